This is an optimization exercise on Yosys and OpenROAD, whose aim is small area and a short achievable clock period, not a production implementation.
At most, simulation tests tie the RTL to the original design; equivalence was not proved.
Runs are listed by start time; runs that overlapped did not see each other's results, and the first one shown may already differ from the original design.
Some runs may be left out. An edit can pass the tests and still lose a function that they never use.
Only the layout flow was run in runs 2, 4, 13 to 15, 21, 22, 26, 27, 31, 33, 36, 41, 42, 45 and 51; the RTL was not checked for function there.

--- design/flow/config.mk ---
export PLATFORM = sky130hd
export DESIGN_NAME = fir
export DESIGN_NICKNAME = fir
export VERILOG_FILES = /design/flow/design.v
export SDC_FILE = /design/flow/constraint.sdc
export NUM_CORES = 4
export LEC_CHECK = 0
export CAP_MARGIN = 20
export CORE_MARGIN = 2
export CORE_UTILIZATION = 40
export SLEW_MARGIN = 20
--- design/flow/constraint.sdc ---
create_clock -name core_clock -period 30.0 [get_ports {clk}]
set_input_delay 6.0000 -clock core_clock [delete_from_list [all_inputs] [get_ports {clk}]]
set_output_delay 6.0000 -clock core_clock [all_outputs]
set_load 0.01 [all_outputs]
--- design/flow/design.v ---
module fixed(
input [15:0] data,
output [15:0] fixed
);
wire sign,expo_sign;
wire [3:0] expo_value;
wire [9:0] value;
reg [14:0] fixed_value,v_abs;
assign sign = data[15];
assign expo_sign = data[14];
assign expo_value =data[13:10];
assign value = data[9:0];
always @ (*) begin
  if(data==16'b0) fixed_value<=0;
  else begin
    if(expo_value==0) fixed_value<={4'b0001,value,1'b0};
    else if(expo_sign) 
            fixed_value<={1'b1,value}<<(expo_value-1);
        else 
            fixed_value<={1'b1,value}>>(expo_value-1);
end
end
always @(*)
begin
  if(sign)
  v_abs=(fixed_value^16'hFFFF)+1;
  else v_abs=fixed_value;
end
assign fixed={sign,v_abs};
endmodule
module fir (
input [15:0] signal,
input clk, 
output [15:0] out,
output [15:0] f1,
output [31:0] f2,f3,f4,
output [15:0] fo1
);
parameter signed[15:0] A0 = 16'b1_1111_11111110111; 
parameter signed[15:0] A1 = 16'b1_1111_11111110101; 
parameter signed[15:0] A2 = 16'b1_1111_11111110110; 
parameter signed[15:0] A3 = 16'b0_0000_00000010010;
parameter signed[15:0] A4 = 16'b0_0000_00001011010;
parameter signed[15:0] A5 = 16'b0_0000_00011001101;
parameter signed[15:0] A6 = 16'b0_0000_00101000111;
parameter signed[15:0] A7 = 16'b0_0000_00110010111;
parameter signed[15:0] A8 = 16'b0_0000_00110010111;
parameter signed[15:0] A9 = 16'b0_0000_00101000111;
parameter signed[15:0] A10 = 16'b0_0000_00011001101;
parameter signed[15:0] A11 = 16'b0_0000_00001011010;
parameter signed[15:0] A12 = 16'b0_0000_00000010010;
parameter signed[15:0] A13 = 16'b1_1111_11111110110;
parameter signed[15:0] A14 = 16'b1_1111_11111110101;
parameter signed[15:0] A15 = 16'b1_1111_11111110111;
wire [15:0] fix;
fixed f(.data(signal),.fixed(fix));
reg signed[15:0] d0,d1,d2,d3,d4,d5,d6,d7,d8,d9,d10,d11,d12,d13,d14,d15;
reg signed[31:0] p0,p1,p2,p3,p4,p5,p6,p7,p8,p9,p10,p11,p12,p13,p14,p15;
wire [15:0] o1,o2,o3,o4,o5,o6,o7;
always@(posedge clk)
begin
  d0<=fix;
  d1<=d0;
  d2<=d1;
  d3<=d2;
  d4<=d3;
  d5<=d4;
  d6<=d5;
  d7<=d6;
  d8<=d7;
  d9<=d8;
  d10<=d9;
  d11<=d10;
  d12<=d11;
  d13<=d12;
  d14<=d13;
  d15<=d14;
end
always@(negedge clk)
begin
  p0<=A0*d0;
  p1<=A1*d1;
  p2<=A2*d2;
  p3<=A3*d3;
  p4<=A4*d4;
  p5<=A5*d5;
  p6<=A6*d6;
  p7<=A7*d7;
  p8<=A8*d8;
  p9<=A9*d9;
  p10<=A10*d10;
  p11<=A11*d11;
  p12<=A12*d12;
  p13<=A13*d13;
  p14<=A14*d14;
  p15<=A15*d15;
end
assign o1=p0[26:11]+p1[26:11]+p2[26:11]; 
assign o2=p3[26:11]+p4[26:11]+p5[26:11];
assign o3=p6[26:11]+p7[26:11]+p8[26:11];
assign o4=p9[26:11]+p10[26:11]+p11[26:11];
assign o5=p12[26:11]+p13[26:11]+p14[26:11];
assign o6=o1+o2+o3;
assign o7=o4+o5+p15[26:11];
assign out=o6+o7;
assign f1=d0;
assign f2=p0;
assign f3=p1;
assign f4=p2;
assign fo1=o1;
endmodule
--- design/flow/run.sh ---
#!/bin/bash
# synth_recipe.tcl (not shown) runs the flow's synth.tcl, then flattens the netlist and writes it again
# the make line also repeats each setting of config.mk as NAME=value (left out here)
make -C /OpenROAD-flow-scripts/flow DESIGN_CONFIG=/design/flow/config.mk WORK_HOME=/design/flow/orfs CLKGATE_MAP_FILE= SYNTH_SCRIPT=/design/flow/synth_recipe.tcl finish
==> summary.txt, run 1 <==
Clocking
  – CTS root buffer: clkbuf_16
  – CTS tree: built
  – Postcts setup bufs: 0
  – CTS max path bufs: 3
  – CTS Hold Bufs: 0
  – Clock latency (worst-skew pair): 0.68 ns
  – Num Clock Sinks: 484
  – Clk slew on worst S/H paths: 0.06 ns
  – Total CTS buffers: 57
  – Htree depth: 2

Setup path
  – Critical Path Sink Type: output pin
  – Data arrival time of the critical path: 23.64 ns
  – CP Launch Type: register
  – WP data required: 24.00 ns
  – CP max stage cell: or4_1
  – Worst r2r path cells: 17
  – Worst-path fanout max: 9
  – Critical Path Start: p0[12]$_DFF_N_
  – Slack of the worst reg-to-reg path: 9.34 ns
  – Worst r2r src: d8[2]$_DFF_P_
  – R2R Path End: p8[25]$_DFF_N_
  – Worst path max stage delay: 0.56 ns
  – WP buf/inv: 3
  – Top cell by count, worst path: fa_1
  – CP Class: reg -> out
  – CP top delay family: adder cells

Synthesis
  – Synth area leader: ha_1
  – Ys async rst share: 0
  – Synthesized cell area: 48520 sq um
  – Sequential area share after synthesis: 0.1997
  – Largest cells by area after synthesis: ha_1 25%, fa_1 24%, dfxtp_1 20%
  – Post-synth EDFFs: 0
  – Main synth FF type: dfxtp_1
  – Warnings, synthesis: 2
  – Post-synth top area share: 0.2496
  – #FFs+latches synth: 484
  – Syn avg cell area: 9.977 sq um
  – Synthesized instance count: 4863
  – Synth unique cells: 80

GRT
  – Global Route Usage Sum: 0.1871
  – Largest net degree at the start of global routing: 33
  – Initial antenna violation count: 4
  – Grt ovf: 0
  – Number of global-route vias before repair: 33909
  – First-pass GRT wire length: 184100 um

Final layout
  – Net count, final: 6823
  – Share of cells above drive strength 1: 0.03319
  – Antenna diodes: 0
  – FF+latch area: 9689 sq um
  – Layout Area Growth over Synthesis: 12.82%
  – Multi-input gate area: 33890 sq um
  – Biggest regs: p0 (21), p1 (21), p2 (20)
  – Fillers: 11510
  – Commonest non-fill, non-tap cell in the layout: inv_1
  – Most frequent cells in the layout: 1459 x inv_1, 967 x ha_1, 584 x fa_1, 484 x dfxtp_1, 238 x xnor2_1

Min path
  – Hold/Removal Path Class: reg -> reg
  – Hold Path Stages: 0
  – Worst Hold End: d13[1]$_DFF_P_
  – Hold Path Origin: d12[1]$_DFF_P_

Die
  – Die Wd: 352.3 um
  – Starting Density: 0.4039
  – Die Area: 124100 sq um
  – Die H: 352.3 um
  – Rows: 127
  – I/O pin count: 161
  – Core Region: 120100 sq um

Place
  – Hpwl dp: 95500 um
  – GPL Wtd Cong: 0.8878
  – Port-buffer cells: 159

Timing
  – Max-slew violation count: 0
  – Worst-Margin Slew: 1.016 ns
  – Setup-failing EPs final: 0
  – Fin. Hold Viols: 0
  – Max transition margin: 0.3155
  – Clock skew: 0.05174 ns
  – Setup TNS: 0 ns

Drt
  – Vias: 32763
  – DRC: 0
  – Wire per inst: 16.29 um
  – DRT iter0 DRCs: 1408
  – DRT antenna net count: 0
  – Drt first pass iters: 5
  – Routed WL: 112600 um
  – Drt via density: 4.738

Flow run
  – Max cap viols: 0

Status
  – Outcome: complete, no violations
-- worst max path at each step --
stage / depth (start not counted) / slack, ns / end
2_1_floorplan: 29 / 1.92 / out[14]
3_3_place_gp: 31 / 0.59 / out[14]
3_5_place_dp: 31 / 0.55 / out[14]
4_1_cts: 32 / 0.001 / out[15]
5_1_grt: 29 / -0.01 / out[14]
6_report: 29 / 0.36 / out[14]
-- cells in the mapped netlist, types with 10 or more instances --
cell type / number
a211oi_1: 17
a21boi_0: 10
a21o_1: 50
a21oi_1: 135
a31oi_1: 29
and2_1: 29
and3_1: 14
buf_4: 39
clkbuf_1: 18
dfxtp_1: 484
fa_1: 584
ha_1: 968
inv_1: 1232
mux2_2: 25
mux2i_1: 18
nand2_1: 109
nand2b_1: 27
nand3_1: 59
nand4_1: 19
nor2_1: 192
nor2b_1: 29
nor3_1: 64
o2111ai_1: 10
o211ai_1: 16
o21a_1: 47
o21ai_0: 117
o21bai_1: 19
o31ai_1: 12
or3_1: 20
xnor2_1: 239
xor2_1: 79
-- timing repair --
| item | in CTS | in global routing |
|---|---|---|
| resized for setup | 4 | 18 |
| setup endpoints to repair | 3 | 5 |
| pin swaps | 1 | 5 |
| cloned | 0 | 0 |
-- cell type report --
type | count | share of cell area
multi-input cells | 3082 | 0.6191
flip-flops and latches | 484 | 0.1770
inverters | 1233 | 0.08455
well taps | 1612 | 0.03685
repair buffers | 168 | 0.03038
clock buffers | 66 | 0.02764
clock inverters | 270 | 0.02448
-- routing by layer --
metal	part of all wire	vias to the layer above	global-route usage
met5	0	-	0
met4	0.023	0	0.04214
met3	0.051	126	0.03120
met2	0.45	500	0.3056
met1	0.47	15832	0.2592
li1	-	16305	-
-- cells by family after synthesis --
kind of cell | share of synthesized area
AND/OR/NAND/NOR | 0.06120
adder cells (fa/ha/maj) | 0.4906
XOR/XNOR | 0.05808
other | 0.00007729
buffers and inverters | 0.1035
flip-flops | 0.1997
multiplexers | 0.01253
AO/OA/AOI/OAI | 0.07432
-- stage by stage --
step | setup WS (ns) | cell area, sq um | utilization | hold WS, ns | std cells
6_report | 0.3594 | 54740 | 0.4556 | 0.3640 | 6915
5_1_grt | -0.01366 | 54740 | 0.4556 | 0.3768 | 6915
4_1_cts | 0.001210 | 54660 | 0.4550 | 0.3732 | 6915
3_5_place_dp | 0.5494 | 51810 | 0.4313 | 0.3647 | 6580
3_3_place_gp | 0.5936 | 51810 | 0.4313 | 0.3648 | 6580
2_1_floorplan | 1.920 | 48520 | - | 0.3313 | 4863
-- worst register-to-register path, delay by kind of cell (launching register included) --
kind            cells  cell delay (ns)
compound gates      6             1.85
simple gates        2             0.46
xor+xnor            1             0.18
fa+ha+maj           6             2.45
flops               1             0.49
buf+inv             2             0.17
Power of run 1 is left out: the tool's default activity adds up to more than one toggle a clock period on the data nets, which glitch-free logic cannot reach.
==> run 2, diff against run 1 <==
==> design/flow/design.v (replaced) <==
module fixed(
input [15:0] data,
output [15:0] fixed
);
wire sign = data[15];
wire expo_sign = data[14];
wire [3:0] expo_value = data[13:10];
wire [9:0] value = data[9:0];
reg [14:0] fixed_value;
always @(*) begin
  if (data == 16'b0) fixed_value = 15'b0;
  else if (expo_value == 4'd0) fixed_value = {4'b0001, value, 1'b0};
  else if (expo_sign) fixed_value = {4'b0000, 1'b1, value} << (expo_value - 4'd1);
  else fixed_value = {4'b0000, 1'b1, value} >> (expo_value - 4'd1);
end
wire [14:0] mag = sign ? (~fixed_value + 15'd1) : fixed_value;
assign fixed = {sign, mag};
endmodule
module fir (
input [15:0] signal,
input clk,
output [15:0] out,
output [15:0] f1,
output [31:0] f2,f3,f4,
output [15:0] fo1
);
wire [15:0] fix;
fixed f(.data(signal),.fixed(fix));
reg signed [15:0] x;
always @(posedge clk) x <= fix;
wire signed [18:0] x19 = x;
wire signed [19:0] x20 = x;
wire signed [18:0] p5   = (x19 <<< 2) + x19;
wire signed [19:0] p9   = (x20 <<< 3) + x20;
wire signed [19:0] p11  = p9 + (x20 <<< 1);
wire signed [21:0] p45  = (p5 <<< 3) + p5;
wire signed [23:0] p205 = p45 + (p5 <<< 5);
wire signed [24:0] p407 = (p45 <<< 3) + p45 + (x20 <<< 1);
wire signed [24:0] p327 = p407 - (p5 <<< 4);
wire signed [19:0] n9   = -p9;
wire signed [19:0] n11  = -p11;
wire signed [18:0] n5   = -p5;
wire signed [8:0]  t9   = n9[19:11];      
wire signed [8:0]  t11  = n11[19:11];     
wire signed [8:0]  t10  = n5[18:10];      
wire signed [9:0]  t18  = p9[19:10];      
wire signed [11:0] t90  = p45[21:10];     
wire signed [12:0] t205 = p205[23:11];    
wire signed [13:0] t327 = p327[24:11];    
wire signed [13:0] t407 = p407[24:11];    
reg signed [8:0]  s15;
reg signed [9:0]  s14;
reg signed [9:0]  s13;
reg signed [10:0] s12;
reg signed [12:0] s11;
reg signed [13:0] s10;
reg signed [14:0] s9;
reg signed [15:0] s8, s7, s6, s5, s4, s3, s2, s1;
reg signed [9:0]  u;
reg signed [19:0] r3;
reg signed [19:0] d10, r4;
always @(posedge clk) begin
  s15 <= t9;
  s14 <= t11  + s15;
  s13 <= t10  + s14;
  s12 <= t18  + s13;
  s11 <= t90  + s12;
  s10 <= t205 + s11;
  s9  <= t327 + s10;
  s8  <= t407 + s9;
  s7  <= t407 + s8;
  s6  <= t327 + s7;
  s5  <= t205 + s6;
  s4  <= t90  + s5;
  s3  <= t18  + s4;
  s2  <= t10  + s3;
  s1  <= t11  + s2;
  u   <= t11 + $signed(d10[19:11]);
  r3  <= n11;
  d10 <= {n5, 1'b0};
  r4  <= d10;
end
wire signed [15:0] t0 = t9;
assign out = t0 + s1;
assign fo1 = t0 + u;
assign f1 = x;
assign f2 = {{12{n9[19]}}, n9};
assign f3 = {{12{r3[19]}}, r3};
assign f4 = {{12{r4[19]}}, r4};
endmodule
==> summary.txt, run 2 <==
Clocking
  – Clock latency (worst-skew pair): 0.56 ns
  – CTS root buffer: clkbuf_16
  – Num Clock Sinks: 293
  – Htree depth: 2
  – CTS tree: built
  – Postcts setup bufs: 0
  – Total CTS buffers: 34
  – CTS max path bufs: 3
  – CTS Hold Bufs: 0
  – Post-CTS resize count: 0
  – Clk slew on worst S/H paths: 0.06 ns

Final layout
  – Cell Count, Final, Fillers Out: 3355
  – Layout Area Growth over Synthesis: 14.86%
  – Most frequent cells in the layout: 336 x ha_1, 309 x xnor2_1, 293 x dfxtp_1, 235 x a21oi_1, 222 x inv_1
  – Largest Register: r3
  – Fin util: 0.4652
  – Fillers: 5269
  – Commonest non-fill, non-tap cell in the layout: ha_1
  – Net count, final: 2978
  – Share of cells above drive strength 1: 0.05063
  – Largest register FFs: 20
  – Biggest regs: r3 (20), r4 (19), d10 (18)
  – Antenna diodes: 0

Synthesis
  – Synth area leader: dfxtp_1
  – Post-synth top area share: 0.2629
  – Syn avg cell area: 9.092 sq um
  – Synthesized instance count: 2454
  – #FFs+latches synth: 293
  – Synthesized cell area: 22310 sq um
  – Post-synth EDFFs: 0
  – Main synth FF type: dfxtp_1
  – Commonest cells post-synth: 336 x ha_1, 311 x xnor2_1, 293 x dfxtp_1
  – Ys async rst share: 0
  – Synth unique cells: 85
  – Cell with the most instances after synthesis: ha_1
  – Sequential area share after synthesis: 0.2629
  – Warnings, synthesis: 2
  – Largest cells by area after synthesis: dfxtp_1 26%, ha_1 19%, xnor2_1 12%

Die
  – Core Region: 55090 sq um
  – I/O pin count: 161
  – Die Area: 57690 sq um
  – Starting Density: 0.4050
  – Die Wd: 240.2 um
  – Rows: 86
  – Die H: 240.2 um

GRT
  – First-pass GRT wire length: 87550 um
  – Initial antenna violation count: 1
  – Global Route Usage Sum: 0.1879
  – Largest net degree at the start of global routing: 33
  – Number of global-route vias before repair: 17470
  – Grt ovf: 0

Drt
  – Routed WL: 53280 um
  – DRT iter0 DRCs: 834
  – Drt via density: 5.084
  – DRC: 0
  – DRT antenna net count: 0
  – Vias: 17058
  – Wire per inst: 15.88 um
  – Drt first pass iters: 5

Setup path
  – WP data required: 24.00 ns
  – Worst-path fanout max: 14
  – CP Launch Type: register
  – CP Class: reg -> out
  – Worst path max stage delay: 0.58 ns
  – Data arrival time of the critical path: 7.40 ns
  – Top cell by count, worst path: a21oi_1
  – Critical Path Sink Type: output pin
  – CP max stage cell: xnor2_1

Timing
  – Fin. Hold Viols: 0
  – FMAX: 0.07462 GHz
  – Max transition margin: 0.3571
  – RSZ-0062 raised after global routing: false
  – Tcrit/Tclk final: 0.4467
  – Clock skew: 0.03044 ns
  – Setup-failing EPs final: 0
  – Setup TNS: 0 ns
  – Fin crit period: 13.40 ns
  – Worst-Margin Slew: 0.9643 ns
  – Max-slew violation count: 0

Flow run
  – Max cap viols: 0

Place
  – Hpwl dp: 42020 um
  – Placed cells: 3298
  – GPL Wtd Cong: 0.8669
  – Port-buffer cells: 159

Status
  – Outcome: complete, no violations

Min path
  – Hold/Removal Path Class: reg -> reg
run 2: worst max-delay path: cells and delay by family (launching register included):
family          cells  cell delay (ns)
compound gates     19             3.39
xor+xnor            3             0.99
fa+ha+maj           3             1.11
buf+inv             1             0.48
flops               1             0.50
simple gates        3             0.38
run 2: final cells by class:
type / instances / area, sq um / area share
Multi-Input combinational cell: 1849 / 15110 / 0.5897
Clock inverter: 14 / 201.4 / 0.007860
Timing Repair Buffer: 178 / 1734 / 0.06767
Sequential cell: 293 / 5866 / 0.2289
Inverter: 230 / 863.3 / 0.03369
Tap cell: 748 / 935.9 / 0.03652
Clock buffer: 43 / 915.9 / 0.03574
run 2: path summary, 6_finish.rpt:
kind,from,to,slack (ns),depth (start not counted)
setup / recovery,x[0]$_DFF_P_,out[15],16.60,29
hold / removal,d10[6]$_DFF_P_,r4[6]$_DFF_P_,0.33,0
setup reg to reg,x[0]$_DFF_P_,s6[15]$_DFF_P_,18.75,41
hold reg to reg,d10[6]$_DFF_P_,r4[6]$_DFF_P_,0.33,0
run 2: kinds of logic after synthesis:
logic type,synth area share
XOR/XNOR,0.1553
AND/OR/NAND/NOR,0.08641
buffers and inverters,0.06051
adder cells (fa/ha/maj),0.2345
other,0.0001681
AO/OA/AOI/OAI,0.1859
multiplexers,0.01436
flip-flops,0.2629
run 2: routing by layer:
metal  wire length [um]  vias to the layer above  GRT usage
met3               1895                       63    0.02411
met4                980                        0    0.04348
met1              24850                     7958     0.2442
met5                  0                        -          0
li1                   -                     8764          -
met2              25550                      273     0.3297
run 2: through the flow:
stage                     worst slack (ns)  hold slack, ns  instance area (sq um)
final                                16.60          0.3251                  25630
after global routing                 15.91          0.3327                  25630
after CTS                            16.55          0.3272                  25630
after detailed placement             17.16          0.3132                  24510
after global placement               17.28          0.3108                  24510
after floorplan                      17.94          0.3096                  22310
Power of run 2 is left out for the same reason.
==> run 3: too many edits to list; what changed since run 2 <==
design/flow/design.v: 90 -> 790 lines; modules unchanged: 0
  fixed: edited, 18 -> 16 lines, not shown
  fir: edited, 72 -> 204 lines, shown in part
  add_sk_16: new, 71 lines, not shown
  add_sk_20: new, 87 lines, not shown
  add_sk_19: new, 81 lines, not shown
  add_sk_22: new, 97 lines, not shown
  add_bk_24: new, 89 lines, not shown
  add_bk_25: new, 91 lines, not shown
  add_rip_10: new, 9 lines
  add_rip_11: new, 9 lines, not shown
  add_rip_13: new, 9 lines, not shown
  add_rip_14: new, 9 lines, not shown
  add_rip_15: new, 9 lines, not shown
  add_rip_16: new, 9 lines, not shown
==> module fir, changes in run 3, first 22 of 255 lines <==
@@ -8,64 +8,196 @@
 );
-wire [15:0] fix;
-fixed f(.data(signal),.fixed(fix));
+wire sign = signal[15];
+wire expo_sign = signal[14];
+wire [3:0] e = signal[13:10];
+wire [11:0] w = {1'b1, signal[9:0], 1'b0};
+wire [26:0] wl = {15'b0, w} << e;
+wire [11:0] wr = w >> e;
+wire left = expo_sign & (e != 4'd0);
+wire zero = (signal == 16'b0);
+wire [14:0] fv = zero ? 15'b0 : (left ? wl[16:2] : {3'b0, wr});
+wire fz = (fv == 15'b0);
+wire [15:0] mg = {sign & fz, fv};
+wire [19:0] sx = {20{~sign}};
+wire signed [15:0] xq_a = {1'b0, fv ^ {15{sign}}};
+wire signed [15:0] xq_b = 16'sd0;
+wire signed [15:0] xq;
+add_sk_16 i_xq (.a(xq_a), .b(xq_b), .ci(sign), .s(xq));
+wire signed [15:0] xin = {sign, xq[14:0]};
+wire signed [19:0] nc_x = {1'b0, mg, 3'b0} ^ sx;
==> module add_rip_10 as of run 3 <==
module add_rip_10(input [9:0] a, input [9:0] b, input ci, output [9:0] s);
wire [10:0] c;
assign c[0] = ci;
genvar i;
generate for (i = 0; i < 10; i = i + 1) begin : r
  assign s[i] = a[i] ^ b[i] ^ c[i];
  assign c[i+1] = (a[i] & b[i]) | (a[i] & c[i]) | (b[i] & c[i]);
end endgenerate
endmodule
==> summary.txt, run 3 <==
Status
  – Outcome: complete, no violations

Final layout
  – Fillers: 4803
  – Finished layout cell area: 24690 sq um
  – Most frequent cells in the layout: 335 x dfxtp_1, 326 x inv_1, 285 x fa_1, 190 x ha_1, 158 x clkdlybuf4s50_1
  – Antenna diodes: 0
  – Share of cells above drive strength 1: 0.04947
  – Largest Register: m45d
  – Commonest non-fill, non-tap cell in the layout: dfxtp_1
  – FF+latch area: 6706 sq um
  – Net count, final: 2547
  – Layout Area Growth over Synthesis: 15.69%
  – Largest register FFs: 21
  – Cell Count, Final, Fillers Out: 2770
  – Multi-input gate area: 12950 sq um
  – Biggest regs: m45d (21), m11d (20), n (20)

Drt
  – DRC: 0
  – DRT iter0 DRCs: 699
  – DRT antenna net count: 0
  – Routed WL: 49650 um
  – Drt first pass iters: 4
  – Wire per inst: 17.92 um
  – Drt via density: 4.883
  – Vias: 13526

Synthesis
  – Synth unique cells: 85
  – Synthesized instance count: 1914
  – Warnings, synthesis: 1
  – Commonest cells post-synth: 335 x dfxtp_1, 326 x inv_1, 285 x fa_1
  – Largest cells by area after synthesis: dfxtp_1 31%, fa_1 27%, ha_1 11%
  – Post-synth top area share: 0.3143
  – Synthesized cell area: 21340 sq um
  – Post-synth EDFFs: 0
  – Main synth FF type: dfxtp_1
  – Syn avg cell area: 11.15 sq um
  – Ys async rst share: 0
  – Sequential area share after synthesis: 0.3143
  – Synth area leader: dfxtp_1
  – #FFs+latches synth: 335
  – Cell with the most instances after synthesis: dfxtp_1

Place
  – Port-buffer cells: 159
  – Placed cells: 2703
  – Post-Place Worst Slack: 18.51 ns
  – GPL Wtd Cong: 0.8243
  – Hpwl dp: 39390 um
  – Area after DPL: 23400 sq um

Timing
  – RSZ-0062 raised after global routing: false
  – Setup TNS: 0 ns
  – FMAX: 0.09152 GHz
  – Worst-Margin Slew: 0.8859 ns
  – Max transition margin: 0.4094
  – Fin crit period: 10.93 ns
  – Worst setup margin: 19.07 ns
  – Tcrit/Tclk final: 0.3642
  – Setup-failing EPs final: 0
  – Max-slew violation count: 0
  – Fin. Hold Viols: 0
  – Clock skew: 0.03394 ns

GRT
  – Largest net degree at the start of global routing: 42
  – Grt ovf: 0
  – Number of global-route vias before repair: 14986
  – Initial antenna violation count: 0
  – First-pass GRT wire length: 81110 um
  – Global Route Usage Sum: 0.1852

Clocking
  – Clock latency (worst-skew pair): 0.56 ns
  – CTS Hold Bufs: 0
  – CTS tree: built
  – Post-CTS resize count: 0
  – CTS max path bufs: 3
  – Total CTS buffers: 38
  – Postcts setup bufs: 0
  – Num Clock Sinks: 335
  – Htree depth: 2
  – Clk slew on worst S/H paths: 0.06 ns
  – CTS root buffer: clkbuf_16

Setup path
  – WP data required: 30.45 ns
  – CP Launch Type: input port
  – Critical Path Sink Type: register
  – Worst-path fanout max: 35
  – CP Class: in -> reg
  – Data arrival time of the critical path: 11.38 ns

Flow run
  – Max cap viols: 0

Die
  – Die Area: 55210 sq um
  – I/O pin count: 161
  – Die Wd: 235.0 um
  – Starting Density: 0.4053
  – Die H: 235.0 um
  – Rows: 84
  – Core Region: 52660 sq um

Min path
  – Hold/Removal Path Class: reg -> reg
[run 3: final timing paths]
kind / start / to / slack, ns / cells after the start
hold / removal: nd[12]$_DFF_P_ / v15[1]$_DFF_P_ / 0.39 / 0
setup / recovery: signal[11] / n[17]$_DFF_P_ / 19.07 / 16
setup reg to reg: m11d[0]$_DFF_P_ / v6[15]$_DFF_P_ / 20.10 / 30
hold reg to reg: nd[12]$_DFF_P_ / v15[1]$_DFF_P_ / 0.39 / 0
[run 3: cell families (layout without fill, tap and decap cells)]
group                      Yosys count  after routing  share of synthesized area
and+or+nand+nor                    299            299                    0.07370
other                                1              1                  0.0001757
xor gates and xnor gates           132            132                    0.05418
muxes                               28             28                    0.02040
AOI/OAI and AO/OA                  250            250                    0.07980
buffers and inverters              394            562                    0.07869
adders and majority gates          475            475                     0.3788
DFF                                335            335                     0.3143
[run 3: critical path: stages]
cell and delay (ns):
clkdlybuf4s50_1 0.45, buf_4 0.35, clkinv_1 0.37, a21oi_1 0.55
a2bb2oi_1 0.22, o32ai_1 0.10, o21ai_0 0.58, ha_1 0.36
ha_1 0.36, nand2_1 0.09, or4b_2 0.67, and2_1 0.21
o21ai_0 0.31, a21oi_1 0.15, fa_1 0.45, xnor2_1 0.13
[run 3: routing by layer]
| metal | part of all wire | up-vias | GRT usage |
|---|---|---|---|
| li1 | - | 6453 | - |
| met1 | 0.46 | 6766 | 0.2515 |
| met2 | 0.48 | 231 | 0.3077 |
| met3 | 0.035 | 76 | 0.02373 |
| met4 | 0.027 | 0 | 0.05888 |
| met5 | 0 | - | 0 |
[run 3: cell type report]
type	count	share of cell area
Multi-Input combinational cell	1185	0.5247
Sequential cell	335	0.2717
Clock inverter	17	0.009021
Tap cell	688	0.03487
Timing Repair Buffer	167	0.06670
Inverter	328	0.04987
Clock buffer	50	0.04318
[run 3: through the flow]
| step | utilization | hold slack [ns] |
|---|---|---|
| after floorplan | - | 0.3513 |
| after global placement | 0.4444 | 0.4091 |
| after detailed placement | 0.4444 | 0.4108 |
| after CTS | 0.4688 | 0.3898 |
| after global routing | 0.4688 | 0.4035 |
| final | 0.4688 | 0.3886 |
Power of run 3 is left out for the same reason.
==> run 4: too many edits to list; what changed since run 3 <==
design/flow/design.v: 790 -> 1076 lines; modules unchanged: 7
  fir: edited, 204 -> 204 lines, not shown
  add_sk_24: new, 111 lines, not shown
  add_sk_25: new, 115 lines, not shown
  add_bk_10: new, 35 lines, not shown
  add_bk_11: new, 37 lines, not shown
  add_bk_13: new, 45 lines, not shown
  add_bk_14: new, 49 lines, not shown
  add_bk_15: new, 51 lines, not shown
  add_bk_16: new, 59 lines, not shown
  removed: add_bk_24, add_bk_25, add_rip_11, add_rip_13, add_rip_14, add_rip_15
==> summary.txt, run 4 <==
Synthesis
  – Ys async rst share: 0
  – Post-synth top area share: 0.2959
  – Synth unique cells: 80
  – Post-synth EDFFs: 0
  – #FFs+latches synth: 335
  – Main synth FF type: dfxtp_1
  – Sequential area share after synthesis: 0.2959
  – Synth area leader: dfxtp_1
  – Syn avg cell area: 10.68 sq um
  – Cell with the most instances after synthesis: dfxtp_1
  – Largest cells by area after synthesis: dfxtp_1 30%, fa_1 18%, ha_1 17%
  – Commonest cells post-synth: 335 x dfxtp_1, 316 x ha_1, 292 x inv_1
  – Warnings, synthesis: 1
  – Synthesized instance count: 2123
  – Synthesized cell area: 22660 sq um

Final layout
  – Most frequent cells in the layout: 335 x dfxtp_1, 316 x ha_1, 292 x inv_1, 202 x fa_1, 159 x clkdlybuf4s50_1
  – FF+latch area: 6706 sq um
  – Antenna diodes: 0
  – Largest Register: m45d
  – Commonest non-fill, non-tap cell in the layout: dfxtp_1
  – Net count, final: 2806
  – Biggest regs: m45d (21), m11d (20), n (20)
  – Largest register FFs: 21
  – Share of cells above drive strength 1: 0.04872
  – Layout Area Growth over Synthesis: 14.98%
  – Multi-input gate area: 14440 sq um
  – Fillers: 5250

Clocking
  – Clk slew on worst S/H paths: 0.06 ns
  – CTS root buffer: clkbuf_16
  – Clock latency (worst-skew pair): 0.56 ns
  – CTS max path bufs: 3
  – Postcts setup bufs: 0
  – CTS tree: built
  – CTS Hold Bufs: 0
  – Post-CTS resize count: 0
  – Total CTS buffers: 37
  – Htree depth: 2
  – Num Clock Sinks: 335

GRT
  – Largest net degree at the start of global routing: 39
  – Grt ovf: 0
  – Number of global-route vias before repair: 16229
  – Initial antenna violation count: 0
  – First-pass GRT wire length: 85380 um
  – Global Route Usage Sum: 0.1823

Timing
  – FMAX: 0.09030 GHz
  – Tcrit/Tclk final: 0.3691
  – Fin. Hold Viols: 0
  – Fin crit period: 11.07 ns
  – Setup-failing EPs final: 0
  – Worst-Margin Slew: 0.9716 ns
  – Max transition margin: 0.3501
  – Max-slew violation count: 0
  – Clock skew: 0.01796 ns
  – Setup TNS: 0 ns
  – RSZ-0062 raised after global routing: false

Drt
  – DRT antenna net count: 0
  – Vias: 14848
  – Drt first pass iters: 4
  – Routed WL: 51850 um
  – Drt via density: 4.860
  – DRC: 0
  – DRT iter0 DRCs: 606
  – Wire per inst: 16.97 um

Setup path
  – Slack of the worst reg-to-reg path: 20.47 ns
  – WP data required: 30.45 ns
  – Worst-path fanout max: 15
  – Data arrival time of the critical path: 11.52 ns
  – R2R Path End: s1[15]$_DFF_P_
  – Worst r2r path cells: 24
  – CP Class: in -> reg
  – CP Launch Type: input port
  – Critical Path Sink Type: register
  – Worst r2r src: n[2]$_DFF_P_

Place
  – Port-buffer cells: 159
  – GPL Wtd Cong: 0.8514
  – Hpwl dp: 41780 um

Min path
  – Hold Path Stages: 0
  – Hold Path Origin: nd[17]$_DFF_P_
  – Hold/Removal Path Class: reg -> reg
  – Worst Hold End: v15[6]$_DFF_P_

Die
  – Starting Density: 0.4035
  – Die H: 242.0 um
  – Rows: 87
  – Die Area: 58580 sq um
  – Die Wd: 242.0 um
  – Core Region: 56170 sq um
  – I/O pin count: 161

Status
  – Outcome: complete, no violations

Flow run
  – Max cap viols: 0
-- run 4: cell types whose count changed in the layout (fill, tap and decap cells not counted), moves of 13 or more --
cell / delta
o21a_1: +26
nand2_1: +13
xnor2_1: +15
a21o_1: +76
inv_1: -34
ha_1: +126
nor2_1: +16
xor2_1: +60
fa_1: -83
-- run 4: layer usage --
layer	vias up	wire length [um]	GRT usage
met5	-	0	0
met4	0	1361	0.05556
met3	84	1796	0.02769
li1	7392	-	-
met2	235	24190	0.3073
met1	7137	24500	0.2412
-- run 4: cell families (layout without fill, tap and decap cells) --
family	count (synthesis)	in the layout	synth area share
adders and majority gates	518	518	0.3529
AOI/OAI and AO/OA	358	358	0.1096
buffers and inverters	352	528	0.06707
DFF	335	335	0.2959
and+or+nand+nor	323	323	0.07199
xor gates and xnor gates	208	208	0.08071
muxes	28	28	0.02170
other	1	1	0.0001655
-- run 4: area by class of cell --
cell class,instances,area share
tap,756,0.03630
clock buffer,47,0.03932
multi-input combinational,1436,0.5540
clock inverter,20,0.006962
sequential,335,0.2574
inverter,292,0.04206
timing repair buffer,169,0.06396
-- run 4: worst max path at each step --
stage                    start       endpoint  depth (start not counted)
floorplan           signal[10]  n[17]$_DFF_P_                         21
global placement    signal[12]  n[16]$_DFF_P_                         21
detailed placement  signal[10]  n[17]$_DFF_P_                         21
CTS                 signal[12]  n[17]$_DFF_P_                         21
global route        signal[11]  n[17]$_DFF_P_                         21
finish              signal[14]  n[17]$_DFF_P_                         20
-- run 4: critical path, cell delays in order --
cell and delay (ns):
clkdlybuf4s50_1 0.72, nor4_1 0.53, a41oi_2 0.32, nand2_1 0.21, a211o_1 0.12, a21oi_1 0.06, a41oi_1 0.33, ha_1 0.33
inv_1 0.07, ha_1 0.22, ha_1 0.31, o21a_1 0.14, o21ai_0 0.15, a211oi_1 0.48, o2111ai_1 0.23, a21boi_0 0.49
o21a_1 0.19, nor2_1 0.06, fa_1 0.43, xnor2_1 0.13
-- run 4: per-stage QoR --
stage               setup WS [ns]  instance area [sq um]  hold slack, ns  instances  utilization
floorplan                   19.83                  22660          0.3308       2123            -
global placement            18.40                  24850          0.3374       2988       0.4425
detailed placement          18.39                  24850          0.3359       2988       0.4425
CTS                         18.98                  26060          0.3528       3055       0.4639
global route                18.43                  26060          0.3667       3055       0.4639
finish                      18.93                  26060          0.3499       3055       0.4639
Power of run 4 is left out for the same reason.
==> run 5, diff against run 4 <==
==> design/flow/design.v: back to that of run 3 <==
--- a/design/flow/config.mk
+++ b/design/flow/config.mk
@@ -7,5 +7,7 @@
 export LEC_CHECK = 0
+export ABC_AREA = 1
 export CAP_MARGIN = 20
 export CORE_MARGIN = 2
-export CORE_UTILIZATION = 40
+export CORE_UTILIZATION = 60
+export CTS_BUF_LIST = sky130_fd_sc_hd__clkbuf_4 sky130_fd_sc_hd__clkbuf_8
 export SLEW_MARGIN = 20
==> summary.txt, run 5 <==
Final layout
  – Layout Area Growth over Synthesis: 14.40%
  – Commonest non-fill, non-tap cell in the layout: inv_1
  – Share of cells above drive strength 1: 0.06952
  – Largest Register: m45d
  – Fillers: 2612
  – Most frequent cells in the layout: 385 x inv_1, 335 x dfxtp_1, 285 x fa_1, 233 x nand2_1, 190 x ha_1
  – Net count, final: 2692
  – Biggest regs: m45d (21), m11d (20), n (20)
  – Antenna diodes: 0
  – Largest register FFs: 21

Timing
  – Fin. Hold Viols: 0
  – FMAX: 0.09611 GHz
  – Tcrit/Tclk final: 0.3468
  – Fin crit period: 10.40 ns
  – RSZ-0062 raised after global routing: false
  – Worst-Margin Slew: 0.9096 ns
  – Setup-failing EPs final: 0
  – Clock skew: 0.02408 ns
  – Max-slew violation count: 0
  – Max transition margin: 0.3928
  – Setup TNS: 0 ns
  – Hold slack: 0.4108 ns

Setup path
  – CP Class: reg -> reg
  – CP Launch Type: register
  – Top cell by count, worst path: fa_1
  – Data arrival time of the critical path: 10.93 ns
  – Worst path max stage delay: 0.54 ns
  – Worst r2r src: m45d[1]$_DFF_P_
  – CP max stage cell: dfxtp_1
  – Worst-path fanout max: 8
  – WP data required: 30.52 ns
  – Critical Path Start: m45d[1]$_DFF_P_
  – Slack of the worst reg-to-reg path: 19.60 ns
  – Critical Path Sink Type: register

Die
  – Starting Density: 0.6094
  – Core Region: 34540 sq um
  – Die H: 191.3 um
  – I/O pin count: 161
  – Die Area: 36600 sq um
  – Rows: 68
  – Die Wd: 191.3 um

GRT
  – Largest net degree at the start of global routing: 31
  – Grt ovf: 0
  – First-pass GRT wire length: 78920 um
  – Number of global-route vias before repair: 14907
  – Global Route Usage Sum: 0.2843
  – Initial antenna violation count: 0

Clocking
  – CTS Hold Bufs: 0
  – CTS root buffer: clkbuf_8
  – CTS max path bufs: 3
  – Postcts setup bufs: 0
  – Clock latency (worst-skew pair): 0.65 ns
  – Htree depth: 2
  – Num Clock Sinks: 335
  – Total CTS buffers: 55
  – Clk slew on worst S/H paths: 0.06 ns
  – Post-CTS resize count: 0
  – CTS tree: built

Synthesis
  – Cell with the most instances after synthesis: inv_1
  – Warnings, synthesis: 1
  – Largest cells by area after synthesis: dfxtp_1 32%, fa_1 27%, ha_1 11%
  – Syn avg cell area: 10.35 sq um
  – Synth area leader: dfxtp_1
  – Mux contribution to synthesized area: 0.001070
  – Main synth FF type: dfxtp_1
  – Largest family of logic cells by synthesized area: adder cells
  – Post-synth EDFFs: 0
  – Synthesized cell area: 21050 sq um
  – Simple-Gate Fraction of Synth Area: 0.1077
  – Post-Synth XOR/XNOR Area: 0.05106
  – Post-synth top area share: 0.3186
  – #FFs+latches synth: 335
  – Sequential area share after synthesis: 0.3186
  – Synth Area in Compound Gates: 0.04773
  – Synthesized instance count: 2033
  – Synth unique cells: 54
  – Synth Area in Adders: 0.3840
  – Ys async rst share: 0
  – Commonest cells post-synth: 385 x inv_1, 335 x dfxtp_1, 285 x fa_1

Drt
  – Routed WL: 48700 um
  – DRT antenna net count: 0
  – Met1 WL: 21880 um
  – Top sig layer: met4
  – DR WL met3: 2496 um
  – DRT iter0 DRCs: 722
  – Drt first pass iters: 5
  – Vias: 13739
  – Met2 Routed Length: 23010 um
  – DRC: 0
  – Drt via density: 5.090
  – Wire per inst: 18.04 um

Flow run
  – Max cap viols: 0

Place
  – Hpwl dp: 39360 um
  – Port-buffer cells: 159
  – GPL Wtd Cong: 0.8597

Status
  – Outcome: complete, no violations

Min path
  – Hold Path Origin: nd[12]$_DFF_P_
  – Hold/Removal Path Class: reg -> reg
run 5: cell count changes in the layout (fill, tap and decap cells not counted), sizes merged, moves of 83 or more:
cell / delta
nand3: +100
inv: +97
nand2: +184
a21o: -96
fa: +83
ha: -126
run 5: worst max-delay path, delay by kind of cell (launching register included):
| family | cells | cell delay [ns] |
|---|---|---|
| AOI/OAI and AO/OA | 5 | 1.09 |
| adders and majority gates | 18 | 7.57 |
| and+or+nand+nor | 4 | 0.41 |
| buffers and inverters | 4 | 0.48 |
| xor gates and xnor gates | 1 | 0.19 |
| DFF | 1 | 0.54 |
run 5: cell families (layout without fill, tap and decap cells):
| logic type | Yosys count | count (layout) |
|---|---|---|
| AOI/OAI and AO/OA | 168 | 168 |
| xor gates and xnor gates | 121 | 121 |
| adders and majority gates | 475 | 475 |
| buffers and inverters | 443 | 654 |
| DFF | 335 | 335 |
| muxes | 2 | 2 |
| other | 1 | 1 |
| and+or+nand+nor | 488 | 488 |
run 5: through the flow:
step	utilization	area [sq um]	worst slack [ns]	cells
final	0.6971	24080	19.60	2699
after CTS	0.6971	24080	19.55	2699
after detailed placement	0.6607	22820	19.27	2598
after global routing	0.6971	24080	19.09	2699
after floorplan	-	21050	20.71	2033
after global placement	0.6607	22820	19.32	2598
run 5: worst paths after layout:
| path | to | cells past startpoint |
|---|---|---|
| hold reg to reg | v15[1]$_DFF_P_ | 0 |
| hold / removal | v15[1]$_DFF_P_ | 0 |
| setup / recovery | v6[15]$_DFF_P_ | 32 |
| setup reg to reg | v6[15]$_DFF_P_ | 32 |
run 5: area by class of cell:
cell class / count / area, sq um / area share
clock buffers: 83 / 1049 / 0.04354
clock inverters: 18 / 210.2 / 0.008729
inverters: 389 / 1463 / 0.06074
multi-input cells: 1255 / 12450 / 0.5172
flip-flops and latches: 335 / 6706 / 0.2785
well taps: 455 / 569.3 / 0.02364
repair buffers: 164 / 1629 / 0.06765
run 5: routing by layer:
| metal | vias up | GRT usage |
|---|---|---|
| met2 | 350 | 0.4670 |
| li1 | 6631 | - |
| met4 | 0 | 0.08521 |
| met5 | - | 0 |
| met3 | 80 | 0.05563 |
| met1 | 6678 | 0.3831 |
Power of run 5 is left out for the same reason.
==> run 6, diff against run 5 <==
==> design/flow/flow/run.sh (new file) <==
#!/bin/bash
# The standard layout, with the ports buffered by sky130_fd_sc_hd__buf_1 cells.
bash standard.sh BUFFER_PORTS_ARGS="-buffer_cell sky130_fd_sc_hd__buf_1" finish > standard.log 2>&1
==> design/flow/standard.sh (new file) <==
#!/bin/bash
# synth_recipe.tcl (not shown) runs the flow's synth.tcl, then flattens the netlist and writes it again
# the make line also repeats each setting of config.mk as NAME=value (left out here)
make -C /OpenROAD-flow-scripts/flow DESIGN_CONFIG=/design/flow/config.mk WORK_HOME=/design/flow/orfs CLKGATE_MAP_FILE= SYNTH_SCRIPT=/design/flow/synth_recipe.tcl "${@:-finish}"
--- a/design/flow/config.mk
+++ b/design/flow/config.mk
@@ -10,4 +10,3 @@
 export CORE_MARGIN = 2
-export CORE_UTILIZATION = 60
-export CTS_BUF_LIST = sky130_fd_sc_hd__clkbuf_4 sky130_fd_sc_hd__clkbuf_8
+export CORE_UTILIZATION = 40
 export SLEW_MARGIN = 20
removed: design/flow/run.sh
==> summary.txt, run 6 <==
Clocking
  – Clk slew on worst S/H paths: 0.06 ns
  – CTS max path bufs: 3
  – CTS tree: built
  – Postcts setup bufs: 0
  – Clock latency (worst-skew pair): 0.58 ns
  – Total CTS buffers: 38
  – Post-CTS resize count: 0
  – Num Clock Sinks: 335
  – CTS root buffer: clkbuf_16
  – CTS Hold Bufs: 0
  – Htree depth: 2

Drt
  – DRT antenna net count: 0
  – Drt via density: 4.661
  – Routed WL: 48650 um
  – DR WL met3: 1928 um
  – Vias: 13509
  – Met1 WL: 22530 um
  – Wire per inst: 16.79 um
  – DRT iter0 DRCs: 662
  – Drt first pass iters: 4
  – Met2 Routed Length: 23030 um
  – DRC: 0
  – Top sig layer: met4

Final layout
  – Biggest regs: m45d (21), m11d (20), n (20)
  – Net count, final: 2679
  – Layout Area Growth over Synthesis: 11.16%
  – Commonest non-fill, non-tap cell in the layout: inv_1
  – Antenna diodes: 0
  – Share of cells above drive strength 1: 0.05249
  – Largest Register: m45d
  – Largest register FFs: 21
  – Most frequent cells in the layout: 385 x inv_1, 335 x dfxtp_1, 285 x fa_1, 233 x nand2_1, 190 x ha_1

Timing
  – Max transition margin: 0.3121
  – RSZ-0062 raised after global routing: false
  – Tcrit/Tclk final: 0.3357
  – Worst-Margin Slew: 1.021 ns
  – Fin crit period: 10.07 ns
  – Setup-failing EPs final: 0
  – Setup TNS: 0 ns
  – FMAX: 0.09930 GHz
  – Max-slew violation count: 0
  – Fin. Hold Viols: 0
  – Clock skew: 0.03409 ns
  – Worst setup margin: 19.93 ns

Synthesis
  – Main synth FF type: dfxtp_1
  – Largest cells by area after synthesis: dfxtp_1 32%, fa_1 27%, ha_1 11%
  – Syn avg cell area: 10.35 sq um
  – Post-synth EDFFs: 0
  – Cell with the most instances after synthesis: inv_1
  – Synth area leader: dfxtp_1
  – Warnings, synthesis: 1
  – Ys async rst share: 0
  – #FFs+latches synth: 335
  – Commonest cells post-synth: 385 x inv_1, 335 x dfxtp_1, 285 x fa_1
  – Synth unique cells: 54
  – Post-synth top area share: 0.3186
  – Sequential area share after synthesis: 0.3186
  – Synthesized instance count: 2033
  – Synthesized cell area: 21050 sq um

Die
  – Die H: 233.4 um
  – I/O pin count: 161
  – Core Region: 52340 sq um
  – Die Wd: 233.4 um
  – Die Area: 54470 sq um
  – Rows: 84
  – Starting Density: 0.4022

GRT
  – Global Route Usage Sum: 0.1906
  – Largest net degree at the start of global routing: 31
  – Number of global-route vias before repair: 14667
  – Initial antenna violation count: 0
  – Grt ovf: 0
  – First-pass GRT wire length: 79230 um

Setup path
  – Critical Path Sink Type: register
  – CP max stage cell: dfxtp_1
  – Worst path max stage delay: 0.49 ns
  – Data arrival time of the critical path: 10.55 ns
  – Critical Path Start: m45d[1]$_DFF_P_
  – Top cell by count, worst path: fa_1
  – WP data required: 30.48 ns
  – CP Launch Type: register
  – CP Class: reg -> reg
  – Worst-path fanout max: 8
  – Worst r2r src: m45d[1]$_DFF_P_

Min path
  – Hold/Removal Path Class: reg -> reg
  – Hold Path Origin: nd[13]$_DFF_P_

Place
  – Hpwl dp: 40040 um
  – Post-Place Worst Slack: 19.75 ns
  – GPL Wtd Cong: 0.8856
  – Port-buffer cells: 159

Flow run
  – Max cap viols: 0

Status
  – Outcome: complete, no violations
[run 6: cell counts after synthesis]
No cell type changed its count.
[run 6: layout make-up]
class	instances	area, sq um
flip-flops and latches	335	6706
well taps	688	860.8
inverters	389	1463
clock buffers	47	1015
repair buffers	168	664.4
clock inverters	16	234.0
fillers	5013	28940
multi-input cells	1255	12450
[run 6: worst max-delay path: cells and delay by family (launching register included)]
| family | cells | cell delay (ns) |
|---|---|---|
| AO/OA/AOI/OAI | 5 | 1.13 |
| XOR/XNOR | 1 | 0.23 |
| adder cells (fa/ha/maj) | 18 | 7.39 |
| buffers and inverters | 4 | 0.39 |
| flip-flops | 1 | 0.49 |
| AND/OR/NAND/NOR | 4 | 0.34 |
[run 6: per-stage QoR]
step,area (sq um),util,hold slack (ns),instances
2_1_floorplan,21050,-,0.3513,2033
3_3_place_gp,22150,0.4232,0.4074,2835
3_5_place_dp,22150,0.4232,0.4088,2835
4_1_cts,23400,0.4470,0.4169,2898
5_1_grt,23400,0.4470,0.4277,2898
6_report,23400,0.4470,0.4137,2898
[run 6: cell families (layout without fill, tap and decap cells)]
group           Yosys count  after routing  share of synthesized area
compound gates          168            168                    0.04773
fa+ha+maj               475            475                     0.3840
other cells               1              1                  0.0001782
flops                   335            335                     0.3186
simple gates            488            488                     0.1077
buf+inv                 443            620                    0.08970
mux                       2              2                   0.001070
xor+xnor                121            121                    0.05106
[run 6: final timing paths]
check / endpoint / slack, ns / cells after the start
min reg2reg: v15[2]$_DFF_P_ / 0.41 / 0
min: v15[2]$_DFF_P_ / 0.41 / 0
max reg2reg: v6[15]$_DFF_P_ / 19.93 / 32
max: v6[15]$_DFF_P_ / 19.93 / 32
[run 6: per-layer routing]
| metal | vias up | track usage |
|---|---|---|
| met5 | - | 0 |
| met4 | 0 | 0.05202 |
| met3 | 72 | 0.03162 |
| met2 | 242 | 0.3176 |
| met1 | 6610 | 0.2568 |
| li1 | 6585 | - |
Power of run 6 is left out for the same reason.
==> run 7, diff against run 6 <==
==> design/flow/flow/run.sh (replaced) <==
#!/bin/bash
# The standard layout, with the ports buffered by sky130_fd_sc_hd__buf_2 cells.
bash standard.sh BUFFER_PORTS_ARGS="-buffer_cell sky130_fd_sc_hd__buf_2" finish > standard.log 2>&1
==> summary.txt, run 7 <==
Status
  – Outcome: complete, no violations

Synthesis
  – Cell with the most instances after synthesis: inv_1
  – Synthesized cell area: 21050 sq um
  – Post-synth EDFFs: 0
  – Largest family of logic cells by synthesized area: adder cells
  – Mux contribution to synthesized area: 0.001070
  – Warnings, synthesis: 1
  – Post-synth top area share: 0.3186
  – Post-Synth XOR/XNOR Area: 0.05106
  – Synth area leader: dfxtp_1
  – Commonest cells post-synth: 385 x inv_1, 335 x dfxtp_1, 285 x fa_1
  – Main synth FF type: dfxtp_1
  – Synth unique cells: 54
  – Syn avg cell area: 10.35 sq um
  – Sequential area share after synthesis: 0.3186
  – Ys async rst share: 0
  – Largest cells by area after synthesis: dfxtp_1 32%, fa_1 27%, ha_1 11%
  – Synth Area in Compound Gates: 0.04773
  – Synthesized instance count: 2033
  – #FFs+latches synth: 335
  – Simple-Gate Fraction of Synth Area: 0.1077
  – Synth Area in Adders: 0.3840

Die
  – Core Region: 52340 sq um
  – Rows: 84
  – Die Wd: 233.4 um
  – I/O pin count: 161
  – Die H: 233.4 um
  – Starting Density: 0.4022
  – Die Area: 54470 sq um

Timing
  – Max-slew violation count: 0
  – Tcrit/Tclk final: 0.3325
  – Fin crit period: 9.976 ns
  – FMAX: 0.1002 GHz
  – RSZ-0062 raised after global routing: false
  – Max transition margin: 0.3513
  – Fin. Hold Viols: 0
  – Setup-failing EPs final: 0
  – Worst setup margin: 20.02 ns
  – Worst-Margin Slew: 0.9628 ns
  – Clock skew: 0.02587 ns
  – Setup TNS: 0 ns

Clocking
  – Htree depth: 2
  – CTS tree: built
  – Post-CTS resize count: 0
  – CTS Hold Bufs: 0
  – Total CTS buffers: 39
  – Clock latency (worst-skew pair): 0.58 ns
  – CTS max path bufs: 3
  – Clk slew on worst S/H paths: 0.06 ns
  – Postcts setup bufs: 0
  – CTS root buffer: clkbuf_16
  – Num Clock Sinks: 335

Final layout
  – Largest register FFs: 21
  – Most frequent cells in the layout: 385 x inv_1, 335 x dfxtp_1, 285 x fa_1, 233 x nand2_1, 190 x ha_1
  – Antenna diodes: 0
  – Finished layout cell area: 23650 sq um
  – Commonest non-fill, non-tap cell in the layout: inv_1
  – Biggest regs: m45d (21), m11d (20), n (20)
  – Net count, final: 2675
  – Largest Register: m45d
  – Layout Area Growth over Synthesis: 12.37%
  – Share of cells above drive strength 1: 0.1248

GRT
  – Largest net degree at the start of global routing: 31
  – Initial antenna violation count: 0
  – Grt ovf: 0
  – Global Route Usage Sum: 0.1890
  – Number of global-route vias before repair: 14517
  – First-pass GRT wire length: 78860 um

Place
  – Post-Place Worst Slack: 19.99 ns
  – Port-buffer cells: 159
  – GPL Wtd Cong: 0.8856
  – Area after DPL: 22310 sq um
  – Hpwl dp: 39710 um

Flow run
  – Max cap viols: 0

Setup path
  – CP Launch Type: register
  – WP data required: 30.43 ns
  – Worst-path fanout max: 8
  – Top cell by count, worst path: fa_1
  – Data arrival time of the critical path: 10.41 ns
  – Critical Path Sink Type: register
  – CP max stage cell: fa_1
  – CP Class: reg -> reg
  – Worst path max stage delay: 0.51 ns

Drt
  – Drt via density: 4.627
  – Wire per inst: 16.79 um
  – DRC: 0
  – Routed WL: 48690 um
  – DRT antenna net count: 0
  – Vias: 13413
  – Drt first pass iters: 5
  – DRT iter0 DRCs: 524

Min path
  – Hold/Removal Path Class: reg -> reg
[run 7: per-layer routing]
metal  vias up  track usage  wire (um)
li1       6570            -          -
met1      6551       0.2547      22770
met2       226       0.3182      23220
met3        66      0.02881       1714
met4         0      0.04826        987
met5         -            0          0
[run 7: logic make-up after synthesis]
logic type                 after synthesis
AOI/OAI and AO/OA                      168
other                                    1
and+or+nand+nor                        488
buffers and inverters                  443
muxes                                    2
DFF                                    335
adders and majority gates              475
xor gates and xnor gates               121
[run 7: worst paths after layout]
check / start / endpoint / slack (ns) / cells after the start
setup / recovery: m45d[1]$_DFF_P_ / v7[15]$_DFF_P_ / 20.02 / 31
hold / removal: nd[12]$_DFF_P_ / v15[1]$_DFF_P_ / 0.41 / 0
setup reg to reg: m45d[1]$_DFF_P_ / v7[15]$_DFF_P_ / 20.02 / 31
hold reg to reg: nd[12]$_DFF_P_ / v15[1]$_DFF_P_ / 0.41 / 0
[run 7: final cells by class]
cell class | instances | area (sq um)
fill | 4914 | 28690
multi-input combinational | 1255 | 12450
sequential | 335 | 6706
inverter | 389 | 1463
clock buffer | 53 | 1109
tap | 688 | 860.8
timing repair buffer | 163 | 825.8
clock inverter | 16 | 234.0
[run 7: per-stage QoR]
| stage | util | hold WS (ns) | instances |
|---|---|---|---|
| 2_1_floorplan | - | 0.3513 | 2033 |
| 3_3_place_gp | 0.4263 | 0.4040 | 2830 |
| 3_5_place_dp | 0.4263 | 0.4099 | 2830 |
| 4_1_cts | 0.4519 | 0.4173 | 2899 |
| 5_1_grt | 0.4519 | 0.4230 | 2899 |
| 6_report | 0.4519 | 0.4123 | 2899 |
[run 7: worst max-delay path, delay by kind of cell, from the launching register on]
family | cells | cell delay [ns]
AOI/OAI and AO/OA | 3 | 0.66
xor gates and xnor gates | 2 | 0.34
adders and majority gates | 19 | 7.68
buffers and inverters | 1 | 0.06
DFF | 1 | 0.50
and+or+nand+nor | 6 | 0.59
Power of run 7 is left out for the same reason.
==> run 8, diff against run 7 <==
==> design/flow/run.sh (new file) <==
#!/bin/bash
# synth_recipe.tcl (not shown) runs the flow's synth.tcl, then flattens the netlist and writes it again
# the make line also repeats each setting of config.mk as NAME=value (left out here)
make -C /OpenROAD-flow-scripts/flow DESIGN_CONFIG=/design/flow/config.mk WORK_HOME=/design/flow/orfs CLKGATE_MAP_FILE= SYNTH_SCRIPT=/design/flow/synth_recipe.tcl finish
removed: design/flow/flow/run.sh
removed: design/flow/standard.sh
==> summary.txt, run 8 <==
Timing
  – Setup TNS: 0 ns
  – Clock skew: 0.03103 ns
  – Fin crit period: 10.32 ns
  – Tcrit/Tclk final: 0.3439
  – Worst-Margin Slew: 1.021 ns
  – Setup-failing EPs final: 0
  – Fin. Hold Viols: 0
  – Max-slew violation count: 0
  – Worst setup margin: 19.68 ns
  – RSZ-0062 raised after global routing: false
  – Max transition margin: 0.3121
  – FMAX: 0.09692 GHz

Flow run
  – Max cap viols: 0

Final layout
  – Net count, final: 2675
  – Most frequent cells in the layout: 385 x inv_1, 335 x dfxtp_1, 285 x fa_1, 233 x nand2_1, 190 x ha_1
  – Largest register FFs: 21
  – Antenna diodes: 0
  – Fin util: 0.4668
  – Commonest non-fill, non-tap cell in the layout: inv_1
  – Share of cells above drive strength 1: 0.05246
  – Largest Register: m45d
  – Layout Area Growth over Synthesis: 16.07%
  – Biggest regs: m45d (21), m11d (20), n (20)

Synthesis
  – Synth area leader: dfxtp_1
  – Sequential area share after synthesis: 0.3186
  – Cell with the most instances after synthesis: inv_1
  – Syn avg cell area: 10.35 sq um
  – Post-synth top area share: 0.3186
  – #FFs+latches synth: 335
  – Main synth FF type: dfxtp_1
  – Ys async rst share: 0
  – Commonest cells post-synth: 385 x inv_1, 335 x dfxtp_1, 285 x fa_1
  – Synthesized cell area: 21050 sq um
  – Synth unique cells: 54
  – Synthesized instance count: 2033
  – Warnings, synthesis: 1
  – Largest cells by area after synthesis: dfxtp_1 32%, fa_1 27%, ha_1 11%
  – Post-synth EDFFs: 0

GRT
  – Largest net degree at the start of global routing: 31
  – Grt ovf: 0
  – Number of global-route vias before repair: 15043
  – Initial antenna violation count: 0
  – Global Route Usage Sum: 0.1935
  – First-pass GRT wire length: 81060 um

Clocking
  – Num Clock Sinks: 335
  – CTS root buffer: clkbuf_16
  – CTS tree: built
  – Htree depth: 2
  – Clock latency (worst-skew pair): 0.58 ns
  – CTS Hold Bufs: 0
  – Post-CTS resize count: 0
  – Postcts setup bufs: 0
  – Total CTS buffers: 38
  – CTS max path bufs: 3
  – Clk slew on worst S/H paths: 0.06 ns

Setup path
  – WP data required: 30.45 ns
  – CP Launch Type: input port
  – Data arrival time of the critical path: 10.77 ns
  – Critical Path Sink Type: register
  – Worst-path fanout max: 17
  – CP Class: in -> reg

Die
  – Die Wd: 233.4 um
  – I/O pin count: 161
  – Core Region: 52340 sq um
  – Die Area: 54470 sq um
  – Rows: 84
  – Die H: 233.4 um
  – Starting Density: 0.4022

Place
  – Hpwl dp: 39920 um
  – GPL Wtd Cong: 0.8930
  – Port-buffer cells: 159
  – Post-Place Worst Slack: 19.13 ns

Drt
  – Routed WL: 49540 um
  – Wire per inst: 17.09 um
  – Drt first pass iters: 5
  – Drt via density: 4.648
  – DRT antenna net count: 0
  – DRC: 0
  – Vias: 13475
  – DRT iter0 DRCs: 627

Min path
  – Hold/Removal Path Class: reg -> reg

Status
  – Outcome: complete, no violations
[run 8: cell counts after synthesis]
Identical to the previous run, type by type.
[run 8: cells by family (layout without fill, tap and decap cells)]
| group | count (synthesis) | after routing | share of synthesized area |
|---|---|---|---|
| compound gates | 168 | 168 | 0.04773 |
| xor+xnor | 121 | 121 | 0.05106 |
| flops | 335 | 335 | 0.3186 |
| mux | 2 | 2 | 0.001070 |
| buf+inv | 443 | 621 | 0.08970 |
| simple gates | 488 | 488 | 0.1077 |
| fa+ha+maj | 475 | 475 | 0.3840 |
| other cells | 1 | 1 | 0.0001782 |
[run 8: critical path, stage by stage]
cell and delay (ns):
clkdlybuf4s50_1 1.08, inv_1 0.48, nor2_2 0.36, inv_1 0.10
nor2_1 0.10, o21ai_0 0.14, ha_1 0.35, inv_1 0.09
ha_1 0.28, ha_1 0.35, inv_1 0.08, o21bai_1 0.19
inv_1 0.08, o21a_1 0.18, o21ai_0 0.10, a21o_1 0.17
inv_1 0.08, fa_1 0.43, xnor2_1 0.13
[run 8: final timing paths]
kind,from,to,slack [ns],depth (start not counted)
worst max register to register,m45d[1]$_DFF_P_,v6[15]$_DFF_P_,19.84,32
worst min-delay path,nd[15]$_DFF_P_,v15[4]$_DFF_P_,0.40,0
worst max-delay path,signal[12],n[17]$_DFF_P_,19.68,19
worst min register to register,nd[15]$_DFF_P_,v15[4]$_DFF_P_,0.40,0
[run 8: final cells by class]
| class | count | area (sq um) |
|---|---|---|
| fillers | 4867 | 27910 |
| multi-input cells | 1255 | 12450 |
| flip-flops and latches | 335 | 6706 |
| repair buffers | 164 | 1629 |
| inverters | 389 | 1463 |
| clock buffers | 52 | 1074 |
| well taps | 688 | 860.8 |
| clock inverters | 16 | 245.2 |
[run 8: layer usage]
metal,vias to the layer above,part of all wire,global-route usage
li1,6575,-,-
met1,6574,0.45,0.2570
met2,250,0.48,0.3245
met3,76,0.041,0.03247
met4,0,0.027,0.05696
met5,-,0,0
[run 8: per-stage QoR]
step | instances | hold WS, ns | area [sq um]
finish | 2899 | 0.3974 | 24430
global route | 2899 | 0.4185 | 24430
CTS | 2899 | 0.4041 | 24430
detailed placement | 2831 | 0.4116 | 23110
global placement | 2831 | 0.4046 | 23110
floorplan | 2033 | 0.3513 | 21050
Power of run 8 is left out for the same reason.
==> run 9, diff against run 8 <==
--- a/design/flow/design.v
+++ b/design/flow/design.v
@@ -68,3 +68,4 @@
 add_sk_22 i_m45 (.a(m45_a), .b(m45_b), .ci(1'b0), .s(m45));
-reg signed [19:0] nd;          
+reg signed [9:0] ndh;          
+reg nz;                        
 reg signed [18:0] m5d;         
@@ -74,3 +75,4 @@
 always @(posedge clk) begin
-  nd <= n;
+  ndh <= n[19:10];
+  nz <= ~|n[9:0];
   m5d <= m5;
@@ -102,6 +104,6 @@
 add_bk_25 i_p327 (.a(p327_a), .b(p327_b), .ci(1'b1), .s(p327));
-wire signed [8:0]  t9   = nd[19:11];
+wire signed [8:0]  t9   = ndh[9:1];
 wire signed [8:0]  t11  = m11d[19:11];
 wire signed [8:0]  t10  = m5d[18:10];
-wire signed [9:0]  c18  = ~nd[19:10];     wire z18  = ~|nd[9:0];
+wire signed [9:0]  c18  = ~ndh;           wire z18  = nz;
 wire signed [11:0] c90  = ~m45d[21:10];   wire z90  = ~|m45d[9:0];
==> design/flow/flow/run.sh (new file) <==
#!/bin/bash
# The standard layout (standard.sh), with the ports buffered by buf_1 cells.
bash standard.sh BUFFER_PORTS_ARGS="-buffer_cell sky130_fd_sc_hd__buf_1" finish > standard.log 2>&1
==> design/flow/standard.sh (new file) <==
#!/bin/bash
# synth_recipe.tcl (not shown) runs the flow's synth.tcl, then flattens the netlist and writes it again
# the make line also repeats each setting of config.mk as NAME=value (left out here)
make -C /OpenROAD-flow-scripts/flow DESIGN_CONFIG=/design/flow/config.mk WORK_HOME=/design/flow/orfs CLKGATE_MAP_FILE= SYNTH_SCRIPT=/design/flow/synth_recipe.tcl "${@:-finish}"
removed: design/flow/run.sh
==> summary.txt, run 9 <==
Status
  – Outcome: complete, no violations

Drt
  – Wire per inst: 16.70 um
  – DRT antenna net count: 0
  – Drt via density: 4.678
  – DRT iter0 DRCs: 642
  – Vias: 13636
  – Drt first pass iters: 6
  – DRC: 0
  – Routed WL: 48690 um

Timing
  – FMAX: 0.09939 GHz
  – RSZ-0062 raised after global routing: false
  – Fin. Hold Viols: 0
  – Max transition margin: 0.3259
  – Setup-failing EPs final: 0
  – Clock skew: 0.02724 ns
  – Worst setup margin: 19.94 ns
  – Fin crit period: 10.06 ns
  – Tcrit/Tclk final: 0.3354
  – Max-slew violation count: 0
  – Worst-Margin Slew: 1.011 ns
  – Setup TNS: 0 ns

Clocking
  – Num Clock Sinks: 328
  – Postcts setup bufs: 0
  – CTS max path bufs: 3
  – Total CTS buffers: 37
  – Htree depth: 2
  – CTS root buffer: clkbuf_16
  – Clock latency (worst-skew pair): 0.58 ns
  – CTS tree: built
  – Clk slew on worst S/H paths: 0.05 ns
  – Post-CTS resize count: 0
  – CTS Hold Bufs: 0

Final layout
  – Most frequent cells in the layout: 394 x inv_1, 328 x dfxtp_1, 285 x fa_1, 253 x nand2_1, 190 x ha_1
  – Net count, final: 2701
  – Finished layout cell area: 23170 sq um
  – Largest Register: m45d
  – Fillers: 4950
  – Layout Area Growth over Synthesis: 10.97%
  – Commonest non-fill, non-tap cell in the layout: inv_1
  – Largest register FFs: 21
  – Biggest regs: m45d (21), m11d (20), n (20)
  – Antenna diodes: 0
  – Share of cells above drive strength 1: 0.04474
  – Fin util: 0.4498

Min path
  – Hold Path Origin: ndh[4]$_DFF_P_
  – Worst Hold End: v15[3]$_DFF_P_
  – Hold Path Stages: 0
  – Hold/Removal Path Class: reg -> reg

GRT
  – Initial antenna violation count: 1
  – First-pass GRT wire length: 79210 um
  – Grt ovf: 0
  – Global Route Usage Sum: 0.1906
  – Largest net degree at the start of global routing: 31
  – Number of global-route vias before repair: 14675

Synthesis
  – Largest cells by area after synthesis: dfxtp_1 31%, fa_1 27%, ha_1 11%
  – Synthesized instance count: 2057
  – Synthesized cell area: 20880 sq um
  – Warnings, synthesis: 1
  – Synth unique cells: 49
  – Ys async rst share: 0
  – Commonest cells post-synth: 394 x inv_1, 328 x dfxtp_1, 285 x fa_1
  – Post-synth EDFFs: 0
  – Post-synth top area share: 0.3145
  – Synth area leader: dfxtp_1
  – Main synth FF type: dfxtp_1
  – Cell with the most instances after synthesis: inv_1
  – #FFs+latches synth: 328
  – Sequential area share after synthesis: 0.3145
  – Syn avg cell area: 10.15 sq um

Die
  – Die Area: 54040 sq um
  – Core Region: 51510 sq um
  – Die Wd: 232.5 um
  – I/O pin count: 161
  – Die H: 232.5 um
  – Starting Density: 0.4053
  – Rows: 83

Place
  – Post-Place Worst Slack: 19.42 ns
  – GPL Wtd Cong: 0.8902
  – Port-buffer cells: 159
  – Area after DPL: 21970 sq um
  – Hpwl dp: 39520 um

Setup path
  – Worst-path fanout max: 17
  – CP Launch Type: input port
  – Worst r2r path cells: 32
  – WP data required: 30.46 ns
  – Data arrival time of the critical path: 10.52 ns
  – Worst r2r src: m45d[1]$_DFF_P_
  – CP Class: in -> reg
  – Critical Path Sink Type: register
  – R2R Path End: v6[15]$_DFF_P_
  – Slack of the worst reg-to-reg path: 19.95 ns

Flow run
  – Max cap viols: 0
[run 9: final cells by class]
class / count / area [sq um] / area share
clock buffers: 55 / 1064 / 0.04590
clock inverters: 10 / 135.1 / 0.005832
inverters: 400 / 1506 / 0.06502
multi-input cells: 1275 / 12390 / 0.5348
flip-flops and latches: 328 / 6566 / 0.2834
well taps: 680 / 850.8 / 0.03672
repair buffers: 167 / 656.9 / 0.02835
[run 9: worst max-delay path by stage]
stage	from	to	slack, ns
2_1_floorplan	m11d[0]$_DFF_P_	v6[15]$_DFF_P_	20.66
4_1_cts	m45d[1]$_DFF_P_	v6[15]$_DFF_P_	19.83
6_report	signal[10]	n[16]$_DFF_P_	19.94
3_3_place_gp	signal[10]	n[16]$_DFF_P_	19.47
3_5_place_dp	signal[10]	n[17]$_DFF_P_	19.42
5_1_grt	m45d[1]$_DFF_P_	v6[15]$_DFF_P_	19.25
[run 9: through the flow]
step                instances  hold WS [ns]
finish                   2915        0.4161
global route             2915        0.4330
CTS                      2915        0.4193
detailed placement       2850        0.4106
global placement         2850        0.4034
floorplan                2057        0.3546
[run 9: cells by family after synthesis]
logic type,Yosys count,share of synthesized area
AND/OR/NAND/NOR,515,0.1102
adder cells (fa/ha/maj),475,0.3871
buffers and inverters,454,0.09211
flip-flops,328,0.3145
AO/OA/AOI/OAI,168,0.04722
XOR/XNOR,116,0.04866
other,1,0.0001796
[run 9: metal layers]
layer / track usage / vias up / part of all wire
met5: 0 / - / 0.00027
met4: 0.06190 / 2 / 0.030
met3: 0.03824 / 78 / 0.044
met2: 0.3137 / 252 / 0.48
met1: 0.2517 / 6640 / 0.45
li1: - / 6664 / -
[run 9: critical path, stage by stage]
cell      delay [ns]
buf_1           0.73
nand2_1         0.20
and2_1          0.24
o21ai_0         0.20
nand2_1         0.08
o211ai_1        0.08
nand2_1         0.08
o21ai_0         0.18
inv_1           0.16
ha_1            0.31
inv_1           0.04
ha_1            0.30
ha_1            0.35
nand2_1         0.07
inv_1           0.05
nand2_1         0.07
a21oi_1         0.14
nor2_1          0.12
o21ai_0         0.42
inv_1           0.13
fa_1            0.55
inv_1           0.03
Power of run 9 is left out for the same reason.
==> run 10, diff against run 9 <==
--- a/design/flow/config.mk
+++ b/design/flow/config.mk
@@ -11,2 +11,4 @@
 export CORE_UTILIZATION = 40
+export CTS_CLUSTER_DIAMETER = 60
+export CTS_CLUSTER_SIZE = 40
 export SLEW_MARGIN = 20
==> summary.txt, run 10 <==
Status
  – Outcome: complete, no violations

Die
  – I/O pin count: 161
  – Core Region: 51510 sq um
  – Die Wd: 232.5 um
  – Die Area: 54040 sq um
  – Rows: 83
  – Starting Density: 0.4053
  – Die H: 232.5 um

Drt
  – DRT antenna net count: 0
  – Drt via density: 4.653
  – Drt first pass iters: 7
  – Vias: 13483
  – DRC: 0
  – DRT iter0 DRCs: 720
  – Routed WL: 47930 um
  – Wire per inst: 16.54 um

Timing
  – Fin. Hold Viols: 0
  – FMAX: 0.09908 GHz
  – Worst-Margin Slew: 1.027 ns
  – Fin crit period: 10.09 ns
  – Max-slew violation count: 0
  – Clock skew: 0.01711 ns
  – Setup-failing EPs final: 0
  – RSZ-0062 raised after global routing: false
  – Max transition margin: 0.3151
  – Setup TNS: 0 ns
  – Tcrit/Tclk final: 0.3364

Synthesis
  – Warnings, synthesis: 1
  – #FFs+latches synth: 328
  – Synth area leader: dfxtp_1
  – Post-synth top area share: 0.3145
  – Synth unique cells: 49
  – Largest cells by area after synthesis: dfxtp_1 31%, fa_1 27%, ha_1 11%
  – Synthesized instance count: 2057
  – Synthesized cell area: 20880 sq um
  – Main synth FF type: dfxtp_1
  – Ys async rst share: 0
  – Post-synth EDFFs: 0
  – Sequential area share after synthesis: 0.3145
  – Cell with the most instances after synthesis: inv_1
  – Syn avg cell area: 10.15 sq um
  – Commonest cells post-synth: 394 x inv_1, 328 x dfxtp_1, 285 x fa_1

GRT
  – Met2 GRT Util: 0.3093
  – First-pass GRT wire length: 78100 um
  – Number of global-route vias before repair: 14511
  – Largest net degree at the start of global routing: 31
  – GRT met3 Usage: 0.02892
  – Initial antenna violation count: 0
  – Met1 GRT Util: 0.2511
  – Global Route Usage Sum: 0.1862
  – GRT busiest layer: met2
  – Grt ovf: 0

Clocking
  – Clock latency (worst-skew pair): 0.57 ns
  – CTS root buffer: clkbuf_16
  – Total CTS buffers: 26
  – Num Clock Sinks: 328
  – Postcts setup bufs: 0
  – Htree depth: 1
  – CTS tree: built
  – CTS max path bufs: 3
  – Clk slew on worst S/H paths: 0.08 ns
  – Post-CTS resize count: 0
  – CTS Hold Bufs: 0

Setup path
  – Worst r2r src: m45d[1]$_DFF_P_
  – CP Class: in -> reg
  – Data arrival time of the critical path: 10.55 ns
  – R2R Path End: v6[15]$_DFF_P_
  – Top cell by count, worst path: nand2_1
  – CP top delay family: adder cells
  – Slack of the worst reg-to-reg path: 19.94 ns
  – Worst path cell trace: buf_1 -> nand2_1 -> and2_1 -> o21ai_0 -> nand2_1 -> o211ai_1 -> nand2_1 -> o21ai_0 -> inv_1 -> ha_1 -> inv_1 -> ha_1 -> ha_1 -> nand2_1 -> inv_1 -> nand2_1 -> a21oi_1 -> nor2_1 -> o21ai_0 -> inv_1 -> fa_1 -> xnor2_1
  – CP Launch Type: input port
  – Worst r2r path cells: 32
  – CP max stage cell: buf_1
  – Critical Path Sink Type: register
  – WP data required: 30.46 ns
  – Worst path max stage delay: 0.74 ns
  – Worst-path fanout max: 17
  – WP buf/inv: 5

Final layout
  – Commonest non-fill, non-tap cell in the layout: inv_1
  – Layout Area Growth over Synthesis: 9.474%
  – Net count, final: 2690
  – Fillers: 4956
  – Antenna diodes: 0
  – Share of cells above drive strength 1: 0.04238
  – Largest Register: m45d
  – Largest register FFs: 21
  – Most frequent cells in the layout: 394 x inv_1, 328 x dfxtp_1, 285 x fa_1, 253 x nand2_1, 190 x ha_1
  – Biggest regs: m45d (21), m11d (20), n (20)

Place
  – Port-buffer cells: 159
  – GPL Wtd Cong: 0.8902
  – Hpwl dp: 39520 um

Flow run
  – Max cap viols: 0

Min path
  – Hold Path Origin: ndh[4]$_DFF_P_
  – Hold/Removal Path Class: reg -> reg
  – Hold Path Stages: 0
  – Worst Hold End: v15[3]$_DFF_P_
run 10: changes by cell type in the layout (fill, tap and decap cells not counted), sizes merged:
cell,delta
bufinv,-1
clkbuf,-28
clkinv,+5
clkinvlp,-1
inv,+8
run 10: cell type report:
cell class | instances | area [sq um] | area share
Multi-Input combinational cell | 1275 | 12390 | 0.5420
Sequential cell | 328 | 6566 | 0.2873
Inverter | 400 | 1506 | 0.06591
Tap cell | 680 | 850.8 | 0.03722
Clock buffer | 27 | 664.4 | 0.02907
Timing Repair Buffer | 167 | 656.9 | 0.02874
Clock inverter | 21 | 222.7 | 0.009744
run 10: per-layer routing:
| metal | wire length, um | share of wire | vias up |
|---|---|---|---|
| met5 | 0 | 0 | - |
| met4 | 1383 | 0.029 | 0 |
| met3 | 1857 | 0.039 | 74 |
| met2 | 22710 | 0.47 | 222 |
| met1 | 21980 | 0.46 | 6539 |
| li1 | - | - | 6648 |
run 10: metrics by stage:
stage / util / hold slack, ns / instances / cell area (sq um) / setup WS, ns
floorplan: - / 0.3546 / 2057 / 20880 / 20.66
global placement: 0.4265 / 0.4034 / 2850 / 21970 / 19.47
detailed placement: 0.4265 / 0.4106 / 2850 / 21970 / 19.42
CTS: 0.4437 / 0.4254 / 2898 / 22860 / 19.81
global route: 0.4437 / 0.4389 / 2898 / 22860 / 19.23
finish: 0.4437 / 0.4200 / 2898 / 22860 / 19.91
run 10: logic make-up (layout without fill, tap and decap cells):
logic type	after synthesis	in the layout	share of synthesized area
compound gates	168	168	0.04722
xor+xnor	116	116	0.04866
fa+ha+maj	475	475	0.3871
buf+inv	454	615	0.09211
flops	328	328	0.3145
other cells	1	1	0.0001796
simple gates	515	515	0.1102
run 10: worst max-delay path by stage:
stage / slack, ns / cells past startpoint / start / endpoint
6_report: 19.91 / 22 / signal[10] / n[17]$_DFF_P_
5_1_grt: 19.23 / 32 / m45d[1]$_DFF_P_ / v6[15]$_DFF_P_
4_1_cts: 19.81 / 32 / m45d[1]$_DFF_P_ / v6[15]$_DFF_P_
3_5_place_dp: 19.42 / 22 / signal[10] / n[17]$_DFF_P_
3_3_place_gp: 19.47 / 22 / signal[10] / n[16]$_DFF_P_
2_1_floorplan: 20.66 / 32 / m11d[0]$_DFF_P_ / v6[15]$_DFF_P_
Power of run 10 is left out for the same reason.
==> run 11, diff against run 10 <==
--- a/design/flow/config.mk
+++ b/design/flow/config.mk
@@ -10,5 +10,6 @@
 export CORE_MARGIN = 2
-export CORE_UTILIZATION = 40
+export CORE_UTILIZATION = 55
 export CTS_CLUSTER_DIAMETER = 60
 export CTS_CLUSTER_SIZE = 40
+export PLACE_DENSITY = 0.7
 export SLEW_MARGIN = 20
==> summary.txt, run 11 <==
Status
  – Outcome: complete, no violations

Timing
  – Clock skew: 0.02818 ns
  – Fin crit period: 10.40 ns
  – Max transition margin: 0.2876
  – Setup TNS: 0 ns
  – Fin. Hold Viols: 0
  – RSZ-0062 raised after global routing: false
  – Setup-failing EPs final: 0
  – FMAX: 0.09615 GHz
  – Tcrit/Tclk final: 0.3467
  – Worst-Margin Slew: 1.069 ns
  – Max-slew violation count: 0

GRT
  – First-pass GRT wire length: 76610 um
  – Met1 GRT Util: 0.3409
  – Global Route Usage Sum: 0.2519
  – Met2 GRT Util: 0.4153
  – Grt ovf: 0
  – GRT met3 Usage: 0.03967
  – Number of global-route vias before repair: 14484
  – GRT busiest layer: met2
  – Largest net degree at the start of global routing: 31
  – Initial antenna violation count: 0

Synthesis
  – Commonest cells post-synth: 394 x inv_1, 328 x dfxtp_1, 285 x fa_1
  – #FFs+latches synth: 328
  – Sequential area share after synthesis: 0.3145
  – Post-synth top area share: 0.3145
  – Synthesized instance count: 2057
  – Syn avg cell area: 10.15 sq um
  – Cell with the most instances after synthesis: inv_1
  – Synth unique cells: 49
  – Warnings, synthesis: 1
  – Largest cells by area after synthesis: dfxtp_1 31%, fa_1 27%, ha_1 11%
  – Ys async rst share: 0
  – Synthesized cell area: 20880 sq um
  – Main synth FF type: dfxtp_1
  – Synth area leader: dfxtp_1
  – Post-synth EDFFs: 0

Setup path
  – CP Class: in -> reg
  – CP Launch Type: input port
  – Slack of the worst reg-to-reg path: 19.80 ns
  – WP buf/inv: 6
  – Worst path max stage delay: 0.77 ns
  – CP max stage cell: buf_1
  – R2R Path End: v6[15]$_DFF_P_
  – WP data required: 30.47 ns
  – Worst r2r path cells: 32
  – Crit path depth: 23
  – Worst-path fanout max: 21
  – CP top delay family: buffers and inverters
  – Top cell by count, worst path: nand2_1
  – Worst r2r src: m11d[0]$_DFF_P_
  – Critical Path Sink Type: register
  – Data arrival time of the critical path: 10.87 ns
  – Worst path cell trace: buf_1 -> inv_2 -> nor2_1 -> nand2_1 -> o21ai_0 -> nand2_1 -> o211ai_1 -> nand2_1 -> o21ai_0 -> inv_1 -> ha_1 -> inv_1 -> ha_1 -> ha_1 -> nand2_1 -> inv_1 -> nand2_1 -> a21oi_1 -> nor2_1 -> o21ai_0 -> inv_1 -> fa_1 -> xnor2_1

Die
  – Die H: 198.8 um
  – Starting Density: 0.5569
  – Core Region: 37490 sq um
  – Die Wd: 198.8 um
  – Rows: 71
  – I/O pin count: 161
  – Die Area: 39540 sq um

Min path
  – Hold Path Origin: ndh[6]$_DFF_P_
  – Hold Path Stages: 0
  – Hold/Removal Path Class: reg -> reg
  – Worst Hold End: v15[5]$_DFF_P_

Clocking
  – CTS tree: built
  – CTS max path bufs: 3
  – CTS root buffer: clkbuf_16
  – Post-CTS resize count: 0
  – Clk slew on worst S/H paths: 0.09 ns
  – Total CTS buffers: 27
  – Htree depth: 1
  – Postcts setup bufs: 0
  – Clock latency (worst-skew pair): 0.59 ns
  – Num Clock Sinks: 328
  – CTS Hold Bufs: 0

Drt
  – Routed WL: 46340 um
  – Drt via density: 5.019
  – DRT iter0 DRCs: 593
  – Drt first pass iters: 6
  – DRT antenna net count: 0
  – DRC: 0
  – Vias: 13702
  – Wire per inst: 16.98 um

Final layout
  – Largest Register: m45d
  – Fin util: 0.6079
  – Biggest regs: m45d (21), m11d (20), n (20)
  – Layout Area Growth over Synthesis: 9.145%
  – Most frequent cells in the layout: 394 x inv_1, 328 x dfxtp_1, 285 x fa_1, 253 x nand2_1, 190 x ha_1
  – Antenna diodes: 0
  – Cell Count, Final, Fillers Out: 2730
  – Largest register FFs: 21
  – Net count, final: 2690
  – Share of cells above drive strength 1: 0.04281
  – Commonest non-fill, non-tap cell in the layout: inv_1

Place
  – GPL Wtd Cong: 0.9038
  – Port-buffer cells: 159
  – Hpwl dp: 37660 um
  – Placed cells: 2680

Flow run
  – Max cap viols: 0
run 11: kinds of logic (layout without fill, tap and decap cells):
| logic type | count (synthesis) | count (layout) | synth area share |
|---|---|---|---|
| and+or+nand+nor | 515 | 515 | 0.1102 |
| AOI/OAI and AO/OA | 168 | 168 | 0.04722 |
| DFF | 328 | 328 | 0.3145 |
| buffers and inverters | 454 | 616 | 0.09211 |
| adders and majority gates | 475 | 475 | 0.3871 |
| xor gates and xnor gates | 116 | 116 | 0.04866 |
| other | 1 | 1 | 0.0001796 |
run 11: worst max-delay path by stage:
stage | from | slack [ns] | to
5_1_grt | signal[11] | 19.05 | n[17]$_DFF_P_
2_1_floorplan | m11d[0]$_DFF_P_ | 20.66 | v6[15]$_DFF_P_
3_3_place_gp | signal[11] | 19.07 | n[16]$_DFF_P_
3_5_place_dp | signal[11] | 19.03 | n[17]$_DFF_P_
4_1_cts | signal[11] | 19.61 | n[17]$_DFF_P_
6_report | signal[11] | 19.60 | n[17]$_DFF_P_
run 11: through the flow:
| stage | hold WS, ns | instance area (sq um) | setup slack (ns) |
|---|---|---|---|
| after floorplan | 0.3546 | 20880 | 20.66 |
| after global placement | 0.4111 | 21750 | 19.07 |
| after detailed placement | 0.4154 | 21750 | 19.03 |
| after CTS | 0.4234 | 22790 | 19.61 |
| after global routing | 0.4371 | 22790 | 19.05 |
| final | 0.4146 | 22790 | 19.60 |
run 11: cell type report:
| class | count | area, sq um |
|---|---|---|
| clock buffers | 29 | 703.2 |
| clock inverters | 21 | 334.1 |
| fillers | 3149 | 14700 |
| inverters | 400 | 1506 |
| multi-input cells | 1275 | 12390 |
| flip-flops and latches | 328 | 6566 |
| well taps | 511 | 639.4 |
| repair buffers | 166 | 649.4 |
run 11: routing by layer:
metal	wire length, um	vias up
met5	0	-
met1	20530	6667
met2	21940	314
met3	2436	81
li1	-	6640
met4	1445	0
Power of run 11 is left out for the same reason.
==> run 12, diff against run 11 <==
--- a/design/flow/config.mk
+++ b/design/flow/config.mk
@@ -10,6 +10,6 @@
 export CORE_MARGIN = 2
-export CORE_UTILIZATION = 55
+export CORE_UTILIZATION = 40
+export CTS_BUF_LIST = sky130_fd_sc_hd__clkbuf_8
 export CTS_CLUSTER_DIAMETER = 60
 export CTS_CLUSTER_SIZE = 40
-export PLACE_DENSITY = 0.7
 export SLEW_MARGIN = 20
==> summary.txt, run 12 <==
Timing
  – Tcrit/Tclk final: 0.3357
  – RSZ-0062 raised after global routing: false
  – Clock skew: 0.02943 ns
  – Setup-failing EPs final: 0
  – FMAX: 0.09929 GHz
  – Max transition margin: 0.3316
  – Fin. Hold Viols: 0
  – Max-slew violation count: 0
  – Fin crit period: 10.07 ns
  – Worst-Margin Slew: 1.003 ns
  – Setup TNS: 0 ns
  – Worst setup margin: 19.93 ns

Synthesis
  – Ys async rst share: 0
  – Main synth FF type: dfxtp_1
  – Sequential area share after synthesis: 0.3145
  – Largest family of logic cells by synthesized area: adder cells
  – Synthesized instance count: 2057
  – Post-Synth XOR/XNOR Area: 0.04866
  – Synth Area in Compound Gates: 0.04722
  – Synthesized cell area: 20880 sq um
  – Largest cells by area after synthesis: dfxtp_1 31%, fa_1 27%, ha_1 11%
  – Synth Area in Adders: 0.3871
  – Cell with the most instances after synthesis: inv_1
  – Simple-Gate Fraction of Synth Area: 0.1102
  – Synth area leader: dfxtp_1
  – Post-synth top area share: 0.3145
  – Syn avg cell area: 10.15 sq um
  – Commonest cells post-synth: 394 x inv_1, 328 x dfxtp_1, 285 x fa_1
  – Synth unique cells: 49
  – Mux contribution to synthesized area: 0
  – Warnings, synthesis: 1
  – #FFs+latches synth: 328
  – Post-synth EDFFs: 0

Final layout
  – Biggest regs: m45d (21), m11d (20), n (20)
  – Largest register FFs: 21
  – Layout Area Growth over Synthesis: 8.036%
  – Most frequent cells in the layout: 394 x inv_1, 328 x dfxtp_1, 285 x fa_1, 253 x nand2_1, 190 x ha_1
  – Net count, final: 2690
  – Commonest non-fill, non-tap cell in the layout: inv_1
  – Antenna diodes: 0
  – Largest Register: m45d
  – Share of cells above drive strength 1: 0.04238
  – Fillers: 5007

Drt
  – Drt via density: 4.639
  – DRT iter0 DRCs: 725
  – DRT antenna net count: 0
  – Drt first pass iters: 5
  – Wire per inst: 16.48 um
  – Vias: 13445
  – DRC: 0
  – Routed WL: 47770 um

Setup path
  – CP Class: reg -> reg
  – Critical Path Sink Type: register
  – Data arrival time of the critical path: 10.59 ns
  – WP buf/inv: 4
  – CP Launch Type: register
  – Worst r2r path cells: 32
  – Worst-path fanout max: 8
  – Crit path depth: 32
  – CP top delay family: adder cells
  – CP max stage cell: dfxtp_1
  – Top cell by count, worst path: fa_1
  – WP data required: 30.52 ns
  – Worst path max stage delay: 0.55 ns

Clocking
  – CTS max path bufs: 3
  – CTS Hold Bufs: 0
  – Num Clock Sinks: 328
  – Clk slew on worst S/H paths: 0.12 ns
  – Htree depth: 1
  – CTS root buffer: clkbuf_8
  – Post-CTS resize count: 0
  – Postcts setup bufs: 0
  – CTS tree: built
  – Total CTS buffers: 26
  – Clock latency (worst-skew pair): 0.63 ns

Die
  – Rows: 83
  – Starting Density: 0.4053
  – Die H: 232.5 um
  – Die Wd: 232.5 um
  – Die Area: 54040 sq um
  – Core Region: 51510 sq um
  – I/O pin count: 161

Place
  – GPL Wtd Cong: 0.8902
  – Port-buffer cells: 159
  – Post-Place Worst Slack: 19.42 ns
  – Hpwl dp: 39520 um

Min path
  – Hold/Removal Path Class: reg -> reg
  – Hold Path Stages: 0

Flow run
  – Max cap viols: 0

GRT
  – Number of global-route vias before repair: 14495
  – Global Route Usage Sum: 0.1862
  – Initial antenna violation count: 0
  – First-pass GRT wire length: 78130 um
  – Grt ovf: 0
  – Largest net degree at the start of global routing: 31

Status
  – Outcome: complete, no violations
-- run 12: cell counts after synthesis --
No cell type changed its count.
-- run 12: cell type report --
| type | count | area, sq um | area share |
|---|---|---|---|
| Multi-Input combinational cell | 1275 | 12390 | 0.5493 |
| Sequential cell | 328 | 6566 | 0.2911 |
| Inverter | 400 | 1506 | 0.06678 |
| Tap cell | 680 | 850.8 | 0.03772 |
| Timing Repair Buffer | 167 | 656.9 | 0.02912 |
| Clock buffer | 27 | 371.6 | 0.01647 |
| Clock inverter | 21 | 215.2 | 0.009541 |
-- run 12: final timing paths --
check                       start             end  slack, ns
setup / recovery  m45d[1]$_DFF_P_  v6[15]$_DFF_P_      19.93
hold / removal     ndh[4]$_DFF_P_  v15[3]$_DFF_P_       0.42
setup reg to reg  m45d[1]$_DFF_P_  v6[15]$_DFF_P_      19.93
hold reg to reg    ndh[4]$_DFF_P_  v15[3]$_DFF_P_       0.42
-- run 12: logic make-up (layout without fill, tap and decap cells) --
family          Yosys count  count (layout)
compound gates          168             168
xor+xnor                116             116
fa+ha+maj               475             475
buf+inv                 454             615
flops                   328             328
other cells               1               1
simple gates            515             515
-- run 12: worst register-to-register path: cells and delay by family, from the launching register on --
kind                     cells  cell delay, ns
AO/OA/AOI/OAI                5            1.12
XOR/XNOR                     1            0.19
adder cells (fa/ha/maj)     18            7.31
buffers and inverters        4            0.42
flip-flops                   1            0.55
AND/OR/NAND/NOR              4            0.35
-- run 12: through the flow --
stage               hold slack [ns]  cells  area (sq um)  utilization
CTS                          0.4304   2898         22560       0.4379
floorplan                    0.3546   2057         20880            -
global route                 0.4432   2898         22560       0.4379
global placement             0.4034   2850         21970       0.4265
detailed placement           0.4106   2850         21970       0.4265
finish                       0.4234   2898         22560       0.4379
-- run 12: per-layer routing --
| metal | GRT usage | vias to the layer above | wire, um |
|---|---|---|---|
| met4 | 0.05036 | 0 | 1224 |
| met2 | 0.3094 | 226 | 22700 |
| met3 | 0.03002 | 61 | 1950 |
| li1 | - | 6641 | - |
| met5 | 0 | - | 0 |
| met1 | 0.2519 | 6517 | 21890 |
Power of run 12 is left out for the same reason.
## Run 13: large edit since run 12, in outline
design/flow/design.v: 792 -> 746 lines; modules unchanged: 11
  fir: edited, 206 -> 281 lines, shown in part
  add_bk_16: new, 59 lines, not shown
  removed: add_bk_24, add_bk_25
==> module fir, changes in run 13, first 32 of 122 lines <==
@@ -66,6 +66,31 @@
 end
-wire signed [23:0] p205_a = m45d;
-wire signed [23:0] p205_b = m5d <<< 5;
-wire signed [23:0] p205;
-add_bk_24 i_p205 (.a(p205_a), .b(p205_b), .ci(1'b0), .s(p205));
+wire [23:0] p205_a = m45d;
+wire [23:0] p205_b = m5d <<< 5;
+wire p205_ci = 1'b0;
+wire [10:0] p205_g = p205_a[10:0] & p205_b[10:0];
+wire [10:0] p205_p = p205_a[10:0] | p205_b[10:0];
+wire [11:0] p205_c;
+wire p205_G1 = p205_g[0] | (p205_p[0] & p205_ci);
+wire p205_G2 = p205_g[2] | (p205_p[2] & p205_g[1]);
+wire p205_P2 = p205_p[2] & p205_p[1];
+wire p205_G3 = p205_g[4] | (p205_p[4] & p205_g[3]);
+wire p205_P3 = p205_p[4] & p205_p[3];
+wire p205_G4 = p205_g[6] | (p205_p[6] & p205_g[5]);
+wire p205_P4 = p205_p[6] & p205_p[5];
+wire p205_G5 = p205_g[8] | (p205_p[8] & p205_g[7]);
+wire p205_P5 = p205_p[8] & p205_p[7];
+wire p205_G6 = p205_g[10] | (p205_p[10] & p205_g[9]);
+wire p205_P6 = p205_p[10] & p205_p[9];
+wire p205_G7 = p205_G2 | (p205_P2 & p205_G1);
+wire p205_G8 = p205_G4 | (p205_P4 & p205_G3);
+wire p205_P8 = p205_P4 & p205_P3;
+wire p205_G9 = p205_G6 | (p205_P6 & p205_G5);
+wire p205_P9 = p205_P6 & p205_P5;
+wire p205_G10 = p205_G8 | (p205_P8 & p205_G7);
+wire p205_G11 = p205_G9 | (p205_P9 & p205_G10);
+assign p205_c[11] = p205_G11;
+wire [10:0] p205_k = {p205_p[9:0], p205_ci};
--- a/design/flow/config.mk
+++ b/design/flow/config.mk
@@ -11,3 +11,2 @@
 export CORE_UTILIZATION = 40
-export CTS_BUF_LIST = sky130_fd_sc_hd__clkbuf_8
 export CTS_CLUSTER_DIAMETER = 60
==> summary.txt, run 13 <==
Status
  – Outcome: complete, no violations

Setup path
  – CP max stage cell: buf_1
  – CP Launch Type: input port
  – Worst path max stage delay: 0.56 ns
  – WP data required: 30.53 ns
  – Data arrival time of the critical path: 11.21 ns
  – Critical Path Sink Type: register
  – Worst path cell trace: buf_1 -> inv_2 -> a21boi_0 -> nor3_1 -> o21ai_0 -> o221ai_1 -> a22oi_1 -> ha_1 -> inv_1 -> ha_1 -> ha_1 -> a21oi_1 -> o21ai_0 -> a21oi_1 -> inv_1 -> a21oi_1 -> o21bai_1 -> a21boi_0 -> o21bai_1 -> nand2_1 -> nand2_1 -> inv_1 -> fa_1 -> inv_1
  – Top cell by count, worst path: inv_1
  – Worst-path fanout max: 16
  – CP Class: in -> reg

Synthesis
  – Post-synth top area share: 0.3140
  – #FFs+latches synth: 328
  – Cell with the most instances after synthesis: inv_1
  – Synthesized cell area: 20910 sq um
  – Warnings, synthesis: 1
  – Commonest cells post-synth: 498 x inv_1, 328 x dfxtp_1, 314 x nand2_1
  – Ys async rst share: 0
  – Main synth FF type: dfxtp_1
  – Synth area leader: dfxtp_1
  – Synthesized instance count: 2223
  – Post-synth EDFFs: 0
  – Sequential area share after synthesis: 0.3140
  – Synth unique cells: 51
  – Syn avg cell area: 9.408 sq um
  – Largest cells by area after synthesis: dfxtp_1 31%, fa_1 22%, ha_1 12%

Timing
  – Max transition margin: 0.3506
  – Setup TNS: 0 ns
  – Worst-Margin Slew: 0.9619 ns
  – Fin crit period: 10.68 ns
  – Setup-failing EPs final: 0
  – Clock skew: 0.01756 ns
  – Tcrit/Tclk final: 0.3561
  – RSZ-0062 raised after global routing: false
  – Fin. Hold Viols: 0
  – FMAX: 0.09361 GHz
  – Max-slew violation count: 0

Drt
  – Vias: 13746
  – Routed WL: 45550 um
  – DRT antenna net count: 0
  – Drt via density: 4.482
  – DRC: 0
  – Wire per inst: 14.85 um
  – DRT iter0 DRCs: 513
  – Drt first pass iters: 5

Die
  – I/O pin count: 161
  – Starting Density: 0.4060
  – Core Region: 51510 sq um
  – Die Area: 54130 sq um
  – Rows: 83
  – Die Wd: 232.7 um
  – Die H: 232.7 um

Place
  – Port-buffer cells: 159
  – Hpwl dp: 37590 um
  – GPL Wtd Cong: 0.8553
  – Area after DPL: 22020 sq um

Clocking
  – Clk slew on worst S/H paths: 0.10 ns
  – CTS max path bufs: 3
  – Htree depth: 1
  – CTS root buffer: clkbuf_16
  – Num Clock Sinks: 328
  – CTS Hold Bufs: 0
  – CTS tree: built
  – Total CTS buffers: 28
  – Post-CTS resize count: 0
  – Postcts setup bufs: 0
  – Clock latency (worst-skew pair): 0.58 ns

Final layout
  – FF+latch area: 6566 sq um
  – Commonest non-fill, non-tap cell in the layout: inv_1
  – Fillers: 5011
  – Largest Register: m45d
  – Layout Area Growth over Synthesis: 10.21%
  – Largest register FFs: 21
  – Share of cells above drive strength 1: 0.04315
  – Biggest regs: m45d (21), m11d (20), n (20)
  – Multi-input gate area: 12060 sq um
  – Most frequent cells in the layout: 498 x inv_1, 328 x dfxtp_1, 314 x nand2_1, 226 x fa_1, 201 x ha_1
  – Fin util: 0.4475
  – Antenna diodes: 0
  – Finished layout cell area: 23050 sq um
  – Net count, final: 2809

GRT
  – Largest net degree at the start of global routing: 31
  – Global Route Usage Sum: 0.1756
  – Initial antenna violation count: 0
  – Number of global-route vias before repair: 14354
  – Grt ovf: 0
  – First-pass GRT wire length: 74840 um

Flow run
  – Max cap viols: 0

Min path
  – Hold/Removal Path Class: reg -> reg
-- run 13: cell count changes after synthesis, sizes merged, moves of 34 or more --
| cell | previous run | this run |
|---|---|---|
| o21ai | 31 | 65 |
| fa | 285 | 226 |
| inv | 400 | 507 |
| nand3 | 125 | 46 |
| nand2 | 264 | 321 |
| xor2 | 62 | 112 |
-- run 13: per-layer routing --
layer	part of all wire	vias up	wire length, um	track usage
li1	-	6978	-	-
met1	0.47	6535	21220	0.2307
met2	0.48	175	21640	0.3022
met3	0.036	58	1653	0.02586
met4	0.023	0	1029	0.04518
met5	0	-	0	0
-- run 13: logic make-up (layout without fill, tap and decap cells) --
family,Yosys count,after routing,share of synthesized area
buf+inv,560,724,0.1096
other cells,1,1,0.0001793
xor+xnor,184,184,0.07742
flops,328,328,0.3140
simple gates,513,513,0.1025
fa+ha+maj,427,427,0.3366
compound gates,210,210,0.05971
-- run 13: worst max-delay path, delay by kind of cell --
family	cells	cell delay, ns
and+or+nand+nor	3	0.21
AOI/OAI and AO/OA	11	2.65
adders and majority gates	4	1.26
buffers and inverters	6	1.09
-- run 13: stage by stage --
step | worst slack (ns) | hold WS [ns] | cells
finish | 19.32 | 0.4126 | 3067
global placement | 18.86 | 0.4057 | 3015
CTS | 19.38 | 0.4194 | 3067
detailed placement | 18.77 | 0.4121 | 3015
global route | 18.76 | 0.4270 | 3067
floorplan | 20.07 | 0.3640 | 2223
-- run 13: path summary, 6_finish.rpt --
path / from / endpoint / slack, ns / cells after the start
worst max-delay path: signal[10] / n[16]$_DFF_P_ / 19.32 / 24
worst min-delay path: ndh[4]$_DFF_P_ / v15[3]$_DFF_P_ / 0.41 / 0
worst max register to register: m5d[9]$_DFF_P_ / v7[15]$_DFF_P_ / 20.77 / 29
worst min register to register: ndh[4]$_DFF_P_ / v15[3]$_DFF_P_ / 0.41 / 0
-- run 13: final cells by class --
class	instances	area share
clock buffers	29	0.03056
well taps	680	0.03691
inverters	507	0.08256
multi-input cells	1335	0.5230
repair buffers	165	0.02785
flip-flops and latches	328	0.2849
clock inverters	23	0.01422
Power of run 13 is left out for the same reason.
--- run 14: outline of the changes from run 13 ---
design/flow/design.v: 746 -> 931 lines; modules unchanged: 5
  fir: edited, 281 -> 739 lines, not shown
  removed: add_sk_19, add_sk_22, add_rip_10, add_rip_11, add_rip_15, add_rip_16, add_bk_16
--- a/design/flow/config.mk
+++ b/design/flow/config.mk
@@ -14 +14,2 @@
 export SLEW_MARGIN = 20
+export SYNTH_HIERARCHICAL = 1
==> summary.txt, run 14 <==
Timing
  – Fin crit period: 9.579 ns
  – RSZ-0062 raised after global routing: false
  – Tcrit/Tclk final: 0.3193
  – Max-slew violation count: 0
  – FMAX: 0.1044 GHz
  – Setup TNS: 0 ns
  – Fin. Hold Viols: 0
  – Worst-Margin Slew: 0.9661 ns
  – Max transition margin: 0.3560
  – Hold slack: 0.4202 ns
  – Clock skew: 0.01853 ns
  – Setup-failing EPs final: 0

Setup path
  – WP data required: 30.47 ns
  – WP buf/inv: 3
  – CP top delay family: adder cells
  – Worst path cell trace: buf_1 -> inv_4 -> nand2_4 -> nand2_1 -> nand2_1 -> a21oi_2 -> nand2_1 -> o211ai_1 -> a21oi_1 -> ha_1 -> inv_1 -> ha_1 -> ha_1 -> nand2_1 -> nand3_2 -> nand2_1 -> nand2_2 -> nand2_2 -> nand2_4 -> fa_1 -> xor2_1
  – CP Launch Type: input port
  – Worst-path fanout max: 18
  – CP Class: in -> reg
  – Critical Path Sink Type: register
  – Top cell by count, worst path: nand2_1
  – Data arrival time of the critical path: 10.05 ns
  – Worst path max stage delay: 0.70 ns
  – CP max stage cell: buf_1

Synthesis
  – Synth area leader: dfxtp_1
  – #FFs+latches synth: 328
  – Commonest cells post-synth: 616 x inv_1, 328 x dfxtp_1, 298 x nand2_1
  – Synth unique cells: 47
  – Sequential area share after synthesis: 0.2962
  – Post-synth EDFFs: 0
  – Ys async rst share: 0
  – Syn avg cell area: 9.419 sq um
  – Post-synth top area share: 0.2962
  – Main synth FF type: dfxtp_1
  – Cell with the most instances after synthesis: inv_1
  – Warnings, synthesis: 7
  – Largest cells by area after synthesis: dfxtp_1 30%, fa_1 26%, ha_1 11%
  – Synthesized cell area: 22170 sq um
  – Synthesized instance count: 2354

Clocking
  – CTS Hold Bufs: 0
  – Post-CTS resize count: 0
  – Total CTS buffers: 29
  – Htree depth: 1
  – Num Clock Sinks: 328
  – Clock latency (worst-skew pair): 0.59 ns
  – Clk slew on worst S/H paths: 0.09 ns
  – CTS root buffer: clkbuf_16
  – CTS tree: built
  – CTS max path bufs: 3
  – Postcts setup bufs: 0

Final layout
  – Fillers: 5284
  – Biggest regs: m45d (21), m11d (20), n (20)
  – FF+latch area: 6566 sq um
  – Layout Area Growth over Synthesis: 10.13%
  – Antenna diodes: 0
  – Commonest non-fill, non-tap cell in the layout: inv_1
  – Multi-input gate area: 12810 sq um
  – Share of cells above drive strength 1: 0.05955
  – Finished layout cell area: 24420 sq um
  – Most frequent cells in the layout: 616 x inv_1, 328 x dfxtp_1, 298 x nand2_1, 287 x fa_1, 198 x ha_1
  – Largest Register: m45d
  – Largest register FFs: 21
  – Net count, final: 2998

Flow run
  – Max cap viols: 0

Drt
  – DRT antenna net count: 0
  – Drt via density: 4.462
  – Drt first pass iters: 5
  – DRT iter0 DRCs: 652
  – Vias: 14576
  – Wire per inst: 14.94 um
  – DRC: 0
  – Routed WL: 48820 um

Die
  – Starting Density: 0.4032
  – Rows: 86
  – I/O pin count: 161
  – Die Area: 57330 sq um
  – Core Region: 54990 sq um
  – Die Wd: 239.4 um
  – Die H: 239.4 um

GRT
  – First-pass GRT wire length: 79440 um
  – Initial antenna violation count: 0
  – Largest net degree at the start of global routing: 36
  – Global Route Usage Sum: 0.1781
  – Grt ovf: 0
  – Number of global-route vias before repair: 15103

Min path
  – Hold/Removal Path Class: reg -> reg

Place
  – Area after DPL: 23320 sq um
  – GPL Wtd Cong: 0.8461
  – Hpwl dp: 40960 um
  – Port-buffer cells: 159

Status
  – Outcome: complete, no violations
==> run 14: cell count changes after synthesis, sizes merged, moves of 6 or more <==
| cell | delta |
|---|---|
| o21bai | -8 |
| fa | +61 |
| nor2 | -30 |
| nor4 | -8 |
| nor3 | +7 |
| inv | +118 |
| nand4 | +8 |
| or2 | -8 |
| nand3 | +119 |
| o21ai | -47 |
| xnor2 | -29 |
| xor2 | -57 |
| o22ai | -6 |
| nand2 | +21 |
==> run 14: layer usage <==
layer  track usage  up-vias  share of wire
met5             0        -              0
met1        0.2365     7036           0.45
met3       0.02754       62          0.042
li1              -     7268              -
met2        0.3054      210           0.48
met4       0.04110        0          0.021
==> run 14: final timing paths <==
| path | slack, ns | cells after the start | to | startpoint |
|---|---|---|---|---|
| worst max-delay path | 20.42 | 21 | n[17]$_DFF_P_ | signal[10] |
| worst min register to register | 0.42 | 0 | r4[5]$_DFF_P_ | m5d[4]$_DFF_P_ |
| worst min-delay path | 0.42 | 0 | r4[5]$_DFF_P_ | m5d[4]$_DFF_P_ |
| worst max register to register | 20.50 | 30 | v7[15]$_DFF_P_ | m11d[0]$_DFF_P_ |
==> run 14: through the flow <==
step,cells,util,setup WS [ns]
2_1_floorplan,2359,-,21.01
3_3_place_gp,3213,0.4242,19.86
3_5_place_dp,3213,0.4242,19.83
4_1_cts,3267,0.4441,20.43
5_1_grt,3267,0.4441,20.03
6_report,3267,0.4441,20.42
==> run 14: kinds of logic (layout without fill, tap and decap cells) <==
| group | count (synthesis) | in the layout | share of synthesized area |
|---|---|---|---|
| xor+xnor | 98 | 98 | 0.03871 |
| compound gates | 135 | 135 | 0.03572 |
| fa+ha+maj | 485 | 485 | 0.3709 |
| other cells | 1 | 6 | 0.0001691 |
| buf+inv | 686 | 846 | 0.1268 |
| simple gates | 621 | 621 | 0.1315 |
| flops | 328 | 328 | 0.2962 |
==> run 14: modules after synthesis (local to each module, per instance) <==
module	times used	flip-flops and latches	area [sq um]
add_rip_13	1	0	296.5
add_rip_14	2	0	316.6
add_sk_16	2	0	760.7
add_sk_20	1	0	904.6
fir	1	328	18820
==> run 14: final cells by class <==
type / count / area share
clock buffer: 32 / 0.03018
clock inverter: 22 / 0.01460
inverter: 626 / 0.09664
multi-input combinational: 1345 / 0.5247
sequential: 328 / 0.2689
tap: 748 / 0.03833
timing repair buffer: 166 / 0.02659
Power of run 14 is left out for the same reason.
==> run 15, diff against run 14 <==
--- a/design/flow/design.v
+++ b/design/flow/design.v
@@ -117,3 +117,87 @@
 wire signed [19:0] nin;
-add_sk_20 i_nin (.a(nin_a), .b(nin_b), .ci(1'b0), .s(nin));
+wire [19:0] nin__p = nin_a ^ nin_b;
+wire [19:0] nin__g0 = nin_a & nin_b;
+wire [19:0] nin__g = {nin__g0[19:1], nin__g0[0] | (nin__p[0] & (1'b0))};
+wire nin__G1 = nin__g[1] | (nin__p[1] & nin__g[0]);
+wire nin__P1 = nin__p[1] & nin__p[0];
+wire nin__G2 = nin__g[3] | (nin__p[3] & nin__g[2]);
+wire nin__P2 = nin__p[3] & nin__p[2];
+wire nin__G3 = nin__g[5] | (nin__p[5] & nin__g[4]);
+wire nin__P3 = nin__p[5] & nin__p[4];
+wire nin__G4 = nin__g[7] | (nin__p[7] & nin__g[6]);
+wire nin__P4 = nin__p[7] & nin__p[6];
+wire nin__G5 = nin__g[9] | (nin__p[9] & nin__g[8]);
+wire nin__P5 = nin__p[9] & nin__p[8];
+wire nin__G6 = nin__g[11] | (nin__p[11] & nin__g[10]);
+wire nin__P6 = nin__p[11] & nin__p[10];
+wire nin__G7 = nin__g[13] | (nin__p[13] & nin__g[12]);
+wire nin__P7 = nin__p[13] & nin__p[12];
+wire nin__G8 = nin__g[15] | (nin__p[15] & nin__g[14]);
+wire nin__P8 = nin__p[15] & nin__p[14];
+wire nin__G9 = nin__g[17] | (nin__p[17] & nin__g[16]);
+wire nin__P9 = nin__p[17] & nin__p[16];
+wire nin__G10 = nin__g[19] | (nin__p[19] & nin__g[18]);
+wire nin__P10 = nin__p[19] & nin__p[18];
+wire nin__G11 = nin__g[2] | (nin__p[2] & nin__G1);
+wire nin__P11 = nin__p[2] & nin__P1;
+wire nin__G12 = nin__G2 | (nin__P2 & nin__G1);
+wire nin__P12 = nin__P2 & nin__P1;
+wire nin__G13 = nin__g[6] | (nin__p[6] & nin__G3);
+wire nin__P13 = nin__p[6] & nin__P3;
+wire nin__G14 = nin__G4 | (nin__P4 & nin__G3);
+wire nin__P14 = nin__P4 & nin__P3;
+wire nin__G15 = nin__g[10] | (nin__p[10] & nin__G5);
+wire nin__P15 = nin__p[10] & nin__P5;
+wire nin__G16 = nin__G6 | (nin__P6 & nin__G5);
+wire nin__P16 = nin__P6 & nin__P5;
+wire nin__G17 = nin__g[14] | (nin__p[14] & nin__G7);
+wire nin__P17 = nin__p[14] & nin__P7;
+wire nin__G18 = nin__G8 | (nin__P8 & nin__G7);
+wire nin__P18 = nin__P8 & nin__P7;
+wire nin__G19 = nin__g[18] | (nin__p[18] & nin__G9);
+wire nin__P19 = nin__p[18] & nin__P9;
+wire nin__G20 = nin__G10 | (nin__P10 & nin__G9);
+wire nin__P20 = nin__P10 & nin__P9;
+wire nin__G21 = nin__g[4] | (nin__p[4] & nin__G12);
+wire nin__P21 = nin__p[4] & nin__P12;
+wire nin__G22 = nin__G3 | (nin__P3 & nin__G12);
+wire nin__P22 = nin__P3 & nin__P12;
+wire nin__G23 = nin__G13 | (nin__P13 & nin__G12);
+wire nin__P23 = nin__P13 & nin__P12;
+wire nin__G24 = nin__G14 | (nin__P14 & nin__G12);
+wire nin__P24 = nin__P14 & nin__P12;
+wire nin__G25 = nin__g[12] | (nin__p[12] & nin__G16);
+wire nin__P25 = nin__p[12] & nin__P16;
+wire nin__G26 = nin__G7 | (nin__P7 & nin__G16);
+wire nin__P26 = nin__P7 & nin__P16;
+wire nin__G27 = nin__G17 | (nin__P17 & nin__G16);
+wire nin__P27 = nin__P17 & nin__P16;
+wire nin__G28 = nin__G18 | (nin__P18 & nin__G16);
+wire nin__P28 = nin__P18 & nin__P16;
+wire nin__G29 = nin__g[8] | (nin__p[8] & nin__G24);
+wire nin__P29 = nin__p[8] & nin__P24;
+wire nin__G30 = nin__G5 | (nin__P5 & nin__G24);
+wire nin__P30 = nin__P5 & nin__P24;
+wire nin__G31 = nin__G15 | (nin__P15 & nin__G24);
+wire nin__P31 = nin__P15 & nin__P24;
+wire nin__G32 = nin__G16 | (nin__P16 & nin__G24);
+wire nin__P32 = nin__P16 & nin__P24;
+wire nin__G33 = nin__G25 | (nin__P25 & nin__G24);
+wire nin__P33 = nin__P25 & nin__P24;
+wire nin__G34 = nin__G26 | (nin__P26 & nin__G24);
+wire nin__P34 = nin__P26 & nin__P24;
+wire nin__G35 = nin__G27 | (nin__P27 & nin__G24);
+wire nin__P35 = nin__P27 & nin__P24;
+wire nin__G36 = nin__G28 | (nin__P28 & nin__G24);
+wire nin__P36 = nin__P28 & nin__P24;
+wire nin__G37 = nin__g[16] | (nin__p[16] & nin__G36);
+wire nin__P37 = nin__p[16] & nin__P36;
+wire nin__G38 = nin__G9 | (nin__P9 & nin__G36);
+wire nin__P38 = nin__P9 & nin__P36;
+wire nin__G39 = nin__G19 | (nin__P19 & nin__G36);
+wire nin__P39 = nin__P19 & nin__P36;
+wire nin__G40 = nin__G20 | (nin__P20 & nin__G36);
+wire nin__P40 = nin__P20 & nin__P36;
+wire [20:0] nin__c = {nin__G40, nin__G39, nin__G38, nin__G37, nin__G36, nin__G35, nin__G34, nin__G33, nin__G32, nin__G31, nin__G30, nin__G29, nin__G24, nin__G23, nin__G22, nin__G21, nin__G12, nin__G11, nin__G1, nin__g[0], (1'b0)};
+assign nin = nin__p ^ nin__c[19:0];
 reg signed [15:0] x;
@@ -755,89 +839,2 @@
 endmodule
-module add_sk_20(input [19:0] a, input [19:0] b, input ci, output [19:0] s);
-wire [19:0] p = a ^ b;
-wire [19:0] g0 = a & b;
-wire [19:0] g = {g0[19:1], g0[0] | (p[0] & ci)};
-wire G1 = g[1] | (p[1] & g[0]);
-wire P1 = p[1] & p[0];
-wire G2 = g[3] | (p[3] & g[2]);
-wire P2 = p[3] & p[2];
-wire G3 = g[5] | (p[5] & g[4]);
-wire P3 = p[5] & p[4];
-wire G4 = g[7] | (p[7] & g[6]);
-wire P4 = p[7] & p[6];
-wire G5 = g[9] | (p[9] & g[8]);
-wire P5 = p[9] & p[8];
-wire G6 = g[11] | (p[11] & g[10]);
-wire P6 = p[11] & p[10];
-wire G7 = g[13] | (p[13] & g[12]);
-wire P7 = p[13] & p[12];
-wire G8 = g[15] | (p[15] & g[14]);
-wire P8 = p[15] & p[14];
-wire G9 = g[17] | (p[17] & g[16]);
-wire P9 = p[17] & p[16];
-wire G10 = g[19] | (p[19] & g[18]);
-wire P10 = p[19] & p[18];
-wire G11 = g[2] | (p[2] & G1);
-wire P11 = p[2] & P1;
-wire G12 = G2 | (P2 & G1);
-wire P12 = P2 & P1;
-wire G13 = g[6] | (p[6] & G3);
-wire P13 = p[6] & P3;
-wire G14 = G4 | (P4 & G3);
-wire P14 = P4 & P3;
-wire G15 = g[10] | (p[10] & G5);
-wire P15 = p[10] & P5;
-wire G16 = G6 | (P6 & G5);
-wire P16 = P6 & P5;
-wire G17 = g[14] | (p[14] & G7);
-wire P17 = p[14] & P7;
-wire G18 = G8 | (P8 & G7);
-wire P18 = P8 & P7;
-wire G19 = g[18] | (p[18] & G9);
-wire P19 = p[18] & P9;
-wire G20 = G10 | (P10 & G9);
-wire P20 = P10 & P9;
-wire G21 = g[4] | (p[4] & G12);
-wire P21 = p[4] & P12;
-wire G22 = G3 | (P3 & G12);
-wire P22 = P3 & P12;
-wire G23 = G13 | (P13 & G12);
-wire P23 = P13 & P12;
-wire G24 = G14 | (P14 & G12);
-wire P24 = P14 & P12;
-wire G25 = g[12] | (p[12] & G16);
-wire P25 = p[12] & P16;
-wire G26 = G7 | (P7 & G16);
-wire P26 = P7 & P16;
-wire G27 = G17 | (P17 & G16);
-wire P27 = P17 & P16;
-wire G28 = G18 | (P18 & G16);
-wire P28 = P18 & P16;
-wire G29 = g[8] | (p[8] & G24);
-wire P29 = p[8] & P24;
-wire G30 = G5 | (P5 & G24);
-wire P30 = P5 & P24;
-wire G31 = G15 | (P15 & G24);
-wire P31 = P15 & P24;
-wire G32 = G16 | (P16 & G24);
-wire P32 = P16 & P24;
-wire G33 = G25 | (P25 & G24);
-wire P33 = P25 & P24;
-wire G34 = G26 | (P26 & G24);
-wire P34 = P26 & P24;
-wire G35 = G27 | (P27 & G24);
-wire P35 = P27 & P24;
-wire G36 = G28 | (P28 & G24);
-wire P36 = P28 & P24;
-wire G37 = g[16] | (p[16] & G36);
-wire P37 = p[16] & P36;
-wire G38 = G9 | (P9 & G36);
-wire P38 = P9 & P36;
-wire G39 = G19 | (P19 & G36);
-wire P39 = P19 & P36;
-wire G40 = G20 | (P20 & G36);
-wire P40 = P20 & P36;
-wire [20:0] c = {G40, G39, G38, G37, G36, G35, G34, G33, G32, G31, G30, G29, G24, G23, G22, G21, G12, G11, G1, g[0], ci};
-assign s = p ^ c[19:0];
-endmodule
 module add_rip_13(input [12:0] a, input [12:0] b, input ci, output [12:0] s);
==> summary.txt, run 15 <==
GRT
  – First-pass GRT wire length: 80440 um
  – Global Route Usage Sum: 0.1804
  – Largest net degree at the start of global routing: 36
  – Number of global-route vias before repair: 15301
  – Grt ovf: 0
  – Initial antenna violation count: 0

Setup path
  – Critical Path Sink Type: register
  – CP Launch Type: input port
  – CP Class: in -> reg
  – Slack of the worst reg-to-reg path: 20.78 ns
  – Worst r2r path cells: 33
  – R2R Path End: v6[15]$_DFF_P_
  – Worst r2r src: m11d[0]$_DFF_P_
  – Data arrival time of the critical path: 10.51 ns
  – WP data required: 30.48 ns
  – Worst-path fanout max: 18

Clocking
  – Clk slew on worst S/H paths: 0.08 ns
  – Total CTS buffers: 31
  – Post-CTS resize count: 0
  – Htree depth: 1
  – CTS root buffer: clkbuf_16
  – CTS max path bufs: 3
  – CTS Hold Bufs: 0
  – Num Clock Sinks: 328
  – Postcts setup bufs: 0
  – Clock latency (worst-skew pair): 0.60 ns
  – CTS tree: built

Place
  – Port-buffer cells: 159
  – Post-Place Worst Slack: 19.43 ns
  – Area after DPL: 23030 sq um
  – Hpwl dp: 40430 um
  – Placed cells: 3129
  – GPL Wtd Cong: 0.8602

Timing
  – Max transition margin: 0.2828
  – Max-slew violation count: 0
  – Fin. Hold Viols: 0
  – Clock skew: 0.02665 ns
  – Setup-failing EPs final: 0
  – RSZ-0062 raised after global routing: false
  – Tcrit/Tclk final: 0.3344
  – Fin crit period: 10.03 ns
  – Setup TNS: 0 ns
  – FMAX: 0.09968 GHz
  – Worst-Margin Slew: 1.076 ns
  – Hold slack: 0.4074 ns
  – Worst setup margin: 19.97 ns

Final layout
  – Most frequent cells in the layout: 620 x inv_1, 328 x dfxtp_1, 285 x fa_1, 278 x nand2_1, 200 x ha_1
  – Net count, final: 2968
  – Biggest regs: m45d (21), m11d (20), n (20)
  – Cell Count, Final, Fillers Out: 3187
  – Largest Register: m45d
  – Fin util: 0.4479
  – Commonest non-fill, non-tap cell in the layout: inv_1
  – Antenna diodes: 0
  – Layout Area Growth over Synthesis: 10.24%
  – Largest register FFs: 21
  – Share of cells above drive strength 1: 0.05379
  – Fillers: 5169
  – Finished layout cell area: 24200 sq um

Die
  – Die Wd: 238.3 um
  – Rows: 85
  – Die Area: 56770 sq um
  – Die H: 238.3 um
  – I/O pin count: 161
  – Core Region: 54030 sq um
  – Starting Density: 0.4063

Synthesis
  – Synthesized instance count: 2323
  – Post-synth top area share: 0.2991
  – Post-synth EDFFs: 0
  – #FFs+latches synth: 328
  – Warnings, synthesis: 7
  – Largest cells by area after synthesis: dfxtp_1 30%, fa_1 26%, ha_1 11%
  – Commonest cells post-synth: 620 x inv_1, 328 x dfxtp_1, 285 x fa_1
  – Sequential area share after synthesis: 0.2991
  – Synth area leader: dfxtp_1
  – Main synth FF type: dfxtp_1
  – Ys async rst share: 0
  – Syn avg cell area: 9.449 sq um
  – Synthesized cell area: 21950 sq um
  – Cell with the most instances after synthesis: inv_1
  – Synth unique cells: 54

Min path
  – Hold/Removal Path Class: reg -> reg
  – Hold Path Origin: m5d[4]$_DFF_P_
  – Hold Path Stages: 0
  – Worst Hold End: r4[5]$_DFF_P_

Drt
  – DRT antenna net count: 0
  – Wire per inst: 15.30 um
  – Drt via density: 4.532
  – Vias: 14445
  – Routed WL: 48770 um
  – DRT iter0 DRCs: 773
  – DRC: 0
  – Drt first pass iters: 5

Flow run
  – Max cap viols: 0

Status
  – Outcome: complete, no violations
run 15: worst max-delay path by stage:
stage	start	endpoint	slack, ns	cells after the start
final	signal[10]	n[17]$_DFF_P_	19.97	22
after floorplan	signal[10]	n[17]$_DFF_P_	20.63	21
after global routing	signal[10]	n[17]$_DFF_P_	19.60	22
after detailed placement	signal[10]	n[17]$_DFF_P_	19.43	22
after CTS	signal[10]	n[17]$_DFF_P_	20.06	22
after global placement	signal[10]	n[16]$_DFF_P_	19.46	23
run 15: layout make-up:
type | count | area (sq um) | area share
Multi-Input combinational cell | 1307 | 12570 | 0.5194
Tap cell | 696 | 870.8 | 0.03599
Clock buffer | 31 | 775.7 | 0.03206
Clock inverter | 27 | 391.6 | 0.01618
Sequential cell | 328 | 6566 | 0.2713
Timing Repair Buffer | 166 | 649.4 | 0.02683
Inverter | 632 | 2377 | 0.09824
run 15: cells by family (layout without fill, tap and decap cells):
family / after synthesis / after routing / share of synthesized area
adder cells (fa/ha/maj): 485 / 485 / 0.3739
AO/OA/AOI/OAI: 140 / 140 / 0.03722
other: 1 / 3 / 0.0001708
AND/OR/NAND/NOR: 575 / 575 / 0.1194
XOR/XNOR: 104 / 104 / 0.04150
flip-flops: 328 / 328 / 0.2991
buffers and inverters: 690 / 856 / 0.1286
run 15: metal layers:
| layer | GRT usage | routed length, um | vias to the layer above |
|---|---|---|---|
| li1 | - | - | 7169 |
| met1 | 0.2422 | 22570 | 7012 |
| met2 | 0.3135 | 23670 | 202 |
| met3 | 0.02221 | 1669 | 62 |
| met4 | 0.03674 | 872 | 0 |
| met5 | 0 | 0 | - |
run 15: critical path, cell delays in order:
cell      delay [ns]
buf_1           0.77
nand2_1         0.26
nand2_1         0.16
nand2_1         0.08
a21oi_1         0.21
or2_2           0.14
nand3_1         0.07
nand2_1         0.13
inv_1           0.08
ha_1            0.32
inv_1           0.05
ha_1            0.28
ha_1            0.34
inv_1           0.05
o211ai_1        0.20
nand2_1         0.10
a21oi_1         0.16
nor2_1          0.12
o21ai_0         0.30
inv_1           0.11
fa_1            0.44
xnor2_1         0.13
run 15: per-module statistics from Yosys (local to each module, per instance):
module      flip-flops and latches  times used
add_rip_14                       0           2
add_rip_13                       0           1
add_sk_16                        0           2
fir                            328           1
Power of run 15 is left out for the same reason.
==> run 16, diff against run 15 <==
==> design/flow/design.v: back to that of run 9 <==
--- a/design/flow/config.mk
+++ b/design/flow/config.mk
@@ -11,2 +11,3 @@
 export CORE_UTILIZATION = 40
+export CTS_BUF_LIST = sky130_fd_sc_hd__clkbuf_8 sky130_fd_sc_hd__clkbuf_16
 export CTS_CLUSTER_DIAMETER = 60
@@ -14,2 +15 @@
 export SLEW_MARGIN = 20
-export SYNTH_HIERARCHICAL = 1
==> summary.txt, run 16 <==
Clocking
  – CTS Hold Bufs: 0
  – Num Clock Sinks: 328
  – CTS root buffer: clkbuf_16
  – Clk slew on worst S/H paths: 0.08 ns
  – Total CTS buffers: 26
  – CTS max path bufs: 3
  – Clock latency (worst-skew pair): 0.57 ns
  – CTS tree: built
  – Post-CTS resize count: 0
  – Postcts setup bufs: 0
  – Htree depth: 1

Drt
  – Drt first pass iters: 7
  – DRT antenna net count: 0
  – Vias: 13483
  – Drt via density: 4.653
  – DRC: 0
  – Routed WL: 47930 um
  – DRT iter0 DRCs: 720
  – Wire per inst: 16.54 um

Setup path
  – CP Launch Type: input port
  – Worst path cell trace: buf_1 -> nand2_1 -> and2_1 -> o21ai_0 -> nand2_1 -> o211ai_1 -> nand2_1 -> o21ai_0 -> inv_1 -> ha_1 -> inv_1 -> ha_1 -> ha_1 -> nand2_1 -> inv_1 -> nand2_1 -> a21oi_1 -> nor2_1 -> o21ai_0 -> inv_1 -> fa_1 -> xnor2_1
  – WP data required: 30.46 ns
  – R2R Path End: v6[15]$_DFF_P_
  – Worst path max stage delay: 0.74 ns
  – Slack of the worst reg-to-reg path: 19.94 ns
  – Crit path depth: 22
  – Critical Path Start: signal[10]
  – CP top delay family: adder cells
  – Top cell by count, worst path: nand2_1
  – Worst-path fanout max: 17
  – Worst r2r src: m45d[1]$_DFF_P_
  – CP max stage cell: buf_1
  – WP buf/inv: 5
  – CP endpoint: n[17]$_DFF_P_
  – Critical Path Sink Type: register
  – CP Class: in -> reg
  – Data arrival time of the critical path: 10.55 ns
  – Worst r2r path cells: 32

Final layout
  – Most frequent cells in the layout: 394 x inv_1, 328 x dfxtp_1, 285 x fa_1, 253 x nand2_1, 190 x ha_1
  – Share of cells above drive strength 1: 0.04238
  – Antenna diodes: 0
  – Biggest regs: m45d (21), m11d (20), n (20)
  – Commonest non-fill, non-tap cell in the layout: inv_1
  – Largest register FFs: 21
  – Finished layout cell area: 22860 sq um
  – Net count, final: 2690
  – Multi-input gate area: 12390 sq um
  – FF+latch area: 6566 sq um
  – Largest Register: m45d
  – Fillers: 4956
  – Layout Area Growth over Synthesis: 9.474%

Synthesis
  – Ys async rst share: 0
  – Commonest cells post-synth: 394 x inv_1, 328 x dfxtp_1, 285 x fa_1
  – Sequential area share after synthesis: 0.3145
  – Main synth FF type: dfxtp_1
  – Synthesized cell area: 20880 sq um
  – Post-synth top area share: 0.3145
  – Synthesized instance count: 2057
  – Post-synth EDFFs: 0
  – Warnings, synthesis: 1
  – Syn avg cell area: 10.15 sq um
  – Largest cells by area after synthesis: dfxtp_1 31%, fa_1 27%, ha_1 11%
  – Synth unique cells: 49
  – Synth area leader: dfxtp_1
  – Cell with the most instances after synthesis: inv_1
  – #FFs+latches synth: 328

Flow run
  – Max cap viols: 0

Die
  – Die H: 232.5 um
  – Starting Density: 0.4053
  – Core Region: 51510 sq um
  – Rows: 83
  – I/O pin count: 161
  – Die Wd: 232.5 um
  – Die Area: 54040 sq um

GRT
  – Initial antenna violation count: 0
  – Number of global-route vias before repair: 14511
  – Grt ovf: 0
  – Global Route Usage Sum: 0.1862
  – Largest net degree at the start of global routing: 31
  – First-pass GRT wire length: 78100 um

Timing
  – Worst-Margin Slew: 1.027 ns
  – Setup-failing EPs final: 0
  – Tcrit/Tclk final: 0.3364
  – Setup TNS: 0 ns
  – Fin. Hold Viols: 0
  – Max-slew violation count: 0
  – Clock skew: 0.01711 ns
  – Max transition margin: 0.3151
  – RSZ-0062 raised after global routing: false
  – FMAX: 0.09908 GHz
  – Fin crit period: 10.09 ns

Min path
  – Hold/Removal Path Class: reg -> reg

Place
  – Port-buffer cells: 159
  – GPL Wtd Cong: 0.8902
  – Area after DPL: 21970 sq um
  – Hpwl dp: 39520 um

Status
  – Outcome: complete, no violations
-- run 16: cell types whose count changed in the layout (fill, tap and decap cells not counted), sizes merged, moves of 5 or more --
cell,before,now
nand2,310,264
nand3,142,125
clkinv,6,11
nand4,13,18
inv,651,409
ha,200,190
a21oi,75,84
xor2,54,62
-- run 16: metal layers --
layer	global-route usage	share of wire	up-vias
met5	0	0	-
met4	0.05494	0.029	0
met2	0.3093	0.47	222
met1	0.2511	0.46	6539
met3	0.02892	0.039	74
li1	-	-	6648
-- run 16: worst min-delay path by stage --
| stage | start | end | slack [ns] | cells past startpoint |
|---|---|---|---|---|
| after CTS | ndh[2]$_DFF_P_ | v15[1]$_DFF_P_ | 0.43 | 0 |
| after global routing | ndh[4]$_DFF_P_ | v15[3]$_DFF_P_ | 0.44 | 0 |
| after floorplan | m5d[4]$_DFF_P_ | r4[5]$_DFF_P_ | 0.35 | 0 |
| after global placement | ndh[4]$_DFF_P_ | v15[3]$_DFF_P_ | 0.40 | 0 |
| after detailed placement | ndh[5]$_DFF_P_ | v15[4]$_DFF_P_ | 0.41 | 0 |
| final | ndh[4]$_DFF_P_ | v15[3]$_DFF_P_ | 0.42 | 0 |
-- run 16: cells by family after synthesis --
family                     Yosys count  synth area share
DFF                                328            0.3145
xor gates and xnor gates           116           0.04866
and+or+nand+nor                    515            0.1102
other                                1         0.0001796
adders and majority gates          475            0.3871
buffers and inverters              454           0.09211
AOI/OAI and AO/OA                  168           0.04722
-- run 16: layout make-up --
class	instances	share of cell area
Multi-Input combinational cell	1275	0.5420
Sequential cell	328	0.2873
Inverter	400	0.06591
Tap cell	680	0.03722
Clock buffer	27	0.02907
Timing Repair Buffer	167	0.02874
Clock inverter	21	0.009744
-- run 16: metrics by stage --
step                worst slack [ns]  utilization  hold WS [ns]  cells
floorplan                      20.66            -        0.3546   2057
CTS                            19.81       0.4437        0.4254   2898
global route                   19.23       0.4437        0.4389   2898
global placement               19.47       0.4265        0.4034   2850
finish                         19.91       0.4437        0.4200   2898
detailed placement             19.42       0.4265        0.4106   2850
-- run 16: worst register-to-register path, delay by kind of cell, from the launching register on --
family / cells / cell delay [ns]
compound gates: 5 / 1.13
xor+xnor: 1 / 0.19
flops: 1 / 0.54
buf+inv: 4 / 0.42
simple gates: 4 / 0.35
fa+ha+maj: 18 / 7.32
Power of run 16 is left out for the same reason.
==> run 17, diff against run 16 <==
--- a/design/flow/config.mk
+++ b/design/flow/config.mk
@@ -11,5 +11,5 @@
 export CORE_UTILIZATION = 40
-export CTS_BUF_LIST = sky130_fd_sc_hd__clkbuf_8 sky130_fd_sc_hd__clkbuf_16
-export CTS_CLUSTER_DIAMETER = 60
-export CTS_CLUSTER_SIZE = 40
+export CTS_BUF_LIST = sky130_fd_sc_hd__clkbuf_8
+export CTS_CLUSTER_DIAMETER = 40
+export CTS_CLUSTER_SIZE = 30
 export SLEW_MARGIN = 20
==> summary.txt, run 17 <==
Synthesis
  – Sequential area share after synthesis: 0.3145
  – Synth Area in Adders: 0.3871
  – Largest family of logic cells by synthesized area: adder cells
  – Simple-Gate Fraction of Synth Area: 0.1102
  – Post-synth EDFFs: 0
  – Main synth FF type: dfxtp_1
  – Synth Area in Compound Gates: 0.04722
  – #FFs+latches synth: 328
  – Synth unique cells: 49
  – Syn avg cell area: 10.15 sq um
  – Commonest cells post-synth: 394 x inv_1, 328 x dfxtp_1, 285 x fa_1
  – Mux contribution to synthesized area: 0
  – Synthesized cell area: 20880 sq um
  – Synth area leader: dfxtp_1
  – Cell with the most instances after synthesis: inv_1
  – Post-Synth XOR/XNOR Area: 0.04866
  – Synthesized instance count: 2057
  – Largest cells by area after synthesis: dfxtp_1 31%, fa_1 27%, ha_1 11%
  – Post-synth top area share: 0.3145
  – Warnings, synthesis: 1
  – Ys async rst share: 0

Die
  – Core Region: 51510 sq um
  – I/O pin count: 161
  – Die Area: 54040 sq um
  – Die H: 232.5 um
  – Die Wd: 232.5 um
  – Rows: 83
  – Starting Density: 0.4053

Setup path
  – Slack of the worst reg-to-reg path: 19.93 ns
  – CP Class: reg -> reg
  – CP Launch Type: register
  – Data arrival time of the critical path: 10.61 ns
  – Worst path max stage delay: 0.54 ns
  – Top cell by count, worst path: fa_1
  – Worst-path fanout max: 8
  – R2R Path End: v6[15]$_DFF_P_
  – WP data required: 30.54 ns
  – CP max stage cell: dfxtp_1
  – Worst r2r src: m45d[1]$_DFF_P_
  – Critical Path Sink Type: register
  – Worst r2r path cells: 32

Drt
  – Drt first pass iters: 5
  – DRC: 0
  – Met2 Routed Length: 22680 um
  – Met1 WL: 21810 um
  – Drt via density: 4.649
  – Wire per inst: 16.47 um
  – DRT antenna net count: 0
  – Top sig layer: met4
  – DRT iter0 DRCs: 710
  – DR WL met3: 2290 um
  – Routed WL: 48370 um
  – Vias: 13654

Place
  – GPL Wtd Cong: 0.8902
  – Port-buffer cells: 159
  – Hpwl dp: 39520 um

Min path
  – Hold/Removal Path Class: reg -> reg
  – Worst Hold End: v15[0]$_DFF_P_
  – Hold Path Origin: ndh[1]$_DFF_P_
  – Hold Path Stages: 0

GRT
  – First-pass GRT wire length: 78900 um
  – Largest net degree at the start of global routing: 31
  – Global Route Usage Sum: 0.1895
  – Initial antenna violation count: 0
  – Number of global-route vias before repair: 14745
  – Grt ovf: 0

Clocking
  – Htree depth: 2
  – Clock latency (worst-skew pair): 0.66 ns
  – Clk slew on worst S/H paths: 0.10 ns
  – Postcts setup bufs: 0
  – CTS root buffer: clkbuf_8
  – CTS Hold Bufs: 0
  – Num Clock Sinks: 328
  – Total CTS buffers: 46
  – Post-CTS resize count: 0
  – CTS max path bufs: 3
  – CTS tree: built

Timing
  – Setup TNS: 0 ns
  – Fin. Hold Viols: 0
  – FMAX: 0.09935 GHz
  – Fin crit period: 10.07 ns
  – Tcrit/Tclk final: 0.3355
  – RSZ-0062 raised after global routing: false
  – Hold slack: 0.3536 ns
  – Max-slew violation count: 0
  – Clock skew: 0.06050 ns
  – Worst-Margin Slew: 0.9993 ns
  – Setup-failing EPs final: 0
  – Max transition margin: 0.3338

Status
  – Outcome: complete, no violations

Final layout
  – Biggest regs: m45d (21), m11d (20), n (20)
  – Share of cells above drive strength 1: 0.05762
  – Commonest non-fill, non-tap cell in the layout: inv_1
  – Fillers: 4956
  – Net count, final: 2710
  – Largest Register: m45d
  – Largest register FFs: 21
  – Most frequent cells in the layout: 396 x inv_1, 328 x dfxtp_1, 285 x fa_1, 253 x nand2_1, 190 x ha_1
  – Fin util: 0.4487
  – Layout Area Growth over Synthesis: 10.71%

Flow run
  – Max cap viols: 0
-- run 17: critical path: cells and delay by family, from the launching register on --
kind | cells | cell delay [ns]
compound gates | 5 | 1.12
xor+xnor | 1 | 0.19
fa+ha+maj | 18 | 7.32
buf+inv | 4 | 0.42
flops | 1 | 0.54
simple gates | 4 | 0.35
-- run 17: logic make-up (layout without fill, tap and decap cells) --
logic type / count (synthesis) / after routing
fa+ha+maj: 475 / 475
flops: 328 / 328
other cells: 1 / 2
simple gates: 515 / 515
compound gates: 168 / 168
buf+inv: 454 / 653
xor+xnor: 116 / 116
-- run 17: worst max path at each step --
stage,from,end,depth (start not counted)
finish,m45d[1]$_DFF_P_,v6[15]$_DFF_P_,32
global route,m45d[1]$_DFF_P_,v6[15]$_DFF_P_,32
CTS,m45d[1]$_DFF_P_,v6[15]$_DFF_P_,32
detailed placement,signal[10],n[17]$_DFF_P_,22
global placement,signal[10],n[16]$_DFF_P_,22
floorplan,m11d[0]$_DFF_P_,v6[15]$_DFF_P_,32
-- run 17: final cells by class --
type / instances / area (sq um) / share of cell area
clock inverter: 36 / 454.2 / 0.01965
clock buffer: 50 / 688.2 / 0.02977
multi-input combinational: 1275 / 12390 / 0.5360
sequential: 328 / 6566 / 0.2841
tap: 680 / 850.8 / 0.03681
inverter: 400 / 1506 / 0.06517
timing repair buffer: 167 / 656.9 / 0.02842
antenna: 1 / 2.502 / 0.0001083
-- run 17: metrics by stage --
step | area (sq um) | setup WS [ns] | std cells
after floorplan | 20880 | 20.66 | 2057
after global placement | 21970 | 19.47 | 2850
after detailed placement | 21970 | 19.42 | 2850
after CTS | 23110 | 19.82 | 2936
after global routing | 23110 | 19.25 | 2936
final | 23110 | 19.93 | 2937
-- run 17: layer usage --
metal / GRT usage / vias to the layer above
met3: 0.03995 / 96
li1: - / 6701
met4: 0.06509 / 0
met5: 0 / -
met1: 0.2495 / 6594
met2: 0.3092 / 263
Power of run 17 is left out for the same reason.
==> run 18, diff against run 17 <==
==> design/flow/flow/run.sh (replaced) <==
#!/bin/bash
# The standard layout (standard.sh); the ports are buffered by flow/ports.tcl
# just before global placement instead of by ORFS's own buffer_ports call.
bash standard.sh DONT_BUFFER_PORTS=1 PRE_GLOBAL_PLACE_TCL="$PWD/flow/ports.tcl" finish > standard.log 2>&1
==> design/flow/flow/ports.tcl (new file) <==
# Port buffering for the layout (replaces ORFS's single buffer_ports call):
# every input but the clock gets a buf_4, every output a buf_1.
buffer_ports -inputs -buffer_cell sky130_fd_sc_hd__buf_4
buffer_ports -outputs -buffer_cell sky130_fd_sc_hd__buf_1
--- a/design/flow/config.mk
+++ b/design/flow/config.mk
@@ -11,5 +11,4 @@
 export CORE_UTILIZATION = 40
-export CTS_BUF_LIST = sky130_fd_sc_hd__clkbuf_8
-export CTS_CLUSTER_DIAMETER = 40
-export CTS_CLUSTER_SIZE = 30
+export CTS_CLUSTER_DIAMETER = 60
+export CTS_CLUSTER_SIZE = 40
 export SLEW_MARGIN = 20
==> summary.txt, run 18 <==
Timing
  – Tcrit/Tclk final: 0.3327
  – Max transition margin: 0.4265
  – Max-slew violation count: 0
  – Clock skew: 0.02229 ns
  – Setup-failing EPs final: 0
  – Setup TNS: 0 ns
  – Fin crit period: 9.980 ns
  – RSZ-0062 raised after global routing: false
  – Worst-Margin Slew: 0.8527 ns
  – Fin. Hold Viols: 0
  – FMAX: 0.1002 GHz

Synthesis
  – Synth unique cells: 49
  – #FFs+latches synth: 328
  – Post-synth top area share: 0.3145
  – Synthesized instance count: 2057
  – Syn avg cell area: 10.15 sq um
  – Cell with the most instances after synthesis: inv_1
  – Main synth FF type: dfxtp_1
  – Largest cells by area after synthesis: dfxtp_1 31%, fa_1 27%, ha_1 11%
  – Synth area leader: dfxtp_1
  – Synthesized cell area: 20880 sq um
  – Sequential area share after synthesis: 0.3145
  – Warnings, synthesis: 1
  – Commonest cells post-synth: 394 x inv_1, 328 x dfxtp_1, 285 x fa_1
  – Post-synth EDFFs: 0
  – Ys async rst share: 0

Clocking
  – Clk slew on worst S/H paths: 0.08 ns
  – Num Clock Sinks: 328
  – Total CTS buffers: 30
  – CTS tree: built
  – Htree depth: 1
  – Post-CTS resize count: 0
  – Clock latency (worst-skew pair): 0.59 ns
  – Postcts setup bufs: 0
  – CTS Hold Bufs: 0
  – CTS max path bufs: 3
  – CTS root buffer: clkbuf_16

Drt
  – Wire per inst: 17.25 um
  – DRC: 0
  – DRT antenna net count: 0
  – Drt via density: 4.700
  – Routed WL: 47310 um
  – Drt first pass iters: 5
  – DRT iter0 DRCs: 555
  – Vias: 12891

Die
  – Starting Density: 0.4053
  – Rows: 83
  – I/O pin count: 161
  – Core Region: 51510 sq um
  – Die Area: 54040 sq um
  – Die H: 232.5 um
  – Die Wd: 232.5 um

GRT
  – Number of global-route vias before repair: 14033
  – Initial antenna violation count: 0
  – First-pass GRT wire length: 77200 um
  – Grt ovf: 0
  – Largest net degree at the start of global routing: 31
  – Global Route Usage Sum: 0.1841

Final layout
  – Share of cells above drive strength 1: 0.04799
  – Largest Register: m45d
  – Largest register FFs: 21
  – Finished layout cell area: 22450 sq um
  – Most frequent cells in the layout: 394 x inv_1, 326 x dfxtp_1, 285 x fa_1, 253 x nand2_1, 190 x ha_1
  – Antenna diodes: 0
  – Biggest regs: m45d (21), m11d (20), n (20)
  – Commonest non-fill, non-tap cell in the layout: inv_1
  – Net count, final: 2531
  – Layout Area Growth over Synthesis: 7.503%

Place
  – GPL Wtd Cong: 0.8585
  – Port-buffer cells: 158
  – Area after DPL: 21350 sq um
  – Hpwl dp: 38780 um

Setup path
  – Worst r2r src: m11d[0]$_DFF_P_
  – CP max stage cell: fa_1
  – Worst path max stage delay: 0.56 ns
  – WP data required: 30.48 ns
  – CP Launch Type: register
  – Data arrival time of the critical path: 10.46 ns
  – Critical Path Sink Type: register
  – Worst-path fanout max: 6
  – Critical Path Start: m11d[0]$_DFF_P_
  – CP Class: reg -> reg
  – Top cell by count, worst path: fa_1

Status
  – Outcome: complete, no violations

Flow run
  – Max cap viols: 0

Min path
  – Hold Path Origin: ndh[5]$_DFF_P_
  – Hold/Removal Path Class: reg -> reg
==> run 18: per-stage QoR <==
stage / std cells / hold slack, ns / setup WS [ns] / util
2_1_floorplan: 2057 / 0.3546 / 20.66 / -
3_3_place_gp: 2687 / 0.4039 / 20.02 / 0.4144
3_5_place_dp: 2687 / 0.4062 / 19.88 / 0.4144
4_1_cts: 2743 / 0.4215 / 19.93 / 0.4358
5_1_grt: 2743 / 0.4245 / 19.41 / 0.4358
6_report: 2743 / 0.4180 / 20.02 / 0.4358
==> run 18: layout make-up <==
| cell class | count | area [sq um] |
|---|---|---|
| clock buffer | 34 | 795.8 |
| inverter | 400 | 1506 |
| sequential | 328 | 6569 |
| clock inverter | 22 | 304.0 |
| timing repair buffer | 4 | 30.03 |
| fill | 4918 | 29060 |
| tap | 680 | 850.8 |
| multi-input combinational | 1275 | 12390 |
==> run 18: final timing paths <==
check / end / slack (ns) / depth (start not counted)
setup / recovery: v6[15]$_DFF_P_ / 20.02 / 32
hold / removal: v15[4]$_DFF_P_ / 0.42 / 0
hold reg to reg: v15[4]$_DFF_P_ / 0.42 / 0
setup reg to reg: v6[15]$_DFF_P_ / 20.02 / 32
==> run 18: cells by family after synthesis <==
kind of cell / share of synthesized area
and+or+nand+nor: 0.1102
adders and majority gates: 0.3871
buffers and inverters: 0.09211
DFF: 0.3145
AOI/OAI and AO/OA: 0.04722
xor gates and xnor gates: 0.04866
other: 0.0001796
==> run 18: critical path: cells and delay by family, from the launching register on <==
family,cells,cell delay (ns)
buf+inv,4,0.34
compound gates,3,0.70
flops,1,0.49
xor+xnor,1,0.19
fa+ha+maj,18,7.65
simple gates,6,0.51
==> run 18: routing by layer <==
metal | up-vias | track usage | part of all wire
li1 | 6314 | - | -
met1 | 6296 | 0.2439 | 0.45
met2 | 221 | 0.3045 | 0.47
met3 | 60 | 0.03971 | 0.057
met4 | 0 | 0.04996 | 0.025
met5 | - | 0 | 0
Power of run 18 is left out for the same reason.
==> run 19, diff against run 18 <==
==> design/flow/flow/run.sh (replaced) <==
#!/bin/bash
# The standard layout (standard.sh); the ports are buffered by flow/ports.tcl
# instead of by ORFS's own buffer_ports call.
bash standard.sh DONT_BUFFER_PORTS=1 PRE_GLOBAL_PLACE_TCL="$PWD/flow/ports.tcl" finish > standard.log 2>&1
==> design/flow/flow/ports.tcl (replaced) <==
# Port buffering, run just before global placement in place of ORFS's own
# remove_buffers + buffer_ports: every input but the clock gets a buf_4,
# every output a buf_1. Placement then runs without ORFS's timing-driven
# mode, whose first step would remove these buffers again.
remove_buffers
buffer_ports -inputs -buffer_cell sky130_fd_sc_hd__buf_4
buffer_ports -outputs -buffer_cell sky130_fd_sc_hd__buf_1
set ::env(GPL_TIMING_DRIVEN) 0
==> summary.txt, run 19 <==
Status
  – Outcome: complete, no violations

Setup path
  – Worst r2r src: m11d[0]$_DFF_P_
  – Top cell by count, worst path: fa_1
  – Critical Path Sink Type: register
  – CP Launch Type: register
  – WP data required: 30.50 ns
  – Critical Path Start: m11d[0]$_DFF_P_
  – CP max stage cell: fa_1
  – Data arrival time of the critical path: 10.72 ns
  – Worst path max stage delay: 0.56 ns
  – CP top delay family: adder cells
  – Worst-path fanout max: 6
  – WP buf/inv: 4
  – CP Class: reg -> reg

GRT
  – Initial antenna violation count: 0
  – Number of global-route vias before repair: 14348
  – Largest net degree at the start of global routing: 31
  – First-pass GRT wire length: 77760 um
  – Grt ovf: 0
  – Global Route Usage Sum: 0.1839

Die
  – Die Area: 54040 sq um
  – Rows: 83
  – Die H: 232.5 um
  – I/O pin count: 161
  – Die Wd: 232.5 um
  – Core Region: 51510 sq um
  – Starting Density: 0.4053

Synthesis
  – Synthesized cell area: 20880 sq um
  – Main synth FF type: dfxtp_1
  – Simple-Gate Fraction of Synth Area: 0.1102
  – Largest cells by area after synthesis: dfxtp_1 31%, fa_1 27%, ha_1 11%
  – Cell with the most instances after synthesis: inv_1
  – Warnings, synthesis: 1
  – Commonest cells post-synth: 394 x inv_1, 328 x dfxtp_1, 285 x fa_1
  – Post-Synth XOR/XNOR Area: 0.04866
  – Sequential area share after synthesis: 0.3145
  – Synth area leader: dfxtp_1
  – Synth unique cells: 49
  – #FFs+latches synth: 328
  – Largest family of logic cells by synthesized area: adder cells
  – Post-synth EDFFs: 0
  – Synthesized instance count: 2057
  – Mux contribution to synthesized area: 0
  – Post-synth top area share: 0.3145
  – Synth Area in Adders: 0.3871
  – Ys async rst share: 0
  – Synth Area in Compound Gates: 0.04722
  – Syn avg cell area: 10.15 sq um

Timing
  – Tcrit/Tclk final: 0.3405
  – Max transition margin: 0.2870
  – Clock skew: 0.04608 ns
  – Setup TNS: 0 ns
  – Fin. Hold Viols: 0
  – RSZ-0062 raised after global routing: false
  – Setup-failing EPs final: 0
  – Max-slew violation count: 0
  – Worst-Margin Slew: 1.068 ns
  – FMAX: 0.09790 GHz
  – Fin crit period: 10.21 ns

Clocking
  – CTS root buffer: clkbuf_16
  – CTS Hold Bufs: 0
  – Clock latency (worst-skew pair): 0.61 ns
  – Post-CTS resize count: 0
  – CTS max path bufs: 3
  – CTS tree: built
  – Htree depth: 1
  – Num Clock Sinks: 328
  – Total CTS buffers: 28
  – Postcts setup bufs: 0
  – Clk slew on worst S/H paths: 0.09 ns

Place
  – Placed cells: 2842
  – Hpwl dp: 38690 um
  – Port-buffer cells: 159
  – GPL Wtd Cong: 0.8368

Min path
  – Hold/Removal Path Class: reg -> reg
  – Hold Path Origin: ndh[4]$_DFF_P_

Final layout
  – Largest register FFs: 21
  – Net count, final: 2684
  – FF+latch area: 6568 sq um
  – Biggest regs: m45d (21), m11d (20), n (20)
  – Most frequent cells in the layout: 394 x inv_1, 327 x dfxtp_1, 285 x fa_1, 253 x nand2_1, 190 x ha_1
  – Layout Area Growth over Synthesis: 10.51%
  – Antenna diodes: 0
  – Largest Register: m45d
  – Multi-input gate area: 12390 sq um
  – Share of cells above drive strength 1: 0.04833
  – Commonest non-fill, non-tap cell in the layout: inv_1
  – Cell Count, Final, Fillers Out: 2894
  – Fin util: 0.4479
  – Fillers: 4953

Drt
  – DRC: 0
  – Routed WL: 47340 um
  – Drt via density: 4.679
  – DRT antenna net count: 0
  – DRT iter0 DRCs: 635
  – Wire per inst: 16.36 um
  – Drt first pass iters: 6
  – Vias: 13541

Flow run
  – Max cap viols: 0
[run 19: cell counts after synthesis]
No cell type changed its count.
[run 19: routing by layer]
metal / global-route usage / part of all wire / up-vias
li1: - / - / 6629
met1: 0.2527 / 0.47 / 6628
met2: 0.3120 / 0.48 / 230
met3: 0.02022 / 0.032 / 54
met4: 0.04160 / 0.019 / 0
met5: 0 / 0 / -
[run 19: area by class of cell]
class,count,share of cell area
Multi-Input combinational cell,1275,0.5370
Inverter,400,0.06529
Tap cell,680,0.03687
Clock inverter,24,0.01741
Timing Repair Buffer,159,0.02847
Clock buffer,28,0.03037
Sequential cell,328,0.2846
[run 19: path summary, 6_finish.rpt]
kind               endpoint  slack (ns)  cells after the start
min reg2reg  v15[3]$_DFF_P_        0.41                      0
max reg2reg  v6[15]$_DFF_P_       19.79                     32
min          v15[3]$_DFF_P_        0.41                      0
max          v6[15]$_DFF_P_       19.79                     32
[run 19: metrics by stage]
| stage | hold WS [ns] | worst slack (ns) | instance area [sq um] |
|---|---|---|---|
| after floorplan | 0.3546 | 20.66 | 20880 |
| after global placement | 0.4018 | 19.52 | 21970 |
| after detailed placement | 0.4130 | 19.51 | 21970 |
| after CTS | 0.4121 | 19.74 | 23070 |
| after global routing | 0.4262 | 19.13 | 23070 |
| final | 0.4128 | 19.79 | 23070 |
[run 19: worst reg2reg max path: cells and delay by family, from the launching register on]
kind / cells / cell delay (ns)
compound gates: 3 / 0.82
fa+ha+maj: 18 / 7.71
xor+xnor: 1 / 0.19
buf+inv: 4 / 0.34
simple gates: 6 / 0.57
flops: 1 / 0.49
[run 19: logic make-up after synthesis]
kind of cell    after synthesis
xor+xnor                    116
flops                       328
buf+inv                     454
compound gates              168
simple gates                515
fa+ha+maj                   475
other cells                   1
Power of run 19 is left out for the same reason.
==> run 20, diff against run 19 <==
==> design/flow/flow/run.sh (replaced) <==
#!/bin/bash
# The standard layout (standard.sh); the ports are buffered by flow/ports.tcl
# instead of by ORFS's own buffer_ports call.
bash standard.sh DONT_BUFFER_PORTS=1 POST_GLOBAL_PLACE_TCL="$PWD/flow/ports.tcl" finish > standard.log 2>&1
==> design/flow/flow/ports.tcl (replaced) <==
# Port buffering, run right after global placement in place of ORFS's own
# buffer_ports: every input but the clock gets a buf_4, every output a buf_1.
buffer_ports -inputs -buffer_cell sky130_fd_sc_hd__buf_4
buffer_ports -outputs -buffer_cell sky130_fd_sc_hd__buf_1
==> summary.txt, run 20 <==
Final layout
  – Most frequent cells in the layout: 394 x inv_1, 326 x dfxtp_1, 285 x fa_1, 253 x nand2_1, 190 x ha_1
  – Largest register FFs: 21
  – Finished layout cell area: 23000 sq um
  – Layout Area Growth over Synthesis: 10.18%
  – Antenna diodes: 0
  – Largest Register: m45d
  – Biggest regs: m45d (21), m11d (20), n (20)
  – Commonest non-fill, non-tap cell in the layout: inv_1
  – Net count, final: 2688
  – Share of cells above drive strength 1: 0.05050

Place
  – Post-Place Worst Slack: 19.85 ns
  – Area after DPL: 22000 sq um
  – Port-buffer cells: 159
  – Hpwl dp: 39480 um

Clocking
  – CTS root buffer: clkbuf_16
  – CTS max path bufs: 3
  – Postcts setup bufs: 0
  – Post-CTS resize count: 0
  – Clock latency (worst-skew pair): 0.58 ns
  – Num Clock Sinks: 328
  – Htree depth: 1
  – CTS Hold Bufs: 0
  – Total CTS buffers: 28
  – Clk slew on worst S/H paths: 0.09 ns
  – CTS tree: built

Synthesis
  – Sequential area share after synthesis: 0.3145
  – Synth area leader: dfxtp_1
  – Post-synth EDFFs: 0
  – Cell with the most instances after synthesis: inv_1
  – Synthesized cell area: 20880 sq um
  – Largest cells by area after synthesis: dfxtp_1 31%, fa_1 27%, ha_1 11%
  – #FFs+latches synth: 328
  – Syn avg cell area: 10.15 sq um
  – Ys async rst share: 0
  – Post-synth top area share: 0.3145
  – Main synth FF type: dfxtp_1
  – Synth unique cells: 49
  – Commonest cells post-synth: 394 x inv_1, 328 x dfxtp_1, 285 x fa_1
  – Warnings, synthesis: 1
  – Synthesized instance count: 2057

Timing
  – Fin. Hold Viols: 0
  – Max-slew violation count: 0
  – Tcrit/Tclk final: 0.3306
  – Worst setup margin: 20.08 ns
  – Fin crit period: 9.919 ns
  – Setup-failing EPs final: 0
  – Setup TNS: 0 ns
  – FMAX: 0.1008 GHz
  – Worst-Margin Slew: 0.7997 ns
  – Max transition margin: 0.4613
  – RSZ-0062 raised after global routing: false
  – Clock skew: 0.01640 ns

GRT
  – Largest net degree at the start of global routing: 31
  – Initial antenna violation count: 0
  – First-pass GRT wire length: 77360 um
  – Number of global-route vias before repair: 14401
  – Grt ovf: 0
  – Global Route Usage Sum: 0.1845

Drt
  – DRT iter0 DRCs: 680
  – Drt first pass iters: 6
  – DRT antenna net count: 0
  – DRC: 0
  – Wire per inst: 16.55 um
  – Vias: 13526
  – Routed WL: 47960 um
  – Drt via density: 4.667

Die
  – Core Region: 51510 sq um
  – I/O pin count: 161
  – Rows: 83
  – Die H: 232.5 um
  – Die Area: 54040 sq um
  – Starting Density: 0.4053
  – Die Wd: 232.5 um

Status
  – Outcome: complete, no violations

Setup path
  – Data arrival time of the critical path: 10.39 ns
  – CP Launch Type: register
  – Critical Path Sink Type: register
  – CP max stage cell: dfxtp_1
  – Worst path max stage delay: 0.51 ns
  – CP Class: reg -> reg
  – Worst-path fanout max: 8
  – Top cell by count, worst path: fa_1
  – WP data required: 30.48 ns

Flow run
  – Max cap viols: 0

Min path
  – Hold/Removal Path Class: reg -> reg
[run 20: cell counts after synthesis]
Identical to the previous run, type by type.
[run 20: worst paths after layout]
check                        from              to  slack (ns)  depth (start not counted)
hold / removal     ndh[4]$_DFF_P_  v15[3]$_DFF_P_        0.41                          0
hold reg to reg    ndh[4]$_DFF_P_  v15[3]$_DFF_P_        0.41                          0
setup / recovery  m45d[1]$_DFF_P_  v6[15]$_DFF_P_       20.08                         32
setup reg to reg  m45d[1]$_DFF_P_  v6[15]$_DFF_P_       20.08                         32
[run 20: cell type report]
type / instances / area [sq um]
fill: 4929 / 28510
multi-input combinational: 1275 / 12390
sequential: 328 / 6569
inverter: 400 / 1506
tap: 680 / 850.8
clock buffer: 28 / 700.7
timing repair buffer: 163 / 686.9
clock inverter: 24 / 300.3
[run 20: worst max-delay path: cells and delay by family (launching register included)]
family | cells | cell delay (ns)
adder cells (fa/ha/maj) | 18 | 7.31
XOR/XNOR | 1 | 0.18
buffers and inverters | 4 | 0.38
AND/OR/NAND/NOR | 4 | 0.34
flip-flops | 1 | 0.51
AO/OA/AOI/OAI | 5 | 1.09
[run 20: kinds of logic after synthesis]
logic type	count (synthesis)	synth area share
XOR/XNOR	116	0.04866
AND/OR/NAND/NOR	515	0.1102
AO/OA/AOI/OAI	168	0.04722
adder cells (fa/ha/maj)	475	0.3871
buffers and inverters	454	0.09211
flip-flops	328	0.3145
other	1	0.0001796
[run 20: through the flow]
stage	hold WS, ns	cells	util
floorplan	0.3546	2057	-
global placement	0.4038	2687	0.4144
detailed placement	0.4058	2846	0.4272
CTS	0.4167	2898	0.4466
global route	0.4338	2898	0.4466
finish	0.4133	2898	0.4466
[run 20: per-layer routing]
layer | wire length, um | up-vias | track usage
met3 | 1681 | 41 | 0.02218
met4 | 708 | 0 | 0.03603
li1 | - | 6639 | -
met1 | 22470 | 6624 | 0.2521
met2 | 23090 | 222 | 0.3159
met5 | 0 | - | 0
Power of run 20 is left out for the same reason.
## Run 21: large edit since run 20, in outline
design/flow/design.v: 792 -> 971 lines; modules unchanged: 4
  fir: edited, 206 -> 736 lines, not shown
  add_o16: new, 72 lines, not shown
  add_f11: new, 42 lines, not shown
  removed: add_sk_16, add_sk_19, add_sk_22, add_bk_24, add_bk_25, add_rip_10, add_rip_11, add_rip_15, add_rip_16
--- a/design/flow/config.mk
+++ b/design/flow/config.mk
@@ -14 +14,2 @@
 export SLEW_MARGIN = 20
+export SYNTH_HIERARCHICAL = 1
==> summary.txt, run 21 <==
Setup path
  – WP buf/inv: 4
  – WP data required: 24.00 ns
  – Worst path cell trace: inv_1 -> fa_1 -> inv_1 -> fa_1 -> nand3_1 -> nand3_2 -> nand2_1 -> nand2_4 -> inv_1 -> fa_1 -> xnor2_1 -> buf_1
  – Data arrival time of the critical path: 3.39 ns
  – CP Class: reg -> out
  – CP max stage cell: dfxtp_1
  – CP top delay family: adder cells
  – Critical Path Sink Type: output pin
  – CP Launch Type: register
  – Worst-path fanout max: 8
  – Worst path max stage delay: 0.61 ns

Clocking
  – Total CTS buffers: 31
  – CTS root buffer: clkbuf_16
  – Clock latency (worst-skew pair): 0.63 ns
  – Postcts setup bufs: 0
  – CTS tree: built
  – CTS max path bufs: 3
  – Htree depth: 1
  – Post-CTS resize count: 0
  – CTS Hold Bufs: 0
  – Num Clock Sinks: 328
  – Clk slew on worst S/H paths: 0.08 ns

Synthesis
  – Synth Area in Compound Gates: 0.03659
  – Post-synth top area share: 0.3024
  – Synth unique cells: 50
  – Cell with the most instances after synthesis: inv_1
  – Mux contribution to synthesized area: 0
  – Sequential area share after synthesis: 0.3024
  – Warnings, synthesis: 7
  – Synth Area in Adders: 0.3758
  – Post-Synth XOR/XNOR Area: 0.03994
  – Simple-Gate Fraction of Synth Area: 0.1171
  – Synthesized cell area: 21710 sq um
  – Ys async rst share: 0
  – #FFs+latches synth: 328
  – Largest cells by area after synthesis: dfxtp_1 30%, fa_1 26%, ha_1 11%
  – Post-synth EDFFs: 0
  – Commonest cells post-synth: 615 x inv_1, 328 x dfxtp_1, 287 x fa_1
  – Main synth FF type: dfxtp_1
  – Synthesized instance count: 2270
  – Largest family of logic cells by synthesized area: adder cells
  – Synth area leader: dfxtp_1
  – Syn avg cell area: 9.565 sq um

Final layout
  – Largest Register: m45d
  – Biggest regs: m45d (21), m11d (20), n (20)
  – Antenna diodes: 0
  – Net count, final: 2906
  – Finished layout cell area: 24040 sq um
  – Layout Area Growth over Synthesis: 10.74%
  – FF+latch area: 6569 sq um
  – Multi-input gate area: 12390 sq um
  – Commonest non-fill, non-tap cell in the layout: inv_1
  – Most frequent cells in the layout: 615 x inv_1, 326 x dfxtp_1, 287 x fa_1, 250 x nand2_1, 193 x ha_1
  – Fillers: 5107
  – Largest register FFs: 21
  – Share of cells above drive strength 1: 0.06491

GRT
  – Largest net degree at the start of global routing: 31
  – Global Route Usage Sum: 0.1783
  – Grt ovf: 0
  – Initial antenna violation count: 0
  – First-pass GRT wire length: 78800 um
  – Number of global-route vias before repair: 14968

Timing
  – Setup TNS: 0 ns
  – Clock skew: 0.04846 ns
  – Fin crit period: 9.386 ns
  – Max-slew violation count: 0
  – RSZ-0062 raised after global routing: false
  – Max transition margin: 0.3906
  – Tcrit/Tclk final: 0.3129
  – Fin. Hold Viols: 0
  – Worst-Margin Slew: 0.9128 ns
  – FMAX: 0.1065 GHz
  – Hold slack: 0.3939 ns
  – Setup-failing EPs final: 0

Die
  – Die H: 237.0 um
  – Die Wd: 237.0 um
  – Core Region: 53710 sq um
  – Rows: 85
  – Starting Density: 0.4043
  – Die Area: 56160 sq um
  – I/O pin count: 161

Min path
  – Hold/Removal Path Class: reg -> reg

Drt
  – DRC: 0
  – Drt first pass iters: 5
  – Wire per inst: 15.31 um
  – DRT iter0 DRCs: 574
  – DRT antenna net count: 0
  – Drt via density: 4.504
  – Vias: 14098
  – Routed WL: 47920 um

Place
  – Area after DPL: 22850 sq um
  – Hpwl dp: 39840 um
  – Port-buffer cells: 159

Flow run
  – Max cap viols: 0

Status
  – Outcome: complete, no violations
-- run 21: cell count changes in the layout (fill, tap and decap cells not counted), moves of 5 or more --
cell,previous run,this run
inv_1,394,615
nand2_2,9,36
nand3_1,120,135
a21oi_1,83,70
xnor2_1,54,41
o21ai_0,27,16
nor2_1,74,64
or2_2,3,9
a21o_1,8,3
a21oi_2,0,5
conb_1,1,6
nand4_1,18,13
nor3_1,12,7
-- run 21: cells by family (layout without fill, tap and decap cells) --
kind of cell | count (synthesis) | after routing
AND/OR/NAND/NOR | 545 | 545
adder cells (fa/ha/maj) | 480 | 480
other | 1 | 6
AO/OA/AOI/OAI | 133 | 133
XOR/XNOR | 99 | 99
flip-flops | 328 | 328
buffers and inverters | 684 | 843
-- run 21: per-module statistics from Yosys (local to each module, per instance) --
module      copies in the design  area (sq um)  cells inside  flip-flops and latches
add_rip_14                     2         316.6            27                       0
add_f11                        1         440.4            64                       0
add_sk_20                      1         904.6           139                       0
fir                            1         18670          1857                     328
add_o16                        1         760.7           129                       0
add_rip_13                     1         299.0            27                       0
-- run 21: stage by stage --
step                      instances  setup slack (ns)    util
final                          3130             20.61  0.4477
after CTS                      3130             20.54  0.4477
after detailed placement       3072             20.43  0.4255
after global placement         2913             20.67  0.4132
after global routing           3130             20.40  0.4477
after floorplan                2275             20.96       -
-- run 21: final timing paths --
kind	depth (start not counted)	end	start	slack, ns
max	12	out[9]	n[11]$_DFF_P_	20.61
min	0	v15[2]$_DFF_P_	ndh[3]$_DFF_P_	0.39
max reg2reg	30	v7[15]$_DFF_P_	m11d[0]$_DFF_P_	20.90
min reg2reg	0	v15[2]$_DFF_P_	ndh[3]$_DFF_P_	0.39
-- run 21: area by class of cell --
type                            count  share of cell area
Tap cell                          696             0.03622
Timing Repair Buffer              163             0.02857
Sequential cell                   328              0.2732
Inverter                          622             0.09721
Clock buffer                       32             0.03284
Multi-Input combinational cell   1263              0.5152
Clock inverter                     26             0.01676
-- run 21: layer usage --
layer | track usage | vias to the layer above | part of all wire
met2 | 0.3036 | 220 | 0.48
met1 | 0.2391 | 6819 | 0.47
met4 | 0.05562 | 0 | 0.028
met3 | 0.01865 | 81 | 0.030
met5 | 0 | - | 0
li1 | - | 6978 | -
Power of run 21 is left out for the same reason.
==> run 22, diff against run 21 <==
--- a/design/flow/config.mk
+++ b/design/flow/config.mk
@@ -14,2 +14 @@
 export SLEW_MARGIN = 20
-export SYNTH_HIERARCHICAL = 1
==> summary.txt, run 22 <==
Status
  – Outcome: complete, no violations

Setup path
  – CP top delay family: simple AND/OR/NAND/NOR gates
  – Worst path max stage delay: 0.63 ns
  – WP data required: 24.00 ns
  – Worst-path fanout max: 7
  – Top cell by count, worst path: inv_1
  – WP buf/inv: 6
  – CP Class: reg -> out
  – CP Launch Type: register
  – Worst path cell trace: inv_1 -> fa_1 -> inv_1 -> nand3_1 -> nand2_1 -> nand3_1 -> nand2_1 -> a21oi_1 -> o21bai_1 -> nand3_1 -> nand2_1 -> a21oi_1 -> inv_1 -> a21oi_1 -> inv_1 -> nand2_1 -> inv_1 -> nor2_1 -> nor2_1 -> nor2_1 -> xor2_1 -> buf_1
  – Critical Path Sink Type: output pin
  – Data arrival time of the critical path: 4.18 ns
  – CP max stage cell: dfxtp_1

Place
  – Port-buffer cells: 159
  – Hpwl dp: 37690 um

Clocking
  – Clk slew on worst S/H paths: 0.08 ns
  – CTS root buffer: clkbuf_16
  – Total CTS buffers: 31
  – Postcts setup bufs: 0
  – CTS Hold Bufs: 0
  – Clock latency (worst-skew pair): 0.62 ns
  – Post-CTS resize count: 0
  – Htree depth: 1
  – CTS max path bufs: 3
  – CTS tree: built
  – Num Clock Sinks: 328

Final layout
  – Antenna diodes: 0
  – Commonest non-fill, non-tap cell in the layout: inv_1
  – Net count, final: 2802
  – Multi-input gate area: 12110 sq um
  – Largest Register: m45d
  – Largest register FFs: 21
  – FF+latch area: 6569 sq um
  – Share of cells above drive strength 1: 0.06630
  – Most frequent cells in the layout: 503 x inv_1, 326 x dfxtp_1, 296 x nand2_1, 226 x fa_1, 201 x ha_1
  – Layout Area Growth over Synthesis: 11.17%
  – Biggest regs: m45d (21), m11d (20), n (20)
  – Fillers: 4950

Flow run
  – Max cap viols: 0

Die
  – Die H: 233.2 um
  – Starting Density: 0.4024
  – Die Wd: 233.2 um
  – Core Region: 52240 sq um
  – I/O pin count: 161
  – Rows: 84
  – Die Area: 54400 sq um

Synthesis
  – Synthesized instance count: 2217
  – Warnings, synthesis: 1
  – Post-synth EDFFs: 0
  – Syn avg cell area: 9.481 sq um
  – Largest cells by area after synthesis: dfxtp_1 31%, fa_1 22%, ha_1 12%
  – Synth unique cells: 62
  – Commonest cells post-synth: 503 x inv_1, 328 x dfxtp_1, 296 x nand2_1
  – Synth area leader: dfxtp_1
  – Cell with the most instances after synthesis: inv_1
  – Sequential area share after synthesis: 0.3124
  – Synthesized cell area: 21020 sq um
  – Ys async rst share: 0
  – Post-synth top area share: 0.3124
  – Main synth FF type: dfxtp_1
  – #FFs+latches synth: 328

Drt
  – Met1 WL: 21190 um
  – Routed WL: 45850 um
  – DRC: 0
  – DR WL met3: 1384 um
  – Wire per inst: 14.93 um
  – DRT antenna net count: 0
  – Drt via density: 4.498
  – Met2 Routed Length: 21960 um
  – DRT iter0 DRCs: 614
  – Vias: 13813
  – Drt first pass iters: 5
  – Top sig layer: met4

GRT
  – GRT met3 Usage: 0.02051
  – Largest net degree at the start of global routing: 30
  – Number of global-route vias before repair: 14547
  – Initial antenna violation count: 0
  – Met2 GRT Util: 0.3066
  – Met1 GRT Util: 0.2331
  – Grt ovf: 0
  – GRT busiest layer: met2
  – Global Route Usage Sum: 0.1776
  – First-pass GRT wire length: 75680 um

Timing
  – Fin crit period: 10.18 ns
  – Fin. Hold Viols: 0
  – FMAX: 0.09825 GHz
  – Clock skew: 0.02517 ns
  – Worst-Margin Slew: 1.057 ns
  – Max transition margin: 0.2864
  – Setup TNS: 0 ns
  – Setup-failing EPs final: 0
  – Tcrit/Tclk final: 0.3393
  – RSZ-0062 raised after global routing: false
  – Max-slew violation count: 0

Min path
  – Hold/Removal Path Class: reg -> reg
-- run 22: cell types whose count changed after synthesis, moves of 10 or more --
cell,before,now
inv_1,615,503
fa_1,287,226
o21bai_1,11,21
nand2_1,250,296
xor2_1,58,107
o21ai_1,1,23
xnor2_1,41,71
o21ai_0,16,27
nand2_2,36,24
nand3_1,135,39
nor2_1,64,93
-- run 22: final cells by class --
| type | count | share of cell area |
|---|---|---|
| clock buffers | 33 | 0.03437 |
| clock inverters | 25 | 0.01697 |
| inverters | 514 | 0.08256 |
| multi-input cells | 1318 | 0.5181 |
| flip-flops and latches | 328 | 0.2811 |
| well taps | 688 | 0.03684 |
| repair buffers | 165 | 0.03004 |
-- run 22: path summary, 6_finish.rpt --
kind / start / to / slack (ns) / depth (start not counted)
worst max-delay path: n[12]$_DFF_P_ / out[14] / 19.82 / 22
worst min-delay path: ndh[7]$_DFF_P_ / v15[6]$_DFF_P_ / 0.41 / 0
worst max register to register: m11d[0]$_DFF_P_ / v7[15]$_DFF_P_ / 20.44 / 35
worst min register to register: ndh[7]$_DFF_P_ / v15[6]$_DFF_P_ / 0.41 / 0
-- run 22: through the flow --
stage / setup slack (ns) / hold slack [ns] / util / area [sq um] / cells
after global routing: 19.43 / 0.4330 / 0.4474 / 23370 / 3071
after detailed placement: 19.31 / 0.4079 / 0.4244 / 22170 / 3013
after floorplan: 20.10 / 0.3640 / - / 21020 / 2217
after global placement: 19.56 / 0.4043 / 0.4118 / 21510 / 2854
after CTS: 19.76 / 0.4165 / 0.4474 / 23370 / 3071
final: 19.82 / 0.4140 / 0.4474 / 23370 / 3071
-- run 22: worst reg2reg max path: cells and delay by family, from the launching register on --
kind	cells	cell delay, ns
adders and majority gates	15	6.58
and+or+nand+nor	11	1.11
AOI/OAI and AO/OA	4	0.56
DFF	1	0.51
buffers and inverters	4	0.46
xor gates and xnor gates	1	0.24
-- run 22: kinds of logic after synthesis --
family / synth area share
flip-flops: 0.3124
AO/OA/AOI/OAI: 0.05863
adder cells (fa/ha/maj): 0.3349
XOR/XNOR: 0.07571
other: 0.0001784
multiplexers: 0.001429
AND/OR/NAND/NOR: 0.1052
buffers and inverters: 0.1116
Power of run 22 is left out for the same reason.
==> run 23, diff against run 22 <==
--- a/design/flow/design.v
+++ b/design/flow/design.v
@@ -511,2 +511,7 @@
 wire signed [13:0] c407 = ~p407_hi;   wire z407 = p407_z;
+wire signed [9:0]  p18  = ndh;
+wire signed [11:0] p90  = m45d[21:10];
+wire signed [12:0] p205h = p205_hi;
+wire signed [13:0] p327h = p327_hi;
+wire signed [13:0] p407h = p407_hi;
 reg signed [8:0] v15;
@@ -524,3 +529,3 @@
 reg signed [15:0] v3;
-wire signed [9:0] v14_n_a = t11;
+wire signed [9:0] v14_n_a = ~t11;
 wire signed [9:0] v14_n_b = v15;
@@ -528,3 +533,3 @@
 wire [10:0] v14_n__c;
-assign v14_n__c[0] = (1'b0);
+assign v14_n__c[0] = (1'b1);
 genvar v14_n__i;
@@ -534,3 +539,3 @@
 end endgenerate
-wire signed [9:0] v13_n_a = t10;
+wire signed [9:0] v13_n_a = ~t10;
 wire signed [9:0] v13_n_b = v14;
@@ -538,3 +543,3 @@
 wire [10:0] v13_n__c;
-assign v13_n__c[0] = (1'b0);
+assign v13_n__c[0] = (1'b1);
 genvar v13_n__i;
@@ -544,3 +549,3 @@
 end endgenerate
-wire signed [10:0] v12_n_a = c18;
+wire signed [10:0] v12_n_a = p18;
 wire signed [10:0] v12_n_b = v13;
@@ -548,3 +553,3 @@
 wire [11:0] v12_n__c;
-assign v12_n__c[0] = (z18);
+assign v12_n__c[0] = (~z18);
 genvar v12_n__i;
@@ -554,3 +559,3 @@
 end endgenerate
-wire signed [12:0] v11_n_a = c90;
+wire signed [12:0] v11_n_a = p90;
 wire signed [12:0] v11_n_b = v12;
@@ -558,3 +563,3 @@
 wire [13:0] v11_n__c;
-assign v11_n__c[0] = (z90);
+assign v11_n__c[0] = (~z90);
 genvar v11_n__i;
@@ -564,3 +569,3 @@
 end endgenerate
-wire signed [13:0] v10_n_a = c205;
+wire signed [13:0] v10_n_a = p205h;
 wire signed [13:0] v10_n_b = v11;
@@ -568,3 +573,3 @@
 wire [14:0] v10_n__c;
-assign v10_n__c[0] = (z205);
+assign v10_n__c[0] = (~z205);
 genvar v10_n__i;
@@ -574,3 +579,3 @@
 end endgenerate
-wire signed [14:0] v9_n_a = c327;
+wire signed [14:0] v9_n_a = p327h;
 wire signed [14:0] v9_n_b = v10;
@@ -578,3 +583,3 @@
 wire [15:0] v9_n__c;
-assign v9_n__c[0] = (z327);
+assign v9_n__c[0] = (~z327);
 genvar v9_n__i;
@@ -584,3 +589,3 @@
 end endgenerate
-wire signed [15:0] v8_n_a = c407;
+wire signed [15:0] v8_n_a = p407h;
 wire signed [15:0] v8_n_b = v9;
@@ -588,3 +593,3 @@
 wire [16:0] v8_n__c;
-assign v8_n__c[0] = (z407);
+assign v8_n__c[0] = (~z407);
 genvar v8_n__i;
@@ -594,3 +599,3 @@
 end endgenerate
-wire signed [15:0] v7_n_a = c407;
+wire signed [15:0] v7_n_a = p407h;
 wire signed [15:0] v7_n_b = v8;
@@ -598,3 +603,3 @@
 wire [16:0] v7_n__c;
-assign v7_n__c[0] = (z407);
+assign v7_n__c[0] = (~z407);
 genvar v7_n__i;
@@ -604,3 +609,3 @@
 end endgenerate
-wire signed [15:0] v6_n_a = c327;
+wire signed [15:0] v6_n_a = p327h;
 wire signed [15:0] v6_n_b = v7;
@@ -608,3 +613,3 @@
 wire [16:0] v6_n__c;
-assign v6_n__c[0] = (z327);
+assign v6_n__c[0] = (~z327);
 genvar v6_n__i;
@@ -614,3 +619,3 @@
 end endgenerate
-wire signed [15:0] v5_n_a = c205;
+wire signed [15:0] v5_n_a = p205h;
 wire signed [15:0] v5_n_b = v6;
@@ -618,3 +623,3 @@
 wire [16:0] v5_n__c;
-assign v5_n__c[0] = (z205);
+assign v5_n__c[0] = (~z205);
 genvar v5_n__i;
@@ -624,3 +629,3 @@
 end endgenerate
-wire signed [15:0] v4_n_a = c90;
+wire signed [15:0] v4_n_a = p90;
 wire signed [15:0] v4_n_b = v5;
@@ -628,3 +633,3 @@
 wire [16:0] v4_n__c;
-assign v4_n__c[0] = (z90);
+assign v4_n__c[0] = (~z90);
 genvar v4_n__i;
@@ -634,3 +639,3 @@
 end endgenerate
-wire signed [15:0] v3_n_a = c18;
+wire signed [15:0] v3_n_a = p18;
 wire signed [15:0] v3_n_b = v4;
@@ -638,3 +643,3 @@
 wire [16:0] v3_n__c;
-assign v3_n__c[0] = (z18);
+assign v3_n__c[0] = (~z18);
 genvar v3_n__i;
@@ -657,3 +662,3 @@
 wire signed [15:0] cs1_y = t10;
-wire signed [15:0] cs1_z = v3;
+wire signed [15:0] cs1_z = ~v3;
 wire signed [15:0] cs1_s = cs1_x ^ cs1_y ^ cs1_z;
@@ -723,3 +728,3 @@
 always @(posedge clk) begin
-  v15 <= t9;
+  v15 <= ~t9;
   v14 <= v14_n;
==> design/flow/flow/ports.tcl (replaced) <==
# Port buffering, run right after global placement in place of ORFS's own
# buffer_ports: every input but the clock gets a buf_8, every output a buf_1.
buffer_ports -inputs -buffer_cell sky130_fd_sc_hd__buf_8
buffer_ports -outputs -buffer_cell sky130_fd_sc_hd__buf_1
--- a/design/flow/config.mk
+++ b/design/flow/config.mk
@@ -14 +14,2 @@
 export SLEW_MARGIN = 20
+export SYNTH_HIERARCHICAL = 1
==> summary.txt, run 23 <==
Status
  – Outcome: complete, no violations

Flow run
  – Max cap viols: 0

Timing
  – Worst setup margin: 20.74 ns
  – RSZ-0062 raised after global routing: false
  – Fin crit period: 9.262 ns
  – Worst-Margin Slew: 0.9593 ns
  – Fin. Hold Viols: 0
  – Max transition margin: 0.3537
  – Tcrit/Tclk final: 0.3087
  – Clock skew: 0.03385 ns
  – Hold slack: 0.4075 ns
  – Max-slew violation count: 0
  – FMAX: 0.1080 GHz
  – Setup TNS: 0 ns
  – Setup-failing EPs final: 0

GRT
  – Largest net degree at the start of global routing: 31
  – GRT met3 Usage: 0.01814
  – Met2 GRT Util: 0.3034
  – Initial antenna violation count: 1
  – GRT busiest layer: met2
  – First-pass GRT wire length: 75540 um
  – Met1 GRT Util: 0.2492
  – Global Route Usage Sum: 0.1794
  – Grt ovf: 0
  – Number of global-route vias before repair: 14111

Clocking
  – CTS tree: built
  – CTS Hold Bufs: 0
  – Postcts setup bufs: 0
  – Htree depth: 1
  – Num Clock Sinks: 328
  – Total CTS buffers: 28
  – Clock latency (worst-skew pair): 0.59 ns
  – Clk slew on worst S/H paths: 0.07 ns
  – CTS max path bufs: 3
  – Post-CTS resize count: 0
  – CTS root buffer: clkbuf_16

Synthesis
  – Synth Area in Compound Gates: 0.03837
  – Syn avg cell area: 10.21 sq um
  – Post-synth top area share: 0.3141
  – Cell with the most instances after synthesis: inv_1
  – Mux contribution to synthesized area: 0
  – Post-Synth XOR/XNOR Area: 0.04148
  – Warnings, synthesis: 7
  – Synth Area in Adders: 0.3936
  – Synthesized instance count: 2047
  – Sequential area share after synthesis: 0.3141
  – Main synth FF type: dfxtp_1
  – Ys async rst share: 0
  – Synth unique cells: 49
  – Largest cells by area after synthesis: dfxtp_1 31%, fa_1 28%, ha_1 11%
  – Commonest cells post-synth: 372 x inv_1, 328 x dfxtp_1, 291 x fa_1
  – Post-synth EDFFs: 0
  – #FFs+latches synth: 328
  – Synth area leader: dfxtp_1
  – Largest family of logic cells by synthesized area: adder cells
  – Simple-Gate Fraction of Synth Area: 0.1224
  – Synthesized cell area: 20900 sq um

Die
  – Core Region: 51510 sq um
  – Starting Density: 0.4058
  – Die H: 232.6 um
  – Rows: 83
  – Die Area: 54100 sq um
  – Die Wd: 232.6 um
  – I/O pin count: 161

Final layout
  – Largest register FFs: 21
  – Commonest non-fill, non-tap cell in the layout: inv_1
  – Largest Register: m45d
  – Biggest regs: m45d (21), m11d (20), n (20)
  – Layout Area Growth over Synthesis: 10.89%
  – Net count, final: 2683
  – Share of cells above drive strength 1: 0.06848
  – Antenna diodes: 0
  – Fillers: 4879
  – Most frequent cells in the layout: 372 x inv_1, 326 x dfxtp_1, 291 x fa_1, 282 x nand2_1, 192 x ha_1

Place
  – Port-buffer cells: 159
  – Post-Place Worst Slack: 20.36 ns
  – Hpwl dp: 38600 um

Drt
  – Drt first pass iters: 5
  – Drt via density: 4.603
  – DRT iter0 DRCs: 796
  – Routed WL: 46420 um
  – DRC: 0
  – Wire per inst: 16.09 um
  – DRT antenna net count: 0
  – Vias: 13280

Setup path
  – Worst path cell trace: inv_1 -> fa_1 -> inv_1 -> fa_1 -> nand3_1 -> nand3_2 -> nand2_1 -> nand2_4 -> inv_1 -> fa_1 -> xnor2_1 -> buf_1
  – CP Class: reg -> out
  – WP data required: 24.00 ns
  – CP max stage cell: dfxtp_1
  – Worst-path fanout max: 8
  – Worst path max stage delay: 0.61 ns
  – Critical Path Sink Type: output pin
  – Data arrival time of the critical path: 3.26 ns
  – CP top delay family: adder cells
  – WP buf/inv: 4
  – CP Launch Type: register

Min path
  – Hold/Removal Path Class: reg -> reg
[run 23: path summary, 6_finish.rpt]
| path | to | from | slack (ns) | cells after the start |
|---|---|---|---|---|
| worst max-delay path | out[9] | n[11]$_DFF_P_ | 20.74 | 12 |
| worst min-delay path | r4[7]$_DFF_P_ | m5d[6]$_DFF_P_ | 0.41 | 0 |
| worst min register to register | r4[7]$_DFF_P_ | m5d[6]$_DFF_P_ | 0.41 | 0 |
| worst max register to register | v6[15]$_DFF_P_ | m11d[0]$_DFF_P_ | 20.96 | 27 |
[run 23: stage by stage]
step / util / instances / cell area (sq um)
5_1_grt: 0.4500 / 2885 / 23180
2_1_floorplan: - / 2052 / 20920
6_report: 0.4500 / 2885 / 23180
3_5_place_dp: 0.4296 / 2833 / 22130
3_3_place_gp: 0.4145 / 2674 / 21350
4_1_cts: 0.4500 / 2885 / 23180
[run 23: metal layers]
| layer | share of wire | vias to the layer above |
|---|---|---|
| met5 | 0 | - |
| met4 | 0.020 | 0 |
| met3 | 0.033 | 58 |
| met2 | 0.47 | 248 |
| met1 | 0.47 | 6440 |
| li1 | - | 6534 |
[run 23: logic make-up (layout without fill, tap and decap cells)]
| group | count (synthesis) | after routing |
|---|---|---|
| AOI/OAI and AO/OA | 132 | 132 |
| adders and majority gates | 483 | 483 |
| DFF | 328 | 328 |
| buffers and inverters | 441 | 594 |
| other | 1 | 6 |
| and+or+nand+nor | 563 | 563 |
| xor gates and xnor gates | 99 | 99 |
[run 23: Yosys stat by module (local to each module, per instance)]
| module | cells inside | area [sq um] | copies in the design | flip-flops and latches |
|---|---|---|---|---|
| fir | 1634 | 17860 | 1 | 328 |
| add_o16 | 129 | 760.7 | 1 | 0 |
| add_rip_13 | 27 | 299.0 | 1 | 0 |
| add_rip_14 | 27 | 316.6 | 2 | 0 |
| add_sk_20 | 139 | 904.6 | 1 | 0 |
| add_f11 | 64 | 440.4 | 1 | 0 |
[run 23: final cells by class]
| type | instances | area [sq um] | share of cell area |
|---|---|---|---|
| Timing Repair Buffer | 163 | 807.0 | 0.03482 |
| Inverter | 379 | 1423 | 0.06138 |
| Clock inverter | 22 | 324.1 | 0.01398 |
| Clock buffer | 30 | 728.2 | 0.03142 |
| Tap cell | 680 | 850.8 | 0.03671 |
| Multi-Input combinational cell | 1283 | 12480 | 0.5383 |
| Sequential cell | 328 | 6569 | 0.2834 |
Power of run 23 is left out for the same reason.
==> run 24, diff against run 23 <==
==> design/flow/flow/ports.tcl (replaced) <==
# Port buffering, run right after global placement in place of ORFS's own
# buffer_ports: every input but the clock gets a buf_4, every output a buf_1.
buffer_ports -inputs -buffer_cell sky130_fd_sc_hd__buf_4
buffer_ports -outputs -buffer_cell sky130_fd_sc_hd__buf_1
==> summary.txt, run 24 <==
Final layout
  – Largest register FFs: 21
  – Fin util: 0.4458
  – Finished layout cell area: 22960 sq um
  – Layout Area Growth over Synthesis: 9.859%
  – Net count, final: 2681
  – Most frequent cells in the layout: 372 x inv_1, 326 x dfxtp_1, 291 x fa_1, 282 x nand2_1, 192 x ha_1
  – Cell Count, Final, Fillers Out: 2881
  – Biggest regs: m45d (21), m11d (20), n (20)
  – Commonest non-fill, non-tap cell in the layout: inv_1
  – Share of cells above drive strength 1: 0.06588
  – Antenna diodes: 0
  – Largest Register: m45d

Timing
  – FMAX: 0.1079 GHz
  – Tcrit/Tclk final: 0.3090
  – Setup TNS: 0 ns
  – RSZ-0062 raised after global routing: false
  – Fin. Hold Viols: 0
  – Setup-failing EPs final: 0
  – Max-slew violation count: 0
  – Worst setup margin: 20.73 ns
  – Fin crit period: 9.269 ns
  – Max transition margin: 0.3182
  – Clock skew: 0.02451 ns
  – Worst-Margin Slew: 1.012 ns
  – Hold slack: 0.3952 ns

Synthesis
  – Synthesized cell area: 20900 sq um
  – Largest cells by area after synthesis: dfxtp_1 31%, fa_1 28%, ha_1 11%
  – Post-synth EDFFs: 0
  – Post-synth top area share: 0.3141
  – Syn avg cell area: 10.21 sq um
  – Ys async rst share: 0
  – Commonest cells post-synth: 372 x inv_1, 328 x dfxtp_1, 291 x fa_1
  – Sequential area share after synthesis: 0.3141
  – #FFs+latches synth: 328
  – Cell with the most instances after synthesis: inv_1
  – Synth unique cells: 49
  – Main synth FF type: dfxtp_1
  – Synth area leader: dfxtp_1
  – Warnings, synthesis: 7
  – Synthesized instance count: 2047

Setup path
  – WP data required: 24.00 ns
  – Data arrival time of the critical path: 3.27 ns
  – Worst r2r src: m11d[0]$_DFF_P_
  – Worst r2r path cells: 27
  – Worst-path fanout max: 8
  – CP Class: reg -> out
  – Critical Path Sink Type: output pin
  – Slack of the worst reg-to-reg path: 20.91 ns
  – CP Launch Type: register
  – R2R Path End: v6[15]$_DFF_P_

Die
  – Die Wd: 232.6 um
  – Die Area: 54100 sq um
  – Core Region: 51510 sq um
  – Rows: 83
  – Starting Density: 0.4058
  – I/O pin count: 161
  – Die H: 232.6 um

GRT
  – Initial antenna violation count: 1
  – Number of global-route vias before repair: 13983
  – First-pass GRT wire length: 75180 um
  – Grt ovf: 0
  – Largest net degree at the start of global routing: 31
  – Global Route Usage Sum: 0.1785

Min path
  – Worst Hold End: r4[5]$_DFF_P_
  – Hold Path Origin: m5d[4]$_DFF_P_
  – Hold/Removal Path Class: reg -> reg
  – Hold Path Stages: 0

Clocking
  – Clk slew on worst S/H paths: 0.10 ns
  – CTS root buffer: clkbuf_16
  – CTS max path bufs: 3
  – CTS Hold Bufs: 0
  – Htree depth: 1
  – Post-CTS resize count: 0
  – Total CTS buffers: 26
  – Postcts setup bufs: 0
  – Clock latency (worst-skew pair): 0.58 ns
  – Num Clock Sinks: 328
  – CTS tree: built

Drt
  – Routed WL: 46070 um
  – DRT antenna net count: 0
  – Drt via density: 4.587
  – Vias: 13214
  – DRC: 0
  – DRT iter0 DRCs: 759
  – Drt first pass iters: 5
  – Wire per inst: 15.99 um

Place
  – Area after DPL: 22010 sq um
  – Placed cells: 2833
  – Post-Place Worst Slack: 20.29 ns
  – Hpwl dp: 38500 um
  – Port-buffer cells: 159

Flow run
  – Max cap viols: 0

Status
  – Outcome: complete, no violations
## run 24: cell counts after synthesis
No cell type changed its count.
## run 24: cell families (layout without fill, tap and decap cells)
| kind of cell | Yosys count | after routing | share of synthesized area |
|---|---|---|---|
| other | 1 | 6 | 0.0001794 |
| XOR/XNOR | 99 | 99 | 0.04148 |
| AND/OR/NAND/NOR | 563 | 563 | 0.1224 |
| flip-flops | 328 | 328 | 0.3141 |
| AO/OA/AOI/OAI | 132 | 132 | 0.03837 |
| adder cells (fa/ha/maj) | 483 | 483 | 0.3936 |
| buffers and inverters | 441 | 590 | 0.08985 |
## run 24: final cells by class
type | count | area (sq um)
clock buffers | 28 | 658.1
clock inverters | 20 | 299.0
fillers | 4913 | 28550
inverters | 379 | 1423
multi-input cells | 1283 | 12480
flip-flops and latches | 328 | 6569
well taps | 680 | 850.8
repair buffers | 163 | 686.9
## run 24: how the worst max path moves through the flow
stage                          from              to  cells after the start
floorplan                signal[11]   n[17]$_DFF_P_                     22
global placement         signal[12]   n[17]$_DFF_P_                     19
detailed placement       signal[12]   n[17]$_DFF_P_                     20
CTS                   n[11]$_DFF_P_          out[9]                     12
global route        m11d[0]$_DFF_P_  v6[15]$_DFF_P_                     27
finish                n[11]$_DFF_P_          out[9]                     12
## run 24: critical path: stages, from the launching register on
cell	delay, ns
dfxtp_1	0.61
inv_1	0.12
fa_1	0.38
inv_1	0.09
fa_1	0.19
nand3_1	0.10
nand3_2	0.14
nand2_1	0.11
nand2_4	0.16
inv_1	0.08
fa_1	0.38
xnor2_1	0.16
buf_1	0.16
## run 24: routing by layer
layer  GRT usage  up-vias  routed length (um)
met1      0.2515     6431               21920
met3     0.01654       62                1490
li1            -     6508                   -
met4     0.04558        0                1084
met2      0.2957      213               21570
met5           0        -                   0
## run 24: modules after synthesis (local to each module, per instance)
| module | flip-flops and latches | copies in the design |
|---|---|---|
| add_rip_13 | 0 | 1 |
| add_f11 | 0 | 1 |
| add_rip_14 | 0 | 2 |
| add_sk_20 | 0 | 1 |
| add_o16 | 0 | 1 |
| fir | 328 | 1 |
Power of run 24 is left out for the same reason.
==> run 25, diff against run 24 <==
--- a/design/flow/config.mk
+++ b/design/flow/config.mk
@@ -11,4 +11,5 @@
 export CORE_UTILIZATION = 40
-export CTS_CLUSTER_DIAMETER = 60
-export CTS_CLUSTER_SIZE = 40
+export CTS_BUF_LIST = sky130_fd_sc_hd__clkbuf_16
+export CTS_CLUSTER_DIAMETER = 50
+export CTS_CLUSTER_SIZE = 60
 export SLEW_MARGIN = 20
==> summary.txt, run 25 <==
Setup path
  – CP Launch Type: register
  – Critical Path Sink Type: output pin
  – R2R Path End: v6[15]$_DFF_P_
  – Worst path cell trace: inv_1 -> fa_1 -> inv_1 -> fa_1 -> nand3_1 -> nand3_2 -> nand2_1 -> nand2_4 -> inv_1 -> fa_1 -> xnor2_1 -> buf_1
  – Worst-path fanout max: 8
  – Slack of the worst reg-to-reg path: 20.91 ns
  – Critical Path Start: n[11]$_DFF_P_
  – Worst r2r path cells: 27
  – Worst r2r src: m11d[0]$_DFF_P_
  – CP max stage cell: dfxtp_1
  – Data arrival time of the critical path: 3.22 ns
  – WP data required: 24.00 ns
  – Worst path max stage delay: 0.57 ns
  – CP Class: reg -> out

Synthesis
  – Post-synth EDFFs: 0
  – Sequential area share after synthesis: 0.3141
  – Synth unique cells: 49
  – Post-synth top area share: 0.3141
  – Syn avg cell area: 10.21 sq um
  – Cell with the most instances after synthesis: inv_1
  – Warnings, synthesis: 7
  – #FFs+latches synth: 328
  – Synthesized instance count: 2047
  – Commonest cells post-synth: 372 x inv_1, 328 x dfxtp_1, 291 x fa_1
  – Synthesized cell area: 20900 sq um
  – Largest cells by area after synthesis: dfxtp_1 31%, fa_1 28%, ha_1 11%
  – Ys async rst share: 0
  – Synth area leader: dfxtp_1
  – Main synth FF type: dfxtp_1

Clocking
  – CTS Hold Bufs: 0
  – Total CTS buffers: 29
  – Clock latency (worst-skew pair): 0.58 ns
  – CTS max path bufs: 3
  – Num Clock Sinks: 328
  – Clk slew on worst S/H paths: 0.07 ns
  – Postcts setup bufs: 0
  – Post-CTS resize count: 0
  – CTS tree: built
  – CTS root buffer: clkbuf_16
  – Htree depth: 1

Timing
  – Setup-failing EPs final: 0
  – Fin. Hold Viols: 0
  – Worst-Margin Slew: 0.9981 ns
  – Setup TNS: 0 ns
  – FMAX: 0.1085 GHz
  – Max-slew violation count: 0
  – Fin crit period: 9.217 ns
  – Max transition margin: 0.3275
  – Clock skew: 0.01120 ns
  – Tcrit/Tclk final: 0.3072
  – RSZ-0062 raised after global routing: false

Status
  – Outcome: complete, no violations

Die
  – Die Wd: 232.6 um
  – Die Area: 54100 sq um
  – Starting Density: 0.4058
  – I/O pin count: 161
  – Die H: 232.6 um
  – Core Region: 51510 sq um
  – Rows: 83

GRT
  – Grt ovf: 0
  – First-pass GRT wire length: 75140 um
  – Initial antenna violation count: 1
  – Number of global-route vias before repair: 14005
  – Global Route Usage Sum: 0.1785
  – Largest net degree at the start of global routing: 31

Place
  – Port-buffer cells: 159
  – Hpwl dp: 38500 um

Min path
  – Hold Path Origin: m5d[4]$_DFF_P_
  – Hold/Removal Path Class: reg -> reg
  – Hold Path Stages: 0
  – Worst Hold End: r4[5]$_DFF_P_

Drt
  – Drt first pass iters: 5
  – Vias: 13317
  – DRC: 0
  – DRT iter0 DRCs: 744
  – DRT antenna net count: 0
  – Drt via density: 4.613
  – Routed WL: 46210 um
  – Wire per inst: 16.00 um

Final layout
  – Share of cells above drive strength 1: 0.06706
  – Layout Area Growth over Synthesis: 10.19%
  – Net count, final: 2684
  – Antenna diodes: 0
  – Most frequent cells in the layout: 375 x inv_1, 326 x dfxtp_1, 291 x fa_1, 282 x nand2_1, 192 x ha_1
  – Fillers: 4906
  – Commonest non-fill, non-tap cell in the layout: inv_1
  – Largest register FFs: 21
  – Biggest regs: m45d (21), m11d (20), n (20)
  – Largest Register: m45d

Flow run
  – Max cap viols: 0
run 25: cell count changes in the layout (fill, tap and decap cells not counted), sizes merged:
cell / before / now
inv: 383 / 390
clkinv: 11 / 9
bufinv: 2 / 3
clkbuf: 28 / 29
clkinvlp: 3 / 2
run 25: Yosys stat by module (local to each module, per instance):
module	flip-flops and latches	copies in the design	area, sq um	cells inside
add_f11	0	1	440.4	64
add_o16	0	1	760.7	129
add_rip_13	0	1	299.0	27
add_rip_14	0	2	316.6	27
add_sk_20	0	1	904.6	139
fir	328	1	17860	1634
run 25: final cells by class:
cell class	count	area (sq um)	share of cell area
timing repair buffer	163	686.9	0.02982
inverter	379	1423	0.06177
clock buffer	29	725.7	0.03151
clock inverter	25	300.3	0.01304
tap	680	850.8	0.03694
multi-input combinational	1283	12480	0.5417
sequential	328	6569	0.2852
run 25: worst max-delay path by stage:
stage	depth (start not counted)	end	slack, ns
after floorplan	22	n[17]$_DFF_P_	20.99
after global placement	19	n[17]$_DFF_P_	20.60
after detailed placement	20	n[17]$_DFF_P_	20.29
after CTS	12	out[9]	20.69
after global routing	27	v6[15]$_DFF_P_	20.38
final	12	out[9]	20.78
run 25: stage by stage:
step	cell area, sq um	std cells	utilization	setup WS [ns]	hold slack [ns]
after detailed placement	22010	2833	0.4272	20.29	0.3864
final	23030	2887	0.4471	20.78	0.3921
after CTS	23030	2887	0.4471	20.69	0.3970
after global routing	23030	2887	0.4471	20.38	0.4016
after global placement	21350	2674	0.4145	20.60	0.3804
after floorplan	20920	2052	-	20.99	0.3546
run 25: cells by family (layout without fill, tap and decap cells):
group,after synthesis,count (layout),synth area share
AOI/OAI and AO/OA,132,132,0.03837
adders and majority gates,483,483,0.3936
other,1,6,0.0001794
DFF,328,328,0.3141
buffers and inverters,441,596,0.08985
and+or+nand+nor,563,563,0.1224
xor gates and xnor gates,99,99,0.04148
run 25: routing by layer:
layer	GRT usage	part of all wire	vias up
met3	0.01740	0.038	60
li1	-	-	6522
met2	0.2960	0.47	239
met1	0.2502	0.47	6496
met4	0.04658	0.023	0
met5	0	0	-
run 25: critical path: cells and delay by family (launching register included):
kind / cells / cell delay [ns]
adder cells (fa/ha/maj): 3 / 0.95
XOR/XNOR: 1 / 0.16
AND/OR/NAND/NOR: 4 / 0.51
buffers and inverters: 4 / 0.45
flip-flops: 1 / 0.57
Power of run 25 is left out for the same reason.
--- run 26: outline of the changes from run 25 ---
design/flow/design.v: 976 -> 875 lines; modules unchanged: 6
  fir: edited, 741 -> 613 lines, not shown
  add_rip_9: new, 9 lines
  add_rip_10: new, 9 lines, not shown
  add_rip_11: new, 9 lines, not shown
==> module add_rip_9 as of run 26 <==
module add_rip_9(input [8:0] a, input [8:0] b, input ci, output [8:0] s);
wire [9:0] c;
assign c[0] = ci;
genvar i;
generate for (i = 0; i < 9; i = i + 1) begin : r
  assign s[i] = a[i] ^ b[i] ^ c[i];
  assign c[i+1] = (a[i] & b[i]) | (a[i] & c[i]) | (b[i] & c[i]);
end endgenerate
endmodule
--- a/design/flow/config.mk
+++ b/design/flow/config.mk
@@ -11,5 +11,4 @@
 export CORE_UTILIZATION = 40
-export CTS_BUF_LIST = sky130_fd_sc_hd__clkbuf_16
-export CTS_CLUSTER_DIAMETER = 50
-export CTS_CLUSTER_SIZE = 60
+export CTS_CLUSTER_DIAMETER = 60
+export CTS_CLUSTER_SIZE = 40
 export SLEW_MARGIN = 20
==> summary.txt, run 26 <==
Status
  – Outcome: complete, no violations

Setup path
  – Data arrival time of the critical path: 9.65 ns
  – Top cell by count, worst path: ha_1
  – CP top delay family: simple AND/OR/NAND/NOR gates
  – Crit path depth: 18
  – Worst r2r path cells: 29
  – Critical Path Sink Type: register
  – CP max stage cell: nor2_1
  – CP Launch Type: input port
  – CP Class: in -> reg
  – WP data required: 30.44 ns
  – Worst path max stage delay: 0.60 ns
  – WP buf/inv: 3
  – Worst-path fanout max: 16
  – Worst path cell trace: buf_4 -> inv_2 -> nor2_1 -> nand3_1 -> nand4_1 -> nand3_1 -> ha_1 -> inv_1 -> ha_1 -> ha_1 -> nand2_1 -> nand2_1 -> a21oi_2 -> nand2_2 -> nand2_2 -> nand2_4 -> fa_1 -> xor2_1

Timing
  – Worst-Margin Slew: 0.7506 ns
  – Fin. Hold Viols: 0
  – Tcrit/Tclk final: 0.3070
  – Fin crit period: 9.209 ns
  – Clock skew: 0.05189 ns
  – FMAX: 0.1086 GHz
  – Max-slew violation count: 0
  – Hold slack: 0.3876 ns
  – Setup-failing EPs final: 0
  – Setup TNS: 0 ns
  – Max transition margin: 0.4978
  – RSZ-0062 raised after global routing: false

Min path
  – Hold Path Stages: 0
  – Hold/Removal Path Class: reg -> reg

Drt
  – DRT iter0 DRCs: 604
  – Drt first pass iters: 5
  – DRC: 0
  – DRT antenna net count: 0
  – Drt via density: 4.630
  – Wire per inst: 16.23 um
  – Vias: 13125
  – Routed WL: 46020 um

Clocking
  – Num Clock Sinks: 331
  – CTS Hold Bufs: 0
  – CTS root buffer: clkbuf_16
  – Total CTS buffers: 28
  – Clk slew on worst S/H paths: 0.09 ns
  – CTS max path bufs: 3
  – Clock latency (worst-skew pair): 0.61 ns
  – Postcts setup bufs: 0
  – CTS tree: built
  – Htree depth: 1
  – Post-CTS resize count: 0

Die
  – I/O pin count: 161
  – Starting Density: 0.4053
  – Die Area: 53930 sq um
  – Rows: 83
  – Die Wd: 232.2 um
  – Die H: 232.2 um
  – Core Region: 51410 sq um

Final layout
  – FF+latch area: 6629 sq um
  – Fillers: 4818
  – Biggest regs: m45d (22), m11d (20), n (20)
  – Largest register FFs: 22
  – Antenna diodes: 0
  – Net count, final: 2627
  – Commonest non-fill, non-tap cell in the layout: inv_1
  – Share of cells above drive strength 1: 0.08260
  – Layout Area Growth over Synthesis: 10.98%
  – Multi-input gate area: 12440 sq um
  – Most frequent cells in the layout: 355 x inv_1, 329 x dfxtp_1, 321 x fa_1, 276 x nand2_1, 156 x ha_1
  – Largest Register: m45d
  – Cell Count, Final, Fillers Out: 2835

Synthesis
  – Sequential area share after synthesis: 0.3181
  – Synthesized cell area: 20830 sq um
  – Cell with the most instances after synthesis: inv_1
  – #FFs+latches synth: 331
  – Post-synth top area share: 0.3181
  – Commonest cells post-synth: 355 x inv_1, 331 x dfxtp_1, 321 x fa_1
  – Synth unique cells: 51
  – Syn avg cell area: 10.49 sq um
  – Synthesized instance count: 1987
  – Warnings, synthesis: 7
  – Largest cells by area after synthesis: dfxtp_1 32%, fa_1 31%, ha_1 9.4%
  – Post-synth EDFFs: 0
  – Main synth FF type: dfxtp_1
  – Ys async rst share: 0
  – Synth area leader: dfxtp_1

Place
  – Port-buffer cells: 159
  – Placed cells: 2783
  – Hpwl dp: 38470 um

GRT
  – Initial antenna violation count: 0
  – Number of global-route vias before repair: 13979
  – Global Route Usage Sum: 0.1790
  – Largest net degree at the start of global routing: 37
  – Grt ovf: 0
  – First-pass GRT wire length: 74930 um

Flow run
  – Max cap viols: 0
-- run 26: layer usage --
| layer | GRT usage | part of all wire | wire, um |
|---|---|---|---|
| met5 | 0 | 0 | 0 |
| met4 | 0.04948 | 0.026 | 1188 |
| met3 | 0.02186 | 0.039 | 1816 |
| met2 | 0.3017 | 0.48 | 22020 |
| met1 | 0.2428 | 0.46 | 20990 |
-- run 26: kinds of logic after synthesis --
logic type / count (synthesis) / synth area share
flops: 331 / 0.3181
compound gates: 112 / 0.03339
simple gates: 560 / 0.1267
other cells: 1 / 0.0001800
xor+xnor: 78 / 0.03279
fa+ha+maj: 477 / 0.4021
buf+inv: 428 / 0.08672
-- run 26: stage by stage --
stage	area (sq um)	setup WS, ns	util
floorplan	20880	20.92	-
global placement	21350	20.51	0.4153
detailed placement	22010	20.23	0.4281
CTS	23120	20.72	0.4498
global route	23120	20.38	0.4498
finish	23120	20.79	0.4498
-- run 26: final cells by class --
type / count / share of cell area
clock inverters: 23 / 0.01737
clock buffers: 29 / 0.03090
multi-input cells: 1239 / 0.5381
repair buffers: 165 / 0.03036
inverters: 368 / 0.05979
well taps: 680 / 0.03680
flip-flops and latches: 331 / 0.2867
-- run 26: worst paths after layout --
path	startpoint	to	slack, ns
max	signal[12]	n[17]$_DFF_P_	20.79
min	ndh[3]$_DFF_P_	v15[2]$_DFF_P_	0.39
max reg2reg	m5d[10]$_DFF_P_	v6[15]$_DFF_P_	20.83
min reg2reg	ndh[3]$_DFF_P_	v15[2]$_DFF_P_	0.39
-- run 26: per-module statistics from Yosys (local to each module, per instance) --
module | cell area, sq um | flip-flops and latches | copies in the design | cells
add_o16 | 760.7 | 0 | 1 | 129
add_rip_14 | 316.6 | 0 | 2 | 27
add_sk_20 | 904.6 | 0 | 1 | 139
fir | 16820 | 331 | 1 | 1477
add_rip_11 | 259.0 | 0 | 2 | 25
add_f11 | 440.4 | 0 | 1 | 64
add_rip_13 | 299.0 | 0 | 1 | 27
add_rip_9 | 219.0 | 0 | 1 | 23
add_rip_10 | 239.0 | 0 | 1 | 24
Power of run 26 is left out for the same reason.
==> run 27, diff against run 26 <==
--- a/design/flow/config.mk
+++ b/design/flow/config.mk
@@ -11,4 +11,5 @@
 export CORE_UTILIZATION = 40
-export CTS_CLUSTER_DIAMETER = 60
-export CTS_CLUSTER_SIZE = 40
+export CTS_BUF_LIST = sky130_fd_sc_hd__clkbuf_16
+export CTS_CLUSTER_DIAMETER = 50
+export CTS_CLUSTER_SIZE = 60
 export SLEW_MARGIN = 20
==> summary.txt, run 27 <==
Synthesis
  – Main synth FF type: dfxtp_1
  – Synthesized instance count: 1987
  – Mux contribution to synthesized area: 0
  – Post-Synth XOR/XNOR Area: 0.03279
  – Largest cells by area after synthesis: dfxtp_1 32%, fa_1 31%, ha_1 9.4%
  – Synth Area in Adders: 0.4021
  – Syn avg cell area: 10.49 sq um
  – Synth Area in Compound Gates: 0.03339
  – Synth unique cells: 51
  – Post-synth top area share: 0.3181
  – Synthesized cell area: 20830 sq um
  – Largest family of logic cells by synthesized area: adder cells
  – Post-synth EDFFs: 0
  – Commonest cells post-synth: 355 x inv_1, 331 x dfxtp_1, 321 x fa_1
  – Synth area leader: dfxtp_1
  – #FFs+latches synth: 331
  – Sequential area share after synthesis: 0.3181
  – Ys async rst share: 0
  – Warnings, synthesis: 7
  – Cell with the most instances after synthesis: inv_1
  – Simple-Gate Fraction of Synth Area: 0.1267

Timing
  – Clock skew: 0.03999 ns
  – Fin crit period: 9.196 ns
  – Worst-Margin Slew: 0.7481 ns
  – RSZ-0062 raised after global routing: false
  – Setup TNS: 0 ns
  – Max-slew violation count: 0
  – FMAX: 0.1087 GHz
  – Max transition margin: 0.4994
  – Fin. Hold Viols: 0
  – Setup-failing EPs final: 0
  – Tcrit/Tclk final: 0.3065

Final layout
  – Multi-input gates: 1239
  – Fillers: 4808
  – ClkCell Share: 0.05186
  – Most frequent cells in the layout: 357 x inv_1, 329 x dfxtp_1, 321 x fa_1, 276 x nand2_1, 156 x ha_1
  – Non-CTS buffers: 165
  – Inverters: 368
  – Commonest non-fill, non-tap cell in the layout: inv_1
  – Largest register FFs: 22
  – Sequential cells: 331
  – Antenna diodes: 0
  – Net count, final: 2633
  – Largest Register: m45d
  – Seq/total area: 0.2856
  – Multi-input gate area: 12440 sq um
  – Biggest Area Class: multi-input gates
  – Multi-input gate share of total cell area: 0.5361
  – Share of cells above drive strength 1: 0.08591
  – Layout Area Growth over Synthesis: 11.40%
  – Clock buf count: 34
  – FF+latch area: 6629 sq um
  – Biggest regs: m45d (22), m11d (20), n (20)
  – Final non-clock buffer share: 0.03024

Clocking
  – Post-CTS resize count: 0
  – Num Clock Sinks: 331
  – Postcts setup bufs: 0
  – CTS max path bufs: 3
  – Clock latency (worst-skew pair): 0.58 ns
  – CTS root buffer: clkbuf_16
  – Htree depth: 2
  – CTS tree: built
  – CTS Hold Bufs: 0
  – Clk slew on worst S/H paths: 0.08 ns
  – Total CTS buffers: 34

Drt
  – DRT antenna net count: 0
  – Drt first pass iters: 5
  – Wire per inst: 16.31 um
  – Vias: 13106
  – DRC: 0
  – Routed WL: 46400 um
  – DRT iter0 DRCs: 553
  – Drt via density: 4.607

Die
  – Die H: 232.2 um
  – Core Region: 51410 sq um
  – Starting Density: 0.4053
  – Rows: 83
  – I/O pin count: 161
  – N_taps: 680
  – Die Wd: 232.2 um
  – Die Area: 53930 sq um

Setup path
  – CP Class: in -> reg
  – CP Launch Type: input port
  – WP data required: 30.45 ns
  – R2R Path End: v6[15]$_DFF_P_
  – Critical Path Sink Type: register
  – Slack of the worst reg-to-reg path: 20.82 ns
  – Worst-path fanout max: 16
  – Worst r2r src: m5d[10]$_DFF_P_
  – Worst r2r path cells: 29
  – Data arrival time of the critical path: 9.64 ns

GRT
  – Grt ovf: 0
  – Largest net degree at the start of global routing: 37
  – First-pass GRT wire length: 75280 um
  – Number of global-route vias before repair: 14056
  – Global Route Usage Sum: 0.1814
  – Initial antenna violation count: 0

Status
  – Outcome: complete, no violations

Place
  – Hpwl dp: 38470 um
  – Port-buffer cells: 159

Min path
  – Hold/Removal Path Class: reg -> reg
  – Worst Hold End: v15[4]$_DFF_P_
  – Hold Path Origin: ndh[5]$_DFF_P_
  – Hold Path Stages: 0

Flow run
  – Max cap viols: 0
==> run 27: critical path, stage by stage <==
cell and delay (ns):
buf_4 0.21, inv_2 0.15, nor2_1 0.60, nand3_1 0.15, nand4_1 0.13, nand3_1 0.14, ha_1 0.40, inv_1 0.07
ha_1 0.30, ha_1 0.34, nand2_1 0.10, nand2_1 0.07, a21oi_2 0.13, nand2_2 0.13, nand2_2 0.10, nand2_4 0.07
fa_1 0.38, xor2_1 0.17
==> run 27: per-stage QoR <==
stage	instance area, sq um	hold slack, ns	worst slack, ns	instances	utilization
3_3_place_gp	21350	0.3796	20.51	2624	0.4153
6_report	23210	0.3991	20.80	2845	0.4515
2_1_floorplan	20880	0.3546	20.92	1998	-
4_1_cts	23210	0.4028	20.72	2845	0.4515
3_5_place_dp	22010	0.3837	20.23	2783	0.4281
5_1_grt	23210	0.4148	20.34	2845	0.4515
==> run 27: worst max path at each step <==
stage / startpoint / endpoint / slack [ns] / depth (start not counted)
final: signal[12] / n[17]$_DFF_P_ / 20.80 / 18
after global routing: m5d[10]$_DFF_P_ / v6[15]$_DFF_P_ / 20.34 / 29
after CTS: n[11]$_DFF_P_ / out[9] / 20.72 / 13
after detailed placement: signal[15] / n[17]$_DFF_P_ / 20.23 / 20
after global placement: signal[13] / n[17]$_DFF_P_ / 20.51 / 19
after floorplan: signal[11] / n[17]$_DFF_P_ / 20.92 / 23
==> run 27: cells by family (layout without fill, tap and decap cells) <==
| family | after synthesis | after routing |
|---|---|---|
| simple gates | 560 | 560 |
| fa+ha+maj | 477 | 477 |
| buf+inv | 428 | 595 |
| flops | 331 | 331 |
| compound gates | 112 | 112 |
| xor+xnor | 78 | 78 |
| other cells | 1 | 12 |
==> run 27: per-module statistics from Yosys, one instance, submodules excluded <==
module,area [sq um],cells
add_f11,440.4,64
add_rip_9,219.0,23
add_rip_10,239.0,24
add_sk_20,904.6,139
add_o16,760.7,129
add_rip_14,316.6,27
fir,16820,1477
add_rip_11,259.0,25
add_rip_13,299.0,27
==> run 27: routing by layer <==
layer  track usage  vias to the layer above  part of all wire
met5             0                        -                 0
met2        0.3020                      229              0.48
met3       0.02873                       78             0.038
li1              -                     6323                 -
met1        0.2420                     6476              0.46
met4       0.05769                        0             0.029
Power of run 27 is left out for the same reason.
==> run 28, diff against run 27 <==
==> design/flow/design.v: back to that of run 23 <==
==> design/flow/flow/run.sh (replaced) <==
#!/bin/bash
# The standard layout (standard.sh); the ports are buffered by flow/ports.tcl
# instead of by ORFS's own buffer_ports call, and clock tree synthesis gets its
# arguments from CTS_ARGS.
bash standard.sh DONT_BUFFER_PORTS=1 POST_GLOBAL_PLACE_TCL="$PWD/flow/ports.tcl" \
  CTS_ARGS="-sink_clustering_enable -repair_clock_nets -sink_clustering_size 20 -sink_clustering_max_diameter 40 -dont_use_dummy_load -sink_clustering_buffer sky130_fd_sc_hd__clkbuf_8" finish > standard.log 2>&1
--- a/design/flow/config.mk
+++ b/design/flow/config.mk
@@ -11,5 +11,2 @@
 export CORE_UTILIZATION = 40
-export CTS_BUF_LIST = sky130_fd_sc_hd__clkbuf_16
-export CTS_CLUSTER_DIAMETER = 50
-export CTS_CLUSTER_SIZE = 60
 export SLEW_MARGIN = 20
==> summary.txt, run 28 <==
Min path
  – Hold/Removal Path Class: reg -> reg
  – Worst Hold End: r4[5]$_DFF_P_
  – Hold Path Origin: m5d[4]$_DFF_P_
  – Hold Path Stages: 0

Setup path
  – Worst-path fanout max: 12
  – WP buf/inv: 5
  – CP Class: in -> reg
  – Critical Path Sink Type: register
  – CP top delay family: adder cells
  – WP data required: 30.40 ns
  – Worst path max stage delay: 0.42 ns
  – Worst r2r src: m11d[0]$_DFF_P_
  – Slack of the worst reg-to-reg path: 20.93 ns
  – Worst r2r path cells: 27
  – R2R Path End: v6[15]$_DFF_P_
  – CP max stage cell: nor2_2
  – Worst path cell trace: buf_4 -> inv_1 -> nor2_2 -> inv_1 -> o211ai_1 -> nand2_1 -> nand2_1 -> inv_1 -> ha_1 -> inv_1 -> ha_1 -> ha_1 -> nand2_1 -> nand3_2 -> nand2_1 -> nand2_2 -> nand2_2 -> nand2_4 -> fa_1 -> xor2_1
  – CP Launch Type: input port
  – Data arrival time of the critical path: 9.62 ns

Drt
  – DRC: 0
  – Wire per inst: 16.09 um
  – Drt first pass iters: 5
  – Routed WL: 46220 um
  – DRT antenna net count: 0
  – Vias: 13276
  – Drt via density: 4.621
  – DRT iter0 DRCs: 669

GRT
  – First-pass GRT wire length: 75360 um
  – Number of global-route vias before repair: 13998
  – Largest net degree at the start of global routing: 31
  – Grt ovf: 0
  – Initial antenna violation count: 1
  – Global Route Usage Sum: 0.1799

Final layout
  – Largest register FFs: 21
  – Fin util: 0.4390
  – FF+latch area: 6569 sq um
  – Most frequent cells in the layout: 372 x inv_1, 326 x dfxtp_1, 291 x fa_1, 282 x nand2_1, 192 x ha_1
  – Biggest regs: m45d (21), m11d (20), n (20)
  – Commonest non-fill, non-tap cell in the layout: inv_1
  – Fillers: 4952
  – Share of cells above drive strength 1: 0.06338
  – Largest Register: m45d
  – Antenna diodes: 0
  – Cell Count, Final, Fillers Out: 2873
  – Net count, final: 2695
  – Layout Area Growth over Synthesis: 8.183%
  – Multi-input gate area: 12480 sq um

Timing
  – Setup TNS: 0 ns
  – Clock skew: 0.07463 ns
  – Fin crit period: 9.212 ns
  – Tcrit/Tclk final: 0.3071
  – Max-slew violation count: 0
  – Max transition margin: 0.3197
  – Worst-Margin Slew: 1.010 ns
  – RSZ-0062 raised after global routing: false
  – Fin. Hold Viols: 0
  – Setup-failing EPs final: 0
  – FMAX: 0.1085 GHz

Clocking
  – Postcts setup bufs: 0
  – Num Clock Sinks: 328
  – Post-CTS resize count: 0
  – CTS max path bufs: 3
  – Htree depth: 2
  – CTS root buffer: clkbuf_16
  – Total CTS buffers: 40
  – CTS Hold Bufs: 0
  – Clk slew on worst S/H paths: 0.07 ns
  – CTS tree: built
  – Clock latency (worst-skew pair): 0.54 ns

Synthesis
  – #FFs+latches synth: 328
  – Largest cells by area after synthesis: dfxtp_1 31%, fa_1 28%, ha_1 11%
  – Synth area leader: dfxtp_1
  – Sequential area share after synthesis: 0.3141
  – Post-synth top area share: 0.3141
  – Synthesized instance count: 2047
  – Syn avg cell area: 10.21 sq um
  – Synth unique cells: 49
  – Main synth FF type: dfxtp_1
  – Warnings, synthesis: 7
  – Ys async rst share: 0
  – Synthesized cell area: 20900 sq um
  – Post-synth EDFFs: 0
  – Commonest cells post-synth: 372 x inv_1, 328 x dfxtp_1, 291 x fa_1
  – Cell with the most instances after synthesis: inv_1

Die
  – Die Wd: 232.6 um
  – Die Area: 54100 sq um
  – I/O pin count: 161
  – Die H: 232.6 um
  – Rows: 83
  – Core Region: 51510 sq um
  – Starting Density: 0.4058

Place
  – Placed cells: 2833
  – Hpwl dp: 38500 um
  – Port-buffer cells: 159

Status
  – Outcome: complete, no violations

Flow run
  – Max cap viols: 0
==> run 28: worst max path at each step <==
stage,start,to,slack [ns],cells past startpoint
4_1_cts,n[11]$_DFF_P_,out[9],20.78,12
3_3_place_gp,signal[12],n[17]$_DFF_P_,20.60,19
3_5_place_dp,signal[12],n[17]$_DFF_P_,20.29,20
6_report,signal[12],n[17]$_DFF_P_,20.79,20
2_1_floorplan,signal[11],n[17]$_DFF_P_,20.99,22
5_1_grt,m11d[0]$_DFF_P_,v6[15]$_DFF_P_,20.39,27
==> run 28: cell families (layout without fill, tap and decap cells) <==
family	after synthesis	count (layout)	synth area share
xor+xnor	99	99	0.04148
buf+inv	441	582	0.08985
fa+ha+maj	483	483	0.3936
other cells	1	6	0.0001794
compound gates	132	132	0.03837
simple gates	563	563	0.1224
flops	328	328	0.3141
==> run 28: layout make-up <==
type	count	area share
Inverter	379	0.06291
Timing Repair Buffer	163	0.03038
Sequential cell	328	0.2905
Clock buffer	40	0.02684
Multi-Input combinational cell	1283	0.5518
Tap cell	680	0.03763
==> run 28: per-module statistics from Yosys, one instance, submodules excluded <==
module      cells  flip-flops and latches  times used  cell area [sq um]
add_f11        64                       0           1              440.4
add_sk_20     139                       0           1              904.6
add_rip_13     27                       0           1              299.0
add_rip_14     27                       0           2              316.6
fir          1634                     328           1              17860
add_o16       129                       0           1              760.7
==> run 28: metrics by stage <==
stage | instance area [sq um] | hold slack, ns | worst slack (ns)
after floorplan | 20920 | 0.3546 | 20.99
after global placement | 21350 | 0.3804 | 20.60
after detailed placement | 22010 | 0.3864 | 20.29
after CTS | 22610 | 0.3967 | 20.78
after global routing | 22610 | 0.4013 | 20.39
final | 22610 | 0.3929 | 20.79
==> run 28: per-layer routing <==
metal | routed length [um] | GRT usage | vias to the layer above
met3 | 1603 | 0.02316 | 53
li1 | - | - | 6521
met2 | 21910 | 0.2995 | 232
met5 | 0 | 0 | -
met4 | 862 | 0.04080 | 0
met1 | 21840 | 0.2499 | 6470
Power of run 28 is left out for the same reason.
==> run 29, diff against run 28 <==
==> design/flow/flow/run.sh (replaced) <==
#!/bin/bash
# The standard layout (standard.sh); the ports are buffered by flow/ports.tcl
# instead of by ORFS's own buffer_ports call, and clock tree synthesis gets its
# arguments from CTS_ARGS.
bash standard.sh DONT_BUFFER_PORTS=1 POST_GLOBAL_PLACE_TCL="$PWD/flow/ports.tcl" \
  CTS_ARGS="-sink_clustering_enable -repair_clock_nets -sink_clustering_size 60 -sink_clustering_max_diameter 50 -dont_use_dummy_load" finish > standard.log 2>&1
==> summary.txt, run 29 <==
Clocking
  – CTS Hold Bufs: 0
  – Clk slew on worst S/H paths: 0.06 ns
  – Num Clock Sinks: 328
  – Total CTS buffers: 29
  – CTS tree: built
  – Postcts setup bufs: 0
  – Htree depth: 1
  – CTS root buffer: clkbuf_16
  – Clock latency (worst-skew pair): 0.58 ns
  – CTS max path bufs: 3
  – Post-CTS resize count: 0

Timing
  – Fin crit period: 9.186 ns
  – Clock skew: 0.06664 ns
  – Max-slew violation count: 0
  – Worst-Margin Slew: 0.9832 ns
  – Setup TNS: 0 ns
  – Setup-failing EPs final: 0
  – Max transition margin: 0.3376
  – Tcrit/Tclk final: 0.3062
  – Fin. Hold Viols: 0
  – RSZ-0062 raised after global routing: false
  – FMAX: 0.1089 GHz

Setup path
  – Data arrival time of the critical path: 9.60 ns
  – Worst-path fanout max: 12
  – Worst path cell trace: buf_4 -> inv_1 -> nor2_2 -> inv_1 -> o211ai_1 -> nand2_1 -> nand2_1 -> inv_1 -> ha_1 -> inv_1 -> ha_1 -> ha_1 -> nand2_1 -> nand3_2 -> nand2_1 -> nand2_2 -> nand2_2 -> nand2_4 -> fa_1 -> xor2_1
  – CP Class: in -> reg
  – CP Launch Type: input port
  – Worst path max stage delay: 0.41 ns
  – WP buf/inv: 5
  – Worst r2r src: m11d[0]$_DFF_P_
  – Critical Path Start: signal[12]
  – WP data required: 30.41 ns
  – CP top delay family: adder cells
  – Critical Path Sink Type: register
  – CP max stage cell: nor2_2

GRT
  – Initial antenna violation count: 1
  – Global Route Usage Sum: 0.1779
  – First-pass GRT wire length: 75090 um
  – Number of global-route vias before repair: 13927
  – Largest net degree at the start of global routing: 31
  – Grt ovf: 0

Die
  – Die Area: 54100 sq um
  – Core Region: 51510 sq um
  – Die H: 232.6 um
  – Die Wd: 232.6 um
  – Rows: 83
  – I/O pin count: 161
  – Starting Density: 0.4058

Synthesis
  – Post-synth EDFFs: 0
  – Post-synth top area share: 0.3141
  – Synth unique cells: 49
  – Commonest cells post-synth: 372 x inv_1, 328 x dfxtp_1, 291 x fa_1
  – Cell with the most instances after synthesis: inv_1
  – Synthesized cell area: 20900 sq um
  – Main synth FF type: dfxtp_1
  – #FFs+latches synth: 328
  – Synth area leader: dfxtp_1
  – Synthesized instance count: 2047
  – Syn avg cell area: 10.21 sq um
  – Largest cells by area after synthesis: dfxtp_1 31%, fa_1 28%, ha_1 11%
  – Ys async rst share: 0
  – Warnings, synthesis: 7
  – Sequential area share after synthesis: 0.3141

Place
  – Area after DPL: 22010 sq um
  – Port-buffer cells: 159
  – Hpwl dp: 38500 um

Final layout
  – Largest register FFs: 21
  – Most frequent cells in the layout: 372 x inv_1, 326 x dfxtp_1, 291 x fa_1, 282 x nand2_1, 192 x ha_1
  – Layout Area Growth over Synthesis: 8.751%
  – Antenna diodes: 0
  – Largest Register: m45d
  – Biggest regs: m45d (21), m11d (20), n (20)
  – Share of cells above drive strength 1: 0.05866
  – Commonest non-fill, non-tap cell in the layout: inv_1
  – Net count, final: 2684
  – Finished layout cell area: 22730 sq um
  – Fillers: 4937

Min path
  – Hold/Removal Path Class: reg -> reg
  – Hold Path Origin: m5d[4]$_DFF_P_

Status
  – Outcome: complete, no violations

Drt
  – DRC: 0
  – Drt via density: 4.626
  – DRT iter0 DRCs: 612
  – Wire per inst: 16.06 um
  – Drt first pass iters: 5
  – Vias: 13241
  – DRT antenna net count: 0
  – Routed WL: 45960 um

Flow run
  – Max cap viols: 0
run 29: cell types whose count changed in the layout (fill, tap and decap cells not counted):
cell,delta
clkbuf_16,+24
clkbuf_8,-35
run 29: per-layer routing:
metal  wire length, um  vias to the layer above  global-route usage  share of wire
li1                  -                     6501                   -              -
met1             21850                     6487              0.2502           0.48
met2             21940                      218              0.3007           0.48
met3              1534                       35             0.01642          0.033
met4               644                        0             0.03404          0.014
met5                 0                        -                   0              0
run 29: logic make-up after synthesis:
logic type / synth area share
compound gates: 0.03837
xor+xnor: 0.04148
fa+ha+maj: 0.3936
buf+inv: 0.08985
flops: 0.3141
other cells: 0.0001794
simple gates: 0.1224
run 29: final cells by class:
class / instances / area (sq um) / share of cell area
inverter: 379 / 1423 / 0.06258
multi-input combinational: 1283 / 12480 / 0.5489
sequential: 328 / 6569 / 0.2890
clock buffer: 29 / 725.7 / 0.03192
tap: 680 / 850.8 / 0.03743
timing repair buffer: 163 / 686.9 / 0.03022
run 29: worst paths after layout:
path / endpoint / slack [ns] / cells after the start
worst max register to register: v6[15]$_DFF_P_ / 20.95 / 27
worst min register to register: r4[5]$_DFF_P_ / 0.39 / 0
worst min-delay path: r4[5]$_DFF_P_ / 0.39 / 0
worst max-delay path: n[17]$_DFF_P_ / 20.81 / 20
run 29: per-module statistics from Yosys, one instance, submodules excluded:
module | flip-flops and latches | cell area [sq um] | times used | cells
fir | 328 | 17860 | 1 | 1634
add_rip_13 | 0 | 299.0 | 1 | 27
add_sk_20 | 0 | 904.6 | 1 | 139
add_o16 | 0 | 760.7 | 1 | 129
add_rip_14 | 0 | 316.6 | 2 | 27
add_f11 | 0 | 440.4 | 1 | 64
run 29: worst reg2reg max path, delay by kind of cell, from the launching register on:
kind / cells / cell delay (ns)
and+or+nand+nor: 2 / 0.38
AOI/OAI and AO/OA: 3 / 0.34
adders and majority gates: 18 / 7.31
xor gates and xnor gates: 1 / 0.13
buffers and inverters: 3 / 0.37
DFF: 1 / 0.43
run 29: per-stage QoR:
stage	cells	util	setup slack, ns	hold WS (ns)
after floorplan	2052	-	20.99	0.3546
after global placement	2674	0.4145	20.60	0.3804
after detailed placement	2833	0.4272	20.29	0.3864
after CTS	2862	0.4413	20.74	0.3955
after global routing	2862	0.4413	20.43	0.3998
final	2862	0.4413	20.81	0.3914
Power of run 29 is left out for the same reason.
==> run 30, diff against run 29 <==
==> design/flow/flow/run.sh (replaced) <==
#!/bin/bash
# The standard layout (standard.sh); the ports are buffered by flow/ports.tcl
# instead of by ORFS's own buffer_ports call, and clock tree synthesis gets its
# arguments from CTS_ARGS.
bash standard.sh DONT_BUFFER_PORTS=1 POST_GLOBAL_PLACE_TCL="$PWD/flow/ports.tcl" \
  CTS_ARGS="-sink_clustering_enable -repair_clock_nets -sink_clustering_size 40 -sink_clustering_max_diameter 60 -dont_use_dummy_load" finish > standard.log 2>&1
==> summary.txt, run 30 <==
Drt
  – Drt first pass iters: 5
  – Wire per inst: 16.06 um
  – Routed WL: 45910 um
  – DRC: 0
  – Drt via density: 4.619
  – DRT antenna net count: 0
  – Vias: 13206
  – DRT iter0 DRCs: 686

Clocking
  – Total CTS buffers: 26
  – Clk slew on worst S/H paths: 0.10 ns
  – Num Clock Sinks: 328
  – Post-CTS resize count: 0
  – CTS Hold Bufs: 0
  – Clock latency (worst-skew pair): 0.57 ns
  – CTS root buffer: clkbuf_16
  – CTS tree: built
  – CTS max path bufs: 3
  – Postcts setup bufs: 0
  – Htree depth: 1

Setup path
  – Critical Path Start: n[11]$_DFF_P_
  – CP max stage cell: dfxtp_1
  – Worst r2r src: m11d[0]$_DFF_P_
  – Worst path max stage delay: 0.60 ns
  – WP data required: 24.00 ns
  – Worst path cell trace: inv_1 -> fa_1 -> inv_1 -> fa_1 -> nand3_1 -> nand3_2 -> nand2_1 -> nand2_4 -> inv_1 -> fa_1 -> xnor2_1 -> buf_1
  – CP top delay family: adder cells
  – CP Class: reg -> out
  – Worst-path fanout max: 8
  – Critical Path Sink Type: output pin
  – WP buf/inv: 4
  – CP Launch Type: register
  – Data arrival time of the critical path: 3.23 ns

Final layout
  – Share of cells above drive strength 1: 0.05737
  – Layout Area Growth over Synthesis: 8.392%
  – Antenna diodes: 0
  – Multi-input gate area: 12480 sq um
  – FF+latch area: 6569 sq um
  – Net count, final: 2681
  – Fillers: 4938
  – Most frequent cells in the layout: 372 x inv_1, 326 x dfxtp_1, 291 x fa_1, 282 x nand2_1, 192 x ha_1
  – Largest register FFs: 21
  – Commonest non-fill, non-tap cell in the layout: inv_1
  – Biggest regs: m45d (21), m11d (20), n (20)
  – Largest Register: m45d

Timing
  – Setup-failing EPs final: 0
  – Setup TNS: 0 ns
  – Fin. Hold Viols: 0
  – Max-slew violation count: 0
  – Clock skew: 0.06873 ns
  – Worst-Margin Slew: 1.006 ns
  – RSZ-0062 raised after global routing: false
  – Fin crit period: 9.232 ns
  – Max transition margin: 0.3219
  – Hold slack: 0.3950 ns
  – Tcrit/Tclk final: 0.3077
  – FMAX: 0.1083 GHz

GRT
  – Initial antenna violation count: 1
  – Largest net degree at the start of global routing: 31
  – Number of global-route vias before repair: 13918
  – Grt ovf: 0
  – Global Route Usage Sum: 0.1778
  – First-pass GRT wire length: 74850 um

Synthesis
  – #FFs+latches synth: 328
  – Cell with the most instances after synthesis: inv_1
  – Synthesized instance count: 2047
  – Ys async rst share: 0
  – Synth area leader: dfxtp_1
  – Warnings, synthesis: 7
  – Synthesized cell area: 20900 sq um
  – Main synth FF type: dfxtp_1
  – Post-synth EDFFs: 0
  – Largest cells by area after synthesis: dfxtp_1 31%, fa_1 28%, ha_1 11%
  – Sequential area share after synthesis: 0.3141
  – Syn avg cell area: 10.21 sq um
  – Post-synth top area share: 0.3141
  – Commonest cells post-synth: 372 x inv_1, 328 x dfxtp_1, 291 x fa_1
  – Synth unique cells: 49

Min path
  – Hold/Removal Path Class: reg -> reg
  – Hold Path Origin: m5d[4]$_DFF_P_

Die
  – I/O pin count: 161
  – Starting Density: 0.4058
  – Rows: 83
  – Die Wd: 232.6 um
  – Core Region: 51510 sq um
  – Die Area: 54100 sq um
  – Die H: 232.6 um

Status
  – Outcome: complete, no violations

Place
  – Port-buffer cells: 159
  – Hpwl dp: 38500 um

Flow run
  – Max cap viols: 0
run 30: cell counts after synthesis:
Identical to the previous run, type by type.
run 30: per-module statistics from Yosys (local to each module, per instance):
module,area [sq um],copies in the design,cells
add_f11,440.4,1,64
add_o16,760.7,1,129
add_rip_13,299.0,1,27
add_rip_14,316.6,2,27
add_sk_20,904.6,1,139
fir,17860,1,1634
run 30: kinds of logic after synthesis:
kind of cell	synth area share
compound gates	0.03837
flops	0.3141
buf+inv	0.08985
other cells	0.0001794
simple gates	0.1224
xor+xnor	0.04148
fa+ha+maj	0.3936
run 30: worst paths after layout:
check / endpoint / depth (start not counted) / slack (ns)
worst max-delay path: out[9] / 12 / 20.77
worst min-delay path: r4[5]$_DFF_P_ / 0 / 0.40
worst max register to register: v6[15]$_DFF_P_ / 27 / 20.96
worst min register to register: r4[5]$_DFF_P_ / 0 / 0.40
run 30: metal layers:
metal,share of wire,GRT usage
met4,0.024,0.04598
met2,0.47,0.2943
met1,0.48,0.2503
met5,0,0
met3,0.031,0.01654
run 30: layout make-up:
cell class	instances	area share
clock buffers	26	0.02872
inverters	379	0.06279
multi-input cells	1283	0.5507
flip-flops and latches	328	0.2899
well taps	680	0.03755
repair buffers	163	0.03032
run 30: metrics by stage:
step	worst slack (ns)	cell area, sq um	cells	utilization
finish	20.77	22660	2859	0.4399
CTS	20.71	22660	2859	0.4399
global route	20.43	22660	2859	0.4399
global placement	20.60	21350	2674	0.4145
detailed placement	20.29	22010	2833	0.4272
floorplan	20.99	20920	2052	-
Power of run 30 is left out for the same reason.
==> run 31: too many edits to list; what changed since run 30 <==
design/flow/design.v: 976 -> 1121 lines; modules unchanged: 5
  fir: edited, 741 -> 828 lines, not shown
  add_ks_20: new, 145 lines, not shown
  removed: add_sk_20
==> summary.txt, run 31 <==
Synthesis
  – Warnings, synthesis: 7
  – Largest cells by area after synthesis: dfxtp_1 31%, fa_1 27%, ha_1 11%
  – Synth area leader: dfxtp_1
  – Synthesized instance count: 2218
  – Sequential area share after synthesis: 0.3080
  – Post-synth EDFFs: 0
  – Synth unique cells: 49
  – Ys async rst share: 0
  – Cell with the most instances after synthesis: nand2_1
  – Main synth FF type: dfxtp_1
  – Synthesized cell area: 21450 sq um
  – Post-synth top area share: 0.3080
  – Commonest cells post-synth: 403 x nand2_1, 380 x inv_1, 330 x dfxtp_1
  – #FFs+latches synth: 330
  – Syn avg cell area: 9.671 sq um

Clocking
  – Total CTS buffers: 25
  – Post-CTS resize count: 0
  – CTS Hold Bufs: 0
  – CTS root buffer: clkbuf_16
  – CTS tree: built
  – Num Clock Sinks: 330
  – Postcts setup bufs: 0
  – Clk slew on worst S/H paths: 0.08 ns
  – Clock latency (worst-skew pair): 0.57 ns
  – Htree depth: 1
  – CTS max path bufs: 3

Timing
  – Fin crit period: 9.600 ns
  – FMAX: 0.1042 GHz
  – Worst-Margin Slew: 0.9924 ns
  – Setup-failing EPs final: 0
  – Hold slack: 0.3851 ns
  – Clock skew: 0.06929 ns
  – Max transition margin: 0.3314
  – RSZ-0062 raised after global routing: false
  – Fin. Hold Viols: 0
  – Tcrit/Tclk final: 0.3200
  – Setup TNS: 0 ns
  – Max-slew violation count: 0

Drt
  – Drt via density: 4.666
  – Vias: 14204
  – DRT iter0 DRCs: 765
  – DRC: 0
  – DRT antenna net count: 0
  – Routed WL: 48740 um
  – Drt first pass iters: 5
  – Wire per inst: 16.01 um

Final layout
  – Largest Register: m45d
  – Finished layout cell area: 23250 sq um
  – Net count, final: 2844
  – Largest register FFs: 21
  – Antenna diodes: 0
  – Fillers: 5032
  – Multi-input gate area: 12980 sq um
  – Commonest non-fill, non-tap cell in the layout: nand2_1
  – Most frequent cells in the layout: 403 x nand2_1, 380 x inv_1, 329 x dfxtp_1, 288 x fa_1, 181 x ha_1
  – Share of cells above drive strength 1: 0.04202
  – FF+latch area: 6608 sq um
  – Biggest regs: m45d (21), m11d (20), nx (20)
  – Layout Area Growth over Synthesis: 8.382%

Die
  – I/O pin count: 161
  – Die H: 235.6 um
  – Die Area: 55500 sq um
  – Rows: 84
  – Starting Density: 0.4066
  – Die Wd: 235.6 um
  – Core Region: 52760 sq um

Place
  – Area after DPL: 22620 sq um
  – Port-buffer cells: 159
  – Hpwl dp: 41220 um

GRT
  – Largest net degree at the start of global routing: 39
  – Number of global-route vias before repair: 15039
  – First-pass GRT wire length: 80300 um
  – Initial antenna violation count: 1
  – Grt ovf: 0
  – Global Route Usage Sum: 0.1825

Setup path
  – CP Launch Type: register
  – Critical Path Sink Type: output pin
  – Data arrival time of the critical path: 3.60 ns
  – WP data required: 24.00 ns
  – CP Class: reg -> out
  – Worst-path fanout max: 6

Flow run
  – Max cap viols: 0

Min path
  – Hold/Removal Path Class: reg -> reg

Status
  – Outcome: complete, no violations
run 31: per-module statistics from Yosys, one instance, submodules excluded:
module      cells  area [sq um]
add_rip_13     27         299.0
add_o16       129         760.7
add_ks_20     223          1154
fir          1721         18160
add_f11        64         440.4
add_rip_14     27         316.6
run 31: worst paths after layout:
check,from,slack [ns],cells past startpoint,to
setup / recovery,sgn$_DFF_P_,20.40,14,f2[17]
hold / removal,ndh[1]$_DFF_P_,0.39,0,v15[0]$_DFF_P_
setup reg to reg,m11d[0]$_DFF_P_,21.08,29,v7[15]$_DFF_P_
hold reg to reg,ndh[1]$_DFF_P_,0.39,0,v15[0]$_DFF_P_
run 31: logic make-up after synthesis:
logic type	share of synthesized area
compound gates	0.03640
flops	0.3080
xor+xnor	0.04981
fa+ha+maj	0.3744
simple gates	0.1427
other cells	0.0001748
buf+inv	0.08860
run 31: layout make-up:
class | instances | area share
Tap cell | 688 | 0.03703
Clock buffer | 25 | 0.02691
Multi-Input combinational cell | 1446 | 0.5584
Sequential cell | 330 | 0.2842
Inverter | 388 | 0.06264
Timing Repair Buffer | 167 | 0.03084
run 31: critical path, cell delays in order (launching register included):
cell	delay (ns)
dfxtp_1	0.32
ha_1	0.14
ha_1	0.16
nand3_1	0.12
nor2_1	0.14
and3_1	0.32
nand4_1	0.15
nor2_1	0.17
inv_1	0.08
nor2_1	0.15
nand2_1	0.09
nor2_1	0.18
ha_1	0.20
xor2_1	0.62
buf_1	0.22
run 31: routing by layer:
metal	vias to the layer above	wire (um)	track usage
li1	7023	-	-
met1	6874	22710	0.2464
met2	246	23140	0.3118
met3	61	1725	0.02158
met4	0	1166	0.04594
met5	-	0	0
run 31: metrics by stage:
step	worst slack, ns	utilization	instances
after floorplan	21.55	-	2228
after global placement	20.94	0.4163	2860
after detailed placement	20.76	0.4288	3019
after CTS	20.35	0.4406	3044
after global routing	19.98	0.4406	3044
final	20.40	0.4406	3044
Power of run 31 is left out for the same reason.
==> run 32, diff against run 31 <==
--- a/design/flow/design.v
+++ b/design/flow/design.v
@@ -109,4 +109,9 @@
 wire signed [15:0] xin = {sign, xq[14:0]};
-wire signed [19:0] nin_a = {1'b0, mg, 3'b0};
-wire signed [19:0] nin_b = {4'b0, mg};
+wire signed [19:0] nc_x = {1'b0, mg, 3'b0} ^ sx;
+wire signed [19:0] nc_y = {4'b0, mg} ^ sx;
+wire signed [19:0] nc_z = {18'b0, ~sign, 1'b0};
+wire signed [19:0] nc_s = nc_x ^ nc_y ^ nc_z;
+wire [19:0] nc_m = (nc_x & nc_y) | (nc_x & nc_z) | (nc_y & nc_z);
+wire signed [19:0] nin_a = nc_s;
+wire signed [19:0] nin_b = {nc_m[18:0], 1'b0};
 wire signed [19:0] nin;
@@ -114,99 +119,7 @@
 reg signed [15:0] x;
-reg [19:0] nx;                
-reg sgn;                      
-reg cf;                       
+reg signed [19:0] n;           
 always @(posedge clk) begin
   x <= xin;
-  nx <= nin ^ {20{~sign}};
-  sgn <= ~sign;
-  cf <= ~sign & ~|fv[10:0];
+  n <= nin;
 end
-wire signed [19:0] n_a = nx;
-wire signed [19:0] n_b = 20'sd0;
-wire signed [19:0] n;
-wire [19:0] n__p = n_a ^ n_b;
-wire [19:0] n__g0 = n_a & n_b;
-wire [19:0] n__g = {n__g0[19:1], n__g0[0] | (n__p[0] & (sgn))};
-wire n__G1 = n__g[1] | (n__p[1] & n__g[0]);
-wire n__P1 = n__p[1] & n__p[0];
-wire n__G2 = n__g[3] | (n__p[3] & n__g[2]);
-wire n__P2 = n__p[3] & n__p[2];
-wire n__G3 = n__g[5] | (n__p[5] & n__g[4]);
-wire n__P3 = n__p[5] & n__p[4];
-wire n__G4 = n__g[7] | (n__p[7] & n__g[6]);
-wire n__P4 = n__p[7] & n__p[6];
-wire n__G5 = n__g[9] | (n__p[9] & n__g[8]);
-wire n__P5 = n__p[9] & n__p[8];
-wire n__G6 = n__g[11] | (n__p[11] & n__g[10]);
-wire n__P6 = n__p[11] & n__p[10];
-wire n__G7 = n__g[13] | (n__p[13] & n__g[12]);
-wire n__P7 = n__p[13] & n__p[12];
-wire n__G8 = n__g[15] | (n__p[15] & n__g[14]);
-wire n__P8 = n__p[15] & n__p[14];
-wire n__G9 = n__g[17] | (n__p[17] & n__g[16]);
-wire n__P9 = n__p[17] & n__p[16];
-wire n__G10 = n__g[19] | (n__p[19] & n__g[18]);
-wire n__P10 = n__p[19] & n__p[18];
-wire n__G11 = n__g[2] | (n__p[2] & n__G1);
-wire n__P11 = n__p[2] & n__P1;
-wire n__G12 = n__G2 | (n__P2 & n__G1);
-wire n__P12 = n__P2 & n__P1;
-wire n__G13 = n__g[6] | (n__p[6] & n__G3);
-wire n__P13 = n__p[6] & n__P3;
-wire n__G14 = n__G4 | (n__P4 & n__G3);
-wire n__P14 = n__P4 & n__P3;
-wire n__G15 = n__g[10] | (n__p[10] & n__G5);
-wire n__P15 = n__p[10] & n__P5;
-wire n__G16 = n__G6 | (n__P6 & n__G5);
-wire n__P16 = n__P6 & n__P5;
-wire n__G17 = n__g[14] | (n__p[14] & n__G7);
-wire n__P17 = n__p[14] & n__P7;
-wire n__G18 = n__G8 | (n__P8 & n__G7);
-wire n__P18 = n__P8 & n__P7;
-wire n__G19 = n__g[18] | (n__p[18] & n__G9);
-wire n__P19 = n__p[18] & n__P9;
-wire n__G20 = n__G10 | (n__P10 & n__G9);
-wire n__P20 = n__P10 & n__P9;
-wire n__G21 = n__g[4] | (n__p[4] & n__G12);
-wire n__P21 = n__p[4] & n__P12;
-wire n__G22 = n__G3 | (n__P3 & n__G12);
-wire n__P22 = n__P3 & n__P12;
-wire n__G23 = n__G13 | (n__P13 & n__G12);
-wire n__P23 = n__P13 & n__P12;
-wire n__G24 = n__G14 | (n__P14 & n__G12);
-wire n__P24 = n__P14 & n__P12;
-wire n__G25 = n__g[12] | (n__p[12] & n__G16);
-wire n__P25 = n__p[12] & n__P16;
-wire n__G26 = n__G7 | (n__P7 & n__G16);
-wire n__P26 = n__P7 & n__P16;
-wire n__G27 = n__G17 | (n__P17 & n__G16);
-wire n__P27 = n__P17 & n__P16;
-wire n__G28 = n__G18 | (n__P18 & n__G16);
-wire n__P28 = n__P18 & n__P16;
-wire n__G29 = n__g[8] | (n__p[8] & n__G24);
-wire n__P29 = n__p[8] & n__P24;
-wire n__G30 = n__G5 | (n__P5 & n__G24);
-wire n__P30 = n__P5 & n__P24;
-wire n__G31 = n__G15 | (n__P15 & n__G24);
-wire n__P31 = n__P15 & n__P24;
-wire n__G32 = n__G16 | (n__P16 & n__G24);
-wire n__P32 = n__P16 & n__P24;
-wire n__G33 = n__G25 | (n__P25 & n__G24);
-wire n__P33 = n__P25 & n__P24;
-wire n__G34 = n__G26 | (n__P26 & n__G24);
-wire n__P34 = n__P26 & n__P24;
-wire n__G35 = n__G27 | (n__P27 & n__G24);
-wire n__P35 = n__P27 & n__P24;
-wire n__G36 = n__G28 | (n__P28 & n__G24);
-wire n__P36 = n__P28 & n__P24;
-wire n__G37 = n__g[16] | (n__p[16] & n__G36);
-wire n__P37 = n__p[16] & n__P36;
-wire n__G38 = n__G9 | (n__P9 & n__G36);
-wire n__P38 = n__P9 & n__P36;
-wire n__G39 = n__G19 | (n__P19 & n__G36);
-wire n__P39 = n__P19 & n__P36;
-wire n__G40 = n__G20 | (n__P20 & n__G36);
-wire n__P40 = n__P20 & n__P36;
-wire [20:0] n__c = {n__G40, n__G39, n__G38, n__G37, n__G36, n__G35, n__G34, n__G33, n__G32, n__G31, n__G30, n__G29, n__G24, n__G23, n__G22, n__G21, n__G12, n__G11, n__G1, n__g[0], (sgn)};
-assign n = n__p ^ n__c[19:0];
 wire signed [18:0] m5_a = n;
@@ -831,7 +744,7 @@
 end
-wire signed [8:0] t0 = nx[19:11];    
+wire signed [8:0] t0 = n[19:11];
 wire [15:0] out_n;
-add_o16 i_out (.a(s1), .bn(t0), .ci(cf), .s(out_n));
+add_o16 i_out (.a(s1), .bn(t0), .ci(1'b0), .s(out_n));
 wire [10:0] fo1_s;
-add_f11 i_fo1 (.a({u[9], u}), .bn(t0), .ci(cf), .s(fo1_s));
+add_f11 i_fo1 (.a({u[9], u}), .bn(t0), .ci(1'b0), .s(fo1_s));
 wire [15:0] fo1_n = {{5{fo1_s[10]}}, fo1_s};
==> summary.txt, run 32 <==
Setup path
  – Worst path cell trace: inv_1 -> fa_1 -> inv_1 -> fa_1 -> nand3_1 -> nand3_2 -> nand2_1 -> nand2_4 -> inv_1 -> fa_1 -> xnor2_1 -> buf_1
  – Worst path max stage delay: 0.63 ns
  – WP data required: 24.00 ns
  – CP Class: reg -> out
  – Worst r2r src: m11d[0]$_DFF_P_
  – CP max stage cell: dfxtp_1
  – Data arrival time of the critical path: 3.20 ns
  – CP Launch Type: register
  – CP top delay family: adder cells
  – Slack of the worst reg-to-reg path: 21.04 ns
  – R2R Path End: v6[15]$_DFF_P_
  – WP buf/inv: 4
  – Critical Path Sink Type: output pin
  – Worst r2r path cells: 32
  – Worst-path fanout max: 8

Flow run
  – Max cap viols: 0

Timing
  – Clock skew: 0.07874 ns
  – FMAX: 0.1087 GHz
  – Worst-Margin Slew: 0.9810 ns
  – Setup-failing EPs final: 0
  – Fin. Hold Viols: 0
  – Max-slew violation count: 0
  – RSZ-0062 raised after global routing: false
  – Setup TNS: 0 ns
  – Tcrit/Tclk final: 0.3067
  – Max transition margin: 0.3451
  – Fin crit period: 9.201 ns

Synthesis
  – Cell with the most instances after synthesis: inv_1
  – Sequential area share after synthesis: 0.3093
  – Post-synth EDFFs: 0
  – Commonest cells post-synth: 353 x inv_1, 333 x nand2_1, 328 x dfxtp_1
  – Synth unique cells: 49
  – Main synth FF type: dfxtp_1
  – Largest family of logic cells by synthesized area: adder cells
  – Synth Area in Compound Gates: 0.03719
  – Post-synth top area share: 0.3093
  – Largest cells by area after synthesis: dfxtp_1 31%, fa_1 27%, ha_1 11%
  – Syn avg cell area: 10.07 sq um
  – Synth Area in Adders: 0.3854
  – Synthesized cell area: 21230 sq um
  – Warnings, synthesis: 7
  – Synth area leader: dfxtp_1
  – Simple-Gate Fraction of Synth Area: 0.1393
  – Ys async rst share: 0
  – Mux contribution to synthesized area: 0
  – #FFs+latches synth: 328
  – Post-Synth XOR/XNOR Area: 0.04085
  – Synthesized instance count: 2108

Die
  – Die H: 234.4 um
  – Die Wd: 234.4 um
  – Starting Density: 0.4039
  – Core Region: 52550 sq um
  – Die Area: 54920 sq um
  – Rows: 84
  – I/O pin count: 161

Clocking
  – Htree depth: 1
  – Total CTS buffers: 25
  – CTS tree: built
  – CTS root buffer: clkbuf_16
  – Post-CTS resize count: 0
  – CTS Hold Bufs: 0
  – Num Clock Sinks: 328
  – Clk slew on worst S/H paths: 0.06 ns
  – Postcts setup bufs: 0
  – CTS max path bufs: 3
  – Clock latency (worst-skew pair): 0.57 ns

Final layout
  – Net count, final: 2740
  – Most frequent cells in the layout: 353 x inv_1, 333 x nand2_1, 326 x dfxtp_1, 288 x fa_1, 193 x ha_1
  – Biggest regs: m45d (21), m11d (20), n (20)
  – Commonest non-fill, non-tap cell in the layout: inv_1
  – Layout Area Growth over Synthesis: 8.040%
  – Largest Register: m45d
  – Largest register FFs: 21
  – Antenna diodes: 0
  – Share of cells above drive strength 1: 0.05357
  – Fillers: 4999

Place
  – Hpwl dp: 39600 um
  – Port-buffer cells: 159

Drt
  – Vias: 13573
  – Drt via density: 4.636
  – Wire per inst: 16.22 um
  – DRT iter0 DRCs: 587
  – Routed WL: 47480 um
  – DRT antenna net count: 0
  – Drt first pass iters: 5
  – DRC: 0

GRT
  – Number of global-route vias before repair: 14174
  – Largest net degree at the start of global routing: 31
  – Global Route Usage Sum: 0.1801
  – Initial antenna violation count: 1
  – Grt ovf: 0
  – First-pass GRT wire length: 76370 um

Min path
  – Hold Path Stages: 0
  – Hold Path Origin: ndh[4]$_DFF_P_
  – Hold/Removal Path Class: reg -> reg
  – Worst Hold End: v15[3]$_DFF_P_

Status
  – Outcome: complete, no violations
-- run 32: cell count changes after synthesis, sizes merged, moves of 10 or more --
cell,delta
inv,-26
a21oi,+16
nand2,-62
nor2,-21
ha,+12
nand3,+10
xnor2,-20
-- run 32: kinds of logic after synthesis --
family          after synthesis
other cells                   1
buf+inv                     424
compound gates              136
fa+ha+maj                   481
xor+xnor                     99
flops                       328
simple gates                639
-- run 32: final cells by class --
type / count / area, sq um / area share
Multi-Input combinational cell: 1361 / 12820 / 0.5589
Sequential cell: 328 / 6569 / 0.2864
Inverter: 362 / 1366 / 0.05958
Tap cell: 688 / 860.8 / 0.03754
Timing Repair Buffer: 164 / 694.4 / 0.03028
Clock buffer: 25 / 625.6 / 0.02728
-- run 32: worst max-delay path by stage --
stage / startpoint / endpoint / slack (ns) / depth (start not counted)
floorplan: signal[13] / n[13]$_DFF_P_ / 21.32 / 23
global placement: signal[10] / n[13]$_DFF_P_ / 20.94 / 21
detailed placement: signal[11] / n[13]$_DFF_P_ / 20.68 / 22
CTS: n[11]$_DFF_P_ / out[9] / 20.76 / 12
global route: n[11]$_DFF_P_ / out[9] / 20.57 / 12
finish: n[11]$_DFF_P_ / out[9] / 20.80 / 12
-- run 32: per-stage QoR --
step	setup WS (ns)	cells	hold slack (ns)	utilization	cell area, sq um
6_report	20.80	2928	0.3935	0.4364	22930
3_3_place_gp	20.94	2744	0.3821	0.4120	21650
5_1_grt	20.57	2928	0.4099	0.4364	22930
3_5_place_dp	20.68	2903	0.3901	0.4245	22310
2_1_floorplan	21.32	2113	0.3546	-	21250
4_1_cts	20.76	2928	0.3984	0.4364	22930
-- run 32: Yosys stat by module, one instance, submodules excluded --
module | flip-flops and latches | cell area [sq um]
fir | 328 | 17940
add_ks_20 | 0 | 1154
add_o16 | 0 | 760.7
add_f11 | 0 | 440.4
add_rip_14 | 0 | 316.6
add_rip_13 | 0 | 299.0
-- run 32: layer usage --
metal / global-route usage / vias to the layer above / wire length (um)
li1: - / 6718 / -
met1: 0.2558 / 6622 / 23170
met2: 0.3005 / 189 / 22260
met3: 0.01787 / 44 / 1406
met4: 0.03459 / 0 / 646
met5: 0 / - / 0
Power of run 32 is left out for the same reason.
==> run 33, diff against run 32 <==
--- a/design/flow/design.v
+++ b/design/flow/design.v
@@ -927,65 +927,99 @@
 wire P1 = p[1] & p[0];
-wire G2 = g[3] | (p[3] & g[2]);
-wire P2 = p[3] & p[2];
-wire G3 = g[5] | (p[5] & g[4]);
-wire P3 = p[5] & p[4];
-wire G4 = g[7] | (p[7] & g[6]);
-wire P4 = p[7] & p[6];
-wire G5 = g[9] | (p[9] & g[8]);
-wire P5 = p[9] & p[8];
-wire G6 = g[11] | (p[11] & g[10]);
-wire P6 = p[11] & p[10];
-wire G7 = g[13] | (p[13] & g[12]);
-wire P7 = p[13] & p[12];
-wire G8 = g[15] | (p[15] & g[14]);
-wire P8 = p[15] & p[14];
-wire G9 = g[2] | (p[2] & G1);
-wire P9 = p[2] & P1;
-wire G10 = G2 | (P2 & G1);
-wire P10 = P2 & P1;
-wire G11 = g[6] | (p[6] & G3);
-wire P11 = p[6] & P3;
-wire G12 = G4 | (P4 & G3);
-wire P12 = P4 & P3;
-wire G13 = g[10] | (p[10] & G5);
-wire P13 = p[10] & P5;
-wire G14 = G6 | (P6 & G5);
-wire P14 = P6 & P5;
-wire G15 = g[14] | (p[14] & G7);
-wire P15 = p[14] & P7;
-wire G16 = G8 | (P8 & G7);
-wire P16 = P8 & P7;
-wire G17 = g[4] | (p[4] & G10);
-wire P17 = p[4] & P10;
-wire G18 = G3 | (P3 & G10);
-wire P18 = P3 & P10;
-wire G19 = G11 | (P11 & G10);
-wire P19 = P11 & P10;
-wire G20 = G12 | (P12 & G10);
-wire P20 = P12 & P10;
-wire G21 = g[12] | (p[12] & G14);
-wire P21 = p[12] & P14;
-wire G22 = G7 | (P7 & G14);
-wire P22 = P7 & P14;
-wire G23 = G15 | (P15 & G14);
-wire P23 = P15 & P14;
-wire G24 = G16 | (P16 & G14);
-wire P24 = P16 & P14;
-wire G25 = g[8] | (p[8] & G20);
-wire P25 = p[8] & P20;
-wire G26 = G5 | (P5 & G20);
-wire P26 = P5 & P20;
-wire G27 = G13 | (P13 & G20);
-wire P27 = P13 & P20;
-wire G28 = G14 | (P14 & G20);
-wire P28 = P14 & P20;
-wire G29 = G21 | (P21 & G20);
-wire P29 = P21 & P20;
-wire G30 = G22 | (P22 & G20);
-wire P30 = P22 & P20;
-wire G31 = G23 | (P23 & G20);
-wire P31 = P23 & P20;
-wire G32 = G24 | (P24 & G20);
-wire P32 = P24 & P20;
-wire [16:0] c = {G32, G31, G30, G29, G28, G27, G26, G25, G20, G19, G18, G17, G10, G9, G1, g[0], ci};
+wire G2 = g[2] | (p[2] & g[1]);
+wire P2 = p[2] & p[1];
+wire G3 = g[3] | (p[3] & g[2]);
+wire P3 = p[3] & p[2];
+wire G4 = g[4] | (p[4] & g[3]);
+wire P4 = p[4] & p[3];
+wire G5 = g[5] | (p[5] & g[4]);
+wire P5 = p[5] & p[4];
+wire G6 = g[6] | (p[6] & g[5]);
+wire P6 = p[6] & p[5];
+wire G7 = g[7] | (p[7] & g[6]);
+wire P7 = p[7] & p[6];
+wire G8 = g[8] | (p[8] & g[7]);
+wire P8 = p[8] & p[7];
+wire G9 = g[9] | (p[9] & g[8]);
+wire P9 = p[9] & p[8];
+wire G10 = g[10] | (p[10] & g[9]);
+wire P10 = p[10] & p[9];
+wire G11 = g[11] | (p[11] & g[10]);
+wire P11 = p[11] & p[10];
+wire G12 = g[12] | (p[12] & g[11]);
+wire P12 = p[12] & p[11];
+wire G13 = g[13] | (p[13] & g[12]);
+wire P13 = p[13] & p[12];
+wire G14 = g[14] | (p[14] & g[13]);
+wire P14 = p[14] & p[13];
+wire G15 = g[15] | (p[15] & g[14]);
+wire P15 = p[15] & p[14];
+wire G16 = G2 | (P2 & g[0]);
+wire P16 = P2 & p[0];
+wire G17 = G3 | (P3 & G1);
+wire P17 = P3 & P1;
+wire G18 = G4 | (P4 & G2);
+wire P18 = P4 & P2;
+wire G19 = G5 | (P5 & G3);
+wire P19 = P5 & P3;
+wire G20 = G6 | (P6 & G4);
+wire P20 = P6 & P4;
+wire G21 = G7 | (P7 & G5);
+wire P21 = P7 & P5;
+wire G22 = G8 | (P8 & G6);
+wire P22 = P8 & P6;
+wire G23 = G9 | (P9 & G7);
+wire P23 = P9 & P7;
+wire G24 = G10 | (P10 & G8);
+wire P24 = P10 & P8;
+wire G25 = G11 | (P11 & G9);
+wire P25 = P11 & P9;
+wire G26 = G12 | (P12 & G10);
+wire P26 = P12 & P10;
+wire G27 = G13 | (P13 & G11);
+wire P27 = P13 & P11;
+wire G28 = G14 | (P14 & G12);
+wire P28 = P14 & P12;
+wire G29 = G15 | (P15 & G13);
+wire P29 = P15 & P13;
+wire G30 = G18 | (P18 & g[0]);
+wire P30 = P18 & p[0];
+wire G31 = G19 | (P19 & G1);
+wire P31 = P19 & P1;
+wire G32 = G20 | (P20 & G16);
+wire P32 = P20 & P16;
+wire G33 = G21 | (P21 & G17);
+wire P33 = P21 & P17;
+wire G34 = G22 | (P22 & G18);
+wire P34 = P22 & P18;
+wire G35 = G23 | (P23 & G19);
+wire P35 = P23 & P19;
+wire G36 = G24 | (P24 & G20);
+wire P36 = P24 & P20;
+wire G37 = G25 | (P25 & G21);
+wire P37 = P25 & P21;
+wire G38 = G26 | (P26 & G22);
+wire P38 = P26 & P22;
+wire G39 = G27 | (P27 & G23);
+wire P39 = P27 & P23;
+wire G40 = G28 | (P28 & G24);
+wire P40 = P28 & P24;
+wire G41 = G29 | (P29 & G25);
+wire P41 = P29 & P25;
+wire G42 = G34 | (P34 & g[0]);
+wire P42 = P34 & p[0];
+wire G43 = G35 | (P35 & G1);
+wire P43 = P35 & P1;
+wire G44 = G36 | (P36 & G16);
+wire P44 = P36 & P16;
+wire G45 = G37 | (P37 & G17);
+wire P45 = P37 & P17;
+wire G46 = G38 | (P38 & G30);
+wire P46 = P38 & P30;
+wire G47 = G39 | (P39 & G31);
+wire P47 = P39 & P31;
+wire G48 = G40 | (P40 & G32);
+wire P48 = P40 & P32;
+wire G49 = G41 | (P41 & G33);
+wire P49 = P41 & P33;
+wire [16:0] c = {G49, G48, G47, G46, G45, G44, G43, G42, G33, G32, G31, G30, G17, G16, G1, g[0], ci};
 assign s = p ^ c[15:0];
@@ -999,35 +1033,59 @@
 wire P1 = p[1] & p[0];
-wire G2 = g[3] | (p[3] & g[2]);
-wire P2 = p[3] & p[2];
-wire G3 = g[5] | (p[5] & g[4]);
-wire P3 = p[5] & p[4];
-wire G4 = g[7] | (p[7] & g[6]);
-wire P4 = p[7] & p[6];
-wire G5 = g[9] | (p[9] & g[8]);
-wire P5 = p[9] & p[8];
-wire G6 = g[2] | (p[2] & G1);
-wire P6 = p[2] & P1;
-wire G7 = G2 | (P2 & G1);
-wire P7 = P2 & P1;
-wire G8 = g[6] | (p[6] & G3);
-wire P8 = p[6] & P3;
-wire G9 = G4 | (P4 & G3);
-wire P9 = P4 & P3;
-wire G10 = g[10] | (p[10] & G5);
-wire P10 = p[10] & P5;
-wire G11 = g[4] | (p[4] & G7);
-wire P11 = p[4] & P7;
-wire G12 = G3 | (P3 & G7);
-wire P12 = P3 & P7;
-wire G13 = G8 | (P8 & G7);
-wire P13 = P8 & P7;
-wire G14 = G9 | (P9 & G7);
-wire P14 = P9 & P7;
-wire G15 = g[8] | (p[8] & G14);
-wire P15 = p[8] & P14;
-wire G16 = G5 | (P5 & G14);
-wire P16 = P5 & P14;
-wire G17 = G10 | (P10 & G14);
-wire P17 = P10 & P14;
-wire [11:0] c = {G17, G16, G15, G14, G13, G12, G11, G7, G6, G1, g[0], ci};
+wire G2 = g[2] | (p[2] & g[1]);
+wire P2 = p[2] & p[1];
+wire G3 = g[3] | (p[3] & g[2]);
+wire P3 = p[3] & p[2];
+wire G4 = g[4] | (p[4] & g[3]);
+wire P4 = p[4] & p[3];
+wire G5 = g[5] | (p[5] & g[4]);
+wire P5 = p[5] & p[4];
+wire G6 = g[6] | (p[6] & g[5]);
+wire P6 = p[6] & p[5];
+wire G7 = g[7] | (p[7] & g[6]);
+wire P7 = p[7] & p[6];
+wire G8 = g[8] | (p[8] & g[7]);
+wire P8 = p[8] & p[7];
+wire G9 = g[9] | (p[9] & g[8]);
+wire P9 = p[9] & p[8];
+wire G10 = g[10] | (p[10] & g[9]);
+wire P10 = p[10] & p[9];
+wire G11 = G2 | (P2 & g[0]);
+wire P11 = P2 & p[0];
+wire G12 = G3 | (P3 & G1);
+wire P12 = P3 & P1;
+wire G13 = G4 | (P4 & G2);
+wire P13 = P4 & P2;
+wire G14 = G5 | (P5 & G3);
+wire P14 = P5 & P3;
+wire G15 = G6 | (P6 & G4);
+wire P15 = P6 & P4;
+wire G16 = G7 | (P7 & G5);
+wire P16 = P7 & P5;
+wire G17 = G8 | (P8 & G6);
+wire P17 = P8 & P6;
+wire G18 = G9 | (P9 & G7);
+wire P18 = P9 & P7;
+wire G19 = G10 | (P10 & G8);
+wire P19 = P10 & P8;
+wire G20 = G13 | (P13 & g[0]);
+wire P20 = P13 & p[0];
+wire G21 = G14 | (P14 & G1);
+wire P21 = P14 & P1;
+wire G22 = G15 | (P15 & G11);
+wire P22 = P15 & P11;
+wire G23 = G16 | (P16 & G12);
+wire P23 = P16 & P12;
+wire G24 = G17 | (P17 & G13);
+wire P24 = P17 & P13;
+wire G25 = G18 | (P18 & G14);
+wire P25 = P18 & P14;
+wire G26 = G19 | (P19 & G15);
+wire P26 = P19 & P15;
+wire G27 = G24 | (P24 & g[0]);
+wire P27 = P24 & p[0];
+wire G28 = G25 | (P25 & G1);
+wire P28 = P25 & P1;
+wire G29 = G26 | (P26 & G11);
+wire P29 = P26 & P11;
+wire [11:0] c = {G29, G28, G27, G23, G22, G21, G20, G12, G11, G1, g[0], ci};
 assign s = p ^ c[10:0];
--- a/design/flow/flow/run.sh
+++ b/design/flow/flow/run.sh
@@ -1,4 +1,4 @@
 #!/bin/bash
-# The standard layout (standard.sh); the ports are buffered by flow/ports.tcl
-# instead of by ORFS's own buffer_ports call, and clock tree synthesis gets its
+# The standard layout (standard.sh); flow/ports.tcl runs after global
+# placement (port buffers, flip-flop drive), and clock tree synthesis gets its
 # arguments from CTS_ARGS.
==> design/flow/flow/ports.tcl (replaced) <==
# Run right after global placement.
# Port buffering in place of ORFS's own buffer_ports: every input but the clock
# gets a buf_4, every output a buf_1.
buffer_ports -inputs -buffer_cell sky130_fd_sc_hd__buf_4
buffer_ports -outputs -buffer_cell sky130_fd_sc_hd__buf_1
# Stronger flip-flops (same cell, drive 4) for the registers that start the
# paths to the outputs, whose Q pins carry the largest loads.
foreach inst [get_cells *] {
  if {[regexp {^(n|s1|u)\[[0-9]+\]\$_DFF_P_$} [get_full_name $inst]] && [get_property $inst ref_name] eq "sky130_fd_sc_hd__dfxtp_1"} {
    replace_cell $inst sky130_fd_sc_hd__dfxtp_4
  }
}
==> summary.txt, run 33 <==
Drt
  – DRT antenna net count: 0
  – DRC: 0
  – DRT iter0 DRCs: 661
  – DR WL met3: 1905 um
  – Drt first pass iters: 5
  – Met1 WL: 22920 um
  – Wire per inst: 16.28 um
  – Drt via density: 4.742
  – Top sig layer: met4
  – Met2 Routed Length: 23110 um
  – Routed WL: 49550 um
  – Vias: 14434

Synthesis
  – Post-synth EDFFs: 0
  – Main synth FF type: dfxtp_1
  – Cell with the most instances after synthesis: nand2_1
  – Synth unique cells: 51
  – Syn avg cell area: 9.766 sq um
  – Largest cells by area after synthesis: dfxtp_1 30%, fa_1 26%, ha_1 11%
  – Synthesized instance count: 2208
  – Post-synth top area share: 0.3045
  – #FFs+latches synth: 328
  – Warnings, synthesis: 7
  – Synthesized cell area: 21560 sq um
  – Ys async rst share: 0
  – Sequential area share after synthesis: 0.3045
  – Commonest cells post-synth: 391 x nand2_1, 368 x inv_1, 328 x dfxtp_1
  – Synth area leader: dfxtp_1

GRT
  – Number of global-route vias before repair: 15273
  – Grt ovf: 0
  – Global Route Usage Sum: 0.1851
  – First-pass GRT wire length: 81560 um
  – Initial antenna violation count: 0
  – Largest net degree at the start of global routing: 29

Die
  – Starting Density: 0.4023
  – Core Region: 53600 sq um
  – I/O pin count: 161
  – Die H: 236.2 um
  – Die Area: 55780 sq um
  – Die Wd: 236.2 um
  – Rows: 85

Timing
  – Fin crit period: 8.956 ns
  – Max transition margin: 0.5866
  – Max-slew violation count: 0
  – FMAX: 0.1117 GHz
  – Tcrit/Tclk final: 0.2985
  – Clock skew: 0.09514 ns
  – Fin. Hold Viols: 0
  – Worst-Margin Slew: 0.6136 ns
  – RSZ-0062 raised after global routing: false
  – Setup TNS: 0 ns
  – Setup-failing EPs final: 0

Setup path
  – CP Class: reg -> reg
  – Critical Path Start: m11d[0]$_DFF_P_
  – Critical Path Sink Type: register
  – Top cell by count, worst path: fa_1
  – WP data required: 30.50 ns
  – Crit path depth: 32
  – R2R Path End: v6[15]$_DFF_P_
  – CP max stage cell: dfxtp_1
  – CP Launch Type: register
  – CP endpoint: v6[15]$_DFF_P_
  – Worst r2r path cells: 32
  – WP buf/inv: 4
  – Slack of the worst reg-to-reg path: 21.04 ns
  – CP top delay family: adder cells
  – Worst path max stage delay: 0.48 ns
  – Worst-path fanout max: 6
  – Worst r2r src: m11d[0]$_DFF_P_
  – Data arrival time of the critical path: 9.46 ns

Clocking
  – Total CTS buffers: 28
  – CTS tree: built
  – Postcts setup bufs: 0
  – Clock latency (worst-skew pair): 0.60 ns
  – Clk slew on worst S/H paths: 0.10 ns
  – CTS max path bufs: 3
  – CTS Hold Bufs: 0
  – Htree depth: 1
  – Num Clock Sinks: 328
  – CTS root buffer: clkbuf_16
  – Post-CTS resize count: 0

Final layout
  – Fillers: 5119
  – Multi-input gate area: 13100 sq um
  – Largest register FFs: 21
  – Share of cells above drive strength 1: 0.07371
  – Commonest non-fill, non-tap cell in the layout: nand2_1
  – FF+latch area: 6738 sq um
  – Biggest regs: m45d (21), m11d (20), n (20)
  – Layout Area Growth over Synthesis: 9.243%
  – Net count, final: 2843
  – Most frequent cells in the layout: 391 x nand2_1, 368 x inv_1, 282 x fa_1, 281 x dfxtp_1, 195 x ha_1
  – Largest Register: m45d

Min path
  – Hold/Removal Path Class: reg -> reg

Place
  – Hpwl dp: 41200 um
  – Port-buffer cells: 159

Status
  – Outcome: complete, no violations

Flow run
  – Max cap viols: 0
## run 33: changes by cell type after synthesis, sizes merged, moves of 3 or more
cell	before	now
nor4	3	6
nand4	15	20
nand3	148	157
inv	362	376
fa	288	282
o21bai	13	9
o21ai	17	20
nor2	88	103
nand2	359	415
xor2	54	57
## run 33: final cells by class
class / count / area share
timing repair buffer: 168 / 0.03075
sequential: 328 / 0.2860
multi-input combinational: 1447 / 0.5562
inverter: 376 / 0.06023
tap: 696 / 0.03697
antenna: 1 / 0.0001062
clock buffer: 28 / 0.02974
## run 33: per-module statistics from Yosys (local to each module, per instance)
module      cell area [sq um]  flops+latches  cells inside  copies in the design
add_ks_20                1154              0           223                     1
add_f11                 599.3              0           114                     1
add_rip_13              296.5              0            26                     1
add_o16                 945.9              0           180                     1
add_rip_14              316.6              0            27                     2
fir                     17930            328          1611                     1
## run 33: worst min-delay path by stage
stage	from	end	slack, ns	cells after the start
5_1_grt	ndh[6]$_DFF_P_	v15[5]$_DFF_P_	0.34	0
3_3_place_gp	ndh[4]$_DFF_P_	v15[3]$_DFF_P_	0.38	0
2_1_floorplan	m5d[4]$_DFF_P_	r4[5]$_DFF_P_	0.35	0
3_5_place_dp	ndh[5]$_DFF_P_	v15[4]$_DFF_P_	0.38	0
4_1_cts	ndh[6]$_DFF_P_	v15[5]$_DFF_P_	0.35	0
6_report	ndh[6]$_DFF_P_	v15[5]$_DFF_P_	0.34	0
## run 33: cell families after synthesis
group | Yosys count | synth area share
AOI/OAI and AO/OA | 136 | 0.03644
xor gates and xnor gates | 100 | 0.04062
adders and majority gates | 477 | 0.3750
buffers and inverters | 438 | 0.08878
DFF | 328 | 0.3045
other | 1 | 0.0001739
and+or+nand+nor | 728 | 0.1545
## run 33: stage by stage
step             util  worst slack (ns)  hold slack [ns]  cell area, sq um  instances
3_3_place_gp   0.4109             20.94           0.3822             22030       2856
4_1_cts        0.4394             20.98           0.3507             23550       3043
3_5_place_dp   0.4264             20.72           0.3828             22850       3015
6_report       0.4395             21.04           0.3441             23560       3044
5_1_grt        0.4394             20.57           0.3443             23550       3043
2_1_floorplan       -             21.32           0.3546             21580       2213
## run 33: routing by layer
metal,vias up,global-route usage
met5,-,0
met4,0,0.05792
met3,86,0.02411
met2,286,0.3062
met1,6999,0.2529
li1,7063,-
Power of run 33 is left out for the same reason.
==> run 34, diff against run 33 <==
==> design/flow/design.v: back to that of run 32 <==
==> summary.txt, run 34 <==
Die
  – Die Wd: 234.4 um
  – Core Region: 52550 sq um
  – Die H: 234.4 um
  – Rows: 84
  – Die Area: 54920 sq um
  – Starting Density: 0.4039
  – I/O pin count: 161

Synthesis
  – Synthesized instance count: 2108
  – Sequential area share after synthesis: 0.3093
  – Syn avg cell area: 10.07 sq um
  – #FFs+latches synth: 328
  – Synthesized cell area: 21230 sq um
  – Synth unique cells: 49
  – Post-synth EDFFs: 0
  – Post-synth top area share: 0.3093
  – Synth area leader: dfxtp_1
  – Largest cells by area after synthesis: dfxtp_1 31%, fa_1 27%, ha_1 11%
  – Cell with the most instances after synthesis: inv_1
  – Commonest cells post-synth: 353 x inv_1, 333 x nand2_1, 328 x dfxtp_1
  – Main synth FF type: dfxtp_1
  – Warnings, synthesis: 7
  – Ys async rst share: 0

Place
  – Hpwl dp: 39660 um
  – Area after DPL: 22480 sq um
  – Port-buffer cells: 159
  – Post-Place Worst Slack: 20.69 ns

Timing
  – Fin. Hold Viols: 0
  – Worst-Margin Slew: 0.9594 ns
  – FMAX: 0.1114 GHz
  – Setup-failing EPs final: 0
  – Clock skew: 0.08326 ns
  – Fin crit period: 8.977 ns
  – Worst setup margin: 21.02 ns
  – Setup TNS: 0 ns
  – RSZ-0062 raised after global routing: false
  – Tcrit/Tclk final: 0.2992
  – Max-slew violation count: 0
  – Max transition margin: 0.3595

Final layout
  – Fin util: 0.4396
  – Layout Area Growth over Synthesis: 8.836%
  – Largest register FFs: 21
  – Share of cells above drive strength 1: 0.07366
  – Net count, final: 2740
  – Largest Register: m45d
  – Most frequent cells in the layout: 353 x inv_1, 333 x nand2_1, 288 x fa_1, 281 x dfxtp_1, 193 x ha_1
  – Fillers: 5002
  – Commonest non-fill, non-tap cell in the layout: inv_1
  – Biggest regs: m45d (21), m11d (20), n (20)
  – Antenna diodes: 0
  – Finished layout cell area: 23100 sq um

Clocking
  – Num Clock Sinks: 328
  – Total CTS buffers: 25
  – Clock latency (worst-skew pair): 0.56 ns
  – CTS Hold Bufs: 0
  – CTS tree: built
  – CTS max path bufs: 3
  – Htree depth: 1
  – Clk slew on worst S/H paths: 0.06 ns
  – Post-CTS resize count: 0
  – CTS root buffer: clkbuf_16
  – Postcts setup bufs: 0

GRT
  – Number of global-route vias before repair: 14205
  – Grt ovf: 0
  – Global Route Usage Sum: 0.1808
  – First-pass GRT wire length: 76670 um
  – Initial antenna violation count: 1
  – Largest net degree at the start of global routing: 31

Drt
  – Wire per inst: 16.24 um
  – DRT antenna net count: 0
  – Drt via density: 4.657
  – Routed WL: 47540 um
  – DRT iter0 DRCs: 698
  – DRC: 0
  – Vias: 13637
  – Drt first pass iters: 7

Min path
  – Hold/Removal Path Class: reg -> reg

Setup path
  – Data arrival time of the critical path: 2.98 ns
  – CP Class: reg -> out
  – WP data required: 24.00 ns
  – CP Launch Type: register
  – Critical Path Sink Type: output pin
  – Worst-path fanout max: 8

Status
  – Outcome: complete, no violations

Flow run
  – Max cap viols: 0
-- run 34: cells by family (layout without fill, tap and decap cells) --
logic type               count (synthesis)  count (layout)  share of synthesized area
XOR/XNOR                                99              99                    0.04085
buffers and inverters                  424             551                    0.08771
adder cells (fa/ha/maj)                481             481                     0.3854
flip-flops                             328             328                     0.3093
AND/OR/NAND/NOR                        639             639                     0.1393
other                                    1               6                  0.0001767
AO/OA/AOI/OAI                          136             136                    0.03719
-- run 34: metrics by stage --
stage | cells | hold slack [ns]
detailed placement | 2903 | 0.3889
finish | 2928 | 0.3935
floorplan | 2113 | 0.3546
CTS | 2928 | 0.3959
global placement | 2744 | 0.3821
global route | 2928 | 0.3999
-- run 34: critical path: stages (launching register included) --
cell     delay [ns]
dfxtp_4        0.39
inv_1          0.09
fa_1           0.17
inv_1          0.06
fa_1           0.39
nand3_1        0.11
nand3_2        0.17
fa_1           0.43
xor2_1         0.45
buf_1          0.21
-- run 34: Yosys stat by module (local to each module, per instance) --
module      flip-flops and latches  copies in the design  cells inside
add_f11                          0                     1            64
add_o16                          0                     1           129
add_ks_20                        0                     1           223
add_rip_14                       0                     2            27
fir                            328                     1          1611
add_rip_13                       0                     1            27
-- run 34: per-layer routing --
| layer | vias up | track usage | share of wire | routed length, um |
|---|---|---|---|---|
| met3 | 34 | 0.02237 | 0.038 | 1821 |
| li1 | 6731 | - | - | - |
| met5 | - | 0 | 0 | 0 |
| met1 | 6649 | 0.2551 | 0.48 | 22730 |
| met4 | 0 | 0.02693 | 0.011 | 545 |
| met2 | 223 | 0.3038 | 0.47 | 22440 |
-- run 34: path summary, 6_finish.rpt --
path,startpoint,endpoint,slack [ns],depth (start not counted)
setup / recovery,n[11]$_DFF_P_,out[5],21.02,9
hold / removal,ndh[4]$_DFF_P_,v15[3]$_DFF_P_,0.39,0
setup reg to reg,m11d[0]$_DFF_P_,v6[15]$_DFF_P_,21.09,32
hold reg to reg,ndh[4]$_DFF_P_,v15[3]$_DFF_P_,0.39,0
-- run 34: final cells by class --
class | instances | area (sq um) | area share
clock buffer | 25 | 625.6 | 0.02708
inverter | 362 | 1366 | 0.05914
multi-input combinational | 1361 | 12820 | 0.5548
sequential | 328 | 6738 | 0.2916
tap | 688 | 860.8 | 0.03726
timing repair buffer | 164 | 694.4 | 0.03006
Power of run 34 is left out for the same reason.
==> run 35, diff against run 34 <==
--- a/design/flow/design.v
+++ b/design/flow/design.v
@@ -406,8 +406,11 @@
 end
+wire signed [23:0] e205a = m45;
+wire signed [23:0] e205b = m5 <<< 5;
 wire [23:0] p205_a = m45d;
 wire [23:0] p205_b = m5d <<< 5;
+wire [10:0] p205_qa = e205a[10:0];
+wire [10:0] p205_qb = e205b[10:0];
 wire p205_ci = 1'b0;
-wire [10:0] p205_g = p205_a[10:0] & p205_b[10:0];
-wire [10:0] p205_p = p205_a[10:0] | p205_b[10:0];
-wire [11:0] p205_c;
+wire [10:0] p205_g = p205_qa & p205_qb;
+wire [10:0] p205_p = p205_qa | p205_qb;
 wire p205_G1 = p205_g[0] | (p205_p[0] & p205_ci);
@@ -430,7 +433,10 @@
 wire p205_G11 = p205_G9 | (p205_P9 & p205_G10);
-assign p205_c[11] = p205_G11;
 wire [10:0] p205_k = {p205_p[9:0], p205_ci};
-wire p205_z = &(~(p205_a[10:0] ^ p205_b[10:0] ^ p205_k));
+reg p205_c11, p205_z;
+always @(posedge clk) begin
+  p205_c11 <= p205_G11;
+  p205_z <= &(~(p205_qa ^ p205_qb ^ p205_k));
+end
 wire [12:0] p205_hi;
-add_rip_13 i_p205_hi (.a(p205_a[23:11]), .b(p205_b[23:11]), .ci(p205_c[11]), .s(p205_hi));
+add_rip_13 i_p205_hi (.a(p205_a[23:11]), .b(p205_b[23:11]), .ci(p205_c11), .s(p205_hi));
 wire signed [24:0] c407_x = m11d <<< 5;
@@ -440,8 +446,14 @@
 wire [24:0] c407_m = (c407_x & c407_y) | (c407_x & c407_z) | (c407_y & c407_z);
+wire signed [24:0] c407p_x = m11 <<< 5;
+wire signed [24:0] c407p_y = m45;
+wire signed [24:0] c407p_z = m5 <<< 1;
+wire signed [24:0] c407p_s = c407p_x ^ c407p_y ^ c407p_z;
+wire [24:0] c407p_m = (c407p_x & c407p_y) | (c407p_x & c407p_z) | (c407p_y & c407p_z);
 wire [24:0] p407_a = c407_s;
 wire [24:0] p407_b = {c407_m[23:0], 1'b0};
+wire [10:0] p407_qa = c407p_s[10:0];
+wire [10:0] p407_qb = {c407p_m[9:0], 1'b0};
 wire p407_ci = 1'b0;
-wire [10:0] p407_g = p407_a[10:0] & p407_b[10:0];
-wire [10:0] p407_p = p407_a[10:0] | p407_b[10:0];
-wire [11:0] p407_c;
+wire [10:0] p407_g = p407_qa & p407_qb;
+wire [10:0] p407_p = p407_qa | p407_qb;
 wire p407_G1 = p407_g[0] | (p407_p[0] & p407_ci);
@@ -464,7 +476,10 @@
 wire p407_G11 = p407_G9 | (p407_P9 & p407_G10);
-assign p407_c[11] = p407_G11;
 wire [10:0] p407_k = {p407_p[9:0], p407_ci};
-wire p407_z = &(~(p407_a[10:0] ^ p407_b[10:0] ^ p407_k));
+reg p407_c11, p407_z;
+always @(posedge clk) begin
+  p407_c11 <= p407_G11;
+  p407_z <= &(~(p407_qa ^ p407_qb ^ p407_k));
+end
 wire [13:0] p407_hi;
-add_rip_14 i_p407_hi (.a(p407_a[24:11]), .b(p407_b[24:11]), .ci(p407_c[11]), .s(p407_hi));
+add_rip_14 i_p407_hi (.a(p407_a[24:11]), .b(p407_b[24:11]), .ci(p407_c11), .s(p407_hi));
 wire signed [24:0] c327_x = m11d <<< 5;
@@ -474,8 +489,14 @@
 wire [24:0] c327_m = (c327_x & c327_y) | (c327_x & c327_z) | (c327_y & c327_z);
+wire signed [24:0] c327p_x = m11 <<< 5;
+wire signed [24:0] c327p_y = ~(m5 <<< 2);
+wire signed [24:0] c327p_z = ~m5;
+wire signed [24:0] c327p_s = c327p_x ^ c327p_y ^ c327p_z;
+wire [24:0] c327p_m = (c327p_x & c327p_y) | (c327p_x & c327p_z) | (c327p_y & c327p_z);
 wire [24:0] p327_a = c327_s;
 wire [24:0] p327_b = {c327_m[23:0], 1'b1};
+wire [10:0] p327_qa = c327p_s[10:0];
+wire [10:0] p327_qb = {c327p_m[9:0], 1'b1};
 wire p327_ci = 1'b1;
-wire [10:0] p327_g = p327_a[10:0] & p327_b[10:0];
-wire [10:0] p327_p = p327_a[10:0] | p327_b[10:0];
-wire [11:0] p327_c;
+wire [10:0] p327_g = p327_qa & p327_qb;
+wire [10:0] p327_p = p327_qa | p327_qb;
 wire p327_G1 = p327_g[0] | (p327_p[0] & p327_ci);
@@ -498,7 +519,10 @@
 wire p327_G11 = p327_G9 | (p327_P9 & p327_G10);
-assign p327_c[11] = p327_G11;
 wire [10:0] p327_k = {p327_p[9:0], p327_ci};
-wire p327_z = &(~(p327_a[10:0] ^ p327_b[10:0] ^ p327_k));
+reg p327_c11, p327_z;
+always @(posedge clk) begin
+  p327_c11 <= p327_G11;
+  p327_z <= &(~(p327_qa ^ p327_qb ^ p327_k));
+end
 wire [13:0] p327_hi;
-add_rip_14 i_p327_hi (.a(p327_a[24:11]), .b(p327_b[24:11]), .ci(p327_c[11]), .s(p327_hi));
+add_rip_14 i_p327_hi (.a(p327_a[24:11]), .b(p327_b[24:11]), .ci(p327_c11), .s(p327_hi));
 wire signed [8:0]  t9   = ndh[9:1];
@@ -941,51 +965,57 @@
 wire P8 = p[15] & p[14];
-wire G9 = g[2] | (p[2] & G1);
-wire P9 = p[2] & P1;
-wire G10 = G2 | (P2 & G1);
-wire P10 = P2 & P1;
-wire G11 = g[6] | (p[6] & G3);
-wire P11 = p[6] & P3;
-wire G12 = G4 | (P4 & G3);
-wire P12 = P4 & P3;
-wire G13 = g[10] | (p[10] & G5);
-wire P13 = p[10] & P5;
-wire G14 = G6 | (P6 & G5);
-wire P14 = P6 & P5;
-wire G15 = g[14] | (p[14] & G7);
-wire P15 = p[14] & P7;
-wire G16 = G8 | (P8 & G7);
-wire P16 = P8 & P7;
-wire G17 = g[4] | (p[4] & G10);
-wire P17 = p[4] & P10;
-wire G18 = G3 | (P3 & G10);
-wire P18 = P3 & P10;
-wire G19 = G11 | (P11 & G10);
-wire P19 = P11 & P10;
-wire G20 = G12 | (P12 & G10);
-wire P20 = P12 & P10;
-wire G21 = g[12] | (p[12] & G14);
-wire P21 = p[12] & P14;
-wire G22 = G7 | (P7 & G14);
-wire P22 = P7 & P14;
-wire G23 = G15 | (P15 & G14);
-wire P23 = P15 & P14;
-wire G24 = G16 | (P16 & G14);
-wire P24 = P16 & P14;
-wire G25 = g[8] | (p[8] & G20);
-wire P25 = p[8] & P20;
-wire G26 = G5 | (P5 & G20);
-wire P26 = P5 & P20;
-wire G27 = G13 | (P13 & G20);
-wire P27 = P13 & P20;
-wire G28 = G14 | (P14 & G20);
-wire P28 = P14 & P20;
-wire G29 = G21 | (P21 & G20);
-wire P29 = P21 & P20;
-wire G30 = G22 | (P22 & G20);
-wire P30 = P22 & P20;
-wire G31 = G23 | (P23 & G20);
-wire P31 = P23 & P20;
-wire G32 = G24 | (P24 & G20);
-wire P32 = P24 & P20;
-wire [16:0] c = {G32, G31, G30, G29, G28, G27, G26, G25, G20, G19, G18, G17, G10, G9, G1, g[0], ci};
+wire G9 = g[2] | (p[2] & g[1]);
+wire P9 = p[2] & p[1];
+wire G10 = G9 | (P9 & g[0]);
+wire P10 = P9 & p[0];
+wire G11 = G2 | (P2 & G1);
+wire P11 = P2 & P1;
+wire G12 = g[6] | (p[6] & G3);
+wire P12 = p[6] & P3;
+wire G13 = G4 | (P4 & G3);
+wire P13 = P4 & P3;
+wire G14 = g[10] | (p[10] & G5);
+wire P14 = p[10] & P5;
+wire G15 = G6 | (P6 & G5);
+wire P15 = P6 & P5;
+wire G16 = g[14] | (p[14] & G7);
+wire P16 = p[14] & P7;
+wire G17 = G8 | (P8 & G7);
+wire P17 = P8 & P7;
+wire G18 = g[4] | (p[4] & g[3]);
+wire P18 = p[4] & p[3];
+wire G19 = G18 | (P18 & G10);
+wire P19 = P18 & P10;
+wire G20 = G3 | (P3 & G11);
+wire P20 = P3 & P11;
+wire G21 = G12 | (P12 & G11);
+wire P21 = P12 & P11;
+wire G22 = G13 | (P13 & G11);
+wire P22 = P13 & P11;
+wire G23 = g[12] | (p[12] & G15);
+wire P23 = p[12] & P15;
+wire G24 = G7 | (P7 & G15);
+wire P24 = P7 & P15;
+wire G25 = G16 | (P16 & G15);
+wire P25 = P16 & P15;
+wire G26 = G17 | (P17 & G15);
+wire P26 = P17 & P15;
+wire G27 = g[8] | (p[8] & g[7]);
+wire P27 = p[8] & p[7];
+wire G28 = G27 | (P27 & G21);
+wire P28 = P27 & P21;
+wire G29 = G5 | (P5 & G22);
+wire P29 = P5 & P22;
+wire G30 = G14 | (P14 & G22);
+wire P30 = P14 & P22;
+wire G31 = G15 | (P15 & G22);
+wire P31 = P15 & P22;
+wire G32 = G23 | (P23 & G22);
+wire P32 = P23 & P22;
+wire G33 = G24 | (P24 & G22);
+wire P33 = P24 & P22;
+wire G34 = G25 | (P25 & G22);
+wire P34 = P25 & P22;
+wire G35 = G26 | (P26 & G22);
+wire P35 = P26 & P22;
+wire [16:0] c = {G35, G34, G33, G32, G31, G30, G29, G28, G22, G21, G20, G19, G11, G10, G1, g[0], ci};
 assign s = p ^ c[15:0];
@@ -1007,27 +1037,33 @@
 wire P5 = p[9] & p[8];
-wire G6 = g[2] | (p[2] & G1);
-wire P6 = p[2] & P1;
-wire G7 = G2 | (P2 & G1);
-wire P7 = P2 & P1;
-wire G8 = g[6] | (p[6] & G3);
-wire P8 = p[6] & P3;
-wire G9 = G4 | (P4 & G3);
-wire P9 = P4 & P3;
-wire G10 = g[10] | (p[10] & G5);
-wire P10 = p[10] & P5;
-wire G11 = g[4] | (p[4] & G7);
-wire P11 = p[4] & P7;
-wire G12 = G3 | (P3 & G7);
-wire P12 = P3 & P7;
-wire G13 = G8 | (P8 & G7);
-wire P13 = P8 & P7;
-wire G14 = G9 | (P9 & G7);
-wire P14 = P9 & P7;
-wire G15 = g[8] | (p[8] & G14);
-wire P15 = p[8] & P14;
-wire G16 = G5 | (P5 & G14);
-wire P16 = P5 & P14;
-wire G17 = G10 | (P10 & G14);
-wire P17 = P10 & P14;
-wire [11:0] c = {G17, G16, G15, G14, G13, G12, G11, G7, G6, G1, g[0], ci};
+wire G6 = g[2] | (p[2] & g[1]);
+wire P6 = p[2] & p[1];
+wire G7 = G6 | (P6 & g[0]);
+wire P7 = P6 & p[0];
+wire G8 = G2 | (P2 & G1);
+wire P8 = P2 & P1;
+wire G9 = g[6] | (p[6] & G3);
+wire P9 = p[6] & P3;
+wire G10 = G4 | (P4 & G3);
+wire P10 = P4 & P3;
+wire G11 = g[10] | (p[10] & G5);
+wire P11 = p[10] & P5;
+wire G12 = g[4] | (p[4] & g[3]);
+wire P12 = p[4] & p[3];
+wire G13 = G12 | (P12 & G7);
+wire P13 = P12 & P7;
+wire G14 = G3 | (P3 & G8);
+wire P14 = P3 & P8;
+wire G15 = G9 | (P9 & G8);
+wire P15 = P9 & P8;
+wire G16 = G10 | (P10 & G8);
+wire P16 = P10 & P8;
+wire G17 = g[8] | (p[8] & g[7]);
+wire P17 = p[8] & p[7];
+wire G18 = G17 | (P17 & G15);
+wire P18 = P17 & P15;
+wire G19 = G5 | (P5 & G16);
+wire P19 = P5 & P16;
+wire G20 = G11 | (P11 & G16);
+wire P20 = P11 & P16;
+wire [11:0] c = {G20, G19, G18, G16, G15, G14, G13, G8, G7, G1, g[0], ci};
 assign s = p ^ c[10:0];
==> summary.txt, run 35 <==
Synthesis
  – Post-synth top area share: 0.3123
  – Synth area leader: dfxtp_1
  – Synth Area in Adders: 0.3756
  – Post-Synth XOR/XNOR Area: 0.04295
  – Mux contribution to synthesized area: 0
  – Cell with the most instances after synthesis: nand2_1
  – Largest family of logic cells by synthesized area: adder cells
  – Simple-Gate Fraction of Synth Area: 0.1452
  – Post-synth EDFFs: 0
  – Synth Area in Compound Gates: 0.04067
  – Largest cells by area after synthesis: dfxtp_1 31%, fa_1 26%, ha_1 11%
  – Ys async rst share: 0
  – Main synth FF type: dfxtp_1
  – Synthesized cell area: 21410 sq um
  – Commonest cells post-synth: 348 x nand2_1, 334 x dfxtp_1, 331 x inv_1
  – Synth unique cells: 56
  – #FFs+latches synth: 334
  – Synthesized instance count: 2154
  – Syn avg cell area: 9.940 sq um
  – Warnings, synthesis: 7
  – Sequential area share after synthesis: 0.3123

Drt
  – Drt first pass iters: 5
  – Routed WL: 50220 um
  – DRT antenna net count: 0
  – Drt via density: 4.750
  – DRC: 0
  – Wire per inst: 16.86 um
  – DRT iter0 DRCs: 708
  – Vias: 14150

Flow run
  – Max cap viols: 0

Final layout
  – Share of cells above drive strength 1: 0.07726
  – Most frequent cells in the layout: 348 x nand2_1, 331 x inv_1, 287 x dfxtp_1, 280 x fa_1, 194 x ha_1
  – Biggest regs: m45d (21), m11d (20), n (20)
  – Largest Register: m45d
  – Layout Area Growth over Synthesis: 9.385%
  – Largest register FFs: 21
  – Commonest non-fill, non-tap cell in the layout: nand2_1
  – Net count, final: 2784
  – Antenna diodes: 0
  – Fin util: 0.4439

Setup path
  – CP Launch Type: input port
  – Worst r2r path cells: 21
  – R2R Path End: v6[15]$_DFF_P_
  – CP top delay family: simple AND/OR/NAND/NOR gates
  – Top cell by count, worst path: nand3_1
  – Crit path depth: 18
  – Worst path max stage delay: 0.39 ns
  – CP endpoint: n[19]$_DFF_P_
  – Critical Path Start: signal[11]
  – Slack of the worst reg-to-reg path: 21.49 ns
  – CP max stage cell: ha_1
  – WP buf/inv: 2
  – WP data required: 30.43 ns
  – CP Class: in -> reg
  – Worst-path fanout max: 25
  – Worst r2r src: m5d[11]$_DFF_P_
  – Data arrival time of the critical path: 9.25 ns
  – Worst path cell trace: buf_4 -> inv_2 -> nand3_1 -> nand3_1 -> a21oi_1 -> o21ai_0 -> nand3_1 -> nor2_1 -> nand3_1 -> o21ai_0 -> ha_1 -> ha_1 -> nand2_1 -> nor2_1 -> and2_1 -> nand3b_1 -> nand4_1 -> nand2_1
  – Critical Path Sink Type: register

Clocking
  – Postcts setup bufs: 0
  – CTS tree: built
  – CTS Hold Bufs: 0
  – Post-CTS resize count: 0
  – Total CTS buffers: 29
  – CTS max path bufs: 3
  – Clk slew on worst S/H paths: 0.06 ns
  – CTS root buffer: clkbuf_16
  – Num Clock Sinks: 334
  – Htree depth: 1
  – Clock latency (worst-skew pair): 0.59 ns

Timing
  – Tcrit/Tclk final: 0.2942
  – Setup TNS: 0 ns
  – RSZ-0062 raised after global routing: false
  – Clock skew: 0.06328 ns
  – Fin. Hold Viols: 0
  – Max transition margin: 0.5197
  – Fin crit period: 8.827 ns
  – Setup-failing EPs final: 0
  – FMAX: 0.1133 GHz
  – Worst-Margin Slew: 0.7195 ns
  – Max-slew violation count: 0

Die
  – Rows: 84
  – Starting Density: 0.4058
  – Die H: 235.4 um
  – Core Region: 52760 sq um
  – I/O pin count: 161
  – Die Wd: 235.4 um
  – Die Area: 55400 sq um

GRT
  – Number of global-route vias before repair: 14767
  – Largest net degree at the start of global routing: 29
  – Global Route Usage Sum: 0.1858
  – Initial antenna violation count: 0
  – Grt ovf: 0
  – First-pass GRT wire length: 80680 um

Place
  – Port-buffer cells: 159
  – Hpwl dp: 42250 um

Status
  – Outcome: complete, no violations

Min path
  – Hold/Removal Path Class: reg -> reg
[run 35: cell type report]
cell class / count / area (sq um)
timing repair buffer: 166 / 709.4
fill: 5004 / 29340
sequential: 334 / 6858
tap: 688 / 860.8
inverter: 340 / 1303
clock buffer: 29 / 725.7
multi-input combinational: 1422 / 12960
[run 35: worst min-delay path by stage]
stage | start | to | slack (ns) | cells after the start
floorplan | m5d[2]$_DFF_P_ | r4[3]$_DFF_P_ | 0.31 | 0
global placement | m5d[4]$_DFF_P_ | r4[5]$_DFF_P_ | 0.31 | 0
detailed placement | m5d[2]$_DFF_P_ | r4[3]$_DFF_P_ | 0.31 | 0
CTS | m5d[2]$_DFF_P_ | r4[3]$_DFF_P_ | 0.33 | 0
global route | m5d[2]$_DFF_P_ | r4[3]$_DFF_P_ | 0.34 | 0
finish | m5d[2]$_DFF_P_ | r4[3]$_DFF_P_ | 0.33 | 0
[run 35: cell families (layout without fill, tap and decap cells)]
kind of cell / after synthesis / after routing
compound gates: 151 / 151
xor+xnor: 105 / 105
fa+ha+maj: 475 / 475
buf+inv: 403 / 535
flops: 334 / 334
other cells: 1 / 6
simple gates: 685 / 685
[run 35: routing by layer]
| layer | track usage | up-vias | wire length, um |
|---|---|---|---|
| met3 | 0.01618 | 62 | 1524 |
| met1 | 0.2528 | 6912 | 23270 |
| li1 | - | 6909 | - |
| met4 | 0.04381 | 0 | 1102 |
| met2 | 0.3211 | 267 | 24320 |
| met5 | 0 | - | 0 |
[run 35: modules after synthesis (local to each module, per instance)]
module | cells | times used | area, sq um
fir | 1639 | 1 | 18080
add_ks_20 | 223 | 1 | 1154
add_o16 | 136 | 1 | 768.2
add_f11 | 75 | 1 | 474.2
add_rip_14 | 27 | 2 | 316.6
add_rip_13 | 27 | 1 | 299.0
[run 35: metrics by stage]
stage / cells / area [sq um] / setup slack (ns) / hold WS, ns
after floorplan: 2159 / 21430 / 21.35 / 0.3096
after global placement: 2791 / 21870 / 20.90 / 0.3130
after detailed placement: 2950 / 22700 / 20.67 / 0.3146
after CTS: 2979 / 23420 / 21.22 / 0.3288
after global routing: 2979 / 23420 / 20.82 / 0.3369
final: 2979 / 23420 / 21.17 / 0.3280
Power of run 35 is left out for the same reason.
==> run 36, diff against run 35 <==
--- a/design/flow/design.v
+++ b/design/flow/design.v
@@ -406,11 +406,8 @@
 end
-wire signed [23:0] e205a = m45;
-wire signed [23:0] e205b = m5 <<< 5;
 wire [23:0] p205_a = m45d;
 wire [23:0] p205_b = m5d <<< 5;
-wire [10:0] p205_qa = e205a[10:0];
-wire [10:0] p205_qb = e205b[10:0];
 wire p205_ci = 1'b0;
-wire [10:0] p205_g = p205_qa & p205_qb;
-wire [10:0] p205_p = p205_qa | p205_qb;
+wire [10:0] p205_g = p205_a[10:0] & p205_b[10:0];
+wire [10:0] p205_p = p205_a[10:0] | p205_b[10:0];
+wire [11:0] p205_c;
 wire p205_G1 = p205_g[0] | (p205_p[0] & p205_ci);
@@ -433,10 +430,7 @@
 wire p205_G11 = p205_G9 | (p205_P9 & p205_G10);
+assign p205_c[11] = p205_G11;
 wire [10:0] p205_k = {p205_p[9:0], p205_ci};
-reg p205_c11, p205_z;
-always @(posedge clk) begin
-  p205_c11 <= p205_G11;
-  p205_z <= &(~(p205_qa ^ p205_qb ^ p205_k));
-end
+wire p205_z = &(~(p205_a[10:0] ^ p205_b[10:0] ^ p205_k));
 wire [12:0] p205_hi;
-add_rip_13 i_p205_hi (.a(p205_a[23:11]), .b(p205_b[23:11]), .ci(p205_c11), .s(p205_hi));
+add_rip_13 i_p205_hi (.a(p205_a[23:11]), .b(p205_b[23:11]), .ci(p205_c[11]), .s(p205_hi));
 wire signed [24:0] c407_x = m11d <<< 5;
@@ -446,14 +440,8 @@
 wire [24:0] c407_m = (c407_x & c407_y) | (c407_x & c407_z) | (c407_y & c407_z);
-wire signed [24:0] c407p_x = m11 <<< 5;
-wire signed [24:0] c407p_y = m45;
-wire signed [24:0] c407p_z = m5 <<< 1;
-wire signed [24:0] c407p_s = c407p_x ^ c407p_y ^ c407p_z;
-wire [24:0] c407p_m = (c407p_x & c407p_y) | (c407p_x & c407p_z) | (c407p_y & c407p_z);
 wire [24:0] p407_a = c407_s;
 wire [24:0] p407_b = {c407_m[23:0], 1'b0};
-wire [10:0] p407_qa = c407p_s[10:0];
-wire [10:0] p407_qb = {c407p_m[9:0], 1'b0};
 wire p407_ci = 1'b0;
-wire [10:0] p407_g = p407_qa & p407_qb;
-wire [10:0] p407_p = p407_qa | p407_qb;
+wire [10:0] p407_g = p407_a[10:0] & p407_b[10:0];
+wire [10:0] p407_p = p407_a[10:0] | p407_b[10:0];
+wire [11:0] p407_c;
 wire p407_G1 = p407_g[0] | (p407_p[0] & p407_ci);
@@ -476,10 +464,7 @@
 wire p407_G11 = p407_G9 | (p407_P9 & p407_G10);
+assign p407_c[11] = p407_G11;
 wire [10:0] p407_k = {p407_p[9:0], p407_ci};
-reg p407_c11, p407_z;
-always @(posedge clk) begin
-  p407_c11 <= p407_G11;
-  p407_z <= &(~(p407_qa ^ p407_qb ^ p407_k));
-end
+wire p407_z = &(~(p407_a[10:0] ^ p407_b[10:0] ^ p407_k));
 wire [13:0] p407_hi;
-add_rip_14 i_p407_hi (.a(p407_a[24:11]), .b(p407_b[24:11]), .ci(p407_c11), .s(p407_hi));
+add_rip_14 i_p407_hi (.a(p407_a[24:11]), .b(p407_b[24:11]), .ci(p407_c[11]), .s(p407_hi));
 wire signed [24:0] c327_x = m11d <<< 5;
@@ -489,14 +474,8 @@
 wire [24:0] c327_m = (c327_x & c327_y) | (c327_x & c327_z) | (c327_y & c327_z);
-wire signed [24:0] c327p_x = m11 <<< 5;
-wire signed [24:0] c327p_y = ~(m5 <<< 2);
-wire signed [24:0] c327p_z = ~m5;
-wire signed [24:0] c327p_s = c327p_x ^ c327p_y ^ c327p_z;
-wire [24:0] c327p_m = (c327p_x & c327p_y) | (c327p_x & c327p_z) | (c327p_y & c327p_z);
 wire [24:0] p327_a = c327_s;
 wire [24:0] p327_b = {c327_m[23:0], 1'b1};
-wire [10:0] p327_qa = c327p_s[10:0];
-wire [10:0] p327_qb = {c327p_m[9:0], 1'b1};
 wire p327_ci = 1'b1;
-wire [10:0] p327_g = p327_qa & p327_qb;
-wire [10:0] p327_p = p327_qa | p327_qb;
+wire [10:0] p327_g = p327_a[10:0] & p327_b[10:0];
+wire [10:0] p327_p = p327_a[10:0] | p327_b[10:0];
+wire [11:0] p327_c;
 wire p327_G1 = p327_g[0] | (p327_p[0] & p327_ci);
@@ -519,10 +498,7 @@
 wire p327_G11 = p327_G9 | (p327_P9 & p327_G10);
+assign p327_c[11] = p327_G11;
 wire [10:0] p327_k = {p327_p[9:0], p327_ci};
-reg p327_c11, p327_z;
-always @(posedge clk) begin
-  p327_c11 <= p327_G11;
-  p327_z <= &(~(p327_qa ^ p327_qb ^ p327_k));
-end
+wire p327_z = &(~(p327_a[10:0] ^ p327_b[10:0] ^ p327_k));
 wire [13:0] p327_hi;
-add_rip_14 i_p327_hi (.a(p327_a[24:11]), .b(p327_b[24:11]), .ci(p327_c11), .s(p327_hi));
+add_rip_14 i_p327_hi (.a(p327_a[24:11]), .b(p327_b[24:11]), .ci(p327_c[11]), .s(p327_hi));
 wire signed [8:0]  t9   = ndh[9:1];
==> summary.txt, run 36 <==
Final layout
  – Most frequent cells in the layout: 338 x inv_1, 325 x nand2_1, 282 x fa_1, 281 x dfxtp_1, 195 x ha_1
  – Antenna diodes: 0
  – Layout Area Growth over Synthesis: 9.297%
  – Multi-input gate area: 12950 sq um
  – FF+latch area: 6738 sq um
  – Fillers: 5004
  – Largest Register: m45d
  – Net count, final: 2757
  – Commonest non-fill, non-tap cell in the layout: inv_1
  – Biggest regs: m45d (21), m11d (20), n (20)
  – Share of cells above drive strength 1: 0.08271
  – Largest register FFs: 21

Place
  – Post-Place Worst Slack: 20.63 ns
  – Hpwl dp: 40280 um
  – Port-buffer cells: 159

Die
  – Die Area: 54990 sq um
  – Die Wd: 234.5 um
  – Die H: 234.5 um
  – I/O pin count: 161
  – Starting Density: 0.4044
  – Core Region: 52550 sq um
  – Rows: 84

Flow run
  – Max cap viols: 0

GRT
  – Global Route Usage Sum: 0.1849
  – Largest net degree at the start of global routing: 29
  – First-pass GRT wire length: 79010 um
  – Number of global-route vias before repair: 14661
  – Initial antenna violation count: 0
  – Grt ovf: 0

Timing
  – Max transition margin: 0.3401
  – Worst-Margin Slew: 0.9885 ns
  – Setup-failing EPs final: 0
  – FMAX: 0.1105 GHz
  – RSZ-0062 raised after global routing: false
  – Fin. Hold Viols: 0
  – Max-slew violation count: 0
  – Clock skew: 0.1114 ns
  – Worst setup margin: 20.95 ns
  – Tcrit/Tclk final: 0.3017
  – Fin crit period: 9.050 ns
  – Setup TNS: 0 ns

Synthesis
  – Commonest cells post-synth: 338 x inv_1, 328 x dfxtp_1, 325 x nand2_1
  – Warnings, synthesis: 7
  – Post-synth top area share: 0.3090
  – Synth unique cells: 50
  – Ys async rst share: 0
  – Post-synth EDFFs: 0
  – Synth area leader: dfxtp_1
  – #FFs+latches synth: 328
  – Synthesized cell area: 21250 sq um
  – Syn avg cell area: 10.00 sq um
  – Sequential area share after synthesis: 0.3090
  – Main synth FF type: dfxtp_1
  – Synthesized instance count: 2125
  – Cell with the most instances after synthesis: inv_1
  – Largest cells by area after synthesis: dfxtp_1 31%, fa_1 27%, ha_1 11%

Setup path
  – Slack of the worst reg-to-reg path: 20.95 ns
  – CP Launch Type: register
  – Critical Path Sink Type: register
  – Worst-path fanout max: 6
  – CP Class: reg -> reg
  – CP max stage cell: fa_1
  – WP data required: 30.48 ns
  – Worst r2r path cells: 27
  – Worst path max stage delay: 0.54 ns
  – R2R Path End: v7[15]$_DFF_P_
  – Worst r2r src: m11d[0]$_DFF_P_
  – Data arrival time of the critical path: 9.53 ns
  – Top cell by count, worst path: fa_1

Clocking
  – Total CTS buffers: 27
  – CTS tree: built
  – Postcts setup bufs: 0
  – Clk slew on worst S/H paths: 0.08 ns
  – CTS Hold Bufs: 0
  – Num Clock Sinks: 328
  – Post-CTS resize count: 0
  – CTS root buffer: clkbuf_16
  – CTS max path bufs: 3
  – Htree depth: 1
  – Clock latency (worst-skew pair): 0.61 ns

Drt
  – DRT antenna net count: 0
  – Vias: 13921
  – Drt first pass iters: 7
  – Drt via density: 4.721
  – Wire per inst: 16.36 um
  – Routed WL: 48230 um
  – DRC: 0
  – DRT iter0 DRCs: 629

Min path
  – Worst Hold End: v15[0]$_DFF_P_
  – Hold/Removal Path Class: reg -> reg
  – Hold Path Origin: ndh[1]$_DFF_P_
  – Hold Path Stages: 0

Status
  – Outcome: complete, no violations
-- run 36: worst max-delay path: cells and delay by family (launching register included) --
kind	cells	cell delay [ns]
AO/OA/AOI/OAI	3	0.69
AND/OR/NAND/NOR	2	0.19
flip-flops	1	0.44
XOR/XNOR	1	0.13
adder cells (fa/ha/maj)	18	7.19
buffers and inverters	3	0.37
-- run 36: layer usage --
layer	vias to the layer above	GRT usage	wire length (um)
li1	6837	-	-
met1	6785	0.2535	22400
met2	239	0.3153	23060
met3	60	0.01986	1820
met4	0	0.04186	951
met5	-	0	0
-- run 36: logic make-up (layout without fill, tap and decap cells) --
family          after synthesis  after routing  share of synthesized area
other cells                   1              6                  0.0001765
flops                       328            328                     0.3090
xor+xnor                    103            103                    0.04245
buf+inv                     406            537                    0.08272
compound gates              145            145                    0.03904
simple gates                665            665                     0.1462
fa+ha+maj                   477            477                     0.3805
-- run 36: cell type report --
class                      instances  area share
clock buffer                      27     0.02909
inverter                         343     0.05554
multi-input combinational       1396      0.5574
sequential                       328      0.2901
tap                              688     0.03706
timing repair buffer             167     0.03087
-- run 36: how the worst max path moves through the flow --
stage | start | to | slack (ns)
final | m11d[0]$_DFF_P_ | v7[15]$_DFF_P_ | 20.95
after global routing | m11d[0]$_DFF_P_ | v8[14]$_DFF_P_ | 20.42
after CTS | m11d[0]$_DFF_P_ | v7[15]$_DFF_P_ | 20.84
after detailed placement | signal[11] | n[19]$_DFF_P_ | 20.63
after global placement | m11d[0]$_DFF_P_ | v7[15]$_DFF_P_ | 20.80
after floorplan | signal[13] | n[13]$_DFF_P_ | 21.24
-- run 36: per-stage QoR --
stage / std cells / utilization / hold WS [ns] / cell area [sq um]
after global routing: 2949 / 0.4420 / 0.3680 / 23230
final: 2949 / 0.4420 / 0.3527 / 23230
after floorplan: 2130 / - / 0.3546 / 21270
after CTS: 2949 / 0.4420 / 0.3491 / 23230
after detailed placement: 2922 / 0.4291 / 0.3848 / 22550
after global placement: 2763 / 0.4134 / 0.3802 / 21730
-- run 36: Yosys stat by module, one instance, submodules excluded --
module	copies in the design	cell area [sq um]	flip-flops and latches
add_f11	1	474.2	0
add_rip_14	2	316.6	0
fir	1	17920	328
add_ks_20	1	1154	0
add_o16	1	768.2	0
add_rip_13	1	299.0	0
Power of run 36 is left out for the same reason.
==> run 37, diff against run 36 <==
==> design/flow/design.v: back to that of run 35 <==
--- a/design/flow/flow/ports.tcl
+++ b/design/flow/flow/ports.tcl
@@ -8,3 +8,3 @@
 foreach inst [get_cells *] {
-  if {[regexp {^(n|s1|u)\[[0-9]+\]\$_DFF_P_$} [get_full_name $inst]] && [get_property $inst ref_name] eq "sky130_fd_sc_hd__dfxtp_1"} {
+  if {[regexp {^(s1|u)\[[0-9]+\]\$_DFF_P_$} [get_full_name $inst]] && [get_property $inst ref_name] eq "sky130_fd_sc_hd__dfxtp_1"} {
     replace_cell $inst sky130_fd_sc_hd__dfxtp_4
==> summary.txt, run 37 <==
Status
  – Outcome: complete, no violations

Drt
  – Met2 Routed Length: 24170 um
  – Wire per inst: 16.90 um
  – Drt via density: 4.764
  – DRT antenna net count: 0
  – Drt first pass iters: 5
  – DR WL met3: 1477 um
  – Met1 WL: 23460 um
  – Routed WL: 50380 um
  – Vias: 14200
  – DRC: 0
  – DRT iter0 DRCs: 680
  – Top sig layer: met4

Synthesis
  – Post-synth EDFFs: 0
  – Synth unique cells: 56
  – Synth area leader: dfxtp_1
  – Warnings, synthesis: 7
  – Synthesized cell area: 21410 sq um
  – Ys async rst share: 0
  – Cell with the most instances after synthesis: nand2_1
  – Synthesized instance count: 2154
  – Largest cells by area after synthesis: dfxtp_1 31%, fa_1 26%, ha_1 11%
  – #FFs+latches synth: 334
  – Post-synth top area share: 0.3123
  – Main synth FF type: dfxtp_1
  – Commonest cells post-synth: 348 x nand2_1, 334 x dfxtp_1, 331 x inv_1
  – Syn avg cell area: 9.940 sq um
  – Sequential area share after synthesis: 0.3123

GRT
  – Largest net degree at the start of global routing: 29
  – Number of global-route vias before repair: 14805
  – Initial antenna violation count: 0
  – Grt ovf: 0
  – First-pass GRT wire length: 81070 um
  – Global Route Usage Sum: 0.1867

Min path
  – Hold/Removal Path Class: reg -> reg

Clocking
  – Clk slew on worst S/H paths: 0.07 ns
  – Postcts setup bufs: 0
  – Htree depth: 1
  – CTS Hold Bufs: 0
  – CTS max path bufs: 3
  – CTS root buffer: clkbuf_16
  – CTS tree: built
  – Total CTS buffers: 31
  – Num Clock Sinks: 334
  – Clock latency (worst-skew pair): 0.60 ns
  – Post-CTS resize count: 0

Setup path
  – Critical Path Sink Type: output pin
  – WP data required: 24.00 ns
  – Worst-path fanout max: 8
  – Data arrival time of the critical path: 2.94 ns
  – CP Class: reg -> out
  – CP Launch Type: register

Timing
  – Setup-failing EPs final: 0
  – RSZ-0062 raised after global routing: false
  – Worst-Margin Slew: 0.7446 ns
  – Max transition margin: 0.5029
  – Max-slew violation count: 0
  – Clock skew: 0.08736 ns
  – FMAX: 0.1119 GHz
  – Setup TNS: 0 ns
  – Tcrit/Tclk final: 0.2980
  – Fin crit period: 8.940 ns
  – Fin. Hold Viols: 0

Die
  – Die Wd: 235.4 um
  – Rows: 84
  – Starting Density: 0.4058
  – Die Area: 55400 sq um
  – Core Region: 52760 sq um
  – I/O pin count: 161
  – Die H: 235.4 um

Place
  – Port-buffer cells: 159
  – Hpwl dp: 42290 um

Final layout
  – Fillers: 4998
  – Biggest regs: m45d (21), m11d (20), n (20)
  – Layout Area Growth over Synthesis: 9.285%
  – Antenna diodes: 0
  – Share of cells above drive strength 1: 0.06978
  – Largest Register: m45d
  – Largest register FFs: 21
  – Net count, final: 2786
  – Most frequent cells in the layout: 348 x nand2_1, 331 x inv_1, 306 x dfxtp_1, 280 x fa_1, 194 x ha_1
  – Commonest non-fill, non-tap cell in the layout: nand2_1

Flow run
  – Max cap viols: 0
[run 37: kinds of logic after synthesis]
family | synth area share
and+or+nand+nor | 0.1452
adders and majority gates | 0.3756
buffers and inverters | 0.08309
DFF | 0.3123
AOI/OAI and AO/OA | 0.04067
xor gates and xnor gates | 0.04295
other | 0.0001751
[run 37: area by class of cell]
cell class,instances,area (sq um),share of cell area
timing repair buffer,166,709.4,0.03032
tap,688,860.8,0.03679
clock buffer,31,775.7,0.03315
multi-input combinational,1422,12960,0.5541
sequential,334,6787,0.2900
inverter,340,1303,0.05566
[run 37: through the flow]
stage                     cells  cell area (sq um)  hold WS (ns)  setup WS (ns)    util
after floorplan            2159              21430        0.3096          21.35       -
after global placement     2791              21870        0.3130          20.90  0.4145
after detailed placement   2950              22620        0.3175          20.66  0.4288
after CTS                  2981              23400        0.3326          21.05  0.4435
after global routing       2981              23400        0.3418          20.81  0.4435
final                      2981              23400        0.3300          21.06  0.4435
[run 37: per-module statistics from Yosys, one instance, submodules excluded]
module / times used / cells inside
fir: 1 / 1639
add_rip_13: 1 / 27
add_f11: 1 / 75
add_rip_14: 2 / 27
add_o16: 1 / 136
add_ks_20: 1 / 223
[run 37: critical path, stage by stage, from the launching register on]
cell and delay [ns]:
dfxtp_1 0.63, inv_1 0.12, fa_1 0.38, inv_1 0.11, fa_1 0.22, nand2_1 0.06
nand2_1 0.18, nand3_1 0.14, nand2_1 0.14, nand2_1 0.08, nand2_1 0.06, nand2_1 0.05
nand2_1 0.07, buf_1 0.15
[run 37: path summary, 6_finish.rpt]
check                   from             end  slack, ns  cells after the start
min reg2reg   m5d[2]$_DFF_P_   r4[3]$_DFF_P_       0.33                      0
max            n[11]$_DFF_P_          out[9]      21.06                     13
max reg2reg  m5d[11]$_DFF_P_  v6[15]$_DFF_P_      21.56                     21
min           m5d[2]$_DFF_P_   r4[3]$_DFF_P_       0.33                      0
[run 37: routing by layer]
layer,global-route usage,up-vias
met3,0.01876,72
met2,0.3181,263
met4,0.04806,0
met1,0.2547,6950
met5,0,-
li1,-,6915
Power of run 37 is left out for the same reason.
==> run 38, diff against run 37 <==
--- a/design/flow/flow/ports.tcl
+++ b/design/flow/flow/ports.tcl
@@ -8,3 +8,3 @@
 foreach inst [get_cells *] {
-  if {[regexp {^(s1|u)\[[0-9]+\]\$_DFF_P_$} [get_full_name $inst]] && [get_property $inst ref_name] eq "sky130_fd_sc_hd__dfxtp_1"} {
+  if {[regexp {^(n\[1[1-9]\]|s1\[[0-9]+\]|u\[[0-9]+\])\$_DFF_P_$} [get_full_name $inst]] && [get_property $inst ref_name] eq "sky130_fd_sc_hd__dfxtp_1"} {
     replace_cell $inst sky130_fd_sc_hd__dfxtp_4
==> summary.txt, run 38 <==
Clocking
  – Postcts setup bufs: 0
  – CTS max path bufs: 3
  – Clk slew on worst S/H paths: 0.06 ns
  – Htree depth: 1
  – CTS Hold Bufs: 0
  – Post-CTS resize count: 0
  – CTS tree: built
  – CTS root buffer: clkbuf_16
  – Clock latency (worst-skew pair): 0.60 ns
  – Num Clock Sinks: 334
  – Total CTS buffers: 31

Drt
  – DRT antenna net count: 0
  – Drt via density: 4.735
  – Routed WL: 50210 um
  – Vias: 14114
  – DRC: 0
  – DRT iter0 DRCs: 700
  – Drt first pass iters: 5
  – Wire per inst: 16.84 um

Die
  – Rows: 84
  – I/O pin count: 161
  – Core Region: 52760 sq um
  – Starting Density: 0.4058
  – Die H: 235.4 um
  – Die Area: 55400 sq um
  – Die Wd: 235.4 um

Setup path
  – Critical Path Sink Type: register
  – Worst-path fanout max: 25
  – Worst path max stage delay: 0.38 ns
  – CP Launch Type: input port
  – Worst path cell trace: buf_4 -> inv_2 -> nand3_1 -> nand3_1 -> a21oi_1 -> o21ai_0 -> nand3_1 -> nor2_1 -> nand3_1 -> o21ai_0 -> ha_1 -> ha_1 -> nand2_1 -> nor2_1 -> and2_1 -> nand3b_1 -> nand4_1 -> nand2_1
  – CP top delay family: simple AND/OR/NAND/NOR gates
  – Top cell by count, worst path: nand3_1
  – CP Class: in -> reg
  – Data arrival time of the critical path: 9.30 ns
  – WP data required: 30.43 ns
  – CP max stage cell: ha_1
  – WP buf/inv: 2

Final layout
  – Multi-input gate area: 12960 sq um
  – Largest Register: m45d
  – Antenna diodes: 0
  – FF+latch area: 6817 sq um
  – Most frequent cells in the layout: 348 x nand2_1, 331 x inv_1, 298 x dfxtp_1, 280 x fa_1, 194 x ha_1
  – Net count, final: 2786
  – Biggest regs: m45d (21), m11d (20), n (20)
  – Fillers: 4996
  – Share of cells above drive strength 1: 0.07327
  – Commonest non-fill, non-tap cell in the layout: nand2_1
  – Largest register FFs: 21
  – Layout Area Growth over Synthesis: 9.426%

Place
  – Hpwl dp: 42270 um
  – Port-buffer cells: 159

Synthesis
  – Cell with the most instances after synthesis: nand2_1
  – Synth Area in Compound Gates: 0.04067
  – Warnings, synthesis: 7
  – Main synth FF type: dfxtp_1
  – Synthesized cell area: 21410 sq um
  – Simple-Gate Fraction of Synth Area: 0.1452
  – Synthesized instance count: 2154
  – Largest family of logic cells by synthesized area: adder cells
  – #FFs+latches synth: 334
  – Post-synth top area share: 0.3123
  – Synth unique cells: 56
  – Commonest cells post-synth: 348 x nand2_1, 334 x dfxtp_1, 331 x inv_1
  – Synth Area in Adders: 0.3756
  – Syn avg cell area: 9.940 sq um
  – Ys async rst share: 0
  – Synth area leader: dfxtp_1
  – Largest cells by area after synthesis: dfxtp_1 31%, fa_1 26%, ha_1 11%
  – Post-Synth XOR/XNOR Area: 0.04295
  – Mux contribution to synthesized area: 0
  – Post-synth EDFFs: 0
  – Sequential area share after synthesis: 0.3123

Timing
  – Setup TNS: 0 ns
  – Fin crit period: 8.869 ns
  – Worst-Margin Slew: 0.6905 ns
  – Setup-failing EPs final: 0
  – Max-slew violation count: 0
  – FMAX: 0.1127 GHz
  – Fin. Hold Viols: 0
  – Tcrit/Tclk final: 0.2956
  – Max transition margin: 0.5277
  – RSZ-0062 raised after global routing: false
  – Clock skew: 0.07739 ns

Flow run
  – Max cap viols: 0

GRT
  – Global Route Usage Sum: 0.1858
  – Initial antenna violation count: 0
  – Number of global-route vias before repair: 14791
  – Grt ovf: 0
  – Largest net degree at the start of global routing: 29
  – First-pass GRT wire length: 80700 um

Status
  – Outcome: complete, no violations

Min path
  – Hold/Removal Path Class: reg -> reg
-- run 38: changes by cell type in the layout (fill, tap and decap cells not counted) --
cell | previous run | this run
dfxtp_4 | 26 | 34
dfxtp_1 | 306 | 298
-- run 38: metal layers --
layer  global-route usage  up-vias  share of wire
met5                    0        -              0
met1               0.2528     6885           0.46
met2               0.3176      247           0.48
met4              0.05018        0          0.026
met3              0.01724       68          0.029
li1                     -     6914              -
-- run 38: per-module statistics from Yosys (local to each module, per instance) --
module | cells | times used | flip-flops and latches
add_f11 | 75 | 1 | 0
add_ks_20 | 223 | 1 | 0
add_o16 | 136 | 1 | 0
add_rip_13 | 27 | 1 | 0
add_rip_14 | 27 | 2 | 0
fir | 1639 | 1 | 334
-- run 38: worst paths after layout --
kind	endpoint	slack, ns	cells after the start	startpoint
hold reg to reg	r4[3]$_DFF_P_	0.33	0	m5d[2]$_DFF_P_
setup reg to reg	v6[15]$_DFF_P_	21.52	21	m5d[11]$_DFF_P_
setup / recovery	n[19]$_DFF_P_	21.13	18	signal[11]
hold / removal	r4[3]$_DFF_P_	0.33	0	m5d[2]$_DFF_P_
-- run 38: kinds of logic (layout without fill, tap and decap cells) --
family / after synthesis / count (layout)
simple gates: 685 / 685
fa+ha+maj: 475 / 475
buf+inv: 403 / 537
flops: 334 / 334
compound gates: 151 / 151
xor+xnor: 105 / 105
other cells: 1 / 6
-- run 38: area by class of cell --
| class | instances | area share |
|---|---|---|
| Inverter | 340 | 0.05559 |
| Multi-Input combinational cell | 1422 | 0.5533 |
| Clock buffer | 31 | 0.03311 |
| Tap cell | 688 | 0.03674 |
| Timing Repair Buffer | 166 | 0.03028 |
| Sequential cell | 334 | 0.2909 |
-- run 38: through the flow --
stage / utilization / setup slack, ns / cell area (sq um) / std cells / hold slack, ns
finish: 0.4441 / 21.13 / 23430 / 2981 / 0.3287
global route: 0.4441 / 20.82 / 23430 / 2981 / 0.3388
CTS: 0.4441 / 21.25 / 23430 / 2981 / 0.3302
detailed placement: 0.4294 / 20.69 / 22650 / 2950 / 0.3168
global placement: 0.4145 / 20.90 / 21870 / 2791 / 0.3130
floorplan: - / 21.35 / 21430 / 2159 / 0.3096
Power of run 38 is left out for the same reason.
==> run 39, diff against run 38 <==
==> design/flow/flow/ports.tcl (replaced) <==
# Run right after global placement.
# Port buffering in place of ORFS's own buffer_ports: every input but the clock
# gets a buf_4, every output a buf_1; the sign and exponent inputs, which fan out
# across the whole input shifter, get a buf_8 instead.
buffer_ports -inputs -buffer_cell sky130_fd_sc_hd__buf_4
buffer_ports -outputs -buffer_cell sky130_fd_sc_hd__buf_1
set block [ord::get_db_block]
foreach b {10 11 12 13 14 15} {
  foreach it [[[$block findBTerm "signal\[$b\]"] getNet] getITerms] {
    replace_cell [get_cells [[$it getInst] getName]] sky130_fd_sc_hd__buf_8
  }
}
# Stronger flip-flops (same cell, drive 4) for the registers that start the
# paths to the outputs, whose Q pins carry the largest loads.
foreach inst [get_cells *] {
  if {[regexp {^(n|s1|u)\[[0-9]+\]\$_DFF_P_$} [get_full_name $inst]] && [get_property $inst ref_name] eq "sky130_fd_sc_hd__dfxtp_1"} {
    replace_cell $inst sky130_fd_sc_hd__dfxtp_4
  }
}
==> summary.txt, run 39 <==
Timing
  – Max transition margin: 0.5130
  – Clock skew: 0.08303 ns
  – Fin crit period: 8.787 ns
  – Fin. Hold Viols: 0
  – RSZ-0062 raised after global routing: false
  – Max-slew violation count: 0
  – Tcrit/Tclk final: 0.2929
  – FMAX: 0.1138 GHz
  – Setup TNS: 0 ns
  – Setup-failing EPs final: 0
  – Worst-Margin Slew: 0.7296 ns
  – Hold slack: 0.3298 ns

Die
  – Core Region: 52760 sq um
  – Starting Density: 0.4058
  – Die Wd: 235.4 um
  – Die H: 235.4 um
  – I/O pin count: 161
  – Die Area: 55400 sq um
  – Rows: 84

Clocking
  – Postcts setup bufs: 0
  – CTS Hold Bufs: 0
  – Total CTS buffers: 31
  – Htree depth: 1
  – Num Clock Sinks: 334
  – Post-CTS resize count: 0
  – Clock latency (worst-skew pair): 0.60 ns
  – CTS max path bufs: 3
  – CTS root buffer: clkbuf_16
  – Clk slew on worst S/H paths: 0.06 ns
  – CTS tree: built

Synthesis
  – Warnings, synthesis: 7
  – Synthesized instance count: 2154
  – Ys async rst share: 0
  – Synth Area in Adders: 0.3756
  – Cell with the most instances after synthesis: nand2_1
  – Post-Synth XOR/XNOR Area: 0.04295
  – Synthesized cell area: 21410 sq um
  – Post-synth EDFFs: 0
  – Mux contribution to synthesized area: 0
  – Largest cells by area after synthesis: dfxtp_1 31%, fa_1 26%, ha_1 11%
  – #FFs+latches synth: 334
  – Largest family of logic cells by synthesized area: adder cells
  – Post-synth top area share: 0.3123
  – Commonest cells post-synth: 348 x nand2_1, 334 x dfxtp_1, 331 x inv_1
  – Main synth FF type: dfxtp_1
  – Sequential area share after synthesis: 0.3123
  – Syn avg cell area: 9.940 sq um
  – Synth unique cells: 56
  – Simple-Gate Fraction of Synth Area: 0.1452
  – Synth area leader: dfxtp_1
  – Synth Area in Compound Gates: 0.04067

Final layout
  – Largest register FFs: 21
  – Largest Register: m45d
  – Antenna diodes: 0
  – Net count, final: 2786
  – Fillers: 5010
  – Fin util: 0.4457
  – Most frequent cells in the layout: 348 x nand2_1, 331 x inv_1, 287 x dfxtp_1, 280 x fa_1, 194 x ha_1
  – Multi-input gate area: 12960 sq um
  – Commonest non-fill, non-tap cell in the layout: nand2_1
  – FF+latch area: 6858 sq um
  – Layout Area Growth over Synthesis: 9.829%
  – Biggest regs: m45d (21), m11d (20), n (20)
  – Share of cells above drive strength 1: 0.07806

Min path
  – Hold Path Origin: m5d[2]$_DFF_P_
  – Hold/Removal Path Class: reg -> reg
  – Hold Path Stages: 0

Setup path
  – WP buf/inv: 2
  – CP max stage cell: ha_1
  – Data arrival time of the critical path: 9.22 ns
  – CP top delay family: simple AND/OR/NAND/NOR gates
  – Critical Path Start: signal[11]
  – CP Class: in -> reg
  – Worst r2r path cells: 21
  – Critical Path Sink Type: register
  – Crit path depth: 18
  – Worst path cell trace: buf_8 -> inv_2 -> nand3_1 -> nand3_1 -> a21oi_1 -> o21ai_0 -> nand3_1 -> nor2_1 -> nand3_1 -> o21ai_0 -> ha_1 -> ha_1 -> nand2_1 -> nor2_1 -> and2_1 -> nand3b_1 -> nand4_1 -> nand2_1
  – Worst r2r src: m5d[11]$_DFF_P_
  – Worst path max stage delay: 0.40 ns
  – WP data required: 30.43 ns
  – Worst-path fanout max: 25
  – CP Launch Type: input port
  – Top cell by count, worst path: nand3_1

Drt
  – Routed WL: 50270 um
  – Drt via density: 4.729
  – DRT antenna net count: 0
  – Drt first pass iters: 5
  – DRT iter0 DRCs: 630
  – Vias: 14097
  – DRC: 0
  – Wire per inst: 16.86 um

Place
  – Port-buffer cells: 159
  – Hpwl dp: 42260 um

GRT
  – First-pass GRT wire length: 80850 um
  – Initial antenna violation count: 0
  – Largest net degree at the start of global routing: 29
  – Grt ovf: 0
  – Number of global-route vias before repair: 14846
  – Global Route Usage Sum: 0.1863

Status
  – Outcome: complete, no violations

Flow run
  – Max cap viols: 0
-- run 39: path summary, 6_finish.rpt --
check	to	slack (ns)
worst max-delay path	n[19]$_DFF_P_	21.21
worst min-delay path	r4[3]$_DFF_P_	0.33
worst max register to register	v6[15]$_DFF_P_	21.54
worst min register to register	r4[3]$_DFF_P_	0.33
-- run 39: per-module statistics from Yosys (local to each module, per instance) --
| module | flip-flops and latches | cell area, sq um | copies in the design |
|---|---|---|---|
| fir | 334 | 18080 | 1 |
| add_ks_20 | 0 | 1154 | 1 |
| add_o16 | 0 | 768.2 | 1 |
| add_f11 | 0 | 474.2 | 1 |
| add_rip_14 | 0 | 316.6 | 2 |
| add_rip_13 | 0 | 299.0 | 1 |
-- run 39: final cells by class --
type                    count  area share
inverters                 340     0.05539
well taps                 688     0.03661
multi-input cells        1422      0.5513
flip-flops and latches    334      0.2916
repair buffers            166     0.03208
clock buffers              31     0.03299
-- run 39: stage by stage --
stage | setup slack, ns | cells | cell area, sq um
final | 21.21 | 2981 | 23520
after floorplan | 21.35 | 2159 | 21430
after global placement | 20.90 | 2791 | 21870
after detailed placement | 20.75 | 2950 | 22740
after CTS | 21.31 | 2981 | 23520
after global routing | 20.90 | 2981 | 23520
-- run 39: layer usage --
| metal | wire, um | GRT usage |
|---|---|---|
| met1 | 23070 | 0.2516 |
| met2 | 23590 | 0.3103 |
| met3 | 1813 | 0.02240 |
| met4 | 1791 | 0.06408 |
| met5 | 0 | 0 |
-- run 39: logic make-up after synthesis --
kind of cell | after synthesis
simple gates | 685
other cells | 1
buf+inv | 403
compound gates | 151
xor+xnor | 105
fa+ha+maj | 475
flops | 334
Power of run 39 is left out for the same reason.
==> run 40, diff against run 39 <==
--- a/design/flow/flow/ports.tcl
+++ b/design/flow/flow/ports.tcl
@@ -3,3 +3,3 @@
 # gets a buf_4, every output a buf_1; the sign and exponent inputs, which fan out
-# across the whole input shifter, get a buf_8 instead.
+# across the whole input shifter, get a buf_16 instead.
 buffer_ports -inputs -buffer_cell sky130_fd_sc_hd__buf_4
@@ -9,3 +9,3 @@
   foreach it [[[$block findBTerm "signal\[$b\]"] getNet] getITerms] {
-    replace_cell [get_cells [[$it getInst] getName]] sky130_fd_sc_hd__buf_8
+    replace_cell [get_cells [[$it getInst] getName]] sky130_fd_sc_hd__buf_16
   }
==> summary.txt, run 40 <==
Synthesis
  – Cell with the most instances after synthesis: nand2_1
  – Ys async rst share: 0
  – Post-synth top area share: 0.3123
  – #FFs+latches synth: 334
  – Synth area leader: dfxtp_1
  – Synthesized cell area: 21410 sq um
  – Synthesized instance count: 2154
  – Synth unique cells: 56
  – Commonest cells post-synth: 348 x nand2_1, 334 x dfxtp_1, 331 x inv_1
  – Largest cells by area after synthesis: dfxtp_1 31%, fa_1 26%, ha_1 11%
  – Warnings, synthesis: 7
  – Post-synth EDFFs: 0
  – Main synth FF type: dfxtp_1
  – Syn avg cell area: 9.940 sq um
  – Sequential area share after synthesis: 0.3123

Drt
  – DRC: 0
  – Drt via density: 4.734
  – DRT antenna net count: 0
  – Wire per inst: 16.88 um
  – Drt first pass iters: 8
  – Routed WL: 50330 um
  – Vias: 14112
  – DRT iter0 DRCs: 618

GRT
  – Global Route Usage Sum: 0.1871
  – Initial antenna violation count: 0
  – Grt ovf: 0
  – Largest net degree at the start of global routing: 29
  – Number of global-route vias before repair: 14757
  – First-pass GRT wire length: 81280 um

Min path
  – Hold/Removal Path Class: reg -> reg
  – Hold Path Stages: 0
  – Hold Path Origin: m5d[2]$_DFF_P_

Clocking
  – CTS max path bufs: 3
  – Clock latency (worst-skew pair): 0.60 ns
  – CTS Hold Bufs: 0
  – CTS root buffer: clkbuf_16
  – CTS tree: built
  – Total CTS buffers: 31
  – Postcts setup bufs: 0
  – Clk slew on worst S/H paths: 0.06 ns
  – Htree depth: 1
  – Post-CTS resize count: 0
  – Num Clock Sinks: 334

Final layout
  – Fillers: 5004
  – Biggest regs: m45d (21), m11d (20), n (20)
  – Layout Area Growth over Synthesis: 10.18%
  – Share of cells above drive strength 1: 0.07806
  – Fin util: 0.4471
  – Most frequent cells in the layout: 348 x nand2_1, 331 x inv_1, 287 x dfxtp_1, 280 x fa_1, 194 x ha_1
  – Largest Register: m45d
  – Antenna diodes: 0
  – Largest register FFs: 21
  – Net count, final: 2786
  – Commonest non-fill, non-tap cell in the layout: nand2_1

Timing
  – Worst-Margin Slew: 0.7081 ns
  – Max-slew violation count: 0
  – Setup TNS: 0 ns
  – Max transition margin: 0.5273
  – Fin crit period: 8.756 ns
  – Fin. Hold Viols: 0
  – Clock skew: 0.07141 ns
  – Tcrit/Tclk final: 0.2919
  – Setup-failing EPs final: 0
  – RSZ-0062 raised after global routing: false
  – FMAX: 0.1142 GHz

Setup path
  – CP max stage cell: ha_1
  – Critical Path Sink Type: register
  – Top cell by count, worst path: nand3_1
  – Critical Path Start: signal[11]
  – Worst r2r src: m5d[11]$_DFF_P_
  – Worst r2r path cells: 21
  – CP Launch Type: input port
  – Worst path max stage delay: 0.39 ns
  – CP Class: in -> reg
  – WP data required: 30.43 ns
  – Worst path cell trace: buf_16 -> inv_2 -> nand3_1 -> nand3_1 -> a21oi_1 -> o21ai_0 -> nand3_1 -> nor2_1 -> nand3_1 -> o21ai_0 -> ha_1 -> ha_1 -> nand2_1 -> nor2_1 -> and2_1 -> nand3b_1 -> nand4_1 -> nand2_1
  – Data arrival time of the critical path: 9.18 ns
  – Worst-path fanout max: 25

Die
  – Starting Density: 0.4058
  – Die Wd: 235.4 um
  – I/O pin count: 161
  – Die H: 235.4 um
  – Rows: 84
  – Die Area: 55400 sq um
  – Core Region: 52760 sq um

Status
  – Outcome: complete, no violations

Place
  – Port-buffer cells: 159
  – Hpwl dp: 42320 um

Flow run
  – Max cap viols: 0
## run 40: final timing paths
| check | endpoint | slack, ns |
|---|---|---|
| worst max-delay path | n[19]$_DFF_P_ | 21.24 |
| worst min-delay path | r4[3]$_DFF_P_ | 0.33 |
| worst max register to register | v6[15]$_DFF_P_ | 21.54 |
| worst min register to register | r4[3]$_DFF_P_ | 0.33 |
## run 40: layout make-up
cell class                 instances  area, sq um  share of cell area
timing repair buffer             166        829.5             0.03516
tap                              688        860.8             0.03649
sequential                       334         6858              0.2907
inverter                         340         1303             0.05521
multi-input combinational       1422        12960              0.5496
clock buffer                      31        775.7             0.03288
## run 40: per-module statistics from Yosys (local to each module, per instance)
module,area (sq um),flops+latches,copies in the design,cells
add_ks_20,1154,0,1,223
fir,18080,334,1,1639
add_f11,474.2,0,1,75
add_rip_13,299.0,0,1,27
add_rip_14,316.6,0,2,27
add_o16,768.2,0,1,136
## run 40: cells by family after synthesis
family | share of synthesized area
compound gates | 0.04067
fa+ha+maj | 0.3756
simple gates | 0.1452
flops | 0.3123
buf+inv | 0.08309
xor+xnor | 0.04295
other cells | 0.0001751
## run 40: per-stage QoR
| stage | setup WS (ns) | hold slack, ns | area (sq um) | cells |
|---|---|---|---|---|
| floorplan | 21.35 | 0.3096 | 21430 | 2159 |
| global placement | 20.90 | 0.3130 | 21870 | 2791 |
| detailed placement | 20.74 | 0.3146 | 22820 | 2950 |
| CTS | 21.29 | 0.3304 | 23590 | 2981 |
| global route | 20.83 | 0.3387 | 23590 | 2981 |
| finish | 21.24 | 0.3296 | 23590 | 2981 |
## run 40: critical path, delay by kind of cell
family,cells,cell delay [ns]
AOI/OAI and AO/OA,3,0.62
buffers and inverters,2,0.41
and+or+nand+nor,11,1.47
adders and majority gates,2,0.66
## run 40: metal layers
layer | track usage | vias to the layer above | share of wire
li1 | - | 6925 | -
met3 | 0.01653 | 64 | 0.034
met2 | 0.3225 | 273 | 0.48
met4 | 0.04343 | 0 | 0.022
met5 | 0 | - | 0
met1 | 0.2554 | 6850 | 0.46
Power of run 40 is left out for the same reason.
==> run 41: too many edits to list; what changed since run 40 <==
design/flow/design.v: 1070 -> 970 lines; modules unchanged: 6
  fir: edited, 765 -> 638 lines, not shown
  add_rip_9: new, 9 lines
  add_rip_10: new, 9 lines, not shown
  add_rip_11: new, 9 lines, not shown
==> module add_rip_9 as of run 41 <==
module add_rip_9(input [8:0] a, input [8:0] b, input ci, output [8:0] s);
wire [9:0] c;
assign c[0] = ci;
genvar i;
generate for (i = 0; i < 9; i = i + 1) begin : r
  assign s[i] = a[i] ^ b[i] ^ c[i];
  assign c[i+1] = (a[i] & b[i]) | (a[i] & c[i]) | (b[i] & c[i]);
end endgenerate
endmodule
==> design/flow/flow/ports.tcl (replaced) <==
# Run right after global placement.
# Port buffering in place of ORFS's own buffer_ports: every input but the clock
# gets a buf_4, every output a buf_1.
buffer_ports -inputs -buffer_cell sky130_fd_sc_hd__buf_4
buffer_ports -outputs -buffer_cell sky130_fd_sc_hd__buf_1
# Stronger flip-flops (same cell, drive 4) for the registers that start the
# paths to the outputs, whose Q pins carry the largest loads.
foreach inst [get_cells *] {
  if {[regexp {^(n|s1|u)\[[0-9]+\]\$_DFF_P_$} [get_full_name $inst]] && [get_property $inst ref_name] eq "sky130_fd_sc_hd__dfxtp_1"} {
    replace_cell $inst sky130_fd_sc_hd__dfxtp_4
  }
}
==> summary.txt, run 41 <==
Setup path
  – CP Launch Type: input port
  – Top cell by count, worst path: nand2_1
  – CP Class: in -> reg
  – Data arrival time of the critical path: 9.61 ns
  – Worst path max stage delay: 0.51 ns
  – CP max stage cell: inv_1
  – Worst-path fanout max: 20
  – Critical Path Sink Type: register
  – WP data required: 30.43 ns
  – Worst path cell trace: buf_4 -> inv_1 -> nand3_1 -> nand2_1 -> inv_1 -> nand2_1 -> o21ai_0 -> o21ai_0 -> ha_1 -> inv_1 -> ha_1 -> ha_1 -> nand2_1 -> inv_1 -> nand2_1 -> nand2_1 -> nand2_1 -> nand3_1 -> nand2_1 -> nand2_1 -> nand2_1 -> nand2_1 -> inv_1 -> nand2_1

Timing
  – Worst setup margin: 20.82 ns
  – Max-slew violation count: 0
  – FMAX: 0.1089 GHz
  – Fin crit period: 9.183 ns
  – Max transition margin: 0.3988
  – Setup TNS: 0 ns
  – Tcrit/Tclk final: 0.3061
  – Clock skew: 0.07778 ns
  – Fin. Hold Viols: 0
  – RSZ-0062 raised after global routing: false
  – Hold slack: 0.3262 ns
  – Setup-failing EPs final: 0
  – Worst-Margin Slew: 0.9005 ns

Drt
  – Drt via density: 4.674
  – Vias: 13686
  – DRC: 0
  – DRT iter0 DRCs: 834
  – Drt first pass iters: 6
  – Routed WL: 48100 um
  – Wire per inst: 16.43 um
  – DRT antenna net count: 0

Flow run
  – Max cap viols: 0

Synthesis
  – Largest cells by area after synthesis: dfxtp_1 32%, fa_1 29%, ha_1 9.3%
  – Synthesized cell area: 21240 sq um
  – Main synth FF type: dfxtp_1
  – Cell with the most instances after synthesis: inv_1
  – Post-synth EDFFs: 0
  – Synthesized instance count: 2096
  – Synth area leader: dfxtp_1
  – Synth unique cells: 55
  – Syn avg cell area: 10.13 sq um
  – Ys async rst share: 0
  – #FFs+latches synth: 337
  – Warnings, synthesis: 7
  – Sequential area share after synthesis: 0.3177
  – Post-synth top area share: 0.3177
  – Commonest cells post-synth: 361 x inv_1, 349 x nand2_1, 337 x dfxtp_1

Clocking
  – Num Clock Sinks: 337
  – CTS Hold Bufs: 0
  – Htree depth: 1
  – Clk slew on worst S/H paths: 0.06 ns
  – Clock latency (worst-skew pair): 0.61 ns
  – CTS tree: built
  – CTS root buffer: clkbuf_16
  – CTS max path bufs: 3
  – Total CTS buffers: 31
  – Post-CTS resize count: 0
  – Postcts setup bufs: 0

Die
  – Rows: 84
  – Core Region: 52550 sq um
  – Die H: 234.4 um
  – I/O pin count: 161
  – Starting Density: 0.4041
  – Die Wd: 234.4 um
  – Die Area: 54950 sq um

Place
  – Hpwl dp: 39940 um
  – Port-buffer cells: 159
  – Post-Place Worst Slack: 20.32 ns

Final layout
  – Net count, final: 2726
  – Antenna diodes: 0
  – Largest Register: m45d
  – Fillers: 5017
  – Most frequent cells in the layout: 361 x inv_1, 349 x nand2_1, 309 x fa_1, 290 x dfxtp_1, 158 x ha_1
  – Share of cells above drive strength 1: 0.07411
  – Largest register FFs: 22
  – Commonest non-fill, non-tap cell in the layout: inv_1
  – Biggest regs: m45d (22), m11d (20), n (20)
  – Layout Area Growth over Synthesis: 9.703%

GRT
  – Number of global-route vias before repair: 14574
  – Global Route Usage Sum: 0.1839
  – Grt ovf: 0
  – First-pass GRT wire length: 78030 um
  – Largest net degree at the start of global routing: 35
  – Initial antenna violation count: 0

Min path
  – Hold/Removal Path Class: reg -> reg

Status
  – Outcome: complete, no violations
-- run 41: critical path: cells and delay by family --
kind | cells | cell delay, ns
and+or+nand+nor | 13 | 1.15
buffers and inverters | 6 | 0.98
adders and majority gates | 3 | 0.96
AOI/OAI and AO/OA | 2 | 0.50
-- run 41: per-stage QoR --
step           instance area (sq um)  instances    util
3_5_place_dp                   22520       2897  0.4286
2_1_floorplan                  21280       2108       -
4_1_cts                        23300       2928  0.4433
3_3_place_gp                   21700       2738  0.4129
6_report                       23300       2928  0.4433
5_1_grt                        23300       2928  0.4433
-- run 41: metal layers --
metal | share of wire | global-route usage | up-vias | wire length [um]
met2 | 0.46 | 0.2974 | 268 | 22050
met1 | 0.48 | 0.2630 | 6674 | 23210
met5 | 0 | 0 | - | 0
met4 | 0.022 | 0.04579 | 0 | 1066
li1 | - | - | 6676 | -
met3 | 0.037 | 0.02277 | 68 | 1778
-- run 41: layout make-up --
| cell class | count | area (sq um) | share of cell area |
|---|---|---|---|
| multi-input cells | 1342 | 12670 | 0.5437 |
| inverters | 366 | 1381 | 0.05929 |
| repair buffers | 164 | 694.4 | 0.02981 |
| well taps | 688 | 860.8 | 0.03695 |
| flip-flops and latches | 337 | 6918 | 0.2969 |
| clock buffers | 31 | 775.7 | 0.03330 |
-- run 41: kinds of logic (layout without fill, tap and decap cells) --
kind of cell | after synthesis | after routing | synth area share
buffers and inverters | 429 | 561 | 0.08796
other | 1 | 13 | 0.0001766
flip-flops | 337 | 337 | 0.3177
XOR/XNOR | 88 | 88 | 0.03629
AND/OR/NAND/NOR | 630 | 630 | 0.1333
AO/OA/AOI/OAI | 143 | 143 | 0.03971
adder cells (fa/ha/maj) | 468 | 468 | 0.3848
-- run 41: final timing paths --
check	slack, ns	to	from	depth (start not counted)
max	20.82	n[18]$_DFF_P_	signal[11]	24
max reg2reg	21.49	v6[15]$_DFF_P_	m5d[11]$_DFF_P_	21
min	0.33	r4[3]$_DFF_P_	m5d[2]$_DFF_P_	0
min reg2reg	0.33	r4[3]$_DFF_P_	m5d[2]$_DFF_P_	0
Power of run 41 is left out for the same reason.
==> run 42, diff against run 41 <==
--- a/design/flow/flow/ports.tcl
+++ b/design/flow/flow/ports.tcl
@@ -2,5 +2,12 @@
 # Port buffering in place of ORFS's own buffer_ports: every input but the clock
-# gets a buf_4, every output a buf_1.
+# gets a buf_4, every output a buf_1; the sign and exponent inputs, which fan out
+# across the whole input shifter, get a buf_16 instead.
 buffer_ports -inputs -buffer_cell sky130_fd_sc_hd__buf_4
 buffer_ports -outputs -buffer_cell sky130_fd_sc_hd__buf_1
+set block [ord::get_db_block]
+foreach b {10 11 12 13 14 15} {
+  foreach it [[[$block findBTerm "signal\[$b\]"] getNet] getITerms] {
+    replace_cell [get_cells [[$it getInst] getName]] sky130_fd_sc_hd__buf_16
+  }
+}
 # Stronger flip-flops (same cell, drive 4) for the registers that start the
==> summary.txt, run 42 <==
Status
  – Outcome: complete, no violations

Final layout
  – Largest register FFs: 22
  – Net count, final: 2726
  – Antenna diodes: 0
  – Layout Area Growth over Synthesis: 10.27%
  – Most frequent cells in the layout: 361 x inv_1, 349 x nand2_1, 309 x fa_1, 290 x dfxtp_1, 158 x ha_1
  – Commonest non-fill, non-tap cell in the layout: inv_1
  – Largest Register: m45d
  – Biggest regs: m45d (22), m11d (20), n (20)
  – Share of cells above drive strength 1: 0.07411

Setup path
  – Worst r2r src: m5d[11]$_DFF_P_
  – CP top delay family: simple AND/OR/NAND/NOR gates
  – Critical Path Start: signal[11]
  – Worst-path fanout max: 20
  – Slack of the worst reg-to-reg path: 21.47 ns
  – Data arrival time of the critical path: 9.51 ns
  – WP buf/inv: 6
  – Crit path depth: 24
  – Worst path cell trace: buf_16 -> inv_1 -> nand3_1 -> nand2_1 -> inv_1 -> nand2_1 -> o21ai_0 -> o21ai_0 -> ha_1 -> inv_1 -> ha_1 -> ha_1 -> nand2_1 -> inv_1 -> nand2_1 -> nand2_1 -> nand2_1 -> nand3_1 -> nand2_1 -> nand2_1 -> nand2_1 -> nand2_1 -> inv_1 -> nand2_1
  – CP Class: in -> reg
  – Critical Path Sink Type: register
  – Worst r2r path cells: 21
  – CP max stage cell: inv_1
  – R2R Path End: v6[15]$_DFF_P_
  – Top cell by count, worst path: nand2_1
  – Worst path max stage delay: 0.50 ns
  – WP data required: 30.43 ns
  – CP Launch Type: input port

Synthesis
  – Largest cells by area after synthesis: dfxtp_1 32%, fa_1 29%, ha_1 9.3%
  – Synth area leader: dfxtp_1
  – Ys async rst share: 0
  – Synth unique cells: 55
  – Main synth FF type: dfxtp_1
  – Syn avg cell area: 10.13 sq um
  – Sequential area share after synthesis: 0.3177
  – Post-synth EDFFs: 0
  – Commonest cells post-synth: 361 x inv_1, 349 x nand2_1, 337 x dfxtp_1
  – Synthesized cell area: 21240 sq um
  – Post-synth top area share: 0.3177
  – Synthesized instance count: 2096
  – Warnings, synthesis: 7
  – #FFs+latches synth: 337
  – Cell with the most instances after synthesis: inv_1

Clocking
  – CTS tree: built
  – Clk slew on worst S/H paths: 0.06 ns
  – Clock latency (worst-skew pair): 0.60 ns
  – Num Clock Sinks: 337
  – CTS max path bufs: 3
  – CTS Hold Bufs: 0
  – CTS root buffer: clkbuf_16
  – Htree depth: 1
  – Post-CTS resize count: 0
  – Total CTS buffers: 31
  – Postcts setup bufs: 0

GRT
  – Grt ovf: 0
  – Largest net degree at the start of global routing: 35
  – Global Route Usage Sum: 0.1836
  – Initial antenna violation count: 0
  – Number of global-route vias before repair: 14531
  – First-pass GRT wire length: 77780 um

Flow run
  – Max cap viols: 0

Drt
  – DRT antenna net count: 0
  – Vias: 13741
  – Drt via density: 4.693
  – Drt first pass iters: 5
  – Routed WL: 47980 um
  – DRC: 0
  – DRT iter0 DRCs: 775
  – Wire per inst: 16.38 um

Min path
  – Hold/Removal Path Class: reg -> reg
  – Hold Path Stages: 0
  – Hold Path Origin: m5d[2]$_DFF_P_
  – Worst Hold End: r4[3]$_DFF_P_

Place
  – Hpwl dp: 39870 um
  – Port-buffer cells: 159

Timing
  – Setup TNS: 0 ns
  – Tcrit/Tclk final: 0.3029
  – Worst-Margin Slew: 0.9041 ns
  – FMAX: 0.1101 GHz
  – Setup-failing EPs final: 0
  – Max-slew violation count: 0
  – Fin. Hold Viols: 0
  – Max transition margin: 0.3964
  – Clock skew: 0.07049 ns
  – RSZ-0062 raised after global routing: false
  – Fin crit period: 9.086 ns

Die
  – Die H: 234.4 um
  – I/O pin count: 161
  – Starting Density: 0.4041
  – Die Area: 54950 sq um
  – Core Region: 52550 sq um
  – Die Wd: 234.4 um
  – Rows: 84
## run 42: metal layers
layer / share of wire / global-route usage / vias up
met2: 0.46 / 0.2969 / 256
li1: - / - / 6668
met3: 0.036 / 0.02253 / 70
met4: 0.025 / 0.05071 / 0
met1: 0.48 / 0.2605 / 6747
met5: 0 / 0 / -
## run 42: kinds of logic (layout without fill, tap and decap cells)
logic type / after synthesis / in the layout / synth area share
AOI/OAI and AO/OA: 143 / 143 / 0.03971
xor gates and xnor gates: 88 / 88 / 0.03629
adders and majority gates: 468 / 468 / 0.3848
buffers and inverters: 429 / 561 / 0.08796
DFF: 337 / 337 / 0.3177
other: 1 / 13 / 0.0001766
and+or+nand+nor: 630 / 630 / 0.1333
## run 42: Yosys stat by module, one instance, submodules excluded
module | times used | flops+latches | area [sq um] | cells inside
add_ks_20 | 1 | 0 | 1154 | 223
add_rip_10 | 1 | 0 | 239.0 | 24
add_rip_13 | 1 | 0 | 299.0 | 27
add_rip_14 | 2 | 0 | 316.6 | 27
add_rip_11 | 2 | 0 | 259.0 | 25
add_o16 | 1 | 0 | 768.2 | 136
add_rip_9 | 1 | 0 | 219.0 | 23
add_f11 | 1 | 0 | 474.2 | 75
fir | 1 | 337 | 16930 | 1484
## run 42: layout make-up
class	instances	area, sq um
fill	4946	29130
inverter	366	1381
timing repair buffer	164	814.5
clock buffer	31	775.7
sequential	337	6918
tap	688	860.8
multi-input combinational	1342	12670
## run 42: worst max-delay path by stage
| stage | slack [ns] | to |
|---|---|---|
| global placement | 20.60 | n[18]$_DFF_P_ |
| floorplan | 21.33 | n[18]$_DFF_P_ |
| finish | 20.91 | n[18]$_DFF_P_ |
| detailed placement | 20.44 | n[18]$_DFF_P_ |
| CTS | 21.04 | n[18]$_DFF_P_ |
| global route | 20.61 | n[18]$_DFF_P_ |
## run 42: stage by stage
step / area, sq um / setup WS [ns] / hold WS [ns] / cells / utilization
floorplan: 21280 / 21.33 / 0.3096 / 2108 / -
global placement: 21700 / 20.60 / 0.3105 / 2738 / 0.4129
detailed placement: 22640 / 20.44 / 0.3121 / 2897 / 0.4309
CTS: 23420 / 21.04 / 0.3217 / 2928 / 0.4456
global route: 23420 / 20.61 / 0.3283 / 2928 / 0.4456
finish: 23420 / 20.91 / 0.3214 / 2928 / 0.4456
Power of run 42 is left out for the same reason.
==> run 43, diff against run 42 <==
==> design/flow/design.v: back to that of run 32 <==
==> summary.txt, run 43 <==
Synthesis
  – Sequential area share after synthesis: 0.3093
  – Synth unique cells: 49
  – Cell with the most instances after synthesis: inv_1
  – Mux contribution to synthesized area: 0
  – Largest cells by area after synthesis: dfxtp_1 31%, fa_1 27%, ha_1 11%
  – Synthesized cell area: 21230 sq um
  – Synth Area in Compound Gates: 0.03719
  – Simple-Gate Fraction of Synth Area: 0.1393
  – Warnings, synthesis: 7
  – Syn avg cell area: 10.07 sq um
  – #FFs+latches synth: 328
  – Post-synth top area share: 0.3093
  – Post-Synth XOR/XNOR Area: 0.04085
  – Ys async rst share: 0
  – Synthesized instance count: 2108
  – Largest family of logic cells by synthesized area: adder cells
  – Synth area leader: dfxtp_1
  – Main synth FF type: dfxtp_1
  – Commonest cells post-synth: 353 x inv_1, 333 x nand2_1, 328 x dfxtp_1
  – Synth Area in Adders: 0.3854
  – Post-synth EDFFs: 0

Timing
  – Max transition margin: 0.3533
  – Clock skew: 0.05487 ns
  – Hold slack: 0.3847 ns
  – Setup TNS: 0 ns
  – Max-slew violation count: 0
  – Worst-Margin Slew: 0.9688 ns
  – RSZ-0062 raised after global routing: false
  – Setup-failing EPs final: 0
  – Fin. Hold Viols: 0
  – FMAX: 0.1112 GHz
  – Fin crit period: 8.993 ns
  – Tcrit/Tclk final: 0.2998

Setup path
  – Critical Path Sink Type: register
  – CP top delay family: adder cells
  – CP endpoint: v6[15]$_DFF_P_
  – Worst path max stage delay: 0.48 ns
  – WP buf/inv: 5
  – Worst r2r path cells: 32
  – Worst-path fanout max: 6
  – CP Launch Type: register
  – Crit path depth: 32
  – WP data required: 30.44 ns
  – Critical Path Start: m11d[0]$_DFF_P_
  – CP max stage cell: fa_1
  – Worst r2r src: m11d[0]$_DFF_P_
  – Data arrival time of the critical path: 9.44 ns
  – CP Class: reg -> reg
  – Slack of the worst reg-to-reg path: 21.01 ns
  – Top cell by count, worst path: fa_1
  – R2R Path End: v6[15]$_DFF_P_

Die
  – Starting Density: 0.4039
  – Core Region: 52550 sq um
  – Die H: 234.4 um
  – Rows: 84
  – I/O pin count: 161
  – Die Area: 54920 sq um
  – Die Wd: 234.4 um

Final layout
  – Biggest regs: m45d (21), m11d (20), n (20)
  – Net count, final: 2741
  – Share of cells above drive strength 1: 0.07407
  – Largest Register: m45d
  – Layout Area Growth over Synthesis: 9.520%
  – Commonest non-fill, non-tap cell in the layout: inv_1
  – Most frequent cells in the layout: 353 x inv_1, 333 x nand2_1, 288 x fa_1, 281 x dfxtp_1, 193 x ha_1
  – Cell Count, Final, Fillers Out: 2929
  – Antenna diodes: 0
  – Fillers: 5004
  – Largest register FFs: 21

GRT
  – Initial antenna violation count: 1
  – Grt ovf: 0
  – Number of global-route vias before repair: 14265
  – Global Route Usage Sum: 0.1810
  – Largest net degree at the start of global routing: 31
  – First-pass GRT wire length: 76670 um

Drt
  – Drt via density: 4.667
  – Vias: 13670
  – Drt first pass iters: 5
  – DRT antenna net count: 0
  – DRT iter0 DRCs: 665
  – Routed WL: 47780 um
  – Wire per inst: 16.31 um
  – DRC: 0

Status
  – Outcome: complete, no violations

Place
  – Port-buffer cells: 159
  – Hpwl dp: 39700 um
  – Placed cells: 2903

Clocking
  – Num Clock Sinks: 328
  – CTS max path bufs: 3
  – Clk slew on worst S/H paths: 0.09 ns
  – Postcts setup bufs: 0
  – Post-CTS resize count: 0
  – Htree depth: 1
  – Clock latency (worst-skew pair): 0.57 ns
  – CTS Hold Bufs: 0
  – CTS tree: built
  – CTS root buffer: clkbuf_16
  – Total CTS buffers: 26

Min path
  – Hold/Removal Path Class: reg -> reg

Flow run
  – Max cap viols: 0
run 43: cell count changes after synthesis, sizes merged, moves of 5 or more:
cell    change
a21oi      +14
nor2       +11
xnor2       +5
o22ai       -7
o21bai      +5
o21ai      -12
nand3      +16
fa         -21
xor2        +6
dfxtp       -9
ha         +35
nand2      -20
run 43: how the worst min path moves through the flow:
stage,start,cells past startpoint,endpoint,slack (ns)
floorplan,m5d[4]$_DFF_P_,0,r4[5]$_DFF_P_,0.35
global placement,ndh[4]$_DFF_P_,0,v15[3]$_DFF_P_,0.38
global route,n[1]$_DFF_P_,0,m45d[1]$_DFF_P_,0.38
detailed placement,n[1]$_DFF_P_,0,m45d[1]$_DFF_P_,0.39
CTS,n[1]$_DFF_P_,0,m45d[1]$_DFF_P_,0.38
finish,n[1]$_DFF_P_,0,m45d[1]$_DFF_P_,0.38
run 43: cell type report:
class,count,area (sq um),share of cell area
timing repair buffer,164,814.5,0.03504
inverter,362,1366,0.05877
tap,688,860.8,0.03703
clock buffer,26,650.6,0.02799
multi-input combinational,1361,12820,0.5513
sequential,328,6738,0.2898
run 43: kinds of logic (layout without fill, tap and decap cells):
kind of cell    Yosys count  after routing
compound gates          136            136
xor+xnor                 99             99
fa+ha+maj               481            481
buf+inv                 424            552
flops                   328            328
other cells               1              6
simple gates            639            639
run 43: Yosys stat by module, one instance, submodules excluded:
| module | cells | times used |
|---|---|---|
| fir | 1611 | 1 |
| add_ks_20 | 223 | 1 |
| add_rip_13 | 27 | 1 |
| add_o16 | 129 | 1 |
| add_f11 | 64 | 1 |
| add_rip_14 | 27 | 2 |
run 43: metrics by stage:
| stage | worst slack (ns) | util | cell area (sq um) |
|---|---|---|---|
| after CTS | 20.90 | 0.4424 | 23250 |
| after global placement | 20.94 | 0.4120 | 21650 |
| after detailed placement | 20.78 | 0.4300 | 22600 |
| after global routing | 20.60 | 0.4424 | 23250 |
| final | 21.01 | 0.4424 | 23250 |
| after floorplan | 21.32 | - | 21250 |
run 43: layer usage:
layer  routed length (um)  global-route usage
met5                    0                   0
met4                  580             0.03145
met3                 1818             0.02152
met2                22510              0.3051
met1                22870              0.2536
Power of run 43 is left out for the same reason.
==> run 44, diff against run 43 <==
==> design/flow/flow/ports.tcl (replaced) <==
# Run right after global placement.
# Port buffering in place of ORFS's own buffer_ports: every input but the clock
# gets a buf_4, every output a buf_1.
buffer_ports -inputs -buffer_cell sky130_fd_sc_hd__buf_4
buffer_ports -outputs -buffer_cell sky130_fd_sc_hd__buf_1
# Stronger flip-flops (same cell, drive 4) for the registers that start the
# paths to the outputs, whose Q pins carry the largest loads.
foreach inst [get_cells *] {
  if {[regexp {^(n|s1|u)\[[0-9]+\]\$_DFF_P_$} [get_full_name $inst]] && [get_property $inst ref_name] eq "sky130_fd_sc_hd__dfxtp_1"} {
    replace_cell $inst sky130_fd_sc_hd__dfxtp_4
  }
}
--- a/design/flow/config.mk
+++ b/design/flow/config.mk
@@ -10,3 +10,4 @@
 export CORE_MARGIN = 2
-export CORE_UTILIZATION = 40
+export CORE_UTILIZATION = 50
+export PLACE_DENSITY = 0.65
 export SLEW_MARGIN = 20
==> summary.txt, run 44 <==
Min path
  – Hold Path Stages: 0
  – Hold/Removal Path Class: reg -> reg
  – Hold Path Origin: n[1]$_DFF_P_

Clocking
  – Post-CTS resize count: 0
  – CTS tree: built
  – Postcts setup bufs: 0
  – Clock latency (worst-skew pair): 0.59 ns
  – Htree depth: 1
  – Total CTS buffers: 27
  – Clk slew on worst S/H paths: 0.07 ns
  – CTS max path bufs: 3
  – CTS root buffer: clkbuf_16
  – CTS Hold Bufs: 0
  – Num Clock Sinks: 328

GRT
  – Initial antenna violation count: 0
  – First-pass GRT wire length: 76580 um
  – Number of global-route vias before repair: 14699
  – Largest net degree at the start of global routing: 31
  – Global Route Usage Sum: 0.2231
  – Grt ovf: 0

Synthesis
  – Synthesized instance count: 2108
  – Post-synth top area share: 0.3093
  – Ys async rst share: 0
  – Synth area leader: dfxtp_1
  – Commonest cells post-synth: 353 x inv_1, 333 x nand2_1, 328 x dfxtp_1
  – Syn avg cell area: 10.07 sq um
  – Warnings, synthesis: 7
  – Cell with the most instances after synthesis: inv_1
  – Largest cells by area after synthesis: dfxtp_1 31%, fa_1 27%, ha_1 11%
  – Main synth FF type: dfxtp_1
  – Synth unique cells: 49
  – #FFs+latches synth: 328
  – Post-synth EDFFs: 0
  – Synthesized cell area: 21230 sq um
  – Sequential area share after synthesis: 0.3093

Timing
  – Hold slack: 0.3852 ns
  – Max transition margin: 0.4885
  – FMAX: 0.1115 GHz
  – Max-slew violation count: 0
  – Setup TNS: 0 ns
  – RSZ-0062 raised after global routing: false
  – Clock skew: 0.08104 ns
  – Fin. Hold Viols: 0
  – Fin crit period: 8.970 ns
  – Setup-failing EPs final: 0
  – Worst-Margin Slew: 0.7662 ns
  – Tcrit/Tclk final: 0.2990

Setup path
  – Worst r2r src: m11d[0]$_DFF_P_
  – Critical Path Sink Type: output pin
  – Worst r2r path cells: 29
  – CP Launch Type: register
  – WP data required: 24.00 ns
  – CP Class: reg -> out
  – Worst-path fanout max: 8
  – Slack of the worst reg-to-reg path: 21.12 ns
  – Data arrival time of the critical path: 2.97 ns
  – Critical Path Start: n[11]$_DFF_P_

Final layout
  – Antenna diodes: 0
  – Net count, final: 2741
  – Commonest non-fill, non-tap cell in the layout: inv_1
  – Most frequent cells in the layout: 353 x inv_1, 333 x nand2_1, 288 x fa_1, 281 x dfxtp_1, 193 x ha_1
  – Share of cells above drive strength 1: 0.07407
  – Fillers: 3683
  – Biggest regs: m45d (21), m11d (20), n (20)
  – Fin util: 0.5473
  – Layout Area Growth over Synthesis: 8.158%
  – Largest Register: m45d
  – FF+latch area: 6738 sq um
  – Multi-input gate area: 12820 sq um
  – Finished layout cell area: 22960 sq um
  – Largest register FFs: 21

Die
  – Die H: 210.0 um
  – Die Area: 44120 sq um
  – Core Region: 41950 sq um
  – Die Wd: 210.0 um
  – Rows: 75
  – Starting Density: 0.5060
  – I/O pin count: 161

Status
  – Outcome: complete, no violations

Drt
  – DRT iter0 DRCs: 720
  – DRT antenna net count: 0
  – Vias: 13912
  – Routed WL: 47010 um
  – DRC: 0
  – Drt via density: 5.004
  – Wire per inst: 16.91 um
  – Drt first pass iters: 6

Flow run
  – Max cap viols: 0

Place
  – Port-buffer cells: 159
  – Hpwl dp: 38840 um
  – Area after DPL: 22280 sq um
## run 44: final timing paths
kind                     endpoint
setup / recovery           out[9]
hold / removal    m45d[1]$_DFF_P_
setup reg to reg   v7[15]$_DFF_P_
hold reg to reg   m45d[1]$_DFF_P_
## run 44: layout make-up
cell class / count / share of cell area
flip-flops and latches: 328 / 0.2935
well taps: 539 / 0.02937
multi-input cells: 1361 / 0.5583
inverters: 362 / 0.05951
repair buffers: 163 / 0.02992
clock buffers: 27 / 0.02943
## run 44: Yosys stat by module, one instance, submodules excluded
module | area, sq um | cells inside
add_f11 | 440.4 | 64
add_ks_20 | 1154 | 223
add_o16 | 760.7 | 129
add_rip_13 | 299.0 | 27
add_rip_14 | 316.6 | 27
fir | 17940 | 1611
## run 44: kinds of logic after synthesis
kind of cell | synth area share
other | 0.0001767
DFF | 0.3093
xor gates and xnor gates | 0.04085
AOI/OAI and AO/OA | 0.03719
and+or+nand+nor | 0.1393
adders and majority gates | 0.3854
buffers and inverters | 0.08771
## run 44: metrics by stage
| stage | setup WS (ns) | std cells |
|---|---|---|
| 3_3_place_gp | 21.00 | 2594 |
| 4_1_cts | 20.97 | 2780 |
| 3_5_place_dp | 20.72 | 2753 |
| 6_report | 21.03 | 2780 |
| 2_1_floorplan | 21.32 | 2113 |
| 5_1_grt | 20.63 | 2780 |
## run 44: worst max-delay path: stages, from the launching register on
cell	delay, ns
dfxtp_4	0.42
inv_1	0.07
fa_1	0.37
inv_1	0.09
fa_1	0.20
nand3_1	0.10
nand3_2	0.12
nand2_1	0.10
nand2_4	0.16
inv_1	0.08
fa_1	0.38
xnor2_1	0.18
buf_1	0.17
## run 44: routing by layer
layer / wire length [um] / track usage / vias up / share of wire
met5: 0 / 0 / - / 0
met1: 22100 / 0.3157 / 6845 / 0.47
met2: 22040 / 0.3721 / 291 / 0.47
met4: 924 / 0.05258 / 0 / 0.020
met3: 1944 / 0.02265 / 56 / 0.041
li1: - / - / 6720 / -
Power of run 44 is left out for the same reason.
==> run 45: too many edits to list; what changed since run 44 <==
design/flow/design.v: 1034 -> 1205 lines; modules unchanged: 4
  fir: edited, 741 -> 856 lines, shown in part
  inc20: new, 44 lines, not shown
  add_o16: edited, 72 -> 78 lines, not shown
  add_f11: edited, 42 -> 48 lines, not shown
==> module fir, changes in run 45, first 24 of 227 lines <==
@@ -93,9 +93,4 @@
 wire signed [15:0] xin = {sign, xq[14:0]};
-wire signed [19:0] nc_x = {1'b0, mg, 3'b0} ^ sx;
-wire signed [19:0] nc_y = {4'b0, mg} ^ sx;
-wire signed [19:0] nc_z = {18'b0, ~sign, 1'b0};
-wire signed [19:0] nc_s = nc_x ^ nc_y ^ nc_z;
-wire [19:0] nc_m = (nc_x & nc_y) | (nc_x & nc_z) | (nc_y & nc_z);
-wire signed [19:0] nin_a = nc_s;
-wire signed [19:0] nin_b = {nc_m[18:0], 1'b0};
+wire signed [19:0] nin_a = {1'b0, mg, 3'b0};
+wire signed [19:0] nin_b = {4'b0, mg};
 wire signed [19:0] nin;
@@ -103,7 +98,103 @@
 reg signed [15:0] x;
-reg signed [19:0] n;           
+reg [19:0] nx;                
+reg sgn;                      
+reg cf;                       
+reg fsg;                      
 always @(posedge clk) begin
   x <= xin;
-  n <= nin;
+  nx <= nin ^ {20{~sign}};
+  sgn <= ~sign;
--- a/design/flow/flow/ports.tcl
+++ b/design/flow/flow/ports.tcl
@@ -8,3 +8,3 @@
 foreach inst [get_cells *] {
-  if {[regexp {^(n|s1|u)\[[0-9]+\]\$_DFF_P_$} [get_full_name $inst]] && [get_property $inst ref_name] eq "sky130_fd_sc_hd__dfxtp_1"} {
+  if {[regexp {^(nx|s1|u|fsg|cf)(\[[0-9]+\])?\$_DFF_P_$} [get_full_name $inst]] && [get_property $inst ref_name] eq "sky130_fd_sc_hd__dfxtp_1"} {
     replace_cell $inst sky130_fd_sc_hd__dfxtp_4
--- a/design/flow/config.mk
+++ b/design/flow/config.mk
@@ -10,4 +10,3 @@
 export CORE_MARGIN = 2
-export CORE_UTILIZATION = 50
-export PLACE_DENSITY = 0.65
+export CORE_UTILIZATION = 40
 export SLEW_MARGIN = 20
==> summary.txt, run 45 <==
Status
  – Outcome: complete, no violations

Clocking
  – Htree depth: 1
  – CTS max path bufs: 3
  – CTS root buffer: clkbuf_16
  – CTS Hold Bufs: 0
  – Post-CTS resize count: 0
  – Clock latency (worst-skew pair): 0.60 ns
  – CTS tree: built
  – Postcts setup bufs: 0
  – Num Clock Sinks: 337
  – Clk slew on worst S/H paths: 0.08 ns
  – Total CTS buffers: 30

Final layout
  – Largest Register: m45d
  – FF+latch area: 6928 sq um
  – Commonest non-fill, non-tap cell in the layout: nand2_1
  – Antenna diodes: 0
  – Multi-input gate area: 13640 sq um
  – Most frequent cells in the layout: 413 x nand2_1, 384 x inv_1, 288 x dfxtp_1, 280 x fa_1, 183 x ha_1
  – Fillers: 5329
  – Largest register FFs: 21
  – Biggest regs: m45d (21), m11d (20), nx (20)
  – Share of cells above drive strength 1: 0.07310
  – Net count, final: 2958
  – Layout Area Growth over Synthesis: 9.633%

Setup path
  – CP Launch Type: register
  – Worst-path fanout max: 7
  – CP max stage cell: fa_1
  – Critical Path Sink Type: output pin
  – Worst path cell trace: inv_1 -> fa_1 -> inv_1 -> fa_1 -> nand2_1 -> nand2_1 -> nand3_2 -> nand2_4 -> a21oi_1 -> nor2_1 -> buf_1
  – Data arrival time of the critical path: 2.76 ns
  – WP buf/inv: 3
  – Critical Path Start: s1[0]$_DFF_P_
  – Worst r2r src: m5d[11]$_DFF_P_
  – CP top delay family: simple AND/OR/NAND/NOR gates
  – CP Class: reg -> out
  – Worst path max stage delay: 0.43 ns
  – WP data required: 24.00 ns

Drt
  – Wire per inst: 16.45 um
  – Routed WL: 53040 um
  – Drt via density: 4.731
  – Drt first pass iters: 5
  – DRC: 0
  – DRT antenna net count: 0
  – Vias: 15254
  – DRT iter0 DRCs: 710

Synthesis
  – Synthesized instance count: 2336
  – Warnings, synthesis: 7
  – Synthesized cell area: 22280 sq um
  – Syn avg cell area: 9.536 sq um

Min path
  – Hold Path Origin: m5d[2]$_DFF_P_
  – Hold/Removal Path Class: reg -> reg

GRT
  – Initial antenna violation count: 0
  – Grt ovf: 0
  – First-pass GRT wire length: 84700 um
  – Number of global-route vias before repair: 15719
  – Largest net degree at the start of global routing: 41
  – Global Route Usage Sum: 0.1906

Timing
  – Clock skew: 0.05241 ns
  – Worst-Margin Slew: 0.8578 ns
  – Fin crit period: 8.756 ns
  – Setup-failing EPs final: 0
  – FMAX: 0.1142 GHz
  – Fin. Hold Viols: 0
  – Max transition margin: 0.4221
  – RSZ-0062 raised after global routing: false
  – Setup TNS: 0 ns
  – Tcrit/Tclk final: 0.2919
  – Max-slew violation count: 0

Die
  – Starting Density: 0.4043
  – Die Area: 57590 sq um
  – Core Region: 55090 sq um
  – Rows: 86
  – Die Wd: 240.0 um
  – Die H: 240.0 um
  – I/O pin count: 161

Place
  – Hpwl dp: 43990 um
  – Port-buffer cells: 159

Flow run
  – Max cap viols: 0
[run 45: cell type report]
| cell class | count | area share |
|---|---|---|
| multi-input cells | 1552 | 0.5586 |
| flip-flops and latches | 337 | 0.2837 |
| inverters | 394 | 0.06056 |
| well taps | 748 | 0.03832 |
| clock buffers | 30 | 0.03074 |
| repair buffers | 163 | 0.02813 |
[run 45: worst reg2reg max path, stage by stage (launching register included)]
cell	delay [ns]
dfxtp_1	0.68
inv_1	0.27
fa_1	0.54
inv_1	0.06
fa_1	0.41
inv_1	0.08
fa_1	0.47
fa_1	0.48
fa_1	0.40
fa_1	0.40
fa_1	0.41
fa_1	0.40
fa_1	0.41
fa_1	0.39
fa_1	0.39
fa_1	0.39
fa_1	0.41
fa_1	0.39
fa_1	0.42
fa_1	0.40
fa_1	0.38
xnor2_1	0.13
[run 45: metal layers]
metal	vias up	share of wire	track usage
met4	0	0.031	0.06023
met2	268	0.47	0.3191
li1	7433	-	-
met1	7473	0.46	0.2611
met3	80	0.032	0.01722
met5	-	0	0
[run 45: path summary, 6_finish.rpt]
check | end | slack, ns | depth (start not counted)
max reg2reg | v6[15]$_DFF_P_ | 21.54 | 21
max | out[10] | 21.24 | 11
min reg2reg | r4[3]$_DFF_P_ | 0.33 | 0
min | r4[3]$_DFF_P_ | 0.33 | 0
[run 45: through the flow]
step                      cell area, sq um  instances  hold slack, ns    util  setup slack, ns
final                                24420       3224          0.3260  0.4433            21.24
after floorplan                      22310       2346          0.3096       -            21.51
after detailed placement             23670       3194          0.3143  0.4296            20.83
after CTS                            24420       3224          0.3252  0.4433            21.23
after global placement               22830       3035          0.3096  0.4143            21.15
after global routing                 24420       3224          0.3453  0.4433            21.05
Power of run 45 is left out for the same reason.
==> run 46, diff against run 45 <==
==> design/flow/design.v: back to that of run 35 <==
--- a/design/flow/flow/ports.tcl
+++ b/design/flow/flow/ports.tcl
@@ -8,3 +8,3 @@
 foreach inst [get_cells *] {
-  if {[regexp {^(nx|s1|u|fsg|cf)(\[[0-9]+\])?\$_DFF_P_$} [get_full_name $inst]] && [get_property $inst ref_name] eq "sky130_fd_sc_hd__dfxtp_1"} {
+  if {[regexp {^(n|s1|u)\[[0-9]+\]\$_DFF_P_$} [get_full_name $inst]] && [get_property $inst ref_name] eq "sky130_fd_sc_hd__dfxtp_1"} {
     replace_cell $inst sky130_fd_sc_hd__dfxtp_4
--- a/design/flow/config.mk
+++ b/design/flow/config.mk
@@ -10,3 +10,4 @@
 export CORE_MARGIN = 2
-export CORE_UTILIZATION = 40
+export CORE_UTILIZATION = 50
+export PLACE_DENSITY = 0.65
 export SLEW_MARGIN = 20
==> summary.txt, run 46 <==
GRT
  – GRT met3 Usage: 0.02780
  – Largest net degree at the start of global routing: 29
  – Initial antenna violation count: 0
  – Global Route Usage Sum: 0.2342
  – GRT busiest layer: met2
  – Met1 GRT Util: 0.3226
  – First-pass GRT wire length: 80720 um
  – Grt ovf: 0
  – Met2 GRT Util: 0.3896
  – Number of global-route vias before repair: 15002

Drt
  – DRC: 0
  – Met1 WL: 22680 um
  – DRT iter0 DRCs: 839
  – Drt first pass iters: 5
  – Routed WL: 49420 um
  – Wire per inst: 17.48 um
  – Drt via density: 5.023
  – Vias: 14201
  – DR WL met3: 2050 um
  – Top sig layer: met4
  – DRT antenna net count: 0
  – Met2 Routed Length: 23220 um

Timing
  – Clock skew: 0.04946 ns
  – Fin. Hold Viols: 0
  – Tcrit/Tclk final: 0.2916
  – Max transition margin: 0.4763
  – Fin crit period: 8.749 ns
  – Hold slack: 0.3252 ns
  – Setup TNS: 0 ns
  – RSZ-0062 raised after global routing: false
  – FMAX: 0.1143 GHz
  – Worst-Margin Slew: 0.7844 ns
  – Worst setup margin: 21.25 ns
  – Setup-failing EPs final: 0
  – Max-slew violation count: 0

Synthesis
  – Synthesized cell area: 21410 sq um
  – #FFs+latches synth: 334
  – Sequential area share after synthesis: 0.3123
  – Synth area leader: dfxtp_1
  – Synth unique cells: 56
  – Post-synth top area share: 0.3123
  – Largest cells by area after synthesis: dfxtp_1 31%, fa_1 26%, ha_1 11%
  – Syn avg cell area: 9.940 sq um
  – Cell with the most instances after synthesis: nand2_1
  – Synthesized instance count: 2154
  – Ys async rst share: 0
  – Post-synth EDFFs: 0
  – Main synth FF type: dfxtp_1
  – Commonest cells post-synth: 348 x nand2_1, 334 x dfxtp_1, 331 x inv_1
  – Warnings, synthesis: 7

Final layout
  – Finished layout cell area: 23190 sq um
  – Biggest regs: m45d (21), m11d (20), n (20)
  – Net count, final: 2781
  – Largest register FFs: 21
  – Most frequent cells in the layout: 348 x nand2_1, 331 x inv_1, 287 x dfxtp_1, 280 x fa_1, 194 x ha_1
  – Layout Area Growth over Synthesis: 8.327%
  – Share of cells above drive strength 1: 0.07605
  – Commonest non-fill, non-tap cell in the layout: nand2_1
  – Largest Register: m45d
  – Antenna diodes: 0

Setup path
  – Worst r2r src: m5d[11]$_DFF_P_
  – Worst-path fanout max: 25
  – WP data required: 30.44 ns
  – R2R Path End: v6[15]$_DFF_P_
  – Slack of the worst reg-to-reg path: 21.57 ns
  – CP Class: in -> reg
  – Data arrival time of the critical path: 9.19 ns
  – CP Launch Type: input port
  – Worst r2r path cells: 21
  – Critical Path Sink Type: register

Die
  – Starting Density: 0.5082
  – Rows: 75
  – Die H: 210.9 um
  – Die Area: 44500 sq um
  – I/O pin count: 161
  – Die Wd: 210.9 um
  – Core Region: 42130 sq um

Clocking
  – Postcts setup bufs: 0
  – Num Clock Sinks: 334
  – CTS root buffer: clkbuf_16
  – CTS tree: built
  – Htree depth: 1
  – Total CTS buffers: 28
  – Clk slew on worst S/H paths: 0.05 ns
  – CTS max path bufs: 3
  – Clock latency (worst-skew pair): 0.58 ns
  – Post-CTS resize count: 0
  – CTS Hold Bufs: 0

Place
  – Hpwl dp: 41250 um
  – Area after DPL: 22490 sq um
  – Post-Place Worst Slack: 20.74 ns
  – Port-buffer cells: 159

Min path
  – Hold/Removal Path Class: reg -> reg
  – Hold Path Stages: 0
  – Worst Hold End: r4[5]$_DFF_P_
  – Hold Path Origin: m5d[4]$_DFF_P_

Status
  – Outcome: complete, no violations

Flow run
  – Max cap viols: 0
==> run 46: how the worst max path moves through the flow <==
| stage | startpoint | to | slack, ns | depth (start not counted) |
|---|---|---|---|---|
| 6_report | signal[11] | n[19]$_DFF_P_ | 21.25 | 20 |
| 5_1_grt | signal[11] | n[18]$_DFF_P_ | 20.95 | 20 |
| 4_1_cts | signal[11] | n[13]$_DFF_P_ | 21.30 | 21 |
| 3_5_place_dp | signal[11] | n[18]$_DFF_P_ | 20.74 | 22 |
| 3_3_place_gp | signal[11] | n[19]$_DFF_P_ | 21.00 | 17 |
| 2_1_floorplan | signal[13] | n[13]$_DFF_P_ | 21.35 | 25 |
==> run 46: metrics by stage <==
stage / cells / utilization
global route: 2827 / 0.5505
CTS: 2827 / 0.5505
finish: 2827 / 0.5505
floorplan: 2159 / -
detailed placement: 2799 / 0.5339
global placement: 2640 / 0.5143
==> run 46: area by class of cell <==
class / count / area [sq um]
clock buffer: 28 / 700.7
fill: 3689 / 18940
inverter: 340 / 1303
multi-input combinational: 1422 / 12960
sequential: 334 / 6858
tap: 539 / 674.4
timing repair buffer: 164 / 694.4
==> run 46: per-module statistics from Yosys, one instance, submodules excluded <==
module | cell area, sq um | cells inside
add_o16 | 768.2 | 136
add_ks_20 | 1154 | 223
add_rip_13 | 299.0 | 27
add_f11 | 474.2 | 75
fir | 18080 | 1639
add_rip_14 | 316.6 | 27
==> run 46: kinds of logic (layout without fill, tap and decap cells) <==
family          Yosys count  after routing  share of synthesized area
xor+xnor                105            105                    0.04295
fa+ha+maj               475            475                     0.3756
other cells               1              6                  0.0001751
buf+inv                 403            532                    0.08309
simple gates            685            685                     0.1452
compound gates          151            151                    0.04067
flops                   334            334                     0.3123
==> run 46: critical path, cell delays in order <==
cell and delay [ns]:
buf_4 0.20, inv_2 0.29, nand3_1 0.12, nand2_1 0.13
o21ai_0 0.09, nand2_1 0.06, o21ai_0 0.07, a21oi_1 0.31
nand2_1 0.08, nor2_1 0.15, nand3_1 0.10, o21ai_0 0.21
ha_1 0.27, ha_1 0.40, nand2_1 0.13, nor2_1 0.14
and2_1 0.16, nand3b_1 0.10, nand4_1 0.11, nand2_1 0.05
Power of run 46 is left out for the same reason.
==> run 47, diff against run 46 <==
--- a/design/flow/config.mk
+++ b/design/flow/config.mk
@@ -10,4 +10,4 @@
 export CORE_MARGIN = 2
-export CORE_UTILIZATION = 50
-export PLACE_DENSITY = 0.65
+export CORE_UTILIZATION = 60
+export PLACE_DENSITY = 0.75
 export SLEW_MARGIN = 20
==> summary.txt, run 47 <==
Status
  – Outcome: complete, no violations

Die
  – Starting Density: 0.6049
  – Die Area: 37210 sq um
  – I/O pin count: 161
  – Rows: 69
  – Die Wd: 192.9 um
  – Die H: 192.9 um
  – Core Region: 35400 sq um

Setup path
  – WP data required: 30.41 ns
  – Top cell by count, worst path: nand2_1
  – Critical Path Sink Type: register
  – Worst-path fanout max: 25
  – CP Class: in -> reg
  – Worst path max stage delay: 0.37 ns
  – CP Launch Type: input port
  – Worst path cell trace: buf_4 -> inv_2 -> nand3_1 -> nand2_1 -> o21ai_0 -> nand2_1 -> o21ai_0 -> a21oi_1 -> nand2_1 -> nor2_1 -> nand3_1 -> o21ai_0 -> ha_1 -> ha_1 -> nand2_1 -> nor2_1 -> and2_1 -> nand3b_1 -> nand4_1 -> nand2_1
  – CP max stage cell: ha_1
  – Data arrival time of the critical path: 9.16 ns

Synthesis
  – Synthesized instance count: 2154
  – Commonest cells post-synth: 348 x nand2_1, 334 x dfxtp_1, 331 x inv_1
  – Post-synth EDFFs: 0
  – Synthesized cell area: 21410 sq um
  – #FFs+latches synth: 334
  – Post-synth top area share: 0.3123
  – Synth unique cells: 56
  – Ys async rst share: 0
  – Cell with the most instances after synthesis: nand2_1
  – Synth Area in Adders: 0.3756
  – Synth area leader: dfxtp_1
  – Syn avg cell area: 9.940 sq um
  – Largest family of logic cells by synthesized area: adder cells
  – Largest cells by area after synthesis: dfxtp_1 31%, fa_1 26%, ha_1 11%
  – Simple-Gate Fraction of Synth Area: 0.1452
  – Main synth FF type: dfxtp_1
  – Post-Synth XOR/XNOR Area: 0.04295
  – Mux contribution to synthesized area: 0
  – Warnings, synthesis: 7
  – Sequential area share after synthesis: 0.3123
  – Synth Area in Compound Gates: 0.04067

Final layout
  – Net count, final: 2778
  – Largest Register: m45d
  – Layout Area Growth over Synthesis: 7.602%
  – Most frequent cells in the layout: 348 x nand2_1, 331 x inv_1, 287 x dfxtp_1, 280 x fa_1, 194 x ha_1
  – Antenna diodes: 0
  – Commonest non-fill, non-tap cell in the layout: nand2_1
  – Biggest regs: m45d (21), m11d (20), n (20)
  – Largest register FFs: 21
  – Share of cells above drive strength 1: 0.07484
  – Finished layout cell area: 23040 sq um

GRT
  – Number of global-route vias before repair: 15007
  – Global Route Usage Sum: 0.2746
  – Largest net degree at the start of global routing: 29
  – First-pass GRT wire length: 78980 um
  – Grt ovf: 0
  – Initial antenna violation count: 1

Clocking
  – CTS tree: built
  – Clk slew on worst S/H paths: 0.05 ns
  – Postcts setup bufs: 0
  – CTS max path bufs: 3
  – Num Clock Sinks: 334
  – Clock latency (worst-skew pair): 0.58 ns
  – Htree depth: 1
  – Total CTS buffers: 26
  – Post-CTS resize count: 0
  – CTS Hold Bufs: 0
  – CTS root buffer: clkbuf_16

Drt
  – DRT iter0 DRCs: 888
  – Vias: 14281
  – Routed WL: 48180 um
  – Drt via density: 5.201
  – DRT antenna net count: 0
  – DRC: 0
  – Drt first pass iters: 5
  – Wire per inst: 17.55 um

Place
  – Hpwl dp: 39610 um
  – Port-buffer cells: 159
  – Post-Place Worst Slack: 20.77 ns
  – Area after DPL: 22390 sq um

Timing
  – FMAX: 0.1143 GHz
  – Fin. Hold Viols: 0
  – Clock skew: 0.06751 ns
  – RSZ-0062 raised after global routing: false
  – Worst-Margin Slew: 0.9757 ns
  – Max-slew violation count: 0
  – Setup TNS: 0 ns
  – Worst setup margin: 21.25 ns
  – Fin crit period: 8.746 ns
  – Max transition margin: 0.3487
  – Tcrit/Tclk final: 0.2915
  – Setup-failing EPs final: 0

Flow run
  – Max cap viols: 0

Min path
  – Hold/Removal Path Class: reg -> reg
[run 47: cell counts after synthesis]
No cell type changed its count.
[run 47: stage by stage]
| step | hold WS (ns) | utilization | instances |
|---|---|---|---|
| 6_report | 0.3221 | 0.6509 | 2746 |
| 3_3_place_gp | 0.3123 | 0.6092 | 2561 |
| 2_1_floorplan | 0.3096 | - | 2159 |
| 4_1_cts | 0.3220 | 0.6509 | 2746 |
| 5_1_grt | 0.3345 | 0.6509 | 2746 |
| 3_5_place_dp | 0.3121 | 0.6325 | 2720 |
[run 47: per-module statistics from Yosys, one instance, submodules excluded]
module	cells inside	cell area (sq um)	flip-flops and latches	copies in the design
add_ks_20	223	1154	0	1
add_f11	75	474.2	0	1
add_o16	136	768.2	0	1
add_rip_13	27	299.0	0	1
add_rip_14	27	316.6	0	2
fir	1639	18080	334	1
[run 47: worst max-delay path: cells and delay by family]
family / cells / cell delay, ns
AOI/OAI and AO/OA: 4 / 0.71
adders and majority gates: 2 / 0.66
buffers and inverters: 2 / 0.50
and+or+nand+nor: 12 / 1.30
[run 47: cell families (layout without fill, tap and decap cells)]
group	Yosys count	after routing
AOI/OAI and AO/OA	151	151
xor gates and xnor gates	105	105
adders and majority gates	475	475
buffers and inverters	403	529
DFF	334	334
other	1	6
and+or+nand+nor	685	685
[run 47: worst paths after layout]
| path | from | end | slack (ns) | cells past startpoint |
|---|---|---|---|---|
| min reg2reg | m5d[2]$_DFF_P_ | r4[3]$_DFF_P_ | 0.32 | 0 |
| min | m5d[2]$_DFF_P_ | r4[3]$_DFF_P_ | 0.32 | 0 |
| max reg2reg | m5d[11]$_DFF_P_ | v6[15]$_DFF_P_ | 21.50 | 21 |
| max | signal[11] | n[19]$_DFF_P_ | 21.25 | 20 |
[run 47: layer usage]
metal  share of wire  GRT usage
met1            0.45     0.3815
met2            0.48     0.4595
met3           0.050    0.03655
met4           0.024    0.06672
met5               0          0
[run 47: area by class of cell]
class                           instances  area, sq um
Multi-Input combinational cell       1422        12960
Timing Repair Buffer                  163        686.9
Fill cell                            2786        12360
Tap cell                              461        576.8
Sequential cell                       334         6858
Inverter                              340         1303
Clock buffer                           26        650.6
Power of run 47 is left out for the same reason.
==> run 48, diff against run 47 <==
--- a/design/flow/flow/ports.tcl
+++ b/design/flow/flow/ports.tcl
@@ -2,5 +2,12 @@
 # Port buffering in place of ORFS's own buffer_ports: every input but the clock
-# gets a buf_4, every output a buf_1.
+# gets a buf_4, every output a buf_1; the sign and exponent inputs, which fan out
+# across the whole input shifter, get a buf_8 instead.
 buffer_ports -inputs -buffer_cell sky130_fd_sc_hd__buf_4
 buffer_ports -outputs -buffer_cell sky130_fd_sc_hd__buf_1
+set block [ord::get_db_block]
+foreach b {10 11 12 13 14 15} {
+  foreach it [[[$block findBTerm "signal\[$b\]"] getNet] getITerms] {
+    replace_cell [get_cells [[$it getInst] getName]] sky130_fd_sc_hd__buf_8
+  }
+}
 # Stronger flip-flops (same cell, drive 4) for the registers that start the
--- a/design/flow/config.mk
+++ b/design/flow/config.mk
@@ -10,4 +10,4 @@
 export CORE_MARGIN = 2
-export CORE_UTILIZATION = 60
-export PLACE_DENSITY = 0.75
+export CORE_UTILIZATION = 50
+export PLACE_DENSITY = 0.65
 export SLEW_MARGIN = 20
==> summary.txt, run 48 <==
Status
  – Outcome: complete, no violations

Setup path
  – Slack of the worst reg-to-reg path: 21.53 ns
  – CP Launch Type: input port
  – CP top delay family: compound AO/OA/AOI/OAI gates
  – Critical Path Sink Type: register
  – R2R Path End: v6[15]$_DFF_P_
  – Worst path max stage delay: 0.39 ns
  – CP Class: in -> reg
  – WP buf/inv: 2
  – Top cell by count, worst path: nand2_1
  – Worst path cell trace: buf_8 -> inv_2 -> nand3_1 -> nand2_1 -> o21ai_0 -> nand2_1 -> o21ai_0 -> a21oi_1 -> nand2_1 -> nor2_1 -> nand3_1 -> o21ai_0 -> ha_1 -> ha_1 -> a21oi_1 -> o21ai_0 -> a21oi_1 -> nand2_1 -> nand2_1 -> nand2_1
  – CP max stage cell: ha_1
  – Data arrival time of the critical path: 9.10 ns
  – Worst r2r path cells: 21
  – WP data required: 30.43 ns
  – Worst r2r src: m5d[11]$_DFF_P_
  – Worst-path fanout max: 25

Drt
  – Vias: 14276
  – Routed WL: 49420 um
  – Wire per inst: 17.48 um
  – DRT iter0 DRCs: 849
  – DRT antenna net count: 0
  – Drt first pass iters: 7
  – Drt via density: 5.050
  – DRC: 0

Final layout
  – Largest Register: m45d
  – Share of cells above drive strength 1: 0.07605
  – Fillers: 3710
  – Layout Area Growth over Synthesis: 8.537%
  – Net count, final: 2781
  – Biggest regs: m45d (21), m11d (20), n (20)
  – Commonest non-fill, non-tap cell in the layout: nand2_1
  – Most frequent cells in the layout: 348 x nand2_1, 331 x inv_1, 287 x dfxtp_1, 280 x fa_1, 194 x ha_1
  – Cell Count, Final, Fillers Out: 2827
  – Antenna diodes: 0
  – Largest register FFs: 21

Die
  – Die H: 210.9 um
  – Die Area: 44500 sq um
  – I/O pin count: 161
  – Rows: 75
  – Starting Density: 0.5082
  – Core Region: 42130 sq um
  – Die Wd: 210.9 um

Synthesis
  – Warnings, synthesis: 7
  – #FFs+latches synth: 334
  – Ys async rst share: 0
  – Simple-Gate Fraction of Synth Area: 0.1452
  – Post-synth top area share: 0.3123
  – Largest cells by area after synthesis: dfxtp_1 31%, fa_1 26%, ha_1 11%
  – Largest family of logic cells by synthesized area: adder cells
  – Main synth FF type: dfxtp_1
  – Sequential area share after synthesis: 0.3123
  – Synthesized cell area: 21410 sq um
  – Mux contribution to synthesized area: 0
  – Synth Area in Compound Gates: 0.04067
  – Post-Synth XOR/XNOR Area: 0.04295
  – Cell with the most instances after synthesis: nand2_1
  – Synth area leader: dfxtp_1
  – Synthesized instance count: 2154
  – Synth Area in Adders: 0.3756
  – Syn avg cell area: 9.940 sq um
  – Post-synth EDFFs: 0
  – Synth unique cells: 56
  – Commonest cells post-synth: 348 x nand2_1, 334 x dfxtp_1, 331 x inv_1

Timing
  – Max-slew violation count: 0
  – RSZ-0062 raised after global routing: false
  – FMAX: 0.1153 GHz
  – Worst-Margin Slew: 0.7691 ns
  – Tcrit/Tclk final: 0.2891
  – Clock skew: 0.04664 ns
  – Setup-failing EPs final: 0
  – Worst setup margin: 21.33 ns
  – Fin. Hold Viols: 0
  – Max transition margin: 0.4866
  – Fin crit period: 8.674 ns
  – Setup TNS: 0 ns

Place
  – Port-buffer cells: 159
  – Hpwl dp: 41260 um
  – Post-Place Worst Slack: 20.81 ns
  – Placed cells: 2799

Clocking
  – Clock latency (worst-skew pair): 0.58 ns
  – Post-CTS resize count: 0
  – CTS Hold Bufs: 0
  – CTS max path bufs: 3
  – CTS tree: built
  – CTS root buffer: clkbuf_16
  – Total CTS buffers: 28
  – Postcts setup bufs: 0
  – Num Clock Sinks: 334
  – Clk slew on worst S/H paths: 0.05 ns
  – Htree depth: 1

Min path
  – Hold Path Stages: 0
  – Hold Path Origin: m5d[4]$_DFF_P_
  – Hold/Removal Path Class: reg -> reg
  – Worst Hold End: r4[5]$_DFF_P_

GRT
  – Largest net degree at the start of global routing: 29
  – First-pass GRT wire length: 79660 um
  – Global Route Usage Sum: 0.2320
  – Initial antenna violation count: 0
  – Grt ovf: 0
  – Number of global-route vias before repair: 15029

Flow run
  – Max cap viols: 0
## run 48: cell types whose count changed in the layout (fill, tap and decap cells not counted)
| cell | delta |
|---|---|
| clkbuf_16 | +2 |
| buf_4 | -5 |
| buf_8 | +6 |
## run 48: modules after synthesis, one instance, submodules excluded
module,times used,cells
add_ks_20,1,223
fir,1,1639
add_rip_13,1,27
add_o16,1,136
add_f11,1,75
add_rip_14,2,27
## run 48: how the worst max path moves through the flow
stage / startpoint / to / slack [ns] / depth (start not counted)
floorplan: signal[13] / n[13]$_DFF_P_ / 21.35 / 25
global placement: signal[11] / n[19]$_DFF_P_ / 21.00 / 17
detailed placement: signal[11] / n[19]$_DFF_P_ / 20.81 / 20
CTS: n[11]$_DFF_P_ / out[11] / 21.34 / 13
global route: signal[11] / n[19]$_DFF_P_ / 21.01 / 21
finish: signal[11] / n[16]$_DFF_P_ / 21.33 / 20
## run 48: stage by stage
step / utilization / area [sq um] / hold WS [ns]
global placement: 0.5143 / 21670 / 0.3107
detailed placement: 0.5349 / 22540 / 0.3121
global route: 0.5516 / 23240 / 0.3416
CTS: 0.5516 / 23240 / 0.3237
floorplan: - / 21430 / 0.3096
finish: 0.5516 / 23240 / 0.3231
## run 48: kinds of logic after synthesis
group                    after synthesis
AO/OA/AOI/OAI                        151
XOR/XNOR                             105
adder cells (fa/ha/maj)              475
buffers and inverters                403
flip-flops                           334
other                                  1
AND/OR/NAND/NOR                      685
## run 48: layout make-up
type | instances | area, sq um | share of cell area
Inverter | 340 | 1303 | 0.05605
Tap cell | 539 | 674.4 | 0.02902
Multi-Input combinational cell | 1422 | 12960 | 0.5579
Clock buffer | 28 | 700.7 | 0.03015
Timing Repair Buffer | 164 | 739.5 | 0.03182
Sequential cell | 334 | 6858 | 0.2951
## run 48: metal layers
metal / part of all wire / global-route usage / up-vias / wire, um
met2: 0.47 / 0.3844 / 343 / 23140
met4: 0.035 / 0.08014 / 0 / 1712
li1: - / - / 6904 / -
met5: 0 / 0 / - / 0
met3: 0.041 / 0.02825 / 86 / 2042
met1: 0.46 / 0.3166 / 6943 / 22520
Power of run 48 is left out for the same reason.
==> run 49, diff against run 48 <==
--- a/design/flow/config.mk
+++ b/design/flow/config.mk
@@ -10,4 +10,4 @@
 export CORE_MARGIN = 2
-export CORE_UTILIZATION = 50
-export PLACE_DENSITY = 0.65
+export CORE_UTILIZATION = 70
+export PLACE_DENSITY = 0.8
 export SLEW_MARGIN = 20
==> summary.txt, run 49 <==
Setup path
  – Worst path cell trace: buf_8 -> inv_2 -> nand3_1 -> nand2_1 -> o21ai_0 -> nand2_1 -> o21ai_0 -> a21oi_1 -> nand2_1 -> nor2_1 -> nand3_1 -> o21ai_0 -> ha_1 -> ha_1 -> nand2_1 -> nor2_1 -> and2_1 -> nand3b_1 -> nand4_1 -> nand2_1
  – Slack of the worst reg-to-reg path: 21.48 ns
  – WP buf/inv: 2
  – WP data required: 30.42 ns
  – Critical Path Sink Type: register
  – CP max stage cell: ha_1
  – Worst-path fanout max: 25
  – Worst r2r path cells: 21
  – CP Class: in -> reg
  – Top cell by count, worst path: nand2_1
  – Worst path max stage delay: 0.40 ns
  – R2R Path End: v6[15]$_DFF_P_
  – Data arrival time of the critical path: 9.09 ns
  – CP Launch Type: input port
  – Worst r2r src: m5d[11]$_DFF_P_
  – CP top delay family: simple AND/OR/NAND/NOR gates

Die
  – Starting Density: 0.7055
  – Core Region: 30350 sq um
  – Die Area: 32000 sq um
  – Die H: 178.9 um
  – Die Wd: 178.9 um
  – I/O pin count: 161
  – Rows: 64

Clocking
  – CTS Hold Bufs: 0
  – Post-CTS resize count: 0
  – Clock latency (worst-skew pair): 0.59 ns
  – CTS tree: built
  – CTS root buffer: clkbuf_16
  – Postcts setup bufs: 0
  – Total CTS buffers: 27
  – Clk slew on worst S/H paths: 0.07 ns
  – Num Clock Sinks: 334
  – CTS max path bufs: 3
  – Htree depth: 1

Drt
  – Drt via density: 5.629
  – DRT iter0 DRCs: 1011
  – DRT antenna net count: 0
  – Vias: 15098
  – Routed WL: 55070 um
  – Drt first pass iters: 7
  – DRC: 0
  – Wire per inst: 20.53 um

Synthesis
  – Cell with the most instances after synthesis: nand2_1
  – Post-synth EDFFs: 0
  – Largest cells by area after synthesis: dfxtp_1 31%, fa_1 26%, ha_1 11%
  – Sequential area share after synthesis: 0.3123
  – #FFs+latches synth: 334
  – Warnings, synthesis: 7
  – Commonest cells post-synth: 348 x nand2_1, 334 x dfxtp_1, 331 x inv_1
  – Main synth FF type: dfxtp_1
  – Synth unique cells: 56
  – Synthesized instance count: 2154
  – Ys async rst share: 0
  – Post-synth top area share: 0.3123
  – Synth area leader: dfxtp_1
  – Syn avg cell area: 9.940 sq um
  – Synthesized cell area: 21410 sq um

GRT
  – Largest net degree at the start of global routing: 29
  – Initial antenna violation count: 2
  – First-pass GRT wire length: 85810 um
  – Grt ovf: 0
  – Global Route Usage Sum: 0.3570
  – Number of global-route vias before repair: 16154

Final layout
  – Largest Register: m45d
  – Cell Count, Final, Fillers Out: 2682
  – Biggest regs: m45d (21), m11d (20), n (20)
  – FF+latch area: 6858 sq um
  – Fin util: 0.7588
  – Net count, final: 2779
  – Multi-input gate area: 12960 sq um
  – Share of cells above drive strength 1: 0.07524
  – Fillers: 1961
  – Commonest non-fill, non-tap cell in the layout: nand2_1
  – Antenna diodes: 0
  – Layout Area Growth over Synthesis: 7.550%
  – Most frequent cells in the layout: 348 x nand2_1, 331 x inv_1, 287 x dfxtp_1, 280 x fa_1, 194 x ha_1
  – Largest register FFs: 21

Min path
  – Hold/Removal Path Class: reg -> reg
  – Hold Path Stages: 0
  – Worst Hold End: r4[5]$_DFF_P_
  – Hold Path Origin: m5d[4]$_DFF_P_

Timing
  – Setup TNS: 0 ns
  – Clock skew: 0.1053 ns
  – RSZ-0062 raised after global routing: false
  – FMAX: 0.1153 GHz
  – Worst-Margin Slew: 0.9969 ns
  – Tcrit/Tclk final: 0.2892
  – Fin. Hold Viols: 0
  – Max transition margin: 0.3345
  – Max-slew violation count: 0
  – Setup-failing EPs final: 0
  – Fin crit period: 8.675 ns

Status
  – Outcome: complete, no violations

Flow run
  – Max cap viols: 0

Place
  – Port-buffer cells: 159
  – Placed cells: 2655
  – Hpwl dp: 42500 um
[run 49: layout make-up]
| type | count | share of cell area |
|---|---|---|
| clock buffers | 27 | 0.02934 |
| inverters | 340 | 0.05656 |
| multi-input cells | 1422 | 0.5630 |
| flip-flops and latches | 334 | 0.2978 |
| well taps | 396 | 0.02152 |
| repair buffers | 163 | 0.03178 |
[run 49: kinds of logic (layout without fill, tap and decap cells)]
group	count (synthesis)	after routing	synth area share
AND/OR/NAND/NOR	685	685	0.1452
adder cells (fa/ha/maj)	475	475	0.3756
flip-flops	334	334	0.3123
other	1	6	0.0001751
buffers and inverters	403	530	0.08309
XOR/XNOR	105	105	0.04295
AO/OA/AOI/OAI	151	151	0.04067
[run 49: worst max path at each step]
stage / slack, ns / endpoint / cells past startpoint / from
CTS: 21.31 / n[19]$_DFF_P_ / 20 / signal[11]
global route: 20.91 / n[19]$_DFF_P_ / 21 / signal[11]
finish: 21.33 / n[19]$_DFF_P_ / 20 / signal[11]
floorplan: 21.35 / n[13]$_DFF_P_ / 25 / signal[13]
detailed placement: 20.80 / n[19]$_DFF_P_ / 20 / signal[11]
global placement: 21.08 / n[19]$_DFF_P_ / 19 / signal[11]
[run 49: modules after synthesis (local to each module, per instance)]
module | area, sq um | times used
add_o16 | 768.2 | 1
add_ks_20 | 1154 | 1
add_f11 | 474.2 | 1
add_rip_13 | 299.0 | 1
add_rip_14 | 316.6 | 2
fir | 18080 | 1
[run 49: routing by layer]
layer  global-route usage  vias to the layer above  part of all wire  wire length, um
li1                     -                     6911                 -                -
met1               0.4427                     7389              0.39            21680
met2               0.6202                      611              0.50            27290
met3              0.06064                      183             0.066             3608
met4               0.1467                        4             0.045             2463
met5                    0                        -           0.00058               32
[run 49: per-stage QoR]
stage / area [sq um] / hold WS (ns) / setup WS, ns
2_1_floorplan: 21430 / 0.3096 / 21.35
3_3_place_gp: 21480 / 0.3132 / 21.08
3_5_place_dp: 22350 / 0.3135 / 20.80
4_1_cts: 23030 / 0.3299 / 21.31
5_1_grt: 23030 / 0.3505 / 20.91
6_report: 23030 / 0.3290 / 21.33
Power of run 49 is left out for the same reason.
==> run 50, diff against run 49 <==
--- a/design/flow/config.mk
+++ b/design/flow/config.mk
@@ -10,4 +10,4 @@
 export CORE_MARGIN = 2
-export CORE_UTILIZATION = 70
-export PLACE_DENSITY = 0.8
+export CORE_UTILIZATION = 60
+export PLACE_DENSITY = 0.75
 export SLEW_MARGIN = 20
==> summary.txt, run 50 <==
Synthesis
  – Cell with the most instances after synthesis: nand2_1
  – Ys async rst share: 0
  – Largest cells by area after synthesis: dfxtp_1 31%, fa_1 26%, ha_1 11%
  – Sequential area share after synthesis: 0.3123
  – Synthesized cell area: 21410 sq um
  – Post-synth top area share: 0.3123
  – Commonest cells post-synth: 348 x nand2_1, 334 x dfxtp_1, 331 x inv_1
  – Warnings, synthesis: 7
  – Synth area leader: dfxtp_1
  – #FFs+latches synth: 334
  – Post-synth EDFFs: 0
  – Main synth FF type: dfxtp_1
  – Synthesized instance count: 2154
  – Synth unique cells: 56
  – Syn avg cell area: 9.940 sq um

GRT
  – Global Route Usage Sum: 0.2782
  – Number of global-route vias before repair: 15066
  – Grt ovf: 0
  – Initial antenna violation count: 1
  – Largest net degree at the start of global routing: 30
  – First-pass GRT wire length: 79150 um

Timing
  – Max transition margin: 0.3440
  – Worst-Margin Slew: 0.9827 ns
  – Fin crit period: 8.681 ns
  – Setup-failing EPs final: 0
  – RSZ-0062 raised after global routing: false
  – Setup TNS: 0 ns
  – Max-slew violation count: 0
  – FMAX: 0.1152 GHz
  – Clock skew: 0.06430 ns
  – Tcrit/Tclk final: 0.2894
  – Fin. Hold Viols: 0

Setup path
  – Critical Path Sink Type: register
  – CP max stage cell: ha_1
  – Crit path depth: 21
  – Worst path max stage delay: 0.38 ns
  – Worst-path fanout max: 25
  – Data arrival time of the critical path: 9.14 ns
  – Critical Path Start: signal[11]
  – CP Launch Type: input port
  – Slack of the worst reg-to-reg path: 21.50 ns
  – Worst r2r path cells: 21
  – Worst path cell trace: buf_8 -> inv_2 -> nand3_1 -> nand2_1 -> o21ai_0 -> nand2_1 -> o21ai_0 -> a21oi_1 -> nand2_1 -> nor2_1 -> nand3_1 -> o21ai_0 -> ha_1 -> ha_1 -> nand2_1 -> nor2_1 -> and2_1 -> nand3b_1 -> nand3_1 -> nand2_1 -> nand2_1
  – WP data required: 30.45 ns
  – Top cell by count, worst path: nand2_1
  – CP Class: in -> reg
  – Worst r2r src: m5d[11]$_DFF_P_
  – CP top delay family: simple AND/OR/NAND/NOR gates
  – WP buf/inv: 2
  – CP endpoint: n[19]$_DFF_P_
  – R2R Path End: v6[15]$_DFF_P_

Drt
  – DRT iter0 DRCs: 901
  – Routed WL: 49010 um
  – Drt via density: 5.240
  – Wire per inst: 17.85 um
  – DRC: 0
  – Drt first pass iters: 7
  – Vias: 14389
  – DRT antenna net count: 0

Die
  – Rows: 69
  – Core Region: 35400 sq um
  – I/O pin count: 161
  – Die H: 192.9 um
  – Starting Density: 0.6049
  – Die Wd: 192.9 um
  – Die Area: 37210 sq um

Clocking
  – Clock latency (worst-skew pair): 0.58 ns
  – CTS max path bufs: 3
  – Clk slew on worst S/H paths: 0.04 ns
  – Htree depth: 1
  – Post-CTS resize count: 0
  – Num Clock Sinks: 334
  – CTS Hold Bufs: 0
  – Postcts setup bufs: 0
  – Total CTS buffers: 25
  – CTS tree: built
  – CTS root buffer: clkbuf_16

Final layout
  – Largest Register: m45d
  – Most frequent cells in the layout: 348 x nand2_1, 331 x inv_1, 287 x dfxtp_1, 280 x fa_1, 194 x ha_1
  – Biggest regs: m45d (21), m11d (20), n (20)
  – Fin util: 0.6515
  – Share of cells above drive strength 1: 0.07443
  – Layout Area Growth over Synthesis: 7.708%
  – Commonest non-fill, non-tap cell in the layout: nand2_1
  – Largest register FFs: 21
  – Net count, final: 2777

Min path
  – Hold/Removal Path Class: reg -> reg
  – Hold Path Origin: m5d[2]$_DFF_P_

Status
  – Outcome: complete, no violations

Place
  – Hpwl dp: 39750 um
  – Port-buffer cells: 159

Flow run
  – Max cap viols: 0
==> run 50: cell types whose count changed in the layout (fill, tap and decap cells not counted), sizes merged <==
| cell | before | now |
|---|---|---|
| clkbuf | 27 | 25 |
| diode | 0 | 1 |
==> run 50: through the flow <==
step	cells	hold WS, ns	instance area [sq um]	worst slack, ns
floorplan	2159	0.3096	21430	21.35
detailed placement	2720	0.3121	22430	20.83
CTS	2745	0.3224	23060	21.36
global placement	2561	0.3123	21560	21.06
finish	2746	0.3230	23060	21.32
global route	2745	0.3347	23060	20.87
==> run 50: how the worst min path moves through the flow <==
stage,depth (start not counted),slack [ns],end
floorplan,0,0.31,r4[3]$_DFF_P_
global placement,0,0.31,r4[3]$_DFF_P_
detailed placement,0,0.31,r4[3]$_DFF_P_
CTS,0,0.32,r4[3]$_DFF_P_
global route,0,0.33,r4[6]$_DFF_P_
finish,0,0.32,r4[3]$_DFF_P_
==> run 50: per-module statistics from Yosys (local to each module, per instance) <==
module | cells inside | flops+latches | cell area, sq um
add_f11 | 75 | 0 | 474.2
add_ks_20 | 223 | 0 | 1154
add_rip_13 | 27 | 0 | 299.0
fir | 1639 | 334 | 18080
add_rip_14 | 27 | 0 | 316.6
add_o16 | 136 | 0 | 768.2
==> run 50: layout make-up <==
cell class	count	area, sq um
antenna	1	2.502
clock buffer	25	625.6
fill	2759	12330
inverter	340	1303
multi-input combinational	1422	12960
sequential	334	6858
tap	461	576.8
timing repair buffer	163	732.0
==> run 50: cell families after synthesis <==
family	share of synthesized area
xor gates and xnor gates	0.04295
buffers and inverters	0.08309
DFF	0.3123
and+or+nand+nor	0.1452
AOI/OAI and AO/OA	0.04067
adders and majority gates	0.3756
other	0.0001751
==> run 50: layer usage <==
layer	vias up	global-route usage	wire length, um
met5	-	0	0
met4	0	0.08362	1483
met3	90	0.05437	3028
met2	416	0.4662	23530
met1	6974	0.3676	20970
li1	6909	-	-
==> run 50: worst reg2reg max path: cells and delay by family (launching register included) <==
family,cells,cell delay (ns)
xor+xnor,1,0.13
fa+ha+maj,17,7.14
buf+inv,3,0.44
flops,1,0.69
Power of run 50 is left out for the same reason.
==> run 51, diff against run 50 <==
--- a/design/flow/design.v
+++ b/design/flow/design.v
@@ -42,3 +42,3 @@
 wire [15:0] xq__g = {xq__g0[15:1], xq__g0[0] | (xq__p[0] & (sign))};
-wire xq__G1 = xq__g[1] | (xq__p[1] & xq__g[0]);
+wire xq__G1 = xq__g[1] | (xq__p[1] & xq_a[0] & xq_b[0]) | (xq__p[1] & xq__p[0] & (sign));
 wire xq__P1 = xq__p[1] & xq__p[0];
@@ -130,3 +130,3 @@
 wire [18:0] m5__g = {m5__g0[18:1], m5__g0[0] | (m5__p[0] & (1'b0))};
-wire m5__G1 = m5__g[1] | (m5__p[1] & m5__g[0]);
+wire m5__G1 = m5__g[1] | (m5__p[1] & m5_a[0] & m5_b[0]) | (m5__p[1] & m5__p[0] & (1'b0));
 wire m5__P1 = m5__p[1] & m5__p[0];
@@ -212,3 +212,3 @@
 wire [19:0] m11__g = {m11__g0[19:1], m11__g0[0] | (m11__p[0] & (1'b1))};
-wire m11__G1 = m11__g[1] | (m11__p[1] & m11__g[0]);
+wire m11__G1 = m11__g[1] | (m11__p[1] & m11_a[0] & m11_b[0]) | (m11__p[1] & m11__p[0] & (1'b1));
 wire m11__P1 = m11__p[1] & m11__p[0];
@@ -300,3 +300,3 @@
 wire [21:0] m45__g = {m45__g0[21:1], m45__g0[0] | (m45__p[0] & (1'b0))};
-wire m45__G1 = m45__g[1] | (m45__p[1] & m45__g[0]);
+wire m45__G1 = m45__g[1] | (m45__p[1] & m45_a[0] & m45_b[0]) | (m45__p[1] & m45__p[0] & (1'b0));
 wire m45__P1 = m45__p[1] & m45__p[0];
@@ -695,3 +695,3 @@
 wire [15:0] s1_n__g = {s1_n__g0[15:1], s1_n__g0[0] | (s1_n__p[0] & (1'b0))};
-wire s1_n__G1 = s1_n__g[1] | (s1_n__p[1] & s1_n__g[0]);
+wire s1_n__G1 = s1_n__g[1] | (s1_n__p[1] & s1_n_a[0] & s1_n_b[0]) | (s1_n__p[1] & s1_n__p[0] & (1'b0));
 wire s1_n__P1 = s1_n__p[1] & s1_n__p[0];
@@ -785,3 +785,3 @@
 wire [19:0] g = {g0[19:1], g0[0] | (p[0] & ci)};
-wire G1 = g[1] | (p[1] & g[0]);
+wire G1 = g[1] | (p[1] & a[0] & b[0]) | (p[1] & p[0] & ci);
 wire P1 = p[1] & p[0];
@@ -949,3 +949,3 @@
 wire [15:0] g = {g0[15:1], g0[0] | (p[0] & ci)};
-wire G1 = g[1] | (p[1] & g[0]);
+wire G1 = g[1] | (p[1] & a[0] & b[0]) | (p[1] & p[0] & ci);
 wire P1 = p[1] & p[0];
@@ -1027,3 +1027,3 @@
 wire [10:0] g = {g0[10:1], g0[0] | (p[0] & ci)};
-wire G1 = g[1] | (p[1] & g[0]);
+wire G1 = g[1] | (p[1] & a[0] & b[0]) | (p[1] & p[0] & ci);
 wire P1 = p[1] & p[0];
==> summary.txt, run 51 <==
Final layout
  – Antenna diodes: 0
  – Finished layout cell area: 23150 sq um
  – Largest Register: m45d
  – Layout Area Growth over Synthesis: 8.312%
  – Fillers: 2777
  – Fin util: 0.6557
  – Net count, final: 2764
  – Commonest non-fill, non-tap cell in the layout: inv_1
  – Share of cells above drive strength 1: 0.08231
  – Multi-input gate area: 13010 sq um
  – Biggest regs: m45d (21), m11d (20), n (20)
  – FF+latch area: 6858 sq um
  – Cell Count, Final, Fillers Out: 2733
  – Most frequent cells in the layout: 331 x inv_1, 299 x nand2_1, 287 x dfxtp_1, 277 x fa_1, 196 x ha_1
  – Largest register FFs: 21

Synthesis
  – Sequential area share after synthesis: 0.3128
  – Syn avg cell area: 10.02 sq um
  – Warnings, synthesis: 7
  – Synth unique cells: 54
  – Synth area leader: dfxtp_1
  – #FFs+latches synth: 334
  – Post-synth EDFFs: 0
  – Cell with the most instances after synthesis: dfxtp_1
  – Synthesized cell area: 21380 sq um
  – Post-synth top area share: 0.3128
  – Ys async rst share: 0
  – Main synth FF type: dfxtp_1
  – Synthesized instance count: 2133
  – Largest cells by area after synthesis: dfxtp_1 31%, fa_1 26%, ha_1 11%
  – Commonest cells post-synth: 334 x dfxtp_1, 331 x inv_1, 299 x nand2_1

Min path
  – Hold/Removal Path Class: reg -> reg
  – Hold Path Stages: 0
  – Worst Hold End: r4[3]$_DFF_P_
  – Hold Path Origin: m5d[2]$_DFF_P_

Clocking
  – Htree depth: 1
  – CTS tree: built
  – Num Clock Sinks: 334
  – CTS max path bufs: 3
  – CTS Hold Bufs: 0
  – Clk slew on worst S/H paths: 0.05 ns
  – Clock latency (worst-skew pair): 0.59 ns
  – Post-CTS resize count: 0
  – Postcts setup bufs: 0
  – CTS root buffer: clkbuf_16
  – Total CTS buffers: 28

Drt
  – DRT iter0 DRCs: 970
  – Routed WL: 48670 um
  – Vias: 14450
  – DRC: 0
  – Drt via density: 5.287
  – Wire per inst: 17.81 um
  – DRT antenna net count: 0
  – Drt first pass iters: 6

GRT
  – Largest net degree at the start of global routing: 29
  – First-pass GRT wire length: 78320 um
  – Number of global-route vias before repair: 15150
  – Initial antenna violation count: 1
  – Grt ovf: 0
  – Global Route Usage Sum: 0.2750

Die
  – Die H: 192.8 um
  – I/O pin count: 161
  – Starting Density: 0.6054
  – Core Region: 35310 sq um
  – Rows: 69
  – Die Area: 37150 sq um
  – Die Wd: 192.8 um

Setup path
  – Critical Path Start: signal[12]
  – Worst path max stage delay: 0.48 ns
  – Critical Path Sink Type: register
  – R2R Path End: v6[15]$_DFF_P_
  – Top cell by count, worst path: nand2_1
  – Data arrival time of the critical path: 9.55 ns
  – Slack of the worst reg-to-reg path: 21.49 ns
  – Worst r2r path cells: 21
  – WP buf/inv: 3
  – CP Launch Type: input port
  – Worst r2r src: m5d[11]$_DFF_P_
  – Worst path cell trace: buf_8 -> nor2_2 -> nand2_2 -> nand2_2 -> inv_2 -> o21ai_0 -> nand2_1 -> o21bai_1 -> ha_1 -> inv_1 -> ha_1 -> ha_1 -> nand2_1 -> o21ai_0 -> nand2_1 -> nand3_1 -> nand2_1 -> nand3_1 -> nand2_1
  – CP top delay family: simple AND/OR/NAND/NOR gates
  – CP Class: in -> reg
  – Worst-path fanout max: 16
  – WP data required: 30.43 ns
  – CP max stage cell: nor2_2

Timing
  – FMAX: 0.1097 GHz
  – Setup-failing EPs final: 0
  – Setup TNS: 0 ns
  – Max-slew violation count: 0
  – Worst-Margin Slew: 0.9313 ns
  – Fin crit period: 9.115 ns
  – Hold slack: 0.3196 ns
  – Fin. Hold Viols: 0
  – Tcrit/Tclk final: 0.3038
  – Worst setup margin: 20.89 ns
  – RSZ-0062 raised after global routing: false
  – Clock skew: 0.05917 ns
  – Max transition margin: 0.3783

Place
  – Port-buffer cells: 159
  – Post-Place Worst Slack: 20.45 ns
  – Placed cells: 2705
  – Area after DPL: 22450 sq um
  – Hpwl dp: 39530 um

Status
  – Outcome: complete, no violations

Flow run
  – Max cap viols: 0
==> run 51: changes by cell type in the layout (fill, tap and decap cells not counted), moves of 4 or more <==
cell | previous run | this run
nand3_2 | 8 | 14
nor2_4 | 5 | 0
conb_1 | 6 | 11
nand2_1 | 348 | 299
nand4_1 | 10 | 15
xor2_1 | 61 | 68
nor2_2 | 4 | 11
nand3_1 | 146 | 142
o21ai_0 | 21 | 26
nor2_1 | 96 | 92
==> run 51: worst max-delay path by stage <==
stage                         end  slack (ns)  depth (start not counted)
floorplan           n[10]$_DFF_P_       21.23                         19
detailed placement  n[17]$_DFF_P_       20.45                         19
global route        n[17]$_DFF_P_       20.56                         20
global placement    n[10]$_DFF_P_       20.69                         17
finish              n[17]$_DFF_P_       20.89                         19
CTS                 n[17]$_DFF_P_       21.00                         19
==> run 51: per-layer routing <==
metal,part of all wire,vias up,global-route usage,wire length [um]
li1,-,6885,-,-
met1,0.45,7110,0.3739,21760
met2,0.49,377,0.4728,23670
met3,0.043,78,0.02637,2098
met4,0.023,0,0.07193,1139
met5,0,-,0,0
==> run 51: cell families (layout without fill, tap and decap cells) <==
family	Yosys count	in the layout	synth area share
adder cells (fa/ha/maj)	474	474	0.3746
buffers and inverters	400	529	0.08037
other	1	11	0.0001754
AO/OA/AOI/OAI	167	167	0.04642
XOR/XNOR	113	113	0.04630
flip-flops	334	334	0.3128
AND/OR/NAND/NOR	644	644	0.1393
==> run 51: cell type report <==
cell class,instances,area share
multi-input combinational,1409,0.5619
inverter,336,0.05447
tap,461,0.02491
clock buffer,28,0.03026
sequential,334,0.2962
timing repair buffer,165,0.03226
==> run 51: worst reg2reg max path: stages, from the launching register on <==
cell and delay (ns):
dfxtp_1 0.70, inv_1 0.29, fa_1 0.54, inv_1 0.05, fa_1 0.52, inv_1 0.08
fa_1 0.43, fa_1 0.41, fa_1 0.40, fa_1 0.41, fa_1 0.40, fa_1 0.44
fa_1 0.42, fa_1 0.42, fa_1 0.39, fa_1 0.42, fa_1 0.40, fa_1 0.39
fa_1 0.39, fa_1 0.39, fa_1 0.38, xnor2_1 0.13
Power of run 51 is left out for the same reason.
==> run 52, diff against run 51 <==
--- a/design/flow/design.v
+++ b/design/flow/design.v
@@ -42,3 +42,3 @@
 wire [15:0] xq__g = {xq__g0[15:1], xq__g0[0] | (xq__p[0] & (sign))};
-wire xq__G1 = xq__g[1] | (xq__p[1] & xq_a[0] & xq_b[0]) | (xq__p[1] & xq__p[0] & (sign));
+wire xq__G1 = xq__g[1] | (xq__p[1] & xq__g[0]);
 wire xq__P1 = xq__p[1] & xq__p[0];
@@ -130,3 +130,3 @@
 wire [18:0] m5__g = {m5__g0[18:1], m5__g0[0] | (m5__p[0] & (1'b0))};
-wire m5__G1 = m5__g[1] | (m5__p[1] & m5_a[0] & m5_b[0]) | (m5__p[1] & m5__p[0] & (1'b0));
+wire m5__G1 = m5__g[1] | (m5__p[1] & m5__g[0]);
 wire m5__P1 = m5__p[1] & m5__p[0];
@@ -212,3 +212,3 @@
 wire [19:0] m11__g = {m11__g0[19:1], m11__g0[0] | (m11__p[0] & (1'b1))};
-wire m11__G1 = m11__g[1] | (m11__p[1] & m11_a[0] & m11_b[0]) | (m11__p[1] & m11__p[0] & (1'b1));
+wire m11__G1 = m11__g[1] | (m11__p[1] & m11__g[0]);
 wire m11__P1 = m11__p[1] & m11__p[0];
@@ -300,3 +300,3 @@
 wire [21:0] m45__g = {m45__g0[21:1], m45__g0[0] | (m45__p[0] & (1'b0))};
-wire m45__G1 = m45__g[1] | (m45__p[1] & m45_a[0] & m45_b[0]) | (m45__p[1] & m45__p[0] & (1'b0));
+wire m45__G1 = m45__g[1] | (m45__p[1] & m45__g[0]);
 wire m45__P1 = m45__p[1] & m45__p[0];
@@ -695,3 +695,3 @@
 wire [15:0] s1_n__g = {s1_n__g0[15:1], s1_n__g0[0] | (s1_n__p[0] & (1'b0))};
-wire s1_n__G1 = s1_n__g[1] | (s1_n__p[1] & s1_n_a[0] & s1_n_b[0]) | (s1_n__p[1] & s1_n__p[0] & (1'b0));
+wire s1_n__G1 = s1_n__g[1] | (s1_n__p[1] & s1_n__g[0]);
 wire s1_n__P1 = s1_n__p[1] & s1_n__p[0];
@@ -785,3 +785,3 @@
 wire [19:0] g = {g0[19:1], g0[0] | (p[0] & ci)};
-wire G1 = g[1] | (p[1] & a[0] & b[0]) | (p[1] & p[0] & ci);
+wire G1 = g[1] | (p[1] & g[0]);
 wire P1 = p[1] & p[0];
@@ -949,3 +949,3 @@
 wire [15:0] g = {g0[15:1], g0[0] | (p[0] & ci)};
-wire G1 = g[1] | (p[1] & a[0] & b[0]) | (p[1] & p[0] & ci);
+wire G1 = g[1] | (p[1] & g[0]);
 wire P1 = p[1] & p[0];
@@ -1027,3 +1027,3 @@
 wire [10:0] g = {g0[10:1], g0[0] | (p[0] & ci)};
-wire G1 = g[1] | (p[1] & a[0] & b[0]) | (p[1] & p[0] & ci);
+wire G1 = g[1] | (p[1] & g[0]);
 wire P1 = p[1] & p[0];
--- a/design/flow/config.mk
+++ b/design/flow/config.mk
@@ -10,4 +10,4 @@
 export CORE_MARGIN = 2
-export CORE_UTILIZATION = 60
-export PLACE_DENSITY = 0.75
+export CORE_UTILIZATION = 65
+export PLACE_DENSITY = 0.8
 export SLEW_MARGIN = 20
==> summary.txt, run 52 <==
Synthesis
  – Post-synth top area share: 0.3123
  – Synthesized cell area: 21410 sq um
  – Cell with the most instances after synthesis: nand2_1
  – Warnings, synthesis: 7
  – Largest cells by area after synthesis: dfxtp_1 31%, fa_1 26%, ha_1 11%
  – Commonest cells post-synth: 348 x nand2_1, 334 x dfxtp_1, 331 x inv_1
  – Sequential area share after synthesis: 0.3123
  – Synth area leader: dfxtp_1
  – #FFs+latches synth: 334
  – Post-synth EDFFs: 0
  – Ys async rst share: 0
  – Synthesized instance count: 2154
  – Synth unique cells: 56
  – Syn avg cell area: 9.940 sq um
  – Main synth FF type: dfxtp_1

Clocking
  – Postcts setup bufs: 0
  – CTS root buffer: clkbuf_16
  – Clk slew on worst S/H paths: 0.06 ns
  – CTS Hold Bufs: 0
  – CTS max path bufs: 3
  – Htree depth: 1
  – Post-CTS resize count: 0
  – Num Clock Sinks: 334
  – Clock latency (worst-skew pair): 0.58 ns
  – CTS tree: built
  – Total CTS buffers: 27

Final layout
  – FF+latch area: 6858 sq um
  – Largest Register: m45d
  – Biggest regs: m45d (21), m11d (20), n (20)
  – Multi-input gate area: 12960 sq um
  – Net count, final: 2780
  – Layout Area Growth over Synthesis: 7.865%
  – Finished layout cell area: 23100 sq um
  – Most frequent cells in the layout: 348 x nand2_1, 331 x inv_1, 287 x dfxtp_1, 280 x fa_1, 194 x ha_1
  – Largest register FFs: 21
  – Commonest non-fill, non-tap cell in the layout: nand2_1
  – Cell Count, Final, Fillers Out: 2730
  – Fillers: 2304
  – Share of cells above drive strength 1: 0.07564

Min path
  – Hold Path Stages: 0
  – Worst Hold End: r4[6]$_DFF_P_
  – Hold/Removal Path Class: reg -> reg
  – Hold Path Origin: m5d[5]$_DFF_P_

GRT
  – Met2 GRT Util: 0.5425
  – GRT busiest layer: met2
  – Number of global-route vias before repair: 16006
  – Met1 GRT Util: 0.4053
  – Initial antenna violation count: 3
  – Grt ovf: 0
  – GRT met3 Usage: 0.04911
  – First-pass GRT wire length: 83060 um
  – Global Route Usage Sum: 0.3165
  – Largest net degree at the start of global routing: 29

Status
  – Outcome: complete, no violations

Timing
  – Setup-failing EPs final: 0
  – Max transition margin: 0.3749
  – Max-slew violation count: 0
  – FMAX: 0.1152 GHz
  – Worst setup margin: 21.32 ns
  – Tcrit/Tclk final: 0.2893
  – Setup TNS: 0 ns
  – RSZ-0062 raised after global routing: false
  – Clock skew: 0.05845 ns
  – Fin. Hold Viols: 0
  – Worst-Margin Slew: 0.9364 ns
  – Fin crit period: 8.678 ns

Die
  – I/O pin count: 161
  – Starting Density: 0.6598
  – Die Wd: 185.5 um
  – Die H: 185.5 um
  – Core Region: 32450 sq um
  – Rows: 66
  – Die Area: 34410 sq um

Setup path
  – WP data required: 24.00 ns
  – Worst r2r path cells: 21
  – Worst-path fanout max: 8
  – Worst r2r src: m5d[11]$_DFF_P_
  – Slack of the worst reg-to-reg path: 21.37 ns
  – CP Class: reg -> out
  – Critical Path Sink Type: output pin
  – Worst path max stage delay: 0.43 ns
  – CP Launch Type: register
  – Data arrival time of the critical path: 2.68 ns
  – Worst path cell trace: inv_1 -> fa_1 -> inv_1 -> fa_1 -> nand2_1 -> nand2_1 -> nand3_2 -> nand2_4 -> xor2_1 -> buf_1
  – R2R Path End: v6[15]$_DFF_P_
  – CP max stage cell: dfxtp_4

Drt
  – DRT iter0 DRCs: 919
  – DRC: 0
  – DRT antenna net count: 0
  – Vias: 14993
  – Wire per inst: 18.90 um
  – Routed WL: 51590 um
  – Drt via density: 5.492
  – Drt first pass iters: 6

Place
  – Port-buffer cells: 159
  – Hpwl dp: 40750 um
  – Placed cells: 2702
  – Area after DPL: 22420 sq um
  – Post-Place Worst Slack: 20.89 ns

Flow run
  – Max cap viols: 0
[run 52: cell count changes in the layout (fill, tap and decap cells not counted), sizes merged, moves of 5 or more]
cell / previous run / this run
o21ai: 30 / 25
conb: 11 / 6
nand2: 338 / 384
nand4: 15 / 10
nor3: 10 / 5
xor2: 68 / 61
[run 52: final cells by class]
cell class | count | area share
multi-input cells | 1422 | 0.5614
flip-flops and latches | 334 | 0.2969
inverters | 340 | 0.05640
repair buffers | 164 | 0.03202
clock buffers | 27 | 0.02925
well taps | 442 | 0.02394
diodes | 1 | 0.0001083
[run 52: metrics by stage]
step,hold slack (ns),utilization
after floorplan,0.3096,-
after CTS,0.3246,0.7116
final,0.3222,0.7117
after detailed placement,0.3138,0.6908
after global placement,0.3096,0.6639
after global routing,0.3252,0.7116
[run 52: modules after synthesis (local to each module, per instance)]
module,copies in the design,flip-flops and latches,area [sq um]
fir,1,334,18080
add_ks_20,1,0,1154
add_o16,1,0,768.2
add_f11,1,0,474.2
add_rip_14,2,0,316.6
add_rip_13,1,0,299.0
[run 52: worst max-delay path by stage]
| stage | startpoint | endpoint | slack (ns) | depth (start not counted) |
|---|---|---|---|---|
| global placement | signal[11] | n[19]$_DFF_P_ | 21.07 | 17 |
| detailed placement | signal[11] | n[19]$_DFF_P_ | 20.89 | 20 |
| CTS | n[11]$_DFF_P_ | out[7] | 21.32 | 10 |
| finish | n[11]$_DFF_P_ | out[8] | 21.32 | 10 |
| global route | signal[11] | n[19]$_DFF_P_ | 21.03 | 21 |
| floorplan | signal[13] | n[13]$_DFF_P_ | 21.35 | 25 |
[run 52: kinds of logic after synthesis]
family                     after synthesis  synth area share
xor gates and xnor gates               105           0.04295
other                                    1         0.0001751
buffers and inverters                  403           0.08309
AOI/OAI and AO/OA                      151           0.04067
and+or+nand+nor                        685            0.1452
DFF                                    334            0.3123
adders and majority gates              475            0.3756
[run 52: worst max-delay path, delay by kind of cell (launching register included)]
family	cells	cell delay [ns]
flops	1	0.43
simple gates	4	0.46
buf+inv	3	0.39
fa+ha+maj	2	0.59
xor+xnor	1	0.26
[run 52: routing by layer]
metal / up-vias / routed length [um]
li1: 6906 / -
met1: 7326 / 20750
met2: 613 / 25500
met3: 146 / 3377
met4: 2 / 1948
met5: - / 13
Power of run 52 is left out for the same reason.
==> run 53, diff against run 52 <==
==> design/flow/flow/run.sh (replaced) <==
#!/bin/bash
# The standard layout (standard.sh); flow/ports.tcl runs after global
# placement (port buffers, flip-flop drive), and clock tree synthesis gets its
# arguments from CTS_ARGS.
bash standard.sh DONT_BUFFER_PORTS=1 POST_GLOBAL_PLACE_TCL="$PWD/flow/ports.tcl" \
  CTS_ARGS="-sink_clustering_enable -repair_clock_nets -sink_clustering_size 20 -sink_clustering_max_diameter 40 -dont_use_dummy_load -sink_clustering_buffer sky130_fd_sc_hd__clkbuf_8" finish > standard.log 2>&1
--- a/design/flow/config.mk
+++ b/design/flow/config.mk
@@ -10,4 +10,4 @@
 export CORE_MARGIN = 2
-export CORE_UTILIZATION = 65
-export PLACE_DENSITY = 0.8
+export CORE_UTILIZATION = 60
+export PLACE_DENSITY = 0.75
 export SLEW_MARGIN = 20
==> summary.txt, run 53 <==
Setup path
  – CP max stage cell: ha_1
  – CP endpoint: n[19]$_DFF_P_
  – WP buf/inv: 2
  – Top cell by count, worst path: nand2_1
  – R2R Path End: v6[15]$_DFF_P_
  – Worst path max stage delay: 0.38 ns
  – Critical Path Start: signal[11]
  – Worst-path fanout max: 25
  – Data arrival time of the critical path: 9.13 ns
  – Critical Path Sink Type: register
  – CP top delay family: simple AND/OR/NAND/NOR gates
  – Crit path depth: 21
  – Worst r2r src: m5d[11]$_DFF_P_
  – CP Class: in -> reg
  – CP Launch Type: input port
  – WP data required: 30.41 ns
  – Slack of the worst reg-to-reg path: 21.53 ns
  – Worst path cell trace: buf_8 -> inv_2 -> nand3_1 -> nand2_1 -> o21ai_0 -> nand2_1 -> o21ai_0 -> a21oi_1 -> nand2_1 -> nor2_1 -> nand3_1 -> o21ai_0 -> ha_1 -> ha_1 -> nand2_1 -> nor2_1 -> and2_1 -> nand3b_1 -> nand3_1 -> nand2_1 -> nand2_1
  – Worst r2r path cells: 21

Synthesis
  – Synth unique cells: 56
  – Cell with the most instances after synthesis: nand2_1
  – Synthesized instance count: 2154
  – Ys async rst share: 0
  – Synthesized cell area: 21410 sq um
  – Sequential area share after synthesis: 0.3123
  – #FFs+latches synth: 334
  – Main synth FF type: dfxtp_1
  – Post-synth EDFFs: 0
  – Synth area leader: dfxtp_1
  – Largest cells by area after synthesis: dfxtp_1 31%, fa_1 26%, ha_1 11%
  – Commonest cells post-synth: 348 x nand2_1, 334 x dfxtp_1, 331 x inv_1
  – Post-synth top area share: 0.3123
  – Syn avg cell area: 9.940 sq um
  – Warnings, synthesis: 7

Final layout
  – Layout Area Growth over Synthesis: 8.070%
  – Net count, final: 2799
  – Largest register FFs: 21
  – Largest Register: m45d
  – Commonest non-fill, non-tap cell in the layout: nand2_1
  – Most frequent cells in the layout: 348 x nand2_1, 331 x inv_1, 287 x dfxtp_1, 280 x fa_1, 194 x ha_1
  – Share of cells above drive strength 1: 0.08326
  – Biggest regs: m45d (21), m11d (20), n (20)
  – Multi-input gate area: 12960 sq um
  – Fillers: 2753
  – FF+latch area: 6858 sq um

Clocking
  – CTS max path bufs: 3
  – CTS tree: built
  – Postcts setup bufs: 0
  – CTS Hold Bufs: 0
  – Total CTS buffers: 47
  – Post-CTS resize count: 0
  – Htree depth: 2
  – Clk slew on worst S/H paths: 0.06 ns
  – Num Clock Sinks: 334
  – Clock latency (worst-skew pair): 0.54 ns
  – CTS root buffer: clkbuf_16

Timing
  – Max transition margin: 0.3327
  – RSZ-0062 raised after global routing: false
  – Fin crit period: 8.712 ns
  – Fin. Hold Viols: 0
  – Worst setup margin: 21.29 ns
  – Clock skew: 0.08657 ns
  – Worst-Margin Slew: 0.9996 ns
  – Setup TNS: 0 ns
  – Setup-failing EPs final: 0
  – Max-slew violation count: 0
  – FMAX: 0.1148 GHz
  – Tcrit/Tclk final: 0.2904

Die
  – Core Region: 35400 sq um
  – Die Wd: 192.9 um
  – Rows: 69
  – Die Area: 37210 sq um
  – Starting Density: 0.6049
  – I/O pin count: 161
  – Die H: 192.9 um

GRT
  – First-pass GRT wire length: 78140 um
  – Initial antenna violation count: 1
  – Global Route Usage Sum: 0.2745
  – Largest net degree at the start of global routing: 29
  – Number of global-route vias before repair: 15048
  – Grt ovf: 0

Drt
  – Wire per inst: 17.36 um
  – DRC: 0
  – Routed WL: 48050 um
  – Drt first pass iters: 5
  – Drt via density: 5.185
  – DRT antenna net count: 0
  – DRT iter0 DRCs: 829
  – Vias: 14352

Place
  – Hpwl dp: 39750 um
  – Post-Place Worst Slack: 20.83 ns
  – Port-buffer cells: 159

Status
  – Outcome: complete, no violations

Flow run
  – Max cap viols: 0

Min path
  – Hold/Removal Path Class: reg -> reg
==> run 53: per-module statistics from Yosys (local to each module, per instance) <==
module | copies in the design | cells
add_f11 | 1 | 75
add_ks_20 | 1 | 223
add_o16 | 1 | 136
add_rip_13 | 1 | 27
add_rip_14 | 2 | 27
fir | 1 | 1639
==> run 53: worst min-delay path by stage <==
stage / cells after the start / from / endpoint
after floorplan: 0 / m5d[2]$_DFF_P_ / r4[3]$_DFF_P_
after global placement: 0 / m5d[2]$_DFF_P_ / r4[3]$_DFF_P_
after detailed placement: 0 / m5d[2]$_DFF_P_ / r4[3]$_DFF_P_
after CTS: 0 / m5d[2]$_DFF_P_ / r4[3]$_DFF_P_
after global routing: 0 / m5d[5]$_DFF_P_ / r4[6]$_DFF_P_
final: 0 / m5d[2]$_DFF_P_ / r4[3]$_DFF_P_
==> run 53: area by class of cell <==
class,count,area share
antenna,1,0.0001081
clock buffer,47,0.03039
inverter,340,0.05629
multi-input combinational,1422,0.5603
sequential,334,0.2964
tap,461,0.02493
timing repair buffer,163,0.03163
==> run 53: metal layers <==
layer | vias to the layer above | global-route usage | part of all wire
li1 | 6937 | - | -
met1 | 6919 | 0.3652 | 0.44
met2 | 405 | 0.4457 | 0.47
met3 | 91 | 0.06256 | 0.063
met4 | 0 | 0.09266 | 0.030
met5 | - | 0 | 0
==> run 53: stage by stage <==
| step | cell area (sq um) | instances | utilization | hold slack (ns) |
|---|---|---|---|---|
| after floorplan | 21430 | 2159 | - | 0.3096 |
| after detailed placement | 22430 | 2720 | 0.6338 | 0.3121 |
| after global routing | 23140 | 2767 | 0.6537 | 0.3381 |
| after CTS | 23140 | 2767 | 0.6537 | 0.3273 |
| after global placement | 21560 | 2561 | 0.6092 | 0.3123 |
| final | 23140 | 2768 | 0.6537 | 0.3281 |
==> run 53: kinds of logic (layout without fill, tap and decap cells) <==
| logic type | after synthesis | after routing | synth area share |
|---|---|---|---|
| other | 1 | 7 | 0.0001751 |
| XOR/XNOR | 105 | 105 | 0.04295 |
| AO/OA/AOI/OAI | 151 | 151 | 0.04067 |
| buffers and inverters | 403 | 550 | 0.08309 |
| flip-flops | 334 | 334 | 0.3123 |
| AND/OR/NAND/NOR | 685 | 685 | 0.1452 |
| adder cells (fa/ha/maj) | 475 | 475 | 0.3756 |
Power of run 53 is left out for the same reason.
==> run 54, diff against run 53 <==
==> design/flow/flow/run.sh (replaced) <==
#!/bin/bash
# The standard layout (standard.sh); flow/ports.tcl runs after global
# placement (port buffers, flip-flop drive), and clock tree synthesis gets its
# arguments from CTS_ARGS.
bash standard.sh DONT_BUFFER_PORTS=1 POST_GLOBAL_PLACE_TCL="$PWD/flow/ports.tcl" \
  CTS_ARGS="-sink_clustering_enable -repair_clock_nets -sink_clustering_size 40 -sink_clustering_max_diameter 60 -dont_use_dummy_load" finish > standard.log 2>&1
--- a/design/flow/flow/ports.tcl
+++ b/design/flow/flow/ports.tcl
@@ -3,3 +3,3 @@
 # gets a buf_4, every output a buf_1; the sign and exponent inputs, which fan out
-# across the whole input shifter, get a buf_8 instead.
+# across the whole input shifter, get a buf_16 instead.
 buffer_ports -inputs -buffer_cell sky130_fd_sc_hd__buf_4
@@ -9,3 +9,3 @@
   foreach it [[[$block findBTerm "signal\[$b\]"] getNet] getITerms] {
-    replace_cell [get_cells [[$it getInst] getName]] sky130_fd_sc_hd__buf_8
+    replace_cell [get_cells [[$it getInst] getName]] sky130_fd_sc_hd__buf_16
   }
==> summary.txt, run 54 <==
Timing
  – Fin. Hold Viols: 0
  – Worst-Margin Slew: 0.9976 ns
  – Tcrit/Tclk final: 0.2882
  – Hold slack: 0.3213 ns
  – Fin crit period: 8.647 ns
  – FMAX: 0.1156 GHz
  – Max-slew violation count: 0
  – Setup TNS: 0 ns
  – Clock skew: 0.06248 ns
  – Setup-failing EPs final: 0
  – Max transition margin: 0.3340
  – RSZ-0062 raised after global routing: false

Synthesis
  – Sequential area share after synthesis: 0.3123
  – Largest cells by area after synthesis: dfxtp_1 31%, fa_1 26%, ha_1 11%
  – Post-synth top area share: 0.3123
  – Synthesized cell area: 21410 sq um
  – Commonest cells post-synth: 348 x nand2_1, 334 x dfxtp_1, 331 x inv_1
  – Synth unique cells: 56
  – Synth area leader: dfxtp_1
  – Post-synth EDFFs: 0
  – Synthesized instance count: 2154
  – Ys async rst share: 0
  – Warnings, synthesis: 7
  – Main synth FF type: dfxtp_1
  – Syn avg cell area: 9.940 sq um
  – Cell with the most instances after synthesis: nand2_1
  – #FFs+latches synth: 334

Setup path
  – Worst path max stage delay: 0.37 ns
  – Slack of the worst reg-to-reg path: 21.53 ns
  – Worst-path fanout max: 25
  – R2R Path End: v6[15]$_DFF_P_
  – CP max stage cell: ha_1
  – Data arrival time of the critical path: 9.11 ns
  – Worst r2r src: m5d[11]$_DFF_P_
  – Worst r2r path cells: 21
  – Top cell by count, worst path: nand2_1
  – CP Launch Type: input port
  – CP Class: in -> reg
  – Critical Path Sink Type: register
  – WP data required: 30.46 ns
  – Worst path cell trace: buf_16 -> inv_2 -> nand3_1 -> nand2_1 -> o21ai_0 -> nand2_1 -> o21ai_0 -> a21oi_1 -> nand2_1 -> nor2_1 -> nand3_1 -> o21ai_0 -> ha_1 -> ha_1 -> nand2_1 -> nor2_1 -> and2_1 -> nand3b_1 -> nand3_1 -> nand2_1 -> nand2_1

GRT
  – Global Route Usage Sum: 0.2776
  – Grt ovf: 0
  – First-pass GRT wire length: 79340 um
  – Largest net degree at the start of global routing: 29
  – Number of global-route vias before repair: 15078
  – Initial antenna violation count: 2

Final layout
  – Largest Register: m45d
  – Net count, final: 2778
  – Biggest regs: m45d (21), m11d (20), n (20)
  – Antenna diodes: 0
  – Share of cells above drive strength 1: 0.07484
  – Commonest non-fill, non-tap cell in the layout: nand2_1
  – Most frequent cells in the layout: 348 x nand2_1, 331 x inv_1, 287 x dfxtp_1, 280 x fa_1, 194 x ha_1
  – Layout Area Growth over Synthesis: 8.163%
  – Largest register FFs: 21

Place
  – Hpwl dp: 39710 um
  – Port-buffer cells: 159

Drt
  – DRT iter0 DRCs: 853
  – DRT antenna net count: 0
  – Drt via density: 5.220
  – DRC: 0
  – Routed WL: 48780 um
  – Drt first pass iters: 6
  – Vias: 14334
  – Wire per inst: 17.76 um

Min path
  – Worst Hold End: r4[3]$_DFF_P_
  – Hold Path Origin: m5d[2]$_DFF_P_
  – Hold/Removal Path Class: reg -> reg
  – Hold Path Stages: 0

Die
  – I/O pin count: 161
  – Starting Density: 0.6049
  – Rows: 69
  – Die Area: 37210 sq um
  – Die H: 192.9 um
  – Core Region: 35400 sq um
  – Die Wd: 192.9 um

Clocking
  – Num Clock Sinks: 334
  – Htree depth: 1
  – CTS root buffer: clkbuf_16
  – CTS Hold Bufs: 0
  – Clock latency (worst-skew pair): 0.57 ns
  – CTS tree: built
  – Postcts setup bufs: 0
  – Clk slew on worst S/H paths: 0.05 ns
  – CTS max path bufs: 3
  – Total CTS buffers: 26
  – Post-CTS resize count: 0

Flow run
  – Max cap viols: 0

Status
  – Outcome: complete, no violations
-- run 54: cell counts after synthesis --
Identical to the previous run, type by type.
-- run 54: logic make-up after synthesis --
| kind of cell | synth area share |
|---|---|
| XOR/XNOR | 0.04295 |
| AND/OR/NAND/NOR | 0.1452 |
| AO/OA/AOI/OAI | 0.04067 |
| adder cells (fa/ha/maj) | 0.3756 |
| flip-flops | 0.3123 |
| other | 0.0001751 |
| buffers and inverters | 0.08309 |
-- run 54: worst max-delay path by stage --
stage | cells after the start | slack (ns) | to | start
2_1_floorplan | 25 | 21.35 | n[13]$_DFF_P_ | signal[13]
3_3_place_gp | 19 | 21.06 | n[19]$_DFF_P_ | signal[11]
3_5_place_dp | 21 | 20.82 | n[19]$_DFF_P_ | signal[11]
4_1_cts | 13 | 21.35 | fo1[11] | n[11]$_DFF_P_
5_1_grt | 21 | 20.91 | n[19]$_DFF_P_ | signal[11]
6_report | 21 | 21.35 | n[19]$_DFF_P_ | signal[11]
-- run 54: per-module statistics from Yosys, one instance, submodules excluded --
module      copies in the design  cells
fir                            1   1639
add_ks_20                      1    223
add_o16                        1    136
add_f11                        1     75
add_rip_14                     2     27
add_rip_13                     1     27
-- run 54: final cells by class --
cell class | instances | area (sq um)
fill | 2717 | 12240
sequential | 334 | 6858
multi-input combinational | 1422 | 12960
tap | 461 | 576.8
clock buffer | 26 | 650.6
inverter | 340 | 1303
timing repair buffer | 163 | 807.0
-- run 54: stage by stage --
stage,area [sq um],std cells,setup WS [ns],utilization
after floorplan,21430,2159,21.35,-
after global placement,21560,2561,21.06,0.6092
after detailed placement,22510,2720,20.82,0.6359
after CTS,23160,2746,21.35,0.6543
after global routing,23160,2746,20.91,0.6543
final,23160,2746,21.35,0.6543
-- run 54: critical path: cells and delay by family --
family                   cells  cell delay (ns)
AND/OR/NAND/NOR             13             1.33
AO/OA/AOI/OAI                4             0.70
adder cells (fa/ha/maj)      2             0.65
buffers and inverters        2             0.42
-- run 54: per-layer routing --
layer | vias up | global-route usage | share of wire | routed length, um
met2 | 394 | 0.4691 | 0.48 | 23410
met4 | 0 | 0.07634 | 0.028 | 1389
met5 | - | 0 | 0 | 0
met1 | 6939 | 0.3687 | 0.43 | 21120
li1 | 6908 | - | - | -
met3 | 93 | 0.05092 | 0.059 | 2855
Power of run 54 is left out for the same reason.
==> run 55, diff against run 54 <==
==> design/flow/flow/ports.tcl (replaced) <==
# Run right after global placement.
# Port buffering in place of ORFS's own buffer_ports: every input but the clock
# gets a buf_4, every output a buf_1; the sign and exponent inputs, which fan out
# across the whole input shifter, get a buf_8 instead.
buffer_ports -inputs -buffer_cell sky130_fd_sc_hd__buf_4
buffer_ports -outputs -buffer_cell sky130_fd_sc_hd__buf_1
set block [ord::get_db_block]
foreach b {10 11 12 13 14 15} {
  foreach it [[[$block findBTerm "signal\[$b\]"] getNet] getITerms] {
    replace_cell [get_cells [[$it getInst] getName]] sky130_fd_sc_hd__buf_8
  }
}
# Stronger flip-flops (same cell, drive 2) for the registers that start the
# paths to the outputs, whose Q pins carry the largest loads.
foreach inst [get_cells *] {
  if {[regexp {^(n|s1|u)\[[0-9]+\]\$_DFF_P_$} [get_full_name $inst]] && [get_property $inst ref_name] eq "sky130_fd_sc_hd__dfxtp_1"} {
    replace_cell $inst sky130_fd_sc_hd__dfxtp_2
  }
}
==> summary.txt, run 55 <==
Drt
  – DRT iter0 DRCs: 798
  – Wire per inst: 17.72 um
  – DRC: 0
  – Drt first pass iters: 5
  – DRT antenna net count: 0
  – Drt via density: 5.226
  – Vias: 14350
  – Routed WL: 48660 um

Clocking
  – Postcts setup bufs: 0
  – Htree depth: 1
  – Num Clock Sinks: 334
  – Total CTS buffers: 26
  – CTS tree: built
  – Post-CTS resize count: 0
  – Clk slew on worst S/H paths: 0.04 ns
  – Clock latency (worst-skew pair): 0.56 ns
  – CTS root buffer: clkbuf_16
  – CTS Hold Bufs: 0
  – CTS max path bufs: 3

Die
  – Die H: 192.9 um
  – Starting Density: 0.6049
  – I/O pin count: 161
  – Core Region: 35400 sq um
  – Die Area: 37210 sq um
  – Rows: 69
  – Die Wd: 192.9 um

Synthesis
  – Syn avg cell area: 9.940 sq um
  – Synth area leader: dfxtp_1
  – Synthesized cell area: 21410 sq um
  – Cell with the most instances after synthesis: nand2_1
  – Synth Area in Compound Gates: 0.04067
  – Main synth FF type: dfxtp_1
  – Largest cells by area after synthesis: dfxtp_1 31%, fa_1 26%, ha_1 11%
  – Ys async rst share: 0
  – Synth Area in Adders: 0.3756
  – Post-Synth XOR/XNOR Area: 0.04295
  – Sequential area share after synthesis: 0.3123
  – Synthesized instance count: 2154
  – Synth unique cells: 56
  – Simple-Gate Fraction of Synth Area: 0.1452
  – #FFs+latches synth: 334
  – Warnings, synthesis: 7
  – Largest family of logic cells by synthesized area: adder cells
  – Post-synth EDFFs: 0
  – Post-synth top area share: 0.3123
  – Commonest cells post-synth: 348 x nand2_1, 334 x dfxtp_1, 331 x inv_1
  – Mux contribution to synthesized area: 0

Timing
  – Worst-Margin Slew: 0.9626 ns
  – FMAX: 0.1146 GHz
  – Worst setup margin: 21.28 ns
  – Setup-failing EPs final: 0
  – Fin crit period: 8.723 ns
  – Clock skew: 0.04917 ns
  – Max-slew violation count: 0
  – Tcrit/Tclk final: 0.2908
  – Setup TNS: 0 ns
  – Fin. Hold Viols: 0
  – Max transition margin: 0.3574
  – Hold slack: 0.3230 ns
  – RSZ-0062 raised after global routing: false

Final layout
  – Antenna diodes: 0
  – FF+latch area: 6745 sq um
  – Net count, final: 2778
  – Multi-input gate area: 12960 sq um
  – Fillers: 2761
  – Share of cells above drive strength 1: 0.07484
  – Most frequent cells in the layout: 348 x nand2_1, 331 x inv_1, 287 x dfxtp_1, 280 x fa_1, 194 x ha_1
  – Largest Register: m45d
  – Biggest regs: m45d (21), m11d (20), n (20)
  – Commonest non-fill, non-tap cell in the layout: nand2_1
  – Largest register FFs: 21
  – Layout Area Growth over Synthesis: 7.287%

GRT
  – Largest net degree at the start of global routing: 29
  – Global Route Usage Sum: 0.2759
  – Initial antenna violation count: 1
  – First-pass GRT wire length: 78640 um
  – Number of global-route vias before repair: 14972
  – Grt ovf: 0

Status
  – Outcome: complete, no violations

Flow run
  – Max cap viols: 0

Place
  – Post-Place Worst Slack: 20.85 ns
  – Port-buffer cells: 159
  – Hpwl dp: 39870 um

Setup path
  – Slack of the worst reg-to-reg path: 21.50 ns
  – CP Launch Type: register
  – Critical Path Sink Type: output pin
  – CP Class: reg -> out
  – WP data required: 24.00 ns
  – Worst-path fanout max: 8
  – Data arrival time of the critical path: 2.72 ns

Min path
  – Hold/Removal Path Class: reg -> reg
run 55: through the flow:
step	area, sq um	util	instances
2_1_floorplan	21430	-	2159
3_3_place_gp	21560	0.6092	2561
3_5_place_dp	22320	0.6306	2720
4_1_cts	22970	0.6490	2746
5_1_grt	22970	0.6490	2746
6_report	22970	0.6490	2746
run 55: per-module statistics from Yosys (local to each module, per instance):
| module | flops+latches | copies in the design |
|---|---|---|
| add_rip_13 | 0 | 1 |
| add_o16 | 0 | 1 |
| add_f11 | 0 | 1 |
| add_rip_14 | 0 | 2 |
| fir | 334 | 1 |
| add_ks_20 | 0 | 1 |
run 55: kinds of logic after synthesis:
family,after synthesis
other cells,1
fa+ha+maj,475
compound gates,151
xor+xnor,105
simple gates,685
flops,334
buf+inv,403
run 55: cell type report:
type | instances | share of cell area
Clock buffer | 26 | 0.02832
Inverter | 340 | 0.05670
Multi-Input combinational cell | 1422 | 0.5644
Sequential cell | 334 | 0.2936
Tap cell | 461 | 0.02511
Timing Repair Buffer | 163 | 0.03186
run 55: path summary, 6_finish.rpt:
kind,startpoint,endpoint,cells past startpoint
worst max-delay path,n[11]$_DFF_P_,fo1[11],13
worst min-delay path,m5d[2]$_DFF_P_,r4[3]$_DFF_P_,0
worst max register to register,m5d[11]$_DFF_P_,v6[15]$_DFF_P_,21
worst min register to register,m5d[2]$_DFF_P_,r4[3]$_DFF_P_,0
run 55: critical path, cell delays in order, from the launching register on:
cell	delay [ns]
dfxtp_2	0.51
inv_1	0.09
fa_1	0.43
inv_1	0.11
fa_1	0.21
nand2_1	0.07
nand2_2	0.11
nand3_1	0.10
nand2_2	0.10
nand2_2	0.05
nand2_1	0.06
nand2_1	0.05
nand2_1	0.13
buf_1	0.17
run 55: per-layer routing:
metal	share of wire	wire length (um)	global-route usage
met1	0.44	21190	0.3756
met2	0.48	23550	0.4628
met3	0.054	2648	0.04146
met4	0.026	1269	0.07547
met5	0	0	0
Power of run 55 is left out for the same reason.

==> port drivers added, routing unchanged <==
The flow's constraints put no driver on any port. The routed layouts listed below were extracted and timed again, unchanged, in two steps.
Step 1 (the two cells are an assumption about what drives the block):
set clk [get_ports {clk}]
set_driving_cell -lib_cell sky130_fd_sc_hd__clkbuf_16 $clk
set_driving_cell -lib_cell sky130_fd_sc_hd__buf_2 [delete_from_list [all_inputs] $clk]
Step 2 adds t to the input delays and takes it off the output delays; t is the mean of the earliest and latest rising clock arrival at the registers after step 1. Input paths then give back, and output paths get back, about the clock's delay inside the block.
Slacks: no drivers / after step 1 / after step 2; pairs: no drivers / after step 1.
run | t, ns | slack for setup (ns) | worst hold slack (ns) | slew at the worst register clock pin (ns) | cell pins on the clock port's net
run 2 | 0.595 | 16.599 / 16.542 / 17.136 | 0.325 / 0.325 / 0.325 | 0.06 / 0.06 | 1
run 3 | 0.597 | 19.074 / 19.105 / 18.508 | 0.389 / 0.389 / 0.389 | 0.07 / 0.07 | 1
run 4 | 0.612 | 18.926 / 18.960 / 18.348 | 0.350 / 0.350 / 0.350 | 0.07 / 0.07 | 1
run 5 | 0.682 | 19.596 / 19.596 / 19.262 | 0.411 / 0.411 / 0.411 | 0.07 / 0.07 | 1
run 6 | 0.619 | 19.930 / 19.930 / 19.730 | 0.414 / 0.414 / 0.414 | 0.06 / 0.06 | 1
run 7 | 0.625 | 20.024 / 20.024 / 19.923 | 0.412 / 0.412 / 0.412 | 0.06 / 0.06 | 1
run 8 | 0.623 | 19.683 / 19.715 / 19.092 | 0.397 / 0.397 / 0.397 | 0.06 / 0.06 | 1
run 9 | 0.615 | 19.939 / 19.951 / 19.346 | 0.416 / 0.416 / 0.416 | 0.08 / 0.08 | 1
run 10 | 0.616 | 19.907 / 19.929 / 19.313 | 0.420 / 0.420 / 0.420 | 0.09 / 0.09 | 1
run 11 | 0.637 | 19.599 / 19.629 / 18.992 | 0.415 / 0.415 / 0.415 | 0.09 / 0.09 | 1
run 12 | 0.663 | 19.929 / 19.929 / 19.348 | 0.423 / 0.423 / 0.423 | 0.13 / 0.13 | 1
run 13 | 0.630 | 19.317 / 19.349 / 18.719 | 0.413 / 0.413 / 0.413 | 0.10 / 0.10 | 1
run 14 | 0.637 | 20.421 / 20.449 / 19.813 | 0.420 / 0.420 / 0.420 | 0.09 / 0.09 | 1
run 15 | 0.645 | 19.968 / 19.994 / 19.349 | 0.407 / 0.407 / 0.407 | 0.10 / 0.10 | 1
run 16 | 0.616 | 19.907 / 19.929 / 19.313 | 0.420 / 0.420 / 0.420 | 0.09 / 0.09 | 1
run 17 | 0.678 | 19.934 / 19.934 / 19.326 | 0.354 / 0.354 / 0.354 | 0.11 / 0.11 | 1
run 18 | 0.635 | 20.020 / 20.020 / 19.730 | 0.418 / 0.418 / 0.418 | 0.08 / 0.08 | 1
run 19 | 0.644 | 19.786 / 19.786 / 19.552 | 0.413 / 0.413 / 0.413 | 0.10 / 0.10 | 1
run 20 | 0.627 | 20.081 / 20.081 / 19.852 | 0.413 / 0.413 / 0.413 | 0.09 / 0.09 | 1
run 21 | 0.659 | 20.614 / 20.559 / 20.404 | 0.394 / 0.394 / 0.394 | 0.09 / 0.09 | 1
run 22 | 0.663 | 19.822 / 19.763 / 19.270 | 0.414 / 0.414 / 0.414 | 0.09 / 0.09 | 1
run 23 | 0.627 | 20.738 / 20.684 / 20.320 | 0.407 / 0.407 / 0.407 | 0.08 / 0.08 | 1
run 24 | 0.617 | 20.731 / 20.677 / 20.258 | 0.395 / 0.395 / 0.395 | 0.10 / 0.10 | 1
run 25 | 0.633 | 20.783 / 20.729 / 20.248 | 0.392 / 0.392 / 0.392 | 0.08 / 0.08 | 1
run 26 | 0.633 | 20.791 / 20.761 / 20.184 | 0.388 / 0.388 / 0.388 | 0.11 / 0.11 | 1
run 27 | 0.613 | 20.804 / 20.765 / 20.220 | 0.399 / 0.399 / 0.399 | 0.08 / 0.08 | 1
run 28 | 0.556 | 20.787 / 20.789 / 20.260 | 0.393 / 0.393 / 0.393 | 0.10 / 0.10 | 1
run 29 | 0.601 | 20.814 / 20.768 / 20.242 | 0.391 / 0.391 / 0.391 | 0.08 / 0.08 | 1
run 30 | 0.589 | 20.768 / 20.715 / 20.238 | 0.395 / 0.395 / 0.395 | 0.10 / 0.10 | 1
run 31 | 0.590 | 20.400 / 20.347 / 20.733 | 0.385 / 0.385 / 0.385 | 0.10 / 0.10 | 1
run 32 | 0.588 | 20.799 / 20.745 / 20.619 | 0.394 / 0.394 / 0.394 | 0.09 / 0.09 | 1
run 33 | 0.608 | 21.044 / 21.044 / 20.673 | 0.344 / 0.344 / 0.344 | 0.10 / 0.10 | 1
run 34 | 0.579 | 21.023 / 20.970 / 20.639 | 0.393 / 0.393 / 0.393 | 0.09 / 0.09 | 1
run 35 | 0.609 | 21.174 / 21.204 / 20.596 | 0.328 / 0.328 / 0.328 | 0.09 / 0.09 | 1
run 36 | 0.606 | 20.950 / 20.950 / 20.584 | 0.353 / 0.353 / 0.353 | 0.10 / 0.10 | 1
run 37 | 0.611 | 21.060 / 21.009 / 20.568 | 0.330 / 0.330 / 0.330 | 0.09 / 0.09 | 1
run 38 | 0.615 | 21.130 / 21.162 / 20.547 | 0.329 / 0.329 / 0.329 | 0.09 / 0.09 | 1
run 39 | 0.617 | 21.213 / 21.227 / 20.610 | 0.330 / 0.330 / 0.330 | 0.09 / 0.09 | 1
run 40 | 0.613 | 21.244 / 21.226 / 20.614 | 0.330 / 0.330 / 0.330 | 0.09 / 0.09 | 1
run 41 | 0.624 | 20.817 / 20.850 / 20.226 | 0.326 / 0.326 / 0.326 | 0.09 / 0.09 | 1
run 42 | 0.623 | 20.914 / 20.903 / 20.280 | 0.321 / 0.321 / 0.321 | 0.10 / 0.10 | 1
run 43 | 0.592 | 21.007 / 20.994 / 20.705 | 0.385 / 0.385 / 0.385 | 0.09 / 0.09 | 1
run 44 | 0.603 | 21.030 / 20.977 / 20.653 | 0.385 / 0.385 / 0.385 | 0.09 / 0.09 | 1
run 45 | 0.622 | 21.244 / 21.191 / 20.765 | 0.326 / 0.326 / 0.326 | 0.09 / 0.09 | 1
run 46 | 0.603 | 21.251 / 21.273 / 20.670 | 0.325 / 0.325 / 0.325 | 0.09 / 0.09 | 1
run 47 | 0.599 | 21.254 / 21.285 / 20.686 | 0.322 / 0.322 / 0.322 | 0.09 / 0.09 | 1
run 48 | 0.605 | 21.326 / 21.286 / 20.735 | 0.323 / 0.323 / 0.323 | 0.09 / 0.09 | 1
run 49 | 0.592 | 21.325 / 21.296 / 20.749 | 0.329 / 0.329 / 0.329 | 0.08 / 0.08 | 1
run 50 | 0.600 | 21.319 / 21.309 / 20.736 | 0.323 / 0.323 / 0.323 | 0.11 / 0.11 | 1
run 51 | 0.609 | 20.885 / 20.898 / 20.289 | 0.320 / 0.320 / 0.320 | 0.10 / 0.10 | 1
run 52 | 0.595 | 21.322 / 21.275 / 20.754 | 0.322 / 0.322 / 0.322 | 0.09 / 0.09 | 1
run 53 | 0.555 | 21.288 / 21.303 / 20.748 | 0.328 / 0.328 / 0.328 | 0.09 / 0.09 | 1
run 54 | 0.594 | 21.353 / 21.302 / 20.754 | 0.321 / 0.321 / 0.321 | 0.09 / 0.09 | 1
run 55 | 0.591 | 21.277 / 21.223 / 20.744 | 0.323 / 0.323 / 0.323 | 0.09 / 0.09 | 1
After both steps setup and hold are still met in every run listed. For run 42, which loses most, drivers alone change the setup slack by -0.011 ns; drivers and shift together by -0.634 ns.
